Context: an optimization exercise on an open-source flow, tuned for small area, a short achievable clock period and few clock cycles per item. The choices shown serve that exercise and are no tape-out recipe.
At most, simulation tests tie the RTL to the original design; equivalence was not proved.
Order is by start time. A run may have started before the one above it ended, and the first run may already hold edits.
The series may have gaps, and a smaller design here may also do less where the tests do not look.
The RTL of runs 1, 14 to 18, 22 to 24 and 31 to 34 was laid out without a check of its function.
Power figures rest on the tool's default switching activity, not on a simulated workload.

<file path="design/flow/design.v">
module f32_mult (
  input logic clk, rst_n,
  input logic [31:0] a, b,
  input logic start,
  output logic done,
  output logic [31:0] p
);
typedef enum logic [2:0] { IDLE, EXTRACT, MULTIPLY, NORMALIZE, DONE } state_t;
state_t state;
logic [31:0] a_reg, b_reg;
logic s_r;
logic [7:0] e_a, e_b;        
logic [23:0] m_a, m_b;       
logic a_is_zero, b_is_zero;
logic a_is_inf, b_is_inf;
logic a_is_nan, b_is_nan;
logic a_is_denormal, b_is_denormal;
logic [47:0] mantissa_product;
logic signed [9:0] exp_sum;
logic [31:0] result_reg;
logic ca_zero, cb_zero, ca_inf, cb_inf, ca_nan, cb_nan, ca_den, cb_den;
assign ca_zero = (a_reg[30:23] == 8'h00) && (a_reg[22:0] == 0);
assign cb_zero = (b_reg[30:23] == 8'h00) && (b_reg[22:0] == 0);
assign ca_inf  = (a_reg[30:23] == 8'hFF) && (a_reg[22:0] == 0);
assign cb_inf  = (b_reg[30:23] == 8'hFF) && (b_reg[22:0] == 0);
assign ca_nan  = (a_reg[30:23] == 8'hFF) && (a_reg[22:0] != 0);
assign cb_nan  = (b_reg[30:23] == 8'hFF) && (b_reg[22:0] != 0);
assign ca_den  = (a_reg[30:23] == 8'h00) && (a_reg[22:0] != 0);
assign cb_den  = (b_reg[30:23] == 8'h00) && (b_reg[22:0] != 0);
logic is_special;
logic [31:0] special_result;
always_comb begin
  is_special = 1'b1;
  special_result = {s_r, 31'h0};
  if (a_is_nan)
    special_result = {s_r, 8'hFF, 1'b1, m_a[21:0]};    
  else if (b_is_nan)
    special_result = {s_r, 8'hFF, 1'b1, m_b[21:0]};    
  else if ((a_is_inf || b_is_inf) && (a_is_zero || b_is_zero))
    special_result = {s_r, 8'hFF, 1'b1, 22'h0};        
  else if (a_is_inf || b_is_inf)
    special_result = {s_r, 8'hFF, 23'h0};              
  else if (a_is_zero || b_is_zero || (a_is_denormal && b_is_denormal))
    special_result = {s_r, 31'h0};                     
  else
    is_special = 1'b0;
end
logic [5:0] lz;
logic [47:0] norm_prod;
logic signed [9:0] norm_exp;
logic [8:0] shift_amt;
logic [47:0] shifted;
logic lost;
logic [30:0] packed_res;
logic guard, sticky, round_up;
logic [30:0] rounded;
logic [31:0] normal_result;
always_comb begin
  lz = 6'd47;
  for (int i = 0; i < 48; i++)
    if (mantissa_product[i]) lz = 6'(47 - i);
  norm_prod = mantissa_product << lz;
  norm_exp = exp_sum + 10'sd1 - $signed({4'b0, lz});
  shift_amt = 9'd0;
  if (norm_exp < 10'sd1)
    shift_amt = (10'sd1 - norm_exp) > 10'sd48 ? 9'd48 : 9'((10'sd1 - norm_exp));
  shifted = norm_prod >> shift_amt;
  lost = 1'b0;
  for (int i = 0; i < 48; i++)
    if (i < shift_amt && norm_prod[i]) lost = 1'b1;
  if (norm_exp < 10'sd1)
    packed_res = {8'h00, shifted[46:24]};
  else
    packed_res = {norm_exp[7:0], shifted[46:24]};
  guard = shifted[23];
  sticky = (|shifted[22:0]) | lost;
  round_up = guard & (sticky | packed_res[0]);
  rounded = packed_res + {30'h0, round_up};
  if (norm_exp >= 10'sd255)
    normal_result = {s_r, 8'hFF, 23'h0};               
  else
    normal_result = {s_r, rounded};
end
always_ff @(posedge clk or negedge rst_n) begin
  if (!rst_n) begin
    state <= IDLE;
    result_reg <= 0;
  end else begin
    case (state)
      IDLE, DONE: begin
        if (start) begin
          a_reg <= a;
          b_reg <= b;
          state <= EXTRACT;
        end else begin
          state <= IDLE;
        end
      end
      EXTRACT: begin
        s_r <= a_reg[31] ^ b_reg[31];
        e_a <= ca_den ? 8'd1 : a_reg[30:23];
        e_b <= cb_den ? 8'd1 : b_reg[30:23];
        m_a <= {~ca_den & ~ca_zero, a_reg[22:0]};
        m_b <= {~cb_den & ~cb_zero, b_reg[22:0]};
        a_is_zero <= ca_zero;  b_is_zero <= cb_zero;
        a_is_inf <= ca_inf;    b_is_inf <= cb_inf;
        a_is_nan <= ca_nan;    b_is_nan <= cb_nan;
        a_is_denormal <= ca_den; b_is_denormal <= cb_den;
        state <= MULTIPLY;
      end
      MULTIPLY: begin
        if (is_special) begin
          result_reg <= special_result;
          state <= DONE;
        end else begin
          mantissa_product <= m_a * m_b;
          exp_sum <= $signed({2'b0, e_a}) + $signed({2'b0, e_b}) - 10'sd127;
          state <= NORMALIZE;
        end
      end
      NORMALIZE: begin
        result_reg <= normal_result;
        state <= DONE;
      end
      default: state <= IDLE;
    endcase
  end
end
assign done = (state == DONE);
assign p = result_reg;
endmodule
</file>
<file path="design/flow/run.sh">
#!/bin/bash
# synth_recipe.tcl (not shown) runs the flow's synth.tcl, then flattens the netlist and writes it again
# the make line also repeats each setting of config.mk as NAME=value (left out here)
make -C /OpenROAD-flow-scripts/flow DESIGN_CONFIG=/design/flow/config.mk WORK_HOME=/design/flow/orfs CLKGATE_MAP_FILE= SYNTH_SCRIPT=/design/flow/synth_recipe.tcl finish
</file>
<file path="design/flow/config.mk">
export PLATFORM = sky130hd
export DESIGN_NAME = f32_mult
export DESIGN_NICKNAME = f32_mult
export VERILOG_FILES = /design/flow/design.v
export SDC_FILE = /design/flow/constraint.sdc
export NUM_CORES = 4
export LEC_CHECK = 0
export CAP_MARGIN = 20
export CORE_MARGIN = 2
export CORE_UTILIZATION = 40
export SLEW_MARGIN = 20
</file>
<file path="design/flow/constraint.sdc">
create_clock -name core_clock -period 12.0 [get_ports {clk}]
set_input_delay 2.4000 -clock core_clock [delete_from_list [all_inputs] [get_ports {clk}]]
set_output_delay 2.4000 -clock core_clock [all_outputs]
set_load 0.01 [all_outputs]
</file>
==> results by group, run 1 <==
CTS
  – Setup bufs post-CTS: 0
  – Worst-case clock buffer depth: 3
  – Post-CTS resize count: 0
  – CTS tree: done
  – Clock-pin slew on the worst setup and hold paths: about 60 ps
  – Clock Sinks: 230
  – CTS Buf Count: 27
  – Root Driver: clkbuf_16
  – Clock latency (worst-skew pair): slightly above 600 ps
  – Cts hold-fix bufs: 0
  – Clock H-tree levels: 1

Yosys
  – Synth cell types: roughly 120
  – Syn_nets: 4931
  – Cells after Synth: about 4200
  – Seq/Total Area, Yosys: 0.1828
  – Syn Area/Cell: between 8 and 9 um^2
  – Yosys warns: 1
  – Number of synthesized flops with an enable pin: 195
  – Async S/R FF share, synth: 0.1522
  – Primary FF master, synth: edfxtp_1
  – Yosys reg bits: 230
  – Area of the mapped netlist: 36830 um^2

Floorplan
  – Overall die area: 94530 um^2
  – IO Pins: 100
  – CORE AREA: a little over 90000 um^2
  – Die width: 307.5 um
  – # rows: around 110
  – Initial Util: 0.4024
  – Die Y: 307.5 um

Routing
  – Drt total wl: 136700 um
  – Initial drt markers: between 2000 and 3000
  – Vias per cell: 5.998
  – Final ANT Viol Nets: 0
  – DRC: 0
  – 1st-pass router iterations: 6
  – Vias: roughly 32000
  – Routed WL per cell: 25.42 um

Worst setup path
  – Crit Path Max Fanout: 38
  – CP required: 12510 ps
  – Worst EP arrival: between 10000 and 15000 ps
  – Crit path kind: reg2reg
  – Critical Path Max Stage Delay: roughly 680 ps
  – CP max-delay cell: xor2_1
  – Worst setup SP type: flip-flop
  – CP Capture Type: flip-flop

Outcome
  – Status: timing/DRC/antenna clean

Global routing
  – Initial antenna violation count: 2
  – GR Overflow Total: 0
  – Number of global-route vias before repair: approximately 33000
  – First-pass GRT wire length: between 200000 and 250000 um
  – Tot GR Track Use: 0.2907
  – Pin count of the biggest net entering global routing: between 60 and 70

Final layout
  – Commonest non-fill, non-tap cell in the layout: nand2_1
  – Most frequent cells in the layout: nand2_1 (587), inv_1 (545), fa_1 (484), nor2_1 (225), and2_1 (217)
  – Most flops, register: mantissa_product
  – Layout cell share with drive strength beyond 1: 0.06586
  – Max FFs per register: 48
  – Area grow syn2layout: 8.696%
  – Layout net count: ~4900

STA
  – Hold Fails Final Rpt: 0
  – Fmax: about 99 MHz
  – Slew margin rel.: 0.2630
  – RSZ-0062 raised after global routing: no
  – Crit share post-route: 0.8417
  – Final Skew: a little over 40 ps
  – Max-slew violation count: 0
  – Least-Margin Pin Slew: 1099 ps
  – Tmin final: 10100 ps
  – Setup TNS: 0 ps
  – Final setup fails: 0

Place
  – PortBufs: 99
  – Post-DP HPWL: 107500 um
  – GP Congestion: 1.024

Min path
  – Worst hold path class: reg2reg

Job
  – Max Cap Viol: 0
==> worst max-delay path: cells and delay by family, from the launching register on <==
kind / cells / cell delay (ps)
compound gates: 11 / 3380
simple gates: 8 / 2720
buf+inv: 5 / 1100
fa+ha+maj: 3 / 980
xor+xnor: 1 / 680
mux: 2 / 580
flops: 1 / 530
==> synth_stat cells, types with 16 or more instances <==
| library cell | n | area share |
|---|---|---|
| o221ai_1 | 16 | 0.0038 |
| a31oi_1 | 28 | 0.0048 |
| edfxtp_1 | 195 | 0.16 |
| and2_1 | 217 | 0.037 |
| xnor2_1 | 52 | 0.012 |
| o21a_1 | 16 | 0.0033 |
| buf_2 | 23 | 0.0031 |
| nor4_1 | 44 | 0.0075 |
| a22oi_1 | 49 | 0.010 |
| dfrtp_1 | 35 | 0.024 |
| nor3_1 | 93 | 0.013 |
| mux2i_1 | 103 | 0.028 |
| nor2_1 | 226 | 0.023 |
| o22ai_1 | 53 | 0.0090 |
| a211oi_1 | 54 | 0.011 |
| a21oi_1 | 178 | 0.024 |
| ha_1 | 205 | 0.070 |
| nand2_1 | 587 | 0.060 |
| and3_1 | 21 | 0.0036 |
| xor2_1 | 27 | 0.0064 |
| clkbuf_1 | 200 | 0.020 |
| nand4_1 | 30 | 0.0051 |
| o21ai_0 | 127 | 0.017 |
| nor2b_1 | 25 | 0.0042 |
| o211ai_1 | 37 | 0.0075 |
| a221oi_1 | 21 | 0.0050 |
| o31ai_1 | 24 | 0.0049 |
| a21o_1 | 28 | 0.0057 |
| inv_1 | 546 | 0.056 |
| fa_1 | 484 | 0.26 |
| nand3_1 | 97 | 0.013 |
==> metrics by stage <==
step | cells | area [um^2] | utilization | hold slack, ps | setup WS, ps
after floorplan | 4175 | 36830 | - | 414.6 | 1506
after global placement | 5328 | 39170 | 0.4280 | 421.9 | 2079
after detailed placement | 5328 | 39170 | 0.4280 | 435.0 | 2169
after CTS | 5377 | 40030 | 0.4374 | 448.7 | 2054
after global routing | 5377 | 40030 | 0.4374 | 452.3 | 1442
final | 5378 | 40040 | 0.4374 | 446.4 | 1899
==> path summary, 6_finish.rpt <==
| kind | slack, ps | cells after the start | from | endpoint |
|---|---|---|---|---|
| max reg2reg | 1900 | 30 | mantissa_product[44] | result_reg[22] |
| min | 450 | 0 | b_reg[10] | m_b[10] |
| min reg2reg | 450 | 0 | b_reg[10] | m_b[10] |
| min in group asynchronous | 1860 | 2 | rst_n | result_reg[29] |
| max | 1900 | 30 | mantissa_product[44] | result_reg[22] |
| max in group asynchronous | 9700 | 2 | rst_n | result_reg[10] |
==> logic make-up after synthesis <==
kind of cell / count (synthesis) / share of synthesized area
XOR/XNOR: 79 / 0.01879
AO/OA/AOI/OAI: 820 / 0.1566
AND/OR/NAND/NOR: 1430 / 0.1861
adder cells (fa/ha/maj): 689 / 0.3327
multiplexers: 127 / 0.03784
flip-flops: 230 / 0.1828
buffers and inverters: 800 / 0.08523
==> layer usage <==
layer	wire, um	up-vias	GRT usage
li1	-	14210	-
met1	57510	16320	0.3935
met2	62440	1426	0.4646
met3	9372	302	0.03510
met4	7404	0	0.1374
met5	0	-	0
==> layout make-up <==
type                       instances  area, um^2
multi-input combinational       3145       27010
timing repair buffer             218        1879
sequential                       230        6731
tap                             1186        1484
clock inverter                    20       177.7
antenna                            1       2.502
fill                            9046       51490
inverter                         549        2068
clock buffer                      29       683.2
Power of run 1 is left out: the tool's default activity adds up to more than one toggle a clock period on the data nets, which glitch-free logic cannot reach.
==> run 2, diff against run 1 <==
==> design/flow/design.v (replaced) <==
module f32_mult (
  input logic clk, rst_n,
  input logic [31:0] a, b,
  input logic start,
  output logic done,
  output logic [31:0] p
);
function automatic logic [4:0] lzc24(input logic [23:0] x);
  lzc24 = 5'd23;
  for (int i = 0; i < 24; i++)
    if (x[i]) lzc24 = 5'(23 - i);
endfunction
function automatic logic [4:0] tzc24(input logic [23:0] x);
  tzc24 = 5'd23;
  for (int i = 23; i >= 0; i--)
    if (x[i]) tzc24 = 5'(i);
endfunction
logic s_r;
logic a_ez, b_ez, a_fz, b_fz, a_emax, b_emax;
logic a_nan, b_nan, a_inf, b_inf, a_zero, b_zero, a_den, b_den;
assign s_r    = a[31] ^ b[31];
assign a_ez   = (a[30:23] == 8'h00);
assign b_ez   = (b[30:23] == 8'h00);
assign a_fz   = (a[22:0] == 23'h0);
assign b_fz   = (b[22:0] == 23'h0);
assign a_emax = (a[30:23] == 8'hFF);
assign b_emax = (b[30:23] == 8'hFF);
assign a_nan  = a_emax & ~a_fz;
assign b_nan  = b_emax & ~b_fz;
assign a_inf  = a_emax & a_fz;
assign b_inf  = b_emax & b_fz;
assign a_zero = a_ez & a_fz;
assign b_zero = b_ez & b_fz;
assign a_den  = a_ez & ~a_fz;
assign b_den  = b_ez & ~b_fz;
logic [23:0] m_a, m_b;
logic [8:0] x_sum;
assign m_a = {~a_ez, a[22:0]};
assign m_b = {~b_ez, b[22:0]};
assign x_sum = {1'b0, a[30:24], a[23] | a_ez} + {1'b0, b[30:24], b[23] | b_ez};
logic [47:0] prod;
assign prod = m_a * m_b;
logic [5:0] lz, tz;             
logic nr;                       
logic [9:0] c_sh;               
logic [5:0] sh;                 
logic [8:0] e_base;
assign lz = {1'b0, lzc24(m_a)} + {1'b0, lzc24(m_b)};
assign tz = {1'b0, tzc24(m_a)} + {1'b0, tzc24(m_b)};
assign c_sh = 10'd151 - {1'b0, x_sum};
assign nr = {1'b0, x_sum} >= 10'd128 + {4'b0, lz};
assign e_base = x_sum - 9'd128 - {3'b0, lz};
always_comb begin
  if (nr)
    sh = 6'd23 - lz;
  else if (c_sh[9:6] != 4'd0)
    sh = 6'd63;
  else
    sh = c_sh[5:0];
end
logic [25:0] win;
logic top;
logic [23:0] mant;
logic guard, sticky, round_up;
logic [8:0] e1, e2;
logic [8:0] e_pre;
logic ovf;
logic [30:0] rounded;
assign win = 26'({prod, 1'b0} >> sh);
assign top = win[25];
assign e1 = e_base + 9'd1;
assign e2 = e_base + 9'd2;
always_comb begin
  if (top) begin
    mant = win[25:2];
    guard = win[1];
    sticky = {1'b0, tz} < {1'b0, sh};
  end else begin
    mant = win[24:1];
    guard = win[0];
    sticky = {1'b0, tz} + 7'd1 < {1'b0, sh};
  end
  if (!nr)
    e_pre = {8'b0, mant[23]};
  else if (top)
    e_pre = e2;
  else
    e_pre = e1;
  ovf = nr & (e_pre >= 9'd255);
  round_up = guard & (sticky | mant[0]);
  rounded = {e_pre[7:0], mant[22:0]} + {30'h0, round_up};
end
logic [31:0] result;
always_comb begin
  if (a_nan)
    result = {s_r, 8'hFF, 1'b1, a[21:0]};
  else if (b_nan)
    result = {s_r, 8'hFF, 1'b1, b[21:0]};
  else if ((a_inf | b_inf) & (a_zero | b_zero))
    result = {s_r, 8'hFF, 1'b1, 22'h0};
  else if (a_inf | b_inf)
    result = {s_r, 8'hFF, 23'h0};
  else if (a_zero | b_zero | (a_den & b_den))
    result = {s_r, 31'h0};
  else if (ovf)
    result = {s_r, 8'hFF, 23'h0};
  else
    result = {s_r, rounded};
end
always_ff @(posedge clk)
  p <= result;
always_ff @(posedge clk or negedge rst_n)
  if (!rst_n)
    done <= 1'b0;
  else
    done <= start;
endmodule
==> results by group, run 2 <==
Floorplan
  – CORE AREA: 71490 um^2 (was 91520 um^2)
  – Die width: 272.5 um (was 307.5 um)
  – Die Y: 272.5 um (was 307.5 um)
  – # rows: 98 (was 111)
  – Initial Util: 0.4034 (was 0.4024)
  – Overall die area: 74250 um^2 (was 94530 um^2)
  – IO Pins: 100 (unchanged)

Outcome
  – Status: timing/DRC/antenna clean (unchanged)

Final layout
  – Area grow syn2layout: 32.47% (was 8.696%)
  – Commonest non-fill, non-tap cell in the layout: buf_4 (was nand2_1)
  – Largest regs: p x32, done x1
  – Layout net count: 5114 (was 4927)
  – Max FFs per register: 32 (was 48)
  – Multi-input logic area: 26090 um^2 (was 27010 um^2)
  – Most frequent cells in the layout: buf_4 (720), inv_1 (556), fa_1 (478), and2_1 (364), nand2_1 (287) (was nand2_1 (587), inv_1 (545), fa_1 (484), nor2_1 (225), and2_1 (217))
  – Layout fillers: 6821 (was 9046)
  – Register area: 665.6 um^2 (was 6731 um^2)
  – Layout cell share with drive strength beyond 1: 0.2454 (was 0.06586)
  – Non-filler cells in the finished layout: 5293 (was 5378)
  – Final Util: 0.5343 (was 0.4374)
  – Most flops, register: p (was mantissa_product)

Routing
  – Routed WL per cell: 22.30 um (was 25.42 um)
  – 1st-pass router iterations: 6 (unchanged)
  – Drt total wl: 118000 um (was 136700 um)
  – Final ANT Viol Nets: 0 (unchanged)
  – DRC: 0 (unchanged)
  – Initial drt markers: 2527 (was 2945)
  – Vias: 29510 (was 32260)
  – Vias per cell: 5.576 (was 5.998)

Yosys
  – Syn_nets: 4439 (was 4931)
  – Synth cell types: 104 (was 121)
  – Yosys reg bits: 33 (was 230)
  – Area of the mapped netlist: 28830 um^2 (was 36830 um^2)
  – Yosys warns: 1 (unchanged)
  – Async S/R FF share, synth: 0.03030 (was 0.1522)
  – Cells after Synth: 3663 (was 4175)
  – Largest area contributor in the netlist: fa_1 (unchanged)
  – Number of synthesized flops with an enable pin: 0 (was 195)
  – Post-synth top cells: inv_1 (570), fa_1 (487), and2_1 (369) (was nand2_1 (587), inv_1 (546), fa_1 (484))
  – Most common cell in the netlist: inv_1 (was nand2_1)
  – Seq/Total Area, Yosys: 0.02309 (was 0.1828)
  – Top-area cell type share of the netlist area: 0.3381 (was 0.2631)
  – Syn Area/Cell: 7.872 um^2 (was 8.822 um^2)
  – Largest cells by area after synthesis: fa_1 (34%), ha_1 (9.6%), and2_1 (8.0%), inv_1 (7.4%), nand2_1 (3.8%) (was fa_1 (26%), edfxtp_1 (16%), ha_1 (7.0%), nand2_1 (6.0%), inv_1 (5.6%))
  – Primary FF master, synth: dfxtp_1 (was edfxtp_1)

STA
  – Hold Fails Final Rpt: 0 (unchanged)
  – RSZ-0062 raised after global routing: yes (was no)
  – Crit share post-route: 0.9847 (was 0.8417)
  – Final setup fails: 0 (unchanged)
  – Tmin final: 11820 ps (was 10100 ps)
  – Final worst setup slack: 183.4 ps (was 1899 ps)
  – Max-slew violation count: 0 (unchanged)
  – Fmax: 84.63 MHz (was 99.00 MHz)
  – Slew margin rel.: 0.3471 (was 0.2630)
  – Least-Margin Pin Slew: 970.3 ps (was 1099 ps)

CTS
  – Cts hold-fix bufs: 0 (unchanged)
  – Clock-pin slew on the worst setup and hold paths: 60 ps (about the same)
  – Worst-case clock buffer depth: 2 (was 3)
  – CTS Buf Count: 5 (was 27)
  – Root Driver: clkbuf_16 (unchanged)
  – CTS tree: done (unchanged)
  – Clock Sinks: 33 (was 230)
  – Clock H-tree levels: 2 (was 1)

Worst setup path
  – CP Capture Type: flip-flop (unchanged)
  – Worst setup SP type: input port (was flip-flop)
  – Worst EP arrival: 12040 ps (was 10610 ps)
  – Critical Path Max Stage Delay: 580 ps (was 680 ps)
  – Crit-path leading delay family: adder cells (was compound AO/OA/AOI/OAI gates)
  – Crit. Startpoint: b[0] (was mantissa_product[44])
  – Crit Path Max Fanout: 11 (was 38)
  – Crit path kind: in2reg (was reg2reg)
  – CP required: 12220 ps (was 12510 ps)
  – CP max-delay cell: fa_2 (was xor2_1)
  – Crit path buf inv count: 15 (was 5)
  – Crit path depth: 40 (was 30)
  – Cell repeated most along the worst path: buf_4

Place
  – Placed insts: 5218 (was 5328)
  – Minimum setup slack after placement: -821.5 ps (was 2169 ps)
  – Post-DP HPWL: 99570 um (was 107500 um)
  – PortBufs: 99 (unchanged)
  – GP Congestion: 0.9959 (was 1.024)

Global routing
  – Tot GR Track Use: 0.3106 (was 0.2907)
  – Pin count of the biggest net entering global routing: 43 (was 63)
  – First-pass GRT wire length: 177300 um (was 209200 um)
  – GR Overflow Total: 0 (unchanged)
  – Number of global-route vias before repair: 29640 (was 32750)
  – Initial antenna violation count: 5 (was 2)

Min path
  – Worst hold path class: in2async (was reg2reg)

Job
  – Max Cap Viol: 0 (unchanged)
[run 2: cell types whose count changed after synthesis, moves of 18 or more]
cell,previous run,this run
edfxtp_1,195,0
mux2i_1,103,24
nand2_1,587,290
inv_1,546,570
dfrtp_1,35,1
nor2_1,226,246
a22oi_1,49,13
o21ai_0,127,109
o22ai_1,53,21
and2_1,217,369
dfxtp_1,0,32
[run 2: what timing repair did]
action / in CTS / in global routing
buffers inserted: 15 / 48
resized for setup: 68 / 252
gates cloned: 0 / 6
pin swaps: 33 / 126
endpoints found under the hold margin: 0 / 0
setup endpoints to repair: 31 / 31
[run 2: worst paths after layout]
path | end
min in group core_clock | done
worst max-delay path | p[10]
worst min-delay path | done
max in group asynchronous | done
[run 2: cells by family after synthesis]
family	Yosys count	synth area share
AOI/OAI and AO/OA	684	0.1617
buffers and inverters	813	0.1086
and+or+nand+nor	1299	0.2322
xor gates and xnor gates	94	0.02881
DFF	33	0.02308
adders and majority gates	710	0.4348
muxes	30	0.01067
[run 2: metrics by stage]
stage | setup TNS (ps) | instance area, um^2 | hold slack, ps
final | 0 | 38200 | 2259
after global routing | -889.4 | 38190 | 2250
after CTS | 0 | 36760 | 2256
after detailed placement | -16370 | 36270 | 2560
after global placement | -13260 | 36270 | 2549
after floorplan | 0 | 28840 | 2104
[run 2: area by class of cell]
cell class                      count  area share
Clock buffer                        5    0.003276
Tap cell                          950     0.03112
Clock inverter                      3   0.0004586
Inverter                          581     0.05759
Sequential cell                    33     0.01743
Antenna cell                        4   0.0002621
Timing Repair Buffer              900      0.2069
Multi-Input combinational cell   2817      0.6830
[run 2: per-layer routing]
| layer | wire length (um) | GRT usage | up-vias |
|---|---|---|---|
| met5 | 0 | 0 | - |
| met4 | 6129 | 0.1170 | 0 |
| met3 | 9305 | 0.04293 | 266 |
| met2 | 53600 | 0.5045 | 1216 |
| met1 | 49020 | 0.4202 | 14650 |
| li1 | - | - | 13380 |
Testbench counts for the RTL of run 2, summed over its fixed seeds: cycles 12,000, ops 12,000.
Power of run 2 is left out for the same reason.
==> run 3: too many edits to list; what changed since run 2 <==
design/flow/design.v: 117 -> 1373 lines; modules unchanged: 0
  f32_mult: edited, 117 -> 117 lines
  f32_mult_mul24: new, 1249 lines, shown in part
  f32_mult_fa: new, 7 lines
==> module f32_mult, changes in run 3 <==
@@ -39,7 +39,7 @@
 assign m_b = {~b_ez, b[22:0]};
 assign x_sum = {1'b0, a[30:24], a[23] | a_ez} + {1'b0, b[30:24], b[23] | b_ez};
 logic [47:0] prod;
-assign prod = m_a * m_b;
+f32_mult_mul24 u_mul (.x(m_a), .y(m_b), .prod(prod));
 logic [5:0] lz, tz;             
 logic nr;                       
 logic [9:0] c_sh;               
==> module f32_mult_mul24 as of run 3, first 19 of 1249 lines <==
module f32_mult_mul24 (
  input  logic [23:0] x, y,
  output logic [47:0] prod
);
  logic pp_0_0, pp_0_1, pp_0_2, pp_0_3, pp_0_4, pp_0_5, pp_0_6, pp_0_7, pp_0_8, pp_0_9, pp_0_10, pp_0_11;
  logic pp_0_12, pp_0_13, pp_0_14, pp_0_15, pp_0_16, pp_0_17, pp_0_18, pp_0_19, pp_0_20, pp_0_21, pp_0_22, pp_0_23;
  logic pp_1_0, pp_1_1, pp_1_2, pp_1_3, pp_1_4, pp_1_5, pp_1_6, pp_1_7, pp_1_8, pp_1_9, pp_1_10, pp_1_11;
  logic pp_1_12, pp_1_13, pp_1_14, pp_1_15, pp_1_16, pp_1_17, pp_1_18, pp_1_19, pp_1_20, pp_1_21, pp_1_22, pp_1_23;
  logic pp_2_0, pp_2_1, pp_2_2, pp_2_3, pp_2_4, pp_2_5, pp_2_6, pp_2_7, pp_2_8, pp_2_9, pp_2_10, pp_2_11;
  logic pp_2_12, pp_2_13, pp_2_14, pp_2_15, pp_2_16, pp_2_17, pp_2_18, pp_2_19, pp_2_20, pp_2_21, pp_2_22, pp_2_23;
  logic pp_3_0, pp_3_1, pp_3_2, pp_3_3, pp_3_4, pp_3_5, pp_3_6, pp_3_7, pp_3_8, pp_3_9, pp_3_10, pp_3_11;
  logic pp_3_12, pp_3_13, pp_3_14, pp_3_15, pp_3_16, pp_3_17, pp_3_18, pp_3_19, pp_3_20, pp_3_21, pp_3_22, pp_3_23;
  logic pp_4_0, pp_4_1, pp_4_2, pp_4_3, pp_4_4, pp_4_5, pp_4_6, pp_4_7, pp_4_8, pp_4_9, pp_4_10, pp_4_11;
  logic pp_4_12, pp_4_13, pp_4_14, pp_4_15, pp_4_16, pp_4_17, pp_4_18, pp_4_19, pp_4_20, pp_4_21, pp_4_22, pp_4_23;
  logic pp_5_0, pp_5_1, pp_5_2, pp_5_3, pp_5_4, pp_5_5, pp_5_6, pp_5_7, pp_5_8, pp_5_9, pp_5_10, pp_5_11;
  logic pp_5_12, pp_5_13, pp_5_14, pp_5_15, pp_5_16, pp_5_17, pp_5_18, pp_5_19, pp_5_20, pp_5_21, pp_5_22, pp_5_23;
  logic pp_6_0, pp_6_1, pp_6_2, pp_6_3, pp_6_4, pp_6_5, pp_6_6, pp_6_7, pp_6_8, pp_6_9, pp_6_10, pp_6_11;
  logic pp_6_12, pp_6_13, pp_6_14, pp_6_15, pp_6_16, pp_6_17, pp_6_18, pp_6_19, pp_6_20, pp_6_21, pp_6_22, pp_6_23;
  logic pp_7_0, pp_7_1, pp_7_2, pp_7_3, pp_7_4, pp_7_5, pp_7_6, pp_7_7, pp_7_8, pp_7_9, pp_7_10, pp_7_11;
==> module f32_mult_fa as of run 3 <==
module f32_mult_fa (
  input  logic a, b, c,
  output logic s, co
);
  assign s = a ^ b ^ c;
  assign co = (a & b) | (a & c) | (b & c);
endmodule
--- a/design/flow/config.mk
+++ b/design/flow/config.mk
@@ -5,7 +5,10 @@
 export SDC_FILE = /design/flow/constraint.sdc
 export NUM_CORES = 4
 export LEC_CHECK = 0
+export ABC_AREA = 1
 export CAP_MARGIN = 20
 export CORE_MARGIN = 2
 export CORE_UTILIZATION = 40
 export SLEW_MARGIN = 20
+export SYNTH_HIERARCHICAL = 1
+export SYNTH_MINIMUM_KEEP_SIZE = 0
==> results by group, run 3 <==
CTS
  – CTS tree: done (unchanged)
  – Clock-pin slew on the worst setup and hold paths: 70 ps (was 60 ps)
  – Setup bufs post-CTS: 0 (was 15)
  – CTS Buf Count: 5 (unchanged)
  – Post-CTS resize count: 0 (was 68)
  – Cts hold-fix bufs: 0 (unchanged)
  – Clock Sinks: 33 (unchanged)
  – Worst-case clock buffer depth: 2 (unchanged)
  – Root Driver: clkbuf_16 (unchanged)
  – Clock H-tree levels: 2 (unchanged)

Global routing
  – Tot GR Track Use: 0.2919 (was 0.3106)
  – GR Layer Usage met1: 0.3945 (was 0.4202)
  – Number of global-route vias before repair: 26220 (was 29640)
  – Initial antenna violation count: 3 (was 5)
  – Pin count of the biggest net entering global routing: 52 (was 43)
  – First-pass GRT wire length: 150600 um (was 177300 um)
  – M3 GR Usage: 0.04842 (was 0.04293)
  – Global route hottest layer: met2 (unchanged)
  – GR Overflow Total: 0 (unchanged)
  – Grt met2 use: 0.4745 (was 0.5045)

STA
  – Crit share post-route: 0.9451 (was 0.9847)
  – Hold Fails Final Rpt: 0 (unchanged)
  – RSZ-0062 raised after global routing: no (was yes)
  – Least-Margin Pin Slew: 1093 ps (was 970.3 ps)
  – Fmax: 88.17 MHz (was 84.63 MHz)
  – Max-slew violation count: 0 (unchanged)
  – Final setup fails: 0 (unchanged)
  – Slew margin rel.: 0.2690 (was 0.3471)
  – Tmin final: 11340 ps (was 11820 ps)
  – Setup TNS: 0 ps (unchanged)

Worst setup path
  – CP required: 12210 ps (was 12220 ps)
  – Cell repeated most along the worst path: nand2_1 (was buf_4)
  – Crit-path leading delay family: adder cells (unchanged)
  – CP max-delay cell: clkdlybuf4s50_1 (was fa_2)
  – Crit path kind: in2reg (unchanged)
  – Worst EP arrival: 11550 ps (was 12040 ps)
  – Worst setup SP type: input port (unchanged)
  – Crit path buf inv count: 5 (was 15)
  – CP Capture Type: flip-flop (unchanged)
  – Critical Path Max Stage Delay: 1130 ps (was 580 ps)
  – Crit Path Max Fanout: 34 (was 11)

Yosys
  – Yosys reg bits: 33 (unchanged)
  – Number of synthesized flops with an enable pin: 0 (unchanged)
  – Primary FF master, synth: dfxtp_1 (unchanged)
  – Syn Area/Cell: 6.701 um^2 (was 7.872 um^2)
  – Async S/R FF share, synth: 0.03030 (unchanged)
  – Largest area contributor in the netlist: fa_1 (unchanged)
  – Cells after Synth: 3860 (was 3663)
  – Area of the mapped netlist: 25870 um^2 (was 28830 um^2)
  – Top-area cell type share of the netlist area: 0.3785 (was 0.3381)
  – Most common cell in the netlist: nand2_1 (was inv_1)
  – Seq/Total Area, Yosys: 0.02573 (was 0.02309)
  – Yosys warns: 7 (was 1)
  – Syn_nets: 4533 (was 4439)
  – Post-synth top cells: nand2_1 (1506), fa_1 (489), inv_1 (461) (was inv_1 (570), fa_1 (487), and2_1 (369))
  – Largest cells by area after synthesis: fa_1 (38%), nand2_1 (22%), nand3_1 (7.9%), inv_1 (6.7%), ha_1 (5.7%) (was fa_1 (34%), ha_1 (9.6%), and2_1 (8.0%), inv_1 (7.4%), nand2_1 (3.8%))
  – Synth cell types: 49 (was 104)

Outcome
  – Status: timing/DRC/antenna clean (unchanged)

Floorplan
  – Die width: 258.3 um (was 272.5 um)
  – Initial Util: 0.4027 (was 0.4034)
  – CORE AREA: 64230 um^2 (was 71490 um^2)
  – Overall die area: 66720 um^2 (was 74250 um^2)
  – # rows: 93 (was 98)
  – Die Y: 258.3 um (was 272.5 um)
  – IO Pins: 100 (unchanged)

Final layout
  – Most flops, register: p (unchanged)
  – Most frequent cells in the layout: nand2_1 (1506), fa_1 (489), inv_1 (461), nand3_1 (408), nor2_1 (271) (was buf_4 (720), inv_1 (556), fa_1 (478), and2_1 (364), nand2_1 (287))
  – Commonest non-fill, non-tap cell in the layout: nand2_1 (was buf_4)
  – Layout fillers: 6920 (was 6821)
  – Max FFs per register: 32 (unchanged)
  – Area grow syn2layout: 8.702% (was 32.47%)
  – Final Util: 0.4377 (was 0.5343)
  – Layout net count: 4582 (was 5114)
  – Register area: 665.6 um^2 (unchanged)
  – Layout cell share with drive strength beyond 1: 0.05806 (was 0.2454)
  – Largest regs: p x32, done x1 (unchanged)
  – Multi-input logic area: 22650 um^2 (was 26090 um^2)

Routing
  – Initial drt markers: 2480 (was 2527)
  – Final ANT Viol Nets: 0 (unchanged)
  – Routed WL per cell: 20.26 um (was 22.30 um)
  – Vias per cell: 5.385 (was 5.576)
  – DRC: 0 (unchanged)
  – Drt total wl: 96540 um (was 118000 um)
  – 1st-pass router iterations: 6 (unchanged)
  – Vias: 25660 (was 29510)

Place
  – PortBufs: 99 (unchanged)
  – GP Congestion: 1.005 (was 0.9959)
  – Post-DP HPWL: 79610 um (was 99570 um)

Job
  – Max Cap Viol: 0 (unchanged)

Min path
  – Worst hold path class: in2async (unchanged)
[run 3: per-module statistics from Yosys, one instance, submodules excluded]
module	cells	times used	cell area, um^2
f32_mult	1758	1	9106
f32_mult_fa	1	483	20.02
f32_mult_mul24	1619	1	7091
[run 3: path summary, 6_finish.rpt]
path	startpoint	end	slack, ps	depth (start not counted)
setup / recovery	a[13]	p[14]	660	39
hold / removal	rst_n	done	2240	1
max in group asynchronous	rst_n	done	9670	1
min in group core_clock	start	done	2550	1
[run 3: stage by stage]
step | hold slack, ps | setup slack (ps) | std cells | instance area [um^2]
final | 2237 | 658.3 | 4766 | 28120
after global routing | 2237 | 152.5 | 4765 | 28110
after CTS | 2238 | 789.3 | 4765 | 28110
after detailed placement | 2551 | 509.3 | 4757 | 27940
after global placement | 2550 | 521.1 | 4757 | 27940
after floorplan | 2104 | 2677 | 3860 | 25870
[run 3: layout make-up]
cell class	count	area share
Tap cell	855	0.03805
Inverter	478	0.06381
Timing Repair Buffer	200	0.06266
Clock inverter	3	0.001646
Antenna cell	1	0.00008900
Sequential cell	33	0.02367
Multi-Input combinational cell	3191	0.8056
Clock buffer	5	0.004450
[run 3: cell families (layout without fill, tap and decap cells)]
group | after synthesis | count (layout) | share of synthesized area
xor+xnor | 56 | 56 | 0.01896
buf+inv | 636 | 686 | 0.09897
simple gates | 2341 | 2341 | 0.3820
other cells | 0 | 1 | 0
fa+ha+maj | 606 | 606 | 0.4351
compound gates | 188 | 188 | 0.03928
flops | 33 | 33 | 0.02573
[run 3: routing by layer]
layer | share of wire | vias up | wire (um)
li1 | - | 11940 | -
met2 | 0.46 | 1167 | 43990
met1 | 0.42 | 12340 | 40840
met3 | 0.081 | 218 | 7789
met5 | 0.00030 | - | 29
met4 | 0.040 | 4 | 3890
Testbench counts for the RTL of run 3, summed over its fixed seeds: cycles 12,000, ops 12,000.
Power of run 3 is left out for the same reason.
==> run 4, diff against run 3 <==
--- a/design/flow/config.mk
+++ b/design/flow/config.mk
@@ -9,6 +9,7 @@
 export CAP_MARGIN = 20
 export CORE_MARGIN = 2
 export CORE_UTILIZATION = 40
+export SETUP_SLACK_MARGIN = 1.5
 export SLEW_MARGIN = 20
 export SYNTH_HIERARCHICAL = 1
 export SYNTH_MINIMUM_KEEP_SIZE = 0
==> results by group, run 4 <==
Outcome
  – Status: timing/DRC/antenna clean (unchanged)

CTS
  – Cts hold-fix bufs: 0 (unchanged)
  – Worst-case clock buffer depth: 2 (unchanged)
  – Clock Sinks: 33 (unchanged)
  – CTS Buf Count: 5 (unchanged)
  – Clock-pin slew on the worst setup and hold paths: 70 ps (about the same)
  – Root Driver: clkbuf_16 (unchanged)
  – Clock H-tree levels: 2 (unchanged)
  – CTS tree: done (unchanged)

STA
  – Tmin final: 10120 ps (was 11340 ps)
  – Hold Fails Final Rpt: 0 (unchanged)
  – Final setup fails: 0 (unchanged)
  – RSZ-0062 raised after global routing: no (unchanged)
  – Least-Margin Pin Slew: 915.5 ps (was 1093 ps)
  – Slew margin rel.: 0.3897 (was 0.2690)
  – Setup TNS: 0 ps (unchanged)
  – Crit share post-route: 0.8436 (was 0.9451)
  – Fmax: 98.79 MHz (was 88.17 MHz)
  – Max-slew violation count: 0 (unchanged)

Final layout
  – Max FFs per register: 32 (unchanged)
  – Most flops, register: p (unchanged)
  – Commonest non-fill, non-tap cell in the layout: nand2_1 (unchanged)
  – Most frequent cells in the layout: nand2_1 (1498), fa_1 (487), inv_1 (459), nand3_1 (403), nor2_1 (247) (was nand2_1 (1506), fa_1 (489), inv_1 (461), nand3_1 (408), nor2_1 (271))
  – Layout net count: 4603 (was 4582)
  – Non-filler cells in the finished layout: 4787 (was 4766)
  – Layout cell share with drive strength beyond 1: 0.08802 (was 0.05806)
  – Area grow syn2layout: 11.09% (was 8.702%)
  – Largest regs: p x32, done x1 (unchanged)

Routing
  – Initial drt markers: 2483 (was 2480)
  – Vias per cell: 5.392 (was 5.385)
  – Vias: 25810 (was 25660)
  – Routed WL per cell: 20.49 um (was 20.26 um)
  – Met3 Wirelength: 8297 um (was 7789 um)
  – Met2 wire len: 44590 um (was 43990 um)
  – DRC: 0 (unchanged)
  – 1st-pass router iterations: 6 (unchanged)
  – Drt total wl: 98070 um (was 96540 um)
  – Final ANT Viol Nets: 0 (unchanged)
  – Top layer in use: met5 (unchanged)
  – Met1 WL: 41220 um (was 40840 um)

Yosys
  – Top-area cell type share of the netlist area: 0.3785 (unchanged)
  – Most common cell in the netlist: nand2_1 (unchanged)
  – Area of the mapped netlist: 25870 um^2 (unchanged)
  – Number of synthesized flops with an enable pin: 0 (unchanged)
  – Largest cells by area after synthesis: fa_1 (38%), nand2_1 (22%), nand3_1 (7.9%), inv_1 (6.7%), ha_1 (5.7%) (unchanged)
  – Yosys warns: 7 (unchanged)
  – Post-synthesis adder-cell area fraction: 0.4351 (unchanged)
  – Syn Area/Cell: 6.701 um^2 (unchanged)
  – Post-synthesis mux area share: 0 (unchanged)
  – Seq/Total Area, Yosys: 0.02573 (unchanged)
  – Yosys reg bits: 33 (unchanged)
  – Largest family of logic cells by synthesized area: adder cells (unchanged)
  – Cells after Synth: 3860 (unchanged)
  – Synth Area in Simple Gates: 0.3820 (unchanged)
  – Compound-Gate Fraction of Synth Area: 0.03928 (unchanged)
  – Primary FF master, synth: dfxtp_1 (unchanged)
  – Synth cell types: 49 (unchanged)
  – XOR/XNOR Fraction of Synth Area: 0.01896 (unchanged)
  – Syn_nets: 4533 (unchanged)
  – Post-synth top cells: nand2_1 (1506), fa_1 (489), inv_1 (461) (unchanged)
  – Largest area contributor in the netlist: fa_1 (unchanged)
  – Async S/R FF share, synth: 0.03030 (unchanged)

Place
  – PortBufs: 99 (unchanged)
  – Placed insts: 4757 (unchanged)
  – Post-DP HPWL: 79610 um (unchanged)
  – GP Congestion: 1.005 (unchanged)

Floorplan
  – IO Pins: 100 (unchanged)
  – Initial Util: 0.4027 (unchanged)
  – CORE AREA: 64230 um^2 (unchanged)
  – # rows: 93 (unchanged)
  – Die width: 258.3 um (unchanged)
  – Overall die area: 66720 um^2 (unchanged)
  – Die Y: 258.3 um (unchanged)

Global routing
  – First-pass GRT wire length: 150800 um (was 150600 um)
  – GR Overflow Total: 0 (unchanged)
  – Number of global-route vias before repair: 26250 (was 26220)
  – Initial antenna violation count: 5 (was 3)
  – Tot GR Track Use: 0.2926 (was 0.2919)
  – Pin count of the biggest net entering global routing: 52 (unchanged)

Worst setup path
  – Crit-path leading delay family: adder cells (unchanged)
  – Worst EP arrival: 10290 ps (was 11550 ps)
  – Worst setup SP type: input port (unchanged)
  – Cell repeated most along the worst path: nand2_1 (unchanged)
  – CP Capture Type: flip-flop (unchanged)
  – CP max-delay cell: fa_1 (was clkdlybuf4s50_1)
  – Crit path kind: in2reg (unchanged)
  – CP required: 12170 ps (was 12210 ps)
  – Critical Path Max Stage Delay: 580 ps (was 1130 ps)
  – Crit path buf inv count: 8 (was 5)
  – Crit Path Max Fanout: 34 (unchanged)

Min path
  – Worst hold path class: in2async (unchanged)

Job
  – Max Cap Viol: 0 (unchanged)
## run 4: cell counts after synthesis
Identical to the previous run, type by type.
## run 4: worst max-delay path by stage
stage / slack, ps / start / depth (start not counted) / end
finish: 1880 / a[14] / 40 / p[2]
global route: 1500 / b[16] / 40 / p[30]
CTS: 1500 / a[8] / 39 / p[14]
detailed placement: 510 / a[13] / 39 / p[14]
global placement: 520 / a[13] / 39 / p[18]
floorplan: 2680 / a[10] / 43 / p[30]
## run 4: layer usage
layer,global-route usage,up-vias
li1,-,11980
met1,0.3954,12440
met2,0.4754,1176
met3,0.04851,210
met4,0.1018,6
met5,0,-
## run 4: per-stage QoR
step,cell area [um^2],hold slack [ps],worst slack [ps],utilization
after floorplan,25870,2104,2677,-
after global placement,27940,2550,521.1,0.4350
after detailed placement,27940,2551,509.3,0.4350
after CTS,28220,2238,1501,0.4394
after global routing,28730,2237,1498,0.4473
final,28730,2232,1877,0.4473
## run 4: cells by family (layout without fill, tap and decap cells)
logic type | Yosys count | count (layout)
xor+xnor | 56 | 56
compound gates | 188 | 189
other cells | 0 | 1
buf+inv | 636 | 704
flops | 33 | 33
fa+ha+maj | 606 | 606
simple gates | 2341 | 2343
## run 4: area by class of cell
| type | count | area, um^2 |
|---|---|---|
| Timing Repair Buffer | 218 | 1971 |
| Clock inverter | 3 | 46.29 |
| Fill cell | 6868 | 35500 |
| Multi-Input combinational cell | 3194 | 23050 |
| Tap cell | 855 | 1070 |
| Sequential cell | 33 | 665.6 |
| Inverter | 478 | 1803 |
| Clock buffer | 5 | 125.1 |
| Antenna cell | 1 | 2.502 |
## run 4: what timing repair did
action | in CTS | in global routing
cloned | 1 | 3
buffers inserted | 7 | 10
pin swaps | 2 | 6
endpoints found under the setup margin | 31 | 31
gates resized for setup | 57 | 178
## run 4: per-module statistics from Yosys, one instance, submodules excluded
module	cells	area (um^2)	times used	flip-flops and latches
f32_mult_fa	1	20.02	483	0
f32_mult_mul24	1619	7091	1	0
f32_mult	1758	9106	1	33
Power of run 4 is left out for the same reason.
==> run 5, diff against run 4 <==
--- a/design/flow/config.mk
+++ b/design/flow/config.mk
@@ -9,7 +9,7 @@
 export CAP_MARGIN = 20
 export CORE_MARGIN = 2
 export CORE_UTILIZATION = 40
-export SETUP_SLACK_MARGIN = 1.5
+export SETUP_SLACK_MARGIN = 3.0
 export SLEW_MARGIN = 20
 export SYNTH_HIERARCHICAL = 1
 export SYNTH_MINIMUM_KEEP_SIZE = 0
==> results by group, run 5 <==
STA
  – RSZ-0062 raised after global routing: yes (was no)
  – Hold Fails Final Rpt: 0 (unchanged)
  – Final setup fails: 0 (unchanged)
  – Max-slew violation count: 0 (unchanged)
  – Least-Margin Pin Slew: 853.9 ps (was 915.5 ps)
  – Setup TNS: 0 ps (unchanged)
  – Crit share post-route: 0.7871 (was 0.8436)
  – Tmin final: 9445 ps (was 10120 ps)
  – Slew margin rel.: 0.4307 (was 0.3897)
  – Fmax: 105.9 MHz (was 98.79 MHz)

Yosys
  – Largest family of logic cells by synthesized area: adder cells (unchanged)
  – Compound-Gate Fraction of Synth Area: 0.03928 (unchanged)
  – Yosys reg bits: 33 (unchanged)
  – Syn Area/Cell: 6.701 um^2 (unchanged)
  – Most common cell in the netlist: nand2_1 (unchanged)
  – Largest area contributor in the netlist: fa_1 (unchanged)
  – Synth Area in Simple Gates: 0.3820 (unchanged)
  – Post-synthesis adder-cell area fraction: 0.4351 (unchanged)
  – Number of synthesized flops with an enable pin: 0 (unchanged)
  – XOR/XNOR Fraction of Synth Area: 0.01896 (unchanged)
  – Cells after Synth: 3860 (unchanged)
  – Syn_nets: 4533 (unchanged)
  – Post-synth top cells: nand2_1 (1506), fa_1 (489), inv_1 (461) (unchanged)
  – Synth cell types: 49 (unchanged)
  – Top-area cell type share of the netlist area: 0.3785 (unchanged)
  – Yosys warns: 7 (unchanged)
  – Largest cells by area after synthesis: fa_1 (38%), nand2_1 (22%), nand3_1 (7.9%), inv_1 (6.7%), ha_1 (5.7%) (unchanged)
  – Seq/Total Area, Yosys: 0.02573 (unchanged)
  – Post-synthesis mux area share: 0 (unchanged)
  – Primary FF master, synth: dfxtp_1 (unchanged)
  – Area of the mapped netlist: 25870 um^2 (unchanged)
  – Async S/R FF share, synth: 0.03030 (unchanged)

Place
  – PortBufs: 99 (unchanged)
  – Post-DP HPWL: 78260 um (was 79610 um)
  – GP Congestion: 0.9810 (was 1.005)

Worst setup path
  – Crit path kind: in2reg (unchanged)
  – Worst setup SP type: input port (unchanged)
  – CP required: 12250 ps (was 12170 ps)
  – Crit path buf inv count: 12 (was 8)
  – CP max-delay cell: fa_1 (unchanged)
  – Worst EP arrival: 9700 ps (was 10290 ps)
  – Crit Path Max Fanout: 7 (was 34)
  – CP Capture Type: flip-flop (unchanged)
  – Crit-path leading delay family: adder cells (unchanged)
  – Cell repeated most along the worst path: fa_1 (was nand2_1)
  – Critical Path Max Stage Delay: 570 ps (was 580 ps)

Global routing
  – First-pass GRT wire length: 157800 um (was 150800 um)
  – Number of global-route vias before repair: 27100 (was 26250)
  – Pin count of the biggest net entering global routing: 52 (unchanged)
  – Tot GR Track Use: 0.3055 (was 0.2926)
  – GR Overflow Total: 0 (unchanged)
  – Initial antenna violation count: 1 (was 5)

Final layout
  – Commonest non-fill, non-tap cell in the layout: nand2_1 (unchanged)
  – Max FFs per register: 32 (unchanged)
  – Most flops, register: p (unchanged)
  – Most frequent cells in the layout: nand2_1 (1377), fa_1 (436), inv_1 (434), nand3_1 (355), nor2_1 (196) (was nand2_1 (1498), fa_1 (487), inv_1 (459), nand3_1 (403), nor2_1 (247))
  – Layout net count: 4748 (was 4603)
  – Largest regs: p x32, done x1 (unchanged)
  – Area grow syn2layout: 24.81% (was 11.09%)
  – ANT cells: 0 (was 1)
  – Final Util: 0.5026 (was 0.4473)
  – Layout cell share with drive strength beyond 1: 0.2144 (was 0.08802)

Routing
  – Final ANT Viol Nets: 0 (unchanged)
  – Vias: 27320 (was 25810)
  – 1st-pass router iterations: 6 (unchanged)
  – DRC: 0 (unchanged)
  – Initial drt markers: 2790 (was 2483)
  – Vias per cell: 5.540 (was 5.392)
  – Routed WL per cell: 21.07 um (was 20.49 um)
  – Drt total wl: 103900 um (was 98070 um)

Floorplan
  – Die width: 258.3 um (unchanged)
  – Die Y: 258.3 um (unchanged)
  – CORE AREA: 64230 um^2 (unchanged)
  – IO Pins: 100 (unchanged)
  – Overall die area: 66720 um^2 (unchanged)
  – # rows: 93 (unchanged)
  – Initial Util: 0.4027 (unchanged)

CTS
  – CTS tree: done (unchanged)
  – Clock H-tree levels: 2 (unchanged)
  – CTS Buf Count: 5 (unchanged)
  – Root Driver: clkbuf_16 (unchanged)
  – Clock Sinks: 33 (unchanged)
  – Clock-pin slew on the worst setup and hold paths: 70 ps (about the same)
  – Worst-case clock buffer depth: 2 (unchanged)

Outcome
  – Status: timing/DRC/antenna clean (unchanged)

Job
  – Max Cap Viol: 0 (unchanged)

Min path
  – Worst hold path class: in2async (unchanged)
## run 5: repair_timing
| item | 4_1_cts | 5_1_grt |
|---|---|---|
| gates resized for setup | 694 | 270 |
| pin swaps | 135 | 114 |
| setup endpoints to repair | 31 | 31 |
| buffers inserted | 100 | 47 |
| hold buffers | 0 | 0 |
| gates cloned | 16 | 4 |
## run 5: worst paths after layout
check | from | to | slack [ps] | cells past startpoint
worst max-delay path | a[10] | p[24] | 2550 | 41
worst min-delay path | rst_n | done | 2240 | 1
max in group asynchronous | rst_n | done | 9660 | 1
min in group core_clock | start | done | 2530 | 1
## run 5: Yosys stat by module (local to each module, per instance)
module / cells inside / area [um^2]
f32_mult: 1758 / 9106
f32_mult_mul24: 1619 / 7091
f32_mult_fa: 1 / 20.02
## run 5: area by class of cell
cell class              instances  area [um^2]
clock inverters                 3        65.06
fillers                      6370        31950
multi-input cells            3202        25050
well taps                     855         1070
repair inverters                1        6.256
inverters                     478         1817
repair buffers                354         3490
clock buffers                   5        125.1
flip-flops and latches         33        665.6
## run 5: cells by family after synthesis
group	after synthesis
AND/OR/NAND/NOR	2341
flip-flops	33
AO/OA/AOI/OAI	188
XOR/XNOR	56
adder cells (fa/ha/maj)	606
buffers and inverters	636
## run 5: stage by stage
stage                     hold WS, ps  instances  setup WS (ps)  cell area [um^2]
after floorplan                  2104       3860           3000             26120
after global placement           2552       4756          644.2             28110
after global routing             2244       4931           2274             32280
after CTS                        2239       4880           2609             30980
after detailed placement         2556       4756          657.6             28110
final                            2237       4931           2555             32280
## run 5: layer usage
metal	global-route usage	wire length [um]	vias up
met5	0	0	-
met4	0.1190	4857	0
met3	0.04920	8644	312
met2	0.4961	47400	1377
met1	0.4091	42970	13340
li1	-	-	12290
Power of run 5 is left out for the same reason.
==> run 6: too many edits to list; what changed since run 5 <==
design/flow/design.v: 1373 -> 923 lines; modules unchanged: 2
  f32_mult_mul24: edited, 1249 -> 799 lines, shown in part
==> module f32_mult_mul24 as of run 6, first 20 of 799 lines <==
module f32_mult_mul24 (
  input  logic [23:0] x, y,
  output logic [47:0] prod
);
  logic b10, b20, bn0, bp_0_0, bp_0_1, bp_0_2, bp_0_3, bp_0_4, bp_0_5, bp_0_6, bp_0_7, bp_0_8;
  logic bp_0_9, bp_0_10, bp_0_11, bp_0_12, bp_0_13, bp_0_14, bp_0_15, bp_0_16, bp_0_17, bp_0_18, bp_0_19, bp_0_20;
  logic bp_0_21, bp_0_22, bp_0_23, bp_0_24, bni0, b11, b21, bn1, bp_1_0, bp_1_1, bp_1_2, bp_1_3;
  logic bp_1_4, bp_1_5, bp_1_6, bp_1_7, bp_1_8, bp_1_9, bp_1_10, bp_1_11, bp_1_12, bp_1_13, bp_1_14, bp_1_15;
  logic bp_1_16, bp_1_17, bp_1_18, bp_1_19, bp_1_20, bp_1_21, bp_1_22, bp_1_23, bp_1_24, bni1, b12, b22;
  logic bn2, bp_2_0, bp_2_1, bp_2_2, bp_2_3, bp_2_4, bp_2_5, bp_2_6, bp_2_7, bp_2_8, bp_2_9, bp_2_10;
  logic bp_2_11, bp_2_12, bp_2_13, bp_2_14, bp_2_15, bp_2_16, bp_2_17, bp_2_18, bp_2_19, bp_2_20, bp_2_21, bp_2_22;
  logic bp_2_23, bp_2_24, bni2, b13, b23, bn3, bp_3_0, bp_3_1, bp_3_2, bp_3_3, bp_3_4, bp_3_5;
  logic bp_3_6, bp_3_7, bp_3_8, bp_3_9, bp_3_10, bp_3_11, bp_3_12, bp_3_13, bp_3_14, bp_3_15, bp_3_16, bp_3_17;
  logic bp_3_18, bp_3_19, bp_3_20, bp_3_21, bp_3_22, bp_3_23, bp_3_24, bni3, b14, b24, bn4, bp_4_0;
  logic bp_4_1, bp_4_2, bp_4_3, bp_4_4, bp_4_5, bp_4_6, bp_4_7, bp_4_8, bp_4_9, bp_4_10, bp_4_11, bp_4_12;
  logic bp_4_13, bp_4_14, bp_4_15, bp_4_16, bp_4_17, bp_4_18, bp_4_19, bp_4_20, bp_4_21, bp_4_22, bp_4_23, bp_4_24;
  logic bni4, b15, b25, bn5, bp_5_0, bp_5_1, bp_5_2, bp_5_3, bp_5_4, bp_5_5, bp_5_6, bp_5_7;
  logic bp_5_8, bp_5_9, bp_5_10, bp_5_11, bp_5_12, bp_5_13, bp_5_14, bp_5_15, bp_5_16, bp_5_17, bp_5_18, bp_5_19;
  logic bp_5_20, bp_5_21, bp_5_22, bp_5_23, bp_5_24, bni5, b16, b26, bn6, bp_6_0, bp_6_1, bp_6_2;
  logic bp_6_3, bp_6_4, bp_6_5, bp_6_6, bp_6_7, bp_6_8, bp_6_9, bp_6_10, bp_6_11, bp_6_12, bp_6_13, bp_6_14;
--- a/design/flow/config.mk
+++ b/design/flow/config.mk
@@ -9,7 +9,7 @@
 export CAP_MARGIN = 20
 export CORE_MARGIN = 2
 export CORE_UTILIZATION = 40
-export SETUP_SLACK_MARGIN = 3.0
+export SETUP_SLACK_MARGIN = 1.5
 export SLEW_MARGIN = 20
 export SYNTH_HIERARCHICAL = 1
 export SYNTH_MINIMUM_KEEP_SIZE = 0
==> results by group, run 6 <==
Routing
  – Drt total wl: 103900 um (about the same)
  – 1st-pass router iterations: 8 (was 6)
  – Routed WL per cell: 22.67 um (was 21.07 um)
  – Final ANT Viol Nets: 0 (unchanged)
  – Initial drt markers: 3454 (was 2790)
  – Vias: 26970 (was 27320)
  – DRC: 0 (unchanged)
  – Vias per cell: 5.884 (was 5.540)

Min path
  – Worst hold path class: in2async (unchanged)

Worst setup path
  – CP required: 12180 ps (was 12250 ps)
  – CP Capture Type: flip-flop (unchanged)
  – Worst setup SP type: input port (unchanged)
  – Critical Path Max Stage Delay: 600 ps (was 570 ps)
  – Crit path kind: in2reg (unchanged)
  – Worst EP arrival: 10470 ps (was 9700 ps)
  – Crit Path Max Fanout: 23 (was 7)
  – CP max-delay cell: fa_1 (unchanged)

CTS
  – Root Driver: clkbuf_16 (unchanged)
  – CTS tree: done (unchanged)
  – CTS Buf Count: 5 (unchanged)
  – Clock H-tree levels: 2 (unchanged)
  – Clock-pin slew on the worst setup and hold paths: 70 ps (about the same)
  – Worst-case clock buffer depth: 2 (unchanged)
  – Clock Sinks: 33 (unchanged)

Global routing
  – Number of global-route vias before repair: 25580 (was 27100)
  – Pin count of the biggest net entering global routing: 55 (was 52)
  – Initial antenna violation count: 0 (was 1)
  – GR Overflow Total: 0 (unchanged)
  – Tot GR Track Use: 0.3194 (was 0.3055)
  – First-pass GRT wire length: 155200 um (was 157800 um)

Yosys
  – Largest area contributor in the netlist: fa_1 (unchanged)
  – Area of the mapped netlist: 24060 um^2 (was 25870 um^2)
  – Syn_nets: 4145 (was 4533)
  – Cells after Synth: 3687 (was 3860)
  – Post-synth top cells: nand2_1 (768), nand3_1 (430), inv_1 (411) (was nand2_1 (1506), fa_1 (489), inv_1 (461))
  – Most common cell in the netlist: nand2_1 (unchanged)
  – Largest cells by area after synthesis: fa_1 (22%), nand2_1 (12%), xor2_1 (11%), nand3_1 (8.9%), o22ai_1 (7.2%) (was fa_1 (38%), nand2_1 (22%), nand3_1 (7.9%), inv_1 (6.7%), ha_1 (5.7%))
  – Syn Area/Cell: 6.526 um^2 (was 6.701 um^2)
  – Top-area cell type share of the netlist area: 0.2180 (was 0.3785)
  – Primary FF master, synth: dfxtp_1 (unchanged)
  – Seq/Total Area, Yosys: 0.02767 (was 0.02573)
  – Async S/R FF share, synth: 0.03030 (unchanged)
  – Yosys warns: 7 (unchanged)
  – Yosys reg bits: 33 (unchanged)
  – Number of synthesized flops with an enable pin: 0 (unchanged)
  – Synth cell types: 58 (was 49)

Place
  – Post-DP HPWL: 82040 um (was 78260 um)
  – PortBufs: 99 (unchanged)
  – GP Congestion: 1.027 (was 0.9810)
  – Minimum setup slack after placement: 724.5 ps (was 657.6 ps)

STA
  – Final setup fails: 0 (unchanged)
  – Final worst setup slack: 1713 ps (was 2555 ps)
  – Least-Margin Pin Slew: 1010 ps (was 853.9 ps)
  – Tmin final: 10290 ps (was 9445 ps)
  – Setup TNS: 0 ps (unchanged)
  – Slew margin rel.: 0.3258 (was 0.4307)
  – RSZ-0062 raised after global routing: no (was yes)
  – Crit share post-route: 0.8573 (was 0.7871)
  – Fmax: 97.21 MHz (was 105.9 MHz)
  – Hold Fails Final Rpt: 0 (unchanged)
  – Max-slew violation count: 0 (unchanged)

Final layout
  – ANT cells: 0 (unchanged)
  – Area grow syn2layout: 14.88% (was 24.81%)
  – Most frequent cells in the layout: nand2_1 (762), nand3_1 (425), inv_1 (382), nor2_1 (312), xor2_1 (296) (was nand2_1 (1377), fa_1 (436), inv_1 (434), nand3_1 (355), nor2_1 (196))
  – Largest regs: p x32, done x1 (unchanged)
  – Layout net count: 4268 (was 4748)
  – Most flops, register: p (unchanged)
  – Layout cell share with drive strength beyond 1: 0.1301 (was 0.2144)
  – Commonest non-fill, non-tap cell in the layout: nand2_1 (unchanged)
  – Max FFs per register: 32 (unchanged)

Floorplan
  – Die width: 249.3 um (was 258.3 um)
  – # rows: 89 (was 93)
  – IO Pins: 100 (unchanged)
  – CORE AREA: 59240 um^2 (was 64230 um^2)
  – Overall die area: 62130 um^2 (was 66720 um^2)
  – Die Y: 249.3 um (was 258.3 um)
  – Initial Util: 0.4061 (was 0.4027)

Job
  – Max Cap Viol: 0 (unchanged)

Outcome
  – Status: timing/DRC/antenna clean (unchanged)
==> run 6: cell count changes in the layout (fill, tap and decap cells not counted), moves of 52 or more <==
cell     previous run  this run
inv_1             434       382
o22ai_1             1       273
nand3_1           355       425
xor2_1             19       296
a21oi_1            69       142
nand2_1          1377       762
nand2_2           118        38
fa_1              436       259
nor2_1            196       312
==> run 6: area by class of cell <==
| type | instances | area [um^2] |
|---|---|---|
| fill | 6223 | 31600 |
| timing repair buffer | 305 | 2743 |
| clock inverter | 1 | 30.03 |
| tap | 773 | 967.2 |
| sequential | 33 | 665.6 |
| inverter | 445 | 1759 |
| timing repair inverter | 4 | 27.53 |
| clock buffer | 7 | 142.6 |
| multi-input combinational | 3016 | 21310 |
==> run 6: worst max-delay path: cells and delay by family <==
kind | cells | cell delay [ps]
simple gates | 17 | 2290
fa+ha+maj | 6 | 2860
xor+xnor | 2 | 410
compound gates | 7 | 1330
buf+inv | 5 | 1170
==> run 6: modules after synthesis, one instance, submodules excluded <==
module          flops+latches  cell area (um^2)  times used
f32_mult_mul24              0              9443           1
f32_mult                   33              9473           1
f32_mult_fa                 0             20.02         257
==> run 6: per-stage QoR <==
step           area, um^2  instances  utilization  hold slack, ps
5_1_grt             27640       4584       0.4666            2247
3_3_place_gp        26230       4511       0.4427            2551
4_1_cts             26780       4536       0.4521            2244
6_report            27640       4584       0.4666            2237
3_5_place_dp        26230       4511       0.4427            2550
2_1_floorplan       24060       3687            -            2104
==> run 6: metal layers <==
| layer | routed length [um] | GRT usage | vias up |
|---|---|---|---|
| li1 | - | - | 12330 |
| met1 | 43830 | 0.4523 | 12690 |
| met2 | 43190 | 0.4832 | 1710 |
| met3 | 12380 | 0.06353 | 243 |
| met4 | 4511 | 0.1077 | 0 |
| met5 | 0 | 0 | - |
==> run 6: kinds of logic after synthesis <==
logic type | share of synthesized area
DFF | 0.02766
AOI/OAI and AO/OA | 0.1431
buffers and inverters | 0.1108
adders and majority gates | 0.2851
and+or+nand+nor | 0.3136
xor gates and xnor gates | 0.1198
==> run 6: final timing paths <==
check                       from     to  slack, ps  depth (start not counted)
min in group core_clock    start   done       2540                          1
hold / removal             rst_n   done       2240                          1
setup / recovery           b[10]  p[13]       1710                         37
max in group asynchronous  rst_n   done       9670                          1
==> run 6: timing repair <==
action / in CTS / in global routing
endpoints found under the setup margin: 31 / 31
resized for setup: 56 / 164
hold buffers: 0 / 0
buffers inserted: 16 / 42
pin swaps: 5 / 13
gates cloned: 1 / 6
Testbench counts for the RTL of run 6, summed over its fixed seeds: cycles 12,000, ops 12,000.
Power of run 6 is left out for the same reason.
==> run 7, diff against run 6 <==
--- a/design/flow/config.mk
+++ b/design/flow/config.mk
@@ -9,7 +9,7 @@
 export CAP_MARGIN = 20
 export CORE_MARGIN = 2
 export CORE_UTILIZATION = 40
-export SETUP_SLACK_MARGIN = 1.5
+export SETUP_SLACK_MARGIN = 2.2
 export SLEW_MARGIN = 20
 export SYNTH_HIERARCHICAL = 1
 export SYNTH_MINIMUM_KEEP_SIZE = 0
==> results by group, run 7 <==
Yosys
  – Yosys warns: 7 (unchanged)
  – Cells after Synth: 3687 (unchanged)
  – Synth cell types: 58 (unchanged)
  – Primary FF master, synth: dfxtp_1 (unchanged)
  – Yosys reg bits: 33 (unchanged)
  – Largest cells by area after synthesis: fa_1 (22%), nand2_1 (12%), xor2_1 (11%), nand3_1 (8.9%), o22ai_1 (7.2%) (unchanged)
  – Syn_nets: 4145 (unchanged)
  – Largest area contributor in the netlist: fa_1 (unchanged)
  – Top-area cell type share of the netlist area: 0.2180 (unchanged)
  – Syn Area/Cell: 6.526 um^2 (unchanged)
  – Area of the mapped netlist: 24060 um^2 (unchanged)
  – Number of synthesized flops with an enable pin: 0 (unchanged)
  – Most common cell in the netlist: nand2_1 (unchanged)
  – Seq/Total Area, Yosys: 0.02767 (unchanged)
  – Post-synth top cells: nand2_1 (768), nand3_1 (430), inv_1 (411) (unchanged)
  – Async S/R FF share, synth: 0.03030 (unchanged)

STA
  – Crit share post-route: 0.8186 (was 0.8573)
  – Setup TNS: 0 ps (unchanged)
  – Final worst setup slack: 2176 ps (was 1713 ps)
  – Max-slew violation count: 0 (unchanged)
  – Final setup fails: 0 (unchanged)
  – Hold Fails Final Rpt: 0 (unchanged)
  – Slew margin rel.: 0.4139 (was 0.3258)
  – Fmax: 101.8 MHz (was 97.21 MHz)
  – Tmin final: 9824 ps (was 10290 ps)
  – RSZ-0062 raised after global routing: yes (was no)
  – Least-Margin Pin Slew: 879.1 ps (was 1010 ps)
  – WHS: 2241 ps (was 2237 ps)

Worst setup path
  – Crit-path leading delay family: adder cells (unchanged)
  – Crit Path Max Fanout: 15 (was 23)
  – Crit path kind: in2reg (unchanged)
  – Worst setup SP type: input port (unchanged)
  – CP required: 12220 ps (was 12180 ps)
  – Worst EP arrival: 10040 ps (was 10470 ps)
  – CP Capture Type: flip-flop (unchanged)
  – Crit path buf inv count: 7 (was 5)
  – CP max-delay cell: fa_2 (was fa_1)
  – Critical Path Max Stage Delay: 590 ps (was 600 ps)

Job
  – Max Cap Viol: 0 (unchanged)

Final layout
  – Layout cell share with drive strength beyond 1: 0.2625 (was 0.1301)
  – Layout net count: 4404 (was 4268)
  – Most flops, register: p (unchanged)
  – Commonest non-fill, non-tap cell in the layout: nand2_1 (unchanged)
  – Most frequent cells in the layout: nand2_1 (701), nand3_1 (386), inv_1 (348), xor2_1 (275), buf_4 (264) (was nand2_1 (762), nand3_1 (425), inv_1 (382), nor2_1 (312), xor2_1 (296))
  – Max FFs per register: 32 (unchanged)
  – Largest regs: p x32, done x1 (unchanged)
  – Area grow syn2layout: 28.83% (was 14.88%)
  – Layout fillers: 5781 (was 6223)

Floorplan
  – Overall die area: 62130 um^2 (unchanged)
  – Initial Util: 0.4061 (unchanged)
  – Die Y: 249.3 um (unchanged)
  – IO Pins: 100 (unchanged)
  – # rows: 89 (unchanged)
  – CORE AREA: 59240 um^2 (unchanged)
  – Die width: 249.3 um (unchanged)

Routing
  – Initial drt markers: 4127 (was 3454)
  – DRC: 0 (unchanged)
  – Final ANT Viol Nets: 0 (unchanged)
  – Vias: 28430 (was 26970)
  – Routed WL per cell: 23.53 um (was 22.67 um)
  – 1st-pass router iterations: 9 (was 8)
  – Drt total wl: 111100 um (was 103900 um)
  – Vias per cell: 6.022 (was 5.884)

Global routing
  – Initial antenna violation count: 2 (was 0)
  – Number of global-route vias before repair: 26350 (was 25580)
  – GR Overflow Total: 0 (unchanged)
  – First-pass GRT wire length: 160200 um (was 155200 um)
  – Tot GR Track Use: 0.3302 (was 0.3194)
  – Pin count of the biggest net entering global routing: 55 (unchanged)

Place
  – PortBufs: 99 (unchanged)
  – Post-DP HPWL: 82040 um (unchanged)
  – Minimum setup slack after placement: 724.5 ps (unchanged)
  – GP Congestion: 1.027 (unchanged)

CTS
  – Cts hold-fix bufs: 0 (unchanged)
  – Worst-case clock buffer depth: 2 (unchanged)
  – CTS tree: done (unchanged)
  – Clock-pin slew on the worst setup and hold paths: 70 ps (about the same)
  – Clock H-tree levels: 2 (unchanged)
  – Clock Sinks: 33 (unchanged)
  – Root Driver: clkbuf_16 (unchanged)
  – CTS Buf Count: 5 (unchanged)

Outcome
  – Status: timing/DRC/antenna clean (unchanged)

Min path
  – Worst hold path class: in2async (unchanged)
## run 7: changes by cell type in the layout (fill, tap and decap cells not counted), sizes merged, moves of 6 or more
cell / change
buf: +134
clkbuf: +13
clkdlybuf4s50: -14
clkinvlp: +10
dlymetal6s2s: -12
inv: -6
## run 7: metal layers
layer / vias up / share of wire / global-route usage
met4: 4 / 0.054 / 0.1368
met5: - / 0.00023 / 0
met2: 2033 / 0.42 / 0.4917
met3: 372 / 0.13 / 0.07095
li1: 12610 / - / -
met1: 13410 / 0.40 / 0.4610
## run 7: cell type report
type / instances / area (um^2) / share of cell area
repair buffers: 432 / 4055 / 0.1308
inverters: 445 / 1807 / 0.05829
diodes: 1 / 2.502 / 0.00008073
clock buffers: 7 / 142.6 / 0.004602
well taps: 773 / 967.2 / 0.03120
flip-flops and latches: 33 / 665.6 / 0.02147
clock inverters: 1 / 30.03 / 0.0009688
repair inverters: 8 / 60.06 / 0.001938
multi-input cells: 3021 / 23270 / 0.7506
## run 7: cell families after synthesis
group	count (synthesis)	synth area share
adder cells (fa/ha/maj)	391	0.2851
AND/OR/NAND/NOR	1703	0.3136
AO/OA/AOI/OAI	592	0.1431
XOR/XNOR	329	0.1198
buffers and inverters	639	0.1108
flip-flops	33	0.02766
## run 7: what timing repair did
action / CTS / global route
setup buffers: 89 / 91
gates cloned: 9 / 12
pin swaps: 62 / 184
setup endpoints to repair: 31 / 31
resized for setup: 316 / 571
endpoints found under the hold margin: 0 / 0
## run 7: through the flow
stage / cell area [um^2] / util / std cells
floorplan: 24060 / - / 3687
global route: 30990 / 0.5232 / 4720
finish: 31000 / 0.5232 / 4721
detailed placement: 26230 / 0.4427 / 4511
CTS: 28190 / 0.4759 / 4617
global placement: 26230 / 0.4427 / 4511
## run 7: how the worst max path moves through the flow
stage | cells past startpoint | slack (ps) | from | to
6_report | 39 | 2180 | b[6] | p[15]
2_1_floorplan | 43 | 2700 | b[5] | p[30]
5_1_grt | 42 | 2000 | b[8] | p[23]
3_3_place_gp | 38 | 590 | b[15] | p[10]
4_1_cts | 46 | 2200 | b[7] | p[1]
3_5_place_dp | 37 | 720 | b[15] | p[10]
## run 7: per-module statistics from Yosys (local to each module, per instance)
module | cells inside | times used
f32_mult_fa | 1 | 257
f32_mult_mul24 | 1607 | 1
f32_mult | 1823 | 1
Power of run 7 is left out for the same reason.
==> run 8, diff against run 7 <==
--- a/design/flow/design.v
+++ b/design/flow/design.v
@@ -45,7 +45,7 @@
 logic [9:0] c_sh;               
 logic [5:0] sh;                 
 logic [8:0] e_base;
-assign lz = {1'b0, lzc24(m_a)} + {1'b0, lzc24(m_b)};
+assign lz = {1'b0, lzc24(a_ez ? m_a : m_b)};
 assign tz = {1'b0, tzc24(m_a)} + {1'b0, tzc24(m_b)};
 assign c_sh = 10'd151 - {1'b0, x_sum};
 assign nr = {1'b0, x_sum} >= 10'd128 + {4'b0, lz};
--- a/design/flow/config.mk
+++ b/design/flow/config.mk
@@ -9,7 +9,7 @@
 export CAP_MARGIN = 20
 export CORE_MARGIN = 2
 export CORE_UTILIZATION = 40
-export SETUP_SLACK_MARGIN = 2.2
+export SETUP_SLACK_MARGIN = 1.0
 export SLEW_MARGIN = 20
 export SYNTH_HIERARCHICAL = 1
 export SYNTH_MINIMUM_KEEP_SIZE = 0
==> results by group, run 8 <==
STA
  – Setup TNS: 0 ps (unchanged)
  – Slew margin rel.: 0.2665 (was 0.4139)
  – Fmax: 92.15 MHz (was 101.8 MHz)
  – RSZ-0062 raised after global routing: no (was yes)
  – Max-slew violation count: 0 (unchanged)
  – Least-Margin Pin Slew: 1099 ps (was 879.1 ps)
  – Crit share post-route: 0.9043 (was 0.8186)
  – Tmin final: 10850 ps (was 9824 ps)
  – Final setup fails: 0 (unchanged)
  – Hold Fails Final Rpt: 0 (unchanged)

Yosys
  – Largest cells by area after synthesis: fa_1 (22%), nand2_1 (12%), xor2_1 (11%), nand3_1 (8.7%), o22ai_1 (7.4%) (was fa_1 (22%), nand2_1 (12%), xor2_1 (11%), nand3_1 (8.9%), o22ai_1 (7.2%))
  – Yosys warns: 7 (unchanged)
  – Area of the mapped netlist: 23470 um^2 (was 24060 um^2)
  – Post-synth top cells: nand2_1 (724), nand3_1 (409), inv_1 (395) (was nand2_1 (768), nand3_1 (430), inv_1 (411))
  – Async S/R FF share, synth: 0.03030 (unchanged)
  – Most common cell in the netlist: nand2_1 (unchanged)
  – Primary FF master, synth: dfxtp_1 (unchanged)
  – Syn Area/Cell: 6.584 um^2 (was 6.526 um^2)
  – Top-area cell type share of the netlist area: 0.2235 (was 0.2180)
  – Cells after Synth: 3565 (was 3687)
  – Seq/Total Area, Yosys: 0.02836 (was 0.02767)
  – Yosys reg bits: 33 (unchanged)
  – Synth cell types: 60 (was 58)
  – Number of synthesized flops with an enable pin: 0 (unchanged)
  – Largest area contributor in the netlist: fa_1 (unchanged)
  – Syn_nets: 4018 (was 4145)

CTS
  – CTS tree: done (unchanged)
  – Root Driver: clkbuf_16 (unchanged)
  – CTS Buf Count: 5 (unchanged)
  – Clock-pin slew on the worst setup and hold paths: 60 ps (was 70 ps)
  – Clock Sinks: 33 (unchanged)
  – Cts hold-fix bufs: 0 (unchanged)
  – Clock H-tree levels: 2 (unchanged)
  – Worst-case clock buffer depth: 2 (unchanged)

Global routing
  – Initial antenna violation count: 0 (was 2)
  – Number of global-route vias before repair: 24070 (was 26350)
  – First-pass GRT wire length: 147600 um (was 160200 um)
  – GR Overflow Total: 0 (unchanged)
  – Pin count of the biggest net entering global routing: 56 (was 55)
  – Tot GR Track Use: 0.3167 (was 0.3302)

Worst setup path
  – Critical Path Max Stage Delay: 700 ps (was 590 ps)
  – Crit path kind: in2reg (unchanged)
  – Crit Path Max Fanout: 19 (was 15)
  – Worst setup SP type: input port (unchanged)
  – Worst EP arrival: 11080 ps (was 10040 ps)
  – CP max-delay cell: inv_1 (was fa_2)
  – CP Capture Type: flip-flop (unchanged)
  – Cell repeated most along the worst path: nand2_1
  – CP required: 12230 ps (was 12220 ps)

Final layout
  – Largest regs: p x32, done x1 (unchanged)
  – Layout cell share with drive strength beyond 1: 0.08797 (was 0.2625)
  – Max FFs per register: 32 (unchanged)
  – Layout fillers: 6163 (was 5781)
  – Most flops, register: p (unchanged)
  – Final Util: 0.4498 (was 0.5232)
  – Commonest non-fill, non-tap cell in the layout: nand2_1 (unchanged)
  – Most frequent cells in the layout: nand2_1 (724), nand3_1 (407), inv_1 (379), nor2_1 (315), xor2_1 (298) (was nand2_1 (701), nand3_1 (386), inv_1 (348), xor2_1 (275), buf_4 (264))
  – Area grow syn2layout: 10.77% (was 28.83%)
  – Layout net count: 4067 (was 4404)

Floorplan
  – Initial Util: 0.4061 (about the same)
  – Die Y: 246.2 um (was 249.3 um)
  – # rows: 88 (was 89)
  – CORE AREA: 57810 um^2 (was 59240 um^2)
  – Overall die area: 60630 um^2 (was 62130 um^2)
  – Die width: 246.2 um (was 249.3 um)
  – IO Pins: 100 (unchanged)

Routing
  – Routed WL per cell: 22.94 um (was 23.53 um)
  – Final ANT Viol Nets: 0 (unchanged)
  – Drt total wl: 100500 um (was 111100 um)
  – Vias: 25830 (was 28430)
  – Initial drt markers: 3626 (was 4127)
  – Vias per cell: 5.895 (was 6.022)
  – 1st-pass router iterations: 8 (was 9)
  – DRC: 0 (unchanged)

Place
  – PortBufs: 99 (unchanged)
  – GP Congestion: 0.9910 (was 1.027)
  – Post-DP HPWL: 78510 um (was 82040 um)

Min path
  – Worst hold path class: in2async (unchanged)

Job
  – Max Cap Viol: 0 (unchanged)

Outcome
  – Status: timing/DRC/antenna clean (unchanged)
==> run 8: cell types whose count changed after synthesis, moves of 16 or more <==
cell and delta:
nand3_1 -21, nor2_1 -17, a21oi_1 -21, nand2_1 -44, inv_1 -16
==> run 8: timing repair <==
action | 4_1_cts | 5_1_grt
pin swaps | 1 | 1
gates resized for setup | 5 | 99
setup endpoints to repair | 17 | 31
buffers inserted | 0 | 26
gates cloned | 1 | 8
==> run 8: final cells by class <==
cell class,count,area (um^2),area share
inverters,424,1638,0.06299
well taps,765,957.2,0.03681
repair inverters,8,57.56,0.002214
diodes,1,2.502,0.00009625
clock inverters,1,30.03,0.001155
flip-flops and latches,33,665.6,0.02560
clock buffers,7,142.6,0.005486
repair buffers,233,2101,0.08080
multi-input cells,2909,20410,0.7848
==> run 8: how the worst max path moves through the flow <==
stage	startpoint	to	cells after the start
finish	a[15]	p[12]	37
global route	b[10]	p[10]	39
CTS	b[15]	p[14]	43
detailed placement	b[11]	p[10]	42
global placement	b[11]	p[14]	42
floorplan	b[5]	p[30]	43
==> run 8: cell families after synthesis <==
| group | share of synthesized area |
|---|---|
| DFF | 0.02836 |
| adders and majority gates | 0.2896 |
| xor gates and xnor gates | 0.1253 |
| buffers and inverters | 0.1112 |
| AOI/OAI and AO/OA | 0.1507 |
| and+or+nand+nor | 0.2949 |
==> run 8: layer usage <==
metal,vias to the layer above,global-route usage,wire length [um]
met2,1586,0.4787,42890
li1,11800,-,-
met5,-,0,0
met3,227,0.05577,10790
met1,12220,0.4595,42830
met4,0,0.08788,3986
==> run 8: per-module statistics from Yosys, one instance, submodules excluded <==
module	cells	cell area, um^2	flip-flops and latches	copies in the design
f32_mult_fa	1	20.02	0	257
f32_mult	1701	8885	33	1
f32_mult_mul24	1607	9443	0	1
==> run 8: per-stage QoR <==
step / hold WS, ps / std cells / setup slack [ps] / cell area, um^2
6_report: 2248 / 4381 / 1149 / 26000
5_1_grt: 2247 / 4380 / 948.0 / 26000
4_1_cts: 2246 / 4346 / 1025 / 25440
3_5_place_dp: 2554 / 4337 / 493.6 / 25250
3_3_place_gp: 2549 / 4337 / 507.8 / 25250
2_1_floorplan: 2104 / 3565 / 2731 / 23470
==> run 8: critical path, delay by kind of cell <==
kind | cells | cell delay (ps)
AO/OA/AOI/OAI | 3 | 640
XOR/XNOR | 2 | 490
buffers and inverters | 7 | 1850
AND/OR/NAND/NOR | 18 | 2550
adder cells (fa/ha/maj) | 7 | 3090
Testbench counts for the RTL of run 8, summed over its fixed seeds: cycles 12,000, ops 12,000.
Power of run 8 is left out for the same reason.
==> run 9, diff against run 8 <==
--- a/design/flow/config.mk
+++ b/design/flow/config.mk
@@ -8,8 +8,8 @@
 export ABC_AREA = 1
 export CAP_MARGIN = 20
 export CORE_MARGIN = 2
-export CORE_UTILIZATION = 40
-export SETUP_SLACK_MARGIN = 1.0
+export CORE_UTILIZATION = 60
+export SETUP_SLACK_MARGIN = 1.5
 export SLEW_MARGIN = 20
 export SYNTH_HIERARCHICAL = 1
 export SYNTH_MINIMUM_KEEP_SIZE = 0
==> results by group, run 9 <==
STA
  – Final setup fails: 0 (unchanged)
  – Fmax: 95.37 MHz (was 92.15 MHz)
  – Max-slew violation count: 0 (unchanged)
  – Final worst setup slack: 1515 ps (was 1149 ps)
  – Least-Margin Pin Slew: 949.6 ps (was 1099 ps)
  – Hold Fails Final Rpt: 0 (unchanged)
  – Crit share post-route: 0.8738 (was 0.9043)
  – RSZ-0062 raised after global routing: no (unchanged)
  – Slew margin rel.: 0.3648 (was 0.2665)
  – Tmin final: 10490 ps (was 10850 ps)

Final layout
  – Layout fillers: 3241 (was 6163)
  – Largest regs: p x32, done x1 (unchanged)
  – ANT cells: 0 (was 1)
  – Layout cell share with drive strength beyond 1: 0.1309 (was 0.08797)
  – Commonest non-fill, non-tap cell in the layout: nand2_1 (unchanged)
  – Most frequent cells in the layout: nand2_1 (715), nand3_1 (402), inv_1 (362), xor2_1 (294), nor2_1 (284) (was nand2_1 (724), nand3_1 (407), inv_1 (379), nor2_1 (315), xor2_1 (298))
  – Max FFs per register: 32 (unchanged)
  – Layout net count: 4127 (was 4067)
  – Area grow syn2layout: 13.58% (was 10.77%)
  – Most flops, register: p (unchanged)
  – Final Util: 0.6898 (was 0.4498)

Yosys
  – Area of the mapped netlist: 23470 um^2 (unchanged)
  – Syn_nets: 4018 (unchanged)
  – Cells after Synth: 3565 (unchanged)
  – Syn Area/Cell: 6.584 um^2 (unchanged)
  – Compound-Gate Fraction of Synth Area: 0.1507 (unchanged)
  – Largest family of logic cells by synthesized area: simple AND/OR/NAND/NOR gates (unchanged)
  – Post-synth top cells: nand2_1 (724), nand3_1 (409), inv_1 (395) (unchanged)
  – Synth cell types: 60 (unchanged)
  – Yosys reg bits: 33 (unchanged)
  – Post-synthesis mux area share: 0 (unchanged)
  – Primary FF master, synth: dfxtp_1 (unchanged)
  – Post-synthesis adder-cell area fraction: 0.2896 (unchanged)
  – XOR/XNOR Fraction of Synth Area: 0.1253 (unchanged)
  – Synth Area in Simple Gates: 0.2949 (unchanged)
  – Yosys warns: 7 (unchanged)
  – Largest cells by area after synthesis: fa_1 (22%), nand2_1 (12%), xor2_1 (11%), nand3_1 (8.7%), o22ai_1 (7.4%) (unchanged)
  – Top-area cell type share of the netlist area: 0.2235 (unchanged)
  – Seq/Total Area, Yosys: 0.02836 (unchanged)
  – Most common cell in the netlist: nand2_1 (unchanged)
  – Number of synthesized flops with an enable pin: 0 (unchanged)
  – Largest area contributor in the netlist: fa_1 (unchanged)
  – Async S/R FF share, synth: 0.03030 (unchanged)

CTS
  – Worst-case clock buffer depth: 2 (unchanged)
  – Root Driver: clkbuf_16 (unchanged)
  – CTS tree: done (unchanged)
  – Clock-pin slew on the worst setup and hold paths: 60 ps (about the same)
  – Clock H-tree levels: 2 (unchanged)
  – Clock Sinks: 33 (unchanged)
  – CTS Buf Count: 5 (unchanged)

Min path
  – Worst hold path class: in2async (unchanged)

Routing
  – Initial drt markers: 4324 (was 3626)
  – Routed WL per cell: 24.91 um (was 22.94 um)
  – 1st-pass router iterations: 14 (was 8)
  – Vias: 28380 (was 25830)
  – Drt total wl: 104500 um (was 100500 um)
  – DRC: 0 (unchanged)
  – Vias per cell: 6.767 (was 5.895)
  – Final ANT Viol Nets: 0 (unchanged)

Place
  – GP Congestion: 1.084 (was 0.9910)
  – PortBufs: 99 (unchanged)
  – Post-DP HPWL: 76720 um (was 78510 um)
  – Minimum setup slack after placement: -21.22 ps (was 493.6 ps)

Global routing
  – Initial antenna violation count: 0 (unchanged)
  – Tot GR Track Use: 0.4889 (was 0.3167)
  – First-pass GRT wire length: 154500 um (was 147600 um)
  – Pin count of the biggest net entering global routing: 56 (unchanged)
  – Number of global-route vias before repair: 26800 (was 24070)
  – GR Overflow Total: 0 (unchanged)

Floorplan
  – Initial Util: 0.6074 (was 0.4061)
  – # rows: 72 (was 88)
  – CORE AREA: 38650 um^2 (was 57810 um^2)
  – IO Pins: 100 (unchanged)
  – Overall die area: 40720 um^2 (was 60630 um^2)
  – Die width: 201.8 um (was 246.2 um)
  – Die Y: 201.8 um (was 246.2 um)

Worst setup path
  – Worst EP arrival: 10660 ps (was 11080 ps)
  – CP Capture Type: flip-flop (unchanged)
  – Cell repeated most along the worst path: nand2_1 (unchanged)
  – CP max-delay cell: fa_1 (was inv_1)
  – Critical Path Max Stage Delay: 580 ps (was 700 ps)
  – Crit path buf inv count: 9 (was 7)
  – Crit Path Max Fanout: 13 (was 19)
  – Crit-path leading delay family: simple AND/OR/NAND/NOR gates (was adder cells)
  – Worst setup SP type: input port (unchanged)
  – Crit path kind: in2reg (unchanged)
  – CP required: 12180 ps (was 12230 ps)

Outcome
  – Status: timing/DRC/antenna clean (unchanged)

Job
  – Max Cap Viol: 0 (unchanged)
run 9: modules after synthesis (local to each module, per instance):
module,flip-flops and latches,cells,copies in the design
f32_mult,33,1701,1
f32_mult_mul24,0,1607,1
f32_mult_fa,0,1,257
run 9: timing repair:
action,4_1_cts,5_1_grt
pin swaps,3,23
hold buffers,0,0
setup endpoints to repair,31,31
cloned,10,4
resized for setup,113,188
setup buffers,58,26
run 9: stage by stage:
stage / cell area (um^2) / hold slack (ps) / std cells / TNS [ps]
6_report: 26660 / 2234 / 4193 / 0
3_5_place_dp: 24920 / 2551 / 4087 / -21.22
5_1_grt: 26660 / 2232 / 4193 / 0
4_1_cts: 25900 / 2235 / 4163 / 0
2_1_floorplan: 23470 / 2104 / 3565 / 0
3_3_place_gp: 24920 / 2548 / 4087 / 0
run 9: layout make-up:
cell class | instances | area, um^2 | area share
multi-input combinational | 2910 | 20860 | 0.7822
sequential | 33 | 665.6 | 0.02497
clock buffer | 7 | 142.6 | 0.005350
tap | 518 | 648.1 | 0.02431
timing repair buffer | 290 | 2559 | 0.09597
clock inverter | 1 | 30.03 | 0.001126
timing repair inverter | 10 | 67.56 | 0.002534
inverter | 424 | 1693 | 0.06350
run 9: kinds of logic (layout without fill, tap and decap cells):
logic type | after synthesis | count (layout)
buffers and inverters | 624 | 732
AO/OA/AOI/OAI | 598 | 598
XOR/XNOR | 334 | 334
adder cells (fa/ha/maj) | 386 | 386
AND/OR/NAND/NOR | 1590 | 1592
flip-flops | 33 | 33
run 9: layer usage:
layer / up-vias / wire length (um) / GRT usage
li1: 11930 / - / -
met1: 12980 / 35620 / 0.5955
met2: 2601 / 43940 / 0.7471
met3: 870 / 14360 / 0.1325
met4: 0 / 10550 / 0.3527
met5: - / 0 / 0
run 9: worst max-delay path by stage:
| stage | slack [ps] | endpoint | start | depth (start not counted) |
|---|---|---|---|---|
| final | 1510 | p[13] | b[11] | 42 |
| after global routing | 1390 | p[27] | b[11] | 45 |
| after CTS | 1530 | p[10] | b[16] | 42 |
| after detailed placement | -20 | p[12] | b[17] | 40 |
| after global placement | 50 | p[12] | b[17] | 40 |
| after floorplan | 2730 | p[30] | b[5] | 43 |
Power of run 9 is left out for the same reason.
==> run 10, diff against run 9 <==
==> design/flow/flow/run.sh (new file) <==
#!/bin/bash
# The standard layout, with the input/output port buffers made from plain
# buf cells (buffer_ports otherwise picks a slow delay cell for them).
set -euo pipefail
bash standard.sh "BUFFER_PORTS_ARGS=-buffer_cell sky130_fd_sc_hd__buf_4" finish > standard_flow.log 2>&1
==> design/flow/standard.sh (new file) <==
#!/bin/bash
# synth_recipe.tcl (not shown) runs the flow's synth.tcl, then flattens the netlist and writes it again
# the make line also repeats each setting of config.mk as NAME=value (left out here)
make -C /OpenROAD-flow-scripts/flow DESIGN_CONFIG=/design/flow/config.mk WORK_HOME=/design/flow/orfs CLKGATE_MAP_FILE= SYNTH_SCRIPT=/design/flow/synth_recipe.tcl "${@:-finish}"
--- a/design/flow/config.mk
+++ b/design/flow/config.mk
@@ -8,7 +8,7 @@
 export ABC_AREA = 1
 export CAP_MARGIN = 20
 export CORE_MARGIN = 2
-export CORE_UTILIZATION = 60
+export CORE_UTILIZATION = 40
 export SETUP_SLACK_MARGIN = 1.5
 export SLEW_MARGIN = 20
 export SYNTH_HIERARCHICAL = 1
removed: design/flow/run.sh
==> results by group, run 10 <==
Yosys
  – Syn_nets: 4018 (unchanged)
  – Top-area cell type share of the netlist area: 0.2235 (unchanged)
  – Post-synth top cells: nand2_1 (724), nand3_1 (409), inv_1 (395) (unchanged)
  – Largest cells by area after synthesis: fa_1 (22%), nand2_1 (12%), xor2_1 (11%), nand3_1 (8.7%), o22ai_1 (7.4%) (unchanged)
  – Primary FF master, synth: dfxtp_1 (unchanged)
  – Yosys warns: 7 (unchanged)
  – Seq/Total Area, Yosys: 0.02836 (unchanged)
  – Yosys reg bits: 33 (unchanged)
  – Syn Area/Cell: 6.584 um^2 (unchanged)
  – Async S/R FF share, synth: 0.03030 (unchanged)
  – Area of the mapped netlist: 23470 um^2 (unchanged)
  – Number of synthesized flops with an enable pin: 0 (unchanged)
  – Largest area contributor in the netlist: fa_1 (unchanged)
  – Synth cell types: 60 (unchanged)
  – Cells after Synth: 3565 (unchanged)
  – Most common cell in the netlist: nand2_1 (unchanged)

Routing
  – DRC: 0 (unchanged)
  – Routed WL per cell: 22.76 um (was 24.91 um)
  – Vias per cell: 5.865 (was 6.767)
  – 1st-pass router iterations: 6 (was 14)
  – Vias: 25600 (was 28380)
  – Initial drt markers: 3048 (was 4324)
  – Drt total wl: 99350 um (was 104500 um)
  – Final ANT Viol Nets: 0 (unchanged)

Worst setup path
  – Cell repeated most along the worst path: nand2_1 (unchanged)
  – Worst EP arrival: 10340 ps (was 10660 ps)
  – Worst setup SP type: input port (unchanged)
  – CP Capture Type: flip-flop (unchanged)
  – CP max-delay cell: fa_1 (unchanged)
  – Crit path kind: in2reg (unchanged)
  – Critical Path Max Stage Delay: 570 ps (was 580 ps)
  – CP endpoint: p[12] (was p[13])
  – Crit Path Max Fanout: 16 (was 13)
  – CP required: 12180 ps (about the same)
  – Crit. Startpoint: b[1] (was b[11])

Place
  – PortBufs: 99 (unchanged)
  – Minimum setup slack after placement: 932.6 ps (was -21.22 ps)
  – GP Congestion: 0.9987 (was 1.084)
  – Area after DPL: 24750 um^2 (was 24920 um^2)
  – Post-DP HPWL: 78200 um (was 76720 um)

Final layout
  – Multi-input logic area: 20620 um^2 (was 20860 um^2)
  – Commonest non-fill, non-tap cell in the layout: nand2_1 (unchanged)
  – Final Cell Area: 25850 um^2 (was 26660 um^2)
  – Largest regs: p x32, done x1 (unchanged)
  – Most frequent cells in the layout: nand2_1 (722), nand3_1 (405), inv_1 (377), nor2_1 (300), xor2_1 (298) (was nand2_1 (715), nand3_1 (402), inv_1 (362), xor2_1 (294), nor2_1 (284))
  – Register area: 665.6 um^2 (unchanged)
  – Layout net count: 4052 (was 4127)
  – Layout fillers: 6129 (was 3241)
  – Area grow syn2layout: 10.11% (was 13.58%)
  – Layout cell share with drive strength beyond 1: 0.1203 (was 0.1309)
  – ANT cells: 0 (unchanged)
  – Most flops, register: p (unchanged)
  – Max FFs per register: 32 (unchanged)

STA
  – WHS: 1866 ps (was 2234 ps)
  – Least-Margin Pin Slew: 953.5 ps (was 949.6 ps)
  – Crit share post-route: 0.8470 (was 0.8738)
  – Fmax: 98.39 MHz (was 95.37 MHz)
  – Max-slew violation count: 0 (unchanged)
  – Hold Fails Final Rpt: 0 (unchanged)
  – RSZ-0062 raised after global routing: no (unchanged)
  – Setup TNS: 0 ps (unchanged)
  – Tmin final: 10160 ps (was 10490 ps)
  – Final worst setup slack: 1836 ps (was 1515 ps)
  – Slew margin rel.: 0.3643 (was 0.3648)
  – Final setup fails: 0 (unchanged)

Floorplan
  – # rows: 88 (was 72)
  – Die Y: 246.2 um (was 201.8 um)
  – Initial Util: 0.4061 (was 0.6074)
  – Die width: 246.2 um (was 201.8 um)
  – IO Pins: 100 (unchanged)
  – CORE AREA: 57810 um^2 (was 38650 um^2)
  – Overall die area: 60630 um^2 (was 40720 um^2)

CTS
  – Root Driver: clkbuf_16 (unchanged)
  – Cts hold-fix bufs: 0 (unchanged)
  – Clock-pin slew on the worst setup and hold paths: 60 ps (about the same)
  – CTS tree: done (unchanged)
  – Clock H-tree levels: 2 (unchanged)
  – Worst-case clock buffer depth: 2 (unchanged)
  – Clock Sinks: 33 (unchanged)
  – CTS Buf Count: 5 (unchanged)

Global routing
  – Tot GR Track Use: 0.3184 (was 0.4889)
  – Initial antenna violation count: 0 (unchanged)
  – GR Overflow Total: 0 (unchanged)
  – Number of global-route vias before repair: 24260 (was 26800)
  – First-pass GRT wire length: 148200 um (was 154500 um)
  – Pin count of the biggest net entering global routing: 56 (unchanged)

Outcome
  – Status: timing/DRC/antenna clean (unchanged)

Job
  – Max Cap Viol: 0 (unchanged)

Min path
  – Worst hold path class: in2async (unchanged)
-- run 10: cell count changes in the layout (fill, tap and decap cells not counted), sizes merged, moves of 7 or more --
cell | before | now
dlymetal6s2s | 12 | 0
buf | 195 | 216
inv | 393 | 405
clkinvlp | 34 | 25
clkdlybuf4s50 | 60 | 0
clkbuf | 22 | 5
dlygate4sd2 | 7 | 0
-- run 10: cell families (layout without fill, tap and decap cells) --
logic type | after synthesis | in the layout | share of synthesized area
and+or+nand+nor | 1590 | 1593 | 0.2949
buffers and inverters | 624 | 655 | 0.1112
AOI/OAI and AO/OA | 598 | 599 | 0.1507
adders and majority gates | 386 | 386 | 0.2896
xor gates and xnor gates | 334 | 334 | 0.1253
DFF | 33 | 33 | 0.02836
-- run 10: per-stage QoR --
step	std cells	utilization
after floorplan	3565	-
after global placement	4303	0.4281
after detailed placement	4303	0.4281
after CTS	4327	0.4338
after global routing	4365	0.4471
final	4365	0.4471
-- run 10: worst max-delay path, delay by kind of cell --
kind                     cells  cell delay, ps
AO/OA/AOI/OAI                5            1090
buffers and inverters        8            1070
XOR/XNOR                     2             400
AND/OR/NAND/NOR             19            2800
adder cells (fa/ha/maj)      6            2560
-- run 10: Yosys stat by module, one instance, submodules excluded --
module	cells inside	area (um^2)	copies in the design
f32_mult_mul24	1607	9443	1
f32_mult_fa	1	20.02	257
f32_mult	1701	8885	1
-- run 10: timing repair --
item                                    4_1_cts  5_1_grt
gates resized for setup                      18      118
endpoints found under the setup margin       30       31
pin swaps                                     1       13
gates cloned                                  5        6
setup buffers                                11       32
-- run 10: worst min-delay path by stage --
stage          start   end  slack [ps]  depth (start not counted)
3_5_place_dp   rst_n  done        2180                          1
3_3_place_gp   rst_n  done        2180                          1
6_report       rst_n  done        1870                          1
4_1_cts        rst_n  done        1860                          1
2_1_floorplan  rst_n  done        2100                          0
5_1_grt        rst_n  done        1860                          1
-- run 10: routing by layer --
| metal | vias to the layer above | part of all wire | track usage |
|---|---|---|---|
| met5 | - | 0 | 0 |
| met4 | 0 | 0.038 | 0.09234 |
| met3 | 199 | 0.11 | 0.07505 |
| met2 | 1491 | 0.42 | 0.4798 |
| met1 | 12130 | 0.43 | 0.4498 |
| li1 | 11780 | - | - |
-- run 10: final cells by class --
class | instances | area share
clock buffer | 5 | 0.004841
clock inverter | 3 | 0.0006777
inverter | 424 | 0.06424
multi-input combinational | 2912 | 0.7980
sequential | 33 | 0.02575
tap | 765 | 0.03703
timing repair buffer | 216 | 0.06763
timing repair inverter | 7 | 0.001840
Power of run 10 is left out for the same reason.
==> run 11, diff against run 10 <==
==> design/flow/flow/run.sh (replaced) <==
#!/bin/bash
# The standard layout, with the input/output port buffers made from plain
# buf cells (buffer_ports otherwise picks a slow delay cell for them).
set -euo pipefail
bash standard.sh "BUFFER_PORTS_ARGS=-buffer_cell sky130_fd_sc_hd__buf_1" finish > standard_flow.log 2>&1
==> results by group, run 11 <==
Yosys
  – Yosys reg bits: 33 (unchanged)
  – Most common cell in the netlist: nand2_1 (unchanged)
  – Async S/R FF share, synth: 0.03030 (unchanged)
  – Number of synthesized flops with an enable pin: 0 (unchanged)
  – Syn_nets: 4018 (unchanged)
  – Largest cells by area after synthesis: fa_1 (22%), nand2_1 (12%), xor2_1 (11%), nand3_1 (8.7%), o22ai_1 (7.4%) (unchanged)
  – Seq/Total Area, Yosys: 0.02836 (unchanged)
  – Largest area contributor in the netlist: fa_1 (unchanged)
  – Top-area cell type share of the netlist area: 0.2235 (unchanged)
  – Area of the mapped netlist: 23470 um^2 (unchanged)
  – Syn Area/Cell: 6.584 um^2 (unchanged)
  – Primary FF master, synth: dfxtp_1 (unchanged)
  – Yosys warns: 7 (unchanged)
  – Synth cell types: 60 (unchanged)
  – Post-synth top cells: nand2_1 (724), nand3_1 (409), inv_1 (395) (unchanged)
  – Cells after Synth: 3565 (unchanged)

Worst setup path
  – CP Capture Type: flip-flop (unchanged)
  – Crit Path Max Fanout: 11 (was 16)
  – CP max-delay cell: fa_1 (unchanged)
  – Cell repeated most along the worst path: nand3_1 (was nand2_1)
  – Worst setup SP type: input port (unchanged)
  – Critical Path Max Stage Delay: 590 ps (was 570 ps)
  – CP required: 12210 ps (was 12180 ps)
  – Crit path kind: in2reg (unchanged)
  – Worst EP arrival: 10510 ps (was 10340 ps)

CTS
  – Worst-case clock buffer depth: 2 (unchanged)
  – Clock H-tree levels: 2 (unchanged)
  – CTS Buf Count: 5 (unchanged)
  – Root Driver: clkbuf_16 (unchanged)
  – Cts hold-fix bufs: 0 (unchanged)
  – Clock Sinks: 33 (unchanged)
  – Clock-pin slew on the worst setup and hold paths: 50 ps (was 60 ps)
  – CTS tree: done (unchanged)

Final layout
  – Most frequent cells in the layout: nand2_1 (723), nand3_1 (406), inv_1 (373), xor2_1 (298), nor2_1 (297) (was nand2_1 (722), nand3_1 (405), inv_1 (377), nor2_1 (300), xor2_1 (298))
  – Max FFs per register: 32 (unchanged)
  – Layout cell share with drive strength beyond 1: 0.1131 (was 0.1203)
  – ANT cells: 0 (unchanged)
  – Layout net count: 4095 (was 4052)
  – Most flops, register: p (unchanged)
  – Area grow syn2layout: 10.27% (was 10.11%)
  – Commonest non-fill, non-tap cell in the layout: nand2_1 (unchanged)
  – Largest regs: p x32, done x1 (unchanged)

Global routing
  – GR Layer Usage met1: 0.4332 (was 0.4498)
  – Number of global-route vias before repair: 24210 (was 24260)
  – Tot GR Track Use: 0.3188 (was 0.3184)
  – Global route hottest layer: met2 (unchanged)
  – Grt met2 use: 0.4791 (was 0.4798)
  – M3 GR Usage: 0.08072 (was 0.07505)
  – First-pass GRT wire length: 147500 um (was 148200 um)
  – GR Overflow Total: 0 (unchanged)
  – Initial antenna violation count: 0 (unchanged)
  – Pin count of the biggest net entering global routing: 56 (unchanged)

STA
  – Tmin final: 10300 ps (was 10160 ps)
  – Max-slew violation count: 0 (unchanged)
  – Slew margin rel.: 0.3809 (was 0.3643)
  – Final setup fails: 0 (unchanged)
  – RSZ-0062 raised after global routing: no (unchanged)
  – Crit share post-route: 0.8586 (was 0.8470)
  – Hold Fails Final Rpt: 0 (unchanged)
  – Fmax: 97.06 MHz (was 98.39 MHz)
  – Setup TNS: 0 ps (unchanged)
  – Least-Margin Pin Slew: 928.7 ps (was 953.5 ps)

Outcome
  – Status: timing/DRC/antenna clean (unchanged)

Place
  – GP Congestion: 1.005 (was 0.9987)
  – Post-DP HPWL: 77130 um (was 78200 um)
  – PortBufs: 99 (unchanged)

Job
  – Max Cap Viol: 0 (unchanged)

Routing
  – 1st-pass router iterations: 6 (unchanged)
  – Routed WL per cell: 23.21 um (was 22.76 um)
  – Vias per cell: 5.920 (was 5.865)
  – Final ANT Viol Nets: 0 (unchanged)
  – DRC: 0 (unchanged)
  – Vias: 26100 (was 25600)
  – Drt total wl: 102300 um (was 99350 um)
  – Initial drt markers: 3457 (was 3048)

Floorplan
  – # rows: 88 (unchanged)
  – Die width: 246.2 um (unchanged)
  – Initial Util: 0.4061 (unchanged)
  – CORE AREA: 57810 um^2 (unchanged)
  – IO Pins: 100 (unchanged)
  – Die Y: 246.2 um (unchanged)
  – Overall die area: 60630 um^2 (unchanged)

Min path
  – Worst hold path class: in2async (unchanged)
-- run 11: changes by cell type in the layout (fill, tap and decap cells not counted), moves of 4 or more --
cell,delta
buf_2,+6
inv_1,-4
clkinvlp_4,+9
inv_2,-5
buf_1,+76
buf_4,-65
nor2_2,+5
a21oi_2,+4
a21oi_1,-5
clkbuf_2,+14
-- run 11: worst paths after layout --
check,end,from,depth (start not counted)
max in group asynchronous,done,rst_n,1
worst max-delay path,p[12],a[17],36
min in group core_clock,done,start,1
worst min-delay path,done,rst_n,1
-- run 11: logic make-up after synthesis --
logic type,after synthesis,synth area share
adders and majority gates,386,0.2896
buffers and inverters,624,0.1112
AOI/OAI and AO/OA,598,0.1507
xor gates and xnor gates,334,0.1253
DFF,33,0.02836
and+or+nand+nor,1590,0.2949
-- run 11: layer usage --
metal  wire [um]  part of all wire
met4        6108             0.060
met1       41510              0.41
met2       42660              0.42
met5           0                 0
met3       12030              0.12
-- run 11: Yosys stat by module (local to each module, per instance) --
module / cell area (um^2) / cells inside / flops+latches / times used
f32_mult: 8885 / 1701 / 33 / 1
f32_mult_fa: 20.02 / 1 / 0 / 257
f32_mult_mul24: 9443 / 1607 / 0 / 1
-- run 11: repair_timing --
item / CTS / global route
gates resized for setup: 33 / 150
cloned: 5 / 11
pin swaps: 2 / 17
endpoints found under the hold margin: 0 / 0
setup endpoints to repair: 31 / 31
buffers inserted: 6 / 54
-- run 11: cell type report --
cell class / count / area [um^2]
fill: 6170 / 31920
timing repair buffer: 254 / 1725
timing repair inverter: 12 / 87.58
clock buffer: 5 / 125.1
inverter: 424 / 1680
clock inverter: 3 / 17.52
sequential: 33 / 665.6
multi-input combinational: 2912 / 20620
tap: 765 / 957.2
-- run 11: through the flow --
stage	hold slack, ps	util	instance area, um^2	setup WS, ps	instances
floorplan	2104	-	23470	2731	3565
global placement	2163	0.4242	24520	468.9	4322
detailed placement	2165	0.4245	24540	533.1	4323
CTS	1864	0.4298	24850	1512	4342
global route	1859	0.4477	25880	1443	4408
finish	1867	0.4477	25880	1697	4408
-- run 11: worst max-delay path: cells and delay by family --
family	cells	cell delay, ps
AO/OA/AOI/OAI	8	1640
XOR/XNOR	2	490
adder cells (fa/ha/maj)	7	2970
buffers and inverters	6	1280
AND/OR/NAND/NOR	13	1720
Power of run 11 is left out for the same reason.
==> run 12, diff against run 11 <==
==> design/flow/flow/run.sh (replaced) <==
#!/bin/bash
# The standard layout, with the input/output port buffers made from plain
# buf cells (buffer_ports otherwise picks a slow delay cell for them).
set -euo pipefail
bash standard.sh "BUFFER_PORTS_ARGS=-buffer_cell sky130_fd_sc_hd__buf_4" finish > standard_flow.log 2>&1
--- a/design/flow/config.mk
+++ b/design/flow/config.mk
@@ -9,7 +9,7 @@
 export CAP_MARGIN = 20
 export CORE_MARGIN = 2
 export CORE_UTILIZATION = 40
-export SETUP_SLACK_MARGIN = 1.5
+export SETUP_SLACK_MARGIN = 2.0
 export SLEW_MARGIN = 20
 export SYNTH_HIERARCHICAL = 1
 export SYNTH_MINIMUM_KEEP_SIZE = 0
==> results by group, run 12 <==
STA
  – Least-Margin Pin Slew: 960.5 ps (was 928.7 ps)
  – Final setup fails: 0 (unchanged)
  – Fmax: 101.3 MHz (was 97.06 MHz)
  – Slew margin rel.: 0.3597 (was 0.3809)
  – Hold Fails Final Rpt: 0 (unchanged)
  – Max-slew violation count: 0 (unchanged)
  – RSZ-0062 raised after global routing: yes (was no)
  – Setup TNS: 0 ps (unchanged)
  – Final worst setup slack: 2126 ps (was 1697 ps)
  – Tmin final: 9874 ps (was 10300 ps)
  – Crit share post-route: 0.8228 (was 0.8586)

Routing
  – Final ANT Viol Nets: 0 (unchanged)
  – Vias: 25950 (was 26100)
  – Initial drt markers: 2983 (was 3457)
  – Routed WL per cell: 22.80 um (was 23.21 um)
  – Vias per cell: 5.892 (was 5.920)
  – DRC: 0 (unchanged)
  – Drt total wl: 100400 um (was 102300 um)
  – 1st-pass router iterations: 7 (was 6)

Yosys
  – Post-synth top cells: nand2_1 (724), nand3_1 (409), inv_1 (395) (unchanged)
  – Primary FF master, synth: dfxtp_1 (unchanged)
  – Area of the mapped netlist: 23470 um^2 (unchanged)
  – Syn_nets: 4018 (unchanged)
  – Yosys reg bits: 33 (unchanged)
  – Largest area contributor in the netlist: fa_1 (unchanged)
  – Seq/Total Area, Yosys: 0.02836 (unchanged)
  – Cells after Synth: 3565 (unchanged)
  – Syn Area/Cell: 6.584 um^2 (unchanged)
  – Number of synthesized flops with an enable pin: 0 (unchanged)
  – Most common cell in the netlist: nand2_1 (unchanged)
  – Largest cells by area after synthesis: fa_1 (22%), nand2_1 (12%), xor2_1 (11%), nand3_1 (8.7%), o22ai_1 (7.4%) (unchanged)
  – Yosys warns: 7 (unchanged)
  – Synth cell types: 60 (unchanged)
  – Top-area cell type share of the netlist area: 0.2235 (unchanged)
  – Async S/R FF share, synth: 0.03030 (unchanged)

Worst setup path
  – CP required: 12220 ps (was 12210 ps)
  – Worst EP arrival: 10100 ps (was 10510 ps)
  – Crit path buf inv count: 9 (was 6)
  – Crit Path Max Fanout: 12 (was 11)
  – Crit path kind: in2reg (unchanged)
  – CP Capture Type: flip-flop (unchanged)
  – CP max-delay cell: fa_1 (unchanged)
  – Worst setup SP type: input port (unchanged)
  – Critical Path Max Stage Delay: 520 ps (was 590 ps)
  – Cell repeated most along the worst path: nand2_1 (was nand3_1)
  – Crit-path leading delay family: simple AND/OR/NAND/NOR gates (was adder cells)

CTS
  – Clock-pin slew on the worst setup and hold paths: 60 ps (was 50 ps)
  – Root Driver: clkbuf_16 (unchanged)
  – CTS tree: done (unchanged)
  – Clock Sinks: 33 (unchanged)
  – CTS Buf Count: 5 (unchanged)
  – Worst-case clock buffer depth: 2 (unchanged)
  – Clock H-tree levels: 2 (unchanged)

Floorplan
  – # rows: 88 (unchanged)
  – CORE AREA: 57810 um^2 (unchanged)
  – IO Pins: 100 (unchanged)
  – Die Y: 246.2 um (unchanged)
  – Die width: 246.2 um (unchanged)
  – Initial Util: 0.4061 (unchanged)
  – Overall die area: 60630 um^2 (unchanged)

Place
  – Post-DP HPWL: 78200 um (was 77130 um)
  – PortBufs: 99 (unchanged)
  – Minimum setup slack after placement: 932.6 ps (was 533.1 ps)
  – GP Congestion: 0.9987 (was 1.005)
  – Area after DPL: 24750 um^2 (was 24540 um^2)

Final layout
  – Largest regs: p x32, done x1 (unchanged)
  – Most frequent cells in the layout: nand2_1 (690), nand3_1 (394), inv_1 (368), xor2_1 (291), o22ai_1 (264) (was nand2_1 (723), nand3_1 (406), inv_1 (373), xor2_1 (298), nor2_1 (297))
  – Max FFs per register: 32 (unchanged)
  – Most flops, register: p (unchanged)
  – Commonest non-fill, non-tap cell in the layout: nand2_1 (unchanged)
  – Area grow syn2layout: 15.42% (was 10.27%)
  – Layout net count: 4090 (was 4095)
  – Final Cell Area: 27090 um^2 (was 25880 um^2)
  – Layout cell share with drive strength beyond 1: 0.1734 (was 0.1131)

Global routing
  – Initial antenna violation count: 0 (unchanged)
  – First-pass GRT wire length: 149900 um (was 147500 um)
  – GR Overflow Total: 0 (unchanged)
  – Pin count of the biggest net entering global routing: 56 (unchanged)
  – Number of global-route vias before repair: 24630 (was 24210)
  – Tot GR Track Use: 0.3224 (was 0.3188)

Job
  – Max Cap Viol: 0 (unchanged)

Min path
  – Worst hold path class: in2async (unchanged)

Outcome
  – Status: timing/DRC/antenna clean (unchanged)
[run 12: cell count changes in the layout (fill, tap and decap cells not counted), sizes merged]
cell / before / now
buf: 237 / 255
clkbuf: 22 / 5
clkinvlp: 33 / 26
inv: 399 / 401
diode: 0 / 1
nand3: 426 / 425
[run 12: path summary, 6_finish.rpt]
path / start / endpoint / cells after the start
worst min-delay path: rst_n / done / 1
worst max-delay path: b[13] / p[19] / 44
max in group asynchronous: rst_n / done / 1
min in group core_clock: start / done / 1
[run 12: cells by family (layout without fill, tap and decap cells)]
kind of cell | count (synthesis) | after routing | synth area share
and+or+nand+nor | 1590 | 1593 | 0.2949
buffers and inverters | 624 | 694 | 0.1112
AOI/OAI and AO/OA | 598 | 598 | 0.1507
adders and majority gates | 386 | 386 | 0.2896
xor gates and xnor gates | 334 | 334 | 0.1253
DFF | 33 | 33 | 0.02836
other | 0 | 1 | 0
[run 12: area by class of cell]
class,instances,area [um^2]
timing repair inverter,7,50.05
antenna,1,2.502
sequential,33,665.6
clock buffer,5,125.1
fill,6005,30710
multi-input combinational,2911,21430
tap,765,957.2
timing repair buffer,255,2163
clock inverter,3,17.52
inverter,424,1680
[run 12: timing repair]
item | in CTS | in global routing
setup buffers | 46 | 36
gates resized for setup | 102 | 266
hold endpoints to repair | 0 | 0
cloned | 10 | 0
endpoints found under the setup margin | 31 | 31
hold buffers | 0 | 0
pin swaps | 12 | 74
[run 12: routing by layer]
| metal | vias up | part of all wire | wire, um | GRT usage |
|---|---|---|---|---|
| met3 | 249 | 0.11 | 11440 | 0.07919 |
| met1 | 12300 | 0.42 | 42340 | 0.4503 |
| met2 | 1548 | 0.42 | 42170 | 0.4813 |
| met5 | - | 0 | 0 | 0 |
| met4 | 0 | 0.045 | 4474 | 0.1112 |
| li1 | 11860 | - | - | - |
[run 12: modules after synthesis, one instance, submodules excluded]
module,flops+latches,copies in the design,area (um^2),cells
f32_mult_fa,0,257,20.02,1
f32_mult,33,1,8885,1701
f32_mult_mul24,0,1,9443,1607
[run 12: metrics by stage]
step | util | hold WS, ps | std cells
floorplan | - | 2104 | 3565
global placement | 0.4281 | 2175 | 4303
detailed placement | 0.4281 | 2177 | 4303
CTS | 0.4448 | 1863 | 4367
global route | 0.4686 | 1861 | 4403
finish | 0.4687 | 1865 | 4404
Power of run 12 is left out for the same reason.
==> run 13, diff against run 12 <==
--- a/design/flow/config.mk
+++ b/design/flow/config.mk
@@ -9,7 +9,8 @@
 export CAP_MARGIN = 20
 export CORE_MARGIN = 2
 export CORE_UTILIZATION = 40
-export SETUP_SLACK_MARGIN = 2.0
+export PLACE_DENSITY = 0.75
+export SETUP_SLACK_MARGIN = 1.5
 export SLEW_MARGIN = 20
 export SYNTH_HIERARCHICAL = 1
 export SYNTH_MINIMUM_KEEP_SIZE = 0
==> results by group, run 13 <==
Yosys
  – Number of synthesized flops with an enable pin: 0 (unchanged)
  – Most common cell in the netlist: nand2_1 (unchanged)
  – Primary FF master, synth: dfxtp_1 (unchanged)
  – Largest cells by area after synthesis: fa_1 (22%), nand2_1 (12%), xor2_1 (11%), nand3_1 (8.7%), o22ai_1 (7.4%) (unchanged)
  – Seq/Total Area, Yosys: 0.02836 (unchanged)
  – Post-synth top cells: nand2_1 (724), nand3_1 (409), inv_1 (395) (unchanged)
  – Async S/R FF share, synth: 0.03030 (unchanged)
  – Synth cell types: 60 (unchanged)
  – Syn_nets: 4018 (unchanged)
  – Yosys warns: 7 (unchanged)
  – Area of the mapped netlist: 23470 um^2 (unchanged)
  – Syn Area/Cell: 6.584 um^2 (unchanged)
  – Cells after Synth: 3565 (unchanged)
  – Top-area cell type share of the netlist area: 0.2235 (unchanged)
  – Largest area contributor in the netlist: fa_1 (unchanged)
  – Yosys reg bits: 33 (unchanged)

Global routing
  – First-pass GRT wire length: 142800 um (was 149900 um)
  – Number of global-route vias before repair: 24910 (was 24630)
  – GR Overflow Total: 0 (unchanged)
  – Pin count of the biggest net entering global routing: 56 (unchanged)
  – Initial antenna violation count: 1 (was 0)
  – Tot GR Track Use: 0.3001 (was 0.3224)

STA
  – Tmin final: 10190 ps (was 9874 ps)
  – Hold Fails Final Rpt: 0 (unchanged)
  – RSZ-0062 raised after global routing: no (was yes)
  – Slew margin rel.: 0.3438 (was 0.3597)
  – Crit share post-route: 0.8491 (was 0.8228)
  – Final setup fails: 0 (unchanged)
  – Least-Margin Pin Slew: 983.3 ps (was 960.5 ps)
  – Final worst setup slack: 1811 ps (was 2126 ps)
  – Max-slew violation count: 0 (unchanged)
  – Setup TNS: 0 ps (unchanged)
  – Fmax: 98.15 MHz (was 101.3 MHz)

Final layout
  – Max FFs per register: 32 (unchanged)
  – Commonest non-fill, non-tap cell in the layout: nand2_1 (unchanged)
  – Final Util: 0.4433 (was 0.4687)
  – Final Cell Area: 25630 um^2 (was 27090 um^2)
  – Area grow syn2layout: 9.174% (was 15.42%)
  – Most flops, register: p (unchanged)
  – Largest regs: p x32, done x1 (unchanged)
  – Most frequent cells in the layout: nand2_1 (723), nand3_1 (402), inv_1 (375), nor2_1 (308), xor2_1 (298) (was nand2_1 (690), nand3_1 (394), inv_1 (368), xor2_1 (291), o22ai_1 (264))
  – Layout cell share with drive strength beyond 1: 0.1105 (was 0.1734)
  – Layout net count: 4028 (was 4090)
  – ANT cells: 0 (was 1)

CTS
  – Clock-pin slew on the worst setup and hold paths: 50 ps (was 60 ps)
  – Clock Sinks: 33 (unchanged)
  – Cts hold-fix bufs: 0 (unchanged)
  – Worst-case clock buffer depth: 2 (unchanged)
  – Clock H-tree levels: 2 (unchanged)
  – CTS tree: done (unchanged)
  – CTS Buf Count: 5 (unchanged)
  – Root Driver: clkbuf_16 (unchanged)

Routing
  – Initial drt markers: 3356 (was 2983)
  – Vias per cell: 6.005 (was 5.892)
  – Routed WL per cell: 21.62 um (was 22.80 um)
  – Final ANT Viol Nets: 0 (unchanged)
  – 1st-pass router iterations: 8 (was 7)
  – DRC: 0 (unchanged)
  – Drt total wl: 93840 um (was 100400 um)
  – Vias: 26070 (was 25950)

Floorplan
  – Die Y: 246.2 um (unchanged)
  – Die width: 246.2 um (unchanged)
  – CORE AREA: 57810 um^2 (unchanged)
  – # rows: 88 (unchanged)
  – IO Pins: 100 (unchanged)
  – Initial Util: 0.4061 (unchanged)
  – Overall die area: 60630 um^2 (unchanged)

Place
  – Post-DP HPWL: 72630 um (was 78200 um)
  – PortBufs: 99 (unchanged)
  – Area after DPL: 24660 um^2 (was 24750 um^2)
  – GP Congestion: 1.022 (was 0.9987)
  – Minimum setup slack after placement: 754.4 ps (was 932.6 ps)

Worst setup path
  – Crit path kind: in2reg (unchanged)
  – Crit path buf inv count: 7 (was 9)
  – CP max-delay cell: fa_1 (unchanged)
  – Worst EP arrival: 10400 ps (was 10100 ps)
  – Crit-path leading delay family: adder cells (was simple AND/OR/NAND/NOR gates)
  – CP required: 12210 ps (was 12220 ps)
  – Critical Path Max Stage Delay: 600 ps (was 520 ps)
  – Cell repeated most along the worst path: nand2_1 (unchanged)
  – CP Capture Type: flip-flop (unchanged)
  – Crit Path Max Fanout: 24 (was 12)
  – Worst setup SP type: input port (unchanged)

Outcome
  – Status: timing/DRC/antenna clean (unchanged)

Job
  – Max Cap Viol: 0 (unchanged)

Min path
  – Worst hold path class: in2async (unchanged)
## run 13: cell counts after synthesis
Identical to the previous run, type by type.
## run 13: cell type report
type,count,area (um^2)
fillers,6003,32180
inverters,424,1650
flip-flops and latches,33,665.6
repair inverters,4,30.03
multi-input cells,2911,20560
clock inverters,2,10.01
clock buffers,6,128.9
repair buffers,196,1625
well taps,765,957.2
## run 13: worst max path at each step
| stage | start | endpoint | cells after the start |
|---|---|---|---|
| CTS | b[17] | p[13] | 39 |
| floorplan | b[5] | p[30] | 43 |
| finish | b[1] | p[10] | 41 |
| global placement | b[19] | p[13] | 42 |
| global route | b[1] | p[26] | 45 |
| detailed placement | b[19] | p[13] | 42 |
## run 13: what timing repair did
action / 4_1_cts / 5_1_grt
pin swaps: 2 / 19
setup buffers: 8 / 27
cloned: 4 / 4
resized for setup: 13 / 105
setup endpoints to repair: 31 / 31
## run 13: through the flow
stage / cells / hold WS (ps)
2_1_floorplan: 3565 / 2104
3_3_place_gp: 4290 / 2175
3_5_place_dp: 4290 / 2176
4_1_cts: 4310 / 1883
5_1_grt: 4341 / 1878
6_report: 4341 / 1883
## run 13: routing by layer
metal | vias to the layer above | share of wire | track usage | wire length [um]
met5 | - | 0.00013 | 0 | 12
met3 | 409 | 0.11 | 0.05904 | 10390
li1 | 11720 | - | - | -
met1 | 12180 | 0.38 | 0.3778 | 35440
met4 | 2 | 0.070 | 0.1699 | 6594
met2 | 1756 | 0.44 | 0.4791 | 41410
## run 13: kinds of logic (layout without fill, tap and decap cells)
logic type	after synthesis	in the layout	share of synthesized area
compound gates	598	598	0.1507
simple gates	1590	1593	0.2949
flops	33	33	0.02836
buf+inv	624	632	0.1112
xor+xnor	334	334	0.1253
fa+ha+maj	386	386	0.2896
## run 13: Yosys stat by module (local to each module, per instance)
module	flops+latches	cells inside	cell area, um^2
f32_mult_mul24	0	1607	9443
f32_mult	33	1701	8885
f32_mult_fa	0	1	20.02
Power of run 13 is left out for the same reason.
==> run 14, diff against run 13 <==
--- a/design/flow/design.v
+++ b/design/flow/design.v
@@ -66,7 +66,22 @@
 logic [8:0] e_pre;
 logic ovf;
 logic [30:0] rounded;
-assign win = 26'({prod, 1'b0} >> sh);
+logic [3:0] d0, d1, d2;
+logic [95:0] v0;
+logic [40:0] v1;
+logic [28:0] v2;
+assign d0 = 4'b1 << sh[1:0];
+assign d1 = 4'b1 << sh[3:2];
+assign d2 = 4'b1 << sh[5:4];
+assign v0 = {47'b0, prod, 1'b0};
+always_comb begin
+  for (int i = 0; i < 41; i++)
+    v1[i] = (d2[0] & v0[i]) | (d2[1] & v0[i + 16]) | (d2[2] & v0[i + 32]) | (d2[3] & v0[i + 48]);
+  for (int i = 0; i < 29; i++)
+    v2[i] = (d1[0] & v1[i]) | (d1[1] & v1[i + 4]) | (d1[2] & v1[i + 8]) | (d1[3] & v1[i + 12]);
+  for (int i = 0; i < 26; i++)
+    win[i] = (d0[0] & v2[i]) | (d0[1] & v2[i + 1]) | (d0[2] & v2[i + 2]) | (d0[3] & v2[i + 3]);
+end
 assign top = win[25];
 assign e1 = e_base + 9'd1;
 assign e2 = e_base + 9'd2;
==> results by group, run 14 <==
Floorplan
  – IO Pins: 100 (unchanged)
  – Overall die area: 60270 um^2 (was 60630 um^2)
  – Die width: 245.5 um (was 246.2 um)
  – CORE AREA: 57700 um^2 (was 57810 um^2)
  – # rows: 88 (unchanged)
  – Die Y: 245.5 um (was 246.2 um)
  – Initial Util: 0.4044 (was 0.4061)

Min path
  – Worst hold path class: in2async (unchanged)

Yosys
  – Synth cell types: 61 (was 60)
  – Yosys warns: 7 (unchanged)
  – Primary FF master, synth: dfxtp_1 (unchanged)
  – Top-area cell type share of the netlist area: 0.2248 (was 0.2235)
  – Post-synthesis adder-cell area fraction: 0.2902 (was 0.2896)
  – Synth Area in Simple Gates: 0.2867 (was 0.2949)
  – XOR/XNOR Fraction of Synth Area: 0.1260 (was 0.1253)
  – Seq/Total Area, Yosys: 0.02853 (was 0.02836)
  – Largest cells by area after synthesis: fa_1 (22%), nand2_1 (13%), xor2_1 (11%), o22ai_1 (7.4%), inv_1 (6.6%) (was fa_1 (22%), nand2_1 (12%), xor2_1 (11%), nand3_1 (8.7%), o22ai_1 (7.4%))
  – Number of synthesized flops with an enable pin: 0 (unchanged)
  – Area of the mapped netlist: 23330 um^2 (was 23470 um^2)
  – Cells after Synth: 3531 (was 3565)
  – Yosys reg bits: 33 (unchanged)
  – Syn Area/Cell: 6.607 um^2 (was 6.584 um^2)
  – Async S/R FF share, synth: 0.03030 (unchanged)
  – Post-synth top cells: nand2_1 (797), inv_1 (408), nor2_1 (309) (was nand2_1 (724), nand3_1 (409), inv_1 (395))
  – Post-synthesis mux area share: 0 (unchanged)
  – Compound-Gate Fraction of Synth Area: 0.1531 (was 0.1507)
  – Syn_nets: 3982 (was 4018)
  – Largest area contributor in the netlist: fa_1 (unchanged)
  – Most common cell in the netlist: nand2_1 (unchanged)
  – Largest family of logic cells by synthesized area: adder cells (was simple AND/OR/NAND/NOR gates)

Worst setup path
  – Worst EP arrival: 10420 ps (was 10400 ps)
  – CP required: 12170 ps (was 12210 ps)
  – CP Capture Type: flip-flop (unchanged)
  – Crit Path Max Fanout: 29 (was 24)
  – Crit path kind: in2reg (unchanged)
  – CP max-delay cell: fa_1 (unchanged)
  – Worst setup SP type: input port (unchanged)
  – Critical Path Max Stage Delay: 520 ps (was 600 ps)
  – Cell repeated most along the worst path: nand2_1 (unchanged)

Final layout
  – ANT cells: 0 (unchanged)
  – Largest regs: p x32, done x1 (unchanged)
  – Layout net count: 3991 (was 4028)
  – Final Util: 0.4397 (was 0.4433)
  – Non-filler cells in the finished layout: 4306 (was 4341)
  – Multi-input logic area: 20210 um^2 (was 20560 um^2)
  – Max FFs per register: 32 (unchanged)
  – Layout cell share with drive strength beyond 1: 0.1228 (was 0.1105)
  – Commonest non-fill, non-tap cell in the layout: nand2_1 (unchanged)
  – Most flops, register: p (unchanged)
  – Register area: 665.6 um^2 (unchanged)
  – Layout fillers: 6045 (was 6003)
  – Most frequent cells in the layout: nand2_1 (793), inv_1 (387), xor2_1 (299), nor2_1 (295), o22ai_1 (276) (was nand2_1 (723), nand3_1 (402), inv_1 (375), nor2_1 (308), xor2_1 (298))
  – Area grow syn2layout: 8.737% (was 9.174%)

Global routing
  – Tot GR Track Use: 0.2953 (was 0.3001)
  – Pin count of the biggest net entering global routing: 56 (unchanged)
  – Initial antenna violation count: 0 (was 1)
  – GR Overflow Total: 0 (unchanged)
  – Number of global-route vias before repair: 23650 (was 24910)
  – First-pass GRT wire length: 139200 um (was 142800 um)

STA
  – Final worst setup slack: 1743 ps (was 1811 ps)
  – Tmin final: 10260 ps (was 10190 ps)
  – Crit share post-route: 0.8547 (was 0.8491)
  – Final setup fails: 0 (unchanged)
  – Slew margin rel.: 0.3011 (was 0.3438)
  – Least-Margin Pin Slew: 1042 ps (was 983.3 ps)
  – RSZ-0062 raised after global routing: no (unchanged)
  – Fmax: 97.50 MHz (was 98.15 MHz)
  – Max-slew violation count: 0 (unchanged)
  – Hold Fails Final Rpt: 0 (unchanged)
  – Setup TNS: 0 ps (unchanged)

Place
  – Post-DP HPWL: 72250 um (was 72630 um)
  – GP Congestion: 1.061 (was 1.022)
  – PortBufs: 99 (unchanged)
  – Minimum setup slack after placement: 935.5 ps (was 754.4 ps)
  – Placed insts: 4267 (was 4290)

CTS
  – Clock Sinks: 33 (unchanged)
  – Cts hold-fix bufs: 0 (unchanged)
  – CTS Buf Count: 5 (unchanged)
  – Root Driver: clkbuf_16 (unchanged)
  – CTS tree: done (unchanged)
  – Clock H-tree levels: 2 (unchanged)
  – Clock-pin slew on the worst setup and hold paths: 60 ps (was 50 ps)
  – Worst-case clock buffer depth: 2 (unchanged)

Routing
  – Vias per cell: 5.910 (was 6.005)
  – Final ANT Viol Nets: 0 (unchanged)
  – 1st-pass router iterations: 9 (was 8)
  – Routed WL per cell: 21.53 um (was 21.62 um)
  – Initial drt markers: 3241 (was 3356)
  – Vias: 25450 (was 26070)
  – DRC: 0 (unchanged)
  – Drt total wl: 92700 um (was 93840 um)

Outcome
  – Status: timing/DRC/antenna clean (unchanged)

Job
  – Max Cap Viol: 0 (unchanged)
run 14: changes by cell type after synthesis, moves of 13 or more:
cell,before,now
nor2_1,327,309
nand2_1,724,797
clkbuf_1,70,83
nand4_1,18,89
nand3_1,409,200
inv_2,22,39
inv_1,395,408
run 14: path summary, 6_finish.rpt:
| check | startpoint | end | slack, ps | cells after the start |
|---|---|---|---|---|
| setup / recovery | b[15] | p[10] | 1740 | 40 |
| hold / removal | rst_n | done | 1880 | 1 |
| max in group asynchronous | rst_n | done | 10040 | 1 |
| min in group core_clock | start | done | 2220 | 1 |
run 14: per-module statistics from Yosys, one instance, submodules excluded:
module / copies in the design / cells inside
f32_mult: 1 / 1667
f32_mult_fa: 257 / 1
f32_mult_mul24: 1 / 1607
run 14: repair_timing:
action                     CTS  global route
pin swaps                    1            10
setup endpoints to repair   14            31
setup buffers               12            12
cloned                       2             5
hold endpoints to repair     0             0
gates resized for setup     18            88
run 14: logic make-up after synthesis:
logic type	count (synthesis)
flip-flops	33
AND/OR/NAND/NOR	1524
adder cells (fa/ha/maj)	384
buffers and inverters	654
AO/OA/AOI/OAI	603
XOR/XNOR	333
run 14: metrics by stage:
stage	cell area (um^2)	hold WS [ps]
floorplan	23330	2104
global placement	24600	2175
detailed placement	24600	2178
CTS	24940	1879
global route	25370	1877
finish	25370	1877
run 14: cell type report:
class / instances / share of cell area
repair inverters: 6 / 0.001381
well taps: 765 / 0.03773
inverters: 456 / 0.07009
multi-input cells: 2844 / 0.7965
clock inverters: 3 / 0.002565
repair buffers: 194 / 0.06052
clock buffers: 5 / 0.004932
flip-flops and latches: 33 / 0.02624
run 14: worst max-delay path, delay by kind of cell:
family	cells	cell delay, ps
AO/OA/AOI/OAI	6	1030
AND/OR/NAND/NOR	19	2680
adder cells (fa/ha/maj)	7	2900
buffers and inverters	6	950
XOR/XNOR	2	410
run 14: metal layers:
layer,vias to the layer above,share of wire,track usage
met3,353,0.13,0.07749
li1,11490,-,-
met1,11760,0.39,0.3920
met5,-,0,0
met2,1845,0.42,0.4522
met4,0,0.059,0.1242
Power of run 14 is left out for the same reason.
==> run 15, diff against run 14 <==
--- a/design/flow/config.mk
+++ b/design/flow/config.mk
@@ -10,7 +10,7 @@
 export CORE_MARGIN = 2
 export CORE_UTILIZATION = 40
 export PLACE_DENSITY = 0.75
-export SETUP_SLACK_MARGIN = 1.5
+export SETUP_SLACK_MARGIN = 1.2
 export SLEW_MARGIN = 20
 export SYNTH_HIERARCHICAL = 1
 export SYNTH_MINIMUM_KEEP_SIZE = 0
==> results by group, run 15 <==
Global routing
  – Initial antenna violation count: 0 (unchanged)
  – Pin count of the biggest net entering global routing: 56 (unchanged)
  – First-pass GRT wire length: 138600 um (was 139200 um)
  – Tot GR Track Use: 0.2942 (was 0.2953)
  – GR Overflow Total: 0 (unchanged)
  – M3 GR Usage: 0.07367 (was 0.07749)
  – Grt met2 use: 0.4497 (was 0.4522)
  – GR Layer Usage met1: 0.3938 (was 0.3920)
  – Number of global-route vias before repair: 23530 (was 23650)
  – Global route hottest layer: met2 (unchanged)

CTS
  – Clock-pin slew on the worst setup and hold paths: 60 ps (about the same)
  – Clock Sinks: 33 (unchanged)
  – CTS Buf Count: 5 (unchanged)
  – Root Driver: clkbuf_16 (unchanged)
  – Clock H-tree levels: 2 (unchanged)
  – CTS tree: done (unchanged)
  – Worst-case clock buffer depth: 2 (unchanged)
  – Cts hold-fix bufs: 0 (unchanged)

Yosys
  – Compound-Gate Fraction of Synth Area: 0.1531 (unchanged)
  – Primary FF master, synth: dfxtp_1 (unchanged)
  – Largest area contributor in the netlist: fa_1 (unchanged)
  – Syn Area/Cell: 6.607 um^2 (unchanged)
  – Post-synth top cells: nand2_1 (797), inv_1 (408), nor2_1 (309) (unchanged)
  – Most common cell in the netlist: nand2_1 (unchanged)
  – Post-synthesis adder-cell area fraction: 0.2902 (unchanged)
  – XOR/XNOR Fraction of Synth Area: 0.1260 (unchanged)
  – Synth cell types: 61 (unchanged)
  – Syn_nets: 3982 (unchanged)
  – Seq/Total Area, Yosys: 0.02853 (unchanged)
  – Cells after Synth: 3531 (unchanged)
  – Largest family of logic cells by synthesized area: adder cells (unchanged)
  – Yosys warns: 7 (unchanged)
  – Yosys reg bits: 33 (unchanged)
  – Area of the mapped netlist: 23330 um^2 (unchanged)
  – Synth Area in Simple Gates: 0.2867 (unchanged)
  – Number of synthesized flops with an enable pin: 0 (unchanged)
  – Largest cells by area after synthesis: fa_1 (22%), nand2_1 (13%), xor2_1 (11%), o22ai_1 (7.4%), inv_1 (6.6%) (unchanged)
  – Top-area cell type share of the netlist area: 0.2248 (unchanged)
  – Async S/R FF share, synth: 0.03030 (unchanged)
  – Post-synthesis mux area share: 0 (unchanged)

Routing
  – Routed WL per cell: 21.39 um (was 21.53 um)
  – Final ANT Viol Nets: 0 (unchanged)
  – Vias: 25300 (was 25450)
  – Initial drt markers: 3350 (was 3241)
  – Drt total wl: 91740 um (was 92700 um)
  – DRC: 0 (unchanged)
  – Vias per cell: 5.897 (was 5.910)
  – 1st-pass router iterations: 8 (was 9)

STA
  – Least-Margin Pin Slew: 1055 ps (was 1042 ps)
  – Final worst setup slack: 1465 ps (was 1743 ps)
  – Max-slew violation count: 0 (unchanged)
  – RSZ-0062 raised after global routing: yes (was no)
  – Slew margin rel.: 0.2926 (was 0.3011)
  – Hold Fails Final Rpt: 0 (unchanged)
  – Fmax: 94.93 MHz (was 97.50 MHz)
  – Crit share post-route: 0.8779 (was 0.8547)
  – Final setup fails: 0 (unchanged)
  – Setup TNS: 0 ps (unchanged)
  – Tmin final: 10530 ps (was 10260 ps)

Worst setup path
  – CP required: 12220 ps (was 12170 ps)
  – Critical Path Max Stage Delay: 570 ps (was 520 ps)
  – CP max-delay cell: fa_1 (unchanged)
  – Crit Path Max Fanout: 29 (unchanged)
  – Crit path kind: in2reg (unchanged)
  – Cell repeated most along the worst path: fa_1 (was nand2_1)
  – CP Capture Type: flip-flop (unchanged)
  – Worst EP arrival: 10760 ps (was 10420 ps)
  – Worst setup SP type: input port (unchanged)

Floorplan
  – Initial Util: 0.4044 (unchanged)
  – Overall die area: 60270 um^2 (unchanged)
  – Die width: 245.5 um (unchanged)
  – # rows: 88 (unchanged)
  – CORE AREA: 57700 um^2 (unchanged)
  – Die Y: 245.5 um (unchanged)
  – IO Pins: 100 (unchanged)

Place
  – PortBufs: 99 (unchanged)
  – Minimum setup slack after placement: 935.5 ps (unchanged)
  – Post-DP HPWL: 72250 um (unchanged)
  – GP Congestion: 1.061 (unchanged)

Min path
  – Worst hold path class: in2async (unchanged)

Final layout
  – Layout cell share with drive strength beyond 1: 0.1064 (was 0.1228)
  – Layout net count: 3975 (was 3991)
  – Most flops, register: p (unchanged)
  – Layout fillers: 6071 (was 6045)
  – Commonest non-fill, non-tap cell in the layout: nand2_1 (unchanged)
  – ANT cells: 0 (unchanged)
  – Area grow syn2layout: 7.369% (was 8.737%)
  – Max FFs per register: 32 (unchanged)
  – Most frequent cells in the layout: nand2_1 (797), inv_1 (398), nor2_1 (304), xor2_1 (302), o22ai_1 (276) (was nand2_1 (793), inv_1 (387), xor2_1 (299), nor2_1 (295), o22ai_1 (276))
  – Largest regs: p x32, done x1 (unchanged)

Job
  – Max Cap Viol: 0 (unchanged)

Outcome
  – Status: timing/DRC/antenna clean (unchanged)
## run 15: changes by cell type in the layout (fill, tap and decap cells not counted), sizes merged
cell / change
buf: -14
clkinvlp: -8
clkinv: -2
inv: +7
nor2: +1
## run 15: repair_timing
| action | 4_1_cts | 5_1_grt |
|---|---|---|
| buffers inserted | 0 | 11 |
| resized for setup | 0 | 42 |
| endpoints found under the setup margin | 0 | 31 |
## run 15: kinds of logic (layout without fill, tap and decap cells)
| kind of cell | count (synthesis) | count (layout) |
|---|---|---|
| AO/OA/AOI/OAI | 603 | 603 |
| XOR/XNOR | 333 | 333 |
| adder cells (fa/ha/maj) | 384 | 384 |
| buffers and inverters | 654 | 647 |
| flip-flops | 33 | 33 |
| AND/OR/NAND/NOR | 1524 | 1525 |
## run 15: path summary, 6_finish.rpt
check / startpoint / endpoint / slack [ps] / cells past startpoint
worst max-delay path: b[7] / p[13] / 1470 / 35
worst min-delay path: rst_n / done / 1870 / 1
max in group asynchronous: rst_n / done / 10040 / 1
min in group core_clock: start / done / 2220 / 1
## run 15: stage by stage
step / area (um^2) / utilization / cells / hold slack [ps]
after global routing: 25050 / 0.4342 / 4290 / 1877
final: 25050 / 0.4342 / 4290 / 1875
after detailed placement: 24600 / 0.4264 / 4267 / 2178
after CTS: 24790 / 0.4297 / 4275 / 1879
after floorplan: 23330 / - / 3531 / 2104
after global placement: 24600 / 0.4264 / 4267 / 2175
## run 15: final cells by class
| type | count | area (um^2) | share of cell area |
|---|---|---|---|
| multi-input combinational | 2845 | 20070 | 0.8011 |
| clock inverter | 3 | 65.06 | 0.002597 |
| timing repair buffer | 180 | 1395 | 0.05569 |
| sequential | 33 | 665.6 | 0.02657 |
| clock buffer | 5 | 125.1 | 0.004995 |
| inverter | 456 | 1757 | 0.07013 |
| timing repair inverter | 3 | 17.52 | 0.0006993 |
| tap | 765 | 957.2 | 0.03821 |
## run 15: layer usage
layer  routed length, um  up-vias
li1                    -    11470
met1               35930    11760
met2               38990     1754
met3               11760      309
met4                5056        0
met5                   0        -
## run 15: critical path: cells and delay by family
kind / cells / cell delay [ps]
adder cells (fa/ha/maj): 6 / 2820
AND/OR/NAND/NOR: 14 / 1950
AO/OA/AOI/OAI: 7 / 1810
buffers and inverters: 6 / 1150
XOR/XNOR: 2 / 580
## run 15: per-module statistics from Yosys, one instance, submodules excluded
module / cells inside / times used / flops+latches / area, um^2
f32_mult: 1667 / 1 / 33 / 8742
f32_mult_mul24: 1607 / 1 / 0 / 9443
f32_mult_fa: 1 / 257 / 0 / 20.02
Power of run 15 is left out for the same reason.
==> run 16, diff against run 15 <==
--- a/design/flow/design.v
+++ b/design/flow/design.v
@@ -926,7 +926,327 @@
   assign hc39 = hc36;
   assign rx = {fc256, fc255, fc254, fc253, fc252, fc251, fc250, fc249, fc248, fc247, fc246, fc245, fc244, fc243, fc242, fc241, fc240, fc239, fc238, fc237, fc236, fc235, fc234, fc233, fc232, fc231, fc230, fc229, fc228, fc227, fc226, fc225, fc224, fc223, fc222, fc221, fc220, fc219, fc218, fc217, fc216, fc215, fc214, hc38, hc37, hs37, bp_0_1, bni0};
   assign ry = {hs39, fs256, fs255, fs254, fs253, fs252, fs251, fs250, fs249, fs248, fs247, fs246, fs245, fs244, fs243, fs242, fs241, fs240, fs239, fs238, fs237, fs236, fs235, fs234, fs233, fs232, fs231, fs230, fs229, fs228, fs227, fs226, fs225, fs224, fs223, fs222, fs221, fs220, fs219, fs218, fs217, fs216, fs215, fs214, hs38, bp_1_0, 1'b1, bp_0_0};
-  assign sum = {rx, 1'b1} + {ry, 1'b1};
+  logic [48:0] ax, ay, g0, p0;
+  assign ax = {rx, 1'b1};
+  assign ay = {ry, 1'b1};
+  assign g0 = ax & ay;
+  assign p0 = ax ^ ay;
+  logic cg0, cp0;
+  assign cg0 = g0[1] | (p0[1] & g0[0]);
+  assign cp0 = p0[1] & p0[0];
+  logic cg1, cp1;
+  assign cg1 = g0[3] | (p0[3] & g0[2]);
+  assign cp1 = p0[3] & p0[2];
+  logic cg2, cp2;
+  assign cg2 = g0[5] | (p0[5] & g0[4]);
+  assign cp2 = p0[5] & p0[4];
+  logic cg3, cp3;
+  assign cg3 = g0[7] | (p0[7] & g0[6]);
+  assign cp3 = p0[7] & p0[6];
+  logic cg4, cp4;
+  assign cg4 = g0[9] | (p0[9] & g0[8]);
+  assign cp4 = p0[9] & p0[8];
+  logic cg5, cp5;
+  assign cg5 = g0[11] | (p0[11] & g0[10]);
+  assign cp5 = p0[11] & p0[10];
+  logic cg6, cp6;
+  assign cg6 = g0[13] | (p0[13] & g0[12]);
+  assign cp6 = p0[13] & p0[12];
+  logic cg7, cp7;
+  assign cg7 = g0[15] | (p0[15] & g0[14]);
+  assign cp7 = p0[15] & p0[14];
+  logic cg8, cp8;
+  assign cg8 = g0[17] | (p0[17] & g0[16]);
+  assign cp8 = p0[17] & p0[16];
+  logic cg9, cp9;
+  assign cg9 = g0[19] | (p0[19] & g0[18]);
+  assign cp9 = p0[19] & p0[18];
+  logic cg10, cp10;
+  assign cg10 = g0[21] | (p0[21] & g0[20]);
+  assign cp10 = p0[21] & p0[20];
+  logic cg11, cp11;
+  assign cg11 = g0[23] | (p0[23] & g0[22]);
+  assign cp11 = p0[23] & p0[22];
+  logic cg12, cp12;
+  assign cg12 = g0[25] | (p0[25] & g0[24]);
+  assign cp12 = p0[25] & p0[24];
+  logic cg13, cp13;
+  assign cg13 = g0[27] | (p0[27] & g0[26]);
+  assign cp13 = p0[27] & p0[26];
+  logic cg14, cp14;
+  assign cg14 = g0[29] | (p0[29] & g0[28]);
+  assign cp14 = p0[29] & p0[28];
+  logic cg15, cp15;
+  assign cg15 = g0[31] | (p0[31] & g0[30]);
+  assign cp15 = p0[31] & p0[30];
+  logic cg16, cp16;
+  assign cg16 = g0[33] | (p0[33] & g0[32]);
+  assign cp16 = p0[33] & p0[32];
+  logic cg17, cp17;
+  assign cg17 = g0[35] | (p0[35] & g0[34]);
+  assign cp17 = p0[35] & p0[34];
+  logic cg18, cp18;
+  assign cg18 = g0[37] | (p0[37] & g0[36]);
+  assign cp18 = p0[37] & p0[36];
+  logic cg19, cp19;
+  assign cg19 = g0[39] | (p0[39] & g0[38]);
+  assign cp19 = p0[39] & p0[38];
+  logic cg20, cp20;
+  assign cg20 = g0[41] | (p0[41] & g0[40]);
+  assign cp20 = p0[41] & p0[40];
+  logic cg21, cp21;
+  assign cg21 = g0[43] | (p0[43] & g0[42]);
+  assign cp21 = p0[43] & p0[42];
+  logic cg22, cp22;
+  assign cg22 = g0[45] | (p0[45] & g0[44]);
+  assign cp22 = p0[45] & p0[44];
+  logic cg23, cp23;
+  assign cg23 = g0[47] | (p0[47] & g0[46]);
+  assign cp23 = p0[47] & p0[46];
+  logic cg24, cp24;
+  assign cg24 = cg1 | (cp1 & cg0);
+  assign cp24 = cp1 & cp0;
+  logic cg25, cp25;
+  assign cg25 = cg3 | (cp3 & cg2);
+  assign cp25 = cp3 & cp2;
+  logic cg26, cp26;
+  assign cg26 = cg5 | (cp5 & cg4);
+  assign cp26 = cp5 & cp4;
+  logic cg27, cp27;
+  assign cg27 = cg7 | (cp7 & cg6);
+  assign cp27 = cp7 & cp6;
+  logic cg28, cp28;
+  assign cg28 = cg9 | (cp9 & cg8);
+  assign cp28 = cp9 & cp8;
+  logic cg29, cp29;
+  assign cg29 = cg11 | (cp11 & cg10);
+  assign cp29 = cp11 & cp10;
+  logic cg30, cp30;
+  assign cg30 = cg13 | (cp13 & cg12);
+  assign cp30 = cp13 & cp12;
+  logic cg31, cp31;
+  assign cg31 = cg15 | (cp15 & cg14);
+  assign cp31 = cp15 & cp14;
+  logic cg32, cp32;
+  assign cg32 = cg17 | (cp17 & cg16);
+  assign cp32 = cp17 & cp16;
+  logic cg33, cp33;
+  assign cg33 = cg19 | (cp19 & cg18);
+  assign cp33 = cp19 & cp18;
+  logic cg34, cp34;
+  assign cg34 = cg21 | (cp21 & cg20);
+  assign cp34 = cp21 & cp20;
+  logic cg35, cp35;
+  assign cg35 = cg23 | (cp23 & cg22);
+  assign cp35 = cp23 & cp22;
+  logic cg36, cp36;
+  assign cg36 = cg25 | (cp25 & cg24);
+  assign cp36 = cp25 & cp24;
+  logic cg37, cp37;
+  assign cg37 = cg27 | (cp27 & cg26);
+  assign cp37 = cp27 & cp26;
+  logic cg38, cp38;
+  assign cg38 = cg29 | (cp29 & cg28);
+  assign cp38 = cp29 & cp28;
+  logic cg39, cp39;
+  assign cg39 = cg31 | (cp31 & cg30);
+  assign cp39 = cp31 & cp30;
+  logic cg40, cp40;
+  assign cg40 = cg33 | (cp33 & cg32);
+  assign cp40 = cp33 & cp32;
+  logic cg41, cp41;
+  assign cg41 = cg35 | (cp35 & cg34);
+  assign cp41 = cp35 & cp34;
+  logic cg42, cp42;
+  assign cg42 = cg37 | (cp37 & cg36);
+  assign cp42 = cp37 & cp36;
+  logic cg43, cp43;
+  assign cg43 = cg39 | (cp39 & cg38);
+  assign cp43 = cp39 & cp38;
+  logic cg44, cp44;
+  assign cg44 = cg41 | (cp41 & cg40);
+  assign cp44 = cp41 & cp40;
+  logic cg45, cp45;
+  assign cg45 = cg43 | (cp43 & cg42);
+  assign cp45 = cp43 & cp42;
+  logic cg46, cp46;
+  assign cg46 = cg44 | (cp44 & cg45);
+  assign cp46 = cp44 & cp45;
+  logic cg47, cp47;
+  assign cg47 = cg38 | (cp38 & cg42);
+  assign cp47 = cp38 & cp42;
+  logic cg48, cp48;
+  assign cg48 = cg40 | (cp40 & cg45);
+  assign cp48 = cp40 & cp45;
+  logic cg49, cp49;
+  assign cg49 = cg26 | (cp26 & cg36);
+  assign cp49 = cp26 & cp36;
+  logic cg50, cp50;
+  assign cg50 = cg28 | (cp28 & cg42);
+  assign cp50 = cp28 & cp42;
+  logic cg51, cp51;
+  assign cg51 = cg30 | (cp30 & cg47);
+  assign cp51 = cp30 & cp47;
+  logic cg52, cp52;
+  assign cg52 = cg32 | (cp32 & cg45);
+  assign cp52 = cp32 & cp45;
+  logic cg53, cp53;
+  assign cg53 = cg34 | (cp34 & cg48);
+  assign cp53 = cp34 & cp48;
+  logic cg54, cp54;
+  assign cg54 = cg2 | (cp2 & cg24);
+  assign cp54 = cp2 & cp24;
+  logic cg55, cp55;
+  assign cg55 = cg4 | (cp4 & cg36);
+  assign cp55 = cp4 & cp36;
+  logic cg56, cp56;
+  assign cg56 = cg6 | (cp6 & cg49);
+  assign cp56 = cp6 & cp49;
+  logic cg57, cp57;
+  assign cg57 = cg8 | (cp8 & cg42);
+  assign cp57 = cp8 & cp42;
+  logic cg58, cp58;
+  assign cg58 = cg10 | (cp10 & cg50);
+  assign cp58 = cp10 & cp50;
+  logic cg59, cp59;
+  assign cg59 = cg12 | (cp12 & cg47);
+  assign cp59 = cp12 & cp47;
+  logic cg60, cp60;
+  assign cg60 = cg14 | (cp14 & cg51);
+  assign cp60 = cp14 & cp51;
+  logic cg61, cp61;
+  assign cg61 = cg16 | (cp16 & cg45);
+  assign cp61 = cp16 & cp45;
+  logic cg62, cp62;
+  assign cg62 = cg18 | (cp18 & cg52);
+  assign cp62 = cp18 & cp52;
+  logic cg63, cp63;
+  assign cg63 = cg20 | (cp20 & cg48);
+  assign cp63 = cp20 & cp48;
+  logic cg64, cp64;
+  assign cg64 = cg22 | (cp22 & cg53);
+  assign cp64 = cp22 & cp53;
+  logic cg65, cp65;
+  assign cg65 = g0[2] | (p0[2] & cg0);
+  assign cp65 = p0[2] & cp0;
+  logic cg66, cp66;
+  assign cg66 = g0[4] | (p0[4] & cg24);
+  assign cp66 = p0[4] & cp24;
+  logic cg67, cp67;
+  assign cg67 = g0[6] | (p0[6] & cg54);
+  assign cp67 = p0[6] & cp54;
+  logic cg68, cp68;
+  assign cg68 = g0[8] | (p0[8] & cg36);
+  assign cp68 = p0[8] & cp36;
+  logic cg69, cp69;
+  assign cg69 = g0[10] | (p0[10] & cg55);
+  assign cp69 = p0[10] & cp55;
+  logic cg70, cp70;
+  assign cg70 = g0[12] | (p0[12] & cg49);
+  assign cp70 = p0[12] & cp49;
+  logic cg71, cp71;
+  assign cg71 = g0[14] | (p0[14] & cg56);
+  assign cp71 = p0[14] & cp56;
+  logic cg72, cp72;
+  assign cg72 = g0[16] | (p0[16] & cg42);
+  assign cp72 = p0[16] & cp42;
+  logic cg73, cp73;
+  assign cg73 = g0[18] | (p0[18] & cg57);
+  assign cp73 = p0[18] & cp57;
+  logic cg74, cp74;
+  assign cg74 = g0[20] | (p0[20] & cg50);
+  assign cp74 = p0[20] & cp50;
+  logic cg75, cp75;
+  assign cg75 = g0[22] | (p0[22] & cg58);
+  assign cp75 = p0[22] & cp58;
+  logic cg76, cp76;
+  assign cg76 = g0[24] | (p0[24] & cg47);
+  assign cp76 = p0[24] & cp47;
+  logic cg77, cp77;
+  assign cg77 = g0[26] | (p0[26] & cg59);
+  assign cp77 = p0[26] & cp59;
+  logic cg78, cp78;
+  assign cg78 = g0[28] | (p0[28] & cg51);
+  assign cp78 = p0[28] & cp51;
+  logic cg79, cp79;
+  assign cg79 = g0[30] | (p0[30] & cg60);
+  assign cp79 = p0[30] & cp60;
+  logic cg80, cp80;
+  assign cg80 = g0[32] | (p0[32] & cg45);
+  assign cp80 = p0[32] & cp45;
+  logic cg81, cp81;
+  assign cg81 = g0[34] | (p0[34] & cg61);
+  assign cp81 = p0[34] & cp61;
+  logic cg82, cp82;
+  assign cg82 = g0[36] | (p0[36] & cg52);
+  assign cp82 = p0[36] & cp52;
+  logic cg83, cp83;
+  assign cg83 = g0[38] | (p0[38] & cg62);
+  assign cp83 = p0[38] & cp62;
+  logic cg84, cp84;
+  assign cg84 = g0[40] | (p0[40] & cg48);
+  assign cp84 = p0[40] & cp48;
+  logic cg85, cp85;
+  assign cg85 = g0[42] | (p0[42] & cg63);
+  assign cp85 = p0[42] & cp63;
+  logic cg86, cp86;
+  assign cg86 = g0[44] | (p0[44] & cg53);
+  assign cp86 = p0[44] & cp53;
+  logic cg87, cp87;
+  assign cg87 = g0[46] | (p0[46] & cg64);
+  assign cp87 = p0[46] & cp64;
+  logic cg88, cp88;
+  assign cg88 = g0[48] | (p0[48] & cg46);
+  assign cp88 = p0[48] & cp46;
+  assign sum[0] = p0[0];
+  assign sum[1] = p0[1] ^ g0[0];
+  assign sum[2] = p0[2] ^ cg0;
+  assign sum[3] = p0[3] ^ cg65;
+  assign sum[4] = p0[4] ^ cg24;
+  assign sum[5] = p0[5] ^ cg66;
+  assign sum[6] = p0[6] ^ cg54;
+  assign sum[7] = p0[7] ^ cg67;
+  assign sum[8] = p0[8] ^ cg36;
+  assign sum[9] = p0[9] ^ cg68;
+  assign sum[10] = p0[10] ^ cg55;
+  assign sum[11] = p0[11] ^ cg69;
+  assign sum[12] = p0[12] ^ cg49;
+  assign sum[13] = p0[13] ^ cg70;
+  assign sum[14] = p0[14] ^ cg56;
+  assign sum[15] = p0[15] ^ cg71;
+  assign sum[16] = p0[16] ^ cg42;
+  assign sum[17] = p0[17] ^ cg72;
+  assign sum[18] = p0[18] ^ cg57;
+  assign sum[19] = p0[19] ^ cg73;
+  assign sum[20] = p0[20] ^ cg50;
+  assign sum[21] = p0[21] ^ cg74;
+  assign sum[22] = p0[22] ^ cg58;
+  assign sum[23] = p0[23] ^ cg75;
+  assign sum[24] = p0[24] ^ cg47;
+  assign sum[25] = p0[25] ^ cg76;
+  assign sum[26] = p0[26] ^ cg59;
+  assign sum[27] = p0[27] ^ cg77;
+  assign sum[28] = p0[28] ^ cg51;
+  assign sum[29] = p0[29] ^ cg78;
+  assign sum[30] = p0[30] ^ cg60;
+  assign sum[31] = p0[31] ^ cg79;
+  assign sum[32] = p0[32] ^ cg45;
+  assign sum[33] = p0[33] ^ cg80;
+  assign sum[34] = p0[34] ^ cg61;
+  assign sum[35] = p0[35] ^ cg81;
+  assign sum[36] = p0[36] ^ cg52;
+  assign sum[37] = p0[37] ^ cg82;
+  assign sum[38] = p0[38] ^ cg62;
+  assign sum[39] = p0[39] ^ cg83;
+  assign sum[40] = p0[40] ^ cg48;
+  assign sum[41] = p0[41] ^ cg84;
+  assign sum[42] = p0[42] ^ cg63;
+  assign sum[43] = p0[43] ^ cg85;
+  assign sum[44] = p0[44] ^ cg53;
+  assign sum[45] = p0[45] ^ cg86;
+  assign sum[46] = p0[46] ^ cg64;
+  assign sum[47] = p0[47] ^ cg87;
+  assign sum[48] = p0[48] ^ cg46;
   assign prod = ~sum[48:1];
 endmodule
 module f32_mult_fa (
--- a/design/flow/config.mk
+++ b/design/flow/config.mk
@@ -10,7 +10,7 @@
 export CORE_MARGIN = 2
 export CORE_UTILIZATION = 40
 export PLACE_DENSITY = 0.75
-export SETUP_SLACK_MARGIN = 1.2
+export SETUP_SLACK_MARGIN = 1.5
 export SLEW_MARGIN = 20
 export SYNTH_HIERARCHICAL = 1
 export SYNTH_MINIMUM_KEEP_SIZE = 0
==> results by group, run 16 <==
Final layout
  – Layout cell share with drive strength beyond 1: 0.1777 (was 0.1064)
  – Commonest non-fill, non-tap cell in the layout: nand2_1 (unchanged)
  – Largest regs: p x32, done x1 (unchanged)
  – Area grow syn2layout: 14.39% (was 7.369%)
  – Max FFs per register: 32 (unchanged)
  – Most frequent cells in the layout: nand2_1 (624), inv_1 (295), xor2_1 (283), o22ai_1 (264), fa_1 (255) (was nand2_1 (797), inv_1 (398), nor2_1 (304), xor2_1 (302), o22ai_1 (276))
  – Most flops, register: p (unchanged)
  – Layout net count: 3595 (was 3975)

Global routing
  – Number of global-route vias before repair: 21190 (was 23530)
  – Initial antenna violation count: 1 (was 0)
  – First-pass GRT wire length: 122900 um (was 138600 um)
  – Tot GR Track Use: 0.2809 (was 0.2942)
  – Pin count of the biggest net entering global routing: 56 (unchanged)
  – GR Overflow Total: 0 (unchanged)

Yosys
  – Most common cell in the netlist: nand2_1 (unchanged)
  – Primary FF master, synth: dfxtp_1 (unchanged)
  – Yosys warns: 7 (unchanged)
  – Async S/R FF share, synth: 0.03030 (unchanged)
  – Largest cells by area after synthesis: fa_1 (26%), xor2_1 (12%), nand2_1 (11%), o22ai_1 (8.1%), ha_1 (7.1%) (was fa_1 (22%), nand2_1 (13%), xor2_1 (11%), o22ai_1 (7.4%), inv_1 (6.6%))
  – Largest area contributor in the netlist: fa_1 (unchanged)
  – Top-area cell type share of the netlist area: 0.2642 (was 0.2248)
  – Seq/Total Area, Yosys: 0.03093 (was 0.02853)
  – Post-synth top cells: nand2_1 (637), inv_1 (322), xor2_1 (289) (was nand2_1 (797), inv_1 (408), nor2_1 (309))
  – Yosys reg bits: 33 (unchanged)
  – Area of the mapped netlist: 21520 um^2 (was 23330 um^2)
  – Syn Area/Cell: 7.080 um^2 (was 6.607 um^2)
  – Number of synthesized flops with an enable pin: 0 (unchanged)
  – Synth cell types: 62 (was 61)
  – Cells after Synth: 3040 (was 3531)
  – Syn_nets: 3513 (was 3982)

STA
  – Slew margin rel.: 0.2467 (was 0.2926)
  – Tmin final: 10570 ps (was 10530 ps)
  – Crit share post-route: 0.8811 (was 0.8779)
  – RSZ-0062 raised after global routing: yes (unchanged)
  – Max-slew violation count: 0 (unchanged)
  – Setup TNS: 0 ps (unchanged)
  – Hold Fails Final Rpt: 0 (unchanged)
  – Fmax: 94.58 MHz (was 94.93 MHz)
  – Final setup fails: 0 (unchanged)
  – WHS: 1879 ps (was 1875 ps)
  – Least-Margin Pin Slew: 1129 ps (was 1055 ps)

Routing
  – Vias: 23320 (was 25300)
  – Vias per cell: 6.104 (was 5.897)
  – Final ANT Viol Nets: 0 (unchanged)
  – Drt total wl: 84200 um (was 91740 um)
  – Initial drt markers: 3364 (was 3350)
  – Routed WL per cell: 22.04 um (was 21.39 um)
  – DRC: 0 (unchanged)
  – 1st-pass router iterations: 8 (unchanged)

Worst setup path
  – CP Capture Type: flip-flop (unchanged)
  – Worst EP arrival: 10790 ps (was 10760 ps)
  – Cell repeated most along the worst path: nand2_1 (was fa_1)
  – Crit Path Max Fanout: 7 (was 29)
  – CP max-delay cell: fa_2 (was fa_1)
  – Crit path kind: in2reg (unchanged)
  – Critical Path Max Stage Delay: 590 ps (was 570 ps)
  – Worst setup SP type: input port (unchanged)
  – CP required: 12210 ps (was 12220 ps)

Floorplan
  – CORE AREA: 53500 um^2 (was 57700 um^2)
  – # rows: 85 (was 88)
  – Die width: 236.0 um (was 245.5 um)
  – IO Pins: 100 (unchanged)
  – Initial Util: 0.4023 (was 0.4044)
  – Die Y: 236.0 um (was 245.5 um)
  – Overall die area: 55680 um^2 (was 60270 um^2)

CTS
  – CTS Buf Count: 5 (unchanged)
  – Worst-case clock buffer depth: 2 (unchanged)
  – Clock-pin slew on the worst setup and hold paths: 60 ps (about the same)
  – Clock H-tree levels: 2 (unchanged)
  – Clock Sinks: 33 (unchanged)
  – Root Driver: clkbuf_16 (unchanged)
  – CTS tree: done (unchanged)

Outcome
  – Status: timing/DRC/antenna clean (unchanged)

Job
  – Max Cap Viol: 0 (unchanged)

Place
  – GP Congestion: 1.043 (was 1.061)
  – Post-DP HPWL: 63620 um (was 72250 um)
  – PortBufs: 99 (unchanged)

Min path
  – Worst hold path class: in2async (unchanged)
-- run 16: cell types whose count changed in the layout (fill, tap and decap cells not counted), moves of 29 or more --
cell and delta:
nand2_1 -173, buf_4 +67, a21oi_1 -59, fa_2 +29, nand3_1 -34, inv_1 -103
nor2_1 -118
-- run 16: what timing repair did --
item | in CTS | in global routing
setup buffers | 6 | 67
cloned | 0 | 5
endpoints found under the hold margin | 0 | 0
gates resized for setup | 27 | 183
setup endpoints to repair | 30 | 31
hold buffers | 0 | 0
pin swaps | 1 | 74
-- run 16: critical path, delay by kind of cell --
| family | cells | cell delay, ps |
|---|---|---|
| fa+ha+maj | 8 | 3370 |
| simple gates | 23 | 2370 |
| buf+inv | 8 | 1150 |
| compound gates | 4 | 750 |
| xor+xnor | 2 | 730 |
-- run 16: cell families after synthesis --
kind of cell / count (synthesis) / share of synthesized area
xor+xnor: 321 / 0.1310
fa+ha+maj: 406 / 0.3351
simple gates: 1230 / 0.2568
buf+inv: 545 / 0.1048
compound gates: 505 / 0.1414
flops: 33 / 0.03093
-- run 16: worst paths after layout --
path / start / slack, ps / cells after the start / endpoint
hold / removal: rst_n / 1880 / 1 / done
min in group core_clock: start / 2220 / 1 / done
setup / recovery: b[10] / 1430 / 45 / p[16]
max in group asynchronous: rst_n / 10040 / 1 / done
-- run 16: cell type report --
| type | instances | area (um^2) |
|---|---|---|
| diodes | 1 | 2.502 |
| inverters | 349 | 1396 |
| clock inverters | 3 | 22.52 |
| repair inverters | 1 | 7.507 |
| clock buffers | 5 | 125.1 |
| flip-flops and latches | 33 | 665.6 |
| fillers | 5181 | 28880 |
| multi-input cells | 2466 | 19340 |
| repair buffers | 266 | 2185 |
| well taps | 696 | 870.8 |
-- run 16: metrics by stage --
step	utilization	setup WS [ps]	instances	area (um^2)
after floorplan	-	2035	3040	21520
after global placement	0.4288	959.1	3733	22940
after detailed placement	0.4288	755.4	3733	22940
after CTS	0.4349	1471	3747	23270
after global routing	0.4602	1237	3820	24620
final	0.4602	1427	3820	24620
-- run 16: metal layers --
| metal | wire length, um | track usage |
|---|---|---|
| met5 | 0 | 0 |
| met4 | 6323 | 0.1471 |
| met3 | 10740 | 0.05418 |
| met2 | 36410 | 0.4413 |
| met1 | 30720 | 0.3666 |
-- run 16: modules after synthesis, one instance, submodules excluded --
module / flip-flops and latches / copies in the design
f32_mult_fa: 0 / 257
f32_mult: 33 / 1
f32_mult_mul24: 0 / 1
Power of run 16 is left out for the same reason.
==> run 17, diff against run 16 <==
--- a/design/flow/design.v
+++ b/design/flow/design.v
@@ -1004,249 +1004,372 @@
   assign cg23 = g0[47] | (p0[47] & g0[46]);
   assign cp23 = p0[47] & p0[46];
   logic cg24, cp24;
-  assign cg24 = cg1 | (cp1 & cg0);
-  assign cp24 = cp1 & cp0;
+  assign cg24 = g0[2] | (p0[2] & cg0);
+  assign cp24 = p0[2] & cp0;
   logic cg25, cp25;
-  assign cg25 = cg3 | (cp3 & cg2);
-  assign cp25 = cp3 & cp2;
+  assign cg25 = cg1 | (cp1 & cg0);
+  assign cp25 = cp1 & cp0;
   logic cg26, cp26;
-  assign cg26 = cg5 | (cp5 & cg4);
-  assign cp26 = cp5 & cp4;
+  assign cg26 = g0[6] | (p0[6] & cg2);
+  assign cp26 = p0[6] & cp2;
   logic cg27, cp27;
-  assign cg27 = cg7 | (cp7 & cg6);
-  assign cp27 = cp7 & cp6;
+  assign cg27 = cg3 | (cp3 & cg2);
+  assign cp27 = cp3 & cp2;
   logic cg28, cp28;
-  assign cg28 = cg9 | (cp9 & cg8);
-  assign cp28 = cp9 & cp8;
+  assign cg28 = g0[10] | (p0[10] & cg4);
+  assign cp28 = p0[10] & cp4;
   logic cg29, cp29;
-  assign cg29 = cg11 | (cp11 & cg10);
-  assign cp29 = cp11 & cp10;
+  assign cg29 = cg5 | (cp5 & cg4);
+  assign cp29 = cp5 & cp4;
   logic cg30, cp30;
-  assign cg30 = cg13 | (cp13 & cg12);
-  assign cp30 = cp13 & cp12;
+  assign cg30 = g0[14] | (p0[14] & cg6);
+  assign cp30 = p0[14] & cp6;
   logic cg31, cp31;
-  assign cg31 = cg15 | (cp15 & cg14);
-  assign cp31 = cp15 & cp14;
+  assign cg31 = cg7 | (cp7 & cg6);
+  assign cp31 = cp7 & cp6;
   logic cg32, cp32;
-  assign cg32 = cg17 | (cp17 & cg16);
-  assign cp32 = cp17 & cp16;
+  assign cg32 = g0[18] | (p0[18] & cg8);
+  assign cp32 = p0[18] & cp8;
   logic cg33, cp33;
-  assign cg33 = cg19 | (cp19 & cg18);
-  assign cp33 = cp19 & cp18;
+  assign cg33 = cg9 | (cp9 & cg8);
+  assign cp33 = cp9 & cp8;
   logic cg34, cp34;
-  assign cg34 = cg21 | (cp21 & cg20);
-  assign cp34 = cp21 & cp20;
+  assign cg34 = g0[22] | (p0[22] & cg10);
+  assign cp34 = p0[22] & cp10;
   logic cg35, cp35;
-  assign cg35 = cg23 | (cp23 & cg22);
-  assign cp35 = cp23 & cp22;
+  assign cg35 = cg11 | (cp11 & cg10);
+  assign cp35 = cp11 & cp10;
   logic cg36, cp36;
-  assign cg36 = cg25 | (cp25 & cg24);
-  assign cp36 = cp25 & cp24;
+  assign cg36 = g0[26] | (p0[26] & cg12);
+  assign cp36 = p0[26] & cp12;
   logic cg37, cp37;
-  assign cg37 = cg27 | (cp27 & cg26);
-  assign cp37 = cp27 & cp26;
+  assign cg37 = cg13 | (cp13 & cg12);
+  assign cp37 = cp13 & cp12;
   logic cg38, cp38;
-  assign cg38 = cg29 | (cp29 & cg28);
-  assign cp38 = cp29 & cp28;
+  assign cg38 = g0[30] | (p0[30] & cg14);
+  assign cp38 = p0[30] & cp14;
   logic cg39, cp39;
-  assign cg39 = cg31 | (cp31 & cg30);
-  assign cp39 = cp31 & cp30;
+  assign cg39 = cg15 | (cp15 & cg14);
+  assign cp39 = cp15 & cp14;
   logic cg40, cp40;
-  assign cg40 = cg33 | (cp33 & cg32);
-  assign cp40 = cp33 & cp32;
+  assign cg40 = g0[34] | (p0[34] & cg16);
+  assign cp40 = p0[34] & cp16;
   logic cg41, cp41;
-  assign cg41 = cg35 | (cp35 & cg34);
-  assign cp41 = cp35 & cp34;
+  assign cg41 = cg17 | (cp17 & cg16);
+  assign cp41 = cp17 & cp16;
   logic cg42, cp42;
-  assign cg42 = cg37 | (cp37 & cg36);
-  assign cp42 = cp37 & cp36;
+  assign cg42 = g0[38] | (p0[38] & cg18);
+  assign cp42 = p0[38] & cp18;
   logic cg43, cp43;
-  assign cg43 = cg39 | (cp39 & cg38);
-  assign cp43 = cp39 & cp38;
+  assign cg43 = cg19 | (cp19 & cg18);
+  assign cp43 = cp19 & cp18;
   logic cg44, cp44;
-  assign cg44 = cg41 | (cp41 & cg40);
-  assign cp44 = cp41 & cp40;
+  assign cg44 = g0[42] | (p0[42] & cg20);
+  assign cp44 = p0[42] & cp20;
   logic cg45, cp45;
-  assign cg45 = cg43 | (cp43 & cg42);
-  assign cp45 = cp43 & cp42;
+  assign cg45 = cg21 | (cp21 & cg20);
+  assign cp45 = cp21 & cp20;
   logic cg46, cp46;
-  assign cg46 = cg44 | (cp44 & cg45);
-  assign cp46 = cp44 & cp45;
+  assign cg46 = g0[46] | (p0[46] & cg22);
+  assign cp46 = p0[46] & cp22;
   logic cg47, cp47;
-  assign cg47 = cg38 | (cp38 & cg42);
-  assign cp47 = cp38 & cp42;
+  assign cg47 = cg23 | (cp23 & cg22);
+  assign cp47 = cp23 & cp22;
   logic cg48, cp48;
-  assign cg48 = cg40 | (cp40 & cg45);
-  assign cp48 = cp40 & cp45;
+  assign cg48 = g0[4] | (p0[4] & cg25);
+  assign cp48 = p0[4] & cp25;
   logic cg49, cp49;
-  assign cg49 = cg26 | (cp26 & cg36);
-  assign cp49 = cp26 & cp36;
+  assign cg49 = cg2 | (cp2 & cg25);
+  assign cp49 = cp2 & cp25;
   logic cg50, cp50;
-  assign cg50 = cg28 | (cp28 & cg42);
-  assign cp50 = cp28 & cp42;
+  assign cg50 = cg26 | (cp26 & cg25);
+  assign cp50 = cp26 & cp25;
   logic cg51, cp51;
-  assign cg51 = cg30 | (cp30 & cg47);
-  assign cp51 = cp30 & cp47;
+  assign cg51 = cg27 | (cp27 & cg25);
+  assign cp51 = cp27 & cp25;
   logic cg52, cp52;
-  assign cg52 = cg32 | (cp32 & cg45);
-  assign cp52 = cp32 & cp45;
+  assign cg52 = g0[12] | (p0[12] & cg29);
+  assign cp52 = p0[12] & cp29;
   logic cg53, cp53;
-  assign cg53 = cg34 | (cp34 & cg48);
-  assign cp53 = cp34 & cp48;
+  assign cg53 = cg6 | (cp6 & cg29);
+  assign cp53 = cp6 & cp29;
   logic cg54, cp54;
-  assign cg54 = cg2 | (cp2 & cg24);
-  assign cp54 = cp2 & cp24;
+  assign cg54 = cg30 | (cp30 & cg29);
+  assign cp54 = cp30 & cp29;
   logic cg55, cp55;
-  assign cg55 = cg4 | (cp4 & cg36);
-  assign cp55 = cp4 & cp36;
+  assign cg55 = cg31 | (cp31 & cg29);
+  assign cp55 = cp31 & cp29;
   logic cg56, cp56;
-  assign cg56 = cg6 | (cp6 & cg49);
-  assign cp56 = cp6 & cp49;
+  assign cg56 = g0[20] | (p0[20] & cg33);
+  assign cp56 = p0[20] & cp33;
   logic cg57, cp57;
-  assign cg57 = cg8 | (cp8 & cg42);
-  assign cp57 = cp8 & cp42;
+  assign cg57 = cg10 | (cp10 & cg33);
+  assign cp57 = cp10 & cp33;
   logic cg58, cp58;
-  assign cg58 = cg10 | (cp10 & cg50);
-  assign cp58 = cp10 & cp50;
+  assign cg58 = cg34 | (cp34 & cg33);
+  assign cp58 = cp34 & cp33;
   logic cg59, cp59;
-  assign cg59 = cg12 | (cp12 & cg47);
-  assign cp59 = cp12 & cp47;
+  assign cg59 = cg35 | (cp35 & cg33);
+  assign cp59 = cp35 & cp33;
   logic cg60, cp60;
-  assign cg60 = cg14 | (cp14 & cg51);
-  assign cp60 = cp14 & cp51;
+  assign cg60 = g0[28] | (p0[28] & cg37);
+  assign cp60 = p0[28] & cp37;
   logic cg61, cp61;
-  assign cg61 = cg16 | (cp16 & cg45);
-  assign cp61 = cp16 & cp45;
+  assign cg61 = cg14 | (cp14 & cg37);
+  assign cp61 = cp14 & cp37;
   logic cg62, cp62;
-  assign cg62 = cg18 | (cp18 & cg52);
-  assign cp62 = cp18 & cp52;
+  assign cg62 = cg38 | (cp38 & cg37);
+  assign cp62 = cp38 & cp37;
   logic cg63, cp63;
-  assign cg63 = cg20 | (cp20 & cg48);
-  assign cp63 = cp20 & cp48;
+  assign cg63 = cg39 | (cp39 & cg37);
+  assign cp63 = cp39 & cp37;
   logic cg64, cp64;
-  assign cg64 = cg22 | (cp22 & cg53);
-  assign cp64 = cp22 & cp53;
+  assign cg64 = g0[36] | (p0[36] & cg41);
+  assign cp64 = p0[36] & cp41;
   logic cg65, cp65;
-  assign cg65 = g0[2] | (p0[2] & cg0);
-  assign cp65 = p0[2] & cp0;
+  assign cg65 = cg18 | (cp18 & cg41);
+  assign cp65 = cp18 & cp41;
   logic cg66, cp66;
-  assign cg66 = g0[4] | (p0[4] & cg24);
-  assign cp66 = p0[4] & cp24;
+  assign cg66 = cg42 | (cp42 & cg41);
+  assign cp66 = cp42 & cp41;
   logic cg67, cp67;
-  assign cg67 = g0[6] | (p0[6] & cg54);
-  assign cp67 = p0[6] & cp54;
+  assign cg67 = cg43 | (cp43 & cg41);
+  assign cp67 = cp43 & cp41;
   logic cg68, cp68;
-  assign cg68 = g0[8] | (p0[8] & cg36);
-  assign cp68 = p0[8] & cp36;
+  assign cg68 = g0[44] | (p0[44] & cg45);
+  assign cp68 = p0[44] & cp45;
   logic cg69, cp69;
-  assign cg69 = g0[10] | (p0[10] & cg55);
-  assign cp69 = p0[10] & cp55;
+  assign cg69 = cg22 | (cp22 & cg45);
+  assign cp69 = cp22 & cp45;
   logic cg70, cp70;
-  assign cg70 = g0[12] | (p0[12] & cg49);
-  assign cp70 = p0[12] & cp49;
+  assign cg70 = cg46 | (cp46 & cg45);
+  assign cp70 = cp46 & cp45;
   logic cg71, cp71;
-  assign cg71 = g0[14] | (p0[14] & cg56);
-  assign cp71 = p0[14] & cp56;
+  assign cg71 = cg47 | (cp47 & cg45);
+  assign cp71 = cp47 & cp45;
   logic cg72, cp72;
-  assign cg72 = g0[16] | (p0[16] & cg42);
-  assign cp72 = p0[16] & cp42;
+  assign cg72 = g0[8] | (p0[8] & cg51);
+  assign cp72 = p0[8] & cp51;
   logic cg73, cp73;
-  assign cg73 = g0[18] | (p0[18] & cg57);
-  assign cp73 = p0[18] & cp57;
+  assign cg73 = cg4 | (cp4 & cg51);
+  assign cp73 = cp4 & cp51;
   logic cg74, cp74;
-  assign cg74 = g0[20] | (p0[20] & cg50);
-  assign cp74 = p0[20] & cp50;
+  assign cg74 = cg28 | (cp28 & cg51);
+  assign cp74 = cp28 & cp51;
   logic cg75, cp75;
-  assign cg75 = g0[22] | (p0[22] & cg58);
-  assign cp75 = p0[22] & cp58;
+  assign cg75 = cg29 | (cp29 & cg51);
+  assign cp75 = cp29 & cp51;
   logic cg76, cp76;
-  assign cg76 = g0[24] | (p0[24] & cg47);
-  assign cp76 = p0[24] & cp47;
+  assign cg76 = cg52 | (cp52 & cg51);
+  assign cp76 = cp52 & cp51;
   logic cg77, cp77;
-  assign cg77 = g0[26] | (p0[26] & cg59);
-  assign cp77 = p0[26] & cp59;
+  assign cg77 = cg53 | (cp53 & cg51);
+  assign cp77 = cp53 & cp51;
   logic cg78, cp78;
-  assign cg78 = g0[28] | (p0[28] & cg51);
-  assign cp78 = p0[28] & cp51;
+  assign cg78 = cg54 | (cp54 & cg51);
+  assign cp78 = cp54 & cp51;
   logic cg79, cp79;
-  assign cg79 = g0[30] | (p0[30] & cg60);
-  assign cp79 = p0[30] & cp60;
+  assign cg79 = cg55 | (cp55 & cg51);
+  assign cp79 = cp55 & cp51;
   logic cg80, cp80;
-  assign cg80 = g0[32] | (p0[32] & cg45);
-  assign cp80 = p0[32] & cp45;
+  assign cg80 = g0[24] | (p0[24] & cg59);
+  assign cp80 = p0[24] & cp59;
   logic cg81, cp81;
-  assign cg81 = g0[34] | (p0[34] & cg61);
-  assign cp81 = p0[34] & cp61;
+  assign cg81 = cg12 | (cp12 & cg59);
+  assign cp81 = cp12 & cp59;
   logic cg82, cp82;
-  assign cg82 = g0[36] | (p0[36] & cg52);
-  assign cp82 = p0[36] & cp52;
+  assign cg82 = cg36 | (cp36 & cg59);
+  assign cp82 = cp36 & cp59;
   logic cg83, cp83;
-  assign cg83 = g0[38] | (p0[38] & cg62);
-  assign cp83 = p0[38] & cp62;
+  assign cg83 = cg37 | (cp37 & cg59);
+  assign cp83 = cp37 & cp59;
   logic cg84, cp84;
-  assign cg84 = g0[40] | (p0[40] & cg48);
-  assign cp84 = p0[40] & cp48;
+  assign cg84 = cg60 | (cp60 & cg59);
+  assign cp84 = cp60 & cp59;
   logic cg85, cp85;
-  assign cg85 = g0[42] | (p0[42] & cg63);
-  assign cp85 = p0[42] & cp63;
+  assign cg85 = cg61 | (cp61 & cg59);
+  assign cp85 = cp61 & cp59;
   logic cg86, cp86;
-  assign cg86 = g0[44] | (p0[44] & cg53);
-  assign cp86 = p0[44] & cp53;
+  assign cg86 = cg62 | (cp62 & cg59);
+  assign cp86 = cp62 & cp59;
   logic cg87, cp87;
-  assign cg87 = g0[46] | (p0[46] & cg64);
-  assign cp87 = p0[46] & cp64;
+  assign cg87 = cg63 | (cp63 & cg59);
+  assign cp87 = cp63 & cp59;
   logic cg88, cp88;
-  assign cg88 = g0[48] | (p0[48] & cg46);
-  assign cp88 = p0[48] & cp46;
+  assign cg88 = g0[40] | (p0[40] & cg67);
+  assign cp88 = p0[40] & cp67;
+  logic cg89, cp89;
+  assign cg89 = cg20 | (cp20 & cg67);
+  assign cp89 = cp20 & cp67;
+  logic cg90, cp90;
+  assign cg90 = cg44 | (cp44 & cg67);
+  assign cp90 = cp44 & cp67;
+  logic cg91, cp91;
+  assign cg91 = cg45 | (cp45 & cg67);
+  assign cp91 = cp45 & cp67;
+  logic cg92, cp92;
+  assign cg92 = cg68 | (cp68 & cg67);
+  assign cp92 = cp68 & cp67;
+  logic cg93, cp93;
+  assign cg93 = cg69 | (cp69 & cg67);
+  assign cp93 = cp69 & cp67;
+  logic cg94, cp94;
+  assign cg94 = cg70 | (cp70 & cg67);
+  assign cp94 = cp70 & cp67;
+  logic cg95, cp95;
+  assign cg95 = cg71 | (cp71 & cg67);
+  assign cp95 = cp71 & cp67;
+  logic cg96, cp96;
+  assign cg96 = g0[16] | (p0[16] & cg79);
+  assign cp96 = p0[16] & cp79;
+  logic cg97, cp97;
+  assign cg97 = cg8 | (cp8 & cg79);
+  assign cp97 = cp8 & cp79;
+  logic cg98, cp98;
+  assign cg98 = cg32 | (cp32 & cg79);
+  assign cp98 = cp32 & cp79;
+  logic cg99, cp99;
+  assign cg99 = cg33 | (cp33 & cg79);
+  assign cp99 = cp33 & cp79;
+  logic cg100, cp100;
+  assign cg100 = cg56 | (cp56 & cg79);
+  assign cp100 = cp56 & cp79;
+  logic cg101, cp101;
+  assign cg101 = cg57 | (cp57 & cg79);
+  assign cp101 = cp57 & cp79;
+  logic cg102, cp102;
+  assign cg102 = cg58 | (cp58 & cg79);
+  assign cp102 = cp58 & cp79;
+  logic cg103, cp103;
+  assign cg103 = cg59 | (cp59 & cg79);
+  assign cp103 = cp59 & cp79;
+  logic cg104, cp104;
+  assign cg104 = cg80 | (cp80 & cg79);
+  assign cp104 = cp80 & cp79;
+  logic cg105, cp105;
+  assign cg105 = cg81 | (cp81 & cg79);
+  assign cp105 = cp81 & cp79;
+  logic cg106, cp106;
+  assign cg106 = cg82 | (cp82 & cg79);
+  assign cp106 = cp82 & cp79;
+  logic cg107, cp107;
+  assign cg107 = cg83 | (cp83 & cg79);
+  assign cp107 = cp83 & cp79;
+  logic cg108, cp108;
+  assign cg108 = cg84 | (cp84 & cg79);
+  assign cp108 = cp84 & cp79;
+  logic cg109, cp109;
+  assign cg109 = cg85 | (cp85 & cg79);
+  assign cp109 = cp85 & cp79;
+  logic cg110, cp110;
+  assign cg110 = cg86 | (cp86 & cg79);
+  assign cp110 = cp86 & cp79;
+  logic cg111, cp111;
+  assign cg111 = cg87 | (cp87 & cg79);
+  assign cp111 = cp87 & cp79;
+  logic cg112, cp112;
+  assign cg112 = g0[48] | (p0[48] & cg95);
+  assign cp112 = p0[48] & cp95;
+  logic cg113, cp113;
+  assign cg113 = g0[32] | (p0[32] & cg111);
+  assign cp113 = p0[32] & cp111;
+  logic cg114, cp114;
+  assign cg114 = cg16 | (cp16 & cg111);
+  assign cp114 = cp16 & cp111;
+  logic cg115, cp115;
+  assign cg115 = cg40 | (cp40 & cg111);
+  assign cp115 = cp40 & cp111;
+  logic cg116, cp116;
+  assign cg116 = cg41 | (cp41 & cg111);
+  assign cp116 = cp41 & cp111;
+  logic cg117, cp117;
+  assign cg117 = cg64 | (cp64 & cg111);
+  assign cp117 = cp64 & cp111;
+  logic cg118, cp118;
+  assign cg118 = cg65 | (cp65 & cg111);
+  assign cp118 = cp65 & cp111;
+  logic cg119, cp119;
+  assign cg119 = cg66 | (cp66 & cg111);
+  assign cp119 = cp66 & cp111;
+  logic cg120, cp120;
+  assign cg120 = cg67 | (cp67 & cg111);
+  assign cp120 = cp67 & cp111;
+  logic cg121, cp121;
+  assign cg121 = cg88 | (cp88 & cg111);
+  assign cp121 = cp88 & cp111;
+  logic cg122, cp122;
+  assign cg122 = cg89 | (cp89 & cg111);
+  assign cp122 = cp89 & cp111;
+  logic cg123, cp123;
+  assign cg123 = cg90 | (cp90 & cg111);
+  assign cp123 = cp90 & cp111;
+  logic cg124, cp124;
+  assign cg124 = cg91 | (cp91 & cg111);
+  assign cp124 = cp91 & cp111;
+  logic cg125, cp125;
+  assign cg125 = cg92 | (cp92 & cg111);
+  assign cp125 = cp92 & cp111;
+  logic cg126, cp126;
+  assign cg126 = cg93 | (cp93 & cg111);
+  assign cp126 = cp93 & cp111;
+  logic cg127, cp127;
+  assign cg127 = cg94 | (cp94 & cg111);
+  assign cp127 = cp94 & cp111;
+  logic cg128, cp128;
+  assign cg128 = cg95 | (cp95 & cg111);
+  assign cp128 = cp95 & cp111;
+  logic cg129, cp129;
+  assign cg129 = cg112 | (cp112 & cg111);
+  assign cp129 = cp112 & cp111;
   assign sum[0] = p0[0];
   assign sum[1] = p0[1] ^ g0[0];
   assign sum[2] = p0[2] ^ cg0;
-  assign sum[3] = p0[3] ^ cg65;
-  assign sum[4] = p0[4] ^ cg24;
-  assign sum[5] = p0[5] ^ cg66;
-  assign sum[6] = p0[6] ^ cg54;
-  assign sum[7] = p0[7] ^ cg67;
-  assign sum[8] = p0[8] ^ cg36;
-  assign sum[9] = p0[9] ^ cg68;
-  assign sum[10] = p0[10] ^ cg55;
-  assign sum[11] = p0[11] ^ cg69;
-  assign sum[12] = p0[12] ^ cg49;
-  assign sum[13] = p0[13] ^ cg70;
-  assign sum[14] = p0[14] ^ cg56;
-  assign sum[15] = p0[15] ^ cg71;
-  assign sum[16] = p0[16] ^ cg42;
-  assign sum[17] = p0[17] ^ cg72;
-  assign sum[18] = p0[18] ^ cg57;
-  assign sum[19] = p0[19] ^ cg73;
-  assign sum[20] = p0[20] ^ cg50;
-  assign sum[21] = p0[21] ^ cg74;
-  assign sum[22] = p0[22] ^ cg58;
-  assign sum[23] = p0[23] ^ cg75;
-  assign sum[24] = p0[24] ^ cg47;
-  assign sum[25] = p0[25] ^ cg76;
-  assign sum[26] = p0[26] ^ cg59;
-  assign sum[27] = p0[27] ^ cg77;
-  assign sum[28] = p0[28] ^ cg51;
-  assign sum[29] = p0[29] ^ cg78;
-  assign sum[30] = p0[30] ^ cg60;
-  assign sum[31] = p0[31] ^ cg79;
-  assign sum[32] = p0[32] ^ cg45;
-  assign sum[33] = p0[33] ^ cg80;
-  assign sum[34] = p0[34] ^ cg61;
-  assign sum[35] = p0[35] ^ cg81;
-  assign sum[36] = p0[36] ^ cg52;
-  assign sum[37] = p0[37] ^ cg82;
-  assign sum[38] = p0[38] ^ cg62;
-  assign sum[39] = p0[39] ^ cg83;
-  assign sum[40] = p0[40] ^ cg48;
-  assign sum[41] = p0[41] ^ cg84;
-  assign sum[42] = p0[42] ^ cg63;
-  assign sum[43] = p0[43] ^ cg85;
-  assign sum[44] = p0[44] ^ cg53;
-  assign sum[45] = p0[45] ^ cg86;
-  assign sum[46] = p0[46] ^ cg64;
-  assign sum[47] = p0[47] ^ cg87;
-  assign sum[48] = p0[48] ^ cg46;
+  assign sum[3] = p0[3] ^ cg24;
+  assign sum[4] = p0[4] ^ cg25;
+  assign sum[5] = p0[5] ^ cg48;
+  assign sum[6] = p0[6] ^ cg49;
+  assign sum[7] = p0[7] ^ cg50;
+  assign sum[8] = p0[8] ^ cg51;
+  assign sum[9] = p0[9] ^ cg72;
+  assign sum[10] = p0[10] ^ cg73;
+  assign sum[11] = p0[11] ^ cg74;
+  assign sum[12] = p0[12] ^ cg75;
+  assign sum[13] = p0[13] ^ cg76;
+  assign sum[14] = p0[14] ^ cg77;
+  assign sum[15] = p0[15] ^ cg78;
+  assign sum[16] = p0[16] ^ cg79;
+  assign sum[17] = p0[17] ^ cg96;
+  assign sum[18] = p0[18] ^ cg97;
+  assign sum[19] = p0[19] ^ cg98;
+  assign sum[20] = p0[20] ^ cg99;
+  assign sum[21] = p0[21] ^ cg100;
+  assign sum[22] = p0[22] ^ cg101;
+  assign sum[23] = p0[23] ^ cg102;
+  assign sum[24] = p0[24] ^ cg103;
+  assign sum[25] = p0[25] ^ cg104;
+  assign sum[26] = p0[26] ^ cg105;
+  assign sum[27] = p0[27] ^ cg106;
+  assign sum[28] = p0[28] ^ cg107;
+  assign sum[29] = p0[29] ^ cg108;
+  assign sum[30] = p0[30] ^ cg109;
+  assign sum[31] = p0[31] ^ cg110;
+  assign sum[32] = p0[32] ^ cg111;
+  assign sum[33] = p0[33] ^ cg113;
+  assign sum[34] = p0[34] ^ cg114;
+  assign sum[35] = p0[35] ^ cg115;
+  assign sum[36] = p0[36] ^ cg116;
+  assign sum[37] = p0[37] ^ cg117;
+  assign sum[38] = p0[38] ^ cg118;
+  assign sum[39] = p0[39] ^ cg119;
+  assign sum[40] = p0[40] ^ cg120;
+  assign sum[41] = p0[41] ^ cg121;
+  assign sum[42] = p0[42] ^ cg122;
+  assign sum[43] = p0[43] ^ cg123;
+  assign sum[44] = p0[44] ^ cg124;
+  assign sum[45] = p0[45] ^ cg125;
+  assign sum[46] = p0[46] ^ cg126;
+  assign sum[47] = p0[47] ^ cg127;
+  assign sum[48] = p0[48] ^ cg128;
   assign prod = ~sum[48:1];
 endmodule
 module f32_mult_fa (
==> results by group, run 17 <==
STA
  – Tmin final: 10260 ps (was 10570 ps)
  – Slew margin rel.: 0.3195 (was 0.2467)
  – Final setup fails: 0 (unchanged)
  – Setup TNS: 0 ps (unchanged)
  – Max-slew violation count: 0 (unchanged)
  – Least-Margin Pin Slew: 1021 ps (was 1129 ps)
  – Hold Fails Final Rpt: 0 (unchanged)
  – Crit share post-route: 0.8549 (was 0.8811)
  – Fmax: 97.47 MHz (was 94.58 MHz)
  – RSZ-0062 raised after global routing: yes (unchanged)

Final layout
  – Layout fillers: 5453 (was 5181)
  – Register area: 665.6 um^2 (unchanged)
  – Largest regs: p x32, done x1 (unchanged)
  – Max FFs per register: 32 (unchanged)
  – Multi-input logic area: 19220 um^2 (was 19340 um^2)
  – Layout cell share with drive strength beyond 1: 0.1294 (was 0.1777)
  – Commonest non-fill, non-tap cell in the layout: nand2_1 (unchanged)
  – Layout net count: 3693 (was 3595)
  – Most flops, register: p (unchanged)
  – Area grow syn2layout: 9.879% (was 14.39%)
  – Most frequent cells in the layout: nand2_1 (732), inv_1 (337), xor2_1 (291), o22ai_1 (275), fa_1 (264) (was nand2_1 (624), inv_1 (295), xor2_1 (283), o22ai_1 (264), fa_1 (255))

CTS
  – CTS tree: done (unchanged)
  – Root Driver: clkbuf_16 (unchanged)
  – Cts hold-fix bufs: 0 (unchanged)
  – Clock-pin slew on the worst setup and hold paths: 60 ps (about the same)
  – Clock Sinks: 33 (unchanged)
  – Worst-case clock buffer depth: 2 (unchanged)
  – CTS Buf Count: 5 (unchanged)
  – Clock H-tree levels: 2 (unchanged)

Routing
  – Final ANT Viol Nets: 0 (unchanged)
  – Initial drt markers: 2933 (was 3364)
  – Vias: 23550 (was 23320)
  – Routed WL per cell: 21.22 um (was 22.04 um)
  – Drt total wl: 83500 um (was 84200 um)
  – Vias per cell: 5.983 (was 6.104)
  – 1st-pass router iterations: 8 (unchanged)
  – DRC: 0 (unchanged)

Floorplan
  – IO Pins: 100 (unchanged)
  – Overall die area: 56670 um^2 (was 55680 um^2)
  – Die width: 238.0 um (was 236.0 um)
  – Die Y: 238.0 um (was 236.0 um)
  – Initial Util: 0.4056 (was 0.4023)
  – # rows: 85 (unchanged)
  – CORE AREA: 54030 um^2 (was 53500 um^2)

Worst setup path
  – CP required: 12220 ps (was 12210 ps)
  – Worst EP arrival: 10480 ps (was 10790 ps)
  – Worst setup SP type: input port (unchanged)
  – Crit path kind: in2reg (unchanged)
  – CP max-delay cell: fa_2 (unchanged)
  – CP Capture Type: flip-flop (unchanged)
  – Critical Path Max Stage Delay: 530 ps (was 590 ps)
  – Crit Path Max Fanout: 12 (was 7)

Yosys
  – Number of synthesized flops with an enable pin: 0 (unchanged)
  – Seq/Total Area, Yosys: 0.03038 (was 0.03093)
  – Yosys reg bits: 33 (unchanged)
  – Area of the mapped netlist: 21910 um^2 (was 21520 um^2)
  – Largest family of logic cells by synthesized area: adder cells (unchanged)
  – Largest area contributor in the netlist: fa_1 (unchanged)
  – Syn Area/Cell: 6.819 um^2 (was 7.080 um^2)
  – Top-area cell type share of the netlist area: 0.2430 (was 0.2642)
  – Post-synth top cells: nand2_1 (736), inv_1 (351), xor2_1 (297) (was nand2_1 (637), inv_1 (322), xor2_1 (289))
  – Primary FF master, synth: dfxtp_1 (unchanged)
  – Compound-Gate Fraction of Synth Area: 0.1422 (was 0.1414)
  – Post-synthesis adder-cell area fraction: 0.3127 (was 0.3351)
  – Synth Area in Simple Gates: 0.2778 (was 0.2568)
  – Largest cells by area after synthesis: fa_1 (24%), nand2_1 (13%), xor2_1 (12%), o22ai_1 (7.9%), ha_1 (7.0%) (was fa_1 (26%), xor2_1 (12%), nand2_1 (11%), o22ai_1 (8.1%), ha_1 (7.1%))
  – Cells after Synth: 3213 (was 3040)
  – Syn_nets: 3668 (was 3513)
  – Post-synthesis mux area share: 0 (unchanged)
  – Synth cell types: 59 (was 62)
  – XOR/XNOR Fraction of Synth Area: 0.1279 (was 0.1310)
  – Most common cell in the netlist: nand2_1 (unchanged)
  – Async S/R FF share, synth: 0.03030 (unchanged)
  – Yosys warns: 7 (unchanged)

Global routing
  – Pin count of the biggest net entering global routing: 55 (was 56)
  – Number of global-route vias before repair: 22070 (was 21190)
  – Tot GR Track Use: 0.2829 (was 0.2809)
  – GR Overflow Total: 0 (unchanged)
  – First-pass GRT wire length: 125800 um (was 122900 um)
  – Initial antenna violation count: 2 (was 1)

Place
  – Post-DP HPWL: 63240 um (was 63620 um)
  – GP Congestion: 1.035 (was 1.043)
  – PortBufs: 99 (unchanged)

Outcome
  – Status: timing/DRC/antenna clean (unchanged)

Min path
  – Worst hold path class: in2async (unchanged)

Job
  – Max Cap Viol: 0 (unchanged)
## run 17: worst paths after layout
| check | start | to | slack (ps) | cells after the start |
|---|---|---|---|---|
| max | b[19] | p[14] | 1740 | 40 |
| min | rst_n | done | 1880 | 1 |
| max in group asynchronous | rst_n | done | 10040 | 1 |
| min in group core_clock | start | done | 2230 | 1 |
## run 17: layout make-up
type                       instances  share of cell area
inverter                         379             0.06148
clock inverter                     1           0.0003118
sequential                        33             0.02765
antenna                            1           0.0001039
timing repair buffer             210             0.06943
multi-input combinational       2606              0.7983
tap                              696             0.03617
clock buffer                       6            0.005769
timing repair inverter             3           0.0008315
## run 17: modules after synthesis, one instance, submodules excluded
module | copies in the design | cells inside
f32_mult_fa | 257 | 1
f32_mult | 1 | 1580
f32_mult_mul24 | 1 | 1376
## run 17: worst max-delay path: cells and delay by family
family                     cells  cell delay [ps]
xor gates and xnor gates       1              260
and+or+nand+nor               22             2850
buffers and inverters          5              860
AOI/OAI and AO/OA              4              680
adders and majority gates      8             3380
## run 17: stage by stage
step | std cells | worst slack (ps) | hold slack, ps | util | instance area [um^2]
finish | 3935 | 1741 | 1883 | 0.4456 | 24080
global route | 3934 | 1389 | 1878 | 0.4456 | 24070
CTS | 3892 | 1501 | 1880 | 0.4322 | 23350
detailed placement | 3877 | 726.7 | 2178 | 0.4276 | 23100
global placement | 3877 | 883.3 | 2175 | 0.4276 | 23100
floorplan | 3213 | 2152 | 2104 | - | 21910
## run 17: repair_timing
item | 4_1_cts | 5_1_grt
resized for setup | 11 | 91
gates cloned | 2 | 4
pin swaps | 1 | 27
buffers inserted | 6 | 38
endpoints found under the setup margin | 31 | 31
## run 17: logic make-up (layout without fill, tap and decap cells)
family	count (synthesis)	after routing
DFF	33	33
and+or+nand+nor	1371	1374
other	0	1
adders and majority gates	388	388
buffers and inverters	577	599
xor gates and xnor gates	319	319
AOI/OAI and AO/OA	525	525
## run 17: routing by layer
layer  share of wire  wire length (um)  track usage  up-vias
met5         0.00016                13            0        -
met4           0.063              5237       0.1472        2
met3            0.14             11320      0.08075      328
met2            0.41             34650       0.4179     1794
met1            0.39             32280       0.3752    10870
li1                -                 -            -    10560
Power of run 17 is left out for the same reason.
==> run 18, diff against run 17 <==
--- a/design/flow/design.v
+++ b/design/flow/design.v
@@ -66,6 +66,8 @@
 logic [8:0] e_pre;
 logic ovf;
 logic [30:0] rounded;
+logic [22:0] ones;
+logic [8:0] e_pre1;
 logic [3:0] d0, d1, d2;
 logic [95:0] v0;
 logic [40:0] v1;
@@ -96,15 +98,33 @@
     sticky = {1'b0, tz} + 7'd1 < {1'b0, sh};
   end
   if (!nr)
+    e_pre1 = {8'b0, mant[23]} + 9'd1;
+  else if (top)
+    e_pre1 = e2 + 9'd1;
+  else
+    e_pre1 = e1 + 9'd1;
+  if (!nr)
     e_pre = {8'b0, mant[23]};
   else if (top)
     e_pre = e2;
   else
     e_pre = e1;
   ovf = nr & (e_pre >= 9'd255);
-  round_up = guard & (sticky | mant[0]);
-  rounded = {e_pre[7:0], mant[22:0]} + {30'h0, round_up};
 end
+logic [22:0] po [0:5];
+always_comb begin
+  po[0] = mant[22:0];
+  for (int l = 0; l < 5; l++)
+    for (int i = 0; i < 23; i++)
+      if ((i >> l) & 1)
+        po[l + 1][i] = po[l][i] & po[l][((i >> l) << l) - 1];
+      else
+        po[l + 1][i] = po[l][i];
+  ones = po[5];
+end
+assign round_up = guard & (sticky | mant[0]);
+assign rounded = {(round_up & ones[22]) ? e_pre1[7:0] : e_pre[7:0],
+                  mant[22:0] ^ ({ones[21:0], 1'b1} & {23{round_up}})};
 logic [31:0] result;
 always_comb begin
   if (a_nan)
@@ -926,450 +946,7 @@
   assign hc39 = hc36;
   assign rx = {fc256, fc255, fc254, fc253, fc252, fc251, fc250, fc249, fc248, fc247, fc246, fc245, fc244, fc243, fc242, fc241, fc240, fc239, fc238, fc237, fc236, fc235, fc234, fc233, fc232, fc231, fc230, fc229, fc228, fc227, fc226, fc225, fc224, fc223, fc222, fc221, fc220, fc219, fc218, fc217, fc216, fc215, fc214, hc38, hc37, hs37, bp_0_1, bni0};
   assign ry = {hs39, fs256, fs255, fs254, fs253, fs252, fs251, fs250, fs249, fs248, fs247, fs246, fs245, fs244, fs243, fs242, fs241, fs240, fs239, fs238, fs237, fs236, fs235, fs234, fs233, fs232, fs231, fs230, fs229, fs228, fs227, fs226, fs225, fs224, fs223, fs222, fs221, fs220, fs219, fs218, fs217, fs216, fs215, fs214, hs38, bp_1_0, 1'b1, bp_0_0};
-  logic [48:0] ax, ay, g0, p0;
-  assign ax = {rx, 1'b1};
-  assign ay = {ry, 1'b1};
-  assign g0 = ax & ay;
-  assign p0 = ax ^ ay;
-  logic cg0, cp0;
-  assign cg0 = g0[1] | (p0[1] & g0[0]);
-  assign cp0 = p0[1] & p0[0];
-  logic cg1, cp1;
-  assign cg1 = g0[3] | (p0[3] & g0[2]);
-  assign cp1 = p0[3] & p0[2];
-  logic cg2, cp2;
-  assign cg2 = g0[5] | (p0[5] & g0[4]);
-  assign cp2 = p0[5] & p0[4];
-  logic cg3, cp3;
-  assign cg3 = g0[7] | (p0[7] & g0[6]);
-  assign cp3 = p0[7] & p0[6];
-  logic cg4, cp4;
-  assign cg4 = g0[9] | (p0[9] & g0[8]);
-  assign cp4 = p0[9] & p0[8];
-  logic cg5, cp5;
-  assign cg5 = g0[11] | (p0[11] & g0[10]);
-  assign cp5 = p0[11] & p0[10];
-  logic cg6, cp6;
-  assign cg6 = g0[13] | (p0[13] & g0[12]);
-  assign cp6 = p0[13] & p0[12];
-  logic cg7, cp7;
-  assign cg7 = g0[15] | (p0[15] & g0[14]);
-  assign cp7 = p0[15] & p0[14];
-  logic cg8, cp8;
-  assign cg8 = g0[17] | (p0[17] & g0[16]);
-  assign cp8 = p0[17] & p0[16];
-  logic cg9, cp9;
-  assign cg9 = g0[19] | (p0[19] & g0[18]);
-  assign cp9 = p0[19] & p0[18];
-  logic cg10, cp10;
-  assign cg10 = g0[21] | (p0[21] & g0[20]);
-  assign cp10 = p0[21] & p0[20];
-  logic cg11, cp11;
-  assign cg11 = g0[23] | (p0[23] & g0[22]);
-  assign cp11 = p0[23] & p0[22];
-  logic cg12, cp12;
-  assign cg12 = g0[25] | (p0[25] & g0[24]);
-  assign cp12 = p0[25] & p0[24];
-  logic cg13, cp13;
-  assign cg13 = g0[27] | (p0[27] & g0[26]);
-  assign cp13 = p0[27] & p0[26];
-  logic cg14, cp14;
-  assign cg14 = g0[29] | (p0[29] & g0[28]);
-  assign cp14 = p0[29] & p0[28];
-  logic cg15, cp15;
-  assign cg15 = g0[31] | (p0[31] & g0[30]);
-  assign cp15 = p0[31] & p0[30];
-  logic cg16, cp16;
-  assign cg16 = g0[33] | (p0[33] & g0[32]);
-  assign cp16 = p0[33] & p0[32];
-  logic cg17, cp17;
-  assign cg17 = g0[35] | (p0[35] & g0[34]);
-  assign cp17 = p0[35] & p0[34];
-  logic cg18, cp18;
-  assign cg18 = g0[37] | (p0[37] & g0[36]);
-  assign cp18 = p0[37] & p0[36];
-  logic cg19, cp19;
-  assign cg19 = g0[39] | (p0[39] & g0[38]);
-  assign cp19 = p0[39] & p0[38];
-  logic cg20, cp20;
-  assign cg20 = g0[41] | (p0[41] & g0[40]);
-  assign cp20 = p0[41] & p0[40];
-  logic cg21, cp21;
-  assign cg21 = g0[43] | (p0[43] & g0[42]);
-  assign cp21 = p0[43] & p0[42];
-  logic cg22, cp22;
-  assign cg22 = g0[45] | (p0[45] & g0[44]);
-  assign cp22 = p0[45] & p0[44];
-  logic cg23, cp23;
-  assign cg23 = g0[47] | (p0[47] & g0[46]);
-  assign cp23 = p0[47] & p0[46];
-  logic cg24, cp24;
-  assign cg24 = g0[2] | (p0[2] & cg0);
-  assign cp24 = p0[2] & cp0;
-  logic cg25, cp25;
-  assign cg25 = cg1 | (cp1 & cg0);
-  assign cp25 = cp1 & cp0;
-  logic cg26, cp26;
-  assign cg26 = g0[6] | (p0[6] & cg2);
-  assign cp26 = p0[6] & cp2;
-  logic cg27, cp27;
-  assign cg27 = cg3 | (cp3 & cg2);
-  assign cp27 = cp3 & cp2;
-  logic cg28, cp28;
-  assign cg28 = g0[10] | (p0[10] & cg4);
-  assign cp28 = p0[10] & cp4;
-  logic cg29, cp29;
-  assign cg29 = cg5 | (cp5 & cg4);
-  assign cp29 = cp5 & cp4;
-  logic cg30, cp30;
-  assign cg30 = g0[14] | (p0[14] & cg6);
-  assign cp30 = p0[14] & cp6;
-  logic cg31, cp31;
-  assign cg31 = cg7 | (cp7 & cg6);
-  assign cp31 = cp7 & cp6;
-  logic cg32, cp32;
-  assign cg32 = g0[18] | (p0[18] & cg8);
-  assign cp32 = p0[18] & cp8;
-  logic cg33, cp33;
-  assign cg33 = cg9 | (cp9 & cg8);
-  assign cp33 = cp9 & cp8;
-  logic cg34, cp34;
-  assign cg34 = g0[22] | (p0[22] & cg10);
-  assign cp34 = p0[22] & cp10;
-  logic cg35, cp35;
-  assign cg35 = cg11 | (cp11 & cg10);
-  assign cp35 = cp11 & cp10;
-  logic cg36, cp36;
-  assign cg36 = g0[26] | (p0[26] & cg12);
-  assign cp36 = p0[26] & cp12;
-  logic cg37, cp37;
-  assign cg37 = cg13 | (cp13 & cg12);
-  assign cp37 = cp13 & cp12;
-  logic cg38, cp38;
-  assign cg38 = g0[30] | (p0[30] & cg14);
-  assign cp38 = p0[30] & cp14;
-  logic cg39, cp39;
-  assign cg39 = cg15 | (cp15 & cg14);
-  assign cp39 = cp15 & cp14;
-  logic cg40, cp40;
-  assign cg40 = g0[34] | (p0[34] & cg16);
-  assign cp40 = p0[34] & cp16;
-  logic cg41, cp41;
-  assign cg41 = cg17 | (cp17 & cg16);
-  assign cp41 = cp17 & cp16;
-  logic cg42, cp42;
-  assign cg42 = g0[38] | (p0[38] & cg18);
-  assign cp42 = p0[38] & cp18;
-  logic cg43, cp43;
-  assign cg43 = cg19 | (cp19 & cg18);
-  assign cp43 = cp19 & cp18;
-  logic cg44, cp44;
-  assign cg44 = g0[42] | (p0[42] & cg20);
-  assign cp44 = p0[42] & cp20;
-  logic cg45, cp45;
-  assign cg45 = cg21 | (cp21 & cg20);
-  assign cp45 = cp21 & cp20;
-  logic cg46, cp46;
-  assign cg46 = g0[46] | (p0[46] & cg22);
-  assign cp46 = p0[46] & cp22;
-  logic cg47, cp47;
-  assign cg47 = cg23 | (cp23 & cg22);
-  assign cp47 = cp23 & cp22;
-  logic cg48, cp48;
-  assign cg48 = g0[4] | (p0[4] & cg25);
-  assign cp48 = p0[4] & cp25;
-  logic cg49, cp49;
-  assign cg49 = cg2 | (cp2 & cg25);
-  assign cp49 = cp2 & cp25;
-  logic cg50, cp50;
-  assign cg50 = cg26 | (cp26 & cg25);
-  assign cp50 = cp26 & cp25;
-  logic cg51, cp51;
-  assign cg51 = cg27 | (cp27 & cg25);
-  assign cp51 = cp27 & cp25;
-  logic cg52, cp52;
-  assign cg52 = g0[12] | (p0[12] & cg29);
-  assign cp52 = p0[12] & cp29;
-  logic cg53, cp53;
-  assign cg53 = cg6 | (cp6 & cg29);
-  assign cp53 = cp6 & cp29;
-  logic cg54, cp54;
-  assign cg54 = cg30 | (cp30 & cg29);
-  assign cp54 = cp30 & cp29;
-  logic cg55, cp55;
-  assign cg55 = cg31 | (cp31 & cg29);
-  assign cp55 = cp31 & cp29;
-  logic cg56, cp56;
-  assign cg56 = g0[20] | (p0[20] & cg33);
-  assign cp56 = p0[20] & cp33;
-  logic cg57, cp57;
-  assign cg57 = cg10 | (cp10 & cg33);
-  assign cp57 = cp10 & cp33;
-  logic cg58, cp58;
-  assign cg58 = cg34 | (cp34 & cg33);
-  assign cp58 = cp34 & cp33;
-  logic cg59, cp59;
-  assign cg59 = cg35 | (cp35 & cg33);
-  assign cp59 = cp35 & cp33;
-  logic cg60, cp60;
-  assign cg60 = g0[28] | (p0[28] & cg37);
-  assign cp60 = p0[28] & cp37;
-  logic cg61, cp61;
-  assign cg61 = cg14 | (cp14 & cg37);
-  assign cp61 = cp14 & cp37;
-  logic cg62, cp62;
-  assign cg62 = cg38 | (cp38 & cg37);
-  assign cp62 = cp38 & cp37;
-  logic cg63, cp63;
-  assign cg63 = cg39 | (cp39 & cg37);
-  assign cp63 = cp39 & cp37;
-  logic cg64, cp64;
-  assign cg64 = g0[36] | (p0[36] & cg41);
-  assign cp64 = p0[36] & cp41;
-  logic cg65, cp65;
-  assign cg65 = cg18 | (cp18 & cg41);
-  assign cp65 = cp18 & cp41;
-  logic cg66, cp66;
-  assign cg66 = cg42 | (cp42 & cg41);
-  assign cp66 = cp42 & cp41;
-  logic cg67, cp67;
-  assign cg67 = cg43 | (cp43 & cg41);
-  assign cp67 = cp43 & cp41;
-  logic cg68, cp68;
-  assign cg68 = g0[44] | (p0[44] & cg45);
-  assign cp68 = p0[44] & cp45;
-  logic cg69, cp69;
-  assign cg69 = cg22 | (cp22 & cg45);
-  assign cp69 = cp22 & cp45;
-  logic cg70, cp70;
-  assign cg70 = cg46 | (cp46 & cg45);
-  assign cp70 = cp46 & cp45;
-  logic cg71, cp71;
-  assign cg71 = cg47 | (cp47 & cg45);
-  assign cp71 = cp47 & cp45;
-  logic cg72, cp72;
-  assign cg72 = g0[8] | (p0[8] & cg51);
-  assign cp72 = p0[8] & cp51;
-  logic cg73, cp73;
-  assign cg73 = cg4 | (cp4 & cg51);
-  assign cp73 = cp4 & cp51;
-  logic cg74, cp74;
-  assign cg74 = cg28 | (cp28 & cg51);
-  assign cp74 = cp28 & cp51;
-  logic cg75, cp75;
-  assign cg75 = cg29 | (cp29 & cg51);
-  assign cp75 = cp29 & cp51;
-  logic cg76, cp76;
-  assign cg76 = cg52 | (cp52 & cg51);
-  assign cp76 = cp52 & cp51;
-  logic cg77, cp77;
-  assign cg77 = cg53 | (cp53 & cg51);
-  assign cp77 = cp53 & cp51;
-  logic cg78, cp78;
-  assign cg78 = cg54 | (cp54 & cg51);
-  assign cp78 = cp54 & cp51;
-  logic cg79, cp79;
-  assign cg79 = cg55 | (cp55 & cg51);
-  assign cp79 = cp55 & cp51;
-  logic cg80, cp80;
-  assign cg80 = g0[24] | (p0[24] & cg59);
-  assign cp80 = p0[24] & cp59;
-  logic cg81, cp81;
-  assign cg81 = cg12 | (cp12 & cg59);
-  assign cp81 = cp12 & cp59;
-  logic cg82, cp82;
-  assign cg82 = cg36 | (cp36 & cg59);
-  assign cp82 = cp36 & cp59;
-  logic cg83, cp83;
-  assign cg83 = cg37 | (cp37 & cg59);
-  assign cp83 = cp37 & cp59;
-  logic cg84, cp84;
-  assign cg84 = cg60 | (cp60 & cg59);
-  assign cp84 = cp60 & cp59;
-  logic cg85, cp85;
-  assign cg85 = cg61 | (cp61 & cg59);
-  assign cp85 = cp61 & cp59;
-  logic cg86, cp86;
-  assign cg86 = cg62 | (cp62 & cg59);
-  assign cp86 = cp62 & cp59;
-  logic cg87, cp87;
-  assign cg87 = cg63 | (cp63 & cg59);
-  assign cp87 = cp63 & cp59;
-  logic cg88, cp88;
-  assign cg88 = g0[40] | (p0[40] & cg67);
-  assign cp88 = p0[40] & cp67;
-  logic cg89, cp89;
-  assign cg89 = cg20 | (cp20 & cg67);
-  assign cp89 = cp20 & cp67;
-  logic cg90, cp90;
-  assign cg90 = cg44 | (cp44 & cg67);
-  assign cp90 = cp44 & cp67;
-  logic cg91, cp91;
-  assign cg91 = cg45 | (cp45 & cg67);
-  assign cp91 = cp45 & cp67;
-  logic cg92, cp92;
-  assign cg92 = cg68 | (cp68 & cg67);
-  assign cp92 = cp68 & cp67;
-  logic cg93, cp93;
-  assign cg93 = cg69 | (cp69 & cg67);
-  assign cp93 = cp69 & cp67;
-  logic cg94, cp94;
-  assign cg94 = cg70 | (cp70 & cg67);
-  assign cp94 = cp70 & cp67;
-  logic cg95, cp95;
-  assign cg95 = cg71 | (cp71 & cg67);
-  assign cp95 = cp71 & cp67;
-  logic cg96, cp96;
-  assign cg96 = g0[16] | (p0[16] & cg79);
-  assign cp96 = p0[16] & cp79;
-  logic cg97, cp97;
-  assign cg97 = cg8 | (cp8 & cg79);
-  assign cp97 = cp8 & cp79;
-  logic cg98, cp98;
-  assign cg98 = cg32 | (cp32 & cg79);
-  assign cp98 = cp32 & cp79;
-  logic cg99, cp99;
-  assign cg99 = cg33 | (cp33 & cg79);
-  assign cp99 = cp33 & cp79;
-  logic cg100, cp100;
-  assign cg100 = cg56 | (cp56 & cg79);
-  assign cp100 = cp56 & cp79;
-  logic cg101, cp101;
-  assign cg101 = cg57 | (cp57 & cg79);
-  assign cp101 = cp57 & cp79;
-  logic cg102, cp102;
-  assign cg102 = cg58 | (cp58 & cg79);
-  assign cp102 = cp58 & cp79;
-  logic cg103, cp103;
-  assign cg103 = cg59 | (cp59 & cg79);
-  assign cp103 = cp59 & cp79;
-  logic cg104, cp104;
-  assign cg104 = cg80 | (cp80 & cg79);
-  assign cp104 = cp80 & cp79;
-  logic cg105, cp105;
-  assign cg105 = cg81 | (cp81 & cg79);
-  assign cp105 = cp81 & cp79;
-  logic cg106, cp106;
-  assign cg106 = cg82 | (cp82 & cg79);
-  assign cp106 = cp82 & cp79;
-  logic cg107, cp107;
-  assign cg107 = cg83 | (cp83 & cg79);
-  assign cp107 = cp83 & cp79;
-  logic cg108, cp108;
-  assign cg108 = cg84 | (cp84 & cg79);
-  assign cp108 = cp84 & cp79;
-  logic cg109, cp109;
-  assign cg109 = cg85 | (cp85 & cg79);
-  assign cp109 = cp85 & cp79;
-  logic cg110, cp110;
-  assign cg110 = cg86 | (cp86 & cg79);
-  assign cp110 = cp86 & cp79;
-  logic cg111, cp111;
-  assign cg111 = cg87 | (cp87 & cg79);
-  assign cp111 = cp87 & cp79;
-  logic cg112, cp112;
-  assign cg112 = g0[48] | (p0[48] & cg95);
-  assign cp112 = p0[48] & cp95;
-  logic cg113, cp113;
-  assign cg113 = g0[32] | (p0[32] & cg111);
-  assign cp113 = p0[32] & cp111;
-  logic cg114, cp114;
-  assign cg114 = cg16 | (cp16 & cg111);
-  assign cp114 = cp16 & cp111;
-  logic cg115, cp115;
-  assign cg115 = cg40 | (cp40 & cg111);
-  assign cp115 = cp40 & cp111;
-  logic cg116, cp116;
-  assign cg116 = cg41 | (cp41 & cg111);
-  assign cp116 = cp41 & cp111;
-  logic cg117, cp117;
-  assign cg117 = cg64 | (cp64 & cg111);
-  assign cp117 = cp64 & cp111;
-  logic cg118, cp118;
-  assign cg118 = cg65 | (cp65 & cg111);
-  assign cp118 = cp65 & cp111;
-  logic cg119, cp119;
-  assign cg119 = cg66 | (cp66 & cg111);
-  assign cp119 = cp66 & cp111;
-  logic cg120, cp120;
-  assign cg120 = cg67 | (cp67 & cg111);
-  assign cp120 = cp67 & cp111;
-  logic cg121, cp121;
-  assign cg121 = cg88 | (cp88 & cg111);
-  assign cp121 = cp88 & cp111;
-  logic cg122, cp122;
-  assign cg122 = cg89 | (cp89 & cg111);
-  assign cp122 = cp89 & cp111;
-  logic cg123, cp123;
-  assign cg123 = cg90 | (cp90 & cg111);
-  assign cp123 = cp90 & cp111;
-  logic cg124, cp124;
-  assign cg124 = cg91 | (cp91 & cg111);
-  assign cp124 = cp91 & cp111;
-  logic cg125, cp125;
-  assign cg125 = cg92 | (cp92 & cg111);
-  assign cp125 = cp92 & cp111;
-  logic cg126, cp126;
-  assign cg126 = cg93 | (cp93 & cg111);
-  assign cp126 = cp93 & cp111;
-  logic cg127, cp127;
-  assign cg127 = cg94 | (cp94 & cg111);
-  assign cp127 = cp94 & cp111;
-  logic cg128, cp128;
-  assign cg128 = cg95 | (cp95 & cg111);
-  assign cp128 = cp95 & cp111;
-  logic cg129, cp129;
-  assign cg129 = cg112 | (cp112 & cg111);
-  assign cp129 = cp112 & cp111;
-  assign sum[0] = p0[0];
-  assign sum[1] = p0[1] ^ g0[0];
-  assign sum[2] = p0[2] ^ cg0;
-  assign sum[3] = p0[3] ^ cg24;
-  assign sum[4] = p0[4] ^ cg25;
-  assign sum[5] = p0[5] ^ cg48;
-  assign sum[6] = p0[6] ^ cg49;
-  assign sum[7] = p0[7] ^ cg50;
-  assign sum[8] = p0[8] ^ cg51;
-  assign sum[9] = p0[9] ^ cg72;
-  assign sum[10] = p0[10] ^ cg73;
-  assign sum[11] = p0[11] ^ cg74;
-  assign sum[12] = p0[12] ^ cg75;
-  assign sum[13] = p0[13] ^ cg76;
-  assign sum[14] = p0[14] ^ cg77;
-  assign sum[15] = p0[15] ^ cg78;
-  assign sum[16] = p0[16] ^ cg79;
-  assign sum[17] = p0[17] ^ cg96;
-  assign sum[18] = p0[18] ^ cg97;
-  assign sum[19] = p0[19] ^ cg98;
-  assign sum[20] = p0[20] ^ cg99;
-  assign sum[21] = p0[21] ^ cg100;
-  assign sum[22] = p0[22] ^ cg101;
-  assign sum[23] = p0[23] ^ cg102;
-  assign sum[24] = p0[24] ^ cg103;
-  assign sum[25] = p0[25] ^ cg104;
-  assign sum[26] = p0[26] ^ cg105;
-  assign sum[27] = p0[27] ^ cg106;
-  assign sum[28] = p0[28] ^ cg107;
-  assign sum[29] = p0[29] ^ cg108;
-  assign sum[30] = p0[30] ^ cg109;
-  assign sum[31] = p0[31] ^ cg110;
-  assign sum[32] = p0[32] ^ cg111;
-  assign sum[33] = p0[33] ^ cg113;
-  assign sum[34] = p0[34] ^ cg114;
-  assign sum[35] = p0[35] ^ cg115;
-  assign sum[36] = p0[36] ^ cg116;
-  assign sum[37] = p0[37] ^ cg117;
-  assign sum[38] = p0[38] ^ cg118;
-  assign sum[39] = p0[39] ^ cg119;
-  assign sum[40] = p0[40] ^ cg120;
-  assign sum[41] = p0[41] ^ cg121;
-  assign sum[42] = p0[42] ^ cg122;
-  assign sum[43] = p0[43] ^ cg123;
-  assign sum[44] = p0[44] ^ cg124;
-  assign sum[45] = p0[45] ^ cg125;
-  assign sum[46] = p0[46] ^ cg126;
-  assign sum[47] = p0[47] ^ cg127;
-  assign sum[48] = p0[48] ^ cg128;
+  assign sum = {rx, 1'b1} + {ry, 1'b1};
   assign prod = ~sum[48:1];
 endmodule
 module f32_mult_fa (
==> results by group, run 18 <==
Outcome
  – Status: timing/DRC/antenna clean (unchanged)

Final layout
  – Area grow syn2layout: 9.553% (was 9.879%)
  – Max FFs per register: 32 (unchanged)
  – Layout net count: 3804 (was 3693)
  – Layout cell share with drive strength beyond 1: 0.1217 (was 0.1294)
  – ANT cells: 0 (was 1)
  – Most flops, register: p (unchanged)
  – Most frequent cells in the layout: nand2_1 (763), inv_1 (365), xor2_1 (291), o22ai_1 (277), fa_1 (259) (was nand2_1 (732), inv_1 (337), xor2_1 (291), o22ai_1 (275), fa_1 (264))
  – Largest regs: p x32, done x1 (unchanged)
  – Final Util: 0.4440 (was 0.4456)
  – Commonest non-fill, non-tap cell in the layout: nand2_1 (unchanged)

Routing
  – DRC: 0 (unchanged)
  – 1st-pass router iterations: 6 (was 8)
  – Drt total wl: 88230 um (was 83500 um)
  – Final ANT Viol Nets: 0 (unchanged)
  – Initial drt markers: 3404 (was 2933)
  – Routed WL per cell: 21.51 um (was 21.22 um)
  – Vias per cell: 5.982 (was 5.983)
  – Vias: 24530 (was 23550)

Worst setup path
  – CP required: 12200 ps (was 12220 ps)
  – Crit. Startpoint: b[9] (was b[19])
  – CP Capture Type: flip-flop (unchanged)
  – Crit path kind: in2reg (unchanged)
  – CP max-delay cell: fa_1 (was fa_2)
  – Cell repeated most along the worst path: nand2_1
  – Critical Path Max Stage Delay: 550 ps (was 530 ps)
  – Worst setup SP type: input port (unchanged)
  – Crit Path Max Fanout: 15 (was 12)
  – Worst EP arrival: 10490 ps (was 10480 ps)
  – CP endpoint: p[20] (was p[14])

Place
  – Post-DP HPWL: 69910 um (was 63240 um)
  – GP Congestion: 1.065 (was 1.035)
  – PortBufs: 99 (unchanged)

Yosys
  – Yosys reg bits: 33 (unchanged)
  – Largest area contributor in the netlist: fa_1 (unchanged)
  – Yosys warns: 8 (was 7)
  – Synth cell types: 61 (was 59)
  – Cells after Synth: 3329 (was 3213)
  – Seq/Total Area, Yosys: 0.02975 (was 0.03038)
  – Most common cell in the netlist: nand2_1 (unchanged)
  – Top-area cell type share of the netlist area: 0.2345 (was 0.2430)
  – Primary FF master, synth: dfxtp_1 (unchanged)
  – Syn Area/Cell: 6.720 um^2 (was 6.819 um^2)
  – Async S/R FF share, synth: 0.03030 (unchanged)
  – Area of the mapped netlist: 22370 um^2 (was 21910 um^2)
  – Largest cells by area after synthesis: fa_1 (23%), nand2_1 (13%), xor2_1 (12%), o22ai_1 (7.7%), ha_1 (6.9%) (was fa_1 (24%), nand2_1 (13%), xor2_1 (12%), o22ai_1 (7.9%), ha_1 (7.0%))
  – Post-synth top cells: nand2_1 (768), inv_1 (376), xor2_1 (294) (was nand2_1 (736), inv_1 (351), xor2_1 (297))
  – Number of synthesized flops with an enable pin: 0 (unchanged)
  – Syn_nets: 3781 (was 3668)

Floorplan
  – Die width: 240.5 um (was 238.0 um)
  – CORE AREA: 55200 um^2 (was 54030 um^2)
  – IO Pins: 100 (unchanged)
  – Initial Util: 0.4053 (was 0.4056)
  – Overall die area: 57840 um^2 (was 56670 um^2)
  – Die Y: 240.5 um (was 238.0 um)
  – # rows: 86 (was 85)

CTS
  – Clock H-tree levels: 2 (unchanged)
  – Clock Sinks: 33 (unchanged)
  – CTS Buf Count: 5 (unchanged)
  – Worst-case clock buffer depth: 2 (unchanged)
  – Clock-pin slew on the worst setup and hold paths: 60 ps (about the same)
  – Root Driver: clkbuf_16 (unchanged)
  – CTS tree: done (unchanged)
  – Cts hold-fix bufs: 0 (unchanged)

STA
  – Setup TNS: 0 ps (unchanged)
  – Max-slew violation count: 0 (unchanged)
  – Crit share post-route: 0.8570 (was 0.8549)
  – Fmax: 97.24 MHz (was 97.47 MHz)
  – Tmin final: 10280 ps (was 10260 ps)
  – Least-Margin Pin Slew: 833.5 ps (was 1021 ps)
  – Final setup fails: 0 (unchanged)
  – Slew margin rel.: 0.4423 (was 0.3195)
  – Hold Fails Final Rpt: 0 (unchanged)
  – RSZ-0062 raised after global routing: no (was yes)

Global routing
  – GR Overflow Total: 0 (unchanged)
  – Pin count of the biggest net entering global routing: 47 (was 55)
  – Tot GR Track Use: 0.2940 (was 0.2829)
  – First-pass GRT wire length: 131500 um (was 125800 um)
  – Initial antenna violation count: 0 (was 2)
  – Number of global-route vias before repair: 22620 (was 22070)

Job
  – Max Cap Viol: 0 (unchanged)

Min path
  – Worst hold path class: in2async (unchanged)
-- run 18: per-module statistics from Yosys (local to each module, per instance) --
| module | flops+latches | copies in the design | cells inside |
|---|---|---|---|
| f32_mult | 33 | 1 | 1465 |
| f32_mult_fa | 0 | 257 | 1 |
| f32_mult_mul24 | 0 | 1 | 1607 |
-- run 18: per-layer routing --
metal | vias to the layer above | part of all wire | global-route usage
li1 | 10920 | - | -
met1 | 11420 | 0.37 | 0.3816
met2 | 1821 | 0.44 | 0.4689
met3 | 368 | 0.12 | 0.06269
met4 | 0 | 0.058 | 0.1308
met5 | - | 0 | 0
-- run 18: worst max-delay path, delay by kind of cell --
family                     cells  cell delay, ps
AOI/OAI and AO/OA              6            1180
buffers and inverters          6            1080
and+or+nand+nor               21            2780
adders and majority gates      6            2770
xor gates and xnor gates       1             260
-- run 18: logic make-up after synthesis --
group,count (synthesis),share of synthesized area
XOR/XNOR,330,0.1302
AND/OR/NAND/NOR,1367,0.2643
flip-flops,33,0.02975
buffers and inverters,604,0.1107
adder cells (fa/ha/maj),385,0.3032
AO/OA/AOI/OAI,610,0.1617
-- run 18: worst min path at each step --
| stage | depth (start not counted) | startpoint | end |
|---|---|---|---|
| after floorplan | 0 | rst_n | done |
| after global placement | 1 | rst_n | done |
| after detailed placement | 1 | rst_n | done |
| after CTS | 1 | rst_n | done |
| after global routing | 1 | rst_n | done |
| final | 1 | rst_n | done |
-- run 18: area by class of cell --
| class | count | area (um^2) |
|---|---|---|
| clock inverter | 3 | 46.29 |
| multi-input combinational | 2695 | 19570 |
| tap | 748 | 935.9 |
| clock buffer | 5 | 125.1 |
| fill | 5647 | 30690 |
| sequential | 33 | 665.6 |
| inverter | 416 | 1598 |
| timing repair buffer | 201 | 1567 |
-- run 18: repair_timing --
item | 4_1_cts | 5_1_grt
gates resized for setup | 8 | 89
pin swaps | 0 | 15
buffers inserted | 0 | 21
endpoints found under the setup margin | 31 | 31
cloned | 0 | 3
-- run 18: through the flow --
step	std cells	worst slack (ps)	hold WS, ps	instance area (um^2)
after floorplan	3329	2930	2104	22370
final	4101	1716	1876	24510
after detailed placement	4069	788.9	2176	23790
after global placement	4069	521.8	2175	23790
after CTS	4077	1524	1876	23990
after global routing	4101	1414	1870	24510
Power of run 18 is left out for the same reason.
==> run 19, diff against run 18 <==
--- a/design/flow/design.v
+++ b/design/flow/design.v
@@ -946,7 +946,450 @@
   assign hc39 = hc36;
   assign rx = {fc256, fc255, fc254, fc253, fc252, fc251, fc250, fc249, fc248, fc247, fc246, fc245, fc244, fc243, fc242, fc241, fc240, fc239, fc238, fc237, fc236, fc235, fc234, fc233, fc232, fc231, fc230, fc229, fc228, fc227, fc226, fc225, fc224, fc223, fc222, fc221, fc220, fc219, fc218, fc217, fc216, fc215, fc214, hc38, hc37, hs37, bp_0_1, bni0};
   assign ry = {hs39, fs256, fs255, fs254, fs253, fs252, fs251, fs250, fs249, fs248, fs247, fs246, fs245, fs244, fs243, fs242, fs241, fs240, fs239, fs238, fs237, fs236, fs235, fs234, fs233, fs232, fs231, fs230, fs229, fs228, fs227, fs226, fs225, fs224, fs223, fs222, fs221, fs220, fs219, fs218, fs217, fs216, fs215, fs214, hs38, bp_1_0, 1'b1, bp_0_0};
-  assign sum = {rx, 1'b1} + {ry, 1'b1};
+  logic [48:0] ax, ay, g0, p0;
+  assign ax = {rx, 1'b1};
+  assign ay = {ry, 1'b1};
+  assign g0 = ax & ay;
+  assign p0 = ax ^ ay;
+  logic cg0, cp0;
+  assign cg0 = g0[1] | (p0[1] & g0[0]);
+  assign cp0 = p0[1] & p0[0];
+  logic cg1, cp1;
+  assign cg1 = g0[3] | (p0[3] & g0[2]);
+  assign cp1 = p0[3] & p0[2];
+  logic cg2, cp2;
+  assign cg2 = g0[5] | (p0[5] & g0[4]);
+  assign cp2 = p0[5] & p0[4];
+  logic cg3, cp3;
+  assign cg3 = g0[7] | (p0[7] & g0[6]);
+  assign cp3 = p0[7] & p0[6];
+  logic cg4, cp4;
+  assign cg4 = g0[9] | (p0[9] & g0[8]);
+  assign cp4 = p0[9] & p0[8];
+  logic cg5, cp5;
+  assign cg5 = g0[11] | (p0[11] & g0[10]);
+  assign cp5 = p0[11] & p0[10];
+  logic cg6, cp6;
+  assign cg6 = g0[13] | (p0[13] & g0[12]);
+  assign cp6 = p0[13] & p0[12];
+  logic cg7, cp7;
+  assign cg7 = g0[15] | (p0[15] & g0[14]);
+  assign cp7 = p0[15] & p0[14];
+  logic cg8, cp8;
+  assign cg8 = g0[17] | (p0[17] & g0[16]);
+  assign cp8 = p0[17] & p0[16];
+  logic cg9, cp9;
+  assign cg9 = g0[19] | (p0[19] & g0[18]);
+  assign cp9 = p0[19] & p0[18];
+  logic cg10, cp10;
+  assign cg10 = g0[21] | (p0[21] & g0[20]);
+  assign cp10 = p0[21] & p0[20];
+  logic cg11, cp11;
+  assign cg11 = g0[23] | (p0[23] & g0[22]);
+  assign cp11 = p0[23] & p0[22];
+  logic cg12, cp12;
+  assign cg12 = g0[25] | (p0[25] & g0[24]);
+  assign cp12 = p0[25] & p0[24];
+  logic cg13, cp13;
+  assign cg13 = g0[27] | (p0[27] & g0[26]);
+  assign cp13 = p0[27] & p0[26];
+  logic cg14, cp14;
+  assign cg14 = g0[29] | (p0[29] & g0[28]);
+  assign cp14 = p0[29] & p0[28];
+  logic cg15, cp15;
+  assign cg15 = g0[31] | (p0[31] & g0[30]);
+  assign cp15 = p0[31] & p0[30];
+  logic cg16, cp16;
+  assign cg16 = g0[33] | (p0[33] & g0[32]);
+  assign cp16 = p0[33] & p0[32];
+  logic cg17, cp17;
+  assign cg17 = g0[35] | (p0[35] & g0[34]);
+  assign cp17 = p0[35] & p0[34];
+  logic cg18, cp18;
+  assign cg18 = g0[37] | (p0[37] & g0[36]);
+  assign cp18 = p0[37] & p0[36];
+  logic cg19, cp19;
+  assign cg19 = g0[39] | (p0[39] & g0[38]);
+  assign cp19 = p0[39] & p0[38];
+  logic cg20, cp20;
+  assign cg20 = g0[41] | (p0[41] & g0[40]);
+  assign cp20 = p0[41] & p0[40];
+  logic cg21, cp21;
+  assign cg21 = g0[43] | (p0[43] & g0[42]);
+  assign cp21 = p0[43] & p0[42];
+  logic cg22, cp22;
+  assign cg22 = g0[45] | (p0[45] & g0[44]);
+  assign cp22 = p0[45] & p0[44];
+  logic cg23, cp23;
+  assign cg23 = g0[47] | (p0[47] & g0[46]);
+  assign cp23 = p0[47] & p0[46];
+  logic cg24, cp24;
+  assign cg24 = g0[2] | (p0[2] & cg0);
+  assign cp24 = p0[2] & cp0;
+  logic cg25, cp25;
+  assign cg25 = cg1 | (cp1 & cg0);
+  assign cp25 = cp1 & cp0;
+  logic cg26, cp26;
+  assign cg26 = g0[6] | (p0[6] & cg2);
+  assign cp26 = p0[6] & cp2;
+  logic cg27, cp27;
+  assign cg27 = cg3 | (cp3 & cg2);
+  assign cp27 = cp3 & cp2;
+  logic cg28, cp28;
+  assign cg28 = g0[10] | (p0[10] & cg4);
+  assign cp28 = p0[10] & cp4;
+  logic cg29, cp29;
+  assign cg29 = cg5 | (cp5 & cg4);
+  assign cp29 = cp5 & cp4;
+  logic cg30, cp30;
+  assign cg30 = g0[14] | (p0[14] & cg6);
+  assign cp30 = p0[14] & cp6;
+  logic cg31, cp31;
+  assign cg31 = cg7 | (cp7 & cg6);
+  assign cp31 = cp7 & cp6;
+  logic cg32, cp32;
+  assign cg32 = g0[18] | (p0[18] & cg8);
+  assign cp32 = p0[18] & cp8;
+  logic cg33, cp33;
+  assign cg33 = cg9 | (cp9 & cg8);
+  assign cp33 = cp9 & cp8;
+  logic cg34, cp34;
+  assign cg34 = g0[22] | (p0[22] & cg10);
+  assign cp34 = p0[22] & cp10;
+  logic cg35, cp35;
+  assign cg35 = cg11 | (cp11 & cg10);
+  assign cp35 = cp11 & cp10;
+  logic cg36, cp36;
+  assign cg36 = g0[26] | (p0[26] & cg12);
+  assign cp36 = p0[26] & cp12;
+  logic cg37, cp37;
+  assign cg37 = cg13 | (cp13 & cg12);
+  assign cp37 = cp13 & cp12;
+  logic cg38, cp38;
+  assign cg38 = g0[30] | (p0[30] & cg14);
+  assign cp38 = p0[30] & cp14;
+  logic cg39, cp39;
+  assign cg39 = cg15 | (cp15 & cg14);
+  assign cp39 = cp15 & cp14;
+  logic cg40, cp40;
+  assign cg40 = g0[34] | (p0[34] & cg16);
+  assign cp40 = p0[34] & cp16;
+  logic cg41, cp41;
+  assign cg41 = cg17 | (cp17 & cg16);
+  assign cp41 = cp17 & cp16;
+  logic cg42, cp42;
+  assign cg42 = g0[38] | (p0[38] & cg18);
+  assign cp42 = p0[38] & cp18;
+  logic cg43, cp43;
+  assign cg43 = cg19 | (cp19 & cg18);
+  assign cp43 = cp19 & cp18;
+  logic cg44, cp44;
+  assign cg44 = g0[42] | (p0[42] & cg20);
+  assign cp44 = p0[42] & cp20;
+  logic cg45, cp45;
+  assign cg45 = cg21 | (cp21 & cg20);
+  assign cp45 = cp21 & cp20;
+  logic cg46, cp46;
+  assign cg46 = g0[46] | (p0[46] & cg22);
+  assign cp46 = p0[46] & cp22;
+  logic cg47, cp47;
+  assign cg47 = cg23 | (cp23 & cg22);
+  assign cp47 = cp23 & cp22;
+  logic cg48, cp48;
+  assign cg48 = g0[4] | (p0[4] & cg25);
+  assign cp48 = p0[4] & cp25;
+  logic cg49, cp49;
+  assign cg49 = cg2 | (cp2 & cg25);
+  assign cp49 = cp2 & cp25;
+  logic cg50, cp50;
+  assign cg50 = cg26 | (cp26 & cg25);
+  assign cp50 = cp26 & cp25;
+  logic cg51, cp51;
+  assign cg51 = cg27 | (cp27 & cg25);
+  assign cp51 = cp27 & cp25;
+  logic cg52, cp52;
+  assign cg52 = g0[12] | (p0[12] & cg29);
+  assign cp52 = p0[12] & cp29;
+  logic cg53, cp53;
+  assign cg53 = cg6 | (cp6 & cg29);
+  assign cp53 = cp6 & cp29;
+  logic cg54, cp54;
+  assign cg54 = cg30 | (cp30 & cg29);
+  assign cp54 = cp30 & cp29;
+  logic cg55, cp55;
+  assign cg55 = cg31 | (cp31 & cg29);
+  assign cp55 = cp31 & cp29;
+  logic cg56, cp56;
+  assign cg56 = g0[20] | (p0[20] & cg33);
+  assign cp56 = p0[20] & cp33;
+  logic cg57, cp57;
+  assign cg57 = cg10 | (cp10 & cg33);
+  assign cp57 = cp10 & cp33;
+  logic cg58, cp58;
+  assign cg58 = cg34 | (cp34 & cg33);
+  assign cp58 = cp34 & cp33;
+  logic cg59, cp59;
+  assign cg59 = cg35 | (cp35 & cg33);
+  assign cp59 = cp35 & cp33;
+  logic cg60, cp60;
+  assign cg60 = g0[28] | (p0[28] & cg37);
+  assign cp60 = p0[28] & cp37;
+  logic cg61, cp61;
+  assign cg61 = cg14 | (cp14 & cg37);
+  assign cp61 = cp14 & cp37;
+  logic cg62, cp62;
+  assign cg62 = cg38 | (cp38 & cg37);
+  assign cp62 = cp38 & cp37;
+  logic cg63, cp63;
+  assign cg63 = cg39 | (cp39 & cg37);
+  assign cp63 = cp39 & cp37;
+  logic cg64, cp64;
+  assign cg64 = g0[36] | (p0[36] & cg41);
+  assign cp64 = p0[36] & cp41;
+  logic cg65, cp65;
+  assign cg65 = cg18 | (cp18 & cg41);
+  assign cp65 = cp18 & cp41;
+  logic cg66, cp66;
+  assign cg66 = cg42 | (cp42 & cg41);
+  assign cp66 = cp42 & cp41;
+  logic cg67, cp67;
+  assign cg67 = cg43 | (cp43 & cg41);
+  assign cp67 = cp43 & cp41;
+  logic cg68, cp68;
+  assign cg68 = g0[44] | (p0[44] & cg45);
+  assign cp68 = p0[44] & cp45;
+  logic cg69, cp69;
+  assign cg69 = cg22 | (cp22 & cg45);
+  assign cp69 = cp22 & cp45;
+  logic cg70, cp70;
+  assign cg70 = cg46 | (cp46 & cg45);
+  assign cp70 = cp46 & cp45;
+  logic cg71, cp71;
+  assign cg71 = cg47 | (cp47 & cg45);
+  assign cp71 = cp47 & cp45;
+  logic cg72, cp72;
+  assign cg72 = g0[8] | (p0[8] & cg51);
+  assign cp72 = p0[8] & cp51;
+  logic cg73, cp73;
+  assign cg73 = cg4 | (cp4 & cg51);
+  assign cp73 = cp4 & cp51;
+  logic cg74, cp74;
+  assign cg74 = cg28 | (cp28 & cg51);
+  assign cp74 = cp28 & cp51;
+  logic cg75, cp75;
+  assign cg75 = cg29 | (cp29 & cg51);
+  assign cp75 = cp29 & cp51;
+  logic cg76, cp76;
+  assign cg76 = cg52 | (cp52 & cg51);
+  assign cp76 = cp52 & cp51;
+  logic cg77, cp77;
+  assign cg77 = cg53 | (cp53 & cg51);
+  assign cp77 = cp53 & cp51;
+  logic cg78, cp78;
+  assign cg78 = cg54 | (cp54 & cg51);
+  assign cp78 = cp54 & cp51;
+  logic cg79, cp79;
+  assign cg79 = cg55 | (cp55 & cg51);
+  assign cp79 = cp55 & cp51;
+  logic cg80, cp80;
+  assign cg80 = g0[24] | (p0[24] & cg59);
+  assign cp80 = p0[24] & cp59;
+  logic cg81, cp81;
+  assign cg81 = cg12 | (cp12 & cg59);
+  assign cp81 = cp12 & cp59;
+  logic cg82, cp82;
+  assign cg82 = cg36 | (cp36 & cg59);
+  assign cp82 = cp36 & cp59;
+  logic cg83, cp83;
+  assign cg83 = cg37 | (cp37 & cg59);
+  assign cp83 = cp37 & cp59;
+  logic cg84, cp84;
+  assign cg84 = cg60 | (cp60 & cg59);
+  assign cp84 = cp60 & cp59;
+  logic cg85, cp85;
+  assign cg85 = cg61 | (cp61 & cg59);
+  assign cp85 = cp61 & cp59;
+  logic cg86, cp86;
+  assign cg86 = cg62 | (cp62 & cg59);
+  assign cp86 = cp62 & cp59;
+  logic cg87, cp87;
+  assign cg87 = cg63 | (cp63 & cg59);
+  assign cp87 = cp63 & cp59;
+  logic cg88, cp88;
+  assign cg88 = g0[40] | (p0[40] & cg67);
+  assign cp88 = p0[40] & cp67;
+  logic cg89, cp89;
+  assign cg89 = cg20 | (cp20 & cg67);
+  assign cp89 = cp20 & cp67;
+  logic cg90, cp90;
+  assign cg90 = cg44 | (cp44 & cg67);
+  assign cp90 = cp44 & cp67;
+  logic cg91, cp91;
+  assign cg91 = cg45 | (cp45 & cg67);
+  assign cp91 = cp45 & cp67;
+  logic cg92, cp92;
+  assign cg92 = cg68 | (cp68 & cg67);
+  assign cp92 = cp68 & cp67;
+  logic cg93, cp93;
+  assign cg93 = cg69 | (cp69 & cg67);
+  assign cp93 = cp69 & cp67;
+  logic cg94, cp94;
+  assign cg94 = cg70 | (cp70 & cg67);
+  assign cp94 = cp70 & cp67;
+  logic cg95, cp95;
+  assign cg95 = cg71 | (cp71 & cg67);
+  assign cp95 = cp71 & cp67;
+  logic cg96, cp96;
+  assign cg96 = g0[16] | (p0[16] & cg79);
+  assign cp96 = p0[16] & cp79;
+  logic cg97, cp97;
+  assign cg97 = cg8 | (cp8 & cg79);
+  assign cp97 = cp8 & cp79;
+  logic cg98, cp98;
+  assign cg98 = cg32 | (cp32 & cg79);
+  assign cp98 = cp32 & cp79;
+  logic cg99, cp99;
+  assign cg99 = cg33 | (cp33 & cg79);
+  assign cp99 = cp33 & cp79;
+  logic cg100, cp100;
+  assign cg100 = cg56 | (cp56 & cg79);
+  assign cp100 = cp56 & cp79;
+  logic cg101, cp101;
+  assign cg101 = cg57 | (cp57 & cg79);
+  assign cp101 = cp57 & cp79;
+  logic cg102, cp102;
+  assign cg102 = cg58 | (cp58 & cg79);
+  assign cp102 = cp58 & cp79;
+  logic cg103, cp103;
+  assign cg103 = cg59 | (cp59 & cg79);
+  assign cp103 = cp59 & cp79;
+  logic cg104, cp104;
+  assign cg104 = cg80 | (cp80 & cg79);
+  assign cp104 = cp80 & cp79;
+  logic cg105, cp105;
+  assign cg105 = cg81 | (cp81 & cg79);
+  assign cp105 = cp81 & cp79;
+  logic cg106, cp106;
+  assign cg106 = cg82 | (cp82 & cg79);
+  assign cp106 = cp82 & cp79;
+  logic cg107, cp107;
+  assign cg107 = cg83 | (cp83 & cg79);
+  assign cp107 = cp83 & cp79;
+  logic cg108, cp108;
+  assign cg108 = cg84 | (cp84 & cg79);
+  assign cp108 = cp84 & cp79;
+  logic cg109, cp109;
+  assign cg109 = cg85 | (cp85 & cg79);
+  assign cp109 = cp85 & cp79;
+  logic cg110, cp110;
+  assign cg110 = cg86 | (cp86 & cg79);
+  assign cp110 = cp86 & cp79;
+  logic cg111, cp111;
+  assign cg111 = cg87 | (cp87 & cg79);
+  assign cp111 = cp87 & cp79;
+  logic cg112, cp112;
+  assign cg112 = g0[48] | (p0[48] & cg95);
+  assign cp112 = p0[48] & cp95;
+  logic cg113, cp113;
+  assign cg113 = g0[32] | (p0[32] & cg111);
+  assign cp113 = p0[32] & cp111;
+  logic cg114, cp114;
+  assign cg114 = cg16 | (cp16 & cg111);
+  assign cp114 = cp16 & cp111;
+  logic cg115, cp115;
+  assign cg115 = cg40 | (cp40 & cg111);
+  assign cp115 = cp40 & cp111;
+  logic cg116, cp116;
+  assign cg116 = cg41 | (cp41 & cg111);
+  assign cp116 = cp41 & cp111;
+  logic cg117, cp117;
+  assign cg117 = cg64 | (cp64 & cg111);
+  assign cp117 = cp64 & cp111;
+  logic cg118, cp118;
+  assign cg118 = cg65 | (cp65 & cg111);
+  assign cp118 = cp65 & cp111;
+  logic cg119, cp119;
+  assign cg119 = cg66 | (cp66 & cg111);
+  assign cp119 = cp66 & cp111;
+  logic cg120, cp120;
+  assign cg120 = cg67 | (cp67 & cg111);
+  assign cp120 = cp67 & cp111;
+  logic cg121, cp121;
+  assign cg121 = cg88 | (cp88 & cg111);
+  assign cp121 = cp88 & cp111;
+  logic cg122, cp122;
+  assign cg122 = cg89 | (cp89 & cg111);
+  assign cp122 = cp89 & cp111;
+  logic cg123, cp123;
+  assign cg123 = cg90 | (cp90 & cg111);
+  assign cp123 = cp90 & cp111;
+  logic cg124, cp124;
+  assign cg124 = cg91 | (cp91 & cg111);
+  assign cp124 = cp91 & cp111;
+  logic cg125, cp125;
+  assign cg125 = cg92 | (cp92 & cg111);
+  assign cp125 = cp92 & cp111;
+  logic cg126, cp126;
+  assign cg126 = cg93 | (cp93 & cg111);
+  assign cp126 = cp93 & cp111;
+  logic cg127, cp127;
+  assign cg127 = cg94 | (cp94 & cg111);
+  assign cp127 = cp94 & cp111;
+  logic cg128, cp128;
+  assign cg128 = cg95 | (cp95 & cg111);
+  assign cp128 = cp95 & cp111;
+  logic cg129, cp129;
+  assign cg129 = cg112 | (cp112 & cg111);
+  assign cp129 = cp112 & cp111;
+  assign sum[0] = p0[0];
+  assign sum[1] = p0[1] ^ g0[0];
+  assign sum[2] = p0[2] ^ cg0;
+  assign sum[3] = p0[3] ^ cg24;
+  assign sum[4] = p0[4] ^ cg25;
+  assign sum[5] = p0[5] ^ cg48;
+  assign sum[6] = p0[6] ^ cg49;
+  assign sum[7] = p0[7] ^ cg50;
+  assign sum[8] = p0[8] ^ cg51;
+  assign sum[9] = p0[9] ^ cg72;
+  assign sum[10] = p0[10] ^ cg73;
+  assign sum[11] = p0[11] ^ cg74;
+  assign sum[12] = p0[12] ^ cg75;
+  assign sum[13] = p0[13] ^ cg76;
+  assign sum[14] = p0[14] ^ cg77;
+  assign sum[15] = p0[15] ^ cg78;
+  assign sum[16] = p0[16] ^ cg79;
+  assign sum[17] = p0[17] ^ cg96;
+  assign sum[18] = p0[18] ^ cg97;
+  assign sum[19] = p0[19] ^ cg98;
+  assign sum[20] = p0[20] ^ cg99;
+  assign sum[21] = p0[21] ^ cg100;
+  assign sum[22] = p0[22] ^ cg101;
+  assign sum[23] = p0[23] ^ cg102;
+  assign sum[24] = p0[24] ^ cg103;
+  assign sum[25] = p0[25] ^ cg104;
+  assign sum[26] = p0[26] ^ cg105;
+  assign sum[27] = p0[27] ^ cg106;
+  assign sum[28] = p0[28] ^ cg107;
+  assign sum[29] = p0[29] ^ cg108;
+  assign sum[30] = p0[30] ^ cg109;
+  assign sum[31] = p0[31] ^ cg110;
+  assign sum[32] = p0[32] ^ cg111;
+  assign sum[33] = p0[33] ^ cg113;
+  assign sum[34] = p0[34] ^ cg114;
+  assign sum[35] = p0[35] ^ cg115;
+  assign sum[36] = p0[36] ^ cg116;
+  assign sum[37] = p0[37] ^ cg117;
+  assign sum[38] = p0[38] ^ cg118;
+  assign sum[39] = p0[39] ^ cg119;
+  assign sum[40] = p0[40] ^ cg120;
+  assign sum[41] = p0[41] ^ cg121;
+  assign sum[42] = p0[42] ^ cg122;
+  assign sum[43] = p0[43] ^ cg123;
+  assign sum[44] = p0[44] ^ cg124;
+  assign sum[45] = p0[45] ^ cg125;
+  assign sum[46] = p0[46] ^ cg126;
+  assign sum[47] = p0[47] ^ cg127;
+  assign sum[48] = p0[48] ^ cg128;
   assign prod = ~sum[48:1];
 endmodule
 module f32_mult_fa (
--- a/design/flow/config.mk
+++ b/design/flow/config.mk
@@ -9,7 +9,7 @@
 export CAP_MARGIN = 20
 export CORE_MARGIN = 2
 export CORE_UTILIZATION = 40
-export PLACE_DENSITY = 0.75
+export PLACE_DENSITY = 0.85
 export SETUP_SLACK_MARGIN = 1.5
 export SLEW_MARGIN = 20
 export SYNTH_HIERARCHICAL = 1
==> results by group, run 19 <==
Yosys
  – Syn_nets: 3563 (was 3781)
  – Cells after Synth: 3107 (was 3329)
  – Synth Area in Simple Gates: 0.2620 (was 0.2643)
  – Seq/Total Area, Yosys: 0.03125 (was 0.02975)
  – Async S/R FF share, synth: 0.03030 (unchanged)
  – Yosys warns: 8 (unchanged)
  – Syn Area/Cell: 6.856 um^2 (was 6.720 um^2)
  – Largest cells by area after synthesis: fa_1 (25%), nand2_1 (13%), xor2_1 (12%), o22ai_1 (8.2%), ha_1 (7.2%) (was fa_1 (23%), nand2_1 (13%), xor2_1 (12%), o22ai_1 (7.7%), ha_1 (6.9%))
  – Largest area contributor in the netlist: fa_1 (unchanged)
  – Compound-Gate Fraction of Synth Area: 0.1465 (was 0.1617)
  – Post-synthesis mux area share: 0 (unchanged)
  – Number of synthesized flops with an enable pin: 0 (unchanged)
  – XOR/XNOR Fraction of Synth Area: 0.1303 (was 0.1302)
  – Most common cell in the netlist: nand2_1 (unchanged)
  – Synth cell types: 59 (was 61)
  – Largest family of logic cells by synthesized area: adder cells (unchanged)
  – Primary FF master, synth: dfxtp_1 (unchanged)
  – Area of the mapped netlist: 21300 um^2 (was 22370 um^2)
  – Yosys reg bits: 33 (unchanged)
  – Post-synthesis adder-cell area fraction: 0.3222 (was 0.3032)
  – Post-synth top cells: nand2_1 (752), inv_1 (348), xor2_1 (292) (was nand2_1 (768), inv_1 (376), xor2_1 (294))
  – Top-area cell type share of the netlist area: 0.2500 (was 0.2345)

Place
  – GP Congestion: 1.032 (was 1.065)
  – Post-DP HPWL: 59890 um (was 69910 um)
  – Area after DPL: 22480 um^2 (was 23790 um^2)
  – PortBufs: 99 (unchanged)
  – Minimum setup slack after placement: 591.5 ps (was 788.9 ps)

Final layout
  – Commonest non-fill, non-tap cell in the layout: nand2_1 (unchanged)
  – Final Util: 0.4551 (was 0.4440)
  – Layout cell share with drive strength beyond 1: 0.1433 (was 0.1217)
  – Area grow syn2layout: 12.48% (was 9.553%)
  – Max FFs per register: 32 (unchanged)
  – Largest regs: p x32, done x1 (unchanged)
  – Most frequent cells in the layout: nand2_1 (740), inv_1 (325), xor2_1 (289), o22ai_1 (274), fa_1 (258) (was nand2_1 (763), inv_1 (365), xor2_1 (291), o22ai_1 (277), fa_1 (259))
  – Most flops, register: p (unchanged)
  – Layout net count: 3631 (was 3804)
  – ANT cells: 0 (unchanged)
  – Final Cell Area: 23960 um^2 (was 24510 um^2)
  – Layout fillers: 5046 (was 5647)

Global routing
  – Pin count of the biggest net entering global routing: 45 (was 47)
  – Number of global-route vias before repair: 21380 (was 22620)
  – Initial antenna violation count: 1 (was 0)
  – GR Overflow Total: 0 (unchanged)
  – First-pass GRT wire length: 120300 um (was 131500 um)
  – Tot GR Track Use: 0.2728 (was 0.2940)

Worst setup path
  – CP required: 12220 ps (was 12200 ps)
  – Cell repeated most along the worst path: nand2_1 (unchanged)
  – Crit path kind: in2reg (unchanged)
  – Worst EP arrival: 10560 ps (was 10490 ps)
  – Crit Path Max Fanout: 14 (was 15)
  – Crit-path leading delay family: adder cells (was simple AND/OR/NAND/NOR gates)
  – CP Capture Type: flip-flop (unchanged)
  – Critical Path Max Stage Delay: 560 ps (was 550 ps)
  – Crit path buf inv count: 8 (was 6)
  – Worst setup SP type: input port (unchanged)
  – CP max-delay cell: fa_2 (was fa_1)

Floorplan
  – Initial Util: 0.4046 (was 0.4053)
  – CORE AREA: 52660 um^2 (was 55200 um^2)
  – # rows: 84 (was 86)
  – IO Pins: 100 (unchanged)
  – Die Y: 234.8 um (was 240.5 um)
  – Die width: 234.8 um (was 240.5 um)
  – Overall die area: 55120 um^2 (was 57840 um^2)

CTS
  – Root Driver: clkbuf_16 (unchanged)
  – Worst-case clock buffer depth: 2 (unchanged)
  – Clock Sinks: 33 (unchanged)
  – CTS tree: done (unchanged)
  – CTS Buf Count: 5 (unchanged)
  – Clock-pin slew on the worst setup and hold paths: 60 ps (about the same)
  – Clock H-tree levels: 2 (unchanged)

Routing
  – Routed WL per cell: 21.14 um (was 21.51 um)
  – Drt total wl: 81670 um (was 88230 um)
  – Vias per cell: 6.065 (was 5.982)
  – Vias: 23440 (was 24530)
  – Initial drt markers: 3942 (was 3404)
  – 1st-pass router iterations: 9 (was 6)
  – DRC: 0 (unchanged)
  – Final ANT Viol Nets: 0 (unchanged)

STA
  – Final worst setup slack: 1657 ps (was 1716 ps)
  – Setup TNS: 0 ps (unchanged)
  – Least-Margin Pin Slew: 1101 ps (was 833.5 ps)
  – Fmax: 96.69 MHz (was 97.24 MHz)
  – RSZ-0062 raised after global routing: no (unchanged)
  – Tmin final: 10340 ps (was 10280 ps)
  – Slew margin rel.: 0.2663 (was 0.4423)
  – Max-slew violation count: 0 (unchanged)
  – Hold Fails Final Rpt: 0 (unchanged)
  – Crit share post-route: 0.8619 (was 0.8570)
  – Final setup fails: 0 (unchanged)

Job
  – Max Cap Viol: 0 (unchanged)

Min path
  – Worst hold path class: in2async (unchanged)

Outcome
  – Status: timing/DRC/antenna clean (unchanged)
## run 19: cell count changes in the layout (fill, tap and decap cells not counted), moves of 10 or more
cell,previous run,this run
o21ai_0,94,55
inv_1,365,325
nor2_1,257,171
o21ai_1,36,21
clkinvlp_4,8,24
inv_2,38,27
buf_4,191,215
nor2_4,12,22
nand2_1,763,740
## run 19: area by class of cell
type,instances,area [um^2],area share
Multi-Input combinational cell,2517,18800,0.7846
Timing Repair Buffer,235,1934,0.08073
Inverter,376,1486,0.06203
Tap cell,688,860.8,0.03593
Sequential cell,33,665.6,0.02778
Clock buffer,6,128.9,0.005378
Timing Repair inverter,7,50.05,0.002089
Clock inverter,2,35.03,0.001462
## run 19: per-stage QoR
stage	hold slack (ps)	instances
3_3_place_gp	2176	3768
3_5_place_dp	2180	3768
4_1_cts	1878	3798
2_1_floorplan	2104	3107
6_report	1881	3864
5_1_grt	1877	3864
## run 19: per-layer routing
layer | up-vias | share of wire | GRT usage
met5 | - | 0.00016 | 0
met4 | 2 | 0.076 | 0.1649
met3 | 428 | 0.15 | 0.08106
met2 | 1962 | 0.41 | 0.3915
met1 | 10760 | 0.37 | 0.3598
li1 | 10280 | - | -
## run 19: path summary, 6_finish.rpt
| check | slack, ps | depth (start not counted) | to | startpoint |
|---|---|---|---|---|
| max | 1660 | 43 | p[10] | b[17] |
| min | 1880 | 1 | done | rst_n |
| max in group asynchronous | 10040 | 1 | done | rst_n |
| min in group core_clock | 2220 | 1 | done | start |
## run 19: cells by family after synthesis
kind of cell	after synthesis
buffers and inverters	561
DFF	33
and+or+nand+nor	1281
xor gates and xnor gates	316
adders and majority gates	389
AOI/OAI and AO/OA	527
## run 19: Yosys stat by module, one instance, submodules excluded
module	copies in the design	cells	cell area, um^2
f32_mult_fa	257	1	20.02
f32_mult	1	1471	7757
f32_mult_mul24	1	1379	8401
## run 19: what timing repair did
item | CTS | global route
gates resized for setup | 25 | 125
endpoints found under the setup margin | 31 | 31
cloned | 4 | 7
pin swaps | 2 | 52
hold buffers | 0 | 0
hold endpoints to repair | 0 | 0
buffers inserted | 18 | 59
Testbench counts for the RTL of run 19, summed over its fixed seeds: cycles 12,000, ops 12,000.
Power of run 19 is left out for the same reason.
==> run 20, diff against run 19 <==
--- a/design/flow/config.mk
+++ b/design/flow/config.mk
@@ -9,7 +9,7 @@
 export CAP_MARGIN = 20
 export CORE_MARGIN = 2
 export CORE_UTILIZATION = 40
-export PLACE_DENSITY = 0.85
+export PLACE_DENSITY = 0.75
 export SETUP_SLACK_MARGIN = 1.5
 export SLEW_MARGIN = 20
 export SYNTH_HIERARCHICAL = 1
==> results by group, run 20 <==
Floorplan
  – Die Y: 234.8 um (unchanged)
  – IO Pins: 100 (unchanged)
  – Die width: 234.8 um (unchanged)
  – Initial Util: 0.4046 (unchanged)
  – Overall die area: 55120 um^2 (unchanged)
  – # rows: 84 (unchanged)
  – CORE AREA: 52660 um^2 (unchanged)

Yosys
  – Synth cell types: 59 (unchanged)
  – Yosys reg bits: 33 (unchanged)
  – Syn Area/Cell: 6.856 um^2 (unchanged)
  – Top-area cell type share of the netlist area: 0.2500 (unchanged)
  – Cells after Synth: 3107 (unchanged)
  – Largest cells by area after synthesis: fa_1 (25%), nand2_1 (13%), xor2_1 (12%), o22ai_1 (8.2%), ha_1 (7.2%) (unchanged)
  – Seq/Total Area, Yosys: 0.03125 (unchanged)
  – Post-synth top cells: nand2_1 (752), inv_1 (348), xor2_1 (292) (unchanged)
  – Number of synthesized flops with an enable pin: 0 (unchanged)
  – Async S/R FF share, synth: 0.03030 (unchanged)
  – Largest area contributor in the netlist: fa_1 (unchanged)
  – Area of the mapped netlist: 21300 um^2 (unchanged)
  – Yosys warns: 8 (unchanged)
  – Most common cell in the netlist: nand2_1 (unchanged)
  – Primary FF master, synth: dfxtp_1 (unchanged)
  – Syn_nets: 3563 (unchanged)

Global routing
  – Pin count of the biggest net entering global routing: 45 (unchanged)
  – First-pass GRT wire length: 120000 um (was 120300 um)
  – GR Overflow Total: 0 (unchanged)
  – Initial antenna violation count: 0 (was 1)
  – Tot GR Track Use: 0.2739 (was 0.2728)
  – Number of global-route vias before repair: 21040 (was 21380)

Place
  – Minimum setup slack after placement: 709.0 ps (was 591.5 ps)
  – GP Congestion: 1.008 (was 1.032)
  – Area after DPL: 22590 um^2 (was 22480 um^2)
  – Placed insts: 3781 (was 3768)
  – PortBufs: 99 (unchanged)
  – Post-DP HPWL: 60870 um (was 59890 um)

Final layout
  – Max FFs per register: 32 (unchanged)
  – Final Cell Area: 23740 um^2 (was 23960 um^2)
  – Area grow syn2layout: 11.44% (was 12.48%)
  – Layout cell share with drive strength beyond 1: 0.1304 (was 0.1433)
  – ANT cells: 0 (unchanged)
  – Commonest non-fill, non-tap cell in the layout: nand2_1 (unchanged)
  – Layout fillers: 5230 (was 5046)
  – Most frequent cells in the layout: nand2_1 (745), inv_1 (331), xor2_1 (288), o22ai_1 (276), fa_1 (264) (was nand2_1 (740), inv_1 (325), xor2_1 (289), o22ai_1 (274), fa_1 (258))
  – Layout net count: 3608 (was 3631)
  – Non-filler cells in the finished layout: 3841 (was 3864)
  – Largest regs: p x32, done x1 (unchanged)
  – Most flops, register: p (unchanged)

Job
  – Max Cap Viol: 0 (unchanged)

CTS
  – Worst-case clock buffer depth: 2 (unchanged)
  – CTS tree: done (unchanged)
  – Cts hold-fix bufs: 0 (unchanged)
  – Clock H-tree levels: 2 (unchanged)
  – Clock Sinks: 33 (unchanged)
  – CTS Buf Count: 5 (unchanged)
  – Clock-pin slew on the worst setup and hold paths: 60 ps (about the same)
  – Root Driver: clkbuf_16 (unchanged)

Outcome
  – Status: timing/DRC/antenna clean (unchanged)

Worst setup path
  – CP required: 12180 ps (was 12220 ps)
  – Worst setup SP type: input port (unchanged)
  – Critical Path Max Stage Delay: 530 ps (was 560 ps)
  – Crit path kind: in2reg (unchanged)
  – CP max-delay cell: fa_1 (was fa_2)
  – Crit. Startpoint: b[17] (unchanged)
  – Cell repeated most along the worst path: nand2_2 (was nand2_1)
  – CP endpoint: p[14] (was p[10])
  – Crit Path Max Fanout: 15 (was 14)
  – CP Capture Type: flip-flop (unchanged)
  – Worst EP arrival: 10420 ps (was 10560 ps)

Routing
  – 1st-pass router iterations: 7 (was 9)
  – Vias: 22880 (was 23440)
  – Routed WL per cell: 20.93 um (was 21.14 um)
  – Initial drt markers: 3214 (was 3942)
  – DRC: 0 (unchanged)
  – Final ANT Viol Nets: 0 (unchanged)
  – Drt total wl: 80380 um (was 81670 um)
  – Vias per cell: 5.957 (was 6.065)

STA
  – Slew margin rel.: 0.2471 (was 0.2663)
  – Tmin final: 10240 ps (was 10340 ps)
  – Final setup fails: 0 (unchanged)
  – Least-Margin Pin Slew: 1129 ps (was 1101 ps)
  – Max-slew violation count: 0 (unchanged)
  – RSZ-0062 raised after global routing: no (unchanged)
  – Hold Fails Final Rpt: 0 (unchanged)
  – Fmax: 97.67 MHz (was 96.69 MHz)
  – Final worst setup slack: 1761 ps (was 1657 ps)
  – Crit share post-route: 0.8532 (was 0.8619)
  – Setup TNS: 0 ps (unchanged)

Min path
  – Worst hold path class: in2async (unchanged)
## run 20: cells by family (layout without fill, tap and decap cells)
group | count (synthesis) | in the layout | share of synthesized area
compound gates | 527 | 528 | 0.1465
flops | 33 | 33 | 0.03125
buf+inv | 561 | 604 | 0.1078
simple gates | 1281 | 1283 | 0.2620
fa+ha+maj | 389 | 389 | 0.3222
xor+xnor | 316 | 316 | 0.1303
## run 20: critical path, delay by kind of cell
family | cells | cell delay (ps)
fa+ha+maj | 7 | 3200
simple gates | 24 | 3110
buf+inv | 7 | 790
compound gates | 4 | 680
xor+xnor | 1 | 210
## run 20: metrics by stage
step | hold WS (ps) | utilization
6_report | 1868 | 0.4508
5_1_grt | 1854 | 0.4508
4_1_cts | 1862 | 0.4368
3_5_place_dp | 2177 | 0.4291
3_3_place_gp | 2175 | 0.4291
2_1_floorplan | 2104 | -
## run 20: timing repair
item,4_1_cts,5_1_grt
gates resized for setup,22,91
setup buffers,13,34
setup endpoints to repair,31,31
pin swaps,4,24
cloned,1,4
endpoints found under the hold margin,0,0
## run 20: worst min path at each step
stage | slack [ps] | endpoint | from
final | 1870 | done | rst_n
after global routing | 1850 | done | rst_n
after CTS | 1860 | done | rst_n
after detailed placement | 2180 | done | rst_n
after global placement | 2180 | done | rst_n
after floorplan | 2100 | done | rst_n
## run 20: modules after synthesis (local to each module, per instance)
| module | area, um^2 | flops+latches | cells inside |
|---|---|---|---|
| f32_mult_fa | 20.02 | 0 | 1 |
| f32_mult_mul24 | 8401 | 0 | 1379 |
| f32_mult | 7757 | 33 | 1471 |
## run 20: final cells by class
class | count | area, um^2 | area share
well taps | 688 | 860.8 | 0.03626
flip-flops and latches | 33 | 665.6 | 0.02804
inverters | 376 | 1460 | 0.06151
clock inverters | 3 | 46.29 | 0.001950
multi-input cells | 2516 | 18730 | 0.7890
repair inverters | 2 | 10.01 | 0.0004217
repair buffers | 218 | 1842 | 0.07758
clock buffers | 5 | 125.1 | 0.005271
## run 20: layer usage
| layer | GRT usage | part of all wire |
|---|---|---|
| met1 | 0.3716 | 0.39 |
| met2 | 0.4013 | 0.41 |
| met3 | 0.06908 | 0.14 |
| met4 | 0.1412 | 0.069 |
| met5 | 0 | 0 |
Power of run 20 is left out for the same reason.
==> run 21, diff against run 20 <==
--- a/design/flow/config.mk
+++ b/design/flow/config.mk
@@ -6,11 +6,11 @@
 export NUM_CORES = 4
 export LEC_CHECK = 0
 export ABC_AREA = 1
-export CAP_MARGIN = 20
+export CAP_MARGIN = 8
 export CORE_MARGIN = 2
 export CORE_UTILIZATION = 40
 export PLACE_DENSITY = 0.75
 export SETUP_SLACK_MARGIN = 1.5
-export SLEW_MARGIN = 20
+export SLEW_MARGIN = 8
 export SYNTH_HIERARCHICAL = 1
 export SYNTH_MINIMUM_KEEP_SIZE = 0
==> results by group, run 21 <==
Outcome
  – Status: timing/DRC/antenna clean (unchanged)

STA
  – RSZ-0062 raised after global routing: no (unchanged)
  – Crit share post-route: 0.8564 (was 0.8532)
  – Slew margin rel.: 0.2007 (was 0.2471)
  – Hold Fails Final Rpt: 0 (unchanged)
  – Final worst setup slack: 1723 ps (was 1761 ps)
  – Least-Margin Pin Slew: 1198 ps (was 1129 ps)
  – Fmax: 97.30 MHz (was 97.67 MHz)
  – Tmin final: 10280 ps (was 10240 ps)
  – Setup TNS: 0 ps (unchanged)
  – Max-slew violation count: 0 (unchanged)
  – Final setup fails: 0 (unchanged)

Yosys
  – Cells after Synth: 3107 (unchanged)
  – Largest area contributor in the netlist: fa_1 (unchanged)
  – Async S/R FF share, synth: 0.03030 (unchanged)
  – Syn Area/Cell: 6.856 um^2 (unchanged)
  – Primary FF master, synth: dfxtp_1 (unchanged)
  – Yosys warns: 8 (unchanged)
  – Top-area cell type share of the netlist area: 0.2500 (unchanged)
  – Number of synthesized flops with an enable pin: 0 (unchanged)
  – Synth cell types: 59 (unchanged)
  – Yosys reg bits: 33 (unchanged)
  – Area of the mapped netlist: 21300 um^2 (unchanged)
  – Seq/Total Area, Yosys: 0.03125 (unchanged)
  – Syn_nets: 3563 (unchanged)
  – Most common cell in the netlist: nand2_1 (unchanged)
  – Largest cells by area after synthesis: fa_1 (25%), nand2_1 (13%), xor2_1 (12%), o22ai_1 (8.2%), ha_1 (7.2%) (unchanged)
  – Post-synth top cells: nand2_1 (752), inv_1 (348), xor2_1 (292) (unchanged)

Worst setup path
  – CP required: 12180 ps (about the same)
  – Worst setup SP type: input port (unchanged)
  – Crit path kind: in2reg (unchanged)
  – Worst EP arrival: 10450 ps (was 10420 ps)
  – CP Capture Type: flip-flop (unchanged)
  – Crit Path Max Fanout: 23 (was 15)
  – CP max-delay cell: fa_1 (unchanged)
  – Crit. Startpoint: b[9] (was b[17])
  – Cell repeated most along the worst path: nand2_2 (unchanged)
  – Critical Path Max Stage Delay: 530 ps (about the same)

CTS
  – Cts hold-fix bufs: 0 (unchanged)
  – Root Driver: clkbuf_16 (unchanged)
  – CTS tree: done (unchanged)
  – Clock Sinks: 33 (unchanged)
  – CTS Buf Count: 5 (unchanged)
  – Clock-pin slew on the worst setup and hold paths: 60 ps (about the same)
  – Worst-case clock buffer depth: 2 (unchanged)
  – Clock H-tree levels: 2 (unchanged)

Global routing
  – GR Overflow Total: 0 (unchanged)
  – First-pass GRT wire length: 120000 um (unchanged)
  – Tot GR Track Use: 0.2739 (unchanged)
  – Pin count of the biggest net entering global routing: 45 (unchanged)
  – Initial antenna violation count: 0 (unchanged)
  – Number of global-route vias before repair: 21040 (unchanged)

Final layout
  – Layout fillers: 5237 (was 5230)
  – Most flops, register: p (unchanged)
  – Layout cell share with drive strength beyond 1: 0.1324 (was 0.1304)
  – Largest regs: p x32, done x1 (unchanged)
  – Max FFs per register: 32 (unchanged)
  – Layout net count: 3611 (was 3608)
  – Most frequent cells in the layout: nand2_1 (744), inv_1 (331), xor2_1 (288), o22ai_1 (275), fa_1 (264) (was nand2_1 (745), inv_1 (331), xor2_1 (288), o22ai_1 (276), fa_1 (264))
  – Area grow syn2layout: 11.52% (was 11.44%)
  – Commonest non-fill, non-tap cell in the layout: nand2_1 (unchanged)
  – ANT cells: 0 (unchanged)

Routing
  – Routed WL per cell: 20.98 um (was 20.93 um)
  – Drt total wl: 80640 um (was 80380 um)
  – Vias: 22880 (about the same)
  – Vias per cell: 5.953 (was 5.957)
  – Initial drt markers: 2981 (was 3214)
  – 1st-pass router iterations: 8 (was 7)
  – DRC: 0 (unchanged)
  – Final ANT Viol Nets: 0 (unchanged)

Floorplan
  – Die Y: 234.8 um (unchanged)
  – Initial Util: 0.4046 (unchanged)
  – Overall die area: 55120 um^2 (unchanged)
  – CORE AREA: 52660 um^2 (unchanged)
  – IO Pins: 100 (unchanged)
  – Die width: 234.8 um (unchanged)
  – # rows: 84 (unchanged)

Place
  – Post-DP HPWL: 60870 um (unchanged)
  – GP Congestion: 1.008 (unchanged)
  – PortBufs: 99 (unchanged)
  – Minimum setup slack after placement: 709.0 ps (unchanged)

Job
  – Max Cap Viol: 0 (unchanged)

Min path
  – Worst hold path class: in2async (unchanged)
## run 21: worst max path at each step
stage / to / slack, ps / depth (start not counted)
detailed placement: p[18] / 710 / 40
floorplan: p[19] / 2250 / 45
finish: p[14] / 1720 / 43
CTS: p[14] / 1500 / 44
global route: p[13] / 1360 / 48
global placement: p[18] / 870 / 40
## run 21: timing repair
item                       4_1_cts  5_1_grt
pin swaps                        4       31
setup endpoints to repair       31       31
resized for setup               22       96
cloned                           1        4
setup buffers                   13       37
## run 21: kinds of logic (layout without fill, tap and decap cells)
family / count (synthesis) / in the layout / share of synthesized area
DFF: 33 / 33 / 0.03125
adders and majority gates: 389 / 389 / 0.3222
AOI/OAI and AO/OA: 527 / 528 / 0.1465
buffers and inverters: 561 / 607 / 0.1078
and+or+nand+nor: 1281 / 1283 / 0.2620
xor gates and xnor gates: 316 / 316 / 0.1303
## run 21: through the flow
step                instance area, um^2  std cells  hold slack, ps  utilization
floorplan                         21300       3107            2104            -
global placement                  22590       3781            2175       0.4291
detailed placement                22590       3781            2177       0.4291
CTS                               23000       3803            1862       0.4368
global route                      23760       3844            1854       0.4512
finish                            23760       3844            1868       0.4512
## run 21: layout make-up
| cell class | instances | area (um^2) | area share |
|---|---|---|---|
| Clock buffer | 5 | 125.1 | 0.005267 |
| Clock inverter | 3 | 46.29 | 0.001949 |
| Inverter | 376 | 1463 | 0.06157 |
| Multi-Input combinational cell | 2516 | 18740 | 0.7886 |
| Sequential cell | 33 | 665.6 | 0.02802 |
| Tap cell | 688 | 860.8 | 0.03624 |
| Timing Repair Buffer | 221 | 1851 | 0.07790 |
| Timing Repair inverter | 2 | 10.01 | 0.0004213 |
## run 21: per-module statistics from Yosys, one instance, submodules excluded
module          copies in the design  cells inside
f32_mult                           1          1471
f32_mult_fa                      257             1
f32_mult_mul24                     1          1379
## run 21: worst max-delay path, delay by kind of cell
family / cells / cell delay, ps
fa+ha+maj: 7 / 3300
simple gates: 25 / 3180
buf+inv: 6 / 840
compound gates: 4 / 510
xor+xnor: 1 / 200
## run 21: layer usage
metal  global-route usage  wire, um
met2               0.4013     33110
met5                    0         0
met4               0.1412      5529
met1               0.3716     30950
met3              0.06908     11040
Power of run 21 is left out for the same reason.
--- run 22: outline of the changes from run 21 ---
design/flow/design.v: 1401 -> 1446 lines; modules unchanged: 2
  f32_mult_mul24: edited, 1242 -> 1287 lines, shown in part
==> module f32_mult_mul24, changes in run 22, first 54 of 755 lines <==
@@ -824,419 +824,464 @@
   assign cg7 = g0[15] | (p0[15] & g0[14]);
   assign cp7 = p0[15] & p0[14];
   logic cg8, cp8;
-  assign cg8 = g0[17] | (p0[17] & g0[16]);
-  assign cp8 = p0[17] & p0[16];
+  assign cg8 = g0[2] | (p0[2] & cg0);
+  assign cp8 = p0[2] & cp0;
   logic cg9, cp9;
-  assign cg9 = g0[19] | (p0[19] & g0[18]);
-  assign cp9 = p0[19] & p0[18];
+  assign cg9 = cg1 | (cp1 & cg0);
+  assign cp9 = cp1 & cp0;
   logic cg10, cp10;
-  assign cg10 = g0[21] | (p0[21] & g0[20]);
-  assign cp10 = p0[21] & p0[20];
+  assign cg10 = g0[6] | (p0[6] & cg2);
+  assign cp10 = p0[6] & cp2;
   logic cg11, cp11;
-  assign cg11 = g0[23] | (p0[23] & g0[22]);
-  assign cp11 = p0[23] & p0[22];
+  assign cg11 = cg3 | (cp3 & cg2);
+  assign cp11 = cp3 & cp2;
   logic cg12, cp12;
-  assign cg12 = g0[25] | (p0[25] & g0[24]);
-  assign cp12 = p0[25] & p0[24];
+  assign cg12 = g0[10] | (p0[10] & cg4);
+  assign cp12 = p0[10] & cp4;
   logic cg13, cp13;
-  assign cg13 = g0[27] | (p0[27] & g0[26]);
-  assign cp13 = p0[27] & p0[26];
+  assign cg13 = cg5 | (cp5 & cg4);
+  assign cp13 = cp5 & cp4;
   logic cg14, cp14;
-  assign cg14 = g0[29] | (p0[29] & g0[28]);
-  assign cp14 = p0[29] & p0[28];
+  assign cg14 = g0[14] | (p0[14] & cg6);
+  assign cp14 = p0[14] & cp6;
   logic cg15, cp15;
-  assign cg15 = g0[31] | (p0[31] & g0[30]);
-  assign cp15 = p0[31] & p0[30];
+  assign cg15 = cg7 | (cp7 & cg6);
+  assign cp15 = cp7 & cp6;
   logic cg16, cp16;
-  assign cg16 = g0[33] | (p0[33] & g0[32]);
-  assign cp16 = p0[33] & p0[32];
+  assign cg16 = g0[4] | (p0[4] & cg9);
+  assign cp16 = p0[4] & cp9;
   logic cg17, cp17;
-  assign cg17 = g0[35] | (p0[35] & g0[34]);
-  assign cp17 = p0[35] & p0[34];
+  assign cg17 = cg2 | (cp2 & cg9);
+  assign cp17 = cp2 & cp9;
   logic cg18, cp18;
--- a/design/flow/config.mk
+++ b/design/flow/config.mk
@@ -6,11 +6,11 @@
 export NUM_CORES = 4
 export LEC_CHECK = 0
 export ABC_AREA = 1
-export CAP_MARGIN = 8
+export CAP_MARGIN = 20
 export CORE_MARGIN = 2
 export CORE_UTILIZATION = 40
 export PLACE_DENSITY = 0.75
 export SETUP_SLACK_MARGIN = 1.5
-export SLEW_MARGIN = 8
+export SLEW_MARGIN = 20
 export SYNTH_HIERARCHICAL = 1
 export SYNTH_MINIMUM_KEEP_SIZE = 0
==> results by group, run 22 <==
Worst setup path
  – CP Capture Type: flip-flop (unchanged)
  – Worst setup SP type: input port (unchanged)
  – Crit Path Max Fanout: 20 (was 23)
  – Crit path kind: in2reg (unchanged)
  – CP max-delay cell: inv_1 (was fa_1)
  – Cell repeated most along the worst path: nand2_1 (was nand2_2)
  – Crit. Startpoint: a[7] (was b[9])
  – CP required: 12200 ps (was 12180 ps)
  – Critical Path Max Stage Delay: 670 ps (was 530 ps)
  – Worst EP arrival: 10410 ps (was 10450 ps)

Yosys
  – Largest area contributor in the netlist: fa_1 (unchanged)
  – Yosys reg bits: 33 (unchanged)
  – Post-synth top cells: nand2_1 (784), inv_1 (327), xor2_1 (285) (was nand2_1 (752), inv_1 (348), xor2_1 (292))
  – Top-area cell type share of the netlist area: 0.2393 (was 0.2500)
  – Synth cell types: 65 (was 59)
  – Most common cell in the netlist: nand2_1 (unchanged)
  – Seq/Total Area, Yosys: 0.02991 (was 0.03125)
  – Async S/R FF share, synth: 0.03030 (unchanged)
  – Primary FF master, synth: dfxtp_1 (unchanged)
  – Area of the mapped netlist: 22250 um^2 (was 21300 um^2)
  – Syn_nets: 3572 (was 3563)
  – Syn Area/Cell: 7.139 um^2 (was 6.856 um^2)
  – Number of synthesized flops with an enable pin: 0 (unchanged)
  – Yosys warns: 8 (unchanged)
  – Cells after Synth: 3117 (was 3107)
  – Largest cells by area after synthesis: fa_1 (24%), nand2_1 (13%), xor2_1 (11%), ha_1 (6.9%), o22ai_1 (5.9%) (was fa_1 (25%), nand2_1 (13%), xor2_1 (12%), o22ai_1 (8.2%), ha_1 (7.2%))

CTS
  – Root Driver: clkbuf_16 (unchanged)
  – CTS Buf Count: 5 (unchanged)
  – Worst-case clock buffer depth: 2 (unchanged)
  – Clock Sinks: 33 (unchanged)
  – CTS tree: done (unchanged)
  – Clock-pin slew on the worst setup and hold paths: 60 ps (about the same)
  – Cts hold-fix bufs: 0 (unchanged)
  – Clock H-tree levels: 2 (unchanged)

Global routing
  – Initial antenna violation count: 0 (unchanged)
  – Tot GR Track Use: 0.2663 (was 0.2739)
  – GR Overflow Total: 0 (unchanged)
  – Number of global-route vias before repair: 21220 (was 21040)
  – Pin count of the biggest net entering global routing: 46 (was 45)
  – First-pass GRT wire length: 119900 um (was 120000 um)

STA
  – Least-Margin Pin Slew: 1011 ps (was 1198 ps)
  – Tmin final: 10220 ps (was 10280 ps)
  – Setup TNS: 0 ps (unchanged)
  – Max-slew violation count: 0 (unchanged)
  – Final setup fails: 0 (unchanged)
  – Slew margin rel.: 0.3250 (was 0.2007)
  – Hold Fails Final Rpt: 0 (unchanged)
  – Fmax: 97.89 MHz (was 97.30 MHz)
  – RSZ-0062 raised after global routing: no (unchanged)
  – Crit share post-route: 0.8513 (was 0.8564)

Place
  – GP Congestion: 1.010 (was 1.008)
  – PortBufs: 99 (unchanged)
  – Placed insts: 3860 (was 3781)
  – Post-DP HPWL: 61540 um (was 60870 um)
  – Area after DPL: 23360 um^2 (was 22590 um^2)

Routing
  – DRC: 0 (unchanged)
  – Initial drt markers: 2748 (was 2981)
  – Drt total wl: 78860 um (was 80640 um)
  – Final ANT Viol Nets: 0 (unchanged)
  – Routed WL per cell: 20.27 um (was 20.98 um)
  – 1st-pass router iterations: 6 (was 8)
  – Vias: 22680 (was 22880)
  – Vias per cell: 5.830 (was 5.953)

Floorplan
  – Overall die area: 57530 um^2 (was 55120 um^2)
  – Die width: 239.9 um (was 234.8 um)
  – IO Pins: 100 (unchanged)
  – Initial Util: 0.4039 (was 0.4046)
  – Die Y: 239.9 um (was 234.8 um)
  – CORE AREA: 55090 um^2 (was 52660 um^2)
  – # rows: 86 (was 84)

Final layout
  – Layout cell share with drive strength beyond 1: 0.1388 (was 0.1324)
  – Most frequent cells in the layout: nand2_1 (773), inv_1 (324), xor2_1 (285), fa_1 (265), o22ai_1 (209) (was nand2_1 (744), inv_1 (331), xor2_1 (288), o22ai_1 (275), fa_1 (264))
  – ANT cells: 0 (unchanged)
  – Final Cell Area: 23840 um^2 (was 23760 um^2)
  – Non-filler cells in the finished layout: 3890 (was 3844)
  – Largest regs: p x32, done x1 (unchanged)
  – Area grow syn2layout: 7.158% (was 11.52%)
  – Max FFs per register: 32 (unchanged)
  – Layout net count: 3596 (was 3611)
  – Commonest non-fill, non-tap cell in the layout: nand2_1 (unchanged)
  – Most flops, register: p (unchanged)

Outcome
  – Status: timing/DRC/antenna clean (unchanged)

Min path
  – Worst hold path class: in2async (unchanged)

Job
  – Max Cap Viol: 0 (unchanged)
-- run 22: cell types whose count changed after synthesis, moves of 21 or more --
cell	delta
clkbuf_1	-73
buf_6	+26
inv_1	-21
a21oi_1	-35
o22ai_2	+69
o22ai_1	-69
nand2_1	+32
-- run 22: area by class of cell --
type	instances	area [um^2]
clock buffers	8	136.4
fillers	5627	31250
inverters	358	1365
multi-input cells	2544	19200
flip-flops and latches	33	665.6
well taps	748	935.9
repair buffers	198	1534
repair inverters	1	5.005
-- run 22: cell families after synthesis --
family	count (synthesis)	synth area share
AOI/OAI and AO/OA	512	0.1584
adders and majority gates	388	0.3079
DFF	33	0.02991
and+or+nand+nor	1325	0.2650
xor gates and xnor gates	317	0.1258
buffers and inverters	542	0.1130
-- run 22: final timing paths --
check                      endpoint  slack (ps)  depth (start not counted)
max                           p[18]        1780                         37
max in group asynchronous      done       10050                          1
min in group core_clock        done        2210                          1
min                            done        1870                          1
-- run 22: worst max-delay path, delay by kind of cell --
family / cells / cell delay [ps]
adders and majority gates: 6 / 2810
buffers and inverters: 7 / 1540
xor gates and xnor gates: 2 / 350
AOI/OAI and AO/OA: 5 / 1010
and+or+nand+nor: 17 / 2260
-- run 22: timing repair --
action                     CTS  global route
gates resized for setup      3            39
cloned                       1             2
pin swaps                    1             7
setup endpoints to repair   10            31
buffers inserted             0            19
-- run 22: Yosys stat by module (local to each module, per instance) --
module | cell area (um^2) | times used | flip-flops and latches
f32_mult_mul24 | 9188 | 1 | 0
f32_mult | 7919 | 1 | 33
f32_mult_fa | 20.02 | 257 | 0
-- run 22: metal layers --
metal | GRT usage | share of wire | wire [um]
met3 | 0.05649 | 0.11 | 8941
met1 | 0.3354 | 0.38 | 29630
met4 | 0.1376 | 0.062 | 4876
met5 | 0 | 0 | 0
met2 | 0.4295 | 0.45 | 35410
-- run 22: per-stage QoR --
| step | hold WS [ps] | worst slack, ps | util |
|---|---|---|---|
| finish | 1872 | 1784 | 0.4328 |
| global route | 1865 | 1464 | 0.4328 |
| floorplan | 2104 | 3056 | - |
| detailed placement | 2178 | 1121 | 0.4241 |
| global placement | 2176 | 1230 | 0.4241 |
| CTS | 1869 | 1588 | 0.4268 |
Power of run 22 is left out for the same reason.
==> run 23, diff against run 22 <==
--- a/design/flow/config.mk
+++ b/design/flow/config.mk
@@ -10,7 +10,7 @@
 export CORE_MARGIN = 2
 export CORE_UTILIZATION = 40
 export PLACE_DENSITY = 0.75
-export SETUP_SLACK_MARGIN = 1.5
+export SETUP_SLACK_MARGIN = 1.2
 export SLEW_MARGIN = 20
 export SYNTH_HIERARCHICAL = 1
 export SYNTH_MINIMUM_KEEP_SIZE = 0
==> results by group, run 23 <==
Routing
  – Vias: 22550 (was 22680)
  – Initial drt markers: 2534 (was 2748)
  – Vias per cell: 5.829 (was 5.830)
  – Routed WL per cell: 20.20 um (was 20.27 um)
  – 1st-pass router iterations: 7 (was 6)
  – Drt total wl: 78140 um (was 78860 um)
  – DRC: 0 (unchanged)
  – Final ANT Viol Nets: 0 (unchanged)

Final layout
  – Most frequent cells in the layout: nand2_1 (778), inv_1 (327), xor2_1 (285), fa_1 (266), o22ai_1 (209) (was nand2_1 (773), inv_1 (324), xor2_1 (285), fa_1 (265), o22ai_1 (209))
  – Commonest non-fill, non-tap cell in the layout: nand2_1 (unchanged)
  – ANT cells: 0 (unchanged)
  – Largest regs: p x32, done x1 (unchanged)
  – Most flops, register: p (unchanged)
  – Layout net count: 3575 (was 3596)
  – Max FFs per register: 32 (unchanged)
  – Layout cell share with drive strength beyond 1: 0.1288 (was 0.1388)
  – Area grow syn2layout: 5.882% (was 7.158%)

CTS
  – CTS tree: done (unchanged)
  – Clock H-tree levels: 2 (unchanged)
  – CTS Buf Count: 5 (unchanged)
  – Clock-pin slew on the worst setup and hold paths: 60 ps (about the same)
  – Worst-case clock buffer depth: 2 (unchanged)
  – Root Driver: clkbuf_16 (unchanged)
  – Clock Sinks: 33 (unchanged)

Global routing
  – Pin count of the biggest net entering global routing: 46 (unchanged)
  – Global route hottest layer: met2 (unchanged)
  – GR Layer Usage met1: 0.3338 (was 0.3354)
  – Number of global-route vias before repair: 21200 (was 21220)
  – Tot GR Track Use: 0.2654 (was 0.2663)
  – Initial antenna violation count: 0 (unchanged)
  – GR Overflow Total: 0 (unchanged)
  – M3 GR Usage: 0.05614 (was 0.05649)
  – First-pass GRT wire length: 119600 um (was 119900 um)
  – Grt met2 use: 0.4292 (was 0.4295)

Floorplan
  – # rows: 86 (unchanged)
  – CORE AREA: 55090 um^2 (unchanged)
  – Die width: 239.9 um (unchanged)
  – Die Y: 239.9 um (unchanged)
  – Overall die area: 57530 um^2 (unchanged)
  – Initial Util: 0.4039 (unchanged)
  – IO Pins: 100 (unchanged)

Worst setup path
  – CP Capture Type: flip-flop (unchanged)
  – CP required: 12190 ps (was 12200 ps)
  – Crit path buf inv count: 7 (unchanged)
  – Worst EP arrival: 10630 ps (was 10410 ps)
  – Critical Path Max Stage Delay: 550 ps (was 670 ps)
  – Crit Path Max Fanout: 18 (was 20)
  – Crit path kind: in2reg (unchanged)
  – Crit. Startpoint: b[3] (was a[7])
  – Cell repeated most along the worst path: nand2_1 (unchanged)
  – CP max-delay cell: fa_1 (was inv_1)
  – Crit-path leading delay family: simple AND/OR/NAND/NOR gates (was adder cells)
  – Worst setup SP type: input port (unchanged)

STA
  – Final worst setup slack: 1561 ps (was 1784 ps)
  – Max-slew violation count: 0 (unchanged)
  – Final setup fails: 0 (unchanged)
  – Least-Margin Pin Slew: 1084 ps (was 1011 ps)
  – Fmax: 95.80 MHz (was 97.89 MHz)
  – Hold Fails Final Rpt: 0 (unchanged)
  – Tmin final: 10440 ps (was 10220 ps)
  – RSZ-0062 raised after global routing: yes (was no)
  – Slew margin rel.: 0.2766 (was 0.3250)
  – Setup TNS: 0 ps (unchanged)
  – Crit share post-route: 0.8699 (was 0.8513)

Yosys
  – Largest area contributor in the netlist: fa_1 (unchanged)
  – Largest cells by area after synthesis: fa_1 (24%), nand2_1 (13%), xor2_1 (11%), ha_1 (6.9%), o22ai_1 (5.9%) (unchanged)
  – Most common cell in the netlist: nand2_1 (unchanged)
  – Synth cell types: 65 (unchanged)
  – Primary FF master, synth: dfxtp_1 (unchanged)
  – Syn_nets: 3572 (unchanged)
  – Top-area cell type share of the netlist area: 0.2393 (unchanged)
  – Syn Area/Cell: 7.139 um^2 (unchanged)
  – Async S/R FF share, synth: 0.03030 (unchanged)
  – Seq/Total Area, Yosys: 0.02991 (unchanged)
  – Yosys warns: 8 (unchanged)
  – Number of synthesized flops with an enable pin: 0 (unchanged)
  – Post-synth top cells: nand2_1 (784), inv_1 (327), xor2_1 (285) (unchanged)
  – Area of the mapped netlist: 22250 um^2 (unchanged)
  – Yosys reg bits: 33 (unchanged)
  – Cells after Synth: 3117 (unchanged)

Place
  – PortBufs: 99 (unchanged)
  – Minimum setup slack after placement: 1121 ps (unchanged)
  – GP Congestion: 1.010 (unchanged)
  – Post-DP HPWL: 61540 um (unchanged)

Outcome
  – Status: timing/DRC/antenna clean (unchanged)

Min path
  – Worst hold path class: in2async (unchanged)

Job
  – Max Cap Viol: 0 (unchanged)
## run 23: changes by cell type in the layout (fill, tap and decap cells not counted), sizes merged
| cell | before | now |
|---|---|---|
| clkinvlp | 5 | 0 |
| nor2 | 227 | 226 |
| clkinv | 5 | 6 |
| buf | 198 | 179 |
| inv | 349 | 352 |
## run 23: how the worst max path moves through the flow
stage | end | slack (ps) | cells after the start
after floorplan | p[29] | 3060 | 41
after global placement | p[18] | 1230 | 42
after detailed placement | p[18] | 1120 | 42
after CTS | p[18] | 1400 | 42
after global routing | p[13] | 1140 | 40
final | p[18] | 1560 | 41
## run 23: per-stage QoR
stage,hold slack (ps),utilization,cell area (um^2),instances
3_3_place_gp,2176,0.4241,23360,3860
2_1_floorplan,2104,-,22250,3117
5_1_grt,1865,0.4276,23560,3869
3_5_place_dp,2178,0.4241,23360,3860
4_1_cts,1869,0.4265,23500,3868
6_report,1869,0.4276,23560,3869
## run 23: per-module statistics from Yosys, one instance, submodules excluded
module,copies in the design,area [um^2]
f32_mult_mul24,1,9188
f32_mult,1,7919
f32_mult_fa,257,20.02
## run 23: cells by family (layout without fill, tap and decap cells)
| family | Yosys count | in the layout | share of synthesized area |
|---|---|---|---|
| xor+xnor | 317 | 317 | 0.1258 |
| fa+ha+maj | 388 | 388 | 0.3079 |
| simple gates | 1325 | 1326 | 0.2650 |
| buf+inv | 542 | 545 | 0.1130 |
| compound gates | 512 | 512 | 0.1584 |
| flops | 33 | 33 | 0.02991 |
## run 23: per-layer routing
layer / part of all wire / routed length [um]
met5: 0 / 0
met2: 0.45 / 35160
met4: 0.061 / 4788
met1: 0.38 / 29670
met3: 0.11 / 8522
## run 23: repair_timing
action | 4_1_cts | 5_1_grt
setup endpoints to repair | 0 | 31
setup buffers | 0 | 0
hold buffers | 0 | 0
resized for setup | 0 | 15
## run 23: layout make-up
class	instances	area, um^2
Clock buffer	8	136.4
Fill cell	5666	31530
Inverter	358	1348
Tap cell	748	935.9
Multi-Input combinational cell	2543	19130
Timing Repair Buffer	179	1344
Sequential cell	33	665.6
Power of run 23 is left out for the same reason.
==> run 24, diff against run 23 <==
--- a/design/flow/config.mk
+++ b/design/flow/config.mk
@@ -10,7 +10,7 @@
 export CORE_MARGIN = 2
 export CORE_UTILIZATION = 40
 export PLACE_DENSITY = 0.75
-export SETUP_SLACK_MARGIN = 1.2
+export SETUP_SLACK_MARGIN = 1.8
 export SLEW_MARGIN = 20
 export SYNTH_HIERARCHICAL = 1
 export SYNTH_MINIMUM_KEEP_SIZE = 0
==> results by group, run 24 <==
Routing
  – Final ANT Viol Nets: 0 (unchanged)
  – Routed WL per cell: 20.48 um (was 20.20 um)
  – Vias: 22850 (was 22550)
  – Vias per cell: 5.829 (about the same)
  – Initial drt markers: 2838 (was 2534)
  – DRC: 0 (unchanged)
  – Drt total wl: 80270 um (was 78140 um)
  – 1st-pass router iterations: 6 (was 7)

Floorplan
  – Die width: 239.9 um (unchanged)
  – Overall die area: 57530 um^2 (unchanged)
  – Die Y: 239.9 um (unchanged)
  – CORE AREA: 55090 um^2 (unchanged)
  – Initial Util: 0.4039 (unchanged)
  – # rows: 86 (unchanged)
  – IO Pins: 100 (unchanged)

Global routing
  – Pin count of the biggest net entering global routing: 46 (unchanged)
  – Number of global-route vias before repair: 21260 (was 21200)
  – Grt met2 use: 0.4308 (was 0.4292)
  – Initial antenna violation count: 0 (unchanged)
  – Tot GR Track Use: 0.2666 (was 0.2654)
  – First-pass GRT wire length: 120000 um (was 119600 um)
  – M3 GR Usage: 0.05672 (was 0.05614)
  – GR Layer Usage met1: 0.3359 (was 0.3338)
  – GR Overflow Total: 0 (unchanged)
  – Global route hottest layer: met2 (unchanged)

Yosys
  – Synth cell types: 65 (unchanged)
  – Async S/R FF share, synth: 0.03030 (unchanged)
  – Yosys warns: 8 (unchanged)
  – Number of synthesized flops with an enable pin: 0 (unchanged)
  – Primary FF master, synth: dfxtp_1 (unchanged)
  – Most common cell in the netlist: nand2_1 (unchanged)
  – Seq/Total Area, Yosys: 0.02991 (unchanged)
  – Largest cells by area after synthesis: fa_1 (24%), nand2_1 (13%), xor2_1 (11%), ha_1 (6.9%), o22ai_1 (5.9%) (unchanged)
  – Syn_nets: 3572 (unchanged)
  – Yosys reg bits: 33 (unchanged)
  – Cells after Synth: 3117 (unchanged)
  – Largest area contributor in the netlist: fa_1 (unchanged)
  – Top-area cell type share of the netlist area: 0.2393 (unchanged)
  – Post-synth top cells: nand2_1 (784), inv_1 (327), xor2_1 (285) (unchanged)
  – Syn Area/Cell: 7.139 um^2 (unchanged)
  – Area of the mapped netlist: 22250 um^2 (unchanged)

STA
  – Least-Margin Pin Slew: 964.3 ps (was 1084 ps)
  – Crit share post-route: 0.8328 (was 0.8699)
  – Max-slew violation count: 0 (unchanged)
  – Slew margin rel.: 0.3565 (was 0.2766)
  – Final setup fails: 0 (unchanged)
  – Hold Fails Final Rpt: 0 (unchanged)
  – Setup TNS: 0 ps (unchanged)
  – Fmax: 100.1 MHz (was 95.80 MHz)
  – RSZ-0062 raised after global routing: no (was yes)
  – Tmin final: 9994 ps (was 10440 ps)

CTS
  – Root Driver: clkbuf_16 (unchanged)
  – Worst-case clock buffer depth: 2 (unchanged)
  – Clock-pin slew on the worst setup and hold paths: 60 ps (about the same)
  – Clock Sinks: 33 (unchanged)
  – CTS Buf Count: 5 (unchanged)
  – Cts hold-fix bufs: 0 (unchanged)
  – Clock H-tree levels: 2 (unchanged)
  – CTS tree: done (unchanged)

Worst setup path
  – Cell repeated most along the worst path: nand2_1 (unchanged)
  – CP max-delay cell: inv_1 (was fa_1)
  – Worst EP arrival: 10200 ps (was 10630 ps)
  – Critical Path Max Stage Delay: 580 ps (was 550 ps)
  – CP Capture Type: flip-flop (unchanged)
  – Crit Path Max Fanout: 15 (was 18)
  – Crit path kind: in2reg (unchanged)
  – Worst setup SP type: input port (unchanged)
  – CP required: 12200 ps (was 12190 ps)

Final layout
  – Area grow syn2layout: 9.401% (was 5.882%)
  – Layout cell share with drive strength beyond 1: 0.1564 (was 0.1288)
  – Layout net count: 3626 (was 3575)
  – Most flops, register: p (unchanged)
  – Layout fillers: 5558 (was 5666)
  – Most frequent cells in the layout: nand2_1 (767), inv_1 (317), xor2_1 (285), fa_1 (263), o22ai_1 (208) (was nand2_1 (778), inv_1 (327), xor2_1 (285), fa_1 (266), o22ai_1 (209))
  – Final Util: 0.4419 (was 0.4276)
  – Max FFs per register: 32 (unchanged)
  – Register area: 665.6 um^2 (unchanged)
  – Multi-input logic area: 19400 um^2 (was 19130 um^2)
  – ANT cells: 0 (unchanged)
  – Commonest non-fill, non-tap cell in the layout: nand2_1 (unchanged)
  – Largest regs: p x32, done x1 (unchanged)

Job
  – Max Cap Viol: 0 (unchanged)

Place
  – PortBufs: 99 (unchanged)
  – GP Congestion: 1.010 (unchanged)
  – Post-DP HPWL: 61540 um (unchanged)

Min path
  – Worst hold path class: in2async (unchanged)

Outcome
  – Status: timing/DRC/antenna clean (unchanged)
-- run 24: cell counts after synthesis --
No cell type changed its count.
-- run 24: worst paths after layout --
check	start	endpoint	slack, ps	cells after the start
setup / recovery	a[9]	p[19]	2010	37
hold / removal	rst_n	done	1870	1
max in group asynchronous	rst_n	done	10050	1
min in group core_clock	start	done	2210	1
-- run 24: per-module statistics from Yosys (local to each module, per instance) --
module          copies in the design  cells
f32_mult                           1   1460
f32_mult_fa                      257      1
f32_mult_mul24                     1   1400
-- run 24: per-layer routing --
metal | vias up | routed length (um)
li1 | 10310 | -
met1 | 10710 | 30130
met2 | 1533 | 36130
met3 | 302 | 9200
met4 | 0 | 4808
met5 | - | 0
-- run 24: area by class of cell --
cell class,instances,area share
Sequential cell,33,0.02734
Timing Repair Buffer,224,0.07376
Timing Repair inverter,3,0.0006168
Inverter,358,0.05731
Tap cell,748,0.03845
Multi-Input combinational cell,2546,0.7969
Clock buffer,8,0.005602
-- run 24: through the flow --
step                      std cells  worst slack, ps  hold slack [ps]  instance area [um^2]
after global placement         3860             1230             2176                 23360
after detailed placement       3860             1121             2178                 23360
after floorplan                3117             3056             2104                 22250
after CTS                      3869             1812             1869                 23560
after global routing           3920             1665             1865                 24340
final                          3920             2006             1869                 24340
-- run 24: repair_timing --
item                                    4_1_cts  5_1_grt
buffers inserted                              0       45
cloned                                        1        6
endpoints found under the setup margin       30       31
hold endpoints to repair                      0        0
pin swaps                                     1       29
gates resized for setup                      14       87
-- run 24: worst max-delay path, delay by kind of cell --
kind	cells	cell delay, ps
fa+ha+maj	6	2760
buf+inv	5	1270
xor+xnor	1	230
compound gates	4	900
simple gates	21	2630
-- run 24: kinds of logic (layout without fill, tap and decap cells) --
kind of cell,count (synthesis),count (layout),synth area share
AOI/OAI and AO/OA,512,512,0.1584
xor gates and xnor gates,317,317,0.1258
adders and majority gates,388,388,0.3079
buffers and inverters,542,593,0.1130
DFF,33,33,0.02991
and+or+nand+nor,1325,1329,0.2650
Power of run 24 is left out for the same reason.
## Run 25: large edit since run 24, in outline
design/flow/design.v: 1446 -> 1446 lines; modules unchanged: 2
  f32_mult_mul24: edited, 1287 -> 1287 lines, shown in part
==> module f32_mult_mul24 as of run 25, first 20 of 1287 lines <==
module f32_mult_mul24 (
  input  logic [23:0] x, y,
  output logic [47:0] prod
);
  logic b10, b20, bn0, bp_0_0, bp_0_1, bp_0_2, bp_0_3, bp_0_4, bp_0_5, bp_0_6, bp_0_7, bp_0_8;
  logic bp_0_9, bp_0_10, bp_0_11, bp_0_12, bp_0_13, bp_0_14, bp_0_15, bp_0_16, bp_0_17, bp_0_18, bp_0_19, bp_0_20;
  logic bp_0_21, bp_0_22, bp_0_23, bp_0_24, bni0, b11, b21, bn1, bp_1_0, bp_1_1, bp_1_2, bp_1_3;
  logic bp_1_4, bp_1_5, bp_1_6, bp_1_7, bp_1_8, bp_1_9, bp_1_10, bp_1_11, bp_1_12, bp_1_13, bp_1_14, bp_1_15;
  logic bp_1_16, bp_1_17, bp_1_18, bp_1_19, bp_1_20, bp_1_21, bp_1_22, bp_1_23, bp_1_24, bni1, b12, b22;
  logic bn2, bp_2_0, bp_2_1, bp_2_2, bp_2_3, bp_2_4, bp_2_5, bp_2_6, bp_2_7, bp_2_8, bp_2_9, bp_2_10;
  logic bp_2_11, bp_2_12, bp_2_13, bp_2_14, bp_2_15, bp_2_16, bp_2_17, bp_2_18, bp_2_19, bp_2_20, bp_2_21, bp_2_22;
  logic bp_2_23, bp_2_24, bni2, b13, b23, bn3, bp_3_0, bp_3_1, bp_3_2, bp_3_3, bp_3_4, bp_3_5;
  logic bp_3_6, bp_3_7, bp_3_8, bp_3_9, bp_3_10, bp_3_11, bp_3_12, bp_3_13, bp_3_14, bp_3_15, bp_3_16, bp_3_17;
  logic bp_3_18, bp_3_19, bp_3_20, bp_3_21, bp_3_22, bp_3_23, bp_3_24, bni3, b14, b24, bn4, bp_4_0;
  logic bp_4_1, bp_4_2, bp_4_3, bp_4_4, bp_4_5, bp_4_6, bp_4_7, bp_4_8, bp_4_9, bp_4_10, bp_4_11, bp_4_12;
  logic bp_4_13, bp_4_14, bp_4_15, bp_4_16, bp_4_17, bp_4_18, bp_4_19, bp_4_20, bp_4_21, bp_4_22, bp_4_23, bp_4_24;
  logic bni4, b15, b25, bn5, bp_5_0, bp_5_1, bp_5_2, bp_5_3, bp_5_4, bp_5_5, bp_5_6, bp_5_7;
  logic bp_5_8, bp_5_9, bp_5_10, bp_5_11, bp_5_12, bp_5_13, bp_5_14, bp_5_15, bp_5_16, bp_5_17, bp_5_18, bp_5_19;
  logic bp_5_20, bp_5_21, bp_5_22, bp_5_23, bp_5_24, bni5, b16, b26, bn6, bp_6_0, bp_6_1, bp_6_2;
  logic bp_6_3, bp_6_4, bp_6_5, bp_6_6, bp_6_7, bp_6_8, bp_6_9, bp_6_10, bp_6_11, bp_6_12, bp_6_13, bp_6_14;
==> results by group, run 25 <==
Routing
  – Initial drt markers: 2689 (was 2838)
  – Vias per cell: 5.952 (was 5.829)
  – Routed WL per cell: 20.55 um (was 20.48 um)
  – 1st-pass router iterations: 6 (unchanged)
  – Drt total wl: 79300 um (was 80270 um)
  – Final ANT Viol Nets: 0 (unchanged)
  – Vias: 22970 (was 22850)
  – DRC: 0 (unchanged)

Place
  – GP Congestion: 1.004 (was 1.010)
  – Minimum setup slack after placement: 1067 ps (was 1121 ps)
  – PortBufs: 99 (unchanged)
  – Post-DP HPWL: 60190 um (was 61540 um)

STA
  – Hold Fails Final Rpt: 0 (unchanged)
  – Final worst setup slack: 2073 ps (was 2006 ps)
  – WHS: 1872 ps (was 1869 ps)
  – Least-Margin Pin Slew: 1011 ps (was 964.3 ps)
  – Fmax: 100.7 MHz (was 100.1 MHz)
  – Max-slew violation count: 0 (unchanged)
  – Slew margin rel.: 0.3250 (was 0.3565)
  – Crit share post-route: 0.8273 (was 0.8328)
  – RSZ-0062 raised after global routing: no (unchanged)
  – Final setup fails: 0 (unchanged)
  – Setup TNS: 0 ps (unchanged)
  – Tmin final: 9927 ps (was 9994 ps)

Global routing
  – Tot GR Track Use: 0.2674 (was 0.2666)
  – GR Overflow Total: 0 (unchanged)
  – Initial antenna violation count: 0 (unchanged)
  – Pin count of the biggest net entering global routing: 46 (unchanged)
  – Number of global-route vias before repair: 21590 (was 21260)
  – First-pass GRT wire length: 118400 um (was 120000 um)

Floorplan
  – # rows: 85 (was 86)
  – Die width: 236.1 um (was 239.9 um)
  – Die Y: 236.1 um (was 239.9 um)
  – Initial Util: 0.4028 (was 0.4039)
  – CORE AREA: 53500 um^2 (was 55090 um^2)
  – IO Pins: 100 (unchanged)
  – Overall die area: 55740 um^2 (was 57530 um^2)

Yosys
  – Async S/R FF share, synth: 0.03030 (unchanged)
  – Most common cell in the netlist: nand2_1 (unchanged)
  – Top-area cell type share of the netlist area: 0.2472 (was 0.2393)
  – Cells after Synth: 3106 (was 3117)
  – Number of synthesized flops with an enable pin: 0 (unchanged)
  – Yosys reg bits: 33 (unchanged)
  – Syn_nets: 3561 (was 3572)
  – Post-synth top cells: nand2_1 (785), inv_1 (329), xor2_1 (290) (was nand2_1 (784), inv_1 (327), xor2_1 (285))
  – Syn Area/Cell: 6.937 um^2 (was 7.139 um^2)
  – Seq/Total Area, Yosys: 0.03089 (was 0.02991)
  – Yosys warns: 8 (unchanged)
  – Largest cells by area after synthesis: fa_1 (25%), nand2_1 (14%), xor2_1 (12%), o22ai_1 (7.4%), ha_1 (7.1%) (was fa_1 (24%), nand2_1 (13%), xor2_1 (11%), ha_1 (6.9%), o22ai_1 (5.9%))
  – Primary FF master, synth: dfxtp_1 (unchanged)
  – Synth cell types: 58 (was 65)
  – Largest area contributor in the netlist: fa_1 (unchanged)
  – Area of the mapped netlist: 21550 um^2 (was 22250 um^2)

CTS
  – Clock H-tree levels: 2 (unchanged)
  – Clock Sinks: 33 (unchanged)
  – Worst-case clock buffer depth: 2 (unchanged)
  – CTS Buf Count: 5 (unchanged)
  – CTS tree: done (unchanged)
  – Root Driver: clkbuf_16 (unchanged)
  – Clock-pin slew on the worst setup and hold paths: 60 ps (about the same)

Worst setup path
  – Crit path buf inv count: 8 (was 5)
  – CP max-delay cell: fa_2 (was inv_1)
  – Worst setup SP type: input port (unchanged)
  – Crit Path Max Fanout: 15 (unchanged)
  – Critical Path Max Stage Delay: 560 ps (was 580 ps)
  – Crit path kind: in2reg (unchanged)
  – Cell repeated most along the worst path: nand2_1 (unchanged)
  – Crit-path leading delay family: adder cells (unchanged)
  – CP required: 12200 ps (about the same)
  – Worst EP arrival: 10120 ps (was 10200 ps)
  – CP Capture Type: flip-flop (unchanged)

Min path
  – Worst hold path class: in2async (unchanged)

Final layout
  – Layout cell share with drive strength beyond 1: 0.1391 (was 0.1564)
  – Most frequent cells in the layout: nand2_1 (777), inv_1 (308), xor2_1 (287), fa_1 (264), o22ai_1 (252) (was nand2_1 (767), inv_1 (317), xor2_1 (285), fa_1 (263), o22ai_1 (208))
  – Layout fillers: 5250 (was 5558)
  – Area grow syn2layout: 11.24% (was 9.401%)
  – Most flops, register: p (unchanged)
  – ANT cells: 0 (unchanged)
  – Commonest non-fill, non-tap cell in the layout: nand2_1 (unchanged)
  – Largest regs: p x32, done x1 (unchanged)
  – Layout net count: 3617 (was 3626)
  – Max FFs per register: 32 (unchanged)

Job
  – Max Cap Viol: 0 (unchanged)

Outcome
  – Status: timing/DRC/antenna clean (unchanged)
==> run 25: cell count changes after synthesis, moves of 11 or more <==
cell and change:
buf_2 +13, buf_6 -16, clkbuf_1 +30, inv_2 -11, nand3_1 +12, nor2_1 +18
o21ai_0 +20, o21ai_1 -13, o22ai_1 +45, o22ai_2 -46, xnor2_1 -12
==> run 25: layout make-up <==
type | count | area (um^2) | area share
Clock buffer | 5 | 125.1 | 0.005220
Clock inverter | 3 | 46.29 | 0.001932
Timing Repair Buffer | 236 | 1994 | 0.08321
Sequential cell | 33 | 665.6 | 0.02777
Tap cell | 696 | 870.8 | 0.03633
Timing Repair inverter | 2 | 12.51 | 0.0005220
Multi-Input combinational cell | 2539 | 18880 | 0.7878
Inverter | 345 | 1371 | 0.05721
==> run 25: kinds of logic (layout without fill, tap and decap cells) <==
group	count (synthesis)	after routing	synth area share
AND/OR/NAND/NOR	1322	1323	0.2661
flip-flops	33	33	0.03089
adder cells (fa/ha/maj)	388	388	0.3180
buffers and inverters	536	591	0.1076
XOR/XNOR	308	308	0.1256
AO/OA/AOI/OAI	519	520	0.1518
==> run 25: worst paths after layout <==
check / depth (start not counted) / from / to
max: 42 / b[19] / p[4]
max in group asynchronous: 1 / rst_n / done
min: 1 / rst_n / done
min in group core_clock: 1 / start / done
==> run 25: per-module statistics from Yosys, one instance, submodules excluded <==
module          times used  area [um^2]  flops+latches
f32_mult_fa            257        20.02              0
f32_mult_mul24           1         8685              0
f32_mult                 1         7716             33
==> run 25: what timing repair did <==
| action | 4_1_cts | 5_1_grt |
|---|---|---|
| hold endpoints to repair | 0 | 0 |
| resized for setup | 6 | 110 |
| hold buffers | 0 | 0 |
| buffers inserted | 0 | 53 |
| endpoints found under the setup margin | 31 | 31 |
| gates cloned | 0 | 5 |
| pin swaps | 0 | 14 |
==> run 25: stage by stage <==
stage | cells | area [um^2] | util
final | 3859 | 23970 | 0.4480
after floorplan | 3106 | 21550 | -
after global placement | 3792 | 22780 | 0.4258
after global routing | 3859 | 23970 | 0.4480
after detailed placement | 3792 | 22780 | 0.4258
after CTS | 3800 | 22970 | 0.4294
==> run 25: metal layers <==
metal | share of wire | global-route usage | up-vias
met5 | 0 | 0 | -
met4 | 0.070 | 0.1581 | 0
met3 | 0.11 | 0.05652 | 344
met2 | 0.45 | 0.4318 | 1537
met1 | 0.37 | 0.3290 | 10790
li1 | - | - | 10300
Testbench counts for the RTL of run 25, summed over its fixed seeds: cycles 12,000, ops 12,000.
Power of run 25 is left out for the same reason.
==> run 26, diff against run 25 <==
--- a/design/flow/config.mk
+++ b/design/flow/config.mk
@@ -10,7 +10,7 @@
 export CORE_MARGIN = 2
 export CORE_UTILIZATION = 40
 export PLACE_DENSITY = 0.75
-export SETUP_SLACK_MARGIN = 1.8
+export SETUP_SLACK_MARGIN = 1.5
 export SLEW_MARGIN = 20
 export SYNTH_HIERARCHICAL = 1
 export SYNTH_MINIMUM_KEEP_SIZE = 0
==> results by group, run 26 <==
Floorplan
  – Die Y: 236.1 um (unchanged)
  – CORE AREA: 53500 um^2 (unchanged)
  – # rows: 85 (unchanged)
  – IO Pins: 100 (unchanged)
  – Initial Util: 0.4028 (unchanged)
  – Overall die area: 55740 um^2 (unchanged)
  – Die width: 236.1 um (unchanged)

CTS
  – CTS Buf Count: 5 (unchanged)
  – Worst-case clock buffer depth: 2 (unchanged)
  – Clock-pin slew on the worst setup and hold paths: 60 ps (about the same)
  – Root Driver: clkbuf_16 (unchanged)
  – CTS tree: done (unchanged)
  – Clock Sinks: 33 (unchanged)
  – Clock H-tree levels: 2 (unchanged)

Routing
  – Vias: 22510 (was 22970)
  – Routed WL per cell: 20.14 um (was 20.55 um)
  – Vias per cell: 5.887 (was 5.952)
  – Initial drt markers: 2517 (was 2689)
  – Final ANT Viol Nets: 0 (unchanged)
  – 1st-pass router iterations: 6 (unchanged)
  – DRC: 0 (unchanged)
  – Drt total wl: 77010 um (was 79300 um)

Yosys
  – Largest cells by area after synthesis: fa_1 (25%), nand2_1 (14%), xor2_1 (12%), o22ai_1 (7.4%), ha_1 (7.1%) (unchanged)
  – Area of the mapped netlist: 21550 um^2 (unchanged)
  – Yosys reg bits: 33 (unchanged)
  – Cells after Synth: 3106 (unchanged)
  – XOR/XNOR Fraction of Synth Area: 0.1256 (unchanged)
  – Largest area contributor in the netlist: fa_1 (unchanged)
  – Most common cell in the netlist: nand2_1 (unchanged)
  – Post-synthesis mux area share: 0 (unchanged)
  – Yosys warns: 8 (unchanged)
  – Syn_nets: 3561 (unchanged)
  – Synth Area in Simple Gates: 0.2661 (unchanged)
  – Async S/R FF share, synth: 0.03030 (unchanged)
  – Post-synthesis adder-cell area fraction: 0.3180 (unchanged)
  – Compound-Gate Fraction of Synth Area: 0.1518 (unchanged)
  – Post-synth top cells: nand2_1 (785), inv_1 (329), xor2_1 (290) (unchanged)
  – Largest family of logic cells by synthesized area: adder cells (unchanged)
  – Syn Area/Cell: 6.937 um^2 (unchanged)
  – Number of synthesized flops with an enable pin: 0 (unchanged)
  – Top-area cell type share of the netlist area: 0.2472 (unchanged)
  – Primary FF master, synth: dfxtp_1 (unchanged)
  – Synth cell types: 58 (unchanged)
  – Seq/Total Area, Yosys: 0.03089 (unchanged)

Outcome
  – Status: timing/DRC/antenna clean (unchanged)

Final layout
  – Commonest non-fill, non-tap cell in the layout: nand2_1 (unchanged)
  – Final Cell Area: 23300 um^2 (was 23970 um^2)
  – Most flops, register: p (unchanged)
  – Non-filler cells in the finished layout: 3823 (was 3859)
  – Layout net count: 3581 (was 3617)
  – Layout cell share with drive strength beyond 1: 0.1142 (was 0.1391)
  – Area grow syn2layout: 8.124% (was 11.24%)
  – ANT cells: 0 (unchanged)
  – Largest regs: p x32, done x1 (unchanged)
  – Most frequent cells in the layout: nand2_1 (782), inv_1 (317), xor2_1 (290), fa_1 (266), o22ai_1 (254) (was nand2_1 (777), inv_1 (308), xor2_1 (287), fa_1 (264), o22ai_1 (252))
  – Final Util: 0.4355 (was 0.4480)
  – Max FFs per register: 32 (unchanged)

STA
  – Setup TNS: 0 ps (unchanged)
  – Hold Fails Final Rpt: 0 (unchanged)
  – Slew margin rel.: 0.3371 (was 0.3250)
  – Max-slew violation count: 0 (unchanged)
  – Final setup fails: 0 (unchanged)
  – Least-Margin Pin Slew: 993.3 ps (was 1011 ps)
  – Crit share post-route: 0.8324 (was 0.8273)
  – Tmin final: 9989 ps (was 9927 ps)
  – RSZ-0062 raised after global routing: no (unchanged)
  – Fmax: 100.1 MHz (was 100.7 MHz)

Worst setup path
  – Cell repeated most along the worst path: nand2_1 (unchanged)
  – Crit Path Max Fanout: 18 (was 15)
  – Crit path kind: in2reg (unchanged)
  – CP required: 12180 ps (was 12200 ps)
  – Worst EP arrival: 10170 ps (was 10120 ps)
  – CP max-delay cell: fa_1 (was fa_2)
  – CP Capture Type: flip-flop (unchanged)
  – Worst setup SP type: input port (unchanged)
  – Critical Path Max Stage Delay: 530 ps (was 560 ps)

Place
  – Area after DPL: 22780 um^2 (unchanged)
  – PortBufs: 99 (unchanged)
  – GP Congestion: 1.004 (unchanged)
  – Post-DP HPWL: 60190 um (unchanged)
  – Placed insts: 3792 (unchanged)

Job
  – Max Cap Viol: 0 (unchanged)

Global routing
  – Number of global-route vias before repair: 21590 (about the same)
  – Pin count of the biggest net entering global routing: 46 (unchanged)
  – GR Overflow Total: 0 (unchanged)
  – Tot GR Track Use: 0.2674 (about the same)
  – Initial antenna violation count: 0 (unchanged)
  – First-pass GRT wire length: 118400 um (unchanged)

Min path
  – Worst hold path class: in2async (unchanged)
[run 26: critical path, delay by kind of cell]
kind                     cells  cell delay, ps
AND/OR/NAND/NOR             29            3130
buffers and inverters        7            1110
AO/OA/AOI/OAI                2             530
adder cells (fa/ha/maj)      6            2700
XOR/XNOR                     1             250
[run 26: worst max-delay path by stage]
| stage | end | cells after the start | startpoint | slack, ps |
|---|---|---|---|---|
| 2_1_floorplan | p[25] | 44 | b[13] | 2950 |
| 3_5_place_dp | p[28] | 46 | b[1] | 1070 |
| 5_1_grt | p[12] | 39 | a[11] | 1480 |
| 3_3_place_gp | p[30] | 46 | b[1] | 1170 |
| 4_1_cts | p[28] | 47 | b[1] | 1520 |
| 6_report | p[28] | 45 | b[19] | 2010 |
[run 26: routing by layer]
metal | share of wire | global-route usage | vias up
met5 | 0 | 0 | -
met4 | 0.070 | 0.1585 | 0
li1 | - | - | 10210
met1 | 0.38 | 0.3288 | 10550
met3 | 0.11 | 0.05699 | 322
met2 | 0.45 | 0.4316 | 1425
[run 26: cell families (layout without fill, tap and decap cells)]
family	Yosys count	in the layout
xor gates and xnor gates	308	308
DFF	33	33
AOI/OAI and AO/OA	519	520
and+or+nand+nor	1322	1322
buffers and inverters	536	556
adders and majority gates	388	388
[run 26: timing repair]
action | in CTS | in global routing
hold buffers | 0 | 0
gates cloned | 0 | 1
endpoints found under the setup margin | 23 | 31
setup buffers | 0 | 21
pin swaps | 0 | 3
gates resized for setup | 1 | 38
[run 26: stage by stage]
stage / hold WS (ps) / setup slack, ps
4_1_cts: 1872 / 1517
3_5_place_dp: 2176 / 1067
5_1_grt: 1873 / 1481
3_3_place_gp: 2175 / 1168
6_report: 1873 / 2011
2_1_floorplan: 2104 / 2946
[run 26: area by class of cell]
| class | instances | area, um^2 |
|---|---|---|
| Clock buffer | 5 | 125.1 |
| Timing Repair Buffer | 203 | 1618 |
| Inverter | 345 | 1335 |
| Multi-Input combinational cell | 2538 | 18640 |
| Clock inverter | 3 | 46.29 |
| Tap cell | 696 | 870.8 |
| Sequential cell | 33 | 665.6 |
| Fill cell | 5344 | 30200 |
[run 26: modules after synthesis, one instance, submodules excluded]
module	times used	flip-flops and latches	area, um^2	cells
f32_mult_fa	257	0	20.02	1
f32_mult_mul24	1	0	8685	1391
f32_mult	1	33	7716	1458
Power of run 26 is left out for the same reason.
==> run 27, diff against run 26 <==
--- a/design/flow/config.mk
+++ b/design/flow/config.mk
@@ -10,7 +10,7 @@
 export CORE_MARGIN = 2
 export CORE_UTILIZATION = 40
 export PLACE_DENSITY = 0.75
-export SETUP_SLACK_MARGIN = 1.5
+export SETUP_SLACK_MARGIN = 0.8
 export SLEW_MARGIN = 20
 export SYNTH_HIERARCHICAL = 1
 export SYNTH_MINIMUM_KEEP_SIZE = 0
==> results by group, run 27 <==
Yosys
  – Top-area cell type share of the netlist area: 0.2472 (unchanged)
  – Syn Area/Cell: 6.937 um^2 (unchanged)
  – Synth cell types: 58 (unchanged)
  – Largest area contributor in the netlist: fa_1 (unchanged)
  – Most common cell in the netlist: nand2_1 (unchanged)
  – Area of the mapped netlist: 21550 um^2 (unchanged)
  – Largest cells by area after synthesis: fa_1 (25%), nand2_1 (14%), xor2_1 (12%), o22ai_1 (7.4%), ha_1 (7.1%) (unchanged)
  – Primary FF master, synth: dfxtp_1 (unchanged)
  – Number of synthesized flops with an enable pin: 0 (unchanged)
  – Post-synth top cells: nand2_1 (785), inv_1 (329), xor2_1 (290) (unchanged)
  – Seq/Total Area, Yosys: 0.03089 (unchanged)
  – Cells after Synth: 3106 (unchanged)
  – Syn_nets: 3561 (unchanged)
  – Async S/R FF share, synth: 0.03030 (unchanged)
  – Yosys warns: 8 (unchanged)
  – Yosys reg bits: 33 (unchanged)

Routing
  – Drt total wl: 76410 um (was 77010 um)
  – Vias: 22380 (was 22510)
  – DRC: 0 (unchanged)
  – Initial drt markers: 2470 (was 2517)
  – Vias per cell: 5.887 (about the same)
  – Final ANT Viol Nets: 0 (unchanged)
  – 1st-pass router iterations: 9 (was 6)
  – Routed WL per cell: 20.10 um (was 20.14 um)

Final layout
  – ANT cells: 0 (unchanged)
  – Layout fillers: 5378 (was 5344)
  – Most frequent cells in the layout: nand2_1 (784), inv_1 (329), xor2_1 (290), fa_1 (266), o22ai_1 (254) (was nand2_1 (782), inv_1 (317), xor2_1 (290), fa_1 (266), o22ai_1 (254))
  – Area grow syn2layout: 6.597% (was 8.124%)
  – Final Cell Area: 22970 um^2 (was 23300 um^2)
  – Most flops, register: p (unchanged)
  – Layout cell share with drive strength beyond 1: 0.1018 (was 0.1142)
  – Commonest non-fill, non-tap cell in the layout: nand2_1 (unchanged)
  – Layout net count: 3559 (was 3581)
  – Largest regs: p x32, done x1 (unchanged)
  – Max FFs per register: 32 (unchanged)

CTS
  – Post-CTS resize count: 0 (was 1)
  – CTS Buf Count: 5 (unchanged)
  – Cts hold-fix bufs: 0 (unchanged)
  – CTS tree: done (unchanged)
  – Clock Sinks: 33 (unchanged)
  – Setup bufs post-CTS: 0 (unchanged)
  – Root Driver: clkbuf_16 (unchanged)
  – Clock-pin slew on the worst setup and hold paths: 60 ps (about the same)
  – Clock H-tree levels: 2 (unchanged)
  – Worst-case clock buffer depth: 2 (unchanged)

Global routing
  – Pin count of the biggest net entering global routing: 46 (unchanged)
  – Number of global-route vias before repair: 21590 (unchanged)
  – Initial antenna violation count: 0 (unchanged)
  – Tot GR Track Use: 0.2674 (unchanged)
  – First-pass GRT wire length: 118400 um (unchanged)
  – GR Overflow Total: 0 (unchanged)

STA
  – Final setup fails: 0 (unchanged)
  – Tmin final: 10420 ps (was 9989 ps)
  – Least-Margin Pin Slew: 1093 ps (was 993.3 ps)
  – RSZ-0062 raised after global routing: no (unchanged)
  – Setup TNS: 0 ps (unchanged)
  – WHS: 1870 ps (was 1873 ps)
  – Crit share post-route: 0.8681 (was 0.8324)
  – Max-slew violation count: 0 (unchanged)
  – Fmax: 95.99 MHz (was 100.1 MHz)
  – Slew margin rel.: 0.2706 (was 0.3371)
  – Hold Fails Final Rpt: 0 (unchanged)

Worst setup path
  – Worst setup SP type: input port (unchanged)
  – Worst EP arrival: 10600 ps (was 10170 ps)
  – CP endpoint: p[28] (unchanged)
  – Cell repeated most along the worst path: nand2_1 (unchanged)
  – Crit path kind: in2reg (unchanged)
  – CP max-delay cell: fa_1 (unchanged)
  – Critical Path Max Stage Delay: 560 ps (was 530 ps)
  – CP required: 12180 ps (about the same)
  – Crit. Startpoint: b[1] (was b[19])
  – Crit Path Max Fanout: 25 (was 18)
  – CP Capture Type: flip-flop (unchanged)

Floorplan
  – Die width: 236.1 um (unchanged)
  – IO Pins: 100 (unchanged)
  – Overall die area: 55740 um^2 (unchanged)
  – Initial Util: 0.4028 (unchanged)
  – CORE AREA: 53500 um^2 (unchanged)
  – Die Y: 236.1 um (unchanged)
  – # rows: 85 (unchanged)

Place
  – GP Congestion: 1.004 (unchanged)
  – Area after DPL: 22780 um^2 (unchanged)
  – Post-DP HPWL: 60190 um (unchanged)
  – PortBufs: 99 (unchanged)

Job
  – Max Cap Viol: 0 (unchanged)

Min path
  – Worst hold path class: in2async (unchanged)

Outcome
  – Status: timing/DRC/antenna clean (unchanged)
-- run 27: worst min-delay path by stage --
stage,start,cells past startpoint,slack [ps],endpoint
after global placement,rst_n,1,2170,done
final,rst_n,1,1870,done
after global routing,rst_n,1,1870,done
after CTS,rst_n,1,1870,done
after floorplan,rst_n,0,2100,done
after detailed placement,rst_n,1,2180,done
-- run 27: logic make-up (layout without fill, tap and decap cells) --
kind of cell,Yosys count,in the layout,share of synthesized area
DFF,33,33,0.03089
AOI/OAI and AO/OA,519,519,0.1518
buffers and inverters,536,535,0.1076
adders and majority gates,388,388,0.3180
and+or+nand+nor,1322,1322,0.2661
xor gates and xnor gates,308,308,0.1256
-- run 27: metrics by stage --
stage,util,setup slack [ps],instances
detailed placement,0.4258,1067,3792
floorplan,-,2946,3106
global route,0.4293,938.5,3801
finish,0.4293,1582,3801
CTS,0.4290,1367,3800
global placement,0.4258,1168,3792
-- run 27: cell type report --
class	instances	area (um^2)	share of cell area
Clock buffer	5	125.1	0.005448
Clock inverter	3	46.29	0.002016
Inverter	345	1295	0.05638
Multi-Input combinational cell	2537	18570	0.8085
Sequential cell	33	665.6	0.02898
Tap cell	696	870.8	0.03792
Timing Repair Buffer	182	1395	0.06074
-- run 27: layer usage --
| metal | up-vias | routed length (um) | share of wire | global-route usage |
|---|---|---|---|---|
| met5 | - | 0 | 0 | 0 |
| li1 | 10170 | - | - | - |
| met3 | 323 | 8207 | 0.11 | 0.05699 |
| met1 | 10450 | 28950 | 0.38 | 0.3288 |
| met4 | 0 | 5253 | 0.069 | 0.1585 |
| met2 | 1435 | 34000 | 0.44 | 0.4316 |
-- run 27: modules after synthesis (local to each module, per instance) --
module,flip-flops and latches,cells inside,copies in the design
f32_mult_fa,0,1,257
f32_mult_mul24,0,1391,1
f32_mult,33,1458,1
-- run 27: worst max-delay path: cells and delay by family --
| kind | cells | cell delay, ps |
|---|---|---|
| compound gates | 1 | 90 |
| xor+xnor | 1 | 200 |
| fa+ha+maj | 6 | 2860 |
| buf+inv | 8 | 1580 |
| simple gates | 30 | 3370 |
Power of run 27 is left out for the same reason.
==> run 28, diff against run 27 <==
==> design/flow/flow/run.sh (replaced) <==
#!/bin/bash
# The standard layout, with the input/output port buffers made from plain
# buf cells (buffer_ports otherwise picks a slow delay cell for them).
set -euo pipefail
bash standard.sh "BUFFER_PORTS_ARGS=-buffer_cell sky130_fd_sc_hd__buf_2" finish > standard_flow.log 2>&1
--- a/design/flow/config.mk
+++ b/design/flow/config.mk
@@ -10,7 +10,7 @@
 export CORE_MARGIN = 2
 export CORE_UTILIZATION = 40
 export PLACE_DENSITY = 0.75
-export SETUP_SLACK_MARGIN = 0.8
+export SETUP_SLACK_MARGIN = 1.5
 export SLEW_MARGIN = 20
 export SYNTH_HIERARCHICAL = 1
 export SYNTH_MINIMUM_KEEP_SIZE = 0
==> results by group, run 28 <==
Place
  – Placed insts: 3799 (was 3792)
  – Post-DP HPWL: 61400 um (was 60190 um)
  – GP Congestion: 1.019 (was 1.004)
  – PortBufs: 99 (unchanged)

Worst setup path
  – CP endpoint: p[22] (was p[28])
  – Worst EP arrival: 10450 ps (was 10600 ps)
  – CP required: 12180 ps (about the same)
  – Crit. Startpoint: b[19] (was b[1])
  – CP max-delay cell: a21oi_4 (was fa_1)
  – Critical Path Max Stage Delay: 530 ps (was 560 ps)
  – Cell repeated most along the worst path: nand2_1 (unchanged)
  – Worst setup SP type: input port (unchanged)
  – Crit Path Max Fanout: 13 (was 25)
  – CP Capture Type: flip-flop (unchanged)
  – Crit path kind: in2reg (unchanged)

Yosys
  – Largest area contributor in the netlist: fa_1 (unchanged)
  – Primary FF master, synth: dfxtp_1 (unchanged)
  – Seq/Total Area, Yosys: 0.03089 (unchanged)
  – Top-area cell type share of the netlist area: 0.2472 (unchanged)
  – Synth cell types: 58 (unchanged)
  – Syn Area/Cell: 6.937 um^2 (unchanged)
  – Yosys warns: 8 (unchanged)
  – Yosys reg bits: 33 (unchanged)
  – Most common cell in the netlist: nand2_1 (unchanged)
  – Syn_nets: 3561 (unchanged)
  – Area of the mapped netlist: 21550 um^2 (unchanged)
  – Async S/R FF share, synth: 0.03030 (unchanged)
  – Cells after Synth: 3106 (unchanged)
  – Post-synth top cells: nand2_1 (785), inv_1 (329), xor2_1 (290) (unchanged)
  – Largest cells by area after synthesis: fa_1 (25%), nand2_1 (14%), xor2_1 (12%), o22ai_1 (7.4%), ha_1 (7.1%) (unchanged)
  – Number of synthesized flops with an enable pin: 0 (unchanged)

STA
  – Fmax: 97.44 MHz (was 95.99 MHz)
  – Slew margin rel.: 0.3190 (was 0.2706)
  – Tmin final: 10260 ps (was 10420 ps)
  – Setup TNS: 0 ps (unchanged)
  – RSZ-0062 raised after global routing: no (unchanged)
  – Hold Fails Final Rpt: 0 (unchanged)
  – Final setup fails: 0 (unchanged)
  – WHS: 1874 ps (was 1870 ps)
  – Crit share post-route: 0.8552 (was 0.8681)
  – Max-slew violation count: 0 (unchanged)
  – Least-Margin Pin Slew: 1020 ps (was 1093 ps)

Floorplan
  – CORE AREA: 53500 um^2 (unchanged)
  – # rows: 85 (unchanged)
  – Initial Util: 0.4028 (unchanged)
  – Overall die area: 55740 um^2 (unchanged)
  – IO Pins: 100 (unchanged)
  – Die Y: 236.1 um (unchanged)
  – Die width: 236.1 um (unchanged)

CTS
  – CTS tree: done (unchanged)
  – Clock-pin slew on the worst setup and hold paths: 60 ps (about the same)
  – CTS Buf Count: 5 (unchanged)
  – Worst-case clock buffer depth: 2 (unchanged)
  – Cts hold-fix bufs: 0 (unchanged)
  – Clock Sinks: 33 (unchanged)
  – Root Driver: clkbuf_16 (unchanged)
  – Clock H-tree levels: 2 (unchanged)

Global routing
  – Tot GR Track Use: 0.2742 (was 0.2674)
  – GR Overflow Total: 0 (unchanged)
  – Initial antenna violation count: 1 (was 0)
  – First-pass GRT wire length: 120700 um (was 118400 um)
  – Pin count of the biggest net entering global routing: 46 (unchanged)
  – Number of global-route vias before repair: 21510 (was 21590)

Min path
  – Worst hold path class: in2async (unchanged)

Routing
  – Initial drt markers: 2910 (was 2470)
  – Vias: 22900 (was 22380)
  – 1st-pass router iterations: 7 (was 9)
  – Vias per cell: 5.936 (was 5.887)
  – Drt total wl: 80480 um (was 76410 um)
  – Routed WL per cell: 20.86 um (was 20.10 um)
  – Final ANT Viol Nets: 0 (unchanged)
  – DRC: 0 (unchanged)

Outcome
  – Status: timing/DRC/antenna clean (unchanged)

Job
  – Max Cap Viol: 0 (unchanged)

Final layout
  – Max FFs per register: 32 (unchanged)
  – Layout net count: 3615 (was 3559)
  – Largest regs: p x32, done x1 (unchanged)
  – Area grow syn2layout: 9.047% (was 6.597%)
  – Most frequent cells in the layout: nand2_1 (777), inv_1 (318), xor2_1 (289), fa_1 (265), o22ai_1 (254) (was nand2_1 (784), inv_1 (329), xor2_1 (290), fa_1 (266), o22ai_1 (254))
  – Commonest non-fill, non-tap cell in the layout: nand2_1 (unchanged)
  – Final Util: 0.4392 (was 0.4293)
  – Layout fillers: 5424 (was 5378)
  – Most flops, register: p (unchanged)
  – Non-filler cells in the finished layout: 3858 (was 3801)
  – Layout cell share with drive strength beyond 1: 0.1300 (was 0.1018)
-- run 28: cell counts after synthesis --
No cell type changed its count.
-- run 28: how the worst min path moves through the flow --
stage	startpoint	to	slack, ps	depth (start not counted)
after global placement	rst_n	done	2180	1
after floorplan	rst_n	done	2100	0
after detailed placement	rst_n	done	2180	1
after global routing	rst_n	done	1870	1
final	rst_n	done	1870	1
after CTS	rst_n	done	1870	1
-- run 28: cell families (layout without fill, tap and decap cells) --
logic type                 Yosys count  count (layout)  synth area share
and+or+nand+nor                   1322            1322            0.2661
AOI/OAI and AO/OA                  519             520            0.1518
xor gates and xnor gates           308             308            0.1256
other                                0               1                 0
buffers and inverters              536             590            0.1076
adders and majority gates          388             388            0.3180
DFF                                 33              33           0.03089
-- run 28: repair_timing --
action,4_1_cts,5_1_grt
cloned,0,4
pin swaps,0,14
setup endpoints to repair,31,31
buffers inserted,0,46
gates resized for setup,7,88
-- run 28: layout make-up --
type                    instances  area [um^2]  share of cell area
repair buffers                235         1649             0.07019
multi-input cells            2538        18770              0.7990
flip-flops and latches         33        665.6             0.02833
well taps                     696        870.8             0.03706
clock inverters                 2        37.54            0.001598
diodes                          1        2.502           0.0001065
repair inverters                2        15.01           0.0006390
clock buffers                   6        138.9            0.005911
inverters                     345         1344             0.05719
-- run 28: metrics by stage --
step | worst slack, ps | cell area [um^2]
final | 1738 | 23500
after global routing | 1459 | 23500
after CTS | 1506 | 22760
after detailed placement | 939.1 | 22560
after global placement | 1042 | 22560
after floorplan | 2946 | 21550
-- run 28: per-module statistics from Yosys, one instance, submodules excluded --
module          flip-flops and latches  cells inside
f32_mult_fa                          0             1
f32_mult_mul24                       0          1391
f32_mult                            33          1458
-- run 28: worst max-delay path: cells and delay by family --
family | cells | cell delay (ps)
compound gates | 3 | 890
xor+xnor | 2 | 300
fa+ha+maj | 6 | 2710
buf+inv | 7 | 1160
simple gates | 23 | 2950
-- run 28: layer usage --
metal | part of all wire | wire length [um] | up-vias | GRT usage
met4 | 0.072 | 5816 | 0 | 0.1533
met3 | 0.12 | 9489 | 355 | 0.05138
met5 | 0 | 0 | - | 0
li1 | - | - | 10280 | -
met2 | 0.45 | 36150 | 1670 | 0.4476
met1 | 0.36 | 29020 | 10590 | 0.3408
Power of run 28 is left out for the same reason.
==> run 29, diff against run 28 <==
==> design/flow/flow/run.sh (replaced) <==
#!/bin/bash
# The standard layout, with the input/output port buffers made from plain
# buf cells (buffer_ports otherwise picks a slow delay cell for them).
set -euo pipefail
bash standard.sh "BUFFER_PORTS_ARGS=-buffer_cell sky130_fd_sc_hd__buf_4" finish > standard_flow.log 2>&1
--- a/design/flow/config.mk
+++ b/design/flow/config.mk
@@ -8,7 +8,7 @@
 export ABC_AREA = 1
 export CAP_MARGIN = 20
 export CORE_MARGIN = 2
-export CORE_UTILIZATION = 40
+export CORE_UTILIZATION = 50
 export PLACE_DENSITY = 0.75
 export SETUP_SLACK_MARGIN = 1.5
 export SLEW_MARGIN = 20
==> results by group, run 29 <==
STA
  – Crit share post-route: 0.8475 (was 0.8552)
  – RSZ-0062 raised after global routing: yes (was no)
  – Final setup fails: 0 (unchanged)
  – Least-Margin Pin Slew: 1041 ps (was 1020 ps)
  – Tmin final: 10170 ps (was 10260 ps)
  – Slew margin rel.: 0.3055 (was 0.3190)
  – Setup TNS: 0 ps (unchanged)
  – Hold Fails Final Rpt: 0 (unchanged)
  – Max-slew violation count: 0 (unchanged)
  – Fmax: 98.33 MHz (was 97.44 MHz)

Yosys
  – Area of the mapped netlist: 21550 um^2 (unchanged)
  – Seq/Total Area, Yosys: 0.03089 (unchanged)
  – Primary FF master, synth: dfxtp_1 (unchanged)
  – Largest area contributor in the netlist: fa_1 (unchanged)
  – Yosys reg bits: 33 (unchanged)
  – Async S/R FF share, synth: 0.03030 (unchanged)
  – Most common cell in the netlist: nand2_1 (unchanged)
  – Top-area cell type share of the netlist area: 0.2472 (unchanged)
  – Post-synth top cells: nand2_1 (785), inv_1 (329), xor2_1 (290) (unchanged)
  – Largest cells by area after synthesis: fa_1 (25%), nand2_1 (14%), xor2_1 (12%), o22ai_1 (7.4%), ha_1 (7.1%) (unchanged)
  – Yosys warns: 8 (unchanged)
  – Cells after Synth: 3106 (unchanged)
  – Number of synthesized flops with an enable pin: 0 (unchanged)
  – Syn Area/Cell: 6.937 um^2 (unchanged)
  – Synth cell types: 58 (unchanged)
  – Syn_nets: 3561 (unchanged)

CTS
  – Clock Sinks: 33 (unchanged)
  – Root Driver: clkbuf_16 (unchanged)
  – CTS tree: done (unchanged)
  – CTS Buf Count: 5 (unchanged)
  – Cts hold-fix bufs: 0 (unchanged)
  – Clock H-tree levels: 2 (unchanged)
  – Clock-pin slew on the worst setup and hold paths: 60 ps (about the same)
  – Worst-case clock buffer depth: 2 (unchanged)

Floorplan
  – IO Pins: 100 (unchanged)
  – Initial Util: 0.5035 (was 0.4028)
  – Die width: 211.6 um (was 236.1 um)
  – # rows: 76 (was 85)
  – Die Y: 211.6 um (was 236.1 um)
  – Overall die area: 44770 um^2 (was 55740 um^2)
  – CORE AREA: 42790 um^2 (was 53500 um^2)

Worst setup path
  – Critical Path Max Stage Delay: 520 ps (was 530 ps)
  – CP max-delay cell: fa_1 (was a21oi_4)
  – CP Capture Type: flip-flop (unchanged)
  – CP required: 12210 ps (was 12180 ps)
  – Worst setup SP type: input port (unchanged)
  – Cell repeated most along the worst path: nand2_1 (unchanged)
  – Crit path kind: in2reg (unchanged)
  – Worst EP arrival: 10380 ps (was 10450 ps)
  – Crit Path Max Fanout: 38 (was 13)

Job
  – Max Cap Viol: 0 (unchanged)

Routing
  – 1st-pass router iterations: 7 (unchanged)
  – Vias: 23110 (was 22900)
  – Drt total wl: 82940 um (was 80480 um)
  – Initial drt markers: 3155 (was 2910)
  – Vias per cell: 6.314 (was 5.936)
  – Final ANT Viol Nets: 0 (unchanged)
  – DRC: 0 (unchanged)
  – Routed WL per cell: 22.66 um (was 20.86 um)

Place
  – PortBufs: 99 (unchanged)
  – GP Congestion: 1.050 (was 1.019)
  – Post-DP HPWL: 63000 um (was 61400 um)

Global routing
  – Initial antenna violation count: 1 (unchanged)
  – Number of global-route vias before repair: 22030 (was 21510)
  – Tot GR Track Use: 0.3607 (was 0.2742)
  – GR Overflow Total: 0 (unchanged)
  – Pin count of the biggest net entering global routing: 46 (unchanged)
  – First-pass GRT wire length: 124600 um (was 120700 um)

Final layout
  – Layout cell share with drive strength beyond 1: 0.1166 (was 0.1300)
  – Commonest non-fill, non-tap cell in the layout: nand2_1 (unchanged)
  – Most flops, register: p (unchanged)
  – ANT cells: 0 (was 1)
  – Max FFs per register: 32 (unchanged)
  – Most frequent cells in the layout: nand2_1 (780), inv_1 (317), xor2_1 (288), fa_1 (265), o22ai_1 (253) (was nand2_1 (777), inv_1 (318), xor2_1 (289), fa_1 (265), o22ai_1 (254))
  – Largest regs: p x32, done x1 (unchanged)
  – Area grow syn2layout: 7.735% (was 9.047%)
  – Layout net count: 3568 (was 3615)

Outcome
  – Status: timing/DRC/antenna clean (unchanged)

Min path
  – Worst hold path class: in2async (unchanged)
==> run 29: kinds of logic (layout without fill, tap and decap cells) <==
| group | count (synthesis) | in the layout | share of synthesized area |
|---|---|---|---|
| AND/OR/NAND/NOR | 1322 | 1322 | 0.2661 |
| buffers and inverters | 536 | 544 | 0.1076 |
| AO/OA/AOI/OAI | 519 | 519 | 0.1518 |
| adder cells (fa/ha/maj) | 388 | 388 | 0.3180 |
| XOR/XNOR | 308 | 308 | 0.1256 |
| flip-flops | 33 | 33 | 0.03089 |
==> run 29: modules after synthesis (local to each module, per instance) <==
module,area [um^2],cells inside,flip-flops and latches
f32_mult,7716,1458,33
f32_mult_mul24,8685,1391,0
f32_mult_fa,20.02,1,0
==> run 29: stage by stage <==
stage / setup WS (ps) / area [um^2] / hold WS (ps) / utilization / cells
6_report: 1830 / 23210 / 1876 / 0.5425 / 3660
4_1_cts: 1524 / 22700 / 1874 / 0.5306 / 3638
3_3_place_gp: 963.5 / 22440 / 2175 / 0.5243 / 3625
5_1_grt: 1429 / 23210 / 1865 / 0.5425 / 3660
3_5_place_dp: 872.9 / 22440 / 2175 / 0.5244 / 3625
2_1_floorplan: 2946 / 21550 / 2104 / - / 3106
==> run 29: cell type report <==
type                    count  area, um^2
inverters                 345        1334
clock buffers               5       125.1
repair inverters            2       10.01
fillers                  4123       19580
clock inverters             3       46.29
well taps                 546       683.2
multi-input cells        2537       18740
repair buffers            189        1604
flip-flops and latches     33       665.6
==> run 29: worst paths after layout <==
kind / from / end / slack, ps / depth (start not counted)
max in group asynchronous: rst_n / done / 10040 / 1
max: b[17] / p[10] / 1830 / 37
min in group core_clock: start / done / 2220 / 1
min: rst_n / done / 1880 / 1
==> run 29: critical path, delay by kind of cell <==
family | cells | cell delay [ps]
AND/OR/NAND/NOR | 22 | 3010
adder cells (fa/ha/maj) | 6 | 2830
buffers and inverters | 4 | 840
AO/OA/AOI/OAI | 4 | 990
XOR/XNOR | 1 | 200
==> run 29: what timing repair did <==
item,4_1_cts,5_1_grt
resized for setup,12,74
pin swaps,0,8
setup endpoints to repair,31,31
setup buffers,5,19
hold endpoints to repair,0,0
gates cloned,0,3
==> run 29: layer usage <==
metal,vias up,track usage,share of wire
met1,10790,0.4727,0.38
met2,1742,0.5549,0.43
met3,381,0.08574,0.13
met5,-,0,0
met4,0,0.1848,0.063
li1,10190,-,-
Power of run 29 is left out for the same reason.
--- run 30: outline of the changes from run 29 ---
design/flow/design.v: 1446 -> 1446 lines; modules unchanged: 2
  f32_mult_mul24: edited, 1287 -> 1287 lines, shown in part
==> module f32_mult_mul24, changes in run 30, first 31 of 311 lines <==
@@ -457,8 +457,8 @@
   assign bh_23 = (x[23] & y[23]);
   assign hs0 = ~bni0;
   assign hc0 = bni0;
-  assign hs1 = ~bp_2_22;
-  assign hc1 = bp_2_22;
+  assign hs1 = ~bh_3;
+  assign hc1 = bh_3;
   assign hs2 = bn8 ^ bp_0_16;
   assign hc2 = bn8 & bp_0_16;
   assign hs3 = bp_0_17 ^ bp_1_15;
@@ -480,50 +480,50 @@
   f32_mult_fa u_fa6 (.a(bp_0_22), .b(bp_1_20), .c(bp_2_18), .s(fs6), .co(fc6));
   f32_mult_fa u_fa7 (.a(bp_3_16), .b(bp_4_14), .c(bp_5_12), .s(fs7), .co(fc7));
   f32_mult_fa u_fa8 (.a(bp_6_10), .b(bp_7_8), .c(bp_8_6), .s(fs8), .co(fc8));
-  f32_mult_fa u_fa9 (.a(bp_1_21), .b(bp_2_19), .c(bp_3_17), .s(fs9), .co(fc9));
-  f32_mult_fa u_fa10 (.a(bp_4_15), .b(bp_5_13), .c(bp_6_11), .s(fs10), .co(fc10));
-  f32_mult_fa u_fa11 (.a(bp_7_9), .b(bp_8_7), .c(bp_9_5), .s(fs11), .co(fc11));
-  assign hs8 = bp_10_3 ^ bp_11_1;
-  assign hc8 = bp_10_3 & bp_11_1;
-  f32_mult_fa u_fa12 (.a(bp_1_22), .b(bp_2_20), .c(bp_3_18), .s(fs12), .co(fc12));
-  f32_mult_fa u_fa13 (.a(bp_4_16), .b(bp_5_14), .c(bp_6_12), .s(fs13), .co(fc13));
-  f32_mult_fa u_fa14 (.a(bp_7_10), .b(bp_8_8), .c(bp_9_6), .s(fs14), .co(fc14));
-  f32_mult_fa u_fa15 (.a(bp_10_4), .b(bp_11_2), .c(bh_1), .s(fs15), .co(fc15));
-  f32_mult_fa u_fa16 (.a(hs0), .b(bp_2_21), .c(bp_3_19), .s(fs16), .co(fc16));
-  f32_mult_fa u_fa17 (.a(bp_4_17), .b(bp_5_15), .c(bp_6_13), .s(fs17), .co(fc17));
-  f32_mult_fa u_fa18 (.a(bp_7_11), .b(bp_8_9), .c(bp_9_7), .s(fs18), .co(fc18));
-  f32_mult_fa u_fa19 (.a(bp_10_5), .b(bp_11_3), .c(bh_2), .s(fs19), .co(fc19));
-  f32_mult_fa u_fa20 (.a(hc0), .b(bp_3_20), .c(bp_4_18), .s(fs20), .co(fc20));
-  f32_mult_fa u_fa21 (.a(bp_5_16), .b(bp_6_14), .c(bp_7_12), .s(fs21), .co(fc21));
-  f32_mult_fa u_fa22 (.a(bp_8_10), .b(bp_9_8), .c(bp_10_6), .s(fs22), .co(fc22));
--- a/design/flow/config.mk
+++ b/design/flow/config.mk
@@ -8,7 +8,7 @@
 export ABC_AREA = 1
 export CAP_MARGIN = 20
 export CORE_MARGIN = 2
-export CORE_UTILIZATION = 50
+export CORE_UTILIZATION = 40
 export PLACE_DENSITY = 0.75
 export SETUP_SLACK_MARGIN = 1.5
 export SLEW_MARGIN = 20
==> results by group, run 30 <==
Yosys
  – Syn Area/Cell: 6.909 um^2 (was 6.937 um^2)
  – Seq/Total Area, Yosys: 0.03114 (was 0.03089)
  – Yosys warns: 8 (unchanged)
  – Cells after Synth: 3094 (was 3106)
  – Area of the mapped netlist: 21380 um^2 (was 21550 um^2)
  – Yosys reg bits: 33 (unchanged)
  – Async S/R FF share, synth: 0.03030 (unchanged)
  – Primary FF master, synth: dfxtp_1 (unchanged)
  – Synth cell types: 56 (was 58)
  – Number of synthesized flops with an enable pin: 0 (unchanged)
  – Syn_nets: 3549 (was 3561)
  – Largest cells by area after synthesis: fa_1 (25%), nand2_1 (13%), xor2_1 (12%), o22ai_1 (8.1%), ha_1 (7.1%) (was fa_1 (25%), nand2_1 (14%), xor2_1 (12%), o22ai_1 (7.4%), ha_1 (7.1%))
  – Largest area contributor in the netlist: fa_1 (unchanged)
  – Top-area cell type share of the netlist area: 0.2491 (was 0.2472)
  – Most common cell in the netlist: nand2_1 (unchanged)
  – Post-synth top cells: nand2_1 (768), inv_1 (309), xor2_1 (291) (was nand2_1 (785), inv_1 (329), xor2_1 (290))

Final layout
  – Max FFs per register: 32 (unchanged)
  – Area grow syn2layout: 7.141% (was 7.735%)
  – Layout cell share with drive strength beyond 1: 0.1055 (was 0.1166)
  – Layout net count: 3534 (was 3568)
  – ANT cells: 0 (unchanged)
  – Most frequent cells in the layout: nand2_1 (766), inv_1 (305), xor2_1 (291), o22ai_1 (277), fa_1 (265) (was nand2_1 (780), inv_1 (317), xor2_1 (288), fa_1 (265), o22ai_1 (253))
  – Non-filler cells in the finished layout: 3768 (was 3660)
  – Commonest non-fill, non-tap cell in the layout: nand2_1 (unchanged)
  – Most flops, register: p (unchanged)
  – Largest regs: p x32, done x1 (unchanged)

Global routing
  – Initial antenna violation count: 0 (was 1)
  – Pin count of the biggest net entering global routing: 46 (unchanged)
  – Tot GR Track Use: 0.2687 (was 0.3607)
  – Number of global-route vias before repair: 21350 (was 22030)
  – GR Overflow Total: 0 (unchanged)
  – First-pass GRT wire length: 119100 um (was 124600 um)

Worst setup path
  – Crit path kind: in2reg (unchanged)
  – Crit Path Max Fanout: 29 (was 38)
  – Worst EP arrival: 10220 ps (was 10380 ps)
  – CP Capture Type: flip-flop (unchanged)
  – Crit-path leading delay family: adder cells (was simple AND/OR/NAND/NOR gates)
  – CP max-delay cell: fa_1 (unchanged)
  – Crit path buf inv count: 8 (was 4)
  – CP required: 12210 ps (about the same)
  – Critical Path Max Stage Delay: 530 ps (was 520 ps)
  – Worst setup SP type: input port (unchanged)
  – Cell repeated most along the worst path: nand2_1 (unchanged)

CTS
  – Clock-pin slew on the worst setup and hold paths: 60 ps (about the same)
  – Cts hold-fix bufs: 0 (unchanged)
  – Root Driver: clkbuf_16 (unchanged)
  – CTS tree: done (unchanged)
  – Worst-case clock buffer depth: 2 (unchanged)
  – Clock H-tree levels: 2 (unchanged)
  – CTS Buf Count: 5 (unchanged)
  – Clock Sinks: 33 (unchanged)

Routing
  – DRC: 0 (unchanged)
  – Vias: 22290 (was 23110)
  – Final ANT Viol Nets: 0 (unchanged)
  – Initial drt markers: 2450 (was 3155)
  – 1st-pass router iterations: 7 (unchanged)
  – Vias per cell: 5.917 (was 6.314)
  – Drt total wl: 76800 um (was 82940 um)
  – Routed WL per cell: 20.38 um (was 22.66 um)

Floorplan
  – Overall die area: 55310 um^2 (was 44770 um^2)
  – IO Pins: 100 (unchanged)
  – Initial Util: 0.4060 (was 0.5035)
  – # rows: 84 (was 76)
  – CORE AREA: 52660 um^2 (was 42790 um^2)
  – Die Y: 235.2 um (was 211.6 um)
  – Die width: 235.2 um (was 211.6 um)

Outcome
  – Status: timing/DRC/antenna clean (unchanged)

Place
  – Placed insts: 3748 (was 3625)
  – GP Congestion: 0.9962 (was 1.050)
  – Minimum setup slack after placement: 1069 ps (was 872.9 ps)
  – Post-DP HPWL: 60460 um (was 63000 um)
  – PortBufs: 99 (unchanged)

STA
  – Max-slew violation count: 0 (unchanged)
  – Setup TNS: 0 ps (unchanged)
  – Least-Margin Pin Slew: 1113 ps (was 1041 ps)
  – Slew margin rel.: 0.2571 (was 0.3055)
  – Fmax: 99.88 MHz (was 98.33 MHz)
  – Crit share post-route: 0.8343 (was 0.8475)
  – Hold Fails Final Rpt: 0 (unchanged)
  – Tmin final: 10010 ps (was 10170 ps)
  – RSZ-0062 raised after global routing: no (was yes)
  – Final setup fails: 0 (unchanged)
  – Final worst setup slack: 1988 ps (was 1830 ps)

Job
  – Max Cap Viol: 0 (unchanged)

Min path
  – Worst hold path class: in2async (unchanged)
-- run 30: through the flow --
stage               instance area, um^2  utilization  hold WS, ps
detailed placement                22450       0.4263         2176
floorplan                         21380            -         2104
global placement                  22450       0.4263         2175
global route                      22900       0.4350         1870
finish                            22900       0.4350         1871
CTS                               22630       0.4297         1867
-- run 30: what timing repair did --
action / in CTS / in global routing
endpoints found under the setup margin: 30 / 31
resized for setup: 2 / 49
pin swaps: 0 / 3
buffers inserted: 0 / 12
hold endpoints to repair: 0 / 0
-- run 30: logic make-up (layout without fill, tap and decap cells) --
kind of cell	Yosys count	in the layout	synth area share
buffers and inverters	527	513	0.1044
flip-flops	33	33	0.03114
adder cells (fa/ha/maj)	388	388	0.3205
XOR/XNOR	309	309	0.1270
AND/OR/NAND/NOR	1318	1318	0.2709
AO/OA/AOI/OAI	519	519	0.1461
-- run 30: cell type report --
type                       count  area (um^2)
fill                        5320        29750
multi-input combinational   2534        18560
timing repair buffer         169         1356
inverter                     336         1294
tap                          688        860.8
sequential                    33        665.6
clock buffer                   5        125.1
clock inverter                 3        46.29
-- run 30: per-module statistics from Yosys (local to each module, per instance) --
| module | flip-flops and latches | times used | cell area (um^2) | cells |
|---|---|---|---|---|
| f32_mult_mul24 | 0 | 1 | 8516 | 1379 |
| f32_mult | 33 | 1 | 7716 | 1458 |
| f32_mult_fa | 0 | 257 | 20.02 | 1 |
-- run 30: path summary, 6_finish.rpt --
check	from	to	slack [ps]	cells past startpoint
setup / recovery	b[11]	p[18]	1990	40
hold / removal	rst_n	done	1870	1
max in group asynchronous	rst_n	done	10050	1
min in group core_clock	start	done	2210	1
-- run 30: routing by layer --
layer  vias up  wire, um  global-route usage
met1     10380     29330              0.3407
met2      1509     33910              0.4174
met3       286      8484             0.05453
li1      10120         -                   -
met5         -         0                   0
met4         0      5070              0.1715
Testbench counts for the RTL of run 30, summed over its fixed seeds: cycles 12,000, ops 12,000.
Power of run 30 is left out for the same reason.
--- run 31: outline of the changes from run 30 ---
design/flow/design.v: 1446 -> 1464 lines; modules unchanged: 1
  f32_mult: edited, 152 -> 1457 lines, shown in part
  removed: f32_mult_mul24
==> module f32_mult, changes in run 31, first 22 of 1393 lines <==
@@ -38,26 +38,1336 @@
 assign m_a = {~a_ez, a[22:0]};
 assign m_b = {~b_ez, b[22:0]};
 assign x_sum = {1'b0, a[30:24], a[23] | a_ez} + {1'b0, b[30:24], b[23] | b_ez};
-logic [47:0] prod;
-f32_mult_mul24 u_mul (.x(m_a), .y(m_b), .prod(prod));
-logic [5:0] lz, tz;             
+logic [47:0] rx, ry;
+  logic b10, b20, bn0, bp_0_0, bp_0_1, bp_0_2, bp_0_3, bp_0_4, bp_0_5, bp_0_6, bp_0_7, bp_0_8;
+  logic bp_0_9, bp_0_10, bp_0_11, bp_0_12, bp_0_13, bp_0_14, bp_0_15, bp_0_16, bp_0_17, bp_0_18, bp_0_19, bp_0_20;
+  logic bp_0_21, bp_0_22, bp_0_23, bp_0_24, bni0, b11, b21, bn1, bp_1_0, bp_1_1, bp_1_2, bp_1_3;
+  logic bp_1_4, bp_1_5, bp_1_6, bp_1_7, bp_1_8, bp_1_9, bp_1_10, bp_1_11, bp_1_12, bp_1_13, bp_1_14, bp_1_15;
+  logic bp_1_16, bp_1_17, bp_1_18, bp_1_19, bp_1_20, bp_1_21, bp_1_22, bp_1_23, bp_1_24, bni1, b12, b22;
+  logic bn2, bp_2_0, bp_2_1, bp_2_2, bp_2_3, bp_2_4, bp_2_5, bp_2_6, bp_2_7, bp_2_8, bp_2_9, bp_2_10;
+  logic bp_2_11, bp_2_12, bp_2_13, bp_2_14, bp_2_15, bp_2_16, bp_2_17, bp_2_18, bp_2_19, bp_2_20, bp_2_21, bp_2_22;
+  logic bp_2_23, bp_2_24, bni2, b13, b23, bn3, bp_3_0, bp_3_1, bp_3_2, bp_3_3, bp_3_4, bp_3_5;
+  logic bp_3_6, bp_3_7, bp_3_8, bp_3_9, bp_3_10, bp_3_11, bp_3_12, bp_3_13, bp_3_14, bp_3_15, bp_3_16, bp_3_17;
+  logic bp_3_18, bp_3_19, bp_3_20, bp_3_21, bp_3_22, bp_3_23, bp_3_24, bni3, b14, b24, bn4, bp_4_0;
+  logic bp_4_1, bp_4_2, bp_4_3, bp_4_4, bp_4_5, bp_4_6, bp_4_7, bp_4_8, bp_4_9, bp_4_10, bp_4_11, bp_4_12;
+  logic bp_4_13, bp_4_14, bp_4_15, bp_4_16, bp_4_17, bp_4_18, bp_4_19, bp_4_20, bp_4_21, bp_4_22, bp_4_23, bp_4_24;
+  logic bni4, b15, b25, bn5, bp_5_0, bp_5_1, bp_5_2, bp_5_3, bp_5_4, bp_5_5, bp_5_6, bp_5_7;
+  logic bp_5_8, bp_5_9, bp_5_10, bp_5_11, bp_5_12, bp_5_13, bp_5_14, bp_5_15, bp_5_16, bp_5_17, bp_5_18, bp_5_19;
--- a/design/flow/config.mk
+++ b/design/flow/config.mk
@@ -10,7 +10,7 @@
 export CORE_MARGIN = 2
 export CORE_UTILIZATION = 40
 export PLACE_DENSITY = 0.75
-export SETUP_SLACK_MARGIN = 1.5
+export SETUP_SLACK_MARGIN = 4.0
 export SLEW_MARGIN = 20
 export SYNTH_HIERARCHICAL = 1
 export SYNTH_MINIMUM_KEEP_SIZE = 0
==> results by group, run 31 <==
Power
  – Internal: about 3.3 mW
  – Switch share: 0.5455
  – P per Cell Area: 286.6 nW/um^2
  – Net Sw Power: 3.963 mW
  – Leak: approximately 12 nW
  – Logic gate share of total power: 0.811
  – Worst VDD drop: between 150 and 200 uV
  – Seq pwr share: 0.117
  – Clock power share: 0.072

CTS
  – Worst-case clock buffer depth: 2 (unchanged)
  – Cts hold-fix bufs: 0 (unchanged)
  – CTS tree: done (unchanged)
  – Clock Sinks: 141 (was 33)
  – Root Driver: clkbuf_16 (unchanged)
  – CTS Buf Count: 17 (was 5)
  – Clock H-tree levels: 4 (was 2)
  – Clock-pin slew on the worst setup and hold paths: 70 ps (was 60 ps)

Yosys
  – Post-synth top cells: nand2_1 (849), o22ai_1 (298), xor2_1 (292) (was nand2_1 (768), inv_1 (309), xor2_1 (291))
  – Cells after Synth: 3199 (was 3094)
  – Async S/R FF share, synth: 0.007092 (was 0.03030)
  – Number of synthesized flops with an enable pin: 0 (unchanged)
  – Syn_nets: 3658 (was 3549)
  – Largest area contributor in the netlist: fa_1 (unchanged)
  – Syn Area/Cell: 7.258 um^2 (was 6.909 um^2)
  – Largest cells by area after synthesis: fa_1 (23%), nand2_1 (14%), dfxtp_1 (12%), xor2_1 (11%), o22ai_1 (8.0%) (was fa_1 (25%), nand2_1 (13%), xor2_1 (12%), o22ai_1 (8.1%), ha_1 (7.1%))
  – Most common cell in the netlist: nand2_1 (unchanged)
  – Seq/Total Area, Yosys: 0.1218 (was 0.03114)
  – Area of the mapped netlist: 23220 um^2 (was 21380 um^2)
  – Top-area cell type share of the netlist area: 0.2259 (was 0.2491)
  – Primary FF master, synth: dfxtp_1 (unchanged)
  – Yosys warns: 8 (unchanged)
  – Synth cell types: 55 (was 56)
  – Yosys reg bits: 141 (was 33)

Outcome
  – Status: timing/DRC/antenna clean (unchanged)

Routing
  – Vias per cell: 5.822 (was 5.917)
  – Drt total wl: 82050 um (was 76800 um)
  – 1st-pass router iterations: 6 (was 7)
  – DRC: 0 (unchanged)
  – Final ANT Viol Nets: 0 (unchanged)
  – Initial drt markers: 3030 (was 2450)
  – Vias: 23130 (was 22290)
  – Routed WL per cell: 20.65 um (was 20.38 um)

Global routing
  – Tot GR Track Use: 0.2671 (was 0.2687)
  – GR Overflow Total: 0 (unchanged)
  – Pin count of the biggest net entering global routing: 54 (was 46)
  – Number of global-route vias before repair: 22390 (was 21350)
  – Initial antenna violation count: 1 (was 0)
  – First-pass GRT wire length: 125400 um (was 119100 um)

Floorplan
  – IO Pins: 100 (unchanged)
  – Die width: 244.9 um (was 235.2 um)
  – Overall die area: 59990 um^2 (was 55310 um^2)
  – Die Y: 244.9 um (was 235.2 um)
  – CORE AREA: 57590 um^2 (was 52660 um^2)
  – Initial Util: 0.4032 (was 0.4060)
  – # rows: 88 (was 84)

Final layout
  – Max FFs per register: 48 (was 32)
  – Most flops, register: p_q (was p)
  – Area grow syn2layout: 9.188% (was 7.141%)
  – Commonest non-fill, non-tap cell in the layout: nand2_1 (unchanged)
  – Largest regs: p_q x48, g_q x46, sp_pay_q x22 (was p x32, done x1)
  – Most frequent cells in the layout: nand2_1 (846), o22ai_1 (298), xor2_1 (292), fa_1 (262), inv_1 (237) (was nand2_1 (766), inv_1 (305), xor2_1 (291), o22ai_1 (277), fa_1 (265))
  – ANT cells: 0 (unchanged)
  – Layout net count: 3654 (was 3534)
  – Layout cell share with drive strength beyond 1: 0.09476 (was 0.1055)

Place
  – GP Congestion: 0.9954 (was 0.9962)
  – PortBufs: 99 (unchanged)
  – Post-DP HPWL: 60390 um (was 60460 um)
  – Minimum setup slack after placement: 4207 ps (was 1069 ps)

STA
  – Max-slew violation count: 0 (unchanged)
  – Slew margin rel.: 0.2018 (was 0.2571)
  – RSZ-0062 raised after global routing: no (unchanged)
  – Hold Fails Final Rpt: 0 (unchanged)
  – Final worst setup slack: 4378 ps (was 1988 ps)
  – Least-Margin Pin Slew: 1190 ps (was 1113 ps)
  – Final setup fails: 0 (unchanged)
  – Fmax: 131.2 MHz (was 99.88 MHz)
  – Tmin final: 7622 ps (was 10010 ps)
  – Setup TNS: 0 ps (unchanged)
  – Crit share post-route: 0.6352 (was 0.8343)

Worst setup path
  – Crit path kind: reg2out (was in2reg)
  – Worst EP arrival: 5220 ps (was 10220 ps)
  – CP max-delay cell: fa_1 (unchanged)
  – Crit-path leading delay family: simple AND/OR/NAND/NOR gates (was adder cells)
  – Worst setup SP type: flip-flop (was input port)
  – Cell repeated most along the worst path: nand2_1 (unchanged)
  – Crit path buf inv count: 8 (unchanged)
  – CP Capture Type: primary output (was flip-flop)
  – Crit Path Max Fanout: 19 (was 29)
  – Critical Path Max Stage Delay: 400 ps (was 530 ps)
  – CP required: 9600 ps (was 12210 ps)

Job
  – Max Cap Viol: 0 (unchanged)

Min path
  – Worst hold path class: in2async (unchanged)
-- run 31: cell count changes after synthesis, sizes merged, moves of 24 or more --
| cell | delta |
|---|---|
| o21ai | -29 |
| clkbuf | +73 |
| inv | -75 |
| nand4 | -33 |
| clkinv | +24 |
| dfxtp | +108 |
| buf | -78 |
| nand2 | +76 |
-- run 31: stage by stage --
stage	total power, mW	util	cells	cell area (um^2)	hold slack, ps
global placement	6.235	0.4228	3910	24350	2175
finish	7.265	0.4402	3973	25350	1721
global route	7.835	0.4402	3973	25350	1702
CTS	6.976	0.4339	3948	24990	1706
detailed placement	6.403	0.4228	3910	24350	2176
floorplan	4.488	-	3199	23220	2104
-- run 31: worst max path at each step --
stage	depth (start not counted)	slack, ps	end	start
after floorplan	15	5380	p_q[28]	a[24]
after global placement	28	4300	p[11]	lz_q[3]
after detailed placement	28	4210	p[9]	lz_q[3]
after CTS	27	4040	p[9]	lz_q[3]
after global routing	33	3980	p[28]	p_q[8]
final	33	4380	p[9]	lz_q[3]
-- run 31: layout make-up --
class,count,area (um^2)
Clock buffer,17,425.4
Clock inverter,15,155.1
Fill cell,5747,32230
Inverter,285,1072
Multi-Input combinational cell,2597,18720
Sequential cell,141,2828
Tap cell,765,957.2
Timing Repair Buffer,153,1199
-- run 31: Yosys stat by module (local to each module, per instance) --
module	area [um^2]	copies in the design	flip-flops and latches
f32_mult_fa	20.02	257	0
f32_mult	18070	1	141
-- run 31: power by group through the flow --
stage               registers [mW]  logic (mW)  clock network [mW]
global route                 0.863        6.43               0.547
detailed placement           0.850        5.55                   0
CTS                          0.841        5.61               0.528
global placement             0.848        5.39                   0
floorplan                    0.806        3.68                   0
finish                       0.849        5.89               0.524
-- run 31: repair_timing --
action	CTS	global route
buffers inserted	2	19
pin swaps	3	13
setup endpoints to repair	31	31
gates cloned	4	6
gates resized for setup	5	26
-- run 31: per-layer routing --
layer | vias up | GRT usage | share of wire
met5 | - | 0 | 0.00017
met4 | 2 | 0.1449 | 0.054
met3 | 284 | 0.05423 | 0.11
met2 | 1556 | 0.4230 | 0.45
met1 | 10780 | 0.3416 | 0.39
li1 | 10510 | - | -
-- run 31: kinds of logic (layout without fill, tap and decap cells) --
| group | count (synthesis) | after routing | share of synthesized area |
|---|---|---|---|
| and+or+nand+nor | 1386 | 1396 | 0.2559 |
| xor gates and xnor gates | 306 | 306 | 0.1154 |
| buffers and inverters | 471 | 470 | 0.08169 |
| adders and majority gates | 392 | 392 | 0.2960 |
| DFF | 141 | 141 | 0.1218 |
| AOI/OAI and AO/OA | 503 | 503 | 0.1293 |
==> run 32, diff against run 31 <==
--- a/design/flow/config.mk
+++ b/design/flow/config.mk
@@ -10,7 +10,7 @@
 export CORE_MARGIN = 2
 export CORE_UTILIZATION = 40
 export PLACE_DENSITY = 0.75
-export SETUP_SLACK_MARGIN = 4.0
+export SETUP_SLACK_MARGIN = 1.5
 export SLEW_MARGIN = 20
 export SYNTH_HIERARCHICAL = 1
 export SYNTH_MINIMUM_KEEP_SIZE = 0
==> results by group, run 32 <==
Outcome
  – Status: timing/DRC/antenna clean (unchanged)

Routing
  – Vias per cell: 5.802 (was 5.822)
  – Met3 Wirelength: 8622 um (was 9107 um)
  – Met2 wire len: 36060 um (was 36790 um)
  – Routed WL per cell: 20.43 um (was 20.65 um)
  – Vias: 22870 (was 23130)
  – Final ANT Viol Nets: 0 (unchanged)
  – Drt total wl: 80540 um (was 82050 um)
  – Initial drt markers: 2645 (was 3030)
  – 1st-pass router iterations: 6 (unchanged)
  – Top layer in use: met5 (unchanged)
  – DRC: 0 (unchanged)
  – Met1 WL: 31460 um (was 31680 um)

Worst setup path
  – Cell repeated most along the worst path: nand2_1 (unchanged)
  – Worst setup SP type: flip-flop (unchanged)
  – CP Capture Type: primary output (unchanged)
  – CP required: 9600 ps (about the same)
  – Crit path kind: reg2out (unchanged)
  – Crit path buf inv count: 3 (was 8)
  – Critical Path Max Stage Delay: 600 ps (was 400 ps)
  – CP max-delay cell: nor2_4 (was fa_1)
  – Crit-path leading delay family: simple AND/OR/NAND/NOR gates (unchanged)
  – Crit Path Max Fanout: 42 (was 19)
  – Worst EP arrival: 5950 ps (was 5220 ps)

Yosys
  – Largest area contributor in the netlist: fa_1 (unchanged)
  – Synth cell types: 55 (unchanged)
  – Yosys reg bits: 141 (unchanged)
  – Cells after Synth: 3199 (unchanged)
  – Post-synth top cells: nand2_1 (849), o22ai_1 (298), xor2_1 (292) (unchanged)
  – Area of the mapped netlist: 23220 um^2 (unchanged)
  – Top-area cell type share of the netlist area: 0.2259 (unchanged)
  – Syn_nets: 3658 (unchanged)
  – Syn Area/Cell: 7.258 um^2 (unchanged)
  – Most common cell in the netlist: nand2_1 (unchanged)
  – Yosys warns: 8 (unchanged)
  – Largest cells by area after synthesis: fa_1 (23%), nand2_1 (14%), dfxtp_1 (12%), xor2_1 (11%), o22ai_1 (8.0%) (unchanged)
  – Primary FF master, synth: dfxtp_1 (unchanged)
  – Async S/R FF share, synth: 0.007092 (unchanged)
  – Seq/Total Area, Yosys: 0.1218 (unchanged)
  – Number of synthesized flops with an enable pin: 0 (unchanged)

STA
  – Final setup fails: 0 (unchanged)
  – Crit share post-route: 0.6956 (was 0.6352)
  – RSZ-0062 raised after global routing: no (unchanged)
  – Final worst setup slack: 3653 ps (was 4378 ps)
  – Max-slew violation count: 0 (unchanged)
  – Fmax: 119.8 MHz (was 131.2 MHz)
  – Slew margin rel.: 0.2139 (was 0.2018)
  – Tmin final: 8347 ps (was 7622 ps)
  – Least-Margin Pin Slew: 1172 ps (was 1190 ps)
  – Hold Fails Final Rpt: 0 (unchanged)
  – Setup TNS: 0 ps (unchanged)

Final layout
  – Layout net count: 3623 (was 3654)
  – Largest regs: p_q x48, g_q x46, sp_pay_q x22 (unchanged)
  – Final Util: 0.4329 (was 0.4402)
  – Layout fillers: 5775 (was 5747)
  – Most flops, register: p_q (unchanged)
  – Area grow syn2layout: 7.361% (was 9.188%)
  – Non-filler cells in the finished layout: 3942 (was 3973)
  – Most frequent cells in the layout: nand2_1 (849), o22ai_1 (298), xor2_1 (292), fa_1 (262), inv_1 (239) (was nand2_1 (846), o22ai_1 (298), xor2_1 (292), fa_1 (262), inv_1 (237))
  – Layout cell share with drive strength beyond 1: 0.08121 (was 0.09476)
  – Commonest non-fill, non-tap cell in the layout: nand2_1 (unchanged)
  – ANT cells: 0 (unchanged)
  – Max FFs per register: 48 (unchanged)

Place
  – GP Congestion: 0.9954 (unchanged)
  – Placed insts: 3910 (unchanged)
  – PortBufs: 99 (unchanged)
  – Post-DP HPWL: 60390 um (unchanged)
  – Minimum setup slack after placement: 4207 ps (unchanged)

CTS
  – Worst-case clock buffer depth: 2 (unchanged)
  – CTS Buf Count: 17 (unchanged)
  – Cts hold-fix bufs: 0 (unchanged)
  – Clock Sinks: 141 (unchanged)
  – Root Driver: clkbuf_16 (unchanged)
  – CTS tree: done (unchanged)
  – Clock H-tree levels: 4 (unchanged)
  – Post-CTS resize count: 0 (was 5)
  – Clock-pin slew on the worst setup and hold paths: 70 ps (about the same)
  – Setup bufs post-CTS: 0 (was 2)

Floorplan
  – CORE AREA: 57590 um^2 (unchanged)
  – Die width: 244.9 um (unchanged)
  – Die Y: 244.9 um (unchanged)
  – # rows: 88 (unchanged)
  – IO Pins: 100 (unchanged)
  – Overall die area: 59990 um^2 (unchanged)
  – Initial Util: 0.4032 (unchanged)

Min path
  – Worst hold path class: in2async (unchanged)

Global routing
  – First-pass GRT wire length: 124500 um (was 125400 um)
  – Number of global-route vias before repair: 22330 (was 22390)
  – Tot GR Track Use: 0.2651 (was 0.2671)
  – Initial antenna violation count: 1 (unchanged)
  – GR Overflow Total: 0 (unchanged)
  – Pin count of the biggest net entering global routing: 54 (unchanged)

Job
  – Max Cap Viol: 0 (unchanged)

Power
  – Leak: 11.66 nW (was 11.89 nW)
  – P per Cell Area: 285.6 nW/um^2 (was 286.6 nW/um^2)
  – Worst VDD drop: 156.4 uV (was 159.4 uV)
  – Total Power: 7.119 mW (was 7.265 mW)
## run 32: cell counts after synthesis
No cell type changed its count.
## run 32: logic make-up after synthesis
group | after synthesis | synth area share
and+or+nand+nor | 1386 | 0.2559
AOI/OAI and AO/OA | 503 | 0.1293
buffers and inverters | 471 | 0.08169
adders and majority gates | 392 | 0.2960
xor gates and xnor gates | 306 | 0.1154
DFF | 141 | 0.1218
## run 32: how the worst max path moves through the flow
stage                   end  cells after the start     from
global placement      p[11]                     28  lz_q[3]
global route          p[12]                     31   p_q[8]
floorplan           p_q[28]                     15    a[24]
CTS                    p[9]                     28  lz_q[3]
finish                 p[9]                     27  lz_q[3]
detailed placement     p[9]                     28  lz_q[3]
## run 32: through the flow
step | instance area (um^2) | hold WS [ps]
global route | 24930 | 1702
global placement | 24350 | 2175
floorplan | 23220 | 2104
CTS | 24930 | 1706
finish | 24930 | 1720
detailed placement | 24350 | 2176
## run 32: area by class of cell
class                      count  area, um^2  area share
timing repair buffer         132       991.0     0.03975
tap                          765       957.2     0.03840
multi-input combinational   2587       18500      0.7422
inverter                     285        1070     0.04292
clock buffer                  17       425.4     0.01707
sequential                   141        2828      0.1134
clock inverter                15       155.1    0.006224
## run 32: Yosys stat by module (local to each module, per instance)
| module | flip-flops and latches | times used | cells |
|---|---|---|---|
| f32_mult | 141 | 1 | 2942 |
| f32_mult_fa | 0 | 257 | 1 |
## run 32: power by group
group | internal [mW] | switching, mW | total, mW
clock network | 0.292 | 0.231 | 0.523
registers | 0.721 | 0.126 | 0.847
logic | 2.22 | 3.53 | 5.75
total | 3.24 | 3.88 | 7.12
## run 32: per-layer routing
layer | GRT usage | vias up
li1 | - | 10430
met1 | 0.3376 | 10680
met2 | 0.4203 | 1487
met3 | 0.05522 | 281
met4 | 0.1442 | 2
met5 | 0 | -
==> run 33, diff against run 32 <==
--- a/design/flow/config.mk
+++ b/design/flow/config.mk
@@ -10,7 +10,7 @@
 export CORE_MARGIN = 2
 export CORE_UTILIZATION = 40
 export PLACE_DENSITY = 0.75
-export SETUP_SLACK_MARGIN = 1.5
+export SETUP_SLACK_MARGIN = 5.0
 export SLEW_MARGIN = 20
 export SYNTH_HIERARCHICAL = 1
 export SYNTH_MINIMUM_KEEP_SIZE = 0
==> results by group, run 33 <==
Place
  – Minimum setup slack after placement: 4207 ps (unchanged)
  – PortBufs: 99 (unchanged)
  – Placed insts: 3910 (unchanged)
  – GP Congestion: 0.9954 (unchanged)
  – Post-DP HPWL: 60390 um (unchanged)

Floorplan
  – IO Pins: 100 (unchanged)
  – Overall die area: 59990 um^2 (unchanged)
  – Die Y: 244.9 um (unchanged)
  – Initial Util: 0.4032 (unchanged)
  – Die width: 244.9 um (unchanged)
  – CORE AREA: 57590 um^2 (unchanged)
  – # rows: 88 (unchanged)

Yosys
  – Largest area contributor in the netlist: fa_1 (unchanged)
  – Primary FF master, synth: dfxtp_1 (unchanged)
  – Post-synth top cells: nand2_1 (849), o22ai_1 (298), xor2_1 (292) (unchanged)
  – Async S/R FF share, synth: 0.007092 (unchanged)
  – Synth cell types: 55 (unchanged)
  – Cells after Synth: 3199 (unchanged)
  – Syn_nets: 3658 (unchanged)
  – Area of the mapped netlist: 23220 um^2 (unchanged)
  – Yosys warns: 8 (unchanged)
  – Most common cell in the netlist: nand2_1 (unchanged)
  – Synth Area in Simple Gates: 0.2559 (unchanged)
  – Compound-Gate Fraction of Synth Area: 0.1293 (unchanged)
  – Post-synthesis mux area share: 0 (unchanged)
  – XOR/XNOR Fraction of Synth Area: 0.1154 (unchanged)
  – Largest cells by area after synthesis: fa_1 (23%), nand2_1 (14%), dfxtp_1 (12%), xor2_1 (11%), o22ai_1 (8.0%) (unchanged)
  – Seq/Total Area, Yosys: 0.1218 (unchanged)
  – Syn Area/Cell: 7.258 um^2 (unchanged)
  – Yosys reg bits: 141 (unchanged)
  – Largest family of logic cells by synthesized area: adder cells (unchanged)
  – Post-synthesis adder-cell area fraction: 0.2960 (unchanged)
  – Number of synthesized flops with an enable pin: 0 (unchanged)
  – Top-area cell type share of the netlist area: 0.2259 (unchanged)

Final layout
  – Layout net count: 3754 (was 3623)
  – Largest regs: p_q x48, g_q x46, sp_pay_q x22 (unchanged)
  – Most flops, register: p_q (unchanged)
  – Area grow syn2layout: 17.85% (was 7.361%)
  – Non-filler cells in the finished layout: 4075 (was 3942)
  – Multi-input logic area: 19760 um^2 (was 18500 um^2)
  – Commonest non-fill, non-tap cell in the layout: nand2_1 (unchanged)
  – Register area: 2836 um^2 (was 2828 um^2)
  – Layout fillers: 5432 (was 5775)
  – Layout cell share with drive strength beyond 1: 0.1781 (was 0.08121)
  – Most frequent cells in the layout: nand2_1 (765), o22ai_1 (298), xor2_1 (286), fa_1 (260), inv_1 (232) (was nand2_1 (849), o22ai_1 (298), xor2_1 (292), fa_1 (262), inv_1 (239))
  – Max FFs per register: 48 (unchanged)

Global routing
  – Tot GR Track Use: 0.2797 (was 0.2651)
  – GR Overflow Total: 0 (unchanged)
  – Number of global-route vias before repair: 23400 (was 22330)
  – Initial antenna violation count: 1 (unchanged)
  – First-pass GRT wire length: 131400 um (was 124500 um)
  – Pin count of the biggest net entering global routing: 54 (unchanged)

STA
  – Setup TNS: 0 ps (unchanged)
  – Max-slew violation count: 0 (unchanged)
  – Final setup fails: 0 (unchanged)
  – Least-Margin Pin Slew: 1184 ps (was 1172 ps)
  – Tmin final: 7346 ps (was 8347 ps)
  – Slew margin rel.: 0.2056 (was 0.2139)
  – WHS: 1720 ps (about the same)
  – Fmax: 136.1 MHz (was 119.8 MHz)
  – Final worst setup slack: 4654 ps (was 3653 ps)
  – Crit share post-route: 0.6122 (was 0.6956)
  – Hold Fails Final Rpt: 0 (unchanged)
  – RSZ-0062 raised after global routing: yes (was no)

Power
  – Logic gate share of total power: 0.830 (was 0.808)
  – Clock power share: 0.065 (was 0.074)
  – Switch share: 0.5381 (was 0.5455)
  – Internal: 3.760 mW (was 3.236 mW)
  – Seq pwr share: 0.105 (was 0.119)
  – Total Power: 8.141 mW (was 7.119 mW)
  – Leak: 12.69 nW (was 11.66 nW)
  – P per Cell Area: 297.5 nW/um^2 (was 285.6 nW/um^2)
  – Net Sw Power: 4.380 mW (was 3.883 mW)
  – Worst VDD drop: 157.7 uV (was 156.4 uV)

Worst setup path
  – CP required: 9600 ps (about the same)
  – CP max-delay cell: dfxtp_2 (was nor2_4)
  – Crit path buf inv count: 5 (was 3)
  – CP endpoint: p[27] (was p[9])
  – Crit-path leading delay family: simple AND/OR/NAND/NOR gates (unchanged)
  – Crit. Startpoint: p_q[12] (was lz_q[3])
  – Worst EP arrival: 4950 ps (was 5950 ps)
  – Worst setup SP type: flip-flop (unchanged)
  – Crit path kind: reg2out (unchanged)
  – Critical Path Max Stage Delay: 340 ps (was 600 ps)
  – Cell repeated most along the worst path: nand2_1 (unchanged)
  – Crit Path Max Fanout: 8 (was 42)
  – Crit path depth: 35 (was 27)
  – CP Capture Type: primary output (unchanged)

CTS
  – CTS tree: done (unchanged)
  – Root Driver: clkbuf_16 (unchanged)
  – CTS Buf Count: 17 (unchanged)
  – Clock H-tree levels: 4 (unchanged)
  – Clock Sinks: 141 (unchanged)
  – Worst-case clock buffer depth: 2 (unchanged)
  – Clock-pin slew on the worst setup and hold paths: 70 ps (about the same)

Routing
  – 1st-pass router iterations: 6 (unchanged)
  – Vias: 24080 (was 22870)
  – DRC: 0 (unchanged)
  – Drt total wl: 86610 um (was 80540 um)
  – Routed WL per cell: 21.25 um (was 20.43 um)
  – Final ANT Viol Nets: 0 (unchanged)
  – Initial drt markers: 3106 (was 2645)
  – Vias per cell: 5.909 (was 5.802)

Job
  – Max Cap Viol: 0 (unchanged)

Outcome
  – Status: timing/DRC/antenna clean (unchanged)

Min path
  – Worst hold path class: in2async (unchanged)
run 33: cell counts after synthesis:
Identical to the previous run, type by type.
run 33: worst min-delay path by stage:
stage,start,end,slack (ps),cells past startpoint
global route,rst_n,done,1710,1
floorplan,rst_n,done,2100,0
CTS,rst_n,done,1710,1
finish,rst_n,done,1720,1
global placement,rst_n,done,2180,1
detailed placement,rst_n,done,2180,1
run 33: repair_timing:
action,4_1_cts,5_1_grt
pin swaps,77,89
gates resized for setup,189,144
hold buffers,0,0
endpoints found under the setup margin,43,33
buffers inserted,78,31
cloned,20,2
run 33: final cells by class:
cell class,instances,share of cell area
multi-input cells,2603,0.7221
flip-flops and latches,141,0.1037
diodes,2,0.0001829
inverters,285,0.04005
clock buffers,17,0.01555
repair buffers,247,0.07782
well taps,765,0.03498
clock inverters,15,0.005670
run 33: cells by family (layout without fill, tap and decap cells):
group	count (synthesis)	in the layout
and+or+nand+nor	1386	1402
AOI/OAI and AO/OA	503	503
buffers and inverters	471	564
adders and majority gates	392	392
xor gates and xnor gates	306	306
DFF	141	141
other	0	2
run 33: per-layer routing:
metal	vias to the layer above	GRT usage	routed length, um
met5	-	0	52
met4	2	0.1670	5919
met3	408	0.05784	9646
met2	1734	0.4418	38540
met1	11210	0.3525	32450
li1	10730	-	-
run 33: per-module statistics from Yosys, one instance, submodules excluded:
module	copies in the design	cells
f32_mult_fa	257	1
f32_mult	1	2942
run 33: through the flow:
step / area, um^2 / utilization
6_report: 27360 / 0.4752
5_1_grt: 27360 / 0.4751
4_1_cts: 26560 / 0.4612
3_5_place_dp: 24350 / 0.4228
3_3_place_gp: 24350 / 0.4228
2_1_floorplan: 23220 / -
run 33: power groups by stage:
stage / clock (mW) / combinational (mW) / sequential, mW
6_report: 0.525 / 6.76 / 0.858
3_3_place_gp: 0 / 5.39 / 0.848
4_1_cts: 0.528 / 6.14 / 0.845
3_5_place_dp: 0 / 5.55 / 0.850
2_1_floorplan: 0 / 3.68 / 0.806
5_1_grt: 0.546 / 7.30 / 0.871
==> run 34, diff against run 33 <==
--- a/design/flow/config.mk
+++ b/design/flow/config.mk
@@ -10,7 +10,7 @@
 export CORE_MARGIN = 2
 export CORE_UTILIZATION = 40
 export PLACE_DENSITY = 0.75
-export SETUP_SLACK_MARGIN = 5.0
+export SETUP_SLACK_MARGIN = 4.6
 export SLEW_MARGIN = 20
 export SYNTH_HIERARCHICAL = 1
 export SYNTH_MINIMUM_KEEP_SIZE = 0
==> results by group, run 34 <==
STA
  – Slew margin rel.: 0.2067 (was 0.2056)
  – Fmax: 136.4 MHz (was 136.1 MHz)
  – Setup TNS: 0 ps (unchanged)
  – Tmin final: 7331 ps (was 7346 ps)
  – Final worst setup slack: 4669 ps (was 4654 ps)
  – Hold Fails Final Rpt: 0 (unchanged)
  – RSZ-0062 raised after global routing: yes (unchanged)
  – Least-Margin Pin Slew: 1183 ps (was 1184 ps)
  – Crit share post-route: 0.6109 (was 0.6122)
  – Max-slew violation count: 0 (unchanged)
  – Final setup fails: 0 (unchanged)

Yosys
  – Synth cell types: 55 (unchanged)
  – Primary FF master, synth: dfxtp_1 (unchanged)
  – Area of the mapped netlist: 23220 um^2 (unchanged)
  – Async S/R FF share, synth: 0.007092 (unchanged)
  – Syn_nets: 3658 (unchanged)
  – Yosys warns: 8 (unchanged)
  – Largest cells by area after synthesis: fa_1 (23%), nand2_1 (14%), dfxtp_1 (12%), xor2_1 (11%), o22ai_1 (8.0%) (unchanged)
  – Top-area cell type share of the netlist area: 0.2259 (unchanged)
  – Yosys reg bits: 141 (unchanged)
  – Syn Area/Cell: 7.258 um^2 (unchanged)
  – Cells after Synth: 3199 (unchanged)
  – Most common cell in the netlist: nand2_1 (unchanged)
  – Largest area contributor in the netlist: fa_1 (unchanged)
  – Number of synthesized flops with an enable pin: 0 (unchanged)
  – Post-synth top cells: nand2_1 (849), o22ai_1 (298), xor2_1 (292) (unchanged)
  – Seq/Total Area, Yosys: 0.1218 (unchanged)

CTS
  – Worst-case clock buffer depth: 2 (unchanged)
  – Clock-pin slew on the worst setup and hold paths: 70 ps (about the same)
  – Root Driver: clkbuf_16 (unchanged)
  – Clock H-tree levels: 4 (unchanged)
  – Cts hold-fix bufs: 0 (unchanged)
  – CTS tree: done (unchanged)
  – Clock Sinks: 141 (unchanged)
  – CTS Buf Count: 17 (unchanged)

Routing
  – DRC: 0 (unchanged)
  – Vias per cell: 5.895 (was 5.909)
  – Vias: 23970 (was 24080)
  – Initial drt markers: 3087 (was 3106)
  – 1st-pass router iterations: 6 (unchanged)
  – Routed WL per cell: 21.08 um (was 21.25 um)
  – Final ANT Viol Nets: 0 (unchanged)
  – Drt total wl: 85700 um (was 86610 um)

Power
  – Seq pwr share: 0.109 (was 0.105)
  – Switch share: 0.5411 (was 0.5381)
  – Clock power share: 0.066 (was 0.065)
  – Internal: 3.603 mW (was 3.760 mW)
  – Logic gate share of total power: 0.824 (was 0.830)
  – Leak: 12.51 nW (was 12.69 nW)
  – Net Sw Power: 4.249 mW (was 4.380 mW)
  – P per Cell Area: 291.3 nW/um^2 (was 297.5 nW/um^2)
  – Worst VDD drop: 156.5 uV (was 157.7 uV)

Final layout
  – Most frequent cells in the layout: nand2_1 (776), o22ai_1 (298), xor2_1 (287), fa_1 (260), inv_1 (233) (was nand2_1 (765), o22ai_1 (298), xor2_1 (286), fa_1 (260), inv_1 (232))
  – Multi-input logic area: 19500 um^2 (was 19760 um^2)
  – Max FFs per register: 48 (unchanged)
  – Layout net count: 3746 (was 3754)
  – Layout fillers: 5529 (was 5432)
  – Register area: 2841 um^2 (was 2836 um^2)
  – Final Cell Area: 26950 um^2 (was 27360 um^2)
  – Layout cell share with drive strength beyond 1: 0.1655 (was 0.1781)
  – Largest regs: p_q x48, g_q x46, sp_pay_q x22 (unchanged)
  – Commonest non-fill, non-tap cell in the layout: nand2_1 (unchanged)
  – Area grow syn2layout: 16.07% (was 17.85%)
  – Most flops, register: p_q (unchanged)

Global routing
  – GR Overflow Total: 0 (unchanged)
  – Number of global-route vias before repair: 22750 (was 23400)
  – Initial antenna violation count: 1 (unchanged)
  – First-pass GRT wire length: 127300 um (was 131400 um)
  – Pin count of the biggest net entering global routing: 54 (unchanged)
  – Tot GR Track Use: 0.2710 (was 0.2797)

Floorplan
  – # rows: 88 (unchanged)
  – IO Pins: 100 (unchanged)
  – Initial Util: 0.4032 (unchanged)
  – Overall die area: 59990 um^2 (unchanged)
  – CORE AREA: 57590 um^2 (unchanged)
  – Die width: 244.9 um (unchanged)
  – Die Y: 244.9 um (unchanged)

Place
  – Post-DP HPWL: 60390 um (unchanged)
  – Area after DPL: 24350 um^2 (unchanged)
  – GP Congestion: 0.9954 (unchanged)
  – Minimum setup slack after placement: 4207 ps (unchanged)
  – PortBufs: 99 (unchanged)

Worst setup path
  – Worst setup SP type: flip-flop (unchanged)
  – CP max-delay cell: dfxtp_2 (unchanged)
  – Crit path kind: reg2out (unchanged)
  – CP Capture Type: primary output (unchanged)
  – Crit Path Max Fanout: 8 (unchanged)
  – Worst EP arrival: 4930 ps (was 4950 ps)
  – CP required: 9600 ps (about the same)
  – Critical Path Max Stage Delay: 330 ps (was 340 ps)
  – Cell repeated most along the worst path: nand2_1 (unchanged)

Outcome
  – Status: timing/DRC/antenna clean (unchanged)

Min path
  – Worst hold path class: in2async (unchanged)

Job
  – Max Cap Viol: 0 (unchanged)
[run 34: area by class of cell]
| cell class | count | area share |
|---|---|---|
| Clock buffer | 17 | 0.01578 |
| Timing Repair inverter | 1 | 0.0002786 |
| Timing Repair Buffer | 238 | 0.07312 |
| Tap cell | 765 | 0.03552 |
| Multi-Input combinational cell | 2603 | 0.7237 |
| Inverter | 285 | 0.04034 |
| Antenna cell | 1 | 0.00009285 |
| Sequential cell | 141 | 0.1054 |
| Clock inverter | 15 | 0.005757 |
[run 34: power by group through the flow]
| stage | Combinational [mW] | Clock (mW) | Sequential, mW |
|---|---|---|---|
| global placement | 5.39 | 0 | 0.848 |
| global route | 7.01 | 0.546 | 0.872 |
| detailed placement | 5.55 | 0 | 0.850 |
| CTS | 5.73 | 0.528 | 0.843 |
| finish | 6.47 | 0.522 | 0.859 |
| floorplan | 3.68 | 0 | 0.806 |
[run 34: cells by family (layout without fill, tap and decap cells)]
family	Yosys count	after routing	synth area share
buf+inv	471	556	0.08169
compound gates	503	503	0.1293
fa+ha+maj	392	392	0.2960
flops	141	141	0.1218
other cells	0	1	0
xor+xnor	306	306	0.1154
simple gates	1386	1402	0.2559
[run 34: per-module statistics from Yosys, one instance, submodules excluded]
| module | flops+latches | copies in the design |
|---|---|---|
| f32_mult | 141 | 1 |
| f32_mult_fa | 0 | 257 |
[run 34: per-layer routing]
metal	vias to the layer above	part of all wire	global-route usage
met4	2	0.065	0.1549
li1	10710	-	-
met1	11170	0.38	0.3450
met5	-	0.00022	0
met3	376	0.11	0.05696
met2	1717	0.44	0.4261
[run 34: repair_timing]
action / CTS / global route
pin swaps: 14 / 105
setup buffers: 29 / 74
setup endpoints to repair: 31 / 31
cloned: 11 / 9
gates resized for setup: 39 / 223
endpoints found under the hold margin: 0 / 0
[run 34: through the flow]
step / hold WS (ps) / cells / power (mW) / utilization
after detailed placement: 2176 / 3910 / 6.403 / 0.4228
after floorplan: 2104 / 3199 / 4.488 / -
final: 1726 / 4066 / 7.852 / 0.4680
after global placement: 2175 / 3910 / 6.235 / 0.4228
after CTS: 1706 / 3982 / 7.098 / 0.4419
after global routing: 1706 / 4065 / 8.428 / 0.4680
[run 34: worst paths after layout]
kind	end	startpoint	slack [ps]	depth (start not counted)
worst max-delay path	p[23]	p_q[12]	4670	32
min in group core_clock	done	start	2070	1
max in group asynchronous	done	rst_n	10190	1
worst min-delay path	done	rst_n	1730	1
[run 34: critical path, delay by kind of cell, from the launching register on]
family | cells | cell delay (ps)
AND/OR/NAND/NOR | 23 | 2810
buffers and inverters | 5 | 670
AO/OA/AOI/OAI | 3 | 460
flip-flops | 1 | 330
adder cells (fa/ha/maj) | 1 | 190
==> run 35, diff against run 34 <==
--- a/design/flow/design.v
+++ b/design/flow/design.v
@@ -833,6 +833,25 @@
 logic [5:0] tz;
 assign lz = lzc24(a_ez ? m_a : m_b);
 assign tz = {1'b0, tzc24(m_a)} + {1'b0, tzc24(m_b)};
+logic nr;                       
+logic [9:0] c_sh;               
+logic [5:0] sh;                 
+logic [8:0] e_base;
+assign c_sh = 10'd151 - {1'b0, x_sum};
+assign nr = {1'b0, x_sum} >= 10'd128 + {5'b0, lz};
+assign e_base = x_sum - 9'd128 - {4'b0, lz};
+always_comb begin
+  if (nr)
+    sh = 6'd23 - {1'b0, lz};
+  else if (c_sh[9:6] != 4'd0)
+    sh = 6'd63;
+  else
+    sh = c_sh[5:0];
+end
+logic [3:0] d0, d1, d2;
+assign d0 = 4'b1 << sh[1:0];
+assign d1 = 4'b1 << sh[3:2];
+assign d2 = 4'b1 << sh[5:4];
 logic [47:0] gr, pr;
 assign gr = rx & ry;
 assign pr = rx ^ ry;
@@ -843,16 +862,21 @@
 assign sp_inf  = a_inf | b_inf;
 assign sp_zero = a_zero | b_zero | (a_den & b_den);
 logic [47:0] g_q, p_q;
-logic [8:0] x_sum_q;
-logic [4:0] lz_q;
-logic [5:0] tz_q;
+logic [5:0] sh_q, tz_q;
+logic [3:0] d0_q, d1_q, d2_q;
+logic [8:0] e_base_q;
+logic nr_q;
 logic s_q, sp_nan_q, sp_inf_q, sp_zero_q;
 logic [21:0] sp_pay_q;
 always_ff @(posedge clk) begin
   g_q <= gr;
   p_q <= pr;
-  x_sum_q <= x_sum;
-  lz_q <= lz;
+  sh_q <= sh;
+  d0_q <= d0;
+  d1_q <= d1;
+  d2_q <= d2;
+  e_base_q <= e_base;
+  nr_q <= nr;
   tz_q <= tz;
   s_q <= s_r;
   sp_nan_q <= sp_nan;
@@ -860,24 +884,9 @@
   sp_zero_q <= sp_zero;
   sp_pay_q <= sp_pay;
 end
-logic nr;                       
-logic [9:0] c_sh;               
-logic [5:0] sh;                 
-logic [8:0] e_base;
-assign c_sh = 10'd151 - {1'b0, x_sum_q};
-assign nr = {1'b0, x_sum_q} >= 10'd128 + {5'b0, lz_q};
-assign e_base = x_sum_q - 9'd128 - {4'b0, lz_q};
-always_comb begin
-  if (nr)
-    sh = 6'd23 - {1'b0, lz_q};
-  else if (c_sh[9:6] != 4'd0)
-    sh = 6'd63;
-  else
-    sh = c_sh[5:0];
-end
 logic st0, st1;
-assign st1 = {1'b0, tz_q} < {1'b0, sh};
-assign st0 = {1'b0, tz_q} + 7'd1 < {1'b0, sh};
+assign st1 = {1'b0, tz_q} < {1'b0, sh_q};
+assign st0 = {1'b0, tz_q} + 7'd1 < {1'b0, sh_q};
 logic [47:0] prod;
   logic [48:0] sum;
   logic [48:0] g0, p0;
@@ -1378,25 +1387,21 @@
 logic [30:0] rounded;
 logic [22:0] ones;
 logic [8:0] e_pre1;
-logic [3:0] d0, d1, d2;
 logic [95:0] v0;
 logic [40:0] v1;
 logic [28:0] v2;
-assign d0 = 4'b1 << sh[1:0];
-assign d1 = 4'b1 << sh[3:2];
-assign d2 = 4'b1 << sh[5:4];
 assign v0 = {47'b0, prod, 1'b0};
 always_comb begin
   for (int i = 0; i < 41; i++)
-    v1[i] = (d2[0] & v0[i]) | (d2[1] & v0[i + 16]) | (d2[2] & v0[i + 32]) | (d2[3] & v0[i + 48]);
+    v1[i] = (d2_q[0] & v0[i]) | (d2_q[1] & v0[i + 16]) | (d2_q[2] & v0[i + 32]) | (d2_q[3] & v0[i + 48]);
   for (int i = 0; i < 29; i++)
-    v2[i] = (d1[0] & v1[i]) | (d1[1] & v1[i + 4]) | (d1[2] & v1[i + 8]) | (d1[3] & v1[i + 12]);
+    v2[i] = (d1_q[0] & v1[i]) | (d1_q[1] & v1[i + 4]) | (d1_q[2] & v1[i + 8]) | (d1_q[3] & v1[i + 12]);
   for (int i = 0; i < 26; i++)
-    win[i] = (d0[0] & v2[i]) | (d0[1] & v2[i + 1]) | (d0[2] & v2[i + 2]) | (d0[3] & v2[i + 3]);
+    win[i] = (d0_q[0] & v2[i]) | (d0_q[1] & v2[i + 1]) | (d0_q[2] & v2[i + 2]) | (d0_q[3] & v2[i + 3]);
 end
 assign top = win[25];
-assign e1 = e_base + 9'd1;
-assign e2 = e_base + 9'd2;
+assign e1 = e_base_q + 9'd1;
+assign e2 = e_base_q + 9'd2;
 always_comb begin
   if (top) begin
     mant = win[25:2];
@@ -1407,19 +1412,19 @@
     guard = win[0];
     sticky = st0;
   end
-  if (!nr)
+  if (!nr_q)
     e_pre1 = {8'b0, mant[23]} + 9'd1;
   else if (top)
     e_pre1 = e2 + 9'd1;
   else
     e_pre1 = e1 + 9'd1;
-  if (!nr)
+  if (!nr_q)
     e_pre = {8'b0, mant[23]};
   else if (top)
     e_pre = e2;
   else
     e_pre = e1;
-  ovf = nr & (e_pre >= 9'd255);
+  ovf = nr_q & (e_pre >= 9'd255);
 end
 logic [22:0] po [0:5];
 always_comb begin
--- a/design/flow/config.mk
+++ b/design/flow/config.mk
@@ -10,7 +10,7 @@
 export CORE_MARGIN = 2
 export CORE_UTILIZATION = 40
 export PLACE_DENSITY = 0.75
-export SETUP_SLACK_MARGIN = 4.6
+export SETUP_SLACK_MARGIN = 4.0
 export SLEW_MARGIN = 20
 export SYNTH_HIERARCHICAL = 1
 export SYNTH_MINIMUM_KEEP_SIZE = 0
==> results by group, run 35 <==
Outcome
  – Status: timing/DRC/antenna clean (unchanged)

Power
  – Net Sw Power: 3.623 mW (was 4.249 mW)
  – Worst VDD drop: 144.7 uV (was 156.5 uV)
  – Switch share: 0.5329 (was 0.5411)
  – Leak: 11.70 nW (was 12.51 nW)
  – P per Cell Area: 269.0 nW/um^2 (was 291.3 nW/um^2)
  – Internal: 3.176 mW (was 3.603 mW)
  – Logic gate share of total power: 0.784 (was 0.824)
  – Clock power share: 0.075 (was 0.066)
  – Seq pwr share: 0.141 (was 0.109)

STA
  – WHS: 1709 ps (was 1726 ps)
  – Fmax: 131.7 MHz (was 136.4 MHz)
  – Slew margin rel.: 0.2068 (was 0.2067)
  – Max-slew violation count: 0 (unchanged)
  – Setup TNS: 0 ps (unchanged)
  – Tmin final: 7591 ps (was 7331 ps)
  – Least-Margin Pin Slew: 1182 ps (was 1183 ps)
  – Hold Fails Final Rpt: 0 (unchanged)
  – RSZ-0062 raised after global routing: no (was yes)
  – Crit share post-route: 0.6326 (was 0.6109)
  – Final setup fails: 0 (unchanged)

Yosys
  – Most common cell in the netlist: nand2_1 (unchanged)
  – Seq/Total Area, Yosys: 0.1328 (was 0.1218)
  – Synth Area in Simple Gates: 0.2438 (was 0.2559)
  – Primary FF master, synth: dfxtp_1 (unchanged)
  – Post-synthesis adder-cell area fraction: 0.2937 (was 0.2960)
  – XOR/XNOR Fraction of Synth Area: 0.1138 (was 0.1154)
  – Area of the mapped netlist: 23390 um^2 (was 23220 um^2)
  – Post-synthesis mux area share: 0 (unchanged)
  – Cells after Synth: 3209 (was 3199)
  – Largest cells by area after synthesis: fa_1 (22%), dfxtp_1 (13%), nand2_1 (13%), xor2_1 (11%), o22ai_1 (7.5%) (was fa_1 (23%), nand2_1 (14%), dfxtp_1 (12%), xor2_1 (11%), o22ai_1 (8.0%))
  – Syn Area/Cell: 7.290 um^2 (was 7.258 um^2)
  – Async S/R FF share, synth: 0.006452 (was 0.007092)
  – Top-area cell type share of the netlist area: 0.2242 (was 0.2259)
  – Syn_nets: 3668 (was 3658)
  – Compound-Gate Fraction of Synth Area: 0.1371 (was 0.1293)
  – Post-synth top cells: nand2_1 (798), xor2_1 (290), o22ai_1 (280) (was nand2_1 (849), o22ai_1 (298), xor2_1 (292))
  – Largest family of logic cells by synthesized area: adder cells (unchanged)
  – Number of synthesized flops with an enable pin: 0 (unchanged)
  – Yosys reg bits: 155 (was 141)
  – Synth cell types: 53 (was 55)
  – Largest area contributor in the netlist: fa_1 (unchanged)
  – Yosys warns: 8 (unchanged)

Floorplan
  – CORE AREA: 57810 um^2 (was 57590 um^2)
  – Die width: 245.8 um (was 244.9 um)
  – IO Pins: 100 (unchanged)
  – Die Y: 245.8 um (was 244.9 um)
  – Overall die area: 60440 um^2 (was 59990 um^2)
  – # rows: 88 (unchanged)
  – Initial Util: 0.4047 (was 0.4032)

Final layout
  – Largest regs: p_q x48, g_q x46, sp_pay_q x22 (unchanged)
  – Most frequent cells in the layout: nand2_1 (797), xor2_1 (290), o22ai_1 (280), fa_1 (262), inv_1 (241) (was nand2_1 (776), o22ai_1 (298), xor2_1 (287), fa_1 (260), inv_1 (233))
  – Non-filler cells in the finished layout: 3957 (was 4066)
  – Layout net count: 3639 (was 3746)
  – Most flops, register: p_q (unchanged)
  – Commonest non-fill, non-tap cell in the layout: nand2_1 (unchanged)
  – Layout cell share with drive strength beyond 1: 0.07803 (was 0.1655)
  – Max FFs per register: 48 (unchanged)
  – Area grow syn2layout: 8.049% (was 16.07%)
  – Final Util: 0.4373 (was 0.4680)

CTS
  – Root Driver: clkbuf_16 (unchanged)
  – Worst-case clock buffer depth: 2 (unchanged)
  – Clock H-tree levels: 4 (unchanged)
  – CTS tree: done (unchanged)
  – Clock Sinks: 155 (was 141)
  – CTS Buf Count: 17 (unchanged)
  – Clock-pin slew on the worst setup and hold paths: 70 ps (about the same)

Place
  – Post-DP HPWL: 60410 um (was 60390 um)
  – Placed insts: 3917 (was 3910)
  – GP Congestion: 1.029 (was 0.9954)
  – PortBufs: 99 (unchanged)

Global routing
  – Tot GR Track Use: 0.2763 (was 0.2710)
  – Pin count of the biggest net entering global routing: 60 (was 54)
  – GR Overflow Total: 0 (unchanged)
  – Number of global-route vias before repair: 22860 (was 22750)
  – First-pass GRT wire length: 129100 um (was 127300 um)
  – Initial antenna violation count: 1 (unchanged)

Worst setup path
  – CP max-delay cell: dfxtp_1 (was dfxtp_2)
  – Cell repeated most along the worst path: nand2_1 (unchanged)
  – Worst setup SP type: flip-flop (unchanged)
  – Worst EP arrival: 5190 ps (was 4930 ps)
  – Crit-path leading delay family: simple AND/OR/NAND/NOR gates (unchanged)
  – Crit path kind: reg2out (unchanged)
  – Crit path buf inv count: 1 (was 5)
  – CP required: 9600 ps (about the same)
  – Critical Path Max Stage Delay: 330 ps (about the same)
  – CP Capture Type: primary output (unchanged)
  – Crit Path Max Fanout: 14 (was 8)

Routing
  – Initial drt markers: 2709 (was 3087)
  – Routed WL per cell: 21.33 um (was 21.08 um)
  – Final ANT Viol Nets: 0 (unchanged)
  – DRC: 0 (unchanged)
  – 1st-pass router iterations: 5 (was 6)
  – Vias per cell: 5.901 (was 5.895)
  – Vias: 23350 (was 23970)
  – Drt total wl: 84390 um (was 85700 um)

Min path
  – Worst hold path class: in2async (unchanged)

Job
  – Max Cap Viol: 0 (unchanged)
==> run 35: changes by cell type after synthesis, sizes merged, moves of 14 or more <==
cell   delta
o22ai    -18
nor2     +14
a21oi    +17
o21ai    +28
nand2    -55
dfxtp    +14
==> run 35: metal layers <==
| layer | global-route usage | vias to the layer above | routed length (um) |
|---|---|---|---|
| met3 | 0.08829 | 402 | 10320 |
| li1 | - | 10490 | - |
| met5 | 0 | - | 0 |
| met2 | 0.4345 | 1584 | 37230 |
| met4 | 0.1490 | 0 | 4880 |
| met1 | 0.3355 | 10880 | 31960 |
==> run 35: worst paths after layout <==
check                        from    end  slack, ps  depth (start not counted)
min in group core_clock     start   done       2050                          1
hold / removal              rst_n   done       1710                          1
max in group asynchronous   rst_n   done      10210                          1
setup / recovery           p_q[8]  p[28]       4410                         30
==> run 35: kinds of logic (layout without fill, tap and decap cells) <==
| group | after synthesis | in the layout |
|---|---|---|
| AO/OA/AOI/OAI | 543 | 543 |
| adder cells (fa/ha/maj) | 392 | 392 |
| flip-flops | 155 | 155 |
| other | 0 | 1 |
| buffers and inverters | 472 | 448 |
| AND/OR/NAND/NOR | 1343 | 1349 |
| XOR/XNOR | 304 | 304 |
==> run 35: timing repair <==
| action | in CTS | in global routing |
|---|---|---|
| gates cloned | 2 | 4 |
| buffers inserted | 0 | 3 |
| resized for setup | 2 | 10 |
| setup endpoints to repair | 31 | 31 |
| hold buffers | 0 | 0 |
| pin swaps | 1 | 4 |
==> run 35: Yosys stat by module (local to each module, per instance) <==
module       cells  flip-flops and latches
f32_mult      2952                     155
f32_mult_fa      1                       0
==> run 35: per-stage QoR <==
stage	setup WS, ps	power (mW)	area [um^2]
2_1_floorplan	5324	4.410	23390
3_3_place_gp	4269	5.920	24600
3_5_place_dp	4152	6.055	24600
4_1_cts	4060	6.625	25180
5_1_grt	4003	7.469	25280
6_report	4409	6.799	25280
==> run 35: power groups by stage <==
| stage | logic (mW) | clock network, mW | registers (mW) |
|---|---|---|---|
| 5_1_grt | 5.96 | 0.538 | 0.973 |
| 3_3_place_gp | 4.96 | 0 | 0.958 |
| 3_5_place_dp | 5.09 | 0 | 0.960 |
| 2_1_floorplan | 3.52 | 0 | 0.887 |
| 6_report | 5.33 | 0.513 | 0.958 |
| 4_1_cts | 5.16 | 0.521 | 0.949 |
==> run 35: final cells by class <==
type / count / area (um^2)
Antenna cell: 1 / 2.502
Clock buffer: 19 / 442.9
Clock inverter: 11 / 112.6
Fill cell: 5783 / 32530
Inverter: 276 / 1036
Multi-Input combinational cell: 2588 / 18550
Sequential cell: 155 / 3108
Tap cell: 765 / 957.2
Timing Repair Buffer: 142 / 1066
Testbench counts for the RTL of run 35, summed over its fixed seeds: cycles 12,000, ops 12,000.
==> run 36, diff against run 35 <==
--- a/design/flow/config.mk
+++ b/design/flow/config.mk
@@ -10,7 +10,7 @@
 export CORE_MARGIN = 2
 export CORE_UTILIZATION = 40
 export PLACE_DENSITY = 0.75
-export SETUP_SLACK_MARGIN = 4.0
+export SETUP_SLACK_MARGIN = 3.6
 export SLEW_MARGIN = 20
 export SYNTH_HIERARCHICAL = 1
 export SYNTH_MINIMUM_KEEP_SIZE = 0
==> results by group, run 36 <==
Worst setup path
  – Worst EP arrival: 5540 ps (was 5190 ps)
  – Crit Path Max Fanout: 25 (was 14)
  – Crit path kind: reg2out (unchanged)
  – Critical Path Max Stage Delay: 450 ps (was 330 ps)
  – CP max-delay cell: nand4_2 (was dfxtp_1)
  – CP required: 9600 ps (about the same)
  – Worst setup SP type: flip-flop (unchanged)
  – CP Capture Type: primary output (unchanged)
  – Cell repeated most along the worst path: nand2_1 (unchanged)

Final layout
  – Commonest non-fill, non-tap cell in the layout: nand2_1 (unchanged)
  – Final Util: 0.4361 (was 0.4373)
  – Layout cell share with drive strength beyond 1: 0.07654 (was 0.07803)
  – Most flops, register: p_q (unchanged)
  – Area grow syn2layout: 7.760% (was 8.049%)
  – Largest regs: p_q x48, g_q x46, sp_pay_q x22 (unchanged)
  – Final Cell Area: 25210 um^2 (was 25280 um^2)
  – Max FFs per register: 48 (unchanged)
  – Layout net count: 3636 (was 3639)
  – Most frequent cells in the layout: nand2_1 (798), xor2_1 (290), o22ai_1 (280), fa_1 (262), inv_1 (241) (was nand2_1 (797), xor2_1 (290), o22ai_1 (280), fa_1 (262), inv_1 (241))

STA
  – Setup TNS: 0 ps (unchanged)
  – Max-slew violation count: 0 (unchanged)
  – Fmax: 126.0 MHz (was 131.7 MHz)
  – Slew margin rel.: 0.2130 (was 0.2068)
  – Tmin final: 7936 ps (was 7591 ps)
  – RSZ-0062 raised after global routing: yes (was no)
  – WHS: 1706 ps (was 1709 ps)
  – Final worst setup slack: 4064 ps (was 4409 ps)
  – Least-Margin Pin Slew: 1173 ps (was 1182 ps)
  – Final setup fails: 0 (unchanged)
  – Crit share post-route: 0.6613 (was 0.6326)
  – Hold Fails Final Rpt: 0 (unchanged)

CTS
  – Clock Sinks: 155 (unchanged)
  – Clock H-tree levels: 4 (unchanged)
  – Root Driver: clkbuf_16 (unchanged)
  – Worst-case clock buffer depth: 2 (unchanged)
  – Cts hold-fix bufs: 0 (unchanged)
  – CTS tree: done (unchanged)
  – CTS Buf Count: 17 (unchanged)
  – Clock-pin slew on the worst setup and hold paths: 70 ps (about the same)

Routing
  – Routed WL per cell: 21.31 um (was 21.33 um)
  – DRC: 0 (unchanged)
  – 1st-pass router iterations: 8 (was 5)
  – Vias: 23330 (was 23350)
  – Initial drt markers: 2625 (was 2709)
  – Drt total wl: 84270 um (was 84390 um)
  – Final ANT Viol Nets: 0 (unchanged)
  – Vias per cell: 5.900 (was 5.901)

Global routing
  – GR Overflow Total: 0 (unchanged)
  – Initial antenna violation count: 1 (unchanged)
  – Tot GR Track Use: 0.2754 (was 0.2763)
  – Number of global-route vias before repair: 22790 (was 22860)
  – First-pass GRT wire length: 128600 um (was 129100 um)
  – Pin count of the biggest net entering global routing: 60 (unchanged)

Floorplan
  – CORE AREA: 57810 um^2 (unchanged)
  – # rows: 88 (unchanged)
  – Die width: 245.8 um (unchanged)
  – Die Y: 245.8 um (unchanged)
  – Initial Util: 0.4047 (unchanged)
  – Overall die area: 60440 um^2 (unchanged)
  – IO Pins: 100 (unchanged)

Yosys
  – Yosys warns: 8 (unchanged)
  – Most common cell in the netlist: nand2_1 (unchanged)
  – Seq/Total Area, Yosys: 0.1328 (unchanged)
  – Largest area contributor in the netlist: fa_1 (unchanged)
  – Top-area cell type share of the netlist area: 0.2242 (unchanged)
  – Primary FF master, synth: dfxtp_1 (unchanged)
  – Async S/R FF share, synth: 0.006452 (unchanged)
  – Post-synth top cells: nand2_1 (798), xor2_1 (290), o22ai_1 (280) (unchanged)
  – Synth cell types: 53 (unchanged)
  – Syn_nets: 3668 (unchanged)
  – Largest cells by area after synthesis: fa_1 (22%), dfxtp_1 (13%), nand2_1 (13%), xor2_1 (11%), o22ai_1 (7.5%) (unchanged)
  – Yosys reg bits: 155 (unchanged)
  – Cells after Synth: 3209 (unchanged)
  – Area of the mapped netlist: 23390 um^2 (unchanged)
  – Syn Area/Cell: 7.290 um^2 (unchanged)
  – Number of synthesized flops with an enable pin: 0 (unchanged)

Outcome
  – Status: timing/DRC/antenna clean (unchanged)

Place
  – PortBufs: 99 (unchanged)
  – Minimum setup slack after placement: 4152 ps (unchanged)
  – GP Congestion: 1.029 (unchanged)
  – Area after DPL: 24600 um^2 (unchanged)
  – Post-DP HPWL: 60410 um (unchanged)

Power
  – Worst VDD drop: 146.2 uV (was 144.7 uV)
  – Leak: 11.66 nW (was 11.70 nW)
  – P per Cell Area: 268.6 nW/um^2 (was 269.0 nW/um^2)

Job
  – Max Cap Viol: 0 (unchanged)

Min path
  – Worst hold path class: in2async (unchanged)
## run 36: cell counts after synthesis
No cell type changed its count.
## run 36: repair_timing
action	CTS	global route
buffers inserted	0	3
endpoints found under the setup margin	0	31
gates resized for setup	0	4
## run 36: layout make-up
type	count	area [um^2]
clock buffers	19	442.9
flip-flops and latches	155	3108
inverters	276	1036
diodes	1	2.502
repair buffers	142	1066
fillers	5788	32600
multi-input cells	2585	18490
well taps	765	957.2
clock inverters	11	112.6
## run 36: final timing paths
check / startpoint / slack [ps] / end
max: p_q[8] / 4060 / p[28]
min: rst_n / 1710 / done
max in group asynchronous: rst_n / 10210 / done
min in group core_clock: start / 2050 / done
## run 36: per-layer routing
metal | wire length, um | track usage
met1 | 31780 | 0.3353
met2 | 37090 | 0.4343
met3 | 10420 | 0.08753
met4 | 4974 | 0.1446
met5 | 0 | 0
## run 36: per-module statistics from Yosys (local to each module, per instance)
| module | area [um^2] | copies in the design |
|---|---|---|
| f32_mult_fa | 20.02 | 257 |
| f32_mult | 18250 | 1 |
## run 36: power by group
part           internal (mW)  total, mW  leakage [nW]  switching, mW
combinational           2.09       5.30          10.1           3.21
sequential             0.787      0.959          1.29          0.172
clock                  0.291      0.515         0.259          0.224
## run 36: worst max-delay path, delay by kind of cell, from the launching register on
kind / cells / cell delay [ps]
buffers and inverters: 2 / 210
AOI/OAI and AO/OA: 4 / 750
and+or+nand+nor: 24 / 3590
adders and majority gates: 1 / 180
DFF: 1 / 330
## run 36: kinds of logic after synthesis
group	share of synthesized area
buffers and inverters	0.07872
adder cells (fa/ha/maj)	0.2937
AO/OA/AOI/OAI	0.1371
XOR/XNOR	0.1138
flip-flops	0.1328
AND/OR/NAND/NOR	0.2438
## run 36: per-stage QoR
step,std cells,power [mW]
after floorplan,3209,4.410
after global placement,3917,5.920
after detailed placement,3917,6.055
after CTS,3947,6.616
after global routing,3954,7.443
final,3954,6.771
==> run 37, diff against run 36 <==
--- a/design/flow/design.v
+++ b/design/flow/design.v
@@ -852,16 +852,21 @@
 assign d0 = 4'b1 << sh[1:0];
 assign d1 = 4'b1 << sh[3:2];
 assign d2 = 4'b1 << sh[5:4];
-logic [47:0] gr, pr;
-assign gr = rx & ry;
-assign pr = rx ^ ry;
+logic [15:0] s_lo;
+logic c_lo;
+logic [47:16] gr, pr;
+assign {c_lo, s_lo} = {1'b0, rx[15:0]} + {1'b0, ry[15:0]};
+assign gr = rx[47:16] & ry[47:16];
+assign pr = rx[47:16] ^ ry[47:16];
 logic sp_nan, sp_inf, sp_zero;
 logic [21:0] sp_pay;
 assign sp_nan  = a_nan | b_nan | ((a_inf | b_inf) & (a_zero | b_zero));
 assign sp_pay  = a_nan ? a[21:0] : b_nan ? b[21:0] : 22'h0;
 assign sp_inf  = a_inf | b_inf;
 assign sp_zero = a_zero | b_zero | (a_den & b_den);
-logic [47:0] g_q, p_q;
+logic [47:16] g_q, p_q;
+logic [15:0] s_lo_q;
+logic c_lo_q;
 logic [5:0] sh_q, tz_q;
 logic [3:0] d0_q, d1_q, d2_q;
 logic [8:0] e_base_q;
@@ -871,6 +876,8 @@
 always_ff @(posedge clk) begin
   g_q <= gr;
   p_q <= pr;
+  s_lo_q <= s_lo;
+  c_lo_q <= c_lo;
   sh_q <= sh;
   d0_q <= d0;
   d1_q <= d1;
@@ -888,495 +895,22 @@
 assign st1 = {1'b0, tz_q} < {1'b0, sh_q};
 assign st0 = {1'b0, tz_q} + 7'd1 < {1'b0, sh_q};
 logic [47:0] prod;
-  logic [48:0] sum;
-  logic [48:0] g0, p0;
-  assign g0 = {g_q, 1'b0};
-  assign p0 = {p_q, 1'b0};
-  logic cg0, cp0;
-  assign cg0 = g0[1] | (p0[1] & g0[0]);
-  assign cp0 = p0[1] & p0[0];
-  logic cg1, cp1;
-  assign cg1 = g0[3] | (p0[3] & g0[2]);
-  assign cp1 = p0[3] & p0[2];
-  logic cg2, cp2;
-  assign cg2 = g0[5] | (p0[5] & g0[4]);
-  assign cp2 = p0[5] & p0[4];
-  logic cg3, cp3;
-  assign cg3 = g0[7] | (p0[7] & g0[6]);
-  assign cp3 = p0[7] & p0[6];
-  logic cg4, cp4;
-  assign cg4 = g0[9] | (p0[9] & g0[8]);
-  assign cp4 = p0[9] & p0[8];
-  logic cg5, cp5;
-  assign cg5 = g0[11] | (p0[11] & g0[10]);
-  assign cp5 = p0[11] & p0[10];
-  logic cg6, cp6;
-  assign cg6 = g0[13] | (p0[13] & g0[12]);
-  assign cp6 = p0[13] & p0[12];
-  logic cg7, cp7;
-  assign cg7 = g0[15] | (p0[15] & g0[14]);
-  assign cp7 = p0[15] & p0[14];
-  logic cg8, cp8;
-  assign cg8 = g0[2] | (p0[2] & cg0);
-  assign cp8 = p0[2] & cp0;
-  logic cg9, cp9;
-  assign cg9 = cg1 | (cp1 & cg0);
-  assign cp9 = cp1 & cp0;
-  logic cg10, cp10;
-  assign cg10 = g0[6] | (p0[6] & cg2);
-  assign cp10 = p0[6] & cp2;
-  logic cg11, cp11;
-  assign cg11 = cg3 | (cp3 & cg2);
-  assign cp11 = cp3 & cp2;
-  logic cg12, cp12;
-  assign cg12 = g0[10] | (p0[10] & cg4);
-  assign cp12 = p0[10] & cp4;
-  logic cg13, cp13;
-  assign cg13 = cg5 | (cp5 & cg4);
-  assign cp13 = cp5 & cp4;
-  logic cg14, cp14;
-  assign cg14 = g0[14] | (p0[14] & cg6);
-  assign cp14 = p0[14] & cp6;
-  logic cg15, cp15;
-  assign cg15 = cg7 | (cp7 & cg6);
-  assign cp15 = cp7 & cp6;
-  logic cg16, cp16;
-  assign cg16 = g0[4] | (p0[4] & cg9);
-  assign cp16 = p0[4] & cp9;
-  logic cg17, cp17;
-  assign cg17 = cg2 | (cp2 & cg9);
-  assign cp17 = cp2 & cp9;
-  logic cg18, cp18;
-  assign cg18 = cg10 | (cp10 & cg9);
-  assign cp18 = cp10 & cp9;
-  logic cg19, cp19;
-  assign cg19 = cg11 | (cp11 & cg9);
-  assign cp19 = cp11 & cp9;
-  logic cg20, cp20;
-  assign cg20 = g0[12] | (p0[12] & cg13);
-  assign cp20 = p0[12] & cp13;
-  logic cg21, cp21;
-  assign cg21 = cg6 | (cp6 & cg13);
-  assign cp21 = cp6 & cp13;
-  logic cg22, cp22;
-  assign cg22 = cg14 | (cp14 & cg13);
-  assign cp22 = cp14 & cp13;
-  logic cg23, cp23;
-  assign cg23 = cg15 | (cp15 & cg13);
-  assign cp23 = cp15 & cp13;
-  logic cg24, cp24;
-  assign cg24 = g0[8] | (p0[8] & cg19);
-  assign cp24 = p0[8] & cp19;
-  logic cg25, cp25;
-  assign cg25 = cg4 | (cp4 & cg19);
-  assign cp25 = cp4 & cp19;
-  logic cg26, cp26;
-  assign cg26 = cg12 | (cp12 & cg19);
-  assign cp26 = cp12 & cp19;
-  logic cg27, cp27;
-  assign cg27 = cg13 | (cp13 & cg19);
-  assign cp27 = cp13 & cp19;
-  logic cg28, cp28;
-  assign cg28 = cg20 | (cp20 & cg19);
-  assign cp28 = cp20 & cp19;
-  logic cg29, cp29;
-  assign cg29 = cg21 | (cp21 & cg19);
-  assign cp29 = cp21 & cp19;
-  logic cg30, cp30;
-  assign cg30 = cg22 | (cp22 & cg19);
-  assign cp30 = cp22 & cp19;
-  logic cg31, cp31;
-  assign cg31 = cg23 | (cp23 & cg19);
-  assign cp31 = cp23 & cp19;
-  logic cg32, cp32;
-  assign cg32 = g0[16] | (p0[16] & cg31);
-  assign cp32 = p0[16] & cp31;
-  logic cg33, cp33;
-  assign cg33 = g0[18] | (p0[18] & g0[17]);
-  assign cp33 = p0[18] & p0[17];
-  logic cg34, cp34;
-  assign cg34 = g0[20] | (p0[20] & g0[19]);
-  assign cp34 = p0[20] & p0[19];
-  logic cg35, cp35;
-  assign cg35 = g0[22] | (p0[22] & g0[21]);
-  assign cp35 = p0[22] & p0[21];
-  logic cg36, cp36;
-  assign cg36 = g0[24] | (p0[24] & g0[23]);
-  assign cp36 = p0[24] & p0[23];
-  logic cg37, cp37;
-  assign cg37 = g0[26] | (p0[26] & g0[25]);
-  assign cp37 = p0[26] & p0[25];
-  logic cg38, cp38;
-  assign cg38 = g0[28] | (p0[28] & g0[27]);
-  assign cp38 = p0[28] & p0[27];
-  logic cg39, cp39;
-  assign cg39 = g0[30] | (p0[30] & g0[29]);
-  assign cp39 = p0[30] & p0[29];
-  logic cg40, cp40;
-  assign cg40 = g0[32] | (p0[32] & g0[31]);
-  assign cp40 = p0[32] & p0[31];
-  logic cg41, cp41;
-  assign cg41 = g0[34] | (p0[34] & g0[33]);
-  assign cp41 = p0[34] & p0[33];
-  logic cg42, cp42;
-  assign cg42 = g0[36] | (p0[36] & g0[35]);
-  assign cp42 = p0[36] & p0[35];
-  logic cg43, cp43;
-  assign cg43 = g0[38] | (p0[38] & g0[37]);
-  assign cp43 = p0[38] & p0[37];
-  logic cg44, cp44;
-  assign cg44 = g0[40] | (p0[40] & g0[39]);
-  assign cp44 = p0[40] & p0[39];
-  logic cg45, cp45;
-  assign cg45 = g0[42] | (p0[42] & g0[41]);
-  assign cp45 = p0[42] & p0[41];
-  logic cg46, cp46;
-  assign cg46 = g0[44] | (p0[44] & g0[43]);
-  assign cp46 = p0[44] & p0[43];
-  logic cg47, cp47;
-  assign cg47 = g0[46] | (p0[46] & g0[45]);
-  assign cp47 = p0[46] & p0[45];
-  logic cg48, cp48;
-  assign cg48 = g0[48] | (p0[48] & g0[47]);
-  assign cp48 = p0[48] & p0[47];
-  logic cg49, cp49;
-  assign cg49 = g0[19] | (p0[19] & cg33);
-  assign cp49 = p0[19] & cp33;
-  logic cg50, cp50;
-  assign cg50 = cg34 | (cp34 & cg33);
-  assign cp50 = cp34 & cp33;
-  logic cg51, cp51;
-  assign cg51 = g0[23] | (p0[23] & cg35);
-  assign cp51 = p0[23] & cp35;
-  logic cg52, cp52;
-  assign cg52 = cg36 | (cp36 & cg35);
-  assign cp52 = cp36 & cp35;
-  logic cg53, cp53;
-  assign cg53 = g0[27] | (p0[27] & cg37);
-  assign cp53 = p0[27] & cp37;
-  logic cg54, cp54;
-  assign cg54 = cg38 | (cp38 & cg37);
-  assign cp54 = cp38 & cp37;
-  logic cg55, cp55;
-  assign cg55 = g0[31] | (p0[31] & cg39);
-  assign cp55 = p0[31] & cp39;
-  logic cg56, cp56;
-  assign cg56 = cg40 | (cp40 & cg39);
-  assign cp56 = cp40 & cp39;
-  logic cg57, cp57;
-  assign cg57 = g0[35] | (p0[35] & cg41);
-  assign cp57 = p0[35] & cp41;
-  logic cg58, cp58;
-  assign cg58 = cg42 | (cp42 & cg41);
-  assign cp58 = cp42 & cp41;
-  logic cg59, cp59;
-  assign cg59 = g0[39] | (p0[39] & cg43);
-  assign cp59 = p0[39] & cp43;
-  logic cg60, cp60;
-  assign cg60 = cg44 | (cp44 & cg43);
-  assign cp60 = cp44 & cp43;
-  logic cg61, cp61;
-  assign cg61 = g0[43] | (p0[43] & cg45);
-  assign cp61 = p0[43] & cp45;
-  logic cg62, cp62;
-  assign cg62 = cg46 | (cp46 & cg45);
-  assign cp62 = cp46 & cp45;
-  logic cg63, cp63;
-  assign cg63 = g0[47] | (p0[47] & cg47);
-  assign cp63 = p0[47] & cp47;
-  logic cg64, cp64;
-  assign cg64 = cg48 | (cp48 & cg47);
-  assign cp64 = cp48 & cp47;
-  logic cg65, cp65;
-  assign cg65 = g0[21] | (p0[21] & cg50);
-  assign cp65 = p0[21] & cp50;
-  logic cg66, cp66;
-  assign cg66 = cg35 | (cp35 & cg50);
-  assign cp66 = cp35 & cp50;
-  logic cg67, cp67;
-  assign cg67 = cg51 | (cp51 & cg50);
-  assign cp67 = cp51 & cp50;
-  logic cg68, cp68;
-  assign cg68 = cg52 | (cp52 & cg50);
-  assign cp68 = cp52 & cp50;
-  logic cg69, cp69;
-  assign cg69 = g0[29] | (p0[29] & cg54);
-  assign cp69 = p0[29] & cp54;
-  logic cg70, cp70;
-  assign cg70 = cg39 | (cp39 & cg54);
-  assign cp70 = cp39 & cp54;
-  logic cg71, cp71;
-  assign cg71 = cg55 | (cp55 & cg54);
-  assign cp71 = cp55 & cp54;
-  logic cg72, cp72;
-  assign cg72 = cg56 | (cp56 & cg54);
-  assign cp72 = cp56 & cp54;
-  logic cg73, cp73;
-  assign cg73 = g0[37] | (p0[37] & cg58);
-  assign cp73 = p0[37] & cp58;
-  logic cg74, cp74;
-  assign cg74 = cg43 | (cp43 & cg58);
-  assign cp74 = cp43 & cp58;
-  logic cg75, cp75;
-  assign cg75 = cg59 | (cp59 & cg58);
-  assign cp75 = cp59 & cp58;
-  logic cg76, cp76;
-  assign cg76 = cg60 | (cp60 & cg58);
-  assign cp76 = cp60 & cp58;
-  logic cg77, cp77;
-  assign cg77 = g0[45] | (p0[45] & cg62);
-  assign cp77 = p0[45] & cp62;
-  logic cg78, cp78;
-  assign cg78 = cg47 | (cp47 & cg62);
-  assign cp78 = cp47 & cp62;
-  logic cg79, cp79;
-  assign cg79 = cg63 | (cp63 & cg62);
-  assign cp79 = cp63 & cp62;
-  logic cg80, cp80;
-  assign cg80 = cg64 | (cp64 & cg62);
-  assign cp80 = cp64 & cp62;
-  logic cg81, cp81;
-  assign cg81 = g0[25] | (p0[25] & cg68);
-  assign cp81 = p0[25] & cp68;
-  logic cg82, cp82;
-  assign cg82 = cg37 | (cp37 & cg68);
-  assign cp82 = cp37 & cp68;
-  logic cg83, cp83;
-  assign cg83 = cg53 | (cp53 & cg68);
-  assign cp83 = cp53 & cp68;
-  logic cg84, cp84;
-  assign cg84 = cg54 | (cp54 & cg68);
-  assign cp84 = cp54 & cp68;
-  logic cg85, cp85;
-  assign cg85 = cg69 | (cp69 & cg68);
-  assign cp85 = cp69 & cp68;
-  logic cg86, cp86;
-  assign cg86 = cg70 | (cp70 & cg68);
-  assign cp86 = cp70 & cp68;
-  logic cg87, cp87;
-  assign cg87 = cg71 | (cp71 & cg68);
-  assign cp87 = cp71 & cp68;
-  logic cg88, cp88;
-  assign cg88 = cg72 | (cp72 & cg68);
-  assign cp88 = cp72 & cp68;
-  logic cg89, cp89;
-  assign cg89 = g0[41] | (p0[41] & cg76);
-  assign cp89 = p0[41] & cp76;
-  logic cg90, cp90;
-  assign cg90 = cg45 | (cp45 & cg76);
-  assign cp90 = cp45 & cp76;
-  logic cg91, cp91;
-  assign cg91 = cg61 | (cp61 & cg76);
-  assign cp91 = cp61 & cp76;
-  logic cg92, cp92;
-  assign cg92 = cg62 | (cp62 & cg76);
-  assign cp92 = cp62 & cp76;
-  logic cg93, cp93;
-  assign cg93 = cg77 | (cp77 & cg76);
-  assign cp93 = cp77 & cp76;
-  logic cg94, cp94;
-  assign cg94 = cg78 | (cp78 & cg76);
-  assign cp94 = cp78 & cp76;
-  logic cg95, cp95;
-  assign cg95 = cg79 | (cp79 & cg76);
-  assign cp95 = cp79 & cp76;
-  logic cg96, cp96;
-  assign cg96 = cg80 | (cp80 & cg76);
-  assign cp96 = cp80 & cp76;
-  logic cg97, cp97;
-  assign cg97 = g0[33] | (p0[33] & cg88);
-  assign cp97 = p0[33] & cp88;
-  logic cg98, cp98;
-  assign cg98 = cg41 | (cp41 & cg88);
-  assign cp98 = cp41 & cp88;
-  logic cg99, cp99;
-  assign cg99 = cg57 | (cp57 & cg88);
-  assign cp99 = cp57 & cp88;
-  logic cg100, cp100;
-  assign cg100 = cg58 | (cp58 & cg88);
-  assign cp100 = cp58 & cp88;
-  logic cg101, cp101;
-  assign cg101 = cg73 | (cp73 & cg88);
-  assign cp101 = cp73 & cp88;
-  logic cg102, cp102;
-  assign cg102 = cg74 | (cp74 & cg88);
-  assign cp102 = cp74 & cp88;
-  logic cg103, cp103;
-  assign cg103 = cg75 | (cp75 & cg88);
-  assign cp103 = cp75 & cp88;
-  logic cg104, cp104;
-  assign cg104 = cg76 | (cp76 & cg88);
-  assign cp104 = cp76 & cp88;
-  logic cg105, cp105;
-  assign cg105 = cg89 | (cp89 & cg88);
-  assign cp105 = cp89 & cp88;
-  logic cg106, cp106;
-  assign cg106 = cg90 | (cp90 & cg88);
-  assign cp106 = cp90 & cp88;
-  logic cg107, cp107;
-  assign cg107 = cg91 | (cp91 & cg88);
-  assign cp107 = cp91 & cp88;
-  logic cg108, cp108;
-  assign cg108 = cg92 | (cp92 & cg88);
-  assign cp108 = cp92 & cp88;
-  logic cg109, cp109;
-  assign cg109 = cg93 | (cp93 & cg88);
-  assign cp109 = cp93 & cp88;
-  logic cg110, cp110;
-  assign cg110 = cg94 | (cp94 & cg88);
-  assign cp110 = cp94 & cp88;
-  logic cg111, cp111;
-  assign cg111 = cg95 | (cp95 & cg88);
-  assign cp111 = cp95 & cp88;
-  logic cg112, cp112;
-  assign cg112 = cg96 | (cp96 & cg88);
-  assign cp112 = cp96 & cp88;
-  logic cg113, cp113;
-  assign cg113 = g0[17] | (p0[17] & cg32);
-  assign cp113 = p0[17] & cp32;
-  logic cg114, cp114;
-  assign cg114 = cg33 | (cp33 & cg32);
-  assign cp114 = cp33 & cp32;
-  logic cg115, cp115;
-  assign cg115 = cg49 | (cp49 & cg32);
-  assign cp115 = cp49 & cp32;
-  logic cg116, cp116;
-  assign cg116 = cg50 | (cp50 & cg32);
-  assign cp116 = cp50 & cp32;
-  logic cg117, cp117;
-  assign cg117 = cg65 | (cp65 & cg32);
-  assign cp117 = cp65 & cp32;
-  logic cg118, cp118;
-  assign cg118 = cg66 | (cp66 & cg32);
-  assign cp118 = cp66 & cp32;
-  logic cg119, cp119;
-  assign cg119 = cg67 | (cp67 & cg32);
-  assign cp119 = cp67 & cp32;
-  logic cg120, cp120;
-  assign cg120 = cg68 | (cp68 & cg32);
-  assign cp120 = cp68 & cp32;
-  logic cg121, cp121;
-  assign cg121 = cg81 | (cp81 & cg32);
-  assign cp121 = cp81 & cp32;
-  logic cg122, cp122;
-  assign cg122 = cg82 | (cp82 & cg32);
-  assign cp122 = cp82 & cp32;
-  logic cg123, cp123;
-  assign cg123 = cg83 | (cp83 & cg32);
-  assign cp123 = cp83 & cp32;
-  logic cg124, cp124;
-  assign cg124 = cg84 | (cp84 & cg32);
-  assign cp124 = cp84 & cp32;
-  logic cg125, cp125;
-  assign cg125 = cg85 | (cp85 & cg32);
-  assign cp125 = cp85 & cp32;
-  logic cg126, cp126;
-  assign cg126 = cg86 | (cp86 & cg32);
-  assign cp126 = cp86 & cp32;
-  logic cg127, cp127;
-  assign cg127 = cg87 | (cp87 & cg32);
-  assign cp127 = cp87 & cp32;
-  logic cg128, cp128;
-  assign cg128 = cg88 | (cp88 & cg32);
-  assign cp128 = cp88 & cp32;
-  logic cg129, cp129;
-  assign cg129 = cg97 | (cp97 & cg32);
-  assign cp129 = cp97 & cp32;
-  logic cg130, cp130;
-  assign cg130 = cg98 | (cp98 & cg32);
-  assign cp130 = cp98 & cp32;
-  logic cg131, cp131;
-  assign cg131 = cg99 | (cp99 & cg32);
-  assign cp131 = cp99 & cp32;
-  logic cg132, cp132;
-  assign cg132 = cg100 | (cp100 & cg32);
-  assign cp132 = cp100 & cp32;
-  logic cg133, cp133;
-  assign cg133 = cg101 | (cp101 & cg32);
-  assign cp133 = cp101 & cp32;
-  logic cg134, cp134;
-  assign cg134 = cg102 | (cp102 & cg32);
-  assign cp134 = cp102 & cp32;
-  logic cg135, cp135;
-  assign cg135 = cg103 | (cp103 & cg32);
-  assign cp135 = cp103 & cp32;
-  logic cg136, cp136;
-  assign cg136 = cg104 | (cp104 & cg32);
-  assign cp136 = cp104 & cp32;
-  logic cg137, cp137;
-  assign cg137 = cg105 | (cp105 & cg32);
-  assign cp137 = cp105 & cp32;
-  logic cg138, cp138;
-  assign cg138 = cg106 | (cp106 & cg32);
-  assign cp138 = cp106 & cp32;
-  logic cg139, cp139;
-  assign cg139 = cg107 | (cp107 & cg32);
-  assign cp139 = cp107 & cp32;
-  logic cg140, cp140;
-  assign cg140 = cg108 | (cp108 & cg32);
-  assign cp140 = cp108 & cp32;
-  logic cg141, cp141;
-  assign cg141 = cg109 | (cp109 & cg32);
-  assign cp141 = cp109 & cp32;
-  logic cg142, cp142;
-  assign cg142 = cg110 | (cp110 & cg32);
-  assign cp142 = cp110 & cp32;
-  logic cg143, cp143;
-  assign cg143 = cg111 | (cp111 & cg32);
-  assign cp143 = cp111 & cp32;
-  logic cg144, cp144;
-  assign cg144 = cg112 | (cp112 & cg32);
-  assign cp144 = cp112 & cp32;
-  assign sum[0] = p0[0];
-  assign sum[1] = p0[1] ^ g0[0];
-  assign sum[2] = p0[2] ^ cg0;
-  assign sum[3] = p0[3] ^ cg8;
-  assign sum[4] = p0[4] ^ cg9;
-  assign sum[5] = p0[5] ^ cg16;
-  assign sum[6] = p0[6] ^ cg17;
-  assign sum[7] = p0[7] ^ cg18;
-  assign sum[8] = p0[8] ^ cg19;
-  assign sum[9] = p0[9] ^ cg24;
-  assign sum[10] = p0[10] ^ cg25;
-  assign sum[11] = p0[11] ^ cg26;
-  assign sum[12] = p0[12] ^ cg27;
-  assign sum[13] = p0[13] ^ cg28;
-  assign sum[14] = p0[14] ^ cg29;
-  assign sum[15] = p0[15] ^ cg30;
-  assign sum[16] = p0[16] ^ cg31;
-  assign sum[17] = p0[17] ^ cg32;
-  assign sum[18] = p0[18] ^ cg113;
-  assign sum[19] = p0[19] ^ cg114;
-  assign sum[20] = p0[20] ^ cg115;
-  assign sum[21] = p0[21] ^ cg116;
-  assign sum[22] = p0[22] ^ cg117;
-  assign sum[23] = p0[23] ^ cg118;
-  assign sum[24] = p0[24] ^ cg119;
-  assign sum[25] = p0[25] ^ cg120;
-  assign sum[26] = p0[26] ^ cg121;
-  assign sum[27] = p0[27] ^ cg122;
-  assign sum[28] = p0[28] ^ cg123;
-  assign sum[29] = p0[29] ^ cg124;
-  assign sum[30] = p0[30] ^ cg125;
-  assign sum[31] = p0[31] ^ cg126;
-  assign sum[32] = p0[32] ^ cg127;
-  assign sum[33] = p0[33] ^ cg128;
-  assign sum[34] = p0[34] ^ cg129;
-  assign sum[35] = p0[35] ^ cg130;
-  assign sum[36] = p0[36] ^ cg131;
-  assign sum[37] = p0[37] ^ cg132;
-  assign sum[38] = p0[38] ^ cg133;
-  assign sum[39] = p0[39] ^ cg134;
-  assign sum[40] = p0[40] ^ cg135;
-  assign sum[41] = p0[41] ^ cg136;
-  assign sum[42] = p0[42] ^ cg137;
-  assign sum[43] = p0[43] ^ cg138;
-  assign sum[44] = p0[44] ^ cg139;
-  assign sum[45] = p0[45] ^ cg140;
-  assign sum[46] = p0[46] ^ cg141;
-  assign sum[47] = p0[47] ^ cg142;
-  assign sum[48] = p0[48] ^ cg143;
-  assign prod = sum[48:1];
+logic [32:0] hg [0:6];
+logic [32:0] hp [0:6];
+always_comb begin
+  hg[0] = {g_q, c_lo_q};
+  hp[0] = {p_q, 1'b0};
+  for (int l = 0; l < 6; l++)
+    for (int i = 0; i < 33; i++)
+      if ((i >> l) & 1) begin
+        hg[l + 1][i] = hg[l][i] | (hp[l][i] & hg[l][((i >> l) << l) - 1]);
+        hp[l + 1][i] = hp[l][i] & hp[l][((i >> l) << l) - 1];
+      end else begin
+        hg[l + 1][i] = hg[l][i];
+        hp[l + 1][i] = hp[l][i];
+      end
+end
+assign prod = {p_q ^ hg[6][31:0], s_lo_q};
 logic [25:0] win;
 logic top;
 logic [23:0] mant;
--- a/design/flow/config.mk
+++ b/design/flow/config.mk
@@ -10,7 +10,7 @@
 export CORE_MARGIN = 2
 export CORE_UTILIZATION = 40
 export PLACE_DENSITY = 0.75
-export SETUP_SLACK_MARGIN = 3.6
+export SETUP_SLACK_MARGIN = 4.0
 export SLEW_MARGIN = 20
 export SYNTH_HIERARCHICAL = 1
 export SYNTH_MINIMUM_KEEP_SIZE = 0
==> results by group, run 37 <==
Yosys
  – Largest cells by area after synthesis: fa_1 (23%), nand2_1 (13%), dfxtp_1 (12%), xor2_1 (12%), o22ai_1 (8.2%) (was fa_1 (22%), dfxtp_1 (13%), nand2_1 (13%), xor2_1 (11%), o22ai_1 (7.5%))
  – Yosys reg bits: 141 (was 155)
  – Primary FF master, synth: dfxtp_1 (unchanged)
  – Top-area cell type share of the netlist area: 0.2266 (was 0.2242)
  – Post-synth top cells: nand2_1 (784), xor2_1 (304), o22ai_1 (302) (was nand2_1 (798), xor2_1 (290), o22ai_1 (280))
  – Compound-Gate Fraction of Synth Area: 0.1377 (was 0.1371)
  – Yosys warns: 10 (was 8)
  – Syn_nets: 3614 (was 3668)
  – Number of synthesized flops with an enable pin: 0 (unchanged)
  – Synth Area in Simple Gates: 0.2391 (was 0.2438)
  – Cells after Synth: 3154 (was 3209)
  – Area of the mapped netlist: 23140 um^2 (was 23390 um^2)
  – Synth cell types: 54 (was 53)
  – Seq/Total Area, Yosys: 0.1222 (was 0.1328)
  – Most common cell in the netlist: nand2_1 (unchanged)
  – Syn Area/Cell: 7.337 um^2 (was 7.290 um^2)
  – Largest area contributor in the netlist: fa_1 (unchanged)
  – Post-synthesis adder-cell area fraction: 0.2975 (was 0.2937)
  – Post-synthesis mux area share: 0 (unchanged)
  – XOR/XNOR Fraction of Synth Area: 0.1204 (was 0.1138)
  – Largest family of logic cells by synthesized area: adder cells (unchanged)
  – Async S/R FF share, synth: 0.007092 (was 0.006452)

STA
  – Max-slew violation count: 0 (unchanged)
  – Fmax: 135.7 MHz (was 126.0 MHz)
  – RSZ-0062 raised after global routing: no (was yes)
  – Tmin final: 7371 ps (was 7936 ps)
  – WHS: 1710 ps (was 1706 ps)
  – Setup TNS: 0 ps (unchanged)
  – Final worst setup slack: 4629 ps (was 4064 ps)
  – Slew margin rel.: 0.2410 (was 0.2130)
  – Crit share post-route: 0.6143 (was 0.6613)
  – Final setup fails: 0 (unchanged)
  – Hold Fails Final Rpt: 0 (unchanged)
  – Least-Margin Pin Slew: 1137 ps (was 1173 ps)

Outcome
  – Status: timing/DRC/antenna clean (unchanged)

Power
  – Leak: 11.73 nW (was 11.66 nW)
  – P per Cell Area: 280.9 nW/um^2 (was 268.6 nW/um^2)
  – Worst VDD drop: 178.3 uV (was 146.2 uV)

Global routing
  – First-pass GRT wire length: 124600 um (was 128600 um)
  – Initial antenna violation count: 3 (was 1)
  – Number of global-route vias before repair: 21940 (was 22790)
  – GR Overflow Total: 0 (unchanged)
  – Tot GR Track Use: 0.2675 (was 0.2754)
  – Pin count of the biggest net entering global routing: 60 (unchanged)

Floorplan
  – CORE AREA: 57480 um^2 (was 57810 um^2)
  – Initial Util: 0.4026 (was 0.4047)
  – Die Y: 244.5 um (was 245.8 um)
  – # rows: 88 (unchanged)
  – Die width: 244.5 um (was 245.8 um)
  – IO Pins: 100 (unchanged)
  – Overall die area: 59790 um^2 (was 60440 um^2)

Final layout
  – Most frequent cells in the layout: nand2_1 (784), xor2_1 (304), o22ai_1 (302), fa_1 (262), inv_1 (247) (was nand2_1 (798), xor2_1 (290), o22ai_1 (280), fa_1 (262), inv_1 (241))
  – Commonest non-fill, non-tap cell in the layout: nand2_1 (unchanged)
  – Area grow syn2layout: 7.759% (was 7.760%)
  – Final Util: 0.4339 (was 0.4361)
  – Max FFs per register: 32 (was 48)
  – Largest regs: p_q x32, g_q x31, sp_pay_q x22 (was p_q x48, g_q x46, sp_pay_q x22)
  – Layout net count: 3576 (was 3636)
  – Layout cell share with drive strength beyond 1: 0.08469 (was 0.07654)
  – Most flops, register: p_q (unchanged)

Worst setup path
  – Critical Path Max Stage Delay: 600 ps (was 450 ps)
  – Crit. Startpoint: c_lo_q (was p_q[8])
  – CP max-delay cell: o21ai_0 (was nand4_2)
  – Cell repeated most along the worst path: nand2_1 (unchanged)
  – Worst EP arrival: 4970 ps (was 5540 ps)
  – Crit path kind: reg2out (unchanged)
  – CP endpoint: p[18] (was p[28])
  – Worst setup SP type: flip-flop (unchanged)
  – Crit Path Max Fanout: 52 (was 25)
  – CP required: 9600 ps (about the same)
  – CP Capture Type: primary output (unchanged)

Routing
  – DRC: 0 (unchanged)
  – Routed WL per cell: 20.64 um (was 21.31 um)
  – Final ANT Viol Nets: 0 (unchanged)
  – Drt total wl: 80380 um (was 84270 um)
  – Initial drt markers: 2905 (was 2625)
  – 1st-pass router iterations: 8 (unchanged)
  – Vias per cell: 5.826 (was 5.900)
  – Vias: 22690 (was 23330)

CTS
  – Clock H-tree levels: 4 (unchanged)
  – Root Driver: clkbuf_16 (unchanged)
  – Clock-pin slew on the worst setup and hold paths: 60 ps (was 70 ps)
  – CTS tree: done (unchanged)
  – Setup bufs post-CTS: 0 (unchanged)
  – Worst-case clock buffer depth: 2 (unchanged)
  – CTS Buf Count: 17 (unchanged)
  – Clock Sinks: 141 (was 155)
  – Post-CTS resize count: 0 (unchanged)
  – Cts hold-fix bufs: 0 (unchanged)

Place
  – Post-DP HPWL: 59430 um (was 60410 um)
  – PortBufs: 99 (unchanged)
  – GP Congestion: 0.9957 (was 1.029)
  – Minimum setup slack after placement: 4350 ps (was 4152 ps)

Job
  – Max Cap Viol: 0 (unchanged)

Min path
  – Worst hold path class: in2async (unchanged)
-- run 37: cell count changes after synthesis, sizes merged, moves of 3 or more --
cell,change
nor2,-42
o22ai,+22
o21ai,-21
inv,+17
dfxtp,-14
xor2,+14
nand3,-9
nand4,-9
a21oi,-6
or2,-6
a31oi,-4
nor4,+3
-- run 37: modules after synthesis, one instance, submodules excluded --
module	cells	area, um^2	times used
f32_mult	2897	18000	1
f32_mult_fa	1	20.02	257
-- run 37: report_power, final --
group	switching, mW	leakage (nW)	internal, mW
logic	3.35	10.3	2.21
registers	0.161	1.17	0.731
clock network	0.232	0.302	0.320
-- run 37: cell type report --
type	count	area, um^2
sequential	141	2828
inverter	291	1092
antenna	1	2.502
timing repair buffer	139	1044
clock buffer	18	439.2
clock inverter	14	172.7
multi-input combinational	2526	18400
tap	765	957.2
fill	5805	32540
-- run 37: worst max-delay path, delay by kind of cell, from the launching register on --
family | cells | cell delay, ps
flip-flops | 1 | 300
adder cells (fa/ha/maj) | 2 | 410
XOR/XNOR | 1 | 150
AO/OA/AOI/OAI | 2 | 700
buffers and inverters | 3 | 250
AND/OR/NAND/NOR | 20 | 2700
-- run 37: metrics by stage --
| step | power (mW) | cells | area, um^2 |
|---|---|---|---|
| floorplan | 4.658 | 3154 | 23140 |
| global placement | 6.108 | 3862 | 24320 |
| detailed placement | 6.286 | 3862 | 24320 |
| CTS | 6.875 | 3894 | 24930 |
| global route | 7.680 | 3895 | 24940 |
| finish | 7.004 | 3895 | 24940 |
-- run 37: how the worst min path moves through the flow --
stage / from / endpoint / slack, ps / depth (start not counted)
CTS: rst_n / done / 1690 / 1
detailed placement: rst_n / done / 2180 / 1
finish: rst_n / done / 1710 / 1
global route: rst_n / done / 1700 / 1
floorplan: rst_n / done / 2100 / 0
global placement: rst_n / done / 2180 / 1
-- run 37: kinds of logic (layout without fill, tap and decap cells) --
kind of cell               after synthesis  count (layout)
xor gates and xnor gates               318             318
AOI/OAI and AO/OA                      534             534
DFF                                    141             141
adders and majority gates              393             393
buffers and inverters                  487             462
and+or+nand+nor                       1281            1281
other                                    0               1
-- run 37: per-layer routing --
metal  wire length (um)  share of wire  track usage
met4               5350          0.067       0.1542
met1              31190           0.39       0.3396
met2              34840           0.43       0.4153
met5                 18        0.00022            0
met3               8983           0.11      0.06398
Testbench counts for the RTL of run 37, summed over its fixed seeds: cycles 12,000, ops 12,000.
==> run 38, diff against run 37 <==
--- a/design/flow/config.mk
+++ b/design/flow/config.mk
@@ -10,7 +10,7 @@
 export CORE_MARGIN = 2
 export CORE_UTILIZATION = 40
 export PLACE_DENSITY = 0.75
-export SETUP_SLACK_MARGIN = 4.0
+export SETUP_SLACK_MARGIN = 4.4
 export SLEW_MARGIN = 20
 export SYNTH_HIERARCHICAL = 1
 export SYNTH_MINIMUM_KEEP_SIZE = 0
==> results by group, run 38 <==
Outcome
  – Status: timing/DRC/antenna clean (unchanged)

Routing
  – Drt total wl: 80570 um (was 80380 um)
  – Routed WL per cell: 20.68 um (was 20.64 um)
  – Initial drt markers: 2930 (was 2905)
  – Vias: 22670 (was 22690)
  – Vias per cell: 5.819 (was 5.826)
  – Final ANT Viol Nets: 0 (unchanged)
  – DRC: 0 (unchanged)
  – 1st-pass router iterations: 7 (was 8)

Yosys
  – Primary FF master, synth: dfxtp_1 (unchanged)
  – Synth cell types: 54 (unchanged)
  – Syn_nets: 3614 (unchanged)
  – Top-area cell type share of the netlist area: 0.2266 (unchanged)
  – Cells after Synth: 3154 (unchanged)
  – Most common cell in the netlist: nand2_1 (unchanged)
  – Largest cells by area after synthesis: fa_1 (23%), nand2_1 (13%), dfxtp_1 (12%), xor2_1 (12%), o22ai_1 (8.2%) (unchanged)
  – Area of the mapped netlist: 23140 um^2 (unchanged)
  – Largest area contributor in the netlist: fa_1 (unchanged)
  – Async S/R FF share, synth: 0.007092 (unchanged)
  – Yosys reg bits: 141 (unchanged)
  – Number of synthesized flops with an enable pin: 0 (unchanged)
  – Syn Area/Cell: 7.337 um^2 (unchanged)
  – Yosys warns: 10 (unchanged)
  – Seq/Total Area, Yosys: 0.1222 (unchanged)
  – Post-synth top cells: nand2_1 (784), xor2_1 (304), o22ai_1 (302) (unchanged)

STA
  – Setup TNS: 0 ps (unchanged)
  – RSZ-0062 raised after global routing: yes (was no)
  – Crit share post-route: 0.6072 (was 0.6143)
  – Least-Margin Pin Slew: 1142 ps (was 1137 ps)
  – Slew margin rel.: 0.2376 (was 0.2410)
  – Fmax: 137.2 MHz (was 135.7 MHz)
  – Hold Fails Final Rpt: 0 (unchanged)
  – Max-slew violation count: 0 (unchanged)
  – Tmin final: 7287 ps (was 7371 ps)
  – Final setup fails: 0 (unchanged)

Power
  – P per Cell Area: 281.2 nW/um^2 (was 280.9 nW/um^2)
  – Total Power: 7.015 mW (was 7.004 mW)
  – Leak: 11.74 nW (was 11.73 nW)
  – Worst VDD drop: 175.5 uV (was 178.3 uV)

CTS
  – Clock-pin slew on the worst setup and hold paths: 60 ps (about the same)
  – Root Driver: clkbuf_16 (unchanged)
  – Cts hold-fix bufs: 0 (unchanged)
  – Clock H-tree levels: 4 (unchanged)
  – Worst-case clock buffer depth: 2 (unchanged)
  – CTS tree: done (unchanged)
  – Setup bufs post-CTS: 0 (unchanged)
  – Clock Sinks: 141 (unchanged)
  – CTS Buf Count: 17 (unchanged)

Global routing
  – Number of global-route vias before repair: 21940 (unchanged)
  – GR Overflow Total: 0 (unchanged)
  – Tot GR Track Use: 0.2675 (unchanged)
  – Initial antenna violation count: 3 (unchanged)
  – Pin count of the biggest net entering global routing: 60 (unchanged)
  – First-pass GRT wire length: 124600 um (unchanged)

Place
  – Post-DP HPWL: 59430 um (unchanged)
  – GP Congestion: 0.9957 (unchanged)
  – PortBufs: 99 (unchanged)

Floorplan
  – Die width: 244.5 um (unchanged)
  – IO Pins: 100 (unchanged)
  – Overall die area: 59790 um^2 (unchanged)
  – Die Y: 244.5 um (unchanged)
  – # rows: 88 (unchanged)
  – CORE AREA: 57480 um^2 (unchanged)
  – Initial Util: 0.4026 (unchanged)

Job
  – Max Cap Viol: 0 (unchanged)

Final layout
  – Layout fillers: 5806 (was 5805)
  – Max FFs per register: 32 (unchanged)
  – Commonest non-fill, non-tap cell in the layout: nand2_1 (unchanged)
  – Largest regs: p_q x32, g_q x31, sp_pay_q x22 (unchanged)
  – Area grow syn2layout: 7.807% (was 7.759%)
  – Most frequent cells in the layout: nand2_1 (784), xor2_1 (304), o22ai_1 (302), fa_1 (262), inv_1 (247) (unchanged)
  – Layout cell share with drive strength beyond 1: 0.08498 (was 0.08469)
  – Layout net count: 3577 (was 3576)
  – Most flops, register: p_q (unchanged)

Worst setup path
  – CP Capture Type: flip-flop (was primary output)
  – Crit path kind: in2reg (was reg2out)
  – Worst setup SP type: input port (was flip-flop)
  – Cell repeated most along the worst path: fa_1 (was nand2_1)
  – CP max-delay cell: o21ai_1 (was o21ai_0)
  – Crit-path cells: buf_4, clkinv_1, o21ai_1, buf_4, o22ai_1, xor2_1, fa_1, fa_1, fa_1, fa_1, fa_1, ha_1
  – Critical Path Max Stage Delay: 880 ps (was 600 ps)
  – Crit Path Max Fanout: 30 (was 52)
  – CP required: 12330 ps (was 9600 ps)
  – Worst EP arrival: 7620 ps (was 4970 ps)

Min path
  – Worst hold path class: in2async (unchanged)
run 38: cell counts after synthesis:
Identical to the previous run, type by type.
run 38: cells by family after synthesis:
group | synth area share
compound gates | 0.1377
xor+xnor | 0.1204
fa+ha+maj | 0.2975
buf+inv | 0.08326
flops | 0.1222
simple gates | 0.2391
run 38: cell type report:
type,instances,area [um^2],share of cell area
antenna,1,2.502,0.0001003
tap,765,957.2,0.03837
clock buffer,18,439.2,0.01760
sequential,141,2828,0.1133
timing repair buffer,139,1044,0.04183
inverter,291,1092,0.04378
clock inverter,14,172.7,0.006921
multi-input combinational,2527,18410,0.7381
run 38: Yosys stat by module (local to each module, per instance):
module | times used | flops+latches | cells | cell area (um^2)
f32_mult | 1 | 141 | 2897 | 18000
f32_mult_fa | 257 | 0 | 1 | 20.02
run 38: metal layers:
layer / GRT usage / up-vias / part of all wire
met5: 0 / - / 0.00032
met4: 0.1542 / 4 / 0.066
met3: 0.06398 / 355 / 0.11
met2: 0.4153 / 1494 / 0.43
met1: 0.3396 / 10520 / 0.39
li1: - / 10300 / -
run 38: worst max-delay path by stage:
stage	from	end	slack [ps]	cells after the start
floorplan	b[3]	p_q[23]	5410	12
global placement	b[5]	p_q[27]	4440	12
detailed placement	b[5]	p_q[25]	4350	12
CTS	c_lo_q	p[18]	4660	28
global route	c_lo_q	p[12]	4350	28
finish	b[5]	p_q[23]	4710	12
run 38: metrics by stage:
stage               instances  setup slack [ps]  cell area (um^2)  utilization  hold slack (ps)
CTS                      3894              4664             24940       0.4338             1690
global placement         3862              4441             24320       0.4231             2175
detailed placement       3862              4350             24320       0.4231             2176
global route             3896              4347             24950       0.4341             1696
floorplan                3154              5410             23140            -             2104
finish                   3896              4713             24950       0.4341             1711
run 38: repair_timing:
item | 4_1_cts | 5_1_grt
pin swaps | 0 | 2
hold endpoints to repair | 0 | 0
resized for setup | 1 | 1
setup endpoints to repair | 2 | 24
gates cloned | 0 | 1
run 38: power breakdown:
part / leakage [nW] / internal (mW) / switching [mW]
Clock: 0.302 / 0.320 / 0.231
Sequential: 1.17 / 0.731 / 0.161
Combinational: 10.3 / 2.21 / 3.36
run 38: worst max-delay path, delay by kind of cell:
kind                       cells  cell delay (ps)
adders and majority gates      6             2710
buffers and inverters          3             1280
xor gates and xnor gates       1              200
AOI/OAI and AO/OA              2             1000
==> run 39, diff against run 38 <==
--- a/design/flow/design.v
+++ b/design/flow/design.v
@@ -872,24 +872,22 @@
 logic [8:0] e_base_q;
 logic nr_q;
 logic s_q, sp_nan_q, sp_inf_q, sp_zero_q;
-logic [21:0] sp_pay_q;
 always_ff @(posedge clk) begin
   g_q <= gr;
   p_q <= pr;
-  s_lo_q <= s_lo;
+  s_lo_q <= sp_nan ? sp_pay[15:0] : s_lo;
   c_lo_q <= c_lo;
   sh_q <= sh;
   d0_q <= d0;
   d1_q <= d1;
   d2_q <= d2;
-  e_base_q <= e_base;
+  e_base_q <= sp_nan ? {3'b0, sp_pay[21:16]} : e_base;
   nr_q <= nr;
   tz_q <= tz;
   s_q <= s_r;
   sp_nan_q <= sp_nan;
   sp_inf_q <= sp_inf;
   sp_zero_q <= sp_zero;
-  sp_pay_q <= sp_pay;
 end
 logic st0, st1;
 assign st1 = {1'b0, tz_q} < {1'b0, sh_q};
@@ -977,7 +975,7 @@
 logic [31:0] result;
 always_comb begin
   if (sp_nan_q)
-    result = {s_q, 8'hFF, 1'b1, sp_pay_q};
+    result = {s_q, 8'hFF, 1'b1, e_base_q[5:0], s_lo_q};
   else if (sp_inf_q)
     result = {s_q, 8'hFF, 23'h0};
   else if (sp_zero_q)
==> results by group, run 39 <==
Routing
  – Vias: 22300 (was 22670)
  – 1st-pass router iterations: 9 (was 7)
  – Routed WL per cell: 20.98 um (was 20.68 um)
  – DRC: 0 (unchanged)
  – Drt total wl: 79410 um (was 80570 um)
  – Initial drt markers: 2516 (was 2930)
  – Vias per cell: 5.891 (was 5.819)
  – Final ANT Viol Nets: 0 (unchanged)

STA
  – Final setup fails: 0 (unchanged)
  – Final worst setup slack: 4803 ps (was 4713 ps)
  – Crit share post-route: 0.5998 (was 0.6072)
  – Slew margin rel.: 0.1954 (was 0.2376)
  – Setup TNS: 0 ps (unchanged)
  – Fmax: 138.9 MHz (was 137.2 MHz)
  – RSZ-0062 raised after global routing: no (was yes)
  – Least-Margin Pin Slew: 1199 ps (was 1142 ps)
  – Max-slew violation count: 0 (unchanged)
  – Hold Fails Final Rpt: 0 (unchanged)
  – Tmin final: 7197 ps (was 7287 ps)

Floorplan
  – # rows: 86 (was 88)
  – IO Pins: 100 (unchanged)
  – Initial Util: 0.4065 (was 0.4026)
  – CORE AREA: 55310 um^2 (was 57480 um^2)
  – Overall die area: 58130 um^2 (was 59790 um^2)
  – Die Y: 241.1 um (was 244.5 um)
  – Die width: 241.1 um (was 244.5 um)

Worst setup path
  – Crit Path Max Fanout: 25 (was 30)
  – Crit-path cells: a21oi_1, nand2_1, a21oi_2, nand2_4, ha_1, nand2_1, nand2_1, nand2_1, nand3_1, nand2_1, nand4_4, inv_8, nand2_1, nand3_1, nand2_2, clkinvlp_4, nand3_1, nor2_1, nand2_1, nand2_1, nand3_1, o21ai_0, buf_4 (was buf_4, clkinv_1, o21ai_1, buf_4, o22ai_1, xor2_1, fa_1, fa_1, fa_1, fa_1, fa_1, ha_1)
  – Cell repeated most along the worst path: nand2_1 (was fa_1)
  – CP required: 9600 ps (was 12330 ps)
  – Worst setup SP type: flip-flop (was input port)
  – CP Capture Type: primary output (was flip-flop)
  – CP max-delay cell: dfxtp_1 (was o21ai_1)
  – Critical Path Max Stage Delay: 400 ps (was 880 ps)
  – Worst EP arrival: 4800 ps (was 7620 ps)
  – Crit path kind: reg2out (was in2reg)

Yosys
  – Top-area cell type share of the netlist area: 0.2333 (was 0.2266)
  – Cells after Synth: 3067 (was 3154)
  – Primary FF master, synth: dfxtp_1 (unchanged)
  – Synth cell types: 54 (unchanged)
  – Largest cells by area after synthesis: fa_1 (23%), nand2_1 (12%), xor2_1 (12%), dfxtp_1 (11%), o22ai_1 (7.9%) (was fa_1 (23%), nand2_1 (13%), dfxtp_1 (12%), xor2_1 (12%), o22ai_1 (8.2%))
  – XOR/XNOR Fraction of Synth Area: 0.1239 (was 0.1204)
  – Most common cell in the netlist: nand2_1 (unchanged)
  – Syn Area/Cell: 7.331 um^2 (was 7.337 um^2)
  – Area of the mapped netlist: 22490 um^2 (was 23140 um^2)
  – Seq/Total Area, Yosys: 0.1062 (was 0.1222)
  – Yosys warns: 10 (unchanged)
  – Post-synthesis adder-cell area fraction: 0.3062 (was 0.2975)
  – Syn_nets: 3527 (was 3614)
  – Yosys reg bits: 119 (was 141)
  – Post-synth top cells: nand2_1 (719), xor2_1 (299), o22ai_1 (283) (was nand2_1 (784), xor2_1 (304), o22ai_1 (302))
  – Largest family of logic cells by synthesized area: adder cells (unchanged)
  – Compound-Gate Fraction of Synth Area: 0.1478 (was 0.1377)
  – Post-synthesis mux area share: 0 (unchanged)
  – Largest area contributor in the netlist: fa_1 (unchanged)
  – Synth Area in Simple Gates: 0.2313 (was 0.2391)
  – Number of synthesized flops with an enable pin: 0 (unchanged)
  – Async S/R FF share, synth: 0.008403 (was 0.007092)

CTS
  – CTS Buf Count: 17 (unchanged)
  – Root Driver: clkbuf_16 (unchanged)
  – Clock Sinks: 119 (was 141)
  – Clock H-tree levels: 4 (unchanged)
  – CTS tree: done (unchanged)
  – Clock-pin slew on the worst setup and hold paths: 70 ps (was 60 ps)
  – Worst-case clock buffer depth: 2 (unchanged)

Outcome
  – Status: timing/DRC/antenna clean (unchanged)

Final layout
  – Most frequent cells in the layout: nand2_1 (719), xor2_1 (299), o22ai_1 (283), fa_1 (262), inv_1 (253) (was nand2_1 (784), xor2_1 (304), o22ai_1 (302), fa_1 (262), inv_1 (247))
  – Layout net count: 3484 (was 3577)
  – Largest regs: p_q x32, g_q x31, s_lo_q x16 (was p_q x32, g_q x31, sp_pay_q x22)
  – Layout cell share with drive strength beyond 1: 0.07837 (was 0.08498)
  – Layout fillers: 5574 (was 5806)
  – Final Util: 0.4384 (was 0.4341)
  – Non-filler cells in the finished layout: 3786 (was 3896)
  – Final Cell Area: 24250 um^2 (was 24950 um^2)
  – Commonest non-fill, non-tap cell in the layout: nand2_1 (unchanged)
  – Area grow syn2layout: 7.841% (was 7.807%)
  – Most flops, register: p_q (unchanged)
  – Max FFs per register: 32 (unchanged)

Place
  – Post-DP HPWL: 58110 um (was 59430 um)
  – PortBufs: 99 (unchanged)
  – Placed insts: 3750 (was 3862)
  – Area after DPL: 23600 um^2 (was 24320 um^2)
  – Minimum setup slack after placement: 4653 ps (was 4350 ps)
  – GP Congestion: 0.9787 (was 0.9957)

Global routing
  – Pin count of the biggest net entering global routing: 60 (unchanged)
  – Initial antenna violation count: 3 (unchanged)
  – Number of global-route vias before repair: 21320 (was 21940)
  – GR Overflow Total: 0 (unchanged)
  – Tot GR Track Use: 0.2714 (was 0.2675)
  – First-pass GRT wire length: 121400 um (was 124600 um)

Job
  – Max Cap Viol: 0 (unchanged)

Power
  – Leak: 11.18 nW (was 11.74 nW)
  – P per Cell Area: 276.6 nW/um^2 (was 281.2 nW/um^2)
  – Worst VDD drop: 144.5 uV (was 175.5 uV)

Min path
  – Worst hold path class: in2async (unchanged)
-- run 39: changes by cell type after synthesis, moves of 7 or more --
cell / previous run / this run
nand2_1: 784 / 719
dfxtp_1: 140 / 118
nor2_1: 194 / 162
inv_2: 22 / 14
nand4_1: 48 / 55
inv_1: 247 / 254
nand2_2: 30 / 20
o221ai_1: 2 / 15
a21oi_1: 93 / 104
nand3_1: 164 / 173
o21ai_0: 73 / 97
o22ai_1: 302 / 283
-- run 39: how the worst max path moves through the flow --
| stage | from | to | slack (ps) | cells after the start |
|---|---|---|---|---|
| finish | p_q[30] | p[7] | 4800 | 23 |
| floorplan | a[25] | d1_q[0] | 5300 | 26 |
| detailed placement | c_lo_q | p[7] | 4650 | 30 |
| global placement | c_lo_q | p[7] | 4750 | 30 |
| CTS | c_lo_q | p[7] | 4450 | 30 |
| global route | c_lo_q | p[7] | 4420 | 31 |
-- run 39: cells by family after synthesis --
group           Yosys count
simple gates           1192
fa+ha+maj               393
compound gates          560
xor+xnor                318
buf+inv                 485
flops                   119
-- run 39: Yosys stat by module, one instance, submodules excluded --
module | flip-flops and latches | area, um^2 | cells
f32_mult | 119 | 17340 | 2810
f32_mult_fa | 0 | 20.02 | 1
-- run 39: report_power, final --
group | switching [mW] | internal [mW]
clock network | 0.234 | 0.276
registers | 0.165 | 0.658
logic | 3.23 | 2.15
total | 3.63 | 3.08
-- run 39: critical path, delay by kind of cell, from the launching register on --
| kind | cells | cell delay [ps] |
|---|---|---|
| flops | 1 | 400 |
| simple gates | 16 | 2180 |
| fa+ha+maj | 1 | 390 |
| compound gates | 3 | 600 |
| buf+inv | 3 | 750 |
-- run 39: layer usage --
layer	up-vias	track usage	wire length, um
met3	307	0.09505	11900
li1	10090	-	-
met1	10300	0.3510	30150
met5	-	0	26
met2	1603	0.4082	33780
met4	4	0.1192	3550
-- run 39: area by class of cell --
cell class                 instances  area (um^2)  area share
antenna                            1        2.502   0.0001032
inverter                         289         1096     0.04520
clock buffer                      17        425.4     0.01754
clock inverter                    15        147.6    0.006089
timing repair buffer             132         1018     0.04200
tap                              748        935.9     0.03860
sequential                       119         2387     0.09845
multi-input combinational       2465        18240      0.7520
-- run 39: per-stage QoR --
step / hold WS [ps] / total power [mW]
global placement: 2175 / 5.869
floorplan: 2104 / 4.532
CTS: 1704 / 6.592
global route: 1705 / 7.382
finish: 1724 / 6.707
detailed placement: 2176 / 6.052
-- run 39: timing repair --
| item | in CTS | in global routing |
|---|---|---|
| endpoints found under the setup margin | 3 | 30 |
| hold buffers | 0 | 0 |
| gates cloned | 0 | 2 |
| gates resized for setup | 1 | 3 |
| pin swaps | 0 | 1 |
| setup buffers | 0 | 0 |
Testbench counts for the RTL of run 39, summed over its fixed seeds: cycles 12,000, ops 12,000.
==> run 40, diff against run 39 <==
--- a/design/flow/config.mk
+++ b/design/flow/config.mk
@@ -10,7 +10,7 @@
 export CORE_MARGIN = 2
 export CORE_UTILIZATION = 40
 export PLACE_DENSITY = 0.75
-export SETUP_SLACK_MARGIN = 4.4
+export SETUP_SLACK_MARGIN = 4.8
 export SLEW_MARGIN = 20
 export SYNTH_HIERARCHICAL = 1
 export SYNTH_MINIMUM_KEEP_SIZE = 0
==> results by group, run 40 <==
Floorplan
  – Die width: 241.1 um (unchanged)
  – Overall die area: 58130 um^2 (unchanged)
  – # rows: 86 (unchanged)
  – Initial Util: 0.4065 (unchanged)
  – Die Y: 241.1 um (unchanged)
  – CORE AREA: 55310 um^2 (unchanged)
  – IO Pins: 100 (unchanged)

Worst setup path
  – Worst EP arrival: 7470 ps (was 4800 ps)
  – Crit-path leading delay family: adder cells (was simple AND/OR/NAND/NOR gates)
  – Critical Path Max Stage Delay: 790 ps (was 400 ps)
  – CP max-delay cell: clkinvlp_2 (was dfxtp_1)
  – CP Capture Type: flip-flop (was primary output)
  – Crit Path Max Fanout: 33 (was 25)
  – Crit-path cells: buf_4, nand2_1, o21ai_1, clkinvlp_2, o22ai_1, xor2_1, fa_1, fa_1, fa_1, fa_1, fa_1, ha_1 (was a21oi_1, nand2_1, a21oi_2, nand2_4, ha_1, nand2_1, nand2_1, nand2_1, nand3_1, nand2_1, nand4_4, inv_8, nand2_1, nand3_1, nand2_2, clkinvlp_4, nand3_1, nor2_1, nand2_1, nand2_1, nand3_1, o21ai_0, buf_4)
  – Crit path buf inv count: 2 (was 3)
  – Cell repeated most along the worst path: fa_1 (was nand2_1)
  – Crit path kind: in2reg (was reg2out)
  – CP required: 12320 ps (was 9600 ps)
  – Worst setup SP type: input port (was flip-flop)

CTS
  – Root Driver: clkbuf_16 (unchanged)
  – Worst-case clock buffer depth: 2 (unchanged)
  – Clock Sinks: 119 (unchanged)
  – Clock-pin slew on the worst setup and hold paths: 60 ps (was 70 ps)
  – CTS Buf Count: 17 (unchanged)
  – Clock H-tree levels: 4 (unchanged)
  – CTS tree: done (unchanged)

Yosys
  – Area of the mapped netlist: 22490 um^2 (unchanged)
  – Largest area contributor in the netlist: fa_1 (unchanged)
  – Seq/Total Area, Yosys: 0.1062 (unchanged)
  – Yosys warns: 10 (unchanged)
  – Syn Area/Cell: 7.331 um^2 (unchanged)
  – Number of synthesized flops with an enable pin: 0 (unchanged)
  – Top-area cell type share of the netlist area: 0.2333 (unchanged)
  – Post-synth top cells: nand2_1 (719), xor2_1 (299), o22ai_1 (283) (unchanged)
  – Yosys reg bits: 119 (unchanged)
  – Primary FF master, synth: dfxtp_1 (unchanged)
  – Syn_nets: 3527 (unchanged)
  – Most common cell in the netlist: nand2_1 (unchanged)
  – Largest cells by area after synthesis: fa_1 (23%), nand2_1 (12%), xor2_1 (12%), dfxtp_1 (11%), o22ai_1 (7.9%) (unchanged)
  – Async S/R FF share, synth: 0.008403 (unchanged)
  – Cells after Synth: 3067 (unchanged)
  – Synth cell types: 54 (unchanged)

Routing
  – Vias per cell: 5.931 (was 5.891)
  – Routed WL per cell: 21.08 um (was 20.98 um)
  – 1st-pass router iterations: 7 (was 9)
  – Vias: 22630 (was 22300)
  – DRC: 0 (unchanged)
  – Initial drt markers: 2685 (was 2516)
  – Final ANT Viol Nets: 0 (unchanged)
  – Drt total wl: 80420 um (was 79410 um)

Final layout
  – Commonest non-fill, non-tap cell in the layout: nand2_1 (unchanged)
  – Max FFs per register: 32 (unchanged)
  – ANT cells: 0 (was 1)
  – Largest regs: p_q x32, g_q x31, s_lo_q x16 (unchanged)
  – Most flops, register: p_q (unchanged)
  – Layout net count: 3514 (was 3484)
  – Multi-input logic area: 18290 um^2 (was 18240 um^2)
  – Area grow syn2layout: 9.243% (was 7.841%)
  – Layout fillers: 5537 (was 5574)
  – Most frequent cells in the layout: nand2_1 (717), xor2_1 (299), o22ai_1 (282), fa_1 (262), inv_1 (249) (was nand2_1 (719), xor2_1 (299), o22ai_1 (283), fa_1 (262), inv_1 (253))
  – Non-filler cells in the finished layout: 3815 (was 3786)
  – Layout cell share with drive strength beyond 1: 0.09162 (was 0.07837)
  – Register area: 2387 um^2 (unchanged)

Global routing
  – GR Layer Usage met1: 0.3526 (was 0.3510)
  – Number of global-route vias before repair: 21340 (was 21320)
  – Initial antenna violation count: 3 (unchanged)
  – Tot GR Track Use: 0.2726 (was 0.2714)
  – Pin count of the biggest net entering global routing: 60 (unchanged)
  – First-pass GRT wire length: 121900 um (was 121400 um)
  – M3 GR Usage: 0.09505 (unchanged)
  – GR Overflow Total: 0 (unchanged)
  – Global route hottest layer: met2 (unchanged)
  – Grt met2 use: 0.4102 (was 0.4082)

STA
  – WHS: 1724 ps (about the same)
  – Slew margin rel.: 0.1686 (was 0.1954)
  – Max-slew violation count: 0 (unchanged)
  – Hold Fails Final Rpt: 0 (unchanged)
  – Fmax: 139.8 MHz (was 138.9 MHz)
  – Setup TNS: 0 ps (unchanged)
  – Final setup fails: 0 (unchanged)
  – Least-Margin Pin Slew: 1236 ps (was 1199 ps)
  – RSZ-0062 raised after global routing: no (unchanged)
  – Crit share post-route: 0.5962 (was 0.5998)
  – Tmin final: 7154 ps (was 7197 ps)

Job
  – Max Cap Viol: 0 (unchanged)

Place
  – Post-DP HPWL: 58110 um (unchanged)
  – Placed insts: 3750 (unchanged)
  – PortBufs: 99 (unchanged)
  – GP Congestion: 0.9787 (unchanged)

Power
  – P per Cell Area: 277.7 nW/um^2 (was 276.6 nW/um^2)
  – Leak: 11.33 nW (was 11.18 nW)
  – Worst VDD drop: 144.6 uV (was 144.5 uV)

Min path
  – Worst hold path class: in2async (unchanged)

Outcome
  – Status: timing/DRC/antenna clean (unchanged)
[run 40: cell types whose count changed in the layout (fill, tap and decap cells not counted), sizes merged]
cell and delta:
buf +24, clkinvlp +9, inv -4, diode -1
nand4 +1
[run 40: worst max path at each step]
stage / start / endpoint / slack (ps) / cells after the start
finish: b[5] / p_q[27] / 4850 / 12
global route: p_q[32] / p[13] / 4770 / 30
CTS: c_lo_q / p[28] / 4830 / 31
detailed placement: c_lo_q / p[7] / 4650 / 30
global placement: c_lo_q / p[7] / 4750 / 30
floorplan: a[25] / d1_q[0] / 5300 / 26
[run 40: per-layer routing]
metal,routed length [um],up-vias
li1,-,10160
met1,30750,10450
met2,33780,1631
met3,11570,381
met4,4294,4
met5,26,-
[run 40: kinds of logic (layout without fill, tap and decap cells)]
| logic type | Yosys count | in the layout | share of synthesized area |
|---|---|---|---|
| compound gates | 560 | 560 | 0.1478 |
| xor+xnor | 318 | 318 | 0.1239 |
| buf+inv | 485 | 482 | 0.08469 |
| flops | 119 | 119 | 0.1062 |
| simple gates | 1192 | 1195 | 0.2313 |
| fa+ha+maj | 393 | 393 | 0.3062 |
[run 40: power by group]
part	leakage, nW	internal [mW]	switching (mW)
Clock	0.274	0.276	0.234
Combinational	10.1	2.21	3.28
Sequential	0.997	0.658	0.166
Total	11.3	3.14	3.68
[run 40: area by class of cell]
type / instances / area share
timing repair buffer: 156 / 0.04982
sequential: 119 / 0.09719
tap: 748 / 0.03810
multi-input combinational: 2466 / 0.7447
timing repair inverter: 5 / 0.001273
clock inverter: 15 / 0.006011
inverter: 289 / 0.04559
clock buffer: 17 / 0.01732
[run 40: modules after synthesis (local to each module, per instance)]
module / flip-flops and latches / times used / cell area (um^2) / cells
f32_mult_fa: 0 / 257 / 20.02 / 1
f32_mult: 119 / 1 / 17340 / 2810
[run 40: through the flow]
stage / utilization / worst slack [ps] / total power [mW] / cell area [um^2]
4_1_cts: 0.4376 / 4831 / 6.607 / 24200
6_report: 0.4441 / 4846 / 6.821 / 24560
5_1_grt: 0.4441 / 4772 / 7.487 / 24560
2_1_floorplan: - / 5303 / 4.532 / 22490
3_5_place_dp: 0.4267 / 4653 / 6.052 / 23600
3_3_place_gp: 0.4265 / 4745 / 5.869 / 23590
[run 40: what timing repair did]
item / in CTS / in global routing
hold buffers: 0 / 0
setup endpoints to repair: 29 / 41
setup buffers: 0 / 24
gates cloned: 2 / 6
hold endpoints to repair: 0 / 0
pin swaps: 0 / 3
gates resized for setup: 3 / 20

[afterwards: timing with drivers on the ports]
In the flow no input, the clock included, has a driving cell. The finished layouts below were timed again as built, in two steps. Step 1 sets driving cells, clkbuf_16 on the clock port and buf_2 on the other inputs (assumed; they add their load-dependent delay and slew). Step 2 also shifts input and output timing later by t, the mid clock arrival at the registers, as if the neighbouring blocks saw the same clock. a / b / c = ideal ports / drivers / drivers and shift; a / b = the first two.
| run | t (ns) | setup slack, ns | worst register clock-pin slew, ns | pins driven straight from the clock port |
|---|---|---|---|---|
| run 1 | 0.649 | 1.899 / 1.899 / 1.899 | 0.08 / 0.08 | 1 |
| run 2 | 0.311 | 0.183 / 0.190 / -0.122 | 0.06 / 0.06 | 1 |
| run 3 | 0.319 | 0.658 / 0.621 / 0.302 | 0.07 / 0.07 | 1 |
| run 4 | 0.322 | 1.877 / 1.836 / 1.514 | 0.07 / 0.07 | 1 |
| run 5 | 0.331 | 2.555 / 2.502 / 2.172 | 0.07 / 0.07 | 1 |
| run 6 | 0.322 | 1.713 / 1.716 / 1.395 | 0.07 / 0.07 | 1 |
| run 7 | 0.319 | 2.176 / 2.182 / 1.863 | 0.07 / 0.07 | 1 |
| run 8 | 0.330 | 1.149 / 1.160 / 0.831 | 0.06 / 0.06 | 1 |
| run 9 | 0.337 | 1.515 / 1.533 / 1.196 | 0.06 / 0.06 | 1 |
| run 10 | 0.325 | 1.836 / 1.817 / 1.492 | 0.06 / 0.06 | 1 |
| run 11 | 0.322 | 1.697 / 1.709 / 1.387 | 0.06 / 0.06 | 1 |
| run 12 | 0.326 | 2.126 / 2.124 / 1.798 | 0.06 / 0.06 | 1 |
| run 13 | 0.304 | 1.811 / 1.802 / 1.497 | 0.05 / 0.05 | 1 |
| run 14 | 0.321 | 1.743 / 1.727 / 1.406 | 0.06 / 0.06 | 1 |
| run 15 | 0.322 | 1.465 / 1.451 / 1.129 | 0.06 / 0.06 | 1 |
| run 16 | 0.317 | 1.427 / 1.417 / 1.101 | 0.07 / 0.07 | 1 |
| run 17 | 0.316 | 1.741 / 1.739 / 1.423 | 0.06 / 0.06 | 1 |
| run 18 | 0.324 | 1.716 / 1.696 / 1.373 | 0.07 / 0.07 | 1 |
| run 19 | 0.318 | 1.657 / 1.653 / 1.335 | 0.06 / 0.06 | 1 |
| run 20 | 0.329 | 1.761 / 1.763 / 1.435 | 0.07 / 0.07 | 1 |
| run 21 | 0.331 | 1.723 / 1.715 / 1.384 | 0.07 / 0.07 | 1 |
| run 22 | 0.328 | 1.784 / 1.800 / 1.472 | 0.06 / 0.06 | 1 |
| run 23 | 0.328 | 1.561 / 1.575 / 1.248 | 0.06 / 0.06 | 1 |
| run 24 | 0.329 | 2.006 / 2.023 / 1.695 | 0.06 / 0.06 | 1 |
| run 25 | 0.323 | 2.073 / 2.066 / 1.744 | 0.06 / 0.06 | 1 |
| run 26 | 0.320 | 2.011 / 2.019 / 1.699 | 0.06 / 0.06 | 1 |
| run 27 | 0.323 | 1.582 / 1.592 / 1.269 | 0.06 / 0.06 | 1 |
| run 28 | 0.319 | 1.738 / 1.750 / 1.431 | 0.06 / 0.06 | 1 |
| run 29 | 0.318 | 1.830 / 1.788 / 1.470 | 0.06 / 0.06 | 1 |
| run 30 | 0.326 | 1.988 / 1.990 / 1.664 | 0.06 / 0.06 | 1 |
| run 31 | 0.490 | 4.378 / 4.322 / 4.258 | 0.07 / 0.07 | 1 |
| run 32 | 0.494 | 3.653 / 3.593 / 4.088 | 0.07 / 0.07 | 1 |
| run 33 | 0.494 | 4.654 / 4.597 / 4.609 | 0.07 / 0.07 | 1 |
| run 34 | 0.489 | 4.669 / 4.611 / 4.283 | 0.07 / 0.07 | 1 |
| run 35 | 0.505 | 4.409 / 4.347 / 4.090 | 0.07 / 0.07 | 1 |
| run 36 | 0.509 | 4.064 / 4.002 / 4.068 | 0.07 / 0.07 | 1 |
| run 37 | 0.505 | 4.629 / 4.571 / 4.237 | 0.07 / 0.07 | 1 |
| run 38 | 0.506 | 4.713 / 4.726 / 4.243 | 0.07 / 0.07 | 1 |
| run 39 | 0.492 | 4.803 / 4.746 / 4.534 | 0.07 / 0.07 | 1 |
| run 40 | 0.492 | 4.846 / 4.879 / 4.387 | 0.07 / 0.07 | 1 |
With both steps, setup timing fails in run 2, where it was met with ideal ports. The setup slack of run 38, which loses most, moves by +0.013 ns with the drivers and by -0.470 ns with both steps.
